This design comes from an exercise in tuning for small area on the open sky130 flow, not from production work.
Where RTL was checked, it was by simulation tests only, not by an equivalence proof against the original.
Runs are listed by start time; runs that overlapped did not see each other's results, and the first one shown may already differ from the original design.
The series may have gaps, and a smaller design here may also do less where the tests do not look.
No functional check of the RTL was part of runs 1 to 4, 10, 11 and 23 to 26.
The flow treats the clock pin as an ideal source, which a real chip does not have.

$ cat constraint.sdc
create_clock -name core_clock -period 10.0 [get_ports {ACLK}]
set_input_delay 2.0000 -clock core_clock [delete_from_list [all_inputs] [get_ports {ACLK}]]
set_output_delay 2.0000 -clock core_clock [all_outputs]
set_load 0.01 [all_outputs]
$ cat config.mk
export PLATFORM = sky130hd
export DESIGN_NAME = axi_gpio_top
export DESIGN_NICKNAME = axi_gpio_top
export VERILOG_FILES = /design/flow/design.v
export SDC_FILE = /design/flow/constraint.sdc
export NUM_CORES = 4
export LEC_CHECK = 0
export ABC_AREA = 1
export CAP_MARGIN = 20
export CORE_MARGIN = 2
export CORE_UTILIZATION = 40
export SLEW_MARGIN = 20
$ cat design.v
 `timescale 1ns/1ps
module synchro( 
  input clk,
  input resetn,
  input  [width-1 : 0]  data_in,
  output [width-1 : 0]  data_out
);
  parameter width = 1; 
  reg  [width-1 : 0] reg_a_s;
  reg  [width-1 : 0] reg_b_s;
  wire [width-1 : 0] reg_b_c;
  always @(posedge clk or negedge resetn) begin
    if (~resetn) begin
      reg_a_s <= 0;
      reg_b_s <= 0;
    end
    else begin
      reg_a_s <= data_in;
      reg_b_s <= reg_b_c;
    end
  end
  assign reg_b_c = reg_a_s;
  assign data_out = reg_b_s;
  endmodule  
 `timescale 1ns/1ps
module debouncer(  
  input        clk,  
  input        res_n,
  input        ena,       
  input  [4:0] deb_time,  
  input        data_in,  
  output       data_out  
);
  reg unsigned [17:0]  cnt_c, cnt_s;  
  reg fil_val_c, fil_val_s;  
  always @(posedge clk or negedge res_n) begin
    if (~res_n) begin
      cnt_s     <= 18'h00000;
      fil_val_s <= 1'b0;
    end
    else begin
      if (ena == 1'b1) begin
        cnt_s     <= cnt_c;
        fil_val_s <= fil_val_c;
      end
    end
  end 
  always @(*) begin
    fil_val_c = fil_val_s;
    if (data_in != fil_val_s && (deb_time + 1) == cnt_s[17:13]) begin
      fil_val_c = data_in;
    end
  end
  always @(*) begin
    cnt_c = cnt_s;
    if (ena == 1'b1 && data_in != fil_val_s) begin
      cnt_c = cnt_s + 1;
    end else begin
      cnt_c = 18'h00000;
    end
  end
  assign data_out = (ena == 1'b1) ? fil_val_s : data_in;
endmodule  
 `timescale 1ns/1ps
module int_ctrl(
  input        clk,
  input        res_n,
  input  [7:0] switch,          
  input  [4:0] button,          
  output [7:0] int_switch_sts,  
  input  [7:0] int_switch_ena,  
  input  [7:0] int_switch_clr,  
  output [4:0] int_button_sts,  
  input  [4:0] int_button_ena,  
  input  [4:0] int_button_clr,  
  input  [4:0] button_posedge,  
  input  [4:0] button_negedge,  
  input        invoke_int,      
  output       interrupt
);
 reg  [7:0] switch_sts_c, switch_sts_s;
 reg  [4:0] button_sts_c, button_sts_s;
 wire [7:0] switch_val_c;
 reg  [7:0] switch_val_s;  
 wire [4:0] button_val_c;
 reg  [4:0] button_val_s;  
 reg  interrupt_s;
 wire interrupt_c;
 integer i,j;
 always @(posedge clk or negedge res_n) begin
    if (~res_n) begin
      switch_sts_s <= 8'h00;
      button_sts_s <= 5'h00;
      switch_val_s <= 8'h00;
      button_val_s <= 5'h00;
      interrupt_s  <= 1'b0;
    end
    else begin
      switch_sts_s <= switch_sts_c;
      button_sts_s <= button_sts_c;
      switch_val_s <= switch_val_c;
      button_val_s <= button_val_c;
      interrupt_s  <= interrupt_c;
    end
 end
 assign button_val_c = button;  
 assign switch_val_c = switch; 
 always @(*) begin
   button_sts_c = button_sts_s;
   for (i = 0; i < 5 ; i = i + 1) begin
       button_sts_c[i] = button_sts_s[i];
     if (int_button_ena[i] == 0) begin
       button_sts_c[i] = 1'b0;
     end else begin
       if (invoke_int == 1'b1) begin  
         button_sts_c[i] = 1'b1;
       end else if (button[i] != button_val_s[i]) begin
         if (button[i] == 1'b1 && button_posedge[i] == 1'b1 || button[i] == 1'b0 && button_negedge[i] == 1'b1) begin
           button_sts_c[i] = 1'b1;  
         end 
       end else if (int_button_clr[i] == 1'b1) begin
         button_sts_c[i] = 1'b0;
       end
     end
   end
 end
 always @(*) begin
   switch_sts_c = switch_sts_s;
   for (j = 0; j < 8 ; j = j + 1) begin 
     if (int_switch_ena[j] == 0) begin
       switch_sts_c[j] = 1'b0;
     end else begin
       if (switch[j] != switch_val_s[j] || invoke_int == 1'b1) begin
         switch_sts_c[j] = 1'b1;
       end else if (int_switch_clr[j] == 1'b1) begin
         switch_sts_c[j] = 1'b0;
       end
     end
   end
 end 
 assign interrupt_c = switch_sts_s[7] | switch_sts_s[6] | switch_sts_s[5] | switch_sts_s[4] | switch_sts_s[3] | switch_sts_s[2] | switch_sts_s[1] | switch_sts_s[0] | button_sts_s[4] | button_sts_s[3] | button_sts_s[2] | button_sts_s[1] | button_sts_s[0];  
 assign interrupt      = interrupt_s;
 assign int_switch_sts = switch_sts_s;
 assign int_button_sts = button_sts_s;
endmodule  
 `timescale 1ns/1ps
module axi_lite(  
  input ACLK,
  input ARESETn,
  input        AWVALID,
  output       AWREADY,
  input [31:0] AWADDR,
  input [2 :0] AWPROT,
  input        WVALID,
  output       WREADY,
  input [31:0] WDATA,
  input [3 :0] WSTRB,  
  output       BVALID,
  input        BREADY,
  output[1 :0] BRESP,
  input        ARVALID,
  output       ARREADY,
  input [31:0] ARADDR,
  input [2 :0] ARPROT,
  output       RVALID,
  input        RREADY,
  output[31:0] RDATA,
  output[1 :0] RRESP,
  output [7:0] led,             
  input  [7:0] switch,          
  input  [4:0] button,          
  input  [7:0] int_switch_sts,  
  output [7:0] int_switch_ena,  
  output [7:0] int_switch_clr,  
  input  [4:0] int_button_sts,  
  output [4:0] int_button_ena,  
  output [4:0] int_button_clr,  
  output [4:0] button_posedge,  
  output [4:0] button_negedge,  
  output [7:0] deb_switch_ena,  
  output [4:0] deb_button_ena,  
  output [4:0] deb_time,        
  output       invoke_int_test
);
  reg  arready_c, arready_s; 
  reg  rvalid_c, rvalid_s;
  reg  awready_c, awready_s;
  reg  wready_c, wready_s;
  reg  bvalid_c, bvalid_s;
  reg  [1:0]  rresp_c, rresp_s;  
  reg  [1:0]  bresp_c, bresp_s;  
  reg  [31:0]  rdata_c, rdata_s;
  reg  [7:0] led_c, led_s;
  reg  [7:0] switch_ena_c, switch_ena_s;
  reg  [4:0] button_ena_c, button_ena_s;
  reg  [7:0] switch_clr_c, switch_clr_s;
  reg  [4:0] button_clr_c, button_clr_s;  
  reg  [4:0] button_pos_c, button_pos_s;  
  reg  [4:0] button_neg_c, button_neg_s;  
  reg  [7:0] deb_switch_ena_c, deb_switch_ena_s;
  reg  [4:0] deb_button_ena_c, deb_button_ena_s;
  reg  [4:0] deb_time_c, deb_time_s; 
  reg        invoke_int_c, invoke_int_s;
  parameter R_IDLE   = 2'b00;
  parameter R_AREADY = 2'b01;
  parameter R_VDATA  = 2'b10;
  reg [1:0] fsm_read_c, fsm_read_s;
  parameter W_IDLE     = 2'b00;
  parameter W_ADDR_DAT = 2'b01;
  parameter W_RESP     = 2'b10;
  reg [1:0] fsm_write_c, fsm_write_s;
  parameter OKAY   = 2'b00;
  parameter EXOKAY = 2'b01;
  parameter SLVERR = 2'b10;
  parameter DECERR = 2'b11;
  integer i;
  always @(posedge ACLK or negedge ARESETn) begin
    if (~ARESETn) begin
      arready_s    <= 1'b0;
      rvalid_s     <= 1'b0;
      awready_s    <= 1'b0;
      wready_s     <= 1'b0;
      bvalid_s     <= 1'b0;
      rresp_s      <= 2'b0;
      bresp_s      <= 2'b0;
      rdata_s      <= 32'h00000000;
      fsm_read_s   <= R_IDLE;  
      fsm_write_s  <= W_IDLE;
      led_s            <= 8'b0;
      switch_ena_s     <= 8'h00;
      button_ena_s     <= 5'b0;
      switch_clr_s     <= 8'h00;
      button_clr_s     <= 5'h00;
      button_pos_s     <= 5'b0;
      button_neg_s     <= 5'b0;
      deb_switch_ena_s <= 8'hff;
      deb_button_ena_s <= 5'h1f;
      deb_time_s       <= 5'b0;
      invoke_int_s     <= 1'b0;
    end
    else begin
      arready_s   <= arready_c;
      rvalid_s    <= rvalid_c;
      awready_s   <= awready_c;
      wready_s    <= wready_c;
      bvalid_s    <= bvalid_c;
      rresp_s     <= rresp_c;
      bresp_s     <= bresp_c;
      led_s       <= led_c; 
      rdata_s     <= rdata_c;
      fsm_read_s  <= fsm_read_c;  
      fsm_write_s <= fsm_write_c;
      led_s            <= led_c;
      switch_ena_s     <= switch_ena_c;
      button_ena_s     <= button_ena_c;
      switch_clr_s     <= switch_clr_c;
      button_clr_s     <= button_clr_c;      
      button_pos_s     <= button_pos_c;
      button_neg_s     <= button_neg_c;
      deb_switch_ena_s <= deb_switch_ena_c;
      deb_button_ena_s <= deb_button_ena_c;
      deb_time_s       <= deb_time_c;
      invoke_int_s     <= invoke_int_c;
    end
  end
  always @(*) begin  
    fsm_read_c = fsm_read_s;
    case (fsm_read_s)
      R_IDLE: begin
        fsm_read_c = R_AREADY;
      end
      R_AREADY: begin
        if (ARVALID == 1'b1) 
          fsm_read_c = R_VDATA;
        else
          fsm_read_c = R_AREADY;
      end
      R_VDATA: begin
        if (RREADY == 1'b1) begin
          fsm_read_c = R_IDLE;
        end else
          fsm_read_c = R_VDATA;
      end
    endcase
  end
  always @(*) begin  
    rvalid_c  = 1'b0;
    arready_c = 1'b0; 
    case (fsm_read_c)
      R_IDLE: begin
        arready_c = 1'b0;
      end
      R_AREADY: begin
        arready_c = 1'b1;
      end
      R_VDATA: begin
        rvalid_c = 1'b1;
      end
    endcase
  end 
  always @(*) begin
    rdata_c = 32'h00000000;
    rresp_c = OKAY;
    if (ARVALID == 1'b1 && fsm_read_s == R_AREADY) begin
        case (ARADDR[5:2])
        4'b0000: begin  
          rdata_c = {24'h000000, led_s};
        end
        4'b0001: begin  
          rdata_c = {16'h0000, 3'b000, button, switch};
        end
        4'b0010: begin  
          rdata_c = {16'h0000, 3'b000, int_button_sts, int_switch_sts};
        end      
        4'b0011: begin  
          rdata_c = {16'h0000, 3'b000, button_ena_s, switch_ena_s};
        end
        4'b0100: begin  
          rdata_c = {16'h0000, 3'b000, button_ena_s, switch_ena_s};
        end
        4'b0101: begin  
          rdata_c = {16'h0000, 3'b000, button_neg_s, 3'b000, button_pos_s};
        end
        4'b0110: begin  
          rdata_c = 32'h00000000;
        end
        4'b0111: begin  
          rdata_c = 32'h00000000;
        end      
        4'b1000: begin  
          rdata_c = {16'h0000, 3'b000, deb_button_ena_s, deb_switch_ena_s};
        end
        4'b1001: begin  
          rdata_c = {24'h000000, 3'b000, deb_time_s};
        end
        4'b1010: begin  
          rdata_c = 32'h7e8155aa;
        end      
        4'b1011: begin  
          rdata_c = 32'h00000000;
        end           
        default: begin
          rresp_c = DECERR;
        end
      endcase
    end else if (fsm_read_s == R_VDATA) begin
      rdata_c = rdata_s;
      rresp_c = rresp_s;
    end else begin
      rdata_c = 8'h00;
    end
  end  
  always @(*) begin  
    fsm_write_c = fsm_write_s;
    case (fsm_write_s)
      W_IDLE: begin
        if (AWVALID == 1'b1 && WVALID == 1'b1) 
          fsm_write_c = W_ADDR_DAT;
      end
      W_ADDR_DAT: begin
        fsm_write_c = W_RESP;
      end
      W_RESP: begin
        if (BREADY == 1'b1) 
          fsm_write_c = W_IDLE;
      end
    endcase
  end
  always @(*) begin  
    awready_c = 1'b0;
    wready_c  = 1'b0;
    bvalid_c  = 1'b0;
    case (fsm_write_c)
      W_IDLE: begin
        awready_c = 1'b0;
        wready_c  = 1'b0;
        bvalid_c  = 1'b0;
      end
      W_ADDR_DAT: begin  
        awready_c = 1'b1;
        wready_c  = 1'b1;
        bvalid_c  = 1'b0;        
      end
      W_RESP: begin
        awready_c = 1'b0;
        wready_c  = 1'b0;
        bvalid_c  = 1'b1;      
      end
    endcase
  end  
  always @(*) begin
    bresp_c = bresp_s;
    led_c            = led_s;
    switch_ena_c     = switch_ena_s;
    button_ena_c     = button_ena_s;
    button_pos_c     = button_pos_s;
    button_neg_c     = button_neg_s;
    deb_switch_ena_c = deb_switch_ena_s;
    deb_button_ena_c = deb_button_ena_s;
    deb_time_c       = deb_time_s;
    invoke_int_c     = 1'b0;
    if (switch_clr_s != 8'h00) begin
      switch_clr_c = 8'h00;
    end else begin
      switch_clr_c = switch_clr_s;
    end
    if (button_clr_s != 5'h00) begin
      button_clr_c = 5'h00;
    end else begin
      button_clr_c = button_clr_s;
    end
    if (fsm_write_s == W_ADDR_DAT) begin
      bresp_c = OKAY;
      case(AWADDR[5:2])
        4'b0000: begin
          if (WSTRB[0] == 1'b1) begin
            led_c = WDATA[7:0];
          end
        end
        4'b0001: begin  
        end
        4'b0010: begin  
          if (WSTRB[0] == 1'b1) begin
            for (i=0; i < 8; i=i+1) begin
              if (WDATA[i] == 1) begin 
                switch_clr_c[i] = 1'b1;
              end
            end
          end
          if (WSTRB[1] == 1'b1) begin
            for (i=0; i < 5; i=i+1) begin
              if (WDATA[i+8] == 1) begin 
                button_clr_c[i] = 1'b1;
              end
            end
          end
        end
        4'b0011: begin  
          if (WSTRB[0] == 1'b1) begin
            for (i=0; i < 8; i=i+1) begin
              if (WDATA[i] == 1) begin 
                switch_ena_c[i] = 1'b1;
              end
            end
          end
          if (WSTRB[1] == 1'b1) begin
            for (i=0; i < 5; i=i+1) begin
              if (WDATA[i+8] == 1) begin 
                button_ena_c[i] = 1'b1;
              end
            end
          end          
        end        
        4'b0100: begin  
          if (WSTRB[0] == 1'b1) begin
            for (i=0; i < 8; i=i+1) begin
              if (WDATA[i] == 1) begin 
                switch_ena_c[i] = 1'b0;
              end
            end
          end
          if (WSTRB[1] == 1'b1) begin
            for (i=0; i < 5; i=i+1) begin
              if (WDATA[i+8] == 1) begin 
                button_ena_c[i] = 1'b0;
              end
            end
          end         
        end
        4'b0101: begin
          if (WSTRB[0] == 1'b1) begin
            button_pos_c = WDATA[4:0];
          end
          if (WSTRB[1] == 1'b1) begin
            button_neg_c = WDATA[12:8];
          end
        end
        4'b0110: begin  
          if (WSTRB[0] == 1'b1 && WDATA[0] == 1'b1) begin
            switch_ena_c = 8'hff;
            button_ena_c = 5'h1f;
            button_pos_c = 5'h1f;
            button_neg_c = 5'h1f;
          end
        end
        4'b0111: begin  
          if (WSTRB[0] == 1'b1 && WDATA[0] == 1'b1) begin
            switch_ena_c = 8'h00;
            button_ena_c = 5'h00;
          end
        end
        4'b1000: begin
          if (WSTRB[0] == 1'b1) begin
            deb_switch_ena_c = WDATA[7:0];
          end 
          if (WSTRB[1] == 1'b1) begin
            deb_button_ena_c = WDATA[12:8];
          end           
        end
        4'b1001: begin
          if (WSTRB[0] == 1'b1) begin
            deb_time_c = WDATA[4:0];
          end           
        end
        4'b1010: begin
        end        
        4'b1011: begin  
          if (WSTRB[0] == 1'b1 && WDATA[0] == 1'b1) begin
            invoke_int_c = 1'b1;
          end  
        end          
        default: begin
          bresp_c = DECERR;
        end        
      endcase
    end
  end
  assign ARREADY = arready_s;
  assign RVALID  = rvalid_s;
  assign RDATA   = rdata_s;
  assign RRESP   = rresp_s;
  assign AWREADY = awready_s;
  assign WREADY  = wready_s;
  assign BVALID  = bvalid_s;
  assign BRESP   = bresp_s;
  assign led            = led_s;  
  assign int_switch_ena = switch_ena_s;
  assign int_button_ena = button_ena_s; 
  assign int_switch_clr = switch_clr_s;
  assign int_button_clr = button_clr_s;
  assign button_posedge = button_pos_s;
  assign button_negedge = button_neg_s;
  assign deb_switch_ena = deb_switch_ena_s;
  assign deb_button_ena = deb_button_ena_s;
  assign deb_time       = deb_time_s;
  assign invoke_int_test= invoke_int_s;
endmodule  
 `timescale 1ns/1ps
module axi_gpio_top(  
  input ACLK,
  input ARESETn,
  input        AWVALID,
  output       AWREADY,
  input [31:0] AWADDR,
  input [2 :0] AWPROT,
  input        WVALID,
  output       WREADY,
  input [31:0] WDATA,
  input [3 :0] WSTRB,  
  output       BVALID,
  input        BREADY,
  output[1 :0] BRESP,
  input        ARVALID,
  output       ARREADY,
  input [31:0] ARADDR,
  input [2 :0] ARPROT,
  output       RVALID,
  input        RREADY,
  output[31:0] RDATA,
  output[1 :0] RRESP,
  output [7:0] led,      
  input  [7:0] switch,   
  input  [4:0] button,    
  output interrupt
);
  wire [7:0] int_switch_sts;
  wire [7:0] int_switch_ena;
  wire [7:0] int_switch_clr;
  wire [4:0] int_button_sts;
  wire [4:0] int_button_ena;
  wire [4:0] int_button_clr;
  wire [4:0] button_posedge;
  wire [4:0] button_negedge;
  wire [7:0] deb_switch_ena;
  wire [4:0] deb_button_ena;
  wire [7:0] switch_synch;
  wire [4:0] button_synch;
  wire [7:0] switch_deb;
  wire [4:0] button_deb;  
  wire [4:0] deb_time;
  wire       invoke_int;
  synchro#(8) 
  synchro_switch(  
    .clk     (ACLK),
    .resetn  (ARESETn),
    .data_in (switch),
    .data_out(switch_synch)
  );
  synchro#(5) 
  synchro_button(  
    .clk     (ACLK),
    .resetn  (ARESETn),
    .data_in (button),
    .data_out(button_synch)
  ); 
 genvar i;
 generate
    for (i=0; i<=7; i=i+1) begin : switch_debouncers 
    debouncer i_debouncer(  
     .clk(ACLK), 
     .res_n(ARESETn),
     .ena(deb_switch_ena[i]),
     .deb_time(deb_time),
     .data_in(switch_synch[i]), 
     .data_out(switch_deb[i])      
 );
 end 
 endgenerate
 genvar j;
 generate
    for (j=0; j<=4; j=j+1) begin : buttton_debouncers
    debouncer j_debouncer(  
     .clk(ACLK), 
     .res_n(ARESETn),
     .ena(deb_button_ena[j]),
     .deb_time(deb_time),
     .data_in(button_synch[j]), 
     .data_out(button_deb[j])      
 );
 end 
 endgenerate
 int_ctrl i_int_ctrl(  
   .clk(ACLK),
   .res_n(ARESETn),
   .switch(switch_deb),          
   .button(button_deb),          
   .int_switch_sts(int_switch_sts),
   .int_switch_ena(int_switch_ena), 
   .int_switch_clr(int_switch_clr),
   .int_button_sts(int_button_sts),
   .int_button_ena(int_button_ena),
   .int_button_clr(int_button_clr),
   .button_posedge(button_posedge),
   .button_negedge(button_negedge), 
   .invoke_int(invoke_int),
   .interrupt(interrupt)
);
 axi_lite i_axi_lite(  
   .ACLK(ACLK),
   .ARESETn(ARESETn),
   .AWVALID(AWVALID),
   .AWREADY(AWREADY),
   .AWADDR(AWADDR),
   .AWPROT(AWPROT),
   .WVALID(WVALID),
   .WREADY(WREADY),
   .WDATA(WDATA),
   .WSTRB(WSTRB),  
   .BVALID(BVALID),
   .BREADY(BREADY),
   .BRESP(BRESP),
   .ARVALID(ARVALID),
   .ARREADY(ARREADY),
   .ARADDR(ARADDR),
   .ARPROT(ARPROT),
   .RVALID(RVALID),
   .RREADY(RREADY),
   .RDATA(RDATA),
   .RRESP(RRESP),
   .led(led),            
   .switch(switch_deb),         
   .button(button_deb),         
   .int_switch_sts(int_switch_sts), 
   .int_switch_ena(int_switch_ena), 
   .int_switch_clr(int_switch_clr), 
   .int_button_sts(int_button_sts), 
   .int_button_ena(int_button_ena),
   .int_button_clr(int_button_clr),
   .button_posedge(button_posedge),
   .button_negedge(button_negedge), 
   .deb_switch_ena(deb_switch_ena),
   .deb_button_ena(deb_button_ena),
   .deb_time(deb_time),
   .invoke_int_test(invoke_int)
);  
endmodule  
$ cat run.sh
#!/bin/bash
# synth_recipe.tcl (not shown) runs the flow's synth.tcl, then flattens the netlist and writes it again
# the make line also repeats each setting of config.mk as NAME=value (left out here)
make -C /OpenROAD-flow-scripts/flow DESIGN_CONFIG=/design/flow/config.mk WORK_HOME=/design/flow/orfs CLKGATE_MAP_FILE= SYNTH_SCRIPT=/design/flow/synth_recipe.tcl finish
==> results of run 1 <==
layer usage:
| layer | track usage (%) | part of all wire (%) | vias to the layer above |
|---|---|---|---|
| li1 | - | - | 9287 |
| met1 | 30.38 | 47 | 8905 |
| met2 | 33.45 | 44 | 527 |
| met3 | 3.248 | 6.2 | 95 |
| met4 | 7.086 | 2.7 | 2 |
| met5 | 0 | 0.023 | - |
area by class of cell:
type,instances,area (sq um)
inverters,379,1425
well taps,680,850.8
clock inverters,17,269.0
flip-flops and latches,387,9701
fillers,5049,27750
multi-input cells,1980,9395
clock buffers,64,1287
repair buffers,94,935.9
cells in the final DEF (no fill, tap or decap), types with 11 or more instances in the layout:
master           instances
nand2_1                746
xor2_1                  29
dfrtp_1                374
nand4_1                 56
o31ai_1                 11
nor2_2                  20
ha_1                    14
o211ai_1                17
dfstp_2                 13
nor3_1                  57
clkdlybuf4s50_1         81
a31oi_1                 16
a22o_1                  11
xnor2_1                 15
inv_1                  368
a21oi_1                116
nand3_1                179
buf_4                   11
nor2_1                 303
o21ai_0                231
nand2_2                 15
clkbuf_16               45
o22ai_1                 38
a22oi_1                 20
o21ai_1                 12
per-stage QoR:
stage	instance area (sq um)	std cells	util [%]	setup WS [ns]	hold WS, ns
after global placement	22280	3519	43.17	5.828	0.3337
after global routing	23860	3601	46.24	6.149	0.3562
after detailed placement	22280	3519	43.17	5.802	0.3347
after floorplan	21010	2820	-	7.024	0.3312
final	23860	3601	46.24	6.336	0.3427
after CTS	23840	3600	46.18	6.308	0.3472
worst paths after layout:
path | start | to | slack, ns
setup / recovery | i_axi_lite.led_s[2]$_DFFE_PN0P_ | led[2] | 6.34
hold / removal | synchro_button.reg_a_s[4]$_DFF_PN0_ | synchro_button.reg_b_s[4]$_DFF_PN0_ | 0.34
setup reg to reg | i_axi_lite.deb_time_s[0]$_DFFE_PN0P_ | buttton_debouncers[0].j_debouncer.fil_val_s$_DFFE_PN0P_ | 6.80
hold reg to reg | synchro_button.reg_a_s[4]$_DFF_PN0_ | synchro_button.reg_b_s[4]$_DFF_PN0_ | 0.34
max in group asynchronous | ARESETn | synchro_button.reg_a_s[4]$_DFF_PN0_ | 6.58
min in group asynchronous | ARESETn | switch_debouncers[0].i_debouncer.cnt_s[4]$_DFFE_PN0P_ | 1.39
synth_stat cells, drive strengths merged, types with 8 or more instances:
| cell | n |
|---|---|
| nand3 | 183 |
| o21ai | 247 |
| dfrtp | 374 |
| xor2 | 29 |
| a21oi | 117 |
| nand4 | 57 |
| nand2 | 761 |
| a22oi | 20 |
| a22o | 11 |
| clkbuf | 13 |
| nor2 | 328 |
| buf | 61 |
| o22ai | 38 |
| o21bai | 8 |
| inv | 376 |
| a31oi | 16 |
| nor4 | 8 |
| o31ai | 11 |
| dfstp | 13 |
| ha | 14 |
| o211ai | 17 |
| nor3 | 59 |
| xnor2 | 15 |
logic make-up (layout without fill, tap and decap cells):
| logic type | count (synthesis) | count (layout) | share of synthesized area, % |
|---|---|---|---|
| AOI/OAI and AO/OA | 496 | 496 | 13.26 |
| xor gates and xnor gates | 44 | 44 | 1.837 |
| adders and majority gates | 14 | 14 | 0.8351 |
| buffers and inverters | 453 | 554 | 9.126 |
| DFF | 387 | 387 | 46.25 |
| muxes | 1 | 1 | 0.05368 |
| other | 1 | 10 | 0.01788 |
| and+or+nand+nor | 1415 | 1415 | 28.63 |
==> results.yml, run 1 <==
setup_path:
  critical_path.top_delay_family: "buffers and inverters"
  cp_slowest_cell: "clkdlybuf4s50_1"
  setup.worst_path.class: "reg -> out"
  start_kind: "flip-flop"
  reg2reg_depth: 11
  crit_required_ns: 8.00
  timing.critical_path.buf_inv: 1
  cp_max_fo: 3
  cp_data_arrival_time_ns: 1.66
  slowest_delay_ns: 0.60
  cp-end-kind: "primary output"
  path_cells: "clkdlybuf4s50_1"
  worst-path-stages: 1
floorplanning:
  io_pins: 176
  die-height_um: 233
  start_util_pct: 40.64
  core_area_sq_mm: 0.05161
  chipWidth_um: 233
  rows: 83
  die_area_sq_mm: 0.05429
cts:
  holdBufCountCts: 0
  clk_pin_slew_ns: 0.06
  clk_latency_ns: 0.57
  cts_buffers: 45
  cts_root_buffer: "clkbuf_16"
  max-clock-path-buffers: 3
  cts_resized: 0
  postCtsSetupBuffers: 0
  cts_tree: "yes"
  clock-sinks: 387
  cts.htree.levels: 2
cells_and_area:
  top_regs: "switch_debouncers.i_debouncer.cnt_s (144), buttton_debouncers.j_debouncer.cnt_s (90), i_axi_lite.rdata_s (14)"
  final_nets: 3027
  largest_register: "switch_debouncers.i_debouncer.cnt_s"
  drive_gt1_share_pct: 5.512
  antenna_cells: 0
  area_delta_synth_final_pct: 13.77
  largest_reg_flops: 144
global_route:
  grt_overflow_total: 0
  grt_pass1_vias: 17980
  grt_pass1_wl_um: 93340
  grt_max_degree: 78
  antenna_found_initial: 1
  groute.usage.overall_pct: 21.42
timing:
  clock.fmax_mhz: 272.9
  rsz0062_at_grt: "false"
  worst_pin_slew_ns: 0.8919
  finalMaxSlewViolations: 0
  finalSetupTns_ns: 0
  hold_viol_final: 0
  skew_ns: 0.01114
  relSlewSlack_pct: 40.54
  setup-violations-final: 0
  fin_crit_sh_pct: 36.64
  fin_crit_ns: 3.664
synthesis:
  synth_async_sr_flop_share_pct: 100.0
  syn_inst: 2811
  synth_top_area_cell: "dfrtp_1"
  syn_area_sq_mm: 0.02098
  synth-edff-count: 0
  ys_seq_area_share_pct: 46.25
  synth_area_per_cell_sq_um: 7.462
  synth_cell_types: 53
  synth-seq-cells: 387
  yosys_warnings: 5
  synth_area_leaders: "dfrtp_1 45%, nand2_1 13%, inv_1 6.6%"
  synth-main-ff-cell: "dfrtp_1"
  yosys.area.top_type_share_pct: 44.62
drt:
  vias: 18820
  first_iter_violations: 1777
  drtAntennaViolNets: 0
  drtPass1Iterations: 6
  wl_per_cell_um: 15.72
  viasPerCell: 5.225
  drc: 0
  drt-total-wl_um: 56620
placement:
  gp_congestion: 0.8879
  io_buffers: 82
  hpwl_um: 39130
status:
  status: "finished clean"
hold_path:
  hold_class: "reg -> reg"
  worstHoldPathCells: 0
job:
  drv_cap: 0
Power of run 1 is not shown: the default activity estimate is doubtful for this run.
==> run 2: changes to the inputs <==
==> design.v (replaced) <==
`timescale 1ns/1ps
module synchro(
  input                clk,
  input                resetn,
  input  [width-1 : 0] data_in,
  output [width-1 : 0] data_out
);
  parameter width = 1;
  reg [width-1 : 0] reg_a_s;
  reg [width-1 : 0] reg_b_s;
  always @(posedge clk or negedge resetn) begin
    if (~resetn) begin
      reg_a_s <= 0;
      reg_b_s <= 0;
    end else begin
      reg_a_s <= data_in;
      reg_b_s <= reg_a_s;
    end
  end
  assign data_out = reg_b_s;
endmodule  
`timescale 1ns/1ps
module debouncer(
  input        clk,
  input        res_n,
  input        ena,       
  input  [4:0] tgt,       
  input        tgt_ok,    
  input        data_in,   
  output       data_out   
);
  reg [12:0] lo;
  reg [4:0]  hi;
  reg        fil;
  wire d     = data_in ^ fil;
  wire z     = ~|lo[11:0];
  wire wrap  = lo[12] & z;                          
  wire fb    = lo[12] ^ lo[3] ^ lo[2] ^ lo[0] ^ z;
  wire match = tgt_ok & (hi == tgt);
  always @(posedge clk or negedge res_n) begin
    if (~res_n) begin
      lo  <= 13'h0;
      hi  <= 5'h0;
      fil <= 1'b0;
    end else if (ena) begin
      if (d) begin
        lo <= {lo[11:0], fb};
        hi <= hi + {4'h0, wrap};
      end else begin
        lo <= 13'h0;
        hi <= 5'h0;
      end
      fil <= fil ^ (d & match);
    end
  end
  assign data_out = ena ? fil : data_in;
endmodule  
`timescale 1ns/1ps
module int_ctrl(
  input        clk,
  input        res_n,
  input  [7:0] switch,          
  input  [4:0] button,          
  output [7:0] int_switch_sts,  
  input  [7:0] int_switch_ena,  
  input  [7:0] int_switch_clr,  
  output [4:0] int_button_sts,  
  input  [4:0] int_button_ena,  
  input  [4:0] int_button_clr,  
  input  [4:0] button_posedge,  
  input  [4:0] button_negedge,  
  input        invoke_int,      
  output       interrupt
);
  reg [7:0] sw_sts;
  reg [4:0] bt_sts;
  reg       irq;
  reg [7:0] sw_prev;
  reg [4:0] bt_prev;
  wire [7:0] sw_chg = switch ^ sw_prev;
  wire [4:0] bt_chg = button ^ bt_prev;
  wire [4:0] bt_hit = bt_chg & ((button & button_posedge) | (~button & button_negedge));
  wire [7:0] sw_nxt = int_switch_ena & ({8{invoke_int}} | sw_chg | (sw_sts & ~int_switch_clr));
  wire [4:0] bt_nxt = int_button_ena & ({5{invoke_int}} | bt_hit | (bt_sts & (bt_chg | ~int_button_clr)));
  always @(posedge clk or negedge res_n) begin
    if (~res_n) begin
      sw_sts <= 8'h00;
      bt_sts <= 5'h00;
      irq    <= 1'b0;
    end else begin
      sw_sts <= sw_nxt;
      bt_sts <= bt_nxt;
      irq    <= |{sw_sts, bt_sts};
    end
  end
  always @(posedge clk) begin
    sw_prev <= switch;
    bt_prev <= button;
  end
  assign interrupt      = irq;
  assign int_switch_sts = sw_sts;
  assign int_button_sts = bt_sts;
endmodule  
`timescale 1ns/1ps
module axi_lite(
  input         ACLK,
  input         ARESETn,
  input         AWVALID,
  output        AWREADY,
  input  [31:0] AWADDR,
  input  [2 :0] AWPROT,
  input         WVALID,
  output        WREADY,
  input  [31:0] WDATA,
  input  [3 :0] WSTRB,
  output        BVALID,
  input         BREADY,
  output [1 :0] BRESP,
  input         ARVALID,
  output        ARREADY,
  input  [31:0] ARADDR,
  input  [2 :0] ARPROT,
  output        RVALID,
  input         RREADY,
  output [31:0] RDATA,
  output [1 :0] RRESP,
  output [7:0] led,
  input  [7:0] switch,
  input  [4:0] button,
  input  [7:0] int_switch_sts,
  output [7:0] int_switch_ena,
  output [7:0] int_switch_clr,
  input  [4:0] int_button_sts,
  output [4:0] int_button_ena,
  output [4:0] int_button_clr,
  output [4:0] button_posedge,
  output [4:0] button_negedge,
  output [7:0] deb_switch_ena,
  output [4:0] deb_button_ena,
  output [4:0] deb_time,
  output       invoke_int_test
);
  localparam [31:0] ID = 32'h7e8155aa;
  reg ar, rv, aw, bv;
  reg [7:0] led_s;
  reg [7:0] sw_ena;
  reg [4:0] bt_ena;
  reg [4:0] bt_pos;
  reg [4:0] bt_neg;
  reg [7:0] deb_sw_ena;
  reg [4:0] deb_bt_ena;
  reg [4:0] deb_t;
  reg [12:0] rdat;
  reg        rid;    
  reg        rdec;   
  reg        bdec;   
  reg [7:0]  sw_clr;
  reg [4:0]  bt_clr;
  reg        inv;
  wire [3:0] wa = AWADDR[5:2];
  wire [3:0] ra = ARADDR[5:2];
  wire s0 = WSTRB[0];
  wire s1 = WSTRB[1];
  wire w0 = s0 & WDATA[0];
  always @(posedge ACLK or negedge ARESETn) begin
    if (~ARESETn) begin
      ar         <= 1'b0;
      rv         <= 1'b0;
      aw         <= 1'b0;
      bv         <= 1'b0;
      led_s      <= 8'h00;
      sw_ena     <= 8'h00;
      bt_ena     <= 5'h00;
      bt_pos     <= 5'h00;
      bt_neg     <= 5'h00;
      deb_sw_ena <= 8'hff;
      deb_bt_ena <= 5'h1f;
      deb_t      <= 5'h00;
    end else begin
      ar <= (~ar & ~rv) | (ar & ~ARVALID);
      rv <= (ar & ARVALID) | (rv & ~RREADY);
      aw <= ~aw & ~bv & AWVALID & WVALID;
      bv <= aw | (bv & ~BREADY);
      if (aw) begin
        case (wa)
          4'd0: if (s0) led_s <= WDATA[7:0];
          4'd3: begin
            if (s0) sw_ena <= sw_ena | WDATA[7:0];
            if (s1) bt_ena <= bt_ena | WDATA[12:8];
          end
          4'd4: begin
            if (s0) sw_ena <= sw_ena & ~WDATA[7:0];
            if (s1) bt_ena <= bt_ena & ~WDATA[12:8];
          end
          4'd5: begin
            if (s0) bt_pos <= WDATA[4:0];
            if (s1) bt_neg <= WDATA[12:8];
          end
          4'd6: if (w0) begin
            sw_ena <= 8'hff;
            bt_ena <= 5'h1f;
            bt_pos <= 5'h1f;
            bt_neg <= 5'h1f;
          end
          4'd7: if (w0) begin
            sw_ena <= 8'h00;
            bt_ena <= 5'h00;
          end
          4'd8: begin
            if (s0) deb_sw_ena <= WDATA[7:0];
            if (s1) deb_bt_ena <= WDATA[12:8];
          end
          4'd9: if (s0) deb_t <= WDATA[4:0];
          default: ;
        endcase
      end
    end
  end
  always @(posedge ACLK) begin
    sw_clr <= {8{aw & (wa == 4'd2) & s0}} & WDATA[7:0];
    bt_clr <= {5{aw & (wa == 4'd2) & s1}} & WDATA[12:8];
    inv    <= aw & (wa == 4'd11) & w0;
    if (aw)
      bdec <= wa[3] & wa[2];
    if (ar) begin
      rid  <= (ra == 4'd10);
      rdec <= ra[3] & ra[2];
      case (ra)
        4'd0:    rdat <= {5'h00, led_s};
        4'd1:    rdat <= {button, switch};
        4'd2:    rdat <= {int_button_sts, int_switch_sts};
        4'd3:    rdat <= {bt_ena, sw_ena};
        4'd4:    rdat <= {bt_ena, sw_ena};
        4'd5:    rdat <= {bt_neg, 3'b000, bt_pos};
        4'd8:    rdat <= {deb_bt_ena, deb_sw_ena};
        4'd9:    rdat <= {8'h00, deb_t};
        4'd10:   rdat <= ID[12:0];
        default: rdat <= 13'h0000;
      endcase
    end
  end
  assign ARREADY = ar;
  assign RVALID  = rv;
  assign RDATA   = {ID[31:13] & {19{rid}}, rdat};
  assign RRESP   = {rdec, rdec};
  assign AWREADY = aw;
  assign WREADY  = aw;
  assign BVALID  = bv;
  assign BRESP   = {bdec, bdec};
  assign led             = led_s;
  assign int_switch_ena  = sw_ena;
  assign int_button_ena  = bt_ena;
  assign int_switch_clr  = sw_clr;
  assign int_button_clr  = bt_clr;
  assign button_posedge  = bt_pos;
  assign button_negedge  = bt_neg;
  assign deb_switch_ena  = deb_sw_ena;
  assign deb_button_ena  = deb_bt_ena;
  assign deb_time        = deb_t;
  assign invoke_int_test = inv;
endmodule  
 `timescale 1ns/1ps
module axi_gpio_top(  
  input ACLK,
  input ARESETn,
  input        AWVALID,
  output       AWREADY,
  input [31:0] AWADDR,
  input [2 :0] AWPROT,
  input        WVALID,
  output       WREADY,
  input [31:0] WDATA,
  input [3 :0] WSTRB,  
  output       BVALID,
  input        BREADY,
  output[1 :0] BRESP,
  input        ARVALID,
  output       ARREADY,
  input [31:0] ARADDR,
  input [2 :0] ARPROT,
  output       RVALID,
  input        RREADY,
  output[31:0] RDATA,
  output[1 :0] RRESP,
  output [7:0] led,      
  input  [7:0] switch,   
  input  [4:0] button,    
  output interrupt
);
  wire [7:0] int_switch_sts;
  wire [7:0] int_switch_ena;
  wire [7:0] int_switch_clr;
  wire [4:0] int_button_sts;
  wire [4:0] int_button_ena;
  wire [4:0] int_button_clr;
  wire [4:0] button_posedge;
  wire [4:0] button_negedge;
  wire [7:0] deb_switch_ena;
  wire [4:0] deb_button_ena;
  wire [7:0] switch_synch;
  wire [4:0] button_synch;
  wire [7:0] switch_deb;
  wire [4:0] button_deb;  
  wire [4:0] deb_time;
  wire       invoke_int;
  wire [4:0] deb_tgt    = deb_time + 5'd1;
  wire       deb_tgt_ok = ~&deb_time;
  synchro#(8) 
  synchro_switch(  
    .clk     (ACLK),
    .resetn  (ARESETn),
    .data_in (switch),
    .data_out(switch_synch)
  );
  synchro#(5) 
  synchro_button(  
    .clk     (ACLK),
    .resetn  (ARESETn),
    .data_in (button),
    .data_out(button_synch)
  ); 
 genvar i;
 generate
    for (i=0; i<=7; i=i+1) begin : switch_debouncers 
    debouncer i_debouncer(  
     .clk(ACLK), 
     .res_n(ARESETn),
     .ena(deb_switch_ena[i]),
     .tgt(deb_tgt),
     .tgt_ok(deb_tgt_ok),
     .data_in(switch_synch[i]), 
     .data_out(switch_deb[i])      
 );
 end 
 endgenerate
 genvar j;
 generate
    for (j=0; j<=4; j=j+1) begin : buttton_debouncers
    debouncer j_debouncer(  
     .clk(ACLK), 
     .res_n(ARESETn),
     .ena(deb_button_ena[j]),
     .tgt(deb_tgt),
     .tgt_ok(deb_tgt_ok),
     .data_in(button_synch[j]), 
     .data_out(button_deb[j])      
 );
 end 
 endgenerate
 int_ctrl i_int_ctrl(  
   .clk(ACLK),
   .res_n(ARESETn),
   .switch(switch_deb),          
   .button(button_deb),          
   .int_switch_sts(int_switch_sts),
   .int_switch_ena(int_switch_ena), 
   .int_switch_clr(int_switch_clr),
   .int_button_sts(int_button_sts),
   .int_button_ena(int_button_ena),
   .int_button_clr(int_button_clr),
   .button_posedge(button_posedge),
   .button_negedge(button_negedge), 
   .invoke_int(invoke_int),
   .interrupt(interrupt)
);
 axi_lite i_axi_lite(  
   .ACLK(ACLK),
   .ARESETn(ARESETn),
   .AWVALID(AWVALID),
   .AWREADY(AWREADY),
   .AWADDR(AWADDR),
   .AWPROT(AWPROT),
   .WVALID(WVALID),
   .WREADY(WREADY),
   .WDATA(WDATA),
   .WSTRB(WSTRB),  
   .BVALID(BVALID),
   .BREADY(BREADY),
   .BRESP(BRESP),
   .ARVALID(ARVALID),
   .ARREADY(ARREADY),
   .ARADDR(ARADDR),
   .ARPROT(ARPROT),
   .RVALID(RVALID),
   .RREADY(RREADY),
   .RDATA(RDATA),
   .RRESP(RRESP),
   .led(led),            
   .switch(switch_deb),         
   .button(button_deb),         
   .int_switch_sts(int_switch_sts), 
   .int_switch_ena(int_switch_ena), 
   .int_switch_clr(int_switch_clr), 
   .int_button_sts(int_button_sts), 
   .int_button_ena(int_button_ena),
   .int_button_clr(int_button_clr),
   .button_posedge(button_posedge),
   .button_negedge(button_negedge), 
   .deb_switch_ena(deb_switch_ena),
   .deb_button_ena(deb_button_ena),
   .deb_time(deb_time),
   .invoke_int_test(invoke_int)
);  
endmodule  
==> results.yml, run 2 <==
placement:
  io_buffers: 82
  gp_congestion: 0.8282
  hpwl_um: 30670
timing:
  skew_ns: 0.007978
  fin_crit_sh_pct: 36.70
  worst_pin_slew_ns: 1.076
  rsz0062_at_grt: "false"
  finalSetupTns_ns: 0
  fin_crit_ns: 3.670
  clock.fmax_mhz: 272.4
  finalMaxSlewViolations: 0
  hold_viol_final: 0
  setup-violations-final: 0
  relSlewSlack_pct: 28.11
drt:
  drt-total-wl_um: 45990
  first_iter_violations: 1120
  viasPerCell: 5.062
  drtPass1Iterations: 6
  drc: 0
  wl_per_cell_um: 15.33
  vias: 15190
  drtAntennaViolNets: 0
setup_path:
  timing.critical_path.buf_inv: 1
  cp-end-kind: "primary output"
  cp_max_fo: 8
  r2r_start: "i_axi_lite.deb_t[1]$_DFFE_PN0P_"
  setup.worst_path.class: "reg -> out"
  reg2reg_depth: 13
  crit_required_ns: 8.00
  cp_slowest_cell: "clkdlybuf4s50_1"
  slowest_delay_ns: 0.60
  path_cells: "clkdlybuf4s50_1"
  start_kind: "flip-flop"
  cp_data_arrival_time_ns: 1.67
  r2r_slack_ns: 6.72
  critical_path.top_delay_family: "buffers and inverters"
synthesis:
  syn_inst: 2309
  yosys.area.top_type_share_pct: 44.35
  syn_area_sq_mm: 0.01845
  ys_seq_area_share_pct: 51.73
  synth-edff-count: 16
  synth_cell_types: 40
  synthXorXnorAreaFrac_pct: 0.7120
  synth_area_per_cell_sq_um: 7.991
  synth_top_family_by_area: "simple AND/OR/NAND/NOR gates"
  synth_async_sr_flop_share_pct: 88.77
  synth-seq-cells: 383
  synth_area_leaders: "dfrtp_1 44%, nand2_1 11%, inv_1 7.7%"
  synth_most_common_cell: "nand2_1"
  synth-main-ff-cell: "dfrtp_1"
  netlist_top_cells_count: "519 x nand2_1, 379 x inv_1, 327 x dfrtp_1"
  synth_top_area_cell: "dfrtp_1"
  synthMuxAreaShare_pct: 0
  synth_compound_area_share_pct: 11.84
  synth-simple-area-share_pct: 23.44
  synth_fa_ha_area_share_pct: 1.899
  yosys_warnings: 5
cells_and_area:
  layout_common_cells: "519 x nand2_1, 379 x inv_1, 327 x dfrtp_1, 263 x nor2_1, 168 x o22ai_1"
  final_nets: 2522
  largest_reg_flops: 104
  multi_input_area_sq_mm: 0.007028
  drive_gt1_share_pct: 5.167
  top_regs: "switch_debouncers.i_debouncer.lo (104), buttton_debouncers.j_debouncer.lo (65), switch_debouncers.i_debouncer.hi (40)"
  layout_commonest_cell: "nand2_1"
  seqCellArea_sq_mm: 0.009545
  antenna_cells: 0
  fillerInstances: 4441
  largest_register: "switch_debouncers.i_debouncer.lo"
  utilization_pct: 46.27
  area_delta_synth_final_pct: 14.04
floorplanning:
  die_area_sq_mm: 0.04786
  io_pins: 176
  chipWidth_um: 218.8
  rows: 78
  start_util_pct: 40.57
  core_area_sq_mm: 0.04548
  die-height_um: 218.8
global_route:
  grt_max_degree: 87
  grt_overflow_total: 0
  antenna_found_initial: 1
  grt_pass1_vias: 14670
  grt_pass1_wl_um: 74870
  groute.usage.overall_pct: 19.64
status:
  status: "finished clean"
cts:
  cts_root_buffer: "clkbuf_16"
  postCtsSetupBuffers: 0
  clk_latency_ns: 0.56
  clock-sinks: 383
  cts_tree: "yes"
  max-clock-path-buffers: 3
  cts_resized: 0
  clk_pin_slew_ns: 0.06
  cts_buffers: 43
  cts.htree.levels: 2
  holdBufCountCts: 0
hold_path:
  worstHoldPathCells: 0
  hold_start: "synchro_button.reg_a_s[3]$_DFF_PN0_"
  hold_class: "reg -> reg"
  holdPathEnd: "synchro_button.reg_b_s[3]$_DFF_PN0_"
job:
  drv_cap: 0
==> run 2: changes by cell type after synthesis, sizes merged, moves of 12 or more <==
| cell | delta |
|---|---|
| nand4 | -30 |
| ha | +14 |
| o22ai | +130 |
| dfrtp | -47 |
| a21oi | -62 |
| o21ai | -129 |
| xor2 | -24 |
| nor2 | -58 |
| nand3 | -48 |
| edfxtp | +16 |
| o211ai | -12 |
| a31oi | -16 |
| nand2 | -229 |
| dfxtp | +27 |
==> run 2: layer usage <==
metal | vias to the layer above | global-route usage, % | wire (um)
met1 | 7219 | 26.64 | 21050
met5 | - | 0 | 10
met3 | 94 | 3.839 | 2438
met2 | 342 | 31.59 | 21130
li1 | 7530 | - | -
met4 | 2 | 6.509 | 1349
==> run 2: stage by stage <==
step	cell area, sq um	cells	hold WS, ns	worst slack (ns)
2_1_floorplan	18490	2318	0.3312	7.069
6_report	21040	3000	0.3427	6.330
3_3_place_gp	19660	2923	0.3342	5.875
3_5_place_dp	19660	2923	0.3373	5.835
4_1_cts	21040	3000	0.3452	6.307
5_1_grt	21040	3000	0.3552	6.236
==> run 2: worst max path at each step <==
stage	cells after the start	slack (ns)	start	to
after floorplan	7	7.07	ARADDR[5]	i_axi_lite.rdat[2]$_DFFE_PP_
after global placement	8	5.87	ARADDR[5]	i_axi_lite.rdat[7]$_DFFE_PP_
after detailed placement	8	5.83	ARADDR[5]	i_axi_lite.rdat[7]$_DFFE_PP_
after CTS	1	6.31	i_axi_lite.aw$_DFF_PN0_	AWREADY
after global routing	3	6.24	ARESETn	switch_debouncers[4].i_debouncer.lo[4]$_DFFE_PN0P_
final	1	6.33	i_axi_lite.aw$_DFF_PN0_	AWREADY
==> run 2: logic make-up (layout without fill, tap and decap cells) <==
family / after synthesis / count (layout)
flops: 383 / 383
other cells: 1 / 10
simple gates: 1036 / 1036
fa+ha+maj: 28 / 28
compound gates: 374 / 374
xor+xnor: 15 / 15
buf+inv: 472 / 554
==> run 2: final cells by class <==
cell class,count,share of cell area (%)
clock buffer,67,6.077
clock inverter,10,0.4519
inverter,387,6.910
multi-input combinational,1463,33.40
sequential,383,45.36
tap,600,3.568
timing repair buffer,90,4.228
Power of run 2 is not shown: the default activity estimate is doubtful for this run.
==> run 3: changes to the inputs <==
--- a/config.mk
+++ b/config.mk
@@ -9,4 +9,5 @@
 export CAP_MARGIN = 20
 export CORE_MARGIN = 2
 export CORE_UTILIZATION = 40
+export CTS_BUF_LIST = sky130_fd_sc_hd__clkbuf_4
 export SLEW_MARGIN = 20
==> results.yml, run 3 <==
global_route:
  grt_overflow_total: 0
  antenna_found_initial: 2
  grt_pass1_vias: 15200
  grt_pass1_wl_um: 75710
  grt_max_degree: 87
  groute.usage.overall_pct: 19.89
cts:
  cts_root_buffer: "clkbuf_4"
  clk_latency_ns: 0.81
  holdBufCountCts: 0
  cts_resized: 0
  cts_buffers: 104
  cts.htree.levels: 3
  clk_pin_slew_ns: 0.07
  cts_tree: "yes"
  postCtsSetupBuffers: 0
  clock-sinks: 383
  max-clock-path-buffers: 3
hold_path:
  holdPathEnd: "synchro_switch.reg_b_s[5]$_DFF_PN0_"
  hold_class: "reg -> reg"
  hold_start: "synchro_switch.reg_a_s[5]$_DFF_PN0_"
  worstHoldPathCells: 0
setup_path:
  start_kind: "flip-flop"
  path_cells: "clkdlybuf4s50_1"
  timing.critical_path.buf_inv: 1
  slowest_delay_ns: 0.60
  reg2reg_depth: 13
  crit_required_ns: 8.00
  cp_data_arrival_time_ns: 1.91
  setup.worst_path.class: "reg -> out"
  r2r_slack_ns: 6.74
  cp-end-kind: "primary output"
  critical_path.top_delay_family: "buffers and inverters"
  r2r_start: "i_axi_lite.deb_t[1]$_DFFE_PN0P_"
  cp_max_fo: 8
  cp_slowest_cell: "clkdlybuf4s50_1"
timing:
  fin_crit_ns: 3.906
  worst_pin_slew_ns: 1.026
  finalSetupTns_ns: 0
  rsz0062_at_grt: "false"
  relSlewSlack_pct: 31.41
  hold_viol_final: 0
  finalMaxSlewViolations: 0
  setup-violations-final: 0
  clock.fmax_mhz: 256.0
  skew_ns: 0.03945
  fin_crit_sh_pct: 39.06
cells_and_area:
  area_delta_synth_final_pct: 13.96
  drive_gt1_share_pct: 9.590
  top_regs: "switch_debouncers.i_debouncer.lo (104), buttton_debouncers.j_debouncer.lo (65), switch_debouncers.i_debouncer.hi (40)"
  largest_reg_flops: 104
  fillerInstances: 4551
  largest_register: "switch_debouncers.i_debouncer.lo"
  layout_commonest_cell: "nand2_1"
  utilization_pct: 46.23
  final_nets: 2583
  layout_common_cells: "519 x nand2_1, 379 x inv_1, 327 x dfrtp_1, 263 x nor2_1, 171 x clkbuf_4"
synthesis:
  synth-seq-cells: 383
  synth_area_leaders: "dfrtp_1 44%, nand2_1 11%, inv_1 7.7%"
  synth-edff-count: 16
  synth_async_sr_flop_share_pct: 88.77
  synth_most_common_cell: "nand2_1"
  ys_seq_area_share_pct: 51.73
  synth_cell_types: 40
  syn_inst: 2309
  yosys.area.top_type_share_pct: 44.35
  synth_top_area_cell: "dfrtp_1"
  netlist_top_cells_count: "519 x nand2_1, 379 x inv_1, 327 x dfrtp_1"
  syn_area_sq_mm: 0.01845
  yosys_warnings: 5
  synth_area_per_cell_sq_um: 7.991
  synth-main-ff-cell: "dfrtp_1"
floorplanning:
  die-height_um: 218.8
  die_area_sq_mm: 0.04786
  io_pins: 176
  rows: 78
  start_util_pct: 40.57
  core_area_sq_mm: 0.04548
  chipWidth_um: 218.8
status:
  status: "finished clean"
drt:
  viasPerCell: 5.017
  vias: 15620
  drt-total-wl_um: 46140
  wl_per_cell_um: 14.82
  first_iter_violations: 1098
  drc: 0
  drtPass1Iterations: 6
  drtAntennaViolNets: 0
placement:
  hpwl_um: 30670
  io_buffers: 82
  gp_congestion: 0.8282
job:
  drv_cap: 0
run 3: cell count changes in the layout (fill, tap and decap cells not counted), sizes merged:
cell    before  now
clkinv       9   17
bufinv       2    0
clkbuf      67  171
inv        386  389
diode        0    1
run 3: logic make-up after synthesis:
family	synth area share, %
compound gates	11.84
xor+xnor	0.7120
fa+ha+maj	1.899
buf+inv	10.36
flops	51.73
other cells	0.02032
simple gates	23.44
run 3: final cells by class:
class	instances	area (sq um)	area share, %
clock inverters	19	72.57	0.3451
flip-flops and latches	383	9545	45.40
diodes	1	2.502	0.01190
repair buffers	90	889.6	4.231
clock buffers	171	1284	6.105
multi-input cells	1463	7028	33.42
inverters	387	1454	6.915
well taps	600	750.7	3.570
run 3: how the worst max path moves through the flow:
stage,slack (ns),endpoint,cells after the start,startpoint
final,6.09,AWREADY,1,i_axi_lite.aw$_DFF_PN0_
after floorplan,7.07,i_axi_lite.rdat[2]$_DFFE_PP_,7,ARADDR[5]
after global routing,6.00,RDATA[25],1,i_axi_lite.rid$_DFFE_PP_
after global placement,5.87,i_axi_lite.rdat[7]$_DFFE_PP_,8,ARADDR[5]
after detailed placement,5.83,i_axi_lite.rdat[7]$_DFFE_PP_,8,ARADDR[5]
after CTS,6.00,AWREADY,1,i_axi_lite.aw$_DFF_PN0_
run 3: layer usage:
| metal | vias up | track usage, % | part of all wire, % | wire length (um) |
|---|---|---|---|---|
| met5 | - | 0 | 0.022 | 10 |
| li1 | 7726 | - | - | - |
| met2 | 386 | 31.70 | 46 | 21440 |
| met4 | 2 | 7.995 | 2.8 | 1310 |
| met3 | 105 | 4.255 | 5.1 | 2359 |
| met1 | 7404 | 26.42 | 46 | 21010 |
run 3: per-stage QoR:
stage,cells,instance area (sq um),hold WS (ns),setup slack [ns]
2_1_floorplan,2318,18490,0.3312,7.069
3_3_place_gp,2923,19660,0.3342,5.875
3_5_place_dp,2923,19660,0.3373,5.835
4_1_cts,3113,21020,0.3523,6.003
5_1_grt,3114,21030,0.3485,5.996
6_report,3114,21030,0.3403,6.094
Power of run 3 is not shown: the default activity estimate is doubtful for this run.
==> run 4: changes to the inputs <==
--- a/config.mk
+++ b/config.mk
@@ -9,5 +9,5 @@
 export CAP_MARGIN = 20
 export CORE_MARGIN = 2
 export CORE_UTILIZATION = 40
-export CTS_BUF_LIST = sky130_fd_sc_hd__clkbuf_4
+export CTS_BUF_LIST = sky130_fd_sc_hd__clkbuf_8
 export SLEW_MARGIN = 20
==> results.yml, run 4 <==
timing:
  hold_viol_final: 0
  finalSetupTns_ns: 0
  worst_pin_slew_ns: 1.070
  setup-violations-final: 0
  fin_crit_sh_pct: 37.33
  skew_ns: 0.02300
  finalMaxSlewViolations: 0
  rsz0062_at_grt: "false"
  fin_crit_ns: 3.733
  relSlewSlack_pct: 28.51
  clock.fmax_mhz: 267.9
setup_path:
  crit_required_ns: 8.00
  cp-end-kind: "primary output"
  start_kind: "flip-flop"
  timing.critical_path.buf_inv: 1
  setup.worst_path.class: "reg -> out"
  critical_path.top_delay_family: "buffers and inverters"
  path_cells: "clkdlybuf4s50_1"
  cp_data_arrival_time_ns: 1.73
  slowest_delay_ns: 0.60
  cp_max_fo: 8
  cp_slowest_cell: "clkdlybuf4s50_1"
synthesis:
  synth_async_sr_flop_share_pct: 88.77
  yosys_warnings: 5
  synth-seq-cells: 383
  synth_area_per_cell_sq_um: 7.991
  synth-main-ff-cell: "dfrtp_1"
  netlist_top_cells_count: "519 x nand2_1, 379 x inv_1, 327 x dfrtp_1"
  yosys.area.top_type_share_pct: 44.35
  synth_cell_types: 40
  synth_most_common_cell: "nand2_1"
  ys_seq_area_share_pct: 51.73
  syn_inst: 2309
  synth_top_area_cell: "dfrtp_1"
  synth_area_leaders: "dfrtp_1 44%, nand2_1 11%, inv_1 7.7%"
  synth-edff-count: 16
  syn_area_sq_mm: 0.01845
drt:
  viasPerCell: 5.045
  vias: 15370
  drt-total-wl_um: 46330
  drtPass1Iterations: 5
  drc: 0
  drtAntennaViolNets: 0
  first_iter_violations: 1217
  wl_per_cell_um: 15.20
cells_and_area:
  final_nets: 2547
  drive_gt1_share_pct: 6.623
  area_delta_synth_final_pct: 14.24
  layout_common_cells: "519 x nand2_1, 406 x inv_1, 327 x dfrtp_1, 263 x nor2_1, 168 x o22ai_1"
  fillerInstances: 4462
  utilization_pct: 46.35
  layout_commonest_cell: "nand2_1"
  largest_register: "switch_debouncers.i_debouncer.lo"
  top_regs: "switch_debouncers.i_debouncer.lo (104), buttton_debouncers.j_debouncer.lo (65), switch_debouncers.i_debouncer.hi (40)"
  largest_reg_flops: 104
cts:
  max-clock-path-buffers: 3
  clk_pin_slew_ns: 0.06
  holdBufCountCts: 0
  cts_resized: 0
  clk_latency_ns: 0.63
  cts_root_buffer: "clkbuf_8"
  cts_buffers: 68
  postCtsSetupBuffers: 0
  cts.htree.levels: 3
  cts_tree: "yes"
  clock-sinks: 383
hold_path:
  hold_class: "reg -> reg"
floorplanning:
  rows: 78
  die-height_um: 218.8
  io_pins: 176
  chipWidth_um: 218.8
  die_area_sq_mm: 0.04786
  core_area_sq_mm: 0.04548
  start_util_pct: 40.57
job:
  drv_cap: 0
placement:
  gp_congestion: 0.8282
  hpwl_um: 30670
  io_buffers: 82
global_route:
  grt_pass1_vias: 14890
  groute.usage.overall_pct: 19.85
  grt_max_degree: 87
  grt_overflow_total: 0
  antenna_found_initial: 1
  grt_pass1_wl_um: 75430
status:
  status: "finished clean"
[run 4: cell types whose count changed in the layout (fill, tap and decap cells not counted), moves of 3 or more]
cell	previous run	this run
clkinv_1	15	0
clkbuf_4	171	0
clkinvlp_4	0	4
inv_1	379	406
inv_2	10	7
clkbuf_8	0	90
[run 4: worst paths after layout]
check | slack, ns | end | cells after the start | from
setup / recovery | 6.27 | AWREADY | 1 | i_axi_lite.aw$_DFF_PN0_
hold / removal | 0.35 | synchro_button.reg_b_s[3]$_DFF_PN0_ | 0 | synchro_button.reg_a_s[3]$_DFF_PN0_
setup reg to reg | 6.71 | flip-flop | 13 | i_axi_lite.deb_t[1]$_DFFE_PN0P_
hold reg to reg | 0.35 | synchro_button.reg_b_s[3]$_DFF_PN0_ | 0 | synchro_button.reg_a_s[3]$_DFF_PN0_
max in group asynchronous | 6.66 | switch_debouncers[4].i_debouncer.hi[4]$_DFFE_PN0P_ | 3 | ARESETn
min in group asynchronous | 1.39 | buttton_debouncers[0].j_debouncer.lo[7]$_DFFE_PN0P_ | 1 | ARESETn
[run 4: area by class of cell]
type | count | area, sq um | share of cell area, %
Inverter | 387 | 1454 | 6.897
Clock inverter | 33 | 170.2 | 0.8073
Clock buffer | 90 | 1239 | 5.876
Sequential cell | 383 | 9545 | 45.28
Timing Repair Buffer | 90 | 889.6 | 4.220
Antenna cell | 1 | 2.502 | 0.01187
Multi-Input combinational cell | 1463 | 7028 | 33.34
Tap cell | 600 | 750.7 | 3.561
[run 4: through the flow]
step                      hold WS [ns]  cell area, sq um  instances  setup slack (ns)
after floorplan                 0.3312             18490       2318             7.069
after detailed placement        0.3373             19660       2923             5.835
final                           0.3492             21080       3047             6.267
after global placement          0.3342             19660       2923             5.875
after global routing            0.3558             21080       3046             6.191
after CTS                       0.3518             21070       3046             6.231
[run 4: metal layers]
metal	part of all wire, %	track usage, %	routed length [um]
met5	0.022	0	10
met4	3.0	7.590	1404
met3	5.2	4.006	2426
met2	46	31.67	21430
met1	45	26.68	21050
[run 4: cells by family (layout without fill, tap and decap cells)]
logic type / Yosys count / after routing / synth area share, %
and+or+nand+nor: 1036 / 1036 / 23.44
adders and majority gates: 28 / 28 / 1.899
xor gates and xnor gates: 15 / 15 / 0.7120
AOI/OAI and AO/OA: 374 / 374 / 11.84
other: 1 / 11 / 0.02032
DFF: 383 / 383 / 51.73
buffers and inverters: 472 / 600 / 10.36
Power of run 4 is not shown: the default activity estimate is doubtful for this run.
==> run 5: changes to the inputs <==
--- a/design.v
+++ b/design.v
@@ -33,24 +33,27 @@
   reg [4:0]  hi;
   reg        fil;
   wire d     = data_in ^ fil;
-  wire z     = ~|lo[11:0];
-  wire wrap  = lo[12] & z;                          
-  wire fb    = lo[12] ^ lo[3] ^ lo[2] ^ lo[0] ^ z;
+  wire hold  = ~ena;
+  wire adv   = ena & d;                             
+  wire lz    = ~|lo[11:0];
+  wire wrap  = lo[12] & lz;                         
+  wire lfb   = lo[12] ^ lo[3] ^ lo[2] ^ lo[0] ^ lz;
+  wire hz    = ~|hi[3:0];
+  wire hfb   = hi[4] ^ hi[2] ^ hz;
+  wire hadv  = adv & wrap;
+  wire hhold = hold | (adv & ~wrap);
   wire match = tgt_ok & (hi == tgt);
+  wire [12:0] lo_n = ({13{hold}} & lo) | ({13{adv}} & {lo[11:0], lfb});
+  wire [4:0]  hi_n = ({5{hhold}} & hi) | ({5{hadv}} & {hi[3:0], hfb});
   always @(posedge clk or negedge res_n) begin
     if (~res_n) begin
       lo  <= 13'h0;
       hi  <= 5'h0;
       fil <= 1'b0;
-    end else if (ena) begin
-      if (d) begin
-        lo <= {lo[11:0], fb};
-        hi <= hi + {4'h0, wrap};
-      end else begin
-        lo <= 13'h0;
-        hi <= 5'h0;
-      end
-      fil <= fil ^ (d & match);
+    end else begin
+      lo  <= lo_n;
+      hi  <= hi_n;
+      fil <= fil ^ (adv & match);
     end
   end
   assign data_out = ena ? fil : data_in;
@@ -303,7 +306,43 @@
   wire [4:0] button_deb;  
   wire [4:0] deb_time;
   wire       invoke_int;
-  wire [4:0] deb_tgt    = deb_time + 5'd1;
+  reg [4:0] deb_tgt;
+  always @(*) begin
+    case (deb_time)
+      5'd0: deb_tgt = 5'd1;
+      5'd1: deb_tgt = 5'd2;
+      5'd2: deb_tgt = 5'd4;
+      5'd3: deb_tgt = 5'd9;
+      5'd4: deb_tgt = 5'd18;
+      5'd5: deb_tgt = 5'd5;
+      5'd6: deb_tgt = 5'd11;
+      5'd7: deb_tgt = 5'd22;
+      5'd8: deb_tgt = 5'd12;
+      5'd9: deb_tgt = 5'd25;
+      5'd10: deb_tgt = 5'd19;
+      5'd11: deb_tgt = 5'd7;
+      5'd12: deb_tgt = 5'd15;
+      5'd13: deb_tgt = 5'd31;
+      5'd14: deb_tgt = 5'd30;
+      5'd15: deb_tgt = 5'd28;
+      5'd16: deb_tgt = 5'd24;
+      5'd17: deb_tgt = 5'd17;
+      5'd18: deb_tgt = 5'd3;
+      5'd19: deb_tgt = 5'd6;
+      5'd20: deb_tgt = 5'd13;
+      5'd21: deb_tgt = 5'd27;
+      5'd22: deb_tgt = 5'd23;
+      5'd23: deb_tgt = 5'd14;
+      5'd24: deb_tgt = 5'd29;
+      5'd25: deb_tgt = 5'd26;
+      5'd26: deb_tgt = 5'd21;
+      5'd27: deb_tgt = 5'd10;
+      5'd28: deb_tgt = 5'd20;
+      5'd29: deb_tgt = 5'd8;
+      5'd30: deb_tgt = 5'd16;
+      default: deb_tgt = 5'd0;
+    endcase
+  end
   wire       deb_tgt_ok = ~&deb_time;
   synchro#(8) 
   synchro_switch(  
--- a/config.mk
+++ b/config.mk
@@ -9,5 +9,6 @@
 export CAP_MARGIN = 20
 export CORE_MARGIN = 2
 export CORE_UTILIZATION = 40
-export CTS_BUF_LIST = sky130_fd_sc_hd__clkbuf_8
+export CTS_CLUSTER_DIAMETER = 100
+export CTS_CLUSTER_SIZE = 30
 export SLEW_MARGIN = 20
==> results.yml, run 5 <==
placement:
  gp_congestion: 0.8697
  io_buffers: 82
  post-place-ws_ns: 5.715
  dp_cells: 2655
  hpwl_um: 29770
timing:
  clock.fmax_mhz: 260.6
  finalSetupTns_ns: 0
  skew_ns: 0.02124
  relSlewSlack_pct: 27.62
  fin_crit_ns: 3.837
  rsz0062_at_grt: "false"
  setup_slack_ns: 6.163
  setup-violations-final: 0
  worst_pin_slew_ns: 1.084
  fin_crit_sh_pct: 38.37
  finalMaxSlewViolations: 0
  hold_viol_final: 0
  hold_slack_ns: 0.3602
synthesis:
  syn_area_sq_mm: 0.01778
  synth_area_leaders: "dfrtp_1 46%, inv_1 8.0%, o22ai_1 7.6%"
  yosys.area.top_type_share_pct: 46.02
  ys_seq_area_share_pct: 53.68
  synth-seq-cells: 383
  synth_most_common_cell: "inv_1"
  netlist_top_cells_count: "379 x inv_1, 360 x nand2_1, 327 x dfrtp_1"
  synth_area_per_cell_sq_um: 8.636
  yosys_warnings: 6
  synth-main-ff-cell: "dfrtp_1"
  synth_cell_types: 44
  synth-edff-count: 16
  synth_top_area_cell: "dfrtp_1"
  synth_async_sr_flop_share_pct: 88.77
  syn_inst: 2059
job:
  drv_cap: 0
floorplanning:
  die-height_um: 214.8
  die_area_sq_mm: 0.04616
  start_util_pct: 40.39
  io_pins: 176
  chipWidth_um: 214.8
  rows: 77
  core_area_sq_mm: 0.04403
setup_path:
  cp-endpoint: "i_axi_lite.rdat[4]$_DFFE_PP_"
  cp_data_arrival_time_ns: 4.10
  setup.worst_path.class: "in -> reg"
  cp-end-kind: "flip-flop"
  cp-startpoint: "ARADDR[3]"
  cp_max_fo: 10
  start_kind: "primary input"
  r2r_start: "i_axi_lite.deb_t[0]$_DFFE_PN0P_"
  reg2reg_to: "switch_debouncers[3].i_debouncer.fil$_DFF_PN0_"
  r2r_slack_ns: 6.98
  crit_required_ns: 10.26
  reg2reg_depth: 13
cells_and_area:
  finalNonFillerCells: 2683
  seqCellArea_sq_mm: 0.009545
  layout_commonest_cell: "inv_1"
  largest_register: "switch_debouncers.i_debouncer.lo"
  fillerInstances: 4322
  largest_reg_flops: 104
  antenna_cells: 0
  layout_common_cells: "379 x inv_1, 360 x nand2_1, 327 x dfrtp_1, 217 x o22ai_1, 124 x nor2_1"
  multi_input_area_sq_mm: 0.006339
  final_nets: 2215
  area_delta_synth_final_pct: 9.246
  drive_gt1_share_pct: 3.778
  top_regs: "switch_debouncers.i_debouncer.lo (104), buttton_debouncers.j_debouncer.lo (65), switch_debouncers.i_debouncer.hi (40)"
drt:
  drtAntennaViolNets: 0
  drt-total-wl_um: 43250
  drtPass1Iterations: 5
  drc: 0
  first_iter_violations: 1107
  viasPerCell: 5.156
  wl_per_cell_um: 16.12
  vias: 13830
cts:
  clock-sinks: 383
  cts_resized: 0
  cts_tree: "yes"
  clk_pin_slew_ns: 0.11
  cts_root_buffer: "clkbuf_16"
  max-clock-path-buffers: 3
  cts.htree.levels: 1
  cts_buffers: 16
  postCtsSetupBuffers: 0
  clk_latency_ns: 0.55
  holdBufCountCts: 0
global_route:
  groute.usage.overall_pct: 18.75
  grt_max_degree: 166
  antenna_found_initial: 0
  grt_pass1_wl_um: 70480
  grt_overflow_total: 0
  grt_pass1_vias: 13290
hold_path:
  hold_class: "reg -> reg"
status:
  status: "finished clean"
==> run 5: kinds of logic (layout without fill, tap and decap cells) <==
group                    count (synthesis)  after routing  share of synthesized area (%)
XOR/XNOR                                58             58                          2.857
other                                    1             10                        0.02109
flip-flops                             383            383                          53.68
adder cells (fa/ha/maj)                  8              8                         0.5629
AO/OA/AOI/OAI                          430            430                          14.66
AND/OR/NAND/NOR                        706            706                          17.34
buffers and inverters                  473            496                          10.88
==> run 5: layout make-up <==
class	count	share of cell area [%]
Clock inverter	1	0.1546
Multi-Input combinational cell	1212	32.63
Inverter	383	7.401
Timing Repair Buffer	85	4.431
Sequential cell	383	49.14
Tap cell	592	3.813
Clock buffer	27	2.435
==> run 5: layer usage <==
metal	vias up	GRT usage [%]	routed length [um]
met3	59	2.463	1915
met5	-	0	0
met2	304	31.09	20400
met1	6646	26.13	20030
met4	0	4.444	897
li1	6825	-	-
==> run 5: worst min path at each step <==
| stage | start | slack [ns] | end | cells past startpoint |
|---|---|---|---|---|
| floorplan | synchro_button.reg_a_s[0]$_DFF_PN0_ | 0.33 | synchro_button.reg_b_s[0]$_DFF_PN0_ | 0 |
| global placement | synchro_switch.reg_a_s[0]$_DFF_PN0_ | 0.33 | synchro_switch.reg_b_s[0]$_DFF_PN0_ | 0 |
| detailed placement | synchro_switch.reg_a_s[1]$_DFF_PN0_ | 0.34 | synchro_switch.reg_b_s[1]$_DFF_PN0_ | 0 |
| CTS | synchro_switch.reg_a_s[0]$_DFF_PN0_ | 0.36 | synchro_switch.reg_b_s[0]$_DFF_PN0_ | 0 |
| global route | synchro_switch.reg_a_s[1]$_DFF_PN0_ | 0.37 | synchro_switch.reg_b_s[1]$_DFF_PN0_ | 0 |
| finish | synchro_switch.reg_a_s[1]$_DFF_PN0_ | 0.36 | synchro_switch.reg_b_s[1]$_DFF_PN0_ | 0 |
==> run 5: worst max-delay path, stage by stage <==
cell,delay [ns]
clkdlybuf4s50_1,0.56
nor2_1,0.10
nand2_1,0.19
clkinv_1,0.51
a221oi_1,0.51
o211ai_1,0.21
==> run 5: metrics by stage <==
stage	area, sq um	util (%)
final	19430	44.12
after global routing	19430	44.12
after CTS	19430	44.12
after detailed placement	18920	42.98
after global placement	18920	42.98
after floorplan	17820	-
Power of run 5 is not shown: the default activity estimate is doubtful for this run.
==> run 6: changes to the inputs <==
--- a/config.mk
+++ b/config.mk
@@ -9,6 +9,4 @@
 export CAP_MARGIN = 20
 export CORE_MARGIN = 2
 export CORE_UTILIZATION = 40
-export CTS_CLUSTER_DIAMETER = 100
-export CTS_CLUSTER_SIZE = 30
 export SLEW_MARGIN = 20
==> results.yml, run 6 <==
status:
  status: "finished clean"
drt:
  drt-total-wl_um: 43980
  viasPerCell: 5.146
  first_iter_violations: 1107
  drtAntennaViolNets: 0
  wl_per_cell_um: 16.10
  vias: 14060
  drtPass1Iterations: 6
  drc: 0
timing:
  finalSetupTns_ns: 0
  setup-violations-final: 0
  hold_viol_final: 0
  rsz0062_at_grt: "false"
  skew_ns: 0.01457
  clock.fmax_mhz: 262.3
  relSlewSlack_pct: 27.47
  fin_crit_ns: 3.813
  worst_pin_slew_ns: 1.087
  hold_slack_ns: 0.3478
  fin_crit_sh_pct: 38.13
  finalMaxSlewViolations: 0
placement:
  placed_cell_area_sq_mm: 0.01892
  gp_congestion: 0.8697
  hpwl_um: 29770
  io_buffers: 82
synthesis:
  synth_area_per_cell_sq_um: 8.636
  synthMuxAreaShare_pct: 0
  syn_area_sq_mm: 0.01778
  synth_fa_ha_area_share_pct: 0.5629
  synth-main-ff-cell: "dfrtp_1"
  synth_cell_types: 44
  synth_top_area_cell: "dfrtp_1"
  syn_inst: 2059
  ys_seq_area_share_pct: 53.68
  synth-seq-cells: 383
  yosys_warnings: 6
  synth_async_sr_flop_share_pct: 88.77
  synth_area_leaders: "dfrtp_1 46%, inv_1 8.0%, o22ai_1 7.6%"
  synth_top_family_by_area: "simple AND/OR/NAND/NOR gates"
  synthXorXnorAreaFrac_pct: 2.857
  yosys.area.top_type_share_pct: 46.02
  synth_most_common_cell: "inv_1"
  synth-edff-count: 16
  synth_compound_area_share_pct: 14.66
  synth-simple-area-share_pct: 17.34
  netlist_top_cells_count: "379 x inv_1, 360 x nand2_1, 327 x dfrtp_1"
cts:
  postCtsSetupBuffers: 0
  cts_root_buffer: "clkbuf_16"
  holdBufCountCts: 0
  clk_latency_ns: 0.55
  cts.htree.levels: 2
  clock-sinks: 383
  cts_resized: 0
  max-clock-path-buffers: 3
  cts_tree: "yes"
  cts_buffers: 42
  clk_pin_slew_ns: 0.06
cells_and_area:
  layout_common_cells: "379 x inv_1, 360 x nand2_1, 327 x dfrtp_1, 217 x o22ai_1, 124 x nor2_1"
  fillerInstances: 4252
  top_regs: "switch_debouncers.i_debouncer.lo (104), buttton_debouncers.j_debouncer.lo (65), switch_debouncers.i_debouncer.hi (40)"
  final_nets: 2241
  area_delta_synth_final_pct: 13.97
  largest_reg_flops: 104
  antenna_cells: 0
  largest_register: "switch_debouncers.i_debouncer.lo"
  drive_gt1_share_pct: 5.841
  utilization_pct: 46.03
  fin_area_sq_mm: 0.02027
  layout_commonest_cell: "inv_1"
setup_path:
  reg2reg_depth: 13
  r2r_slack_ns: 6.99
  crit_required_ns: 10.26
  r2r_start: "i_axi_lite.deb_t[0]$_DFFE_PN0P_"
  reg2reg_to: "switch_debouncers[3].i_debouncer.fil$_DFF_PN0_"
  cp-end-kind: "flip-flop"
  setup.worst_path.class: "in -> reg"
  cp_data_arrival_time_ns: 4.07
  cp_max_fo: 10
  start_kind: "primary input"
global_route:
  grt_max_degree: 166
  grt_overflow_total: 0
  grt_pass1_wl_um: 71260
  use_met3_pct: 2.788
  busiest_layer: "met2"
  groute.usage.overall_pct: 19.08
  grt_use_met2_pct: 31.56
  grt_pass1_vias: 13590
  antenna_found_initial: 0
  met1_usage_pct: 26.10
floorplanning:
  io_pins: 176
  die_area_sq_mm: 0.04616
  chipWidth_um: 214.8
  die-height_um: 214.8
  rows: 77
  start_util_pct: 40.39
  core_area_sq_mm: 0.04403
hold_path:
  holdPathEnd: "synchro_switch.reg_b_s[1]$_DFF_PN0_"
  hold_start: "synchro_switch.reg_a_s[1]$_DFF_PN0_"
  hold_class: "reg -> reg"
  worstHoldPathCells: 0
job:
  drv_cap: 0
[run 6: cell counts after synthesis]
Identical to the previous run, type by type.
[run 6: logic make-up after synthesis]
logic type / Yosys count
flip-flops: 383
AO/OA/AOI/OAI: 430
other: 1
buffers and inverters: 473
AND/OR/NAND/NOR: 706
adder cells (fa/ha/maj): 8
XOR/XNOR: 58
[run 6: worst max-delay path, stage by stage]
cell and delay (ns):
clkdlybuf4s50_1 0.57, nor2_1 0.11, nand2_1 0.19, clkinv_1 0.48, a221oi_1 0.50, o211ai_1 0.21
[run 6: metal layers]
metal  vias up  wire [um]  part of all wire, %
li1       6908          -                    -
met4         0        991                  2.3
met3        75       2127                  4.8
met1      6743      20130                   46
met5         -          0                    0
met2       333      20730                   47
[run 6: metrics by stage]
| step | instances | worst slack (ns) |
|---|---|---|
| after floorplan | 2068 | 6.797 |
| after global placement | 2655 | 5.716 |
| after detailed placement | 2655 | 5.715 |
| after CTS | 2732 | 6.291 |
| after global routing | 2732 | 6.040 |
| final | 2732 | 6.187 |
[run 6: final cells by class]
cell class                      instances  area, sq um  area share [%]
Sequential cell                       383         9545           47.10
Clock inverter                         13        98.84          0.4877
Multi-Input combinational cell       1212         6339           31.28
Inverter                              383         1438           7.093
Clock buffer                           64         1245           6.143
Timing Repair Buffer                   85        860.8           4.247
Tap cell                              592        740.7           3.655
[run 6: how the worst max path moves through the flow]
stage | from | endpoint | slack, ns | cells after the start
detailed placement | ARADDR[5] | i_axi_lite.rdat[4]$_DFFE_PP_ | 5.72 | 6
global placement | ARADDR[5] | i_axi_lite.rdat[4]$_DFFE_PP_ | 5.72 | 6
finish | ARADDR[3] | i_axi_lite.rdat[4]$_DFFE_PP_ | 6.19 | 6
global route | ARADDR[5] | i_axi_lite.rdat[4]$_DFFE_PP_ | 6.04 | 6
floorplan | AWADDR[2] | i_axi_lite.sw_ena[5]$_DFFE_PN0P_ | 6.80 | 9
CTS | ARADDR[5] | i_axi_lite.rdat[4]$_DFFE_PP_ | 6.29 | 6
Power of run 6 is not shown: the default activity estimate is doubtful for this run.
==> run 7: changes to the inputs <==
==> flow/run.sh (new file) <==
#!/bin/bash
# Own layout flow: the standard flow (standard.sh) with two changes:
#  - synthesis maps the logic with an area-oriented ABC script (abc_area.script
#    here) instead of ORFS's; everything else in the synthesis is unchanged,
#    so the registers are the standard synthesis's;
#  - port buffering uses sky130_fd_sc_hd__buf_1 cells.
# Each tool's full output stays in orfs/logs/; make's output goes to make.log.
set -euo pipefail
W=$(pwd)
cat > "$W/own_synth.tcl" <<EOT
rename abc my_std_abc
proc abc {args} {
  set i [lsearch -exact \$args -script]
  if {\$i >= 0} { lset args [expr {\$i + 1}] {$W/flow/abc_area.script} }
  my_std_abc {*}\$args
}
source {$W/synth_recipe.tcl}
EOT
sed -e "s#SYNTH_SCRIPT=[^ ']*#SYNTH_SCRIPT=$W/own_synth.tcl#" \
    -e "s#CLKGATE_MAP_FILE= #CLKGATE_MAP_FILE= 'BUFFER_PORTS_ARGS=-buffer_cell sky130_fd_sc_hd__buf_1' #" \
    standard.sh > own_standard.sh
grep -q own_synth.tcl own_standard.sh
grep -q BUFFER_PORTS_ARGS own_standard.sh
bash own_standard.sh > make.log 2>&1
==> flow/abc_area.script (new file) <==
strash
dch
amap
topo
==> standard.sh (new file) <==
#!/bin/bash
# synth_recipe.tcl (not shown) runs the flow's synth.tcl, then flattens the netlist and writes it again
# the make line also repeats each setting of config.mk as NAME=value (left out here)
make -C /OpenROAD-flow-scripts/flow DESIGN_CONFIG=/design/flow/config.mk WORK_HOME=/design/flow/orfs CLKGATE_MAP_FILE= SYNTH_SCRIPT=/design/flow/synth_recipe.tcl "${@:-finish}"
--- a/config.mk
+++ b/config.mk
@@ -9,4 +9,6 @@
 export CAP_MARGIN = 20
 export CORE_MARGIN = 2
 export CORE_UTILIZATION = 40
+export CTS_CLUSTER_DIAMETER = 100
+export CTS_CLUSTER_SIZE = 30
 export SLEW_MARGIN = 20
removed: run.sh
==> results.yml, run 7 <==
status:
  status: "stopped before the end"
  error_line: "ERROR: TCL interpreter returned an error: can't rename \"abc\": command doesn't exist"
  lastStage: "synthesis (1_2_yosys)"
synthesis:
  yosys_warnings: 6
==> run 8: changes to the inputs <==
--- a/flow/run.sh
+++ b/flow/run.sh
@@ -8,11 +8,10 @@
 set -euo pipefail
 W=$(pwd)
 cat > "$W/own_synth.tcl" <<EOT
-rename abc my_std_abc
 proc abc {args} {
   set i [lsearch -exact \$args -script]
   if {\$i >= 0} { lset args [expr {\$i + 1}] {$W/flow/abc_area.script} }
-  my_std_abc {*}\$args
+  yosys abc {*}\$args
 }
 source {$W/synth_recipe.tcl}
 EOT
==> results.yml, run 8 <==
timing:
  fin_crit_sh_pct: 48.02
  setup-violations-final: 0
  skew_ns: 0.01779
  fin_crit_ns: 4.802
  finalSetupTns_ns: 0
  rsz0062_at_grt: "false"
  clock.fmax_mhz: 208.3
  finalMaxSlewViolations: 0
  worst_pin_slew_ns: 1.033
  hold_viol_final: 0
  relSlewSlack_pct: 30.89
setup_path:
  r2r_slack_ns: 6.02
  cp-startpoint: "AWADDR[2]"
  start_kind: "primary input"
  r2r_start: "i_axi_lite.deb_t[0]$_DFFE_PN0P_"
  cp-end-kind: "flip-flop"
  path_common_cell: "nor2_1"
  setup.worst_path.class: "in -> reg"
  timing.critical_path.buf_inv: 3
  cp_max_fo: 12
  critical_path.top_delay_family: "simple AND/OR/NAND/NOR gates"
  reg2reg_to: "buttton_debouncers[3].j_debouncer.fil$_DFF_PN0_"
  reg2reg_depth: 12
  cp_data_arrival_time_ns: 5.22
  crit_required_ns: 10.42
  path_cells: "buf_1, or2_0, nor2_1, nor2_1, clkinv_1, o221ai_1, nor2_1, clkinv_1, o21ai_0, o31a_1"
  slowest_delay_ns: 0.65
  cp_slowest_cell: "nor2_1"
synthesis:
  synth_cell_types: 40
  synth_async_sr_flop_share_pct: 88.77
  synth-seq-cells: 383
  synth-edff-count: 16
  syn_area_sq_mm: 0.01643
  yosys.area.top_type_share_pct: 49.80
  synth_top_area_cell: "dfrtp_1"
  ys_seq_area_share_pct: 58.09
  synth_area_per_cell_sq_um: 9.780
  netlist_top_cells_count: "372 x clkinv_1, 352 x o22ai_1, 327 x dfrtp_1"
  syn_inst: 1680
  synth-main-ff-cell: "dfrtp_1"
  yosys_warnings: 6
  synth_area_leaders: "dfrtp_1 50%, o22ai_1 13%, clkinv_1 8.5%"
  synth_most_common_cell: "clkinv_1"
global_route:
  antenna_found_initial: 3
  grt_pass1_wl_um: 65670
  busiest_layer: "met2"
  grt_use_met2_pct: 30.98
  grt_overflow_total: 0
  use_met3_pct: 2.606
  met1_usage_pct: 27.23
  groute.usage.overall_pct: 19.29
  grt_pass1_vias: 12370
  grt_max_degree: 189
cts:
  clk_latency_ns: 0.54
  cts_root_buffer: "clkbuf_16"
  clk_pin_slew_ns: 0.11
  cts_buffers: 16
  clock-sinks: 383
  max-clock-path-buffers: 3
  holdBufCountCts: 0
  cts_tree: "yes"
  postCtsSetupBuffers: 0
  cts.htree.levels: 1
  cts_resized: 0
cells_and_area:
  largest_reg_flops: 104
  drive_gt1_share_pct: 3.621
  fillerInstances: 3944
  top_regs: "switch_debouncers.i_debouncer.lo (104), buttton_debouncers.j_debouncer.lo (65), switch_debouncers.i_debouncer.hi (40)"
  utilization_pct: 44.34
  layout_common_cells: "372 x clkinv_1, 352 x o22ai_1, 327 x dfrtp_1, 134 x nor2_1, 81 x buf_1"
  area_delta_synth_final_pct: 9.678
  final_nets: 1919
  largest_register: "switch_debouncers.i_debouncer.lo"
  layout_commonest_cell: "clkinv_1"
floorplanning:
  io_pins: 176
  rows: 74
  die-height_um: 206.7
  chipWidth_um: 206.7
  start_util_pct: 40.42
  core_area_sq_mm: 0.04065
  die_area_sq_mm: 0.04271
hold_path:
  worstHoldPathCells: 0
  hold_start: "synchro_switch.reg_a_s[5]$_DFF_PN0_"
  holdPathEnd: "synchro_switch.reg_b_s[5]$_DFF_PN0_"
  hold_class: "reg -> reg"
placement:
  hpwl_um: 27780
  io_buffers: 82
  gp_congestion: 0.8714
status:
  status: "finished clean"
drt:
  first_iter_violations: 851
  drtPass1Iterations: 5
  drc: 0
  viasPerCell: 5.624
  drtAntennaViolNets: 0
  wl_per_cell_um: 17.70
  drt-total-wl_um: 41250
  vias: 13110
job:
  drv_cap: 0
-- run 8: final cells by class --
class                   instances  area, sq um  area share (%)
flip-flops and latches        383         9545           52.97
multi-input cells             910         5440           30.19
inverters                     372         1396           7.748
well taps                     532        665.6           3.694
repair buffers                102        494.2           2.742
clock buffers                  27        462.9           2.569
clock inverters                 1        8.758         0.04860
diodes                          3        7.507         0.04166
-- run 8: through the flow --
stage | instances | worst slack, ns | hold slack [ns] | cell area, sq um
global route | 2327 | 4.780 | 0.3725 | 18010
detailed placement | 2298 | 4.683 | 0.3347 | 17470
floorplan | 1689 | 5.963 | 0.3312 | 16460
CTS | 2326 | 5.244 | 0.3620 | 17940
finish | 2330 | 5.198 | 0.3597 | 18020
global placement | 2295 | 4.797 | 0.3375 | 17450
-- run 8: logic make-up after synthesis --
logic type      synth area share [%]
flops                          58.09
compound gates                 22.84
buf+inv                        9.595
other cells                  0.02282
fa+ha+maj                     0.6092
simple gates                   8.841
-- run 8: worst max-delay path by stage --
stage / to / cells past startpoint
after global placement: i_axi_lite.sw_ena[2]$_DFFE_PN0P_ / 10
after CTS: i_axi_lite.sw_ena[3]$_DFFE_PN0P_ / 10
after global routing: i_axi_lite.sw_ena[0]$_DFFE_PN0P_ / 10
final: i_axi_lite.sw_ena[4]$_DFFE_PN0P_ / 10
after floorplan: i_axi_lite.sw_ena[0]$_DFFE_PN0P_ / 9
after detailed placement: i_axi_lite.sw_ena[3]$_DFFE_PN0P_ / 10
-- run 8: routing by layer --
metal | part of all wire, % | up-vias
li1 | - | 6334
met1 | 46 | 6361
met2 | 46 | 331
met3 | 5.1 | 75
met4 | 3.2 | 4
met5 | 0.068 | -
Power of run 8 is not shown: the default activity estimate is doubtful for this run.
==> run 9: changes to the inputs <==
--- a/config.mk
+++ b/config.mk
@@ -8,7 +8,7 @@
 export ABC_AREA = 1
 export CAP_MARGIN = 20
 export CORE_MARGIN = 2
-export CORE_UTILIZATION = 40
+export CORE_UTILIZATION = 65
 export CTS_CLUSTER_DIAMETER = 100
 export CTS_CLUSTER_SIZE = 30
 export SLEW_MARGIN = 20
==> results.yml, run 9 <==
status:
  status: "finished clean"
synthesis:
  synth_top_area_cell: "dfrtp_1"
  syn_inst: 1680
  synth_most_common_cell: "clkinv_1"
  synth-edff-count: 16
  yosys_warnings: 6
  synth-main-ff-cell: "dfrtp_1"
  ys_seq_area_share_pct: 58.09
  netlist_top_cells_count: "372 x clkinv_1, 352 x o22ai_1, 327 x dfrtp_1"
  synth_async_sr_flop_share_pct: 88.77
  synth-seq-cells: 383
  synth_cell_types: 40
  synth_area_per_cell_sq_um: 9.780
  yosys.area.top_type_share_pct: 49.80
  syn_area_sq_mm: 0.01643
  synth_area_leaders: "dfrtp_1 50%, o22ai_1 13%, clkinv_1 8.5%"
cells_and_area:
  layout_commonest_cell: "clkinv_1"
  multi_input_area_sq_mm: 0.005461
  layout_common_cells: "372 x clkinv_1, 352 x o22ai_1, 327 x dfrtp_1, 135 x nor2_1, 81 x buf_1"
  antenna_cells: 0
  area_delta_synth_final_pct: 7.950
  fillerInstances: 1934
  drive_gt1_share_pct: 3.408
  largest_register: "switch_debouncers.i_debouncer.lo"
  fin_area_sq_mm: 0.01774
  largest_reg_flops: 104
  final_nets: 1914
  top_regs: "switch_debouncers.i_debouncer.lo (104), buttton_debouncers.j_debouncer.lo (65), switch_debouncers.i_debouncer.hi (40)"
  seqCellArea_sq_mm: 0.009545
timing:
  finalMaxSlewViolations: 0
  hold_slack_ns: 0.3592
  fin_crit_sh_pct: 47.89
  setup-violations-final: 0
  rsz0062_at_grt: "false"
  worst_pin_slew_ns: 1.033
  relSlewSlack_pct: 30.94
  hold_viol_final: 0
  finalSetupTns_ns: 0
  skew_ns: 0.01599
  fin_crit_ns: 4.789
  clock.fmax_mhz: 208.8
placement:
  gp_congestion: 0.9324
  placed_cell_area_sq_mm: 0.01721
  hpwl_um: 26690
  io_buffers: 82
drt:
  first_iter_violations: 1139
  drc: 0
  drtPass1Iterations: 7
  wl_per_cell_um: 18.40
  drtAntennaViolNets: 0
  viasPerCell: 6.204
  drt-total-wl_um: 39020
  vias: 13150
setup_path:
  slowest_delay_ns: 0.61
  start_kind: "primary input"
  cp-end-kind: "flip-flop"
  cp_slowest_cell: "or2_0"
  crit_required_ns: 10.43
  cp_max_fo: 12
  setup.worst_path.class: "in -> reg"
  path_cells: "buf_1, or2_0, nor2_1, nor2_1, clkinv_1, o221ai_1, nor2_1, clkinv_1, o21ai_0, o31a_1"
  cp_data_arrival_time_ns: 5.22
  path_common_cell: "nor2_1"
cts:
  clk_latency_ns: 0.53
  cts.htree.levels: 1
  cts_resized: 0
  cts_buffers: 16
  max-clock-path-buffers: 3
  clock-sinks: 383
  clk_pin_slew_ns: 0.12
  holdBufCountCts: 0
  cts_tree: "yes"
  cts_root_buffer: "clkbuf_16"
  postCtsSetupBuffers: 0
job:
  drv_cap: 0
global_route:
  antenna_found_initial: 0
  grt_max_degree: 141
  grt_pass1_wl_um: 63400
  grt_overflow_total: 0
  grt_pass1_vias: 12720
  groute.usage.overall_pct: 29.91
floorplanning:
  die-height_um: 163.0
  io_pins: 176
  chipWidth_um: 163.0
  die_area_sq_mm: 0.02657
  core_area_sq_mm: 0.02496
  start_util_pct: 65.82
  rows: 58
hold_path:
  hold_class: "reg -> reg"
==> run 9: cells by family after synthesis <==
| family | Yosys count | share of synthesized area (%) |
|---|---|---|
| adders and majority gates | 8 | 0.6092 |
| AOI/OAI and AO/OA | 574 | 22.84 |
| DFF | 383 | 58.09 |
| and+or+nand+nor | 318 | 8.841 |
| other | 1 | 0.02282 |
| buffers and inverters | 396 | 9.595 |
==> run 9: metal layers <==
layer / global-route usage, % / vias to the layer above / part of all wire [%]
met5: 0 / - / 0
met4: 10.94 / 0 / 3.8
met3: 4.023 / 109 / 5.8
met2: 48.96 / 425 / 48
met1: 41.34 / 6297 / 42
li1: - / 6321 / -
==> run 9: path summary, 6_finish.rpt <==
| path | startpoint | endpoint | slack (ns) | cells past startpoint |
|---|---|---|---|---|
| max in group asynchronous | ARESETn | switch_debouncers[3].i_debouncer.lo[5]$_DFF_PN0_ | 7.19 | 2 |
| min reg2reg | synchro_switch.reg_a_s[5]$_DFF_PN0_ | synchro_switch.reg_b_s[5]$_DFF_PN0_ | 0.36 | 0 |
| max | AWADDR[2] | i_axi_lite.sw_ena[4]$_DFFE_PN0P_ | 5.21 | 10 |
| min | synchro_switch.reg_a_s[5]$_DFF_PN0_ | synchro_switch.reg_b_s[5]$_DFF_PN0_ | 0.36 | 0 |
| max reg2reg | i_axi_lite.deb_t[0]$_DFFE_PN0P_ | switch_debouncers[3].i_debouncer.fil$_DFF_PN0_ | 5.89 | 13 |
| min in group asynchronous | ARESETn | synchro_switch.reg_a_s[4]$_DFF_PN0_ | 1.60 | 1 |
==> run 9: cell type report <==
cell class | count | area share, %
Timing Repair Buffer | 97 | 2.532
Sequential cell | 383 | 53.82
Clock buffer | 27 | 2.610
Tap cell | 330 | 2.328
Multi-Input combinational cell | 910 | 30.79
Inverter | 372 | 7.872
Clock inverter | 1 | 0.04938
==> run 9: worst max-delay path, delay by kind of cell <==
kind                   cells  cell delay (ns)
AO/OA/AOI/OAI              3             0.61
AND/OR/NAND/NOR            4             1.70
buffers and inverters      3             0.90
==> run 9: per-stage QoR <==
step | std cells | util, % | setup WS, ns
after global placement | 2090 | 68.88 | 4.834
final | 2120 | 71.05 | 5.211
after detailed placement | 2092 | 68.94 | 4.835
after global routing | 2120 | 71.05 | 4.915
after floorplan | 1689 | - | 5.963
after CTS | 2120 | 70.83 | 5.375
Power of run 9 is not shown: the default activity estimate is doubtful for this run.
==> run 10: changes to the inputs <==
--- a/design.v
+++ b/design.v
@@ -219,28 +219,29 @@
       end
     end
   end
+  reg [12:0] rmux;
+  always @(*) begin
+    case (ra)
+      4'd0:    rmux = {5'h00, led_s};
+      4'd1:    rmux = {button, switch};
+      4'd2:    rmux = {int_button_sts, int_switch_sts};
+      4'd3:    rmux = {bt_ena, sw_ena};
+      4'd4:    rmux = {bt_ena, sw_ena};
+      4'd5:    rmux = {bt_neg, 3'b000, bt_pos};
+      4'd8:    rmux = {deb_bt_ena, deb_sw_ena};
+      4'd9:    rmux = {8'h00, deb_t};
+      4'd10:   rmux = ID[12:0];
+      default: rmux = 13'h0000;
+    endcase
+  end
   always @(posedge ACLK) begin
     sw_clr <= {8{aw & (wa == 4'd2) & s0}} & WDATA[7:0];
     bt_clr <= {5{aw & (wa == 4'd2) & s1}} & WDATA[12:8];
     inv    <= aw & (wa == 4'd11) & w0;
-    if (aw)
-      bdec <= wa[3] & wa[2];
-    if (ar) begin
-      rid  <= (ra == 4'd10);
-      rdec <= ra[3] & ra[2];
-      case (ra)
-        4'd0:    rdat <= {5'h00, led_s};
-        4'd1:    rdat <= {button, switch};
-        4'd2:    rdat <= {int_button_sts, int_switch_sts};
-        4'd3:    rdat <= {bt_ena, sw_ena};
-        4'd4:    rdat <= {bt_ena, sw_ena};
-        4'd5:    rdat <= {bt_neg, 3'b000, bt_pos};
-        4'd8:    rdat <= {deb_bt_ena, deb_sw_ena};
-        4'd9:    rdat <= {8'h00, deb_t};
-        4'd10:   rdat <= ID[12:0];
-        default: rdat <= 13'h0000;
-      endcase
-    end
+    bdec   <= (aw & wa[3] & wa[2]) | (bv & bdec);
+    rid    <= (ar & (ra == 4'd10)) | (rv & rid);
+    rdec   <= (ar & ra[3] & ra[2]) | (rv & rdec);
+    rdat   <= ({13{ar}} & rmux) | ({13{rv}} & rdat);
   end
   assign ARREADY = ar;
   assign RVALID  = rv;
--- a/config.mk
+++ b/config.mk
@@ -9,6 +9,6 @@
 export CAP_MARGIN = 20
 export CORE_MARGIN = 2
 export CORE_UTILIZATION = 65
-export CTS_CLUSTER_DIAMETER = 100
-export CTS_CLUSTER_SIZE = 30
+export CTS_CLUSTER_DIAMETER = 60
+export CTS_CLUSTER_SIZE = 20
 export SLEW_MARGIN = 20
==> results.yml, run 10 <==
status:
  status: "finished clean"
cells_and_area:
  largest_reg_flops: 104
  area_delta_synth_final_pct: 12.87
  fin_area_sq_mm: 0.01848
  antenna_cells: 0
  utilization_pct: 74.03
  largest_register: "switch_debouncers.i_debouncer.lo"
  layout_common_cells: "363 x o22ai_1, 352 x clkinv_1, 327 x dfrtp_1, 137 x nor2_1, 81 x buf_1"
  drive_gt1_share_pct: 5.914
  layout_commonest_cell: "o22ai_1"
  final_nets: 1969
  top_regs: "switch_debouncers.i_debouncer.lo (104), buttton_debouncers.j_debouncer.lo (65), switch_debouncers.i_debouncer.hi (40)"
global_route:
  grt_max_degree: 80
  grt_use_met2_pct: 51.64
  met1_usage_pct: 41.21
  groute.usage.overall_pct: 30.50
  grt_overflow_total: 0
  grt_pass1_wl_um: 64660
  busiest_layer: "met2"
  use_met3_pct: 4.456
  grt_pass1_vias: 12840
  antenna_found_initial: 0
cts:
  holdBufCountCts: 0
  cts_resized: 0
  clk_pin_slew_ns: 0.08
  postCtsSetupBuffers: 0
  cts_tree: "yes"
  cts_root_buffer: "clkbuf_16"
  cts_buffers: 34
  max-clock-path-buffers: 3
  cts.htree.levels: 2
  clock-sinks: 383
  clk_latency_ns: 0.52
synthesis:
  synth_area_leaders: "dfrtp_1 50%, o22ai_1 14%, clkinv_1 8.1%"
  yosys.area.top_type_share_pct: 49.97
  synth-seq-cells: 383
  yosys_warnings: 6
  synth-edff-count: 0
  synth_top_area_cell: "dfrtp_1"
  synth_async_sr_flop_share_pct: 88.77
  synth_area_per_cell_sq_um: 9.604
  synth-main-ff-cell: "dfrtp_1"
  synth_cell_types: 42
  ys_seq_area_share_pct: 57.32
  netlist_top_cells_count: "363 x o22ai_1, 352 x clkinv_1, 327 x dfrtp_1"
  synth_most_common_cell: "o22ai_1"
  syn_inst: 1705
  syn_area_sq_mm: 0.01637
drt:
  vias: 13470
  first_iter_violations: 1195
  drtAntennaViolNets: 0
  drt-total-wl_um: 39990
  drc: 0
  viasPerCell: 6.150
  drtPass1Iterations: 5
  wl_per_cell_um: 18.26
setup_path:
  cp_slowest_cell: "nor2_1"
  path_common_cell: "nor2_1"
  start_kind: "primary input"
  timing.critical_path.buf_inv: 3
  cp_max_fo: 12
  critical_path.top_delay_family: "simple AND/OR/NAND/NOR gates"
  path_cells: "buf_1, clkinv_1, nand2_1, nor2_1, nor2_1, clkinv_1, nor2_1, nor2_1, o21ai_1, a211oi_1, o22ai_1"
  cp-end-kind: "flip-flop"
  cp_data_arrival_time_ns: 4.98
  slowest_delay_ns: 0.73
  setup.worst_path.class: "in -> reg"
  crit_required_ns: 10.44
  r2r_slack_ns: 6.29
timing:
  setup_slack_ns: 5.466
  fin_crit_ns: 4.534
  hold_viol_final: 0
  worst_pin_slew_ns: 0.9686
  relSlewSlack_pct: 35.19
  finalMaxSlewViolations: 0
  finalSetupTns_ns: 0
  rsz0062_at_grt: "false"
  setup-violations-final: 0
  skew_ns: 0.02112
  fin_crit_sh_pct: 45.34
  clock.fmax_mhz: 220.6
floorplanning:
  chipWidth_um: 162.7
  rows: 58
  die_area_sq_mm: 0.02648
  start_util_pct: 65.59
  core_area_sq_mm: 0.02496
  die-height_um: 162.7
  io_pins: 176
placement:
  hpwl_um: 26720
  io_buffers: 82
  placed_cell_area_sq_mm: 0.01720
  gp_congestion: 0.9183
  post-place-ws_ns: 4.976
job:
  drv_cap: 0
hold_path:
  hold_class: "reg -> reg"
==> run 10: cell count changes after synthesis, moves of 8 or more <==
cell      previous run  this run
clkinv_1           372       352
a221oi_1            10         1
o221ai_1            23        12
nor2b_1              5        13
o21ai_0             61        70
o22ai_1            352       363
edfxtp_1            16         0
dfxtp_1             27        43
nand2_1             63        78
a21oi_1             31        47
==> run 10: path summary, 6_finish.rpt <==
path | end | from | cells past startpoint
setup / recovery | i_axi_lite.bt_ena[1]$_DFFE_PN0P_ | AWADDR[2] | 11
hold / removal | synchro_button.reg_b_s[2]$_DFF_PN0_ | synchro_button.reg_a_s[2]$_DFF_PN0_ | 0
setup reg to reg | switch_debouncers[2].i_debouncer.fil$_DFF_PN0_ | i_axi_lite.deb_t[0]$_DFFE_PN0P_ | 10
hold reg to reg | synchro_button.reg_b_s[2]$_DFF_PN0_ | synchro_button.reg_a_s[2]$_DFF_PN0_ | 0
max in group asynchronous | switch_debouncers[5].i_debouncer.hi[2]$_DFF_PN0_ | ARESETn | 2
min in group asynchronous | switch_debouncers[0].i_debouncer.lo[7]$_DFF_PN0_ | ARESETn | 1
==> run 10: logic make-up after synthesis <==
group	count (synthesis)	synth area share [%]
compound gates	589	23.09
flops	383	57.32
buf+inv	376	9.169
simple gates	347	9.735
fa+ha+maj	8	0.6113
xor+xnor	1	0.05350
other cells	1	0.02290
==> run 10: layout make-up <==
type	instances	area, sq um
Sequential cell	383	9385
Fill cell	1853	6482
Multi-Input combinational cell	955	5588
Inverter	352	1321
Clock buffer	36	879.6
Timing Repair Buffer	109	534.3
Tap cell	330	412.9
Clock inverter	25	360.3
==> run 10: per-stage QoR <==
stage / std cells / hold WS, ns
after floorplan: 1714 / 0.3312
after global placement: 2127 / 0.3338
after detailed placement: 2128 / 0.3363
after CTS: 2189 / 0.3542
after global routing: 2190 / 0.3629
final: 2190 / 0.3526
==> run 10: layer usage <==
metal	wire, um	up-vias
met1	17020	6513
li1	-	6446
met4	974	0
met5	0	-
met3	2406	73
met2	19580	436
==> run 10: worst register-to-register path: cells and delay by family (launching register included) <==
kind	cells	cell delay, ns
compound gates	5	1.30
buf+inv	2	0.68
simple gates	1	0.53
flops	1	0.52
fa+ha+maj	1	0.40
xor+xnor	1	0.13
Power of run 10 is not shown: the default activity estimate is doubtful for this run.
==> run 11: changes to the inputs <==
==> flow/run.sh (replaced) <==
#!/bin/bash
# Own layout flow: the standard flow (standard.sh), with these changes:
#  - synthesis maps the logic with an area-oriented ABC script (abc_area.script
#    here) instead of ORFS's; everything else in the synthesis is unchanged,
#    so the registers are the standard synthesis's;
#  - port buffering uses sky130_fd_sc_hd__buf_1 cells;
#  - CTS without dummy loads;
#  - after CTS, cells off the critical paths are sized down (post_cts.tcl).
# Each tool's full output stays in orfs/logs/; make's output goes to make.log.
set -euo pipefail
W=$(pwd)
cat > "$W/own_synth.tcl" <<EOT
proc abc {args} {
  set i [lsearch -exact \$args -script]
  if {\$i >= 0} { lset args [expr {\$i + 1}] {$W/flow/abc_area.script} }
  yosys abc {*}\$args
}
source {$W/synth_recipe.tcl}
EOT
EXTRA="'BUFFER_PORTS_ARGS=-buffer_cell sky130_fd_sc_hd__buf_1'"
EXTRA+=" 'CTS_ARGS=-sink_clustering_enable -repair_clock_nets -sink_clustering_size 30 -sink_clustering_max_diameter 100 -dont_use_dummy_load'"
EXTRA+=" 'POST_CTS_TCL=$W/flow/post_cts.tcl'"
sed -e "s#SYNTH_SCRIPT=[^ ']*#SYNTH_SCRIPT=$W/own_synth.tcl#" \
    -e "s#CLKGATE_MAP_FILE= #CLKGATE_MAP_FILE= $EXTRA #" \
    standard.sh > own_standard.sh
grep -q own_synth.tcl own_standard.sh
grep -q POST_CTS_TCL own_standard.sh
bash own_standard.sh > make.log 2>&1
==> flow/post_cts.tcl (new file) <==
# size down cells on paths with slack to spare, then re-legalise
log_cmd repair_timing -recover_power 100 -setup_margin 0 -hold_margin 0 -verbose
detailed_placement
check_placement -verbose
--- a/config.mk
+++ b/config.mk
@@ -8,7 +8,7 @@
 export ABC_AREA = 1
 export CAP_MARGIN = 20
 export CORE_MARGIN = 2
-export CORE_UTILIZATION = 65
-export CTS_CLUSTER_DIAMETER = 60
-export CTS_CLUSTER_SIZE = 20
+export CORE_UTILIZATION = 40
+export CTS_CLUSTER_DIAMETER = 100
+export CTS_CLUSTER_SIZE = 30
 export SLEW_MARGIN = 20
==> results.yml, run 11 <==
status:
  status: "finished clean"
setup_path:
  reg2reg_depth: 11
  r2r_slack_ns: 5.32
  cp-end-kind: "flip-flop"
  start_kind: "primary input"
  reg2reg_to: "buttton_debouncers[0].j_debouncer.fil$_DFF_PN0_"
  cp_max_fo: 13
  cp-startpoint: "AWADDR[2]"
  setup.worst_path.class: "in -> reg"
  cp_data_arrival_time_ns: 5.60
  r2r_start: "i_axi_lite.deb_t[0]$_DFFE_PN0P_"
  cp-endpoint: "i_axi_lite.sw_ena[5]$_DFFE_PN0P_"
  crit_required_ns: 10.39
cells_and_area:
  layout_common_cells: "363 x o22ai_1, 352 x clkinv_1, 327 x dfrtp_1, 137 x nor2_1, 79 x buf_1"
  drive_gt1_share_pct: 2.200
  top_regs: "switch_debouncers.i_debouncer.lo (104), buttton_debouncers.j_debouncer.lo (65), switch_debouncers.i_debouncer.hi (40)"
  largest_register: "switch_debouncers.i_debouncer.lo"
  fin_area_sq_mm: 0.01793
  area_delta_synth_final_pct: 9.490
  final_nets: 1954
  layout_commonest_cell: "o22ai_1"
  finalNonFillerCells: 2351
  largest_reg_flops: 104
synthesis:
  synth-main-ff-cell: "dfrtp_1"
  synth_most_common_cell: "o22ai_1"
  synth_top_area_cell: "dfrtp_1"
  yosys.area.top_type_share_pct: 49.97
  yosys_warnings: 6
  syn_inst: 1705
  synth_async_sr_flop_share_pct: 88.77
  synth-seq-cells: 383
  ys_seq_area_share_pct: 57.32
  synth_area_per_cell_sq_um: 9.604
  netlist_top_cells_count: "363 x o22ai_1, 352 x clkinv_1, 327 x dfrtp_1"
  synth-edff-count: 0
  synth_cell_types: 42
  syn_area_sq_mm: 0.01637
  synth_area_leaders: "dfrtp_1 50%, o22ai_1 14%, clkinv_1 8.1%"
timing:
  clock.fmax_mhz: 192.0
  finalSetupTns_ns: 0
  fin_crit_sh_pct: 52.08
  relSlewSlack_pct: 29.50
  finalMaxSlewViolations: 0
  rsz0062_at_grt: "false"
  fin_crit_ns: 5.208
  skew_ns: 0.06730
  hold_viol_final: 0
  worst_pin_slew_ns: 1.058
  setup-violations-final: 0
floorplanning:
  die-height_um: 206.3
  io_pins: 176
  start_util_pct: 40.29
  rows: 74
  core_area_sq_mm: 0.04065
  chipWidth_um: 206.3
  die_area_sq_mm: 0.04257
global_route:
  busiest_layer: "met2"
  antenna_found_initial: 4
  grt_pass1_wl_um: 65750
  met1_usage_pct: 28.39
  grt_max_degree: 177
  groute.usage.overall_pct: 19.45
  grt_overflow_total: 0
  grt_pass1_vias: 12410
  use_met3_pct: 3.264
  grt_use_met2_pct: 29.39
drt:
  drc: 0
  drtAntennaViolNets: 0
  vias: 13160
  viasPerCell: 5.597
  drtPass1Iterations: 7
  drt-total-wl_um: 40870
  wl_per_cell_um: 17.38
  first_iter_violations: 1020
cts:
  clk_pin_slew_ns: 0.11
  cts_tree: "yes"
  clk_latency_ns: 0.55
  clock-sinks: 383
placement:
  gp_congestion: 0.8847
  placed_cell_area_sq_mm: 0.01746
  dp_cells: 2330
  io_buffers: 82
  hpwl_um: 28280
job:
  drv_cap: 0
hold_path:
  hold_class: "reg -> reg"
[run 11: routing by layer]
metal / up-vias / routed length (um)
li1: 6420 / -
met1: 6281 / 19450
met2: 376 / 17870
met3: 76 / 2361
met4: 6 / 1154
met5: - / 30
[run 11: cell families after synthesis]
logic type	after synthesis	share of synthesized area, %
simple gates	347	9.735
flops	383	57.32
other cells	1	0.02290
compound gates	589	23.09
fa+ha+maj	8	0.6113
buf+inv	376	9.169
xor+xnor	1	0.05350
[run 11: cell type report]
cell class / instances / area (sq um)
fillers: 3928 / 22720
flip-flops and latches: 383 / 9385
multi-input cells: 955 / 5585
inverters: 352 / 1321
well taps: 532 / 665.6
repair buffers: 111 / 543.0
clock buffers: 17 / 425.4
diodes: 1 / 2.502
[run 11: worst min-delay path by stage]
stage                                   startpoint  slack, ns  depth (start not counted)                                   to
3_3_place_gp   synchro_button.reg_a_s[1]$_DFF_PN0_       0.34                          0  synchro_button.reg_b_s[1]$_DFF_PN0_
3_5_place_dp   synchro_button.reg_a_s[4]$_DFF_PN0_       0.33                          0  synchro_button.reg_b_s[4]$_DFF_PN0_
5_1_grt        synchro_button.reg_a_s[0]$_DFF_PN0_       0.32                          0  synchro_button.reg_b_s[0]$_DFF_PN0_
6_report       synchro_button.reg_a_s[0]$_DFF_PN0_       0.30                          0  synchro_button.reg_b_s[0]$_DFF_PN0_
2_1_floorplan  synchro_button.reg_a_s[0]$_DFF_PN0_       0.33                          0  synchro_button.reg_b_s[0]$_DFF_PN0_
[run 11: critical path, cell delays in order]
cell and delay [ns]:
buf_1 0.18, clkinv_1 0.19, nand2_1 0.32, nor2_1 0.30
nor2_1 0.66, clkinv_1 0.50, nor2_1 0.19, nor2_1 0.06
o21ai_0 0.17, clkbuf_1 0.49, clkinv_1 0.31, o32a_1 0.22
[run 11: metrics by stage]
stage	setup slack, ns	hold slack [ns]	utilization [%]
global placement	4.808	0.3360	42.93
detailed placement	4.778	0.3347	42.95
global route	4.532	0.3206	44.11
floorplan	5.740	0.3312	-
finish	4.792	0.3046	44.11
Power of run 11 is not shown: the default activity estimate is doubtful for this run.
==> run 12: changes to the inputs <==
--- a/design.v
+++ b/design.v
@@ -23,7 +23,7 @@
 module debouncer(
   input        clk,
   input        res_n,
-  input        ena,       
+  input        dis,       
   input  [4:0] tgt,       
   input        tgt_ok,    
   input        data_in,   
@@ -33,8 +33,8 @@
   reg [4:0]  hi;
   reg        fil;
   wire d     = data_in ^ fil;
-  wire hold  = ~ena;
-  wire adv   = ena & d;                             
+  wire hold  = dis;
+  wire adv   = ~dis & d;                            
   wire lz    = ~|lo[11:0];
   wire wrap  = lo[12] & lz;                         
   wire lfb   = lo[12] ^ lo[3] ^ lo[2] ^ lo[0] ^ lz;
@@ -56,7 +56,7 @@
       fil <= fil ^ (adv & match);
     end
   end
-  assign data_out = ena ? fil : data_in;
+  assign data_out = dis ? data_in : fil;
 endmodule  
 `timescale 1ns/1ps
 module int_ctrl(
@@ -138,8 +138,8 @@
   output [4:0] int_button_clr,
   output [4:0] button_posedge,
   output [4:0] button_negedge,
-  output [7:0] deb_switch_ena,
-  output [4:0] deb_button_ena,
+  output [7:0] deb_switch_dis,  
+  output [4:0] deb_button_dis,
   output [4:0] deb_time,
   output       invoke_int_test
 );
@@ -150,8 +150,8 @@
   reg [4:0] bt_ena;
   reg [4:0] bt_pos;
   reg [4:0] bt_neg;
-  reg [7:0] deb_sw_ena;
-  reg [4:0] deb_bt_ena;
+  reg [7:0] deb_sw_dis;   
+  reg [4:0] deb_bt_dis;
   reg [4:0] deb_t;
   reg [12:0] rdat;
   reg        rid;    
@@ -176,8 +176,8 @@
       bt_ena     <= 5'h00;
       bt_pos     <= 5'h00;
       bt_neg     <= 5'h00;
-      deb_sw_ena <= 8'hff;
-      deb_bt_ena <= 5'h1f;
+      deb_sw_dis <= 8'h00;
+      deb_bt_dis <= 5'h00;
       deb_t      <= 5'h00;
     end else begin
       ar <= (~ar & ~rv) | (ar & ~ARVALID);
@@ -210,8 +210,8 @@
             bt_ena <= 5'h00;
           end
           4'd8: begin
-            if (s0) deb_sw_ena <= WDATA[7:0];
-            if (s1) deb_bt_ena <= WDATA[12:8];
+            if (s0) deb_sw_dis <= ~WDATA[7:0];
+            if (s1) deb_bt_dis <= ~WDATA[12:8];
           end
           4'd9: if (s0) deb_t <= WDATA[4:0];
           default: ;
@@ -228,7 +228,7 @@
       4'd3:    rmux = {bt_ena, sw_ena};
       4'd4:    rmux = {bt_ena, sw_ena};
       4'd5:    rmux = {bt_neg, 3'b000, bt_pos};
-      4'd8:    rmux = {deb_bt_ena, deb_sw_ena};
+      4'd8:    rmux = ~{deb_bt_dis, deb_sw_dis};
       4'd9:    rmux = {8'h00, deb_t};
       4'd10:   rmux = ID[12:0];
       default: rmux = 13'h0000;
@@ -258,8 +258,8 @@
   assign int_button_clr  = bt_clr;
   assign button_posedge  = bt_pos;
   assign button_negedge  = bt_neg;
-  assign deb_switch_ena  = deb_sw_ena;
-  assign deb_button_ena  = deb_bt_ena;
+  assign deb_switch_dis  = deb_sw_dis;
+  assign deb_button_dis  = deb_bt_dis;
   assign deb_time        = deb_t;
   assign invoke_int_test = inv;
 endmodule  
@@ -299,8 +299,8 @@
   wire [4:0] int_button_clr;
   wire [4:0] button_posedge;
   wire [4:0] button_negedge;
-  wire [7:0] deb_switch_ena;
-  wire [4:0] deb_button_ena;
+  wire [7:0] deb_switch_dis;
+  wire [4:0] deb_button_dis;
   wire [7:0] switch_synch;
   wire [4:0] button_synch;
   wire [7:0] switch_deb;
@@ -365,7 +365,7 @@
     debouncer i_debouncer(  
      .clk(ACLK), 
      .res_n(ARESETn),
-     .ena(deb_switch_ena[i]),
+     .dis(deb_switch_dis[i]),
      .tgt(deb_tgt),
      .tgt_ok(deb_tgt_ok),
      .data_in(switch_synch[i]), 
@@ -379,7 +379,7 @@
     debouncer j_debouncer(  
      .clk(ACLK), 
      .res_n(ARESETn),
-     .ena(deb_button_ena[j]),
+     .dis(deb_button_dis[j]),
      .tgt(deb_tgt),
      .tgt_ok(deb_tgt_ok),
      .data_in(button_synch[j]), 
@@ -436,8 +436,8 @@
    .int_button_clr(int_button_clr),
    .button_posedge(button_posedge),
    .button_negedge(button_negedge), 
-   .deb_switch_ena(deb_switch_ena),
-   .deb_button_ena(deb_button_ena),
+   .deb_switch_dis(deb_switch_dis),
+   .deb_button_dis(deb_button_dis),
    .deb_time(deb_time),
    .invoke_int_test(invoke_int)
 );  
==> flow/abc_area.script (replaced) <==
strash
dch
amap
strash
dch
amap
strash
dch
amap
topo
==> results.yml, run 12 <==
global_route:
  antenna_found_initial: 4
  grt_pass1_wl_um: 66540
  grt_pass1_vias: 12310
  groute.usage.overall_pct: 19.75
  grt_overflow_total: 0
  grt_max_degree: 179
floorplanning:
  rows: 73
  core_area_sq_mm: 0.04001
  die_area_sq_mm: 0.04237
  die-height_um: 205.8
  io_pins: 176
  start_util_pct: 40.73
  chipWidth_um: 205.8
timing:
  finalMaxSlewViolations: 0
  fin_crit_sh_pct: 46.39
  setup-violations-final: 0
  finalSetupTns_ns: 0
  clock.fmax_mhz: 215.5
  relSlewSlack_pct: 27.47
  rsz0062_at_grt: "false"
  skew_ns: 0.06218
  hold_viol_final: 0
  worst_pin_slew_ns: 1.077
  fin_crit_ns: 4.639
cells_and_area:
  layout_commonest_cell: "o22ai_1"
  fillerInstances: 3902
  largest_register: "switch_debouncers.i_debouncer.lo"
  area_delta_synth_final_pct: 9.705
  top_regs: "switch_debouncers.i_debouncer.lo (104), buttton_debouncers.j_debouncer.lo (65), switch_debouncers.i_debouncer.hi (40)"
  drive_gt1_share_pct: 2.694
  utilization_pct: 44.69
  layout_common_cells: "354 x o22ai_1, 353 x clkinv_1, 340 x dfrtp_1, 157 x nor2_1, 79 x buf_1"
  final_nets: 1955
  largest_reg_flops: 104
setup_path:
  slowest_delay_ns: 0.80
  start_kind: "flip-flop"
  cp_slowest_cell: "a32oi_1"
  cp-end-kind: "flip-flop"
  path_cells: "clkinv_1, ha_1, a21oi_1, o21ai_0, a32oi_1, buf_4, clkinv_1, o22ai_1, o221ai_1, a221oi_1, o221ai_1, nor4_1, nor2_1, a21oi_1"
  crit_required_ns: 10.49
  setup.worst_path.class: "reg -> reg"
  cp_data_arrival_time_ns: 5.13
  cp_max_fo: 12
synthesis:
  synth-seq-cells: 383
  syn_inst: 1705
  synth_area_per_cell_sq_um: 9.558
  synth_cell_types: 38
  synth-edff-count: 0
  synth_top_area_cell: "dfrtp_1"
  synth-main-ff-cell: "dfrtp_1"
  synth_async_sr_flop_share_pct: 88.77
  synth_top_family_by_area: "compound AO/OA/AOI/OAI gates"
  yosys_warnings: 6
  ys_seq_area_share_pct: 57.49
  yosys.area.top_type_share_pct: 52.21
  synth_area_leaders: "dfrtp_1 52%, o22ai_1 14%, clkinv_1 8.1%"
  synthMuxAreaShare_pct: 0
  synth_most_common_cell: "o22ai_1"
  synth-simple-area-share_pct: 10.04
  synth_compound_area_share_pct: 22.60
  netlist_top_cells_count: "354 x o22ai_1, 353 x clkinv_1, 340 x dfrtp_1"
  synth_fa_ha_area_share_pct: 0.6143
  syn_area_sq_mm: 0.01630
  synthXorXnorAreaFrac_pct: 0
cts:
  clock-sinks: 383
  clk_pin_slew_ns: 0.12
  clk_latency_ns: 0.55
  cts_tree: "yes"
job:
  drv_cap: 0
placement:
  gp_congestion: 0.8884
  io_buffers: 82
  hpwl_um: 28900
drt:
  wl_per_cell_um: 17.81
  drt-total-wl_um: 41750
  viasPerCell: 5.625
  first_iter_violations: 894
  drc: 0
  vias: 13190
  drtAntennaViolNets: 0
  drtPass1Iterations: 5
status:
  status: "finished clean"
hold_path:
  hold_class: "reg -> reg"
[run 12: critical path, delay by kind of cell (launching register included)]
kind / cells / cell delay, ns
DFF: 1 / 0.49
AOI/OAI and AO/OA: 8 / 2.06
buffers and inverters: 3 / 1.27
adders and majority gates: 1 / 0.31
and+or+nand+nor: 2 / 0.42
[run 12: layout make-up]
class | count | area, sq um | area share, %
sequential | 383 | 9369 | 52.41
multi-input combinational | 954 | 5528 | 30.92
inverter | 353 | 1325 | 7.412
tap | 525 | 656.9 | 3.674
timing repair buffer | 112 | 570.5 | 3.191
clock buffer | 17 | 425.4 | 2.380
antenna | 1 | 2.502 | 0.01400
[run 12: worst paths after layout]
check / start / to / slack [ns] / cells after the start
max: i_axi_lite.deb_t[0]$_DFFE_PN0P_ / switch_debouncers[1].i_debouncer.fil$_DFF_PN0_ / 5.36 / 14
min: synchro_switch.reg_a_s[2]$_DFF_PN0_ / synchro_switch.reg_b_s[2]$_DFF_PN0_ / 0.33 / 0
max reg2reg: i_axi_lite.deb_t[0]$_DFFE_PN0P_ / switch_debouncers[1].i_debouncer.fil$_DFF_PN0_ / 5.36 / 14
min reg2reg: synchro_switch.reg_a_s[2]$_DFF_PN0_ / synchro_switch.reg_b_s[2]$_DFF_PN0_ / 0.33 / 0
max in group asynchronous: ARESETn / buttton_debouncers[0].j_debouncer.lo[0]$_DFF_PN0_ / 7.12 / 4
min in group asynchronous: ARESETn / switch_debouncers[1].i_debouncer.lo[10]$_DFF_PN0_ / 1.30 / 1
[run 12: kinds of logic (layout without fill, tap and decap cells)]
group           count (synthesis)  in the layout
compound gates                581            581
buf+inv                       377            482
simple gates                  355            355
fa+ha+maj                       8              8
other cells                     1             11
flops                         383            383
[run 12: per-layer routing]
| layer | GRT usage, % | routed length [um] | vias to the layer above |
|---|---|---|---|
| met2 | 30.77 | 19050 | 367 |
| li1 | - | - | 6399 |
| met3 | 3.342 | 2692 | 88 |
| met1 | 28.00 | 18710 | 6332 |
| met5 | 0 | 24 | - |
| met4 | 6.607 | 1274 | 4 |
[run 12: stage by stage]
stage	hold WS, ns	cell area [sq um]	setup WS [ns]	instances
3_5_place_dp	0.3347	17370	5.464	2324
3_3_place_gp	0.3359	17370	5.525	2324
5_1_grt	0.3439	17880	5.078	2345
2_1_floorplan	0.3312	16330	5.892	1714
6_report	0.3338	17880	5.361	2345
Power of run 12 is not shown: the default activity estimate is doubtful for this run.
==> run 13: changes to the inputs <==
--- a/flow/run.sh
+++ b/flow/run.sh
@@ -18,7 +18,7 @@
 source {$W/synth_recipe.tcl}
 EOT
 EXTRA="'BUFFER_PORTS_ARGS=-buffer_cell sky130_fd_sc_hd__buf_1'"
-EXTRA+=" 'CTS_ARGS=-sink_clustering_enable -repair_clock_nets -sink_clustering_size 30 -sink_clustering_max_diameter 100 -dont_use_dummy_load'"
+EXTRA+=" 'CTS_ARGS=-sink_clustering_enable -repair_clock_nets -sink_clustering_size 30 -sink_clustering_max_diameter 70 -dont_use_dummy_load'"
 EXTRA+=" 'POST_CTS_TCL=$W/flow/post_cts.tcl'"
 sed -e "s#SYNTH_SCRIPT=[^ ']*#SYNTH_SCRIPT=$W/own_synth.tcl#" \
     -e "s#CLKGATE_MAP_FILE= #CLKGATE_MAP_FILE= $EXTRA #" \
==> results.yml, run 13 <==
status:
  status: "finished clean"
floorplanning:
  start_util_pct: 40.73
  core_area_sq_mm: 0.04001
  die-height_um: 205.8
  io_pins: 176
  die_area_sq_mm: 0.04237
  rows: 73
  chipWidth_um: 205.8
drt:
  drt-total-wl_um: 41910
  vias: 13170
  wl_per_cell_um: 17.82
  drtAntennaViolNets: 0
  drc: 0
  drtPass1Iterations: 5
  first_iter_violations: 934
  viasPerCell: 5.601
setup_path:
  cp_max_fo: 16
  crit_required_ns: 10.49
  start_kind: "flip-flop"
  cp_data_arrival_time_ns: 5.05
  cp-end-kind: "flip-flop"
  setup.worst_path.class: "reg -> reg"
synthesis:
  yosys.area.top_type_share_pct: 52.21
  synth_area_leaders: "dfrtp_1 52%, o22ai_1 14%, clkinv_1 8.1%"
  ys_seq_area_share_pct: 57.49
  synth_top_area_cell: "dfrtp_1"
  synth_async_sr_flop_share_pct: 88.77
  syn_area_sq_mm: 0.01630
  synth-main-ff-cell: "dfrtp_1"
  synth-seq-cells: 383
  synth_area_per_cell_sq_um: 9.558
  synth_cell_types: 38
  yosys_warnings: 6
  synth_most_common_cell: "o22ai_1"
  syn_inst: 1705
  netlist_top_cells_count: "354 x o22ai_1, 353 x clkinv_1, 340 x dfrtp_1"
  synth-edff-count: 0
global_route:
  grt_pass1_vias: 12410
  grt_overflow_total: 0
  grt_pass1_wl_um: 67160
  antenna_found_initial: 3
  grt_max_degree: 179
  groute.usage.overall_pct: 19.90
timing:
  clock.fmax_mhz: 219.3
  fin_crit_sh_pct: 45.60
  setup-violations-final: 0
  finalSetupTns_ns: 0
  fin_crit_ns: 4.560
  finalMaxSlewViolations: 0
  hold_viol_final: 0
  worst_pin_slew_ns: 1.051
  hold_slack_ns: 0.3321
  skew_ns: 0.04318
  setup_slack_ns: 5.440
  rsz0062_at_grt: "false"
  relSlewSlack_pct: 29.93
placement:
  hpwl_um: 28900
  post-place-ws_ns: 5.464
  io_buffers: 82
  gp_congestion: 0.8884
cells_and_area:
  utilization_pct: 45.17
  largest_reg_flops: 104
  antenna_cells: 0
  largest_register: "switch_debouncers.i_debouncer.lo"
  drive_gt1_share_pct: 3.120
  area_delta_synth_final_pct: 10.90
  top_regs: "switch_debouncers.i_debouncer.lo (104), buttton_debouncers.j_debouncer.lo (65), switch_debouncers.i_debouncer.hi (40)"
  final_nets: 1963
  layout_common_cells: "354 x o22ai_1, 353 x clkinv_1, 340 x dfrtp_1, 157 x nor2_1, 79 x buf_1"
  layout_commonest_cell: "o22ai_1"
job:
  drv_cap: 0
cts:
  clk_pin_slew_ns: 0.11
  clk_latency_ns: 0.57
  cts_tree: "yes"
  clock-sinks: 383
hold_path:
  hold_class: "reg -> reg"
run 13: final timing paths:
check / from / endpoint / slack (ns) / depth (start not counted)
max: i_axi_lite.deb_t[2]$_DFFE_PN0P_ / switch_debouncers[1].i_debouncer.fil$_DFF_PN0_ / 5.44 / 13
min: synchro_button.reg_a_s[1]$_DFF_PN0_ / synchro_button.reg_b_s[1]$_DFF_PN0_ / 0.33 / 0
max reg2reg: i_axi_lite.deb_t[2]$_DFFE_PN0P_ / switch_debouncers[1].i_debouncer.fil$_DFF_PN0_ / 5.44 / 13
min reg2reg: synchro_button.reg_a_s[1]$_DFF_PN0_ / synchro_button.reg_b_s[1]$_DFF_PN0_ / 0.33 / 0
max in group asynchronous: ARESETn / buttton_debouncers[4].j_debouncer.hi[0]$_DFF_PN0_ / 7.12 / 3
min in group asynchronous: ARESETn / switch_debouncers[1].i_debouncer.lo[3]$_DFF_PN0_ / 1.29 / 1
run 13: layout make-up:
class / count / area [sq um]
Timing Repair Buffer: 111 / 543.0
Clock buffer: 26 / 650.6
Sequential cell: 383 / 9369
Inverter: 353 / 1325
Tap cell: 525 / 656.9
Fill cell: 3884 / 21930
Multi-Input combinational cell: 954 / 5528
run 13: cells by family (layout without fill, tap and decap cells):
| logic type | after synthesis | after routing | share of synthesized area [%] |
|---|---|---|---|
| buffers and inverters | 377 | 490 | 9.237 |
| AOI/OAI and AO/OA | 581 | 581 | 22.60 |
| DFF | 383 | 383 | 57.49 |
| adders and majority gates | 8 | 8 | 0.6143 |
| and+or+nand+nor | 355 | 355 | 10.04 |
| other | 1 | 10 | 0.02301 |
run 13: metrics by stage:
stage	instances	instance area, sq um
3_5_place_dp	2324	17370
5_1_grt	2352	18070
3_3_place_gp	2324	17370
2_1_floorplan	1714	16330
6_report	2352	18070
run 13: critical path: stages, from the launching register on:
cell      delay [ns]
dfrtp_1         0.52
clkinv_1        0.49
a21oi_1         0.25
o21ai_0         0.11
a32oi_1         0.78
buf_4           0.38
clkinv_1        0.53
o22ai_1         0.36
o221ai_1        0.15
a221oi_1        0.22
o221ai_1        0.16
nor4_1          0.36
nor2_1          0.07
a21oi_1         0.13
run 13: routing by layer:
layer / track usage, % / up-vias / wire [um] / part of all wire (%)
li1: - / 6409 / - / -
met1: 28.13 / 6315 / 19020 / 45
met2: 31.27 / 367 / 19160 / 46
met3: 3.168 / 79 / 2371 / 5.7
met4: 6.607 / 4 / 1343 / 3.2
met5: 0 / - / 23 / 0.055
Power of run 13 is not shown: the default activity estimate is doubtful for this run.
==> run 14: changes to the inputs <==
--- a/flow/run.sh
+++ b/flow/run.sh
@@ -18,7 +18,7 @@
 source {$W/synth_recipe.tcl}
 EOT
 EXTRA="'BUFFER_PORTS_ARGS=-buffer_cell sky130_fd_sc_hd__buf_1'"
-EXTRA+=" 'CTS_ARGS=-sink_clustering_enable -repair_clock_nets -sink_clustering_size 30 -sink_clustering_max_diameter 70 -dont_use_dummy_load'"
+EXTRA+=" 'CTS_ARGS=-sink_clustering_enable -repair_clock_nets -sink_clustering_size 30 -sink_clustering_max_diameter 100 -dont_use_dummy_load'"
 EXTRA+=" 'POST_CTS_TCL=$W/flow/post_cts.tcl'"
 sed -e "s#SYNTH_SCRIPT=[^ ']*#SYNTH_SCRIPT=$W/own_synth.tcl#" \
     -e "s#CLKGATE_MAP_FILE= #CLKGATE_MAP_FILE= $EXTRA #" \
==> flow/abc_area.script (replaced) <==
strash
dch
amap
strash
&get -n
&dch
&nf -a -R 1000
&put
==> results.yml, run 14 <==
status:
  status: "finished clean"
synthesis:
  synth_area_per_cell_sq_um: 11.84
  synth_top_area_cell: "dfrtp_1"
  yosys.area.top_type_share_pct: 52.57
  synth_async_sr_flop_share_pct: 88.77
  synth-edff-count: 0
  yosys_warnings: 6
  ys_seq_area_share_pct: 57.89
  syn_area_sq_mm: 0.01618
  synth_area_leaders: "dfrtp_1 53%, a22o_1 13%, dfxtp_1 5.3%"
  synth-seq-cells: 383
  synth-main-ff-cell: "dfrtp_1"
  syn_inst: 1367
  synth_most_common_cell: "dfrtp_1"
  synth_cell_types: 48
  netlist_top_cells_count: "340 x dfrtp_1, 234 x a22o_1, 85 x xnor2_1"
floorplanning:
  core_area_sq_mm: 0.03982
  chipWidth_um: 205.2
  rows: 73
  io_pins: 176
  die-height_um: 205.2
  start_util_pct: 40.64
  die_area_sq_mm: 0.04209
setup_path:
  r2r_slack_ns: 6.17
  cp_slowest_cell: "clkbuf_2"
  slowest_delay_ns: 0.61
  cp_max_fo: 12
  setup.worst_path.class: "reg -> reg"
  cp_data_arrival_time_ns: 4.23
  start_kind: "flip-flop"
  path_common_cell: "a31oi_1"
  crit_required_ns: 10.40
  path_cells: "clkinv_1, ha_1, o21a_1, a31oi_1, nor2_1, a31oi_1, clkbuf_2, xnor2_1, o2111ai_1, a2111oi_0, xor2_1"
  cp-end-kind: "flip-flop"
placement:
  io_buffers: 82
  gp_congestion: 0.8421
  placed_cell_area_sq_mm: 0.01716
  hpwl_um: 25220
timing:
  fin_crit_sh_pct: 38.33
  skew_ns: 0.05594
  setup-violations-final: 0
  finalSetupTns_ns: 0
  fin_crit_ns: 3.833
  worst_pin_slew_ns: 1.050
  rsz0062_at_grt: "false"
  finalMaxSlewViolations: 0
  hold_viol_final: 0
  clock.fmax_mhz: 260.9
  relSlewSlack_pct: 29.41
cells_and_area:
  largest_register: "switch_debouncers.i_debouncer.lo"
  largest_reg_flops: 104
  seqCellArea_sq_mm: 0.009369
  fillerInstances: 3752
  layout_common_cells: "340 x dfrtp_1, 234 x a22o_1, 85 x xnor2_1, 82 x nor2_1, 76 x buf_1"
  multi_input_area_sq_mm: 0.006583
  final_nets: 1600
  drive_gt1_share_pct: 2.732
  utilization_pct: 44.24
  top_regs: "switch_debouncers.i_debouncer.lo (104), buttton_debouncers.j_debouncer.lo (65), switch_debouncers.i_debouncer.hi (40)"
  area_delta_synth_final_pct: 8.859
  fin_area_sq_mm: 0.01762
  layout_commonest_cell: "dfrtp_1"
drt:
  viasPerCell: 5.806
  drtPass1Iterations: 5
  drc: 0
  drtAntennaViolNets: 0
  vias: 11570
  drt-total-wl_um: 38560
  first_iter_violations: 805
  wl_per_cell_um: 19.35
global_route:
  grt_pass1_wl_um: 62310
  use_met3_pct: 3.086
  grt_overflow_total: 0
  grt_pass1_vias: 11230
  antenna_found_initial: 4
  busiest_layer: "met2"
  grt_max_degree: 153
  grt_use_met2_pct: 29.17
  groute.usage.overall_pct: 18.65
  met1_usage_pct: 26.83
cts:
  cts_tree: "yes"
  clk_latency_ns: 0.54
  clock-sinks: 383
  clk_pin_slew_ns: 0.11
hold_path:
  hold_class: "reg -> reg"
job:
  drv_cap: 0
## run 14: stage by stage
stage | hold WS [ns] | instances | setup slack, ns
floorplan | 0.3312 | 1376 | 6.311
global placement | 0.3341 | 1971 | 5.166
detailed placement | 0.3347 | 1971 | 5.476
global route | 0.3658 | 1991 | 5.905
finish | 0.3608 | 1992 | 6.167
## run 14: per-layer routing
layer / wire (um) / part of all wire, %
met3: 1747 / 4.5
met5: 13 / 0.034
met4: 973 / 2.5
met2: 17550 / 46
met1: 18270 / 47
## run 14: logic make-up (layout without fill, tap and decap cells)
| family | count (synthesis) | count (layout) | synth area share (%) |
|---|---|---|---|
| and+or+nand+nor | 318 | 318 | 9.571 |
| buffers and inverters | 58 | 146 | 1.902 |
| xor gates and xnor gates | 117 | 117 | 6.332 |
| adders and majority gates | 8 | 8 | 0.6185 |
| muxes | 24 | 24 | 1.631 |
| other | 1 | 13 | 0.02317 |
| DFF | 383 | 383 | 57.89 |
| AOI/OAI and AO/OA | 458 | 458 | 22.03 |
## run 14: critical path, delay by kind of cell, from the launching register on
family          cells  cell delay (ns)
flops               1             0.59
buf+inv             2             0.89
fa+ha+maj           1             0.36
xor+xnor            2             0.32
simple gates        1             0.05
compound gates      5             1.47
## run 14: final timing paths
check,from,to,cells past startpoint
hold / removal,synchro_switch.reg_a_s[5]$_DFF_PN0_,synchro_switch.reg_b_s[5]$_DFF_PN0_,0
hold reg to reg,synchro_switch.reg_a_s[5]$_DFF_PN0_,synchro_switch.reg_b_s[5]$_DFF_PN0_,0
min in group asynchronous,ARESETn,buttton_debouncers[0].j_debouncer.lo[7]$_DFF_PN0_,1
setup / recovery,i_axi_lite.deb_t[1]$_DFFE_PN0P_,switch_debouncers[2].i_debouncer.fil$_DFF_PN0_,11
max in group asynchronous,ARESETn,buttton_debouncers[3].j_debouncer.hi[1]$_DFF_PN0_,3
setup reg to reg,i_axi_lite.deb_t[1]$_DFFE_PN0P_,switch_debouncers[2].i_debouncer.fil$_DFF_PN0_,11
## run 14: final cells by class
cell class / instances / area share, %
flip-flops and latches: 383 / 53.18
multi-input cells: 935 / 37.36
well taps: 525 / 3.728
repair buffers: 95 / 2.550
clock buffers: 17 / 2.415
inverters: 34 / 0.7244
diodes: 3 / 0.04261
Power of run 14 is not shown: the default activity estimate is doubtful for this run.
==> run 15: changes to the inputs <==
--- a/flow/run.sh
+++ b/flow/run.sh
@@ -3,6 +3,7 @@
 #  - synthesis maps the logic with an area-oriented ABC script (abc_area.script
 #    here) instead of ORFS's; everything else in the synthesis is unchanged,
 #    so the registers are the standard synthesis's;
+#  - no half/full adder extraction before mapping;
 #  - port buffering uses sky130_fd_sc_hd__buf_1 cells;
 #  - CTS without dummy loads;
 #  - after CTS, cells off the critical paths are sized down (post_cts.tcl).
@@ -15,6 +16,8 @@
   if {\$i >= 0} { lset args [expr {\$i + 1}] {$W/flow/abc_area.script} }
   yosys abc {*}\$args
 }
+# ORFS's half/full adder extraction only hurts the area here
+proc extract_fa {args} {}
 source {$W/synth_recipe.tcl}
 EOT
 EXTRA="'BUFFER_PORTS_ARGS=-buffer_cell sky130_fd_sc_hd__buf_1'"
==> results.yml, run 15 <==
hold_path:
  hold_class: "reg -> reg"
  holdPathEnd: "synchro_switch.reg_b_s[3]$_DFF_PN0_"
  worstHoldPathCells: 0
  hold_start: "synchro_switch.reg_a_s[3]$_DFF_PN0_"
synthesis:
  ys_seq_area_share_pct: 58.25
  synth-seq-cells: 383
  yosys_warnings: 6
  synth_area_per_cell_sq_um: 11.91
  synth_cell_types: 46
  synth-edff-count: 0
  syn_inst: 1351
  synth_most_common_cell: "dfrtp_1"
  yosys.area.top_type_share_pct: 52.90
  synth_top_area_cell: "dfrtp_1"
  syn_area_sq_mm: 0.01608
  synth_area_leaders: "dfrtp_1 53%, a22o_1 13%, dfxtp_1 5.4%"
  netlist_top_cells_count: "340 x dfrtp_1, 234 x a22o_1, 93 x nor2_1"
  synth-main-ff-cell: "dfrtp_1"
  synth_async_sr_flop_share_pct: 88.77
timing:
  hold_viol_final: 0
  finalMaxSlewViolations: 0
  worst_pin_slew_ns: 1.095
  clock.fmax_mhz: 247.4
  finalSetupTns_ns: 0
  setup-violations-final: 0
  rsz0062_at_grt: "false"
  fin_crit_sh_pct: 40.41
  skew_ns: 0.05100
  relSlewSlack_pct: 27.03
  fin_crit_ns: 4.041
floorplanning:
  die-height_um: 204.5
  core_area_sq_mm: 0.03973
  start_util_pct: 40.48
  die_area_sq_mm: 0.04183
  chipWidth_um: 204.5
  io_pins: 176
  rows: 73
setup_path:
  cp_data_arrival_time_ns: 4.49
  cp_max_fo: 17
  crit_required_ns: 10.45
  start_kind: "primary input"
  setup.worst_path.class: "in -> reg"
  slowest_delay_ns: 0.87
  r2r_start: "i_axi_lite.deb_t[1]$_DFFE_PN0P_"
  reg2reg_to: "buttton_debouncers[1].j_debouncer.fil$_DFF_PN0_"
  r2r_slack_ns: 6.90
  reg2reg_depth: 9
  cp-end-kind: "flip-flop"
  cp_slowest_cell: "or2_0"
  path_common_cell: "or2_0"
  path_cells: "buf_1, or2_0, nor2_1, a31oi_1, o21ai_0, clkbuf_1, or2_0, o22a_1"
global_route:
  groute.usage.overall_pct: 17.43
  grt_max_degree: 146
  antenna_found_initial: 4
  grt_pass1_wl_um: 58790
  grt_overflow_total: 0
  grt_pass1_vias: 10740
drt:
  wl_met3_um: 1597
  first_iter_violations: 776
  wl_met2_um: 16770
  drt-total-wl_um: 36610
  viasPerCell: 5.645
  met1_length_um: 17250
  drtAntennaViolNets: 0
  drc: 0
  drtPass1Iterations: 5
  vias: 11160
  highest_layer: "met5"
  wl_per_cell_um: 18.52
cts:
  clock-sinks: 383
  clk_latency_ns: 0.55
  cts_tree: "yes"
  clk_pin_slew_ns: 0.12
cells_and_area:
  fillerInstances: 3727
  layout_commonest_cell: "dfrtp_1"
  top_regs: "switch_debouncers.i_debouncer.lo (104), buttton_debouncers.j_debouncer.lo (65), switch_debouncers.i_debouncer.hi (40)"
  layout_common_cells: "340 x dfrtp_1, 234 x a22o_1, 93 x nor2_1, 77 x buf_1, 70 x xnor2_1"
  largest_reg_flops: 104
  largest_register: "switch_debouncers.i_debouncer.lo"
  area_delta_synth_final_pct: 9.024
  drive_gt1_share_pct: 2.481
  final_nets: 1579
job:
  drv_cap: 0
placement:
  gp_congestion: 0.8057
  io_buffers: 82
  hpwl_um: 24500
status:
  status: "finished clean"
run 15: changes by cell type after synthesis, moves of 6 or more:
cell      before  now
nand2_1       71   64
nand3_1       19   12
nor4_1        48   54
o21ai_0       68   49
xnor2_1       85   70
xor2_1        32   67
clkinv_1      34   28
ha_1           8    0
nor2_1        83   93
run 15: how the worst max path moves through the flow:
| stage | from | endpoint | slack [ns] |
|---|---|---|---|
| after floorplan | AWADDR[3] | i_axi_lite.sw_ena[5]$_DFFE_PN0P_ | 6.24 |
| after global placement | AWADDR[3] | i_axi_lite.sw_ena[7]$_DFFE_PN0P_ | 5.57 |
| after detailed placement | AWADDR[3] | i_axi_lite.sw_ena[7]$_DFFE_PN0P_ | 5.53 |
| after global routing | AWADDR[3] | i_axi_lite.sw_ena[0]$_DFFE_PN0P_ | 5.80 |
| final | AWADDR[3] | i_axi_lite.sw_ena[7]$_DFFE_PN0P_ | 5.96 |
run 15: cell families after synthesis:
group | count (synthesis) | synth area share, %
AOI/OAI and AO/OA | 422 | 20.74
DFF | 383 | 58.25
and+or+nand+nor | 332 | 10.17
xor gates and xnor gates | 137 | 7.460
buffers and inverters | 52 | 1.774
muxes | 24 | 1.587
other | 1 | 0.02331
run 15: layout make-up:
type,instances,area [sq um],area share (%)
sequential,383,9369,53.43
tap,525,656.9,3.746
multi-input combinational,925,6516,37.16
antenna,1,2.502,0.01427
timing repair buffer,98,460.4,2.626
clock buffer,17,425.4,2.426
inverter,28,105.1,0.5994
run 15: metrics by stage:
| step | setup slack [ns] | hold slack, ns | util (%) | std cells | cell area (sq um) |
|---|---|---|---|---|---|
| finish | 5.959 | 0.3173 | 44.13 | 1977 | 17540 |
| global placement | 5.565 | 0.3357 | 42.96 | 1956 | 17070 |
| global route | 5.802 | 0.3250 | 44.13 | 1976 | 17530 |
| floorplan | 6.243 | 0.3312 | - | 1360 | 16120 |
| detailed placement | 5.535 | 0.3347 | 42.96 | 1956 | 17070 |
run 15: critical path, delay by kind of cell:
family | cells | cell delay, ns
buffers and inverters | 2 | 0.46
AND/OR/NAND/NOR | 3 | 1.40
AO/OA/AOI/OAI | 3 | 0.63
run 15: layer usage:
| metal | GRT usage [%] | vias to the layer above |
|---|---|---|
| met5 | 0 | - |
| met3 | 2.832 | 52 |
| met1 | 25.00 | 5591 |
| met4 | 4.710 | 6 |
| li1 | - | 5310 |
| met2 | 27.43 | 201 |
Power of run 15 is not shown: the default activity estimate is doubtful for this run.
==> run 16: changes to the inputs <==
--- a/flow/run.sh
+++ b/flow/run.sh
@@ -21,7 +21,7 @@
 source {$W/synth_recipe.tcl}
 EOT
 EXTRA="'BUFFER_PORTS_ARGS=-buffer_cell sky130_fd_sc_hd__buf_1'"
-EXTRA+=" 'CTS_ARGS=-sink_clustering_enable -repair_clock_nets -sink_clustering_size 30 -sink_clustering_max_diameter 100 -dont_use_dummy_load'"
+EXTRA+=" 'CTS_ARGS=-sink_clustering_enable -repair_clock_nets -buf_list sky130_fd_sc_hd__clkbuf_8 -sink_clustering_size 18 -sink_clustering_max_diameter 70 -dont_use_dummy_load'"
 EXTRA+=" 'POST_CTS_TCL=$W/flow/post_cts.tcl'"
 sed -e "s#SYNTH_SCRIPT=[^ ']*#SYNTH_SCRIPT=$W/own_synth.tcl#" \
     -e "s#CLKGATE_MAP_FILE= #CLKGATE_MAP_FILE= $EXTRA #" \
==> results.yml, run 16 <==
placement:
  post-place-ws_ns: 5.535
  placed_cell_area_sq_mm: 0.01707
  hpwl_um: 24500
  gp_congestion: 0.8057
  io_buffers: 82
timing:
  rsz0062_at_grt: "false"
  fin_crit_sh_pct: 39.87
  hold_slack_ns: 0.3149
  hold_viol_final: 0
  fin_crit_ns: 3.987
  skew_ns: 0.03111
  setup_slack_ns: 6.013
  relSlewSlack_pct: 26.75
  finalSetupTns_ns: 0
  clock.fmax_mhz: 250.8
  finalMaxSlewViolations: 0
  worst_pin_slew_ns: 1.099
  setup-violations-final: 0
setup_path:
  crit_required_ns: 10.50
  setup.worst_path.class: "in -> reg"
  r2r_slack_ns: 6.91
  cp-end-kind: "flip-flop"
  cp-startpoint: "AWADDR[3]"
  r2r_start: "i_axi_lite.deb_t[2]$_DFFE_PN0P_"
  slowest_delay_ns: 0.87
  cp_data_arrival_time_ns: 4.49
  start_kind: "primary input"
  path_common_cell: "or2_0"
  cp_max_fo: 17
  cp_slowest_cell: "or2_0"
  path_cells: "buf_1, or2_0, nor2_1, a31oi_1, o21ai_0, clkbuf_1, or2_0, o22a_1"
cts:
  cts_tree: "yes"
  clk_pin_slew_ns: 0.10
  clk_latency_ns: 0.61
  clock-sinks: 383
global_route:
  grt_overflow_total: 0
  groute.usage.overall_pct: 17.67
  grt_pass1_vias: 10820
  antenna_found_initial: 4
  grt_pass1_wl_um: 59310
  grt_max_degree: 146
cells_and_area:
  seqCellArea_sq_mm: 0.009369
  largest_register: "switch_debouncers.i_debouncer.lo"
  multi_input_area_sq_mm: 0.006516
  top_regs: "switch_debouncers.i_debouncer.lo (104), buttton_debouncers.j_debouncer.lo (65), switch_debouncers.i_debouncer.hi (40)"
  largest_reg_flops: 104
  fillerInstances: 3733
  layout_common_cells: "340 x dfrtp_1, 234 x a22o_1, 93 x nor2_1, 77 x buf_1, 70 x xnor2_1"
  drive_gt1_share_pct: 3.151
  fin_area_sq_mm: 0.01748
  area_delta_synth_final_pct: 8.658
  final_nets: 1588
  layout_commonest_cell: "dfrtp_1"
synthesis:
  synth_area_leaders: "dfrtp_1 53%, a22o_1 13%, dfxtp_1 5.4%"
  ys_seq_area_share_pct: 58.25
  synth_most_common_cell: "dfrtp_1"
  netlist_top_cells_count: "340 x dfrtp_1, 234 x a22o_1, 93 x nor2_1"
  synth-edff-count: 0
  syn_area_sq_mm: 0.01608
  yosys.area.top_type_share_pct: 52.90
  synth-seq-cells: 383
  synth_area_per_cell_sq_um: 11.91
  synth_cell_types: 46
  synth-main-ff-cell: "dfrtp_1"
  synth_async_sr_flop_share_pct: 88.77
  yosys_warnings: 6
  syn_inst: 1351
  synth_top_area_cell: "dfrtp_1"
hold_path:
  hold_start: "synchro_button.reg_a_s[1]$_DFF_PN0_"
  hold_class: "reg -> reg"
drt:
  highest_layer: "met5"
  wl_per_cell_um: 18.57
  drtPass1Iterations: 5
  drc: 0
  vias: 11220
  drt-total-wl_um: 36900
  met1_length_um: 17300
  first_iter_violations: 702
  drtAntennaViolNets: 0
  viasPerCell: 5.645
  wl_met3_um: 1825
  wl_met2_um: 16710
floorplanning:
  io_pins: 176
  start_util_pct: 40.48
  die-height_um: 204.5
  chipWidth_um: 204.5
  core_area_sq_mm: 0.03973
  rows: 73
  die_area_sq_mm: 0.04183
job:
  drv_cap: 0
status:
  status: "finished clean"
-- run 16: changes by cell type in the layout (fill, tap and decap cells not counted), sizes merged --
cell / previous run / this run
clkbuf: 26 / 35
diode: 1 / 2
-- run 16: cell type report --
| class | count | share of cell area (%) |
|---|---|---|
| multi-input cells | 925 | 37.29 |
| inverters | 28 | 0.6014 |
| diodes | 2 | 0.02864 |
| repair buffers | 97 | 2.592 |
| flip-flops and latches | 383 | 53.61 |
| well taps | 525 | 3.759 |
| clock buffers | 27 | 2.126 |
-- run 16: worst paths after layout --
kind,depth (start not counted),endpoint
worst max-delay path,8,i_axi_lite.sw_ena[7]$_DFFE_PN0P_
worst min-delay path,0,synchro_button.reg_b_s[1]$_DFF_PN0_
worst max register to register,9,buttton_debouncers[4].j_debouncer.fil$_DFF_PN0_
worst min register to register,0,synchro_button.reg_b_s[1]$_DFF_PN0_
max in group asynchronous,3,buttton_debouncers[3].j_debouncer.hi[2]$_DFF_PN0_
min in group asynchronous,1,switch_debouncers[5].i_debouncer.lo[7]$_DFF_PN0_
-- run 16: cells by family after synthesis --
| logic type | synth area share [%] |
|---|---|
| other cells | 0.02331 |
| mux | 1.587 |
| buf+inv | 1.774 |
| simple gates | 10.17 |
| flops | 58.25 |
| compound gates | 20.74 |
| xor+xnor | 7.460 |
-- run 16: metrics by stage --
stage	instances	utilization, %
2_1_floorplan	1360	-
6_report	1987	43.99
5_1_grt	1985	43.97
3_3_place_gp	1956	42.96
3_5_place_dp	1956	42.96
-- run 16: worst max-delay path, delay by kind of cell --
kind | cells | cell delay, ns
AND/OR/NAND/NOR | 3 | 1.40
AO/OA/AOI/OAI | 3 | 0.62
buffers and inverters | 2 | 0.46
-- run 16: metal layers --
layer  track usage (%)  vias up
li1                  -     5322
met1             25.17     5616
met2             27.32      207
met5                 0        -
met4             5.228        6
met3             3.516       66
Power of run 16 is not shown: the default activity estimate is doubtful for this run.
==> run 17: changes to the inputs <==
--- a/flow/run.sh
+++ b/flow/run.sh
@@ -21,7 +21,7 @@
 source {$W/synth_recipe.tcl}
 EOT
 EXTRA="'BUFFER_PORTS_ARGS=-buffer_cell sky130_fd_sc_hd__buf_1'"
-EXTRA+=" 'CTS_ARGS=-sink_clustering_enable -repair_clock_nets -buf_list sky130_fd_sc_hd__clkbuf_8 -sink_clustering_size 18 -sink_clustering_max_diameter 70 -dont_use_dummy_load'"
+EXTRA+=" 'CTS_ARGS=-sink_clustering_enable -repair_clock_nets -root_buf sky130_fd_sc_hd__clkbuf_16 -tree_buf sky130_fd_sc_hd__clkbuf_16 -buf_list sky130_fd_sc_hd__clkbuf_4 -sink_clustering_size 10 -sink_clustering_max_diameter 50 -dont_use_dummy_load'"
 EXTRA+=" 'POST_CTS_TCL=$W/flow/post_cts.tcl'"
 sed -e "s#SYNTH_SCRIPT=[^ ']*#SYNTH_SCRIPT=$W/own_synth.tcl#" \
     -e "s#CLKGATE_MAP_FILE= #CLKGATE_MAP_FILE= $EXTRA #" \
==> results.yml, run 17 <==
cells_and_area:
  area_delta_synth_final_pct: 9.117
  fillerInstances: 3740
  largest_reg_flops: 104
  final_nets: 1609
  fin_area_sq_mm: 0.01755
  layout_commonest_cell: "dfrtp_1"
  layout_common_cells: "340 x dfrtp_1, 234 x a22o_1, 93 x nor2_1, 77 x buf_1, 70 x xnor2_1"
  top_regs: "switch_debouncers.i_debouncer.lo (104), buttton_debouncers.j_debouncer.lo (65), switch_debouncers.i_debouncer.hi (40)"
  drive_gt1_share_pct: 4.524
  largest_register: "switch_debouncers.i_debouncer.lo"
drt:
  drtAntennaViolNets: 0
  wl_per_cell_um: 18.55
  drt-total-wl_um: 37230
  drtPass1Iterations: 5
  first_iter_violations: 671
  viasPerCell: 5.651
  vias: 11340
  drc: 0
setup_path:
  reg2reg_depth: 9
  start_kind: "primary input"
  cp-end-kind: "flip-flop"
  reg2reg_to: "buttton_debouncers[4].j_debouncer.fil$_DFF_PN0_"
  r2r_start: "i_axi_lite.deb_t[2]$_DFFE_PN0P_"
  r2r_slack_ns: 6.95
  cp_max_fo: 17
  setup.worst_path.class: "in -> reg"
  crit_required_ns: 10.42
  cp_data_arrival_time_ns: 4.48
synthesis:
  yosys_warnings: 6
  synth_top_area_cell: "dfrtp_1"
  synth_area_leaders: "dfrtp_1 53%, a22o_1 13%, dfxtp_1 5.4%"
  synth-edff-count: 0
  synth_async_sr_flop_share_pct: 88.77
  netlist_top_cells_count: "340 x dfrtp_1, 234 x a22o_1, 93 x nor2_1"
  syn_area_sq_mm: 0.01608
  syn_inst: 1351
  synth_cell_types: 46
  synth_area_per_cell_sq_um: 11.91
  synth_most_common_cell: "dfrtp_1"
  synth-main-ff-cell: "dfrtp_1"
  synth-seq-cells: 383
  ys_seq_area_share_pct: 58.25
  yosys.area.top_type_share_pct: 52.90
timing:
  worst_pin_slew_ns: 1.081
  skew_ns: 0.05532
  finalMaxSlewViolations: 0
  clock.fmax_mhz: 246.4
  fin_crit_sh_pct: 40.58
  fin_crit_ns: 4.058
  setup_slack_ns: 5.942
  relSlewSlack_pct: 27.94
  rsz0062_at_grt: "false"
  hold_slack_ns: 0.3426
  hold_viol_final: 0
  finalSetupTns_ns: 0
  setup-violations-final: 0
placement:
  hpwl_um: 24500
  io_buffers: 82
  placed_cell_area_sq_mm: 0.01707
  post-place-ws_ns: 5.535
  gp_congestion: 0.8057
floorplanning:
  rows: 73
  die_area_sq_mm: 0.04183
  start_util_pct: 40.48
  core_area_sq_mm: 0.03973
  chipWidth_um: 204.5
  io_pins: 176
  die-height_um: 204.5
hold_path:
  hold_class: "reg -> reg"
  worstHoldPathCells: 0
  holdPathEnd: "synchro_button.reg_b_s[2]$_DFF_PN0_"
  hold_start: "synchro_button.reg_a_s[2]$_DFF_PN0_"
global_route:
  antenna_found_initial: 4
  grt_max_degree: 146
  groute.usage.overall_pct: 17.97
  grt_overflow_total: 0
  grt_pass1_wl_um: 59750
  grt_pass1_vias: 11060
cts:
  clock-sinks: 383
  clk_latency_ns: 0.54
  cts_tree: "yes"
  clk_pin_slew_ns: 0.12
status:
  status: "finished clean"
job:
  drv_cap: 0
## run 17: cell counts after synthesis
No cell type changed its count.
## run 17: cell type report
class,count,area (sq um),area share (%)
antenna,1,2.502,0.01426
clock buffer,48,447.9,2.552
inverter,28,105.1,0.5988
multi-input combinational,925,6516,37.13
sequential,383,9369,53.38
tap,525,656.9,3.743
timing repair buffer,97,452.9,2.581
## run 17: logic make-up after synthesis
family	Yosys count	synth area share (%)
AOI/OAI and AO/OA	422	20.74
xor gates and xnor gates	137	7.460
buffers and inverters	52	1.774
DFF	383	58.25
muxes	24	1.587
other	1	0.02331
and+or+nand+nor	332	10.17
## run 17: metrics by stage
| stage | utilization, % | instances |
|---|---|---|
| 3_3_place_gp | 42.96 | 1956 |
| 5_1_grt | 44.17 | 2006 |
| 3_5_place_dp | 42.96 | 1956 |
| 2_1_floorplan | - | 1360 |
| 6_report | 44.17 | 2007 |
## run 17: critical path, stage by stage
cell and delay (ns):
buf_1 0.20, or2_0 0.86, nor2_1 0.07, a31oi_1 0.24, o21ai_0 0.11, clkbuf_1 0.26, or2_0 0.46, o22a_1 0.28
## run 17: worst max path at each step
stage	from	end	slack [ns]
after floorplan	AWADDR[3]	i_axi_lite.sw_ena[5]$_DFFE_PN0P_	6.24
after global placement	AWADDR[3]	i_axi_lite.sw_ena[7]$_DFFE_PN0P_	5.57
after detailed placement	AWADDR[3]	i_axi_lite.sw_ena[7]$_DFFE_PN0P_	5.53
after global routing	AWADDR[3]	i_axi_lite.sw_ena[7]$_DFFE_PN0P_	5.79
final	AWADDR[3]	i_axi_lite.sw_ena[7]$_DFFE_PN0P_	5.94
## run 17: layer usage
layer  share of wire, %  GRT usage, %
met5              0.091             0
met4                3.2         7.298
met3                5.7         4.025
met2                 45         27.58
met1                 46         24.69
Power of run 17 is not shown: the default activity estimate is doubtful for this run.
==> run 18: changes to the inputs <==
--- a/flow/run.sh
+++ b/flow/run.sh
@@ -21,7 +21,7 @@
 source {$W/synth_recipe.tcl}
 EOT
 EXTRA="'BUFFER_PORTS_ARGS=-buffer_cell sky130_fd_sc_hd__buf_1'"
-EXTRA+=" 'CTS_ARGS=-sink_clustering_enable -repair_clock_nets -root_buf sky130_fd_sc_hd__clkbuf_16 -tree_buf sky130_fd_sc_hd__clkbuf_16 -buf_list sky130_fd_sc_hd__clkbuf_4 -sink_clustering_size 10 -sink_clustering_max_diameter 50 -dont_use_dummy_load'"
+EXTRA+=" 'CTS_ARGS=-sink_clustering_enable -repair_clock_nets -root_buf sky130_fd_sc_hd__clkbuf_16 -tree_buf sky130_fd_sc_hd__clkbuf_16 -buf_list sky130_fd_sc_hd__clkbuf_8 -sink_clustering_size 20 -sink_clustering_max_diameter 60 -dont_use_dummy_load'"
 EXTRA+=" 'POST_CTS_TCL=$W/flow/post_cts.tcl'"
 sed -e "s#SYNTH_SCRIPT=[^ ']*#SYNTH_SCRIPT=$W/own_synth.tcl#" \
     -e "s#CLKGATE_MAP_FILE= #CLKGATE_MAP_FILE= $EXTRA #" \
==> results.yml, run 18 <==
timing:
  relSlewSlack_pct: 27.33
  skew_ns: 0.04011
  hold_viol_final: 0
  setup-violations-final: 0
  fin_crit_sh_pct: 40.46
  finalMaxSlewViolations: 0
  fin_crit_ns: 4.046
  rsz0062_at_grt: "false"
  finalSetupTns_ns: 0
  clock.fmax_mhz: 247.2
  setup_slack_ns: 5.954
  worst_pin_slew_ns: 1.090
setup_path:
  slowest_delay_ns: 0.87
  worst-path-stages: 8
  crit_required_ns: 10.42
  path_cells: "buf_1, or2_0, nor2_1, a31oi_1, o21ai_0, clkbuf_1, or2_0, o22a_1"
  r2r_slack_ns: 6.96
  setup.worst_path.class: "in -> reg"
  critical_path.top_delay_family: "simple AND/OR/NAND/NOR gates"
  cp_data_arrival_time_ns: 4.47
  reg2reg_depth: 9
  path_common_cell: "or2_0"
  timing.critical_path.buf_inv: 2
  cp-end-kind: "flip-flop"
  cp_slowest_cell: "or2_0"
  cp-startpoint: "AWADDR[3]"
  cp_max_fo: 17
  reg2reg_to: "buttton_debouncers[1].j_debouncer.fil$_DFF_PN0_"
  start_kind: "primary input"
  r2r_start: "i_axi_lite.deb_t[1]$_DFFE_PN0P_"
drt:
  drc: 0
  drtAntennaViolNets: 0
  viasPerCell: 5.656
  vias: 11250
  drtPass1Iterations: 6
  wl_per_cell_um: 18.57
  drt-total-wl_um: 36930
  first_iter_violations: 698
synthesis:
  synth_cell_types: 46
  synth-main-ff-cell: "dfrtp_1"
  synth_top_area_cell: "dfrtp_1"
  synth_area_leaders: "dfrtp_1 53%, a22o_1 13%, dfxtp_1 5.4%"
  synth_area_per_cell_sq_um: 11.91
  netlist_top_cells_count: "340 x dfrtp_1, 234 x a22o_1, 93 x nor2_1"
  synth_most_common_cell: "dfrtp_1"
  synth_async_sr_flop_share_pct: 88.77
  syn_inst: 1351
  synth-edff-count: 0
  synth-seq-cells: 383
  yosys_warnings: 6
  ys_seq_area_share_pct: 58.25
  yosys.area.top_type_share_pct: 52.90
  syn_area_sq_mm: 0.01608
global_route:
  grt_pass1_wl_um: 59340
  grt_pass1_vias: 10870
  grt_max_degree: 146
  groute.usage.overall_pct: 17.69
  antenna_found_initial: 4
  grt_overflow_total: 0
floorplanning:
  start_util_pct: 40.48
  rows: 73
  die_area_sq_mm: 0.04183
  chipWidth_um: 204.5
  io_pins: 176
  die-height_um: 204.5
  core_area_sq_mm: 0.03973
cells_and_area:
  drive_gt1_share_pct: 3.349
  final_nets: 1591
  layout_common_cells: "340 x dfrtp_1, 234 x a22o_1, 93 x nor2_1, 77 x buf_1, 70 x xnor2_1"
  area_delta_synth_final_pct: 9.109
  layout_commonest_cell: "dfrtp_1"
  utilization_pct: 44.17
  top_regs: "switch_debouncers.i_debouncer.lo (104), buttton_debouncers.j_debouncer.lo (65), switch_debouncers.i_debouncer.hi (40)"
  largest_reg_flops: 104
  largest_register: "switch_debouncers.i_debouncer.lo"
  finalNonFillerCells: 1989
hold_path:
  holdPathEnd: "synchro_button.reg_b_s[0]$_DFF_PN0_"
  hold_start: "synchro_button.reg_a_s[0]$_DFF_PN0_"
  hold_class: "reg -> reg"
  worstHoldPathCells: 0
placement:
  post-place-ws_ns: 5.535
  hpwl_um: 24500
  io_buffers: 82
  dp_cells: 1956
  gp_congestion: 0.8057
cts:
  clock-sinks: 383
  clk_pin_slew_ns: 0.10
  clk_latency_ns: 0.55
  cts_tree: "yes"
status:
  status: "finished clean"
job:
  drv_cap: 0
==> run 18: how the worst max path moves through the flow <==
stage | to | slack [ns]
final | i_axi_lite.sw_ena[5]$_DFFE_PN0P_ | 5.95
after global routing | i_axi_lite.sw_ena[5]$_DFFE_PN0P_ | 5.79
after detailed placement | i_axi_lite.sw_ena[7]$_DFFE_PN0P_ | 5.53
after global placement | i_axi_lite.sw_ena[7]$_DFFE_PN0P_ | 5.57
after floorplan | i_axi_lite.sw_ena[5]$_DFFE_PN0P_ | 6.24
==> run 18: final cells by class <==
cell class | instances | area (sq um)
Multi-Input combinational cell | 925 | 6516
Sequential cell | 383 | 9369
Antenna cell | 1 | 2.502
Tap cell | 525 | 656.9
Fill cell | 3726 | 22180
Inverter | 28 | 105.1
Timing Repair Buffer | 97 | 452.9
Clock buffer | 30 | 446.7
==> run 18: routing by layer <==
| layer | vias to the layer above | GRT usage, % | wire [um] |
|---|---|---|---|
| met3 | 63 | 3.595 | 1805 |
| met4 | 6 | 5.409 | 1083 |
| li1 | 5341 | - | - |
| met2 | 225 | 27.55 | 16730 |
| met5 | - | 0 | 34 |
| met1 | 5615 | 24.91 | 17280 |
==> run 18: cell families (layout without fill, tap and decap cells) <==
group                  after synthesis  in the layout  share of synthesized area, %
AO/OA/AOI/OAI                      422            422                         20.74
AND/OR/NAND/NOR                    332            332                         10.17
other                                1             11                       0.02331
multiplexers                        24             24                         1.587
buffers and inverters               52            155                         1.774
flip-flops                         383            383                         58.25
XOR/XNOR                           137            137                         7.460
==> run 18: worst register-to-register path: stages (launching register included) <==
cell	delay, ns
dfrtp_1	0.53
xnor2_1	0.39
xor2_1	0.19
nor2_1	0.09
o31ai_4	0.61
buf_4	0.34
xor2_1	0.10
nor4_1	0.32
nand4_1	0.17
xnor2_1	0.20
==> run 18: metrics by stage <==
step | area, sq um | hold slack [ns]
final | 17550 | 0.3426
after global routing | 17550 | 0.3499
after detailed placement | 17070 | 0.3347
after global placement | 17070 | 0.3357
after floorplan | 16120 | 0.3312
Power of run 18 is not shown: the default activity estimate is doubtful for this run.
==> run 19: changes to the inputs <==
--- a/flow/run.sh
+++ b/flow/run.sh
@@ -21,7 +21,7 @@
 source {$W/synth_recipe.tcl}
 EOT
 EXTRA="'BUFFER_PORTS_ARGS=-buffer_cell sky130_fd_sc_hd__buf_1'"
-EXTRA+=" 'CTS_ARGS=-sink_clustering_enable -repair_clock_nets -root_buf sky130_fd_sc_hd__clkbuf_16 -tree_buf sky130_fd_sc_hd__clkbuf_16 -buf_list sky130_fd_sc_hd__clkbuf_8 -sink_clustering_size 20 -sink_clustering_max_diameter 60 -dont_use_dummy_load'"
+EXTRA+=" 'CTS_ARGS=-sink_clustering_enable -repair_clock_nets -buf_list sky130_fd_sc_hd__clkbuf_8 -sink_clustering_size 18 -sink_clustering_max_diameter 70 -dont_use_dummy_load'"
 EXTRA+=" 'POST_CTS_TCL=$W/flow/post_cts.tcl'"
 sed -e "s#SYNTH_SCRIPT=[^ ']*#SYNTH_SCRIPT=$W/own_synth.tcl#" \
     -e "s#CLKGATE_MAP_FILE= #CLKGATE_MAP_FILE= $EXTRA #" \
--- a/config.mk
+++ b/config.mk
@@ -6,9 +6,7 @@
 export NUM_CORES = 4
 export LEC_CHECK = 0
 export ABC_AREA = 1
-export CAP_MARGIN = 20
+export CAP_MARGIN = 0
 export CORE_MARGIN = 2
 export CORE_UTILIZATION = 40
-export CTS_CLUSTER_DIAMETER = 100
-export CTS_CLUSTER_SIZE = 30
-export SLEW_MARGIN = 20
+export SLEW_MARGIN = 0
==> results.yml, run 19 <==
synthesis:
  syn_inst: 1351
  ys_seq_area_share_pct: 58.25
  yosys_warnings: 6
  synth-seq-cells: 383
  synth-edff-count: 0
  synth_area_per_cell_sq_um: 11.91
  synth_most_common_cell: "dfrtp_1"
  syn_area_sq_mm: 0.01608
  synth_async_sr_flop_share_pct: 88.77
  netlist_top_cells_count: "340 x dfrtp_1, 234 x a22o_1, 93 x nor2_1"
  synth_top_area_cell: "dfrtp_1"
  synth_cell_types: 46
  synth-main-ff-cell: "dfrtp_1"
  yosys.area.top_type_share_pct: 52.90
  synth_area_leaders: "dfrtp_1 53%, a22o_1 13%, dfxtp_1 5.4%"
global_route:
  groute.usage.overall_pct: 17.67
  antenna_found_initial: 4
  grt_overflow_total: 0
  grt_pass1_vias: 10820
  grt_max_degree: 146
  grt_pass1_wl_um: 59310
cells_and_area:
  final_nets: 1587
  largest_register: "switch_debouncers.i_debouncer.lo"
  layout_commonest_cell: "dfrtp_1"
  drive_gt1_share_pct: 3.016
  utilization_pct: 43.87
  layout_common_cells: "340 x dfrtp_1, 234 x a22o_1, 93 x nor2_1, 77 x buf_1, 70 x xnor2_1"
  area_delta_synth_final_pct: 8.370
  top_regs: "switch_debouncers.i_debouncer.lo (104), buttton_debouncers.j_debouncer.lo (65), switch_debouncers.i_debouncer.hi (40)"
  largest_reg_flops: 104
setup_path:
  crit_required_ns: 10.50
  path_cells: "buf_1, or2_0, nor2_1, a31oi_1, o21ai_0, clkbuf_1, or2_0, o22a_1"
  slowest_delay_ns: 0.86
  timing.critical_path.buf_inv: 2
  cp-end-kind: "flip-flop"
  setup.worst_path.class: "in -> reg"
  start_kind: "primary input"
  cp_slowest_cell: "or2_0"
  worst-path-stages: 8
  critical_path.top_delay_family: "simple AND/OR/NAND/NOR gates"
  cp_max_fo: 17
  reg2reg_depth: 9
  cp_data_arrival_time_ns: 4.49
  path_common_cell: "or2_0"
cts:
  clk_pin_slew_ns: 0.10
  clock-sinks: 383
  clk_latency_ns: 0.61
  cts_tree: "yes"
hold_path:
  worstHoldPathCells: 0
  hold_class: "reg -> reg"
drt:
  drtAntennaViolNets: 0
  vias: 11170
  drtPass1Iterations: 5
  wl_per_cell_um: 18.59
  drt-total-wl_um: 36910
  viasPerCell: 5.629
  first_iter_violations: 774
  drc: 0
floorplanning:
  chipWidth_um: 204.5
  rows: 73
  die_area_sq_mm: 0.04183
  die-height_um: 204.5
  start_util_pct: 40.48
  core_area_sq_mm: 0.03973
  io_pins: 176
timing:
  worst_pin_slew_ns: 1.089
  hold_slack_ns: 0.3145
  finalMaxSlewViolations: 0
  skew_ns: 0.03156
  setup-violations-final: 0
  fin_crit_ns: 3.995
  clock.fmax_mhz: 250.3
  relSlewSlack_pct: 27.39
  rsz0062_at_grt: "false"
  fin_crit_sh_pct: 39.95
  hold_viol_final: 0
  finalSetupTns_ns: 0
placement:
  gp_congestion: 0.8057
  io_buffers: 82
  hpwl_um: 24500
status:
  status: "finished clean"
job:
  drv_cap: 0
run 19: cell counts after synthesis:
No cell type changed its count.
run 19: cell type report:
type | count | area [sq um]
tap | 525 | 656.9
timing repair buffer | 96 | 415.4
antenna | 1 | 2.502
fill | 3735 | 22300
inverter | 28 | 105.1
clock buffer | 27 | 371.6
sequential | 383 | 9369
multi-input combinational | 925 | 6510
run 19: final timing paths:
check,from,endpoint,slack (ns)
max reg2reg,i_axi_lite.deb_t[0]$_DFFE_PN0P_,switch_debouncers[7].i_debouncer.fil$_DFF_PN0_,6.85
max,AWADDR[3],i_axi_lite.sw_ena[7]$_DFFE_PN0P_,6.01
min in group asynchronous,ARESETn,switch_debouncers[4].i_debouncer.hi[1]$_DFF_PN0_,1.51
max in group asynchronous,ARESETn,buttton_debouncers[3].j_debouncer.hi[2]$_DFF_PN0_,7.07
min reg2reg,synchro_button.reg_a_s[1]$_DFF_PN0_,synchro_button.reg_b_s[1]$_DFF_PN0_,0.31
min,synchro_button.reg_a_s[1]$_DFF_PN0_,synchro_button.reg_b_s[1]$_DFF_PN0_,0.31
run 19: cells by family after synthesis:
kind of cell,after synthesis,share of synthesized area [%]
AOI/OAI and AO/OA,422,20.74
DFF,383,58.25
and+or+nand+nor,332,10.17
xor gates and xnor gates,137,7.460
buffers and inverters,52,1.774
muxes,24,1.587
other,1,0.02331
run 19: worst reg2reg max path: cells and delay by family, from the launching register on:
kind / cells / cell delay [ns]
AOI/OAI and AO/OA: 2 / 1.04
xor gates and xnor gates: 3 / 0.51
and+or+nand+nor: 3 / 0.63
buffers and inverters: 1 / 0.24
DFF: 1 / 0.60
run 19: per-stage QoR:
stage	std cells	setup WS, ns	cell area, sq um
after global placement	1956	5.565	17070
after global routing	1984	5.879	17430
final	1985	6.005	17430
after detailed placement	1956	5.535	17070
after floorplan	1360	6.243	16120
run 19: metal layers:
layer / GRT usage (%) / vias to the layer above / wire length (um)
met5: 0 / - / 34
met4: 5.228 / 6 / 1030
met3: 3.516 / 66 / 1923
met2: 27.32 / 217 / 16710
met1: 25.17 / 5568 / 17210
li1: - / 5317 / -
Power of run 19 is not shown: the default activity estimate is doubtful for this run.
==> run 20: changes to the inputs <==
--- a/config.mk
+++ b/config.mk
@@ -6,7 +6,7 @@
 export NUM_CORES = 4
 export LEC_CHECK = 0
 export ABC_AREA = 1
-export CAP_MARGIN = 0
+export CAP_MARGIN = 10
 export CORE_MARGIN = 2
 export CORE_UTILIZATION = 40
-export SLEW_MARGIN = 0
+export SLEW_MARGIN = 10
==> results.yml, run 20 <==
setup_path:
  setup.worst_path.class: "in -> reg"
  cp_data_arrival_time_ns: 4.48
  reg2reg_depth: 9
  path_common_cell: "or2_0"
  start_kind: "primary input"
  crit_required_ns: 10.50
  timing.critical_path.buf_inv: 2
  cp_slowest_cell: "or2_0"
  slowest_delay_ns: 0.86
  cp-end-kind: "flip-flop"
  worst-path-stages: 8
  critical_path.top_delay_family: "simple AND/OR/NAND/NOR gates"
  path_cells: "buf_1, or2_0, nor2_1, a31oi_1, o21ai_0, clkbuf_1, or2_0, o22a_1"
  cp_max_fo: 17
hold_path:
  hold_class: "reg -> reg"
  worstHoldPathCells: 0
global_route:
  grt_pass1_vias: 10820
  antenna_found_initial: 4
  grt_pass1_wl_um: 59310
  groute.usage.overall_pct: 17.67
  grt_max_degree: 146
  grt_overflow_total: 0
cells_and_area:
  layout_common_cells: "340 x dfrtp_1, 234 x a22o_1, 93 x nor2_1, 77 x buf_1, 70 x xnor2_1"
  drive_gt1_share_pct: 3.084
  top_regs: "switch_debouncers.i_debouncer.lo (104), buttton_debouncers.j_debouncer.lo (65), switch_debouncers.i_debouncer.hi (40)"
  fillerInstances: 3733
  finalNonFillerCells: 1985
  area_delta_synth_final_pct: 8.549
  layout_commonest_cell: "dfrtp_1"
  largest_register: "switch_debouncers.i_debouncer.lo"
  largest_reg_flops: 104
  final_nets: 1587
timing:
  worst_pin_slew_ns: 1.083
  fin_crit_ns: 3.983
  clock.fmax_mhz: 251.0
  setup-violations-final: 0
  relSlewSlack_pct: 27.77
  hold_viol_final: 0
  skew_ns: 0.03117
  finalSetupTns_ns: 0
  rsz0062_at_grt: "false"
  finalMaxSlewViolations: 0
  fin_crit_sh_pct: 39.83
drt:
  first_iter_violations: 756
  drt-total-wl_um: 36900
  wl_per_cell_um: 18.59
  vias: 11230
  drtPass1Iterations: 5
  drtAntennaViolNets: 0
  drc: 0
  viasPerCell: 5.656
synthesis:
  synth_top_area_cell: "dfrtp_1"
  synth_area_per_cell_sq_um: 11.91
  synth_area_leaders: "dfrtp_1 53%, a22o_1 13%, dfxtp_1 5.4%"
  synth-seq-cells: 383
  synth_async_sr_flop_share_pct: 88.77
  synth-edff-count: 0
  synth_most_common_cell: "dfrtp_1"
  yosys.area.top_type_share_pct: 52.90
  netlist_top_cells_count: "340 x dfrtp_1, 234 x a22o_1, 93 x nor2_1"
  synth_cell_types: 46
  ys_seq_area_share_pct: 58.25
  syn_inst: 1351
  synth-main-ff-cell: "dfrtp_1"
  yosys_warnings: 6
  syn_area_sq_mm: 0.01608
placement:
  hpwl_um: 24500
  dp_cells: 1956
  gp_congestion: 0.8057
  io_buffers: 82
cts:
  clk_latency_ns: 0.61
  clock-sinks: 383
  clk_pin_slew_ns: 0.10
  cts_tree: "yes"
floorplanning:
  chipWidth_um: 204.5
  core_area_sq_mm: 0.03973
  io_pins: 176
  die_area_sq_mm: 0.04183
  die-height_um: 204.5
  start_util_pct: 40.48
  rows: 73
job:
  drv_cap: 0
status:
  status: "finished clean"
## run 20: cell count changes in the layout (fill, tap and decap cells not counted)
cell      delta
buf_16       +1
nor4bb_1     -1
clkbuf_2     -1
nor4bb_2     +1
## run 20: area by class of cell
| type | count | area, sq um | share of cell area, % |
|---|---|---|---|
| Clock buffer | 27 | 371.6 | 2.128 |
| Antenna cell | 1 | 2.502 | 0.01433 |
| Tap cell | 525 | 656.9 | 3.762 |
| Inverter | 28 | 105.1 | 0.6020 |
| Multi-Input combinational cell | 925 | 6516 | 37.32 |
| Timing Repair Buffer | 96 | 437.9 | 2.508 |
| Sequential cell | 383 | 9369 | 53.66 |
## run 20: per-stage QoR
stage               utilization, %  setup WS [ns]  hold WS [ns]  instance area [sq um]
detailed placement           42.96          5.535        0.3347                  17070
floorplan                        -          6.243        0.3312                  16120
global placement             42.96          5.565        0.3357                  17070
finish                       43.94          6.017        0.3148                  17460
global route                 43.94          5.879        0.3104                  17460
## run 20: worst paths after layout
check                                                    start                                           endpoint  slack (ns)
min in group asynchronous                              ARESETn   switch_debouncers[5].i_debouncer.lo[8]$_DFF_PN0_        1.40
hold / removal             synchro_button.reg_a_s[1]$_DFF_PN0_                synchro_button.reg_b_s[1]$_DFF_PN0_        0.31
max in group asynchronous                              ARESETn  buttton_debouncers[3].j_debouncer.hi[2]$_DFF_PN0_        7.38
setup reg to reg               i_axi_lite.deb_t[0]$_DFFE_PN0P_     switch_debouncers[7].i_debouncer.fil$_DFF_PN0_        6.83
hold reg to reg            synchro_button.reg_a_s[1]$_DFF_PN0_                synchro_button.reg_b_s[1]$_DFF_PN0_        0.31
setup / recovery                                     AWADDR[3]                   i_axi_lite.sw_ena[7]$_DFFE_PN0P_        6.02
## run 20: worst reg2reg max path: cells and delay by family, from the launching register on
family	cells	cell delay, ns
AOI/OAI and AO/OA	2	1.05
xor gates and xnor gates	3	0.51
DFF	1	0.61
buffers and inverters	1	0.25
and+or+nand+nor	3	0.63
## run 20: cells by family (layout without fill, tap and decap cells)
family,Yosys count,after routing,synth area share [%]
other,1,11,0.02331
XOR/XNOR,137,137,7.460
buffers and inverters,52,151,1.774
multiplexers,24,24,1.587
AO/OA/AOI/OAI,422,422,20.74
AND/OR/NAND/NOR,332,332,10.17
flip-flops,383,383,58.25
## run 20: per-layer routing
metal | wire [um] | up-vias | global-route usage, %
li1 | - | 5315 | -
met5 | 34 | - | 0
met1 | 17220 | 5638 | 25.17
met2 | 16750 | 202 | 27.32
met3 | 1859 | 67 | 3.516
met4 | 1036 | 6 | 5.228
Power of run 20 is not shown: the default activity estimate is doubtful for this run.
==> run 21: changes to the inputs <==
--- a/design.v
+++ b/design.v
@@ -22,7 +22,7 @@
 `timescale 1ns/1ps
 module debouncer(
   input        clk,
-  input        res_n,
+  input        up,        
   input        dis,       
   input  [4:0] tgt,       
   input        tgt_ok,    
@@ -32,36 +32,34 @@
   reg [12:0] lo;
   reg [4:0]  hi;
   reg        fil;
-  wire d     = data_in ^ fil;
-  wire hold  = dis;
+  wire fil_v = fil & up;                            
+  wire d     = data_in ^ fil_v;
   wire adv   = ~dis & d;                            
+  wire hold  = dis & up;
+  wire step  = adv & up;
   wire lz    = ~|lo[11:0];
   wire wrap  = lo[12] & lz;                         
   wire lfb   = lo[12] ^ lo[3] ^ lo[2] ^ lo[0] ^ lz;
   wire hz    = ~|hi[3:0];
   wire hfb   = hi[4] ^ hi[2] ^ hz;
-  wire hadv  = adv & wrap;
-  wire hhold = hold | (adv & ~wrap);
+  wire hadv  = step & wrap;
+  wire hhold = hold | (step & ~wrap);
   wire match = tgt_ok & (hi == tgt);
-  wire [12:0] lo_n = ({13{hold}} & lo) | ({13{adv}} & {lo[11:0], lfb});
+  wire [12:0] lo_n = ({13{hold}} & lo) | ({12'h000, adv} & {12'h000, lfb | ~up})
+                   | ({13{step}} & {lo[11:0], 1'b0});
   wire [4:0]  hi_n = ({5{hhold}} & hi) | ({5{hadv}} & {hi[3:0], hfb});
-  always @(posedge clk or negedge res_n) begin
-    if (~res_n) begin
-      lo  <= 13'h0;
-      hi  <= 5'h0;
-      fil <= 1'b0;
-    end else begin
-      lo  <= lo_n;
-      hi  <= hi_n;
-      fil <= fil ^ (adv & match);
-    end
+  always @(posedge clk) begin
+    lo  <= lo_n;
+    hi  <= hi_n;
+    fil <= up & (fil ^ (adv & match));
   end
-  assign data_out = dis ? data_in : fil;
+  assign data_out = dis ? data_in : fil_v;
 endmodule  
 `timescale 1ns/1ps
 module int_ctrl(
   input        clk,
   input        res_n,
+  input        up,              
   input  [7:0] switch,          
   input  [4:0] button,          
   output [7:0] int_switch_sts,  
@@ -86,15 +84,14 @@
   wire [7:0] sw_nxt = int_switch_ena & ({8{invoke_int}} | sw_chg | (sw_sts & ~int_switch_clr));
   wire [4:0] bt_nxt = int_button_ena & ({5{invoke_int}} | bt_hit | (bt_sts & (bt_chg | ~int_button_clr)));
   always @(posedge clk or negedge res_n) begin
-    if (~res_n) begin
-      sw_sts <= 8'h00;
-      bt_sts <= 5'h00;
-      irq    <= 1'b0;
-    end else begin
-      sw_sts <= sw_nxt;
-      bt_sts <= bt_nxt;
-      irq    <= |{sw_sts, bt_sts};
-    end
+    if (~res_n)
+      irq <= 1'b0;
+    else
+      irq <= up & |{sw_sts, bt_sts};
+  end
+  always @(posedge clk) begin
+    sw_sts <= sw_nxt;
+    bt_sts <= bt_nxt;
   end
   always @(posedge clk) begin
     sw_prev <= switch;
@@ -345,6 +342,10 @@
     endcase
   end
   wire       deb_tgt_ok = ~&deb_time;
+  reg up_s;
+  always @(posedge ACLK or negedge ARESETn)
+    if (~ARESETn) up_s <= 1'b0;
+    else          up_s <= 1'b1;
   synchro#(8) 
   synchro_switch(  
     .clk     (ACLK),
@@ -364,7 +365,7 @@
     for (i=0; i<=7; i=i+1) begin : switch_debouncers 
     debouncer i_debouncer(  
      .clk(ACLK), 
-     .res_n(ARESETn),
+     .up(up_s),
      .dis(deb_switch_dis[i]),
      .tgt(deb_tgt),
      .tgt_ok(deb_tgt_ok),
@@ -378,7 +379,7 @@
     for (j=0; j<=4; j=j+1) begin : buttton_debouncers
     debouncer j_debouncer(  
      .clk(ACLK), 
-     .res_n(ARESETn),
+     .up(up_s),
      .dis(deb_button_dis[j]),
      .tgt(deb_tgt),
      .tgt_ok(deb_tgt_ok),
@@ -390,6 +391,7 @@
  int_ctrl i_int_ctrl(  
    .clk(ACLK),
    .res_n(ARESETn),
+   .up(up_s),
    .switch(switch_deb),          
    .button(button_deb),          
    .int_switch_sts(int_switch_sts),
==> results.yml, run 21 <==
setup_path:
  r2r_start: "i_axi_lite.deb_t[0]$_DFFE_PN0P_"
  setup.worst_path.class: "in -> reg"
  cp_data_arrival_time_ns: 4.53
  r2r_slack_ns: 6.03
  reg2reg_depth: 11
  crit_required_ns: 10.46
  start_kind: "primary input"
  cp-end-kind: "flip-flop"
  cp_max_fo: 10
  reg2reg_to: "switch_debouncers[7].i_debouncer.fil$_DFF_P_"
global_route:
  grt_pass1_wl_um: 58250
  antenna_found_initial: 2
  grt_pass1_vias: 10660
  grt_max_degree: 69
  groute.usage.overall_pct: 18.35
  grt_overflow_total: 0
cells_and_area:
  layout_commonest_cell: "dfxtp_1"
  top_regs: "switch_debouncers.i_debouncer.lo (104), buttton_debouncers.j_debouncer.lo (65), switch_debouncers.i_debouncer.hi (40)"
  largest_register: "switch_debouncers.i_debouncer.lo"
  fillerInstances: 3673
  layout_common_cells: "303 x dfxtp_1, 247 x a22o_1, 96 x nor2_1, 96 x xnor2_1, 93 x nand2_1"
  final_nets: 1685
  multi_input_area_sq_mm: 0.006958
  largest_reg_flops: 104
  area_delta_synth_final_pct: 8.727
  drive_gt1_share_pct: 2.826
  seqCellArea_sq_mm: 0.008093
synthesis:
  syn_inst: 1448
  netlist_top_cells_count: "303 x dfxtp_1, 247 x a22o_1, 96 x nor2_1, 96 x xnor2_1, 93 x nand2_1"
  synth_area_per_cell_sq_um: 10.54
  synth-seq-cells: 384
  yosys.area.top_type_share_pct: 39.73
  syn_area_sq_mm: 0.01527
  yosys_warnings: 6
  synth_top_area_cell: "dfxtp_1"
  synth-main-ff-cell: "dfxtp_1"
  synth_area_leaders: "dfxtp_1 40%, a22o_1 14%, dfrtp_1 13%"
  synth_most_common_cell: "dfxtp_1"
  synth_cell_types: 44
  ys_seq_area_share_pct: 53.00
  synth_async_sr_flop_share_pct: 21.09
  synth-edff-count: 0
drt:
  wl_per_cell_um: 17.50
  viasPerCell: 5.468
  vias: 11310
  drtAntennaViolNets: 0
  drt-total-wl_um: 36210
  first_iter_violations: 648
  drc: 0
  drtPass1Iterations: 5
placement:
  io_buffers: 82
  hpwl_um: 24230
  gp_congestion: 0.8388
timing:
  relSlewSlack_pct: 19.29
  finalMaxSlewViolations: 0
  setup-violations-final: 0
  fin_crit_ns: 4.071
  rsz0062_at_grt: "false"
  hold_viol_final: 0
  worst_pin_slew_ns: 1.211
  clock.fmax_mhz: 245.6
  skew_ns: 0.04137
  fin_crit_sh_pct: 40.71
  finalSetupTns_ns: 0
floorplanning:
  chipWidth_um: 199.4
  die_area_sq_mm: 0.03975
  die-height_um: 199.4
  rows: 71
  start_util_pct: 40.54
  io_pins: 176
  core_area_sq_mm: 0.03767
hold_path:
  hold_start: "synchro_switch.reg_a_s[7]$_DFF_PN0_"
  worstHoldPathCells: 0
  holdPathEnd: "synchro_switch.reg_b_s[7]$_DFF_PN0_"
  hold_class: "reg -> reg"
cts:
  clk_pin_slew_ns: 0.09
  clock-sinks: 384
  cts_tree: "yes"
  clk_latency_ns: 0.61
status:
  status: "finished clean"
job:
  drv_cap: 0
==> run 21: changes by cell type after synthesis, sizes merged, moves of 13 or more <==
cell   previous run  this run
a22o            234       247
and2             21        54
and3              4        28
dfrtp           340        81
dfxtp            43       303
nand2            64        93
nand3            12        26
nand4            23         8
o21ai            49        64
xnor2            70        96
==> run 21: layer usage <==
metal / GRT usage (%) / share of wire (%)
met5: 0 / 0.028
met4: 5.048 / 2.0
met1: 26.08 / 49
met2: 29.05 / 45
met3: 2.802 / 4.2
==> run 21: final cells by class <==
cell class                      count  area share (%)
Clock buffer                       29           2.404
Antenna cell                        1         0.01507
Sequential cell                   384           48.75
Inverter                           26          0.5879
Timing Repair Buffer               95           2.480
Tap cell                          511           3.851
Multi-Input combinational cell   1023           41.91
==> run 21: stage by stage <==
| step | setup slack (ns) | instance area, sq um | hold WS (ns) | util (%) | instances |
|---|---|---|---|---|---|
| after floorplan | 6.264 | 15300 | 0.3312 | - | 1457 |
| after detailed placement | 5.368 | 16200 | 0.3358 | 43.01 | 2038 |
| after global placement | 5.478 | 16200 | 0.3337 | 43.01 | 2038 |
| final | 5.929 | 16600 | 0.3137 | 44.07 | 2069 |
| after global routing | 5.727 | 16600 | 0.3297 | 44.07 | 2069 |
==> run 21: worst max-delay path: stages <==
cell and delay, ns:
clkbuf_1 0.18, or2_0 0.51, nor2_1 0.47, a31oi_1 0.14, o21ai_0 0.87, nor2_1 0.11, o22a_1 0.23
==> run 21: worst max-delay path by stage <==
stage | startpoint | slack, ns | to
final | AWADDR[3] | 5.93 | i_axi_lite.sw_ena[2]$_DFFE_PN0P_
after global routing | i_axi_lite.deb_t[0]$_DFFE_PN0P_ | 5.73 | switch_debouncers[7].i_debouncer.fil$_DFF_P_
after detailed placement | AWADDR[3] | 5.37 | i_axi_lite.sw_ena[1]$_DFFE_PN0P_
after global placement | AWADDR[3] | 5.48 | i_axi_lite.sw_ena[3]$_DFFE_PN0P_
after floorplan | AWADDR[3] | 6.26 | i_axi_lite.sw_ena[0]$_DFFE_PN0P_
==> run 21: cells by family (layout without fill, tap and decap cells) <==
family	count (synthesis)	in the layout	share of synthesized area (%)
AOI/OAI and AO/OA	444	444	22.41
and+or+nand+nor	400	400	12.90
DFF	384	384	53.00
xor gates and xnor gates	157	157	9.006
buffers and inverters	50	150	1.819
muxes	11	11	0.8113
other	2	12	0.04919
Power of run 21 is not shown: the default activity estimate is doubtful for this run.
==> run 22: changes to the inputs <==
--- a/config.mk
+++ b/config.mk
@@ -8,5 +8,5 @@
 export ABC_AREA = 1
 export CAP_MARGIN = 10
 export CORE_MARGIN = 2
-export CORE_UTILIZATION = 40
+export CORE_UTILIZATION = 60
 export SLEW_MARGIN = 10
==> results.yml, run 22 <==
status:
  status: "finished clean"
synthesis:
  yosys.area.top_type_share_pct: 39.73
  synth_most_common_cell: "dfxtp_1"
  synth_area_leaders: "dfxtp_1 40%, a22o_1 14%, dfrtp_1 13%"
  synth_top_area_cell: "dfxtp_1"
  yosys_warnings: 6
  syn_inst: 1448
  synth-edff-count: 0
  syn_area_sq_mm: 0.01527
  synth-main-ff-cell: "dfxtp_1"
  netlist_top_cells_count: "303 x dfxtp_1, 247 x a22o_1, 96 x nor2_1, 96 x xnor2_1, 93 x nand2_1"
  ys_seq_area_share_pct: 53.00
  synth-seq-cells: 384
  synth_async_sr_flop_share_pct: 21.09
  synth_cell_types: 44
  synth_area_per_cell_sq_um: 10.54
timing:
  worst_pin_slew_ns: 1.147
  relSlewSlack_pct: 23.54
  clock.fmax_mhz: 251.2
  hold_viol_final: 0
  skew_ns: 0.01340
  setup-violations-final: 0
  rsz0062_at_grt: "false"
  setup_slack_ns: 6.020
  fin_crit_sh_pct: 39.80
  finalSetupTns_ns: 0
  finalMaxSlewViolations: 0
  fin_crit_ns: 3.980
setup_path:
  setup.worst_path.class: "in -> reg"
  cp_data_arrival_time_ns: 4.45
  cp_max_fo: 10
  crit_required_ns: 10.47
  cp-end-kind: "flip-flop"
  start_kind: "primary input"
  reg2reg_depth: 10
placement:
  placed_cell_area_sq_mm: 0.01598
  post-place-ws_ns: 5.487
  io_buffers: 82
  hpwl_um: 22310
  gp_congestion: 0.8832
floorplanning:
  rows: 58
  die-height_um: 163.5
  core_area_sq_mm: 0.02511
  start_util_pct: 60.81
  io_pins: 176
  die_area_sq_mm: 0.02674
  chipWidth_um: 163.5
global_route:
  grt_overflow_total: 0
  met1_usage_pct: 37.10
  grt_pass1_vias: 10490
  grt_pass1_wl_um: 54970
  grt_max_degree: 77
  grt_use_met2_pct: 39.68
  antenna_found_initial: 0
  busiest_layer: "met2"
  use_met3_pct: 3.631
  groute.usage.overall_pct: 25.36
drt:
  first_iter_violations: 869
  wl_per_cell_um: 18.05
  vias: 11250
  drt-total-wl_um: 34010
  drtPass1Iterations: 5
  viasPerCell: 5.970
  drtAntennaViolNets: 0
  drc: 0
cells_and_area:
  top_regs: "switch_debouncers.i_debouncer.lo (104), buttton_debouncers.j_debouncer.lo (65), switch_debouncers.i_debouncer.hi (40)"
  drive_gt1_share_pct: 2.831
  final_nets: 1682
  layout_commonest_cell: "dfxtp_1"
  antenna_cells: 0
  largest_reg_flops: 104
  fin_area_sq_mm: 0.01636
  area_delta_synth_final_pct: 7.121
  layout_common_cells: "303 x dfxtp_1, 247 x a22o_1, 96 x nor2_1, 96 x xnor2_1, 93 x nand2_1"
  largest_register: "switch_debouncers.i_debouncer.lo"
hold_path:
  worstHoldPathCells: 0
  hold_class: "reg -> reg"
cts:
  clk_latency_ns: 0.58
  clock-sinks: 384
  cts_tree: "yes"
  clk_pin_slew_ns: 0.11
job:
  drv_cap: 0
-- run 22: cell types whose count changed in the layout (fill, tap and decap cells not counted), sizes merged --
cell,delta
buf,+3
clkbuf,-6
diode,-1
-- run 22: logic make-up after synthesis --
family | Yosys count | share of synthesized area [%]
compound gates | 444 | 22.41
simple gates | 400 | 12.90
flops | 384 | 53.00
xor+xnor | 157 | 9.006
buf+inv | 50 | 1.819
mux | 11 | 0.8113
other cells | 2 | 0.04919
-- run 22: final cells by class --
class / count / area, sq um
Inverter: 26 / 97.59
Timing Repair Buffer: 96 / 435.4
Fill cell: 2085 / 8753
Multi-Input combinational cell: 1023 / 6972
Clock buffer: 25 / 344.1
Tap cell: 330 / 412.9
Sequential cell: 384 / 8094
-- run 22: worst max-delay path, cell delays in order --
cell and delay (ns):
clkbuf_1 0.17, or2_0 0.48, nor2_1 0.43, a31oi_1 0.12
o21ai_0 0.89, nor2_1 0.12, o22a_1 0.24
-- run 22: path summary, 6_finish.rpt --
path / start / to / slack [ns]
hold reg to reg: synchro_button.reg_a_s[2]$_DFF_PN0_ / synchro_button.reg_b_s[2]$_DFF_PN0_ / 0.35
setup reg to reg: i_axi_lite.deb_t[0]$_DFFE_PN0P_ / switch_debouncers[5].i_debouncer.fil$_DFF_P_ / 6.83
setup / recovery: AWADDR[3] / i_axi_lite.sw_ena[3]$_DFFE_PN0P_ / 6.02
hold / removal: synchro_button.reg_a_s[2]$_DFF_PN0_ / synchro_button.reg_b_s[2]$_DFF_PN0_ / 0.35
min in group asynchronous: ARESETn / synchro_switch.reg_a_s[1]$_DFF_PN0_ / 1.26
max in group asynchronous: ARESETn / i_axi_lite.bt_neg[1]$_DFFE_PN0P_ / 7.66
-- run 22: through the flow --
step	util [%]	cells	hold slack, ns
floorplan	-	1457	0.3312
global route	65.14	1884	0.3642
finish	65.14	1884	0.3541
detailed placement	63.63	1857	0.3347
global placement	63.63	1857	0.3325
-- run 22: routing by layer --
layer  share of wire [%]  up-vias
met4                 2.4        0
met1                  48     5373
met3                 5.2       56
met2                  44      267
met5                   0        -
li1                    -     5551
Power of run 22 is not shown: the default activity estimate is doubtful for this run.
==> run 23: changes to the inputs <==
--- a/design.v
+++ b/design.v
@@ -35,7 +35,7 @@
   wire fil_v = fil & up;                            
   wire d     = data_in ^ fil_v;
   wire adv   = ~dis & d;                            
-  wire hold  = dis & up;
+  wire hold  = dis;                                 
   wire step  = adv & up;
   wire lz    = ~|lo[11:0];
   wire wrap  = lo[12] & lz;                         
@@ -162,6 +162,9 @@
   wire s0 = WSTRB[0];
   wire s1 = WSTRB[1];
   wire w0 = s0 & WDATA[0];
+  wire [12:0] wmask = {{5{s1}} & WDATA[12:8], {8{s0}} & WDATA[7:0]};
+  wire [12:0] ena_set = {13{aw & (wa == 4'd3)}} & wmask | {13{aw & (wa == 4'd6) & w0}};
+  wire [12:0] ena_clr = {13{aw & (wa == 4'd4)}} & wmask | {13{aw & (wa == 4'd7) & w0}};
   always @(posedge ACLK or negedge ARESETn) begin
     if (~ARESETn) begin
       ar         <= 1'b0;
@@ -181,31 +184,19 @@
       rv <= (ar & ARVALID) | (rv & ~RREADY);
       aw <= ~aw & ~bv & AWVALID & WVALID;
       bv <= aw | (bv & ~BREADY);
+      sw_ena <= (sw_ena & ~ena_clr[7:0]) | ena_set[7:0];
+      bt_ena <= (bt_ena & ~ena_clr[12:8]) | ena_set[12:8];
       if (aw) begin
         case (wa)
           4'd0: if (s0) led_s <= WDATA[7:0];
-          4'd3: begin
-            if (s0) sw_ena <= sw_ena | WDATA[7:0];
-            if (s1) bt_ena <= bt_ena | WDATA[12:8];
-          end
-          4'd4: begin
-            if (s0) sw_ena <= sw_ena & ~WDATA[7:0];
-            if (s1) bt_ena <= bt_ena & ~WDATA[12:8];
-          end
           4'd5: begin
             if (s0) bt_pos <= WDATA[4:0];
             if (s1) bt_neg <= WDATA[12:8];
           end
           4'd6: if (w0) begin
-            sw_ena <= 8'hff;
-            bt_ena <= 5'h1f;
             bt_pos <= 5'h1f;
             bt_neg <= 5'h1f;
           end
-          4'd7: if (w0) begin
-            sw_ena <= 8'h00;
-            bt_ena <= 5'h00;
-          end
           4'd8: begin
             if (s0) deb_sw_dis <= ~WDATA[7:0];
             if (s1) deb_bt_dis <= ~WDATA[12:8];
@@ -216,21 +207,15 @@
       end
     end
   end
-  reg [12:0] rmux;
-  always @(*) begin
-    case (ra)
-      4'd0:    rmux = {5'h00, led_s};
-      4'd1:    rmux = {button, switch};
-      4'd2:    rmux = {int_button_sts, int_switch_sts};
-      4'd3:    rmux = {bt_ena, sw_ena};
-      4'd4:    rmux = {bt_ena, sw_ena};
-      4'd5:    rmux = {bt_neg, 3'b000, bt_pos};
-      4'd8:    rmux = ~{deb_bt_dis, deb_sw_dis};
-      4'd9:    rmux = {8'h00, deb_t};
-      4'd10:   rmux = ID[12:0];
-      default: rmux = 13'h0000;
-    endcase
-  end
+  wire [12:0] rmux =
+      ({13{ra == 4'd0}}  & {5'h00, led_s})
+    | ({13{ra == 4'd1}}  & {button, switch})
+    | ({13{ra == 4'd2}}  & {int_button_sts, int_switch_sts})
+    | ({13{ra == 4'd3 || ra == 4'd4}} & {bt_ena, sw_ena})
+    | ({13{ra == 4'd5}}  & {bt_neg, 3'b000, bt_pos})
+    | ({13{ra == 4'd8}}  & ~{deb_bt_dis, deb_sw_dis})
+    | ({13{ra == 4'd9}}  & {8'h00, deb_t})
+    | ({13{ra == 4'd10}} & ID[12:0]);
   always @(posedge ACLK) begin
     sw_clr <= {8{aw & (wa == 4'd2) & s0}} & WDATA[7:0];
     bt_clr <= {5{aw & (wa == 4'd2) & s1}} & WDATA[12:8];
==> flow/run.sh (replaced) <==
#!/bin/bash
# Own layout flow: the standard flow (standard.sh), with these changes:
#  - synthesis maps the logic with an area-oriented ABC script (abc_area.script
#    here) instead of ORFS's, and skips ORFS's half/full adder extraction;
#    everything else in the synthesis is unchanged, so the registers are the
#    standard synthesis's;
#  - port buffering uses sky130_fd_sc_hd__buf_1 cells;
#  - CTS clusters at most 18 flip-flops per sky130_fd_sc_hd__clkbuf_8, with no
#    dummy loads;
#  - after CTS, cells off the critical paths are sized down (post_cts.tcl).
# Each tool's full output stays in orfs/logs/; make's output goes to make.log.
set -euo pipefail
W=$(pwd)
cat > "$W/own_synth.tcl" <<EOT
proc abc {args} {
  set i [lsearch -exact \$args -script]
  if {\$i >= 0} { lset args [expr {\$i + 1}] {$W/flow/abc_area.script} }
  yosys abc {*}\$args
}
# ORFS's half/full adder extraction only hurts the area here
proc extract_fa {args} {}
source {$W/synth_recipe.tcl}
EOT
EXTRA="'BUFFER_PORTS_ARGS=-buffer_cell sky130_fd_sc_hd__buf_1'"
EXTRA+=" 'CTS_ARGS=-sink_clustering_enable -repair_clock_nets -buf_list sky130_fd_sc_hd__clkbuf_8 -sink_clustering_size 16 -sink_clustering_max_diameter 50 -dont_use_dummy_load'"
EXTRA+=" 'POST_CTS_TCL=$W/flow/post_cts.tcl'"
sed -e "s#SYNTH_SCRIPT=[^ ']*#SYNTH_SCRIPT=$W/own_synth.tcl#" \
    -e "s#CLKGATE_MAP_FILE= #CLKGATE_MAP_FILE= $EXTRA #" \
    standard.sh > own_standard.sh
grep -q own_synth.tcl own_standard.sh
grep -q POST_CTS_TCL own_standard.sh
bash own_standard.sh > make.log 2>&1
==> flow/abc_area.script (replaced) <==
strash
dch
amap
strash
&get -n
&dch
&nf -a -R 1000
&put
strash
dch
amap
strash
&get -n
&dch
&nf -a -R 1000
&put
--- a/config.mk
+++ b/config.mk
@@ -8,5 +8,5 @@
 export ABC_AREA = 1
 export CAP_MARGIN = 10
 export CORE_MARGIN = 2
-export CORE_UTILIZATION = 60
+export CORE_UTILIZATION = 40
 export SLEW_MARGIN = 10
==> results.yml, run 23 <==
synthesis:
  syn_area_sq_mm: 0.01508
  yosys_warnings: 6
  synth_area_per_cell_sq_um: 10.55
  syn_inst: 1429
  synth-seq-cells: 384
  ys_seq_area_share_pct: 53.66
  synth_top_area_cell: "dfxtp_1"
  synth-main-ff-cell: "dfxtp_1"
  netlist_top_cells_count: "303 x dfxtp_1, 246 x a22o_1, 146 x nand2_1"
  synth_area_leaders: "dfxtp_1 40%, a22o_1 14%, dfrtp_1 13%"
  synth-edff-count: 0
  synth_async_sr_flop_share_pct: 21.09
  synth_most_common_cell: "dfxtp_1"
  synth_cell_types: 43
  yosys.area.top_type_share_pct: 40.22
cells_and_area:
  layout_common_cells: "303 x dfxtp_1, 246 x a22o_1, 146 x nand2_1, 84 x nor2_1, 81 x dfrtp_1"
  top_regs: "switch_debouncers.i_debouncer.lo (104), buttton_debouncers.j_debouncer.lo (65), switch_debouncers.i_debouncer.hi (40)"
  drive_gt1_share_pct: 3.558
  largest_reg_flops: 104
  area_delta_synth_final_pct: 9.607
  final_nets: 1674
  utilization_pct: 44.20
  layout_commonest_cell: "dfxtp_1"
  largest_register: "switch_debouncers.i_debouncer.lo"
hold_path:
  holdPathEnd: "synchro_switch.reg_b_s[2]$_DFF_PN0_"
  hold_start: "synchro_switch.reg_a_s[2]$_DFF_PN0_"
  worstHoldPathCells: 0
  hold_class: "reg -> reg"
timing:
  finalSetupTns_ns: 0
  relSlewSlack_pct: 25.38
  worst_pin_slew_ns: 1.119
  setup_slack_ns: 6.170
  skew_ns: 0.04358
  rsz0062_at_grt: "false"
  fin_crit_sh_pct: 38.30
  clock.fmax_mhz: 261.1
  setup-violations-final: 0
  fin_crit_ns: 3.830
  finalMaxSlewViolations: 0
  hold_viol_final: 0
floorplanning:
  io_pins: 176
  chipWidth_um: 198.2
  rows: 71
  die-height_um: 198.2
  core_area_sq_mm: 0.03740
  start_util_pct: 40.33
  die_area_sq_mm: 0.03927
setup_path:
  reg2reg_to: "switch_debouncers[3].i_debouncer.hi[4]$_DFF_P_"
  start_kind: "primary input"
  r2r_start: "up_s$_DFF_PN0_"
  cp_slowest_cell: "clkbuf_1"
  r2r_slack_ns: 6.61
  cp_data_arrival_time_ns: 4.24
  slowest_delay_ns: 0.83
  cp-end-kind: "flip-flop"
  reg2reg_depth: 7
  crit_required_ns: 10.41
  setup.worst_path.class: "in -> reg"
  path_cells: "buf_1, clkbuf_1, nand3_1, mux2_1"
  cp_max_fo: 23
placement:
  gp_congestion: 0.8184
  post-place-ws_ns: 6.019
  io_buffers: 82
  hpwl_um: 23250
drt:
  drt-total-wl_um: 35590
  wl_per_cell_um: 17.29
  drtAntennaViolNets: 0
  vias: 11320
  first_iter_violations: 788
  drc: 0
  drtPass1Iterations: 5
  viasPerCell: 5.502
global_route:
  antenna_found_initial: 1
  grt_overflow_total: 0
  groute.usage.overall_pct: 18.11
  grt_max_degree: 62
  grt_pass1_wl_um: 56960
  grt_pass1_vias: 10620
job:
  drv_cap: 0
cts:
  clk_latency_ns: 0.56
  cts_tree: "yes"
  clk_pin_slew_ns: 0.09
  clock-sinks: 384
status:
  status: "finished clean"
==> run 23: cell types whose count changed in the layout (fill, tap and decap cells not counted), sizes merged, moves of 10 or more <==
cell | previous run | this run
nand2 | 93 | 146
and2 | 54 | 20
xnor2 | 96 | 71
nand3 | 26 | 50
o21ai | 64 | 49
a21oi | 41 | 27
clkbuf | 32 | 45
nor2 | 96 | 84
clkinv | 26 | 15
xor2 | 61 | 71
==> run 23: through the flow <==
step | instance area [sq um] | hold slack [ns] | cells
6_report | 16530 | 0.3266 | 2058
5_1_grt | 16530 | 0.3320 | 2058
3_5_place_dp | 16010 | 0.3371 | 2019
3_3_place_gp | 16010 | 0.3338 | 2019
2_1_floorplan | 15120 | 0.3312 | 1438
==> run 23: critical path: cells and delay by family <==
kind | cells | cell delay [ns]
simple gates | 1 | 0.79
mux | 1 | 0.53
buf+inv | 2 | 0.91
==> run 23: routing by layer <==
metal	track usage, %	vias up	part of all wire, %
met3	2.879	47	5.5
met5	0	-	0
met2	28.02	257	44
met4	4.985	0	2.0
li1	-	5529	-
met1	26.16	5491	49
==> run 23: kinds of logic (layout without fill, tap and decap cells) <==
| family | Yosys count | count (layout) | share of synthesized area [%] |
|---|---|---|---|
| AO/OA/AOI/OAI | 418 | 418 | 22.00 |
| XOR/XNOR | 142 | 142 | 8.246 |
| buffers and inverters | 39 | 147 | 1.568 |
| flip-flops | 384 | 384 | 53.66 |
| multiplexers | 12 | 12 | 0.8960 |
| other | 2 | 12 | 0.04979 |
| AND/OR/NAND/NOR | 432 | 432 | 13.58 |
==> run 23: final cells by class <==
| cell class | count | area (sq um) |
|---|---|---|
| Fill cell | 3622 | 20870 |
| Tap cell | 511 | 639.4 |
| Sequential cell | 384 | 8093 |
| Multi-Input combinational cell | 1015 | 6822 |
| Inverter | 15 | 56.30 |
| Antenna cell | 1 | 2.502 |
| Clock buffer | 37 | 509.2 |
| Timing Repair Buffer | 95 | 409.1 |
==> run 23: how the worst max path moves through the flow <==
| stage | start | endpoint | slack (ns) | depth (start not counted) |
|---|---|---|---|---|
| 6_report | WSTRB[0] | i_axi_lite.led_s[4]$_DFFE_PN0P_ | 6.17 | 4 |
| 5_1_grt | WSTRB[0] | i_axi_lite.sw_ena[6]$_DFF_PN0_ | 6.06 | 7 |
| 3_5_place_dp | ARADDR[4] | i_axi_lite.rdat[8]$_DFF_P_ | 6.02 | 7 |
| 3_3_place_gp | ARADDR[4] | i_axi_lite.rdat[8]$_DFF_P_ | 6.03 | 7 |
| 2_1_floorplan | ARADDR[5] | i_axi_lite.rdat[2]$_DFF_P_ | 6.39 | 7 |
Power of run 23 is not shown: the default activity estimate is doubtful for this run.
==> run 24: changes to the inputs <==
--- a/flow/run.sh
+++ b/flow/run.sh
@@ -22,7 +22,7 @@
 source {$W/synth_recipe.tcl}
 EOT
 EXTRA="'BUFFER_PORTS_ARGS=-buffer_cell sky130_fd_sc_hd__buf_1'"
-EXTRA+=" 'CTS_ARGS=-sink_clustering_enable -repair_clock_nets -buf_list sky130_fd_sc_hd__clkbuf_8 -sink_clustering_size 16 -sink_clustering_max_diameter 50 -dont_use_dummy_load'"
+EXTRA+=" 'CTS_ARGS=-sink_clustering_enable -repair_clock_nets -buf_list sky130_fd_sc_hd__clkbuf_8 -sink_clustering_size 15 -sink_clustering_max_diameter 60 -dont_use_dummy_load'"
 EXTRA+=" 'POST_CTS_TCL=$W/flow/post_cts.tcl'"
 sed -e "s#SYNTH_SCRIPT=[^ ']*#SYNTH_SCRIPT=$W/own_synth.tcl#" \
     -e "s#CLKGATE_MAP_FILE= #CLKGATE_MAP_FILE= $EXTRA #" \
--- a/config.mk
+++ b/config.mk
@@ -8,5 +8,5 @@
 export ABC_AREA = 1
 export CAP_MARGIN = 10
 export CORE_MARGIN = 2
-export CORE_UTILIZATION = 40
+export CORE_UTILIZATION = 60
 export SLEW_MARGIN = 10
==> results.yml, run 24 <==
drt:
  vias: 11360
  viasPerCell: 6.064
  first_iter_violations: 904
  drtPass1Iterations: 7
  wl_per_cell_um: 18.39
  drt-total-wl_um: 34450
  drtAntennaViolNets: 0
  drc: 0
setup_path:
  timing.critical_path.buf_inv: 2
  crit_required_ns: 10.44
  path_cells: "clkinv_1, nand2_1, nand2b_1, a21oi_1, a311oi_1, a31oi_2, clkbuf_1, xor2_1, o21ai_0, nor4_1, nand2_1, nand2_1, nor2_1"
  cp_slowest_cell: "a31oi_2"
  path_common_cell: "nand2_1"
  setup.worst_path.class: "reg -> reg"
  cp_max_fo: 10
  slowest_delay_ns: 0.73
  critical_path.top_delay_family: "compound AO/OA/AOI/OAI gates"
  cp_data_arrival_time_ns: 4.06
  start_kind: "flip-flop"
  cp-end-kind: "flip-flop"
timing:
  fin_crit_sh_pct: 36.19
  relSlewSlack_pct: 19.60
  setup_slack_ns: 6.381
  rsz0062_at_grt: "false"
  skew_ns: 0.03918
  worst_pin_slew_ns: 1.197
  hold_viol_final: 0
  finalSetupTns_ns: 0
  finalMaxSlewViolations: 0
  setup-violations-final: 0
  fin_crit_ns: 3.619
  clock.fmax_mhz: 276.4
cells_and_area:
  fin_area_sq_mm: 0.01626
  largest_register: "switch_debouncers.i_debouncer.lo"
  antenna_cells: 0
  layout_common_cells: "303 x dfxtp_1, 246 x a22o_1, 146 x nand2_1, 84 x nor2_1, 81 x dfrtp_1"
  area_delta_synth_final_pct: 7.823
  final_nets: 1671
  drive_gt1_share_pct: 3.370
  top_regs: "switch_debouncers.i_debouncer.lo (104), buttton_debouncers.j_debouncer.lo (65), switch_debouncers.i_debouncer.hi (40)"
  layout_commonest_cell: "dfxtp_1"
  fillerInstances: 2084
  largest_reg_flops: 104
synthesis:
  synth_area_leaders: "dfxtp_1 40%, a22o_1 14%, dfrtp_1 13%"
  synth_area_per_cell_sq_um: 10.55
  synth-edff-count: 0
  synth_cell_types: 43
  synth-main-ff-cell: "dfxtp_1"
  yosys_warnings: 6
  synth-seq-cells: 384
  synth_most_common_cell: "dfxtp_1"
  synth_top_area_cell: "dfxtp_1"
  netlist_top_cells_count: "303 x dfxtp_1, 246 x a22o_1, 146 x nand2_1"
  syn_area_sq_mm: 0.01508
  synth_async_sr_flop_share_pct: 21.09
  yosys.area.top_type_share_pct: 40.22
  syn_inst: 1429
  ys_seq_area_share_pct: 53.66
floorplanning:
  die_area_sq_mm: 0.02642
  rows: 58
  die-height_um: 162.5
  io_pins: 176
  start_util_pct: 60.41
  core_area_sq_mm: 0.02496
  chipWidth_um: 162.5
global_route:
  grt_max_degree: 64
  antenna_found_initial: 0
  grt_pass1_wl_um: 54620
  grt_pass1_vias: 10370
  grt_overflow_total: 0
  groute.usage.overall_pct: 25.67
placement:
  placed_cell_area_sq_mm: 0.01578
  hpwl_um: 22190
  gp_congestion: 0.8719
  io_buffers: 82
  post-place-ws_ns: 6.009
hold_path:
  hold_class: "reg -> reg"
status:
  status: "finished clean"
cts:
  cts_tree: "yes"
  clk_latency_ns: 0.55
  clk_pin_slew_ns: 0.09
  clock-sinks: 384
job:
  drv_cap: 0
==> run 24: cell counts after synthesis <==
No cell type changed its count.
==> run 24: final timing paths <==
check	slack, ns	depth (start not counted)	start	end
worst max register to register	6.38	13	i_axi_lite.deb_t[0]$_DFFE_PN0P_	switch_debouncers[1].i_debouncer.fil$_DFF_P_
worst max-delay path	6.38	13	i_axi_lite.deb_t[0]$_DFFE_PN0P_	switch_debouncers[1].i_debouncer.fil$_DFF_P_
worst min register to register	0.34	0	synchro_button.reg_a_s[1]$_DFF_PN0_	synchro_button.reg_b_s[1]$_DFF_PN0_
worst min-delay path	0.34	0	synchro_button.reg_a_s[1]$_DFF_PN0_	synchro_button.reg_b_s[1]$_DFF_PN0_
max in group asynchronous	7.06	3	ARESETn	synchro_switch.reg_a_s[1]$_DFF_PN0_
min in group asynchronous	1.63	1	ARESETn	i_axi_lite.aw$_DFF_PN0_
==> run 24: per-stage QoR <==
step           hold WS, ns  utilization, %  cells
2_1_floorplan       0.3312               -   1438
3_3_place_gp        0.3328           63.20   1838
3_5_place_dp        0.3347           63.20   1838
5_1_grt             0.3423           65.14   1873
6_report            0.3374           65.14   1873
==> run 24: cell families after synthesis <==
logic type	count (synthesis)	synth area share [%]
AND/OR/NAND/NOR	432	13.58
other	2	0.04979
multiplexers	12	0.8960
XOR/XNOR	142	8.246
flip-flops	384	53.66
buffers and inverters	39	1.568
AO/OA/AOI/OAI	418	22.00
==> run 24: cell type report <==
type	instances	area, sq um	area share, %
Inverter	15	56.30	0.3462
Timing Repair Buffer	95	419.2	2.578
Tap cell	330	412.9	2.539
Clock buffer	34	467.9	2.878
Sequential cell	384	8093	49.77
Multi-Input combinational cell	1015	6813	41.89
==> run 24: metal layers <==
layer	track usage [%]	vias to the layer above	routed length [um]
met2	39.85	342	15250
met4	6.557	0	612
met5	0	-	0
met3	4.074	50	2158
met1	37.67	5433	16430
li1	-	5532	-
==> run 24: worst register-to-register path, cell delays in order (launching register included) <==
cell and delay, ns:
dfrtp_1 0.57, clkinv_1 0.23, nand2_1 0.13, nand2b_1 0.11, a21oi_1 0.13, a311oi_1 0.07, a31oi_2 0.73, clkbuf_1 0.67
xor2_1 0.19, o21ai_0 0.10, nor4_1 0.36, nand2_1 0.09, nand2_1 0.07, nor2_1 0.05
Power of run 24 is not shown: the default activity estimate is doubtful for this run.
==> run 25: changes to the inputs <==
--- a/flow/run.sh
+++ b/flow/run.sh
@@ -22,7 +22,7 @@
 source {$W/synth_recipe.tcl}
 EOT
 EXTRA="'BUFFER_PORTS_ARGS=-buffer_cell sky130_fd_sc_hd__buf_1'"
-EXTRA+=" 'CTS_ARGS=-sink_clustering_enable -repair_clock_nets -buf_list sky130_fd_sc_hd__clkbuf_8 -sink_clustering_size 15 -sink_clustering_max_diameter 60 -dont_use_dummy_load'"
+EXTRA+=" 'CTS_ARGS=-sink_clustering_enable -repair_clock_nets -buf_list sky130_fd_sc_hd__clkbuf_8 -sink_clustering_size 17 -sink_clustering_max_diameter 55 -dont_use_dummy_load'"
 EXTRA+=" 'POST_CTS_TCL=$W/flow/post_cts.tcl'"
 sed -e "s#SYNTH_SCRIPT=[^ ']*#SYNTH_SCRIPT=$W/own_synth.tcl#" \
     -e "s#CLKGATE_MAP_FILE= #CLKGATE_MAP_FILE= $EXTRA #" \
==> results.yml, run 25 <==
hold_path:
  holdPathEnd: "synchro_button.reg_b_s[1]$_DFF_PN0_"
  hold_start: "synchro_button.reg_a_s[1]$_DFF_PN0_"
  worstHoldPathCells: 0
  hold_class: "reg -> reg"
timing:
  hold_viol_final: 0
  finalSetupTns_ns: 0
  skew_ns: 0.03764
  clock.fmax_mhz: 278.5
  finalMaxSlewViolations: 0
  rsz0062_at_grt: "false"
  fin_crit_ns: 3.591
  setup-violations-final: 0
  fin_crit_sh_pct: 35.91
  relSlewSlack_pct: 22.21
  worst_pin_slew_ns: 1.158
global_route:
  groute.usage.overall_pct: 25.48
  grt_pass1_vias: 10280
  grt_pass1_wl_um: 54200
  grt_max_degree: 64
  antenna_found_initial: 0
  grt_overflow_total: 0
drt:
  first_iter_violations: 1087
  drc: 0
  drtPass1Iterations: 5
  vias: 11380
  drt-total-wl_um: 34220
  viasPerCell: 6.070
  wl_per_cell_um: 18.26
  drtAntennaViolNets: 0
synthesis:
  synth-main-ff-cell: "dfxtp_1"
  yosys_warnings: 6
  synth_area_per_cell_sq_um: 10.55
  synth-seq-cells: 384
  synth_area_leaders: "dfxtp_1 40%, a22o_1 14%, dfrtp_1 13%"
  netlist_top_cells_count: "303 x dfxtp_1, 246 x a22o_1, 146 x nand2_1"
  synth_top_area_cell: "dfxtp_1"
  yosys.area.top_type_share_pct: 40.22
  syn_area_sq_mm: 0.01508
  ys_seq_area_share_pct: 53.66
  synth_most_common_cell: "dfxtp_1"
  synth_cell_types: 43
  synth_async_sr_flop_share_pct: 21.09
  synth-edff-count: 0
  syn_inst: 1429
setup_path:
  cp_max_fo: 10
  cp-end-kind: "flip-flop"
  r2r_slack_ns: 6.41
  reg2reg_depth: 13
  cp_data_arrival_time_ns: 4.04
  r2r_start: "i_axi_lite.deb_t[0]$_DFFE_PN0P_"
  crit_required_ns: 10.45
  setup.worst_path.class: "reg -> reg"
  cp-startpoint: "i_axi_lite.deb_t[0]$_DFFE_PN0P_"
  start_kind: "flip-flop"
  reg2reg_to: "switch_debouncers[1].i_debouncer.fil$_DFF_P_"
floorplanning:
  io_pins: 176
  core_area_sq_mm: 0.02496
  die_area_sq_mm: 0.02642
  rows: 58
  start_util_pct: 60.41
  die-height_um: 162.5
  chipWidth_um: 162.5
status:
  status: "finished clean"
cts:
  clk_latency_ns: 0.55
  cts_tree: "yes"
  clk_pin_slew_ns: 0.10
  clock-sinks: 384
cells_and_area:
  final_nets: 1672
  antenna_cells: 0
  layout_common_cells: "303 x dfxtp_1, 246 x a22o_1, 146 x nand2_1, 84 x nor2_1, 81 x dfrtp_1"
  largest_register: "switch_debouncers.i_debouncer.lo"
  layout_commonest_cell: "dfxtp_1"
  finalNonFillerCells: 1874
  top_regs: "switch_debouncers.i_debouncer.lo (104), buttton_debouncers.j_debouncer.lo (65), switch_debouncers.i_debouncer.hi (40)"
  area_delta_synth_final_pct: 7.914
  drive_gt1_share_pct: 3.433
  largest_reg_flops: 104
placement:
  gp_congestion: 0.8719
  io_buffers: 82
  hpwl_um: 22190
  dp_cells: 1838
job:
  drv_cap: 0
-- run 25: cell counts after synthesis --
No cell type changed its count.
-- run 25: worst max-delay path by stage --
stage | endpoint | cells after the start
2_1_floorplan | i_axi_lite.rdat[2]$_DFF_P_ | 7
3_5_place_dp | i_axi_lite.rdat[2]$_DFF_P_ | 10
6_report | switch_debouncers[1].i_debouncer.fil$_DFF_P_ | 13
5_1_grt | switch_debouncers[7].i_debouncer.fil$_DFF_P_ | 12
3_3_place_gp | i_axi_lite.rdat[3]$_DFF_P_ | 7
-- run 25: cell type report --
type | instances | area (sq um)
Clock buffer | 35 | 481.7
Fill cell | 2078 | 8688
Inverter | 15 | 56.30
Multi-Input combinational cell | 1015 | 6813
Sequential cell | 384 | 8093
Tap cell | 330 | 412.9
Timing Repair Buffer | 95 | 419.2
-- run 25: kinds of logic (layout without fill, tap and decap cells) --
kind of cell | count (synthesis) | after routing | share of synthesized area, %
multiplexers | 12 | 12 | 0.8960
flip-flops | 384 | 384 | 53.66
other | 2 | 11 | 0.04979
buffers and inverters | 39 | 145 | 1.568
AND/OR/NAND/NOR | 432 | 432 | 13.58
XOR/XNOR | 142 | 142 | 8.246
AO/OA/AOI/OAI | 418 | 418 | 22.00
-- run 25: critical path, cell delays in order, from the launching register on --
cell and delay (ns):
dfrtp_1 0.56, clkinv_1 0.22, nand2_1 0.13, nand2b_1 0.11
a21oi_1 0.13, a311oi_1 0.07, a31oi_2 0.73, clkbuf_1 0.68
xor2_1 0.18, o21ai_0 0.10, nor4_1 0.36, nand2_1 0.09
nand2_1 0.07, nor2_1 0.05
-- run 25: metrics by stage --
| stage | util, % | cell area [sq um] | hold slack, ns | setup slack [ns] |
|---|---|---|---|---|
| after global placement | 63.20 | 15780 | 0.3328 | 6.053 |
| after global routing | 65.20 | 16280 | 0.3362 | 6.129 |
| after detailed placement | 63.20 | 15780 | 0.3347 | 6.009 |
| final | 65.20 | 16280 | 0.3299 | 6.409 |
| after floorplan | - | 15120 | 0.3312 | 6.388 |
-- run 25: metal layers --
metal	up-vias	global-route usage (%)	routed length, um
li1	5532	-	-
met1	5446	37.60	16330
met2	339	39.34	15160
met3	58	3.871	2069
met4	0	6.758	672
met5	-	0	0
Power of run 25 is not shown: the default activity estimate is doubtful for this run.
==> run 26: changes to the inputs <==
--- a/flow/run.sh
+++ b/flow/run.sh
@@ -22,7 +22,7 @@
 source {$W/synth_recipe.tcl}
 EOT
 EXTRA="'BUFFER_PORTS_ARGS=-buffer_cell sky130_fd_sc_hd__buf_1'"
-EXTRA+=" 'CTS_ARGS=-sink_clustering_enable -repair_clock_nets -buf_list sky130_fd_sc_hd__clkbuf_8 -sink_clustering_size 17 -sink_clustering_max_diameter 55 -dont_use_dummy_load'"
+EXTRA+=" 'CTS_ARGS=-sink_clustering_enable -repair_clock_nets -buf_list sky130_fd_sc_hd__clkbuf_16 -sink_clustering_size 28 -sink_clustering_max_diameter 45 -dont_use_dummy_load'"
 EXTRA+=" 'POST_CTS_TCL=$W/flow/post_cts.tcl'"
 sed -e "s#SYNTH_SCRIPT=[^ ']*#SYNTH_SCRIPT=$W/own_synth.tcl#" \
     -e "s#CLKGATE_MAP_FILE= #CLKGATE_MAP_FILE= $EXTRA #" \
==> results.yml, run 26 <==
status:
  status: "finished clean"
cells_and_area:
  drive_gt1_share_pct: 3.806
  fillerInstances: 2002
  layout_common_cells: "303 x dfxtp_1, 246 x a22o_1, 146 x nand2_1, 84 x nor2_1, 81 x dfrtp_1"
  largest_reg_flops: 104
  antenna_cells: 0
  top_regs: "switch_debouncers.i_debouncer.lo (104), buttton_debouncers.j_debouncer.lo (65), switch_debouncers.i_debouncer.hi (40)"
  largest_register: "switch_debouncers.i_debouncer.lo"
  final_nets: 1678
  area_delta_synth_final_pct: 11.52
  finalNonFillerCells: 1880
  layout_commonest_cell: "dfxtp_1"
hold_path:
  hold_class: "reg -> reg"
drt:
  wl_per_cell_um: 18.46
  drc: 0
  drt-total-wl_um: 34700
  viasPerCell: 6.068
  drtPass1Iterations: 6
  drtAntennaViolNets: 0
  first_iter_violations: 1133
  vias: 11410
synthesis:
  synth-seq-cells: 384
  yosys_warnings: 6
  netlist_top_cells_count: "303 x dfxtp_1, 246 x a22o_1, 146 x nand2_1"
  synth_compound_area_share_pct: 22.00
  synth_area_leaders: "dfxtp_1 40%, a22o_1 14%, dfrtp_1 13%"
  synthMuxAreaShare_pct: 0.8960
  synth_most_common_cell: "dfxtp_1"
  yosys.area.top_type_share_pct: 40.22
  synthXorXnorAreaFrac_pct: 8.246
  ys_seq_area_share_pct: 53.66
  synth_area_per_cell_sq_um: 10.55
  synth_top_area_cell: "dfxtp_1"
  synth_cell_types: 43
  synth-edff-count: 0
  synth_async_sr_flop_share_pct: 21.09
  synth_top_family_by_area: "compound AO/OA/AOI/OAI gates"
  synth-simple-area-share_pct: 13.58
  synth-main-ff-cell: "dfxtp_1"
  synth_fa_ha_area_share_pct: 0
  syn_area_sq_mm: 0.01508
  syn_inst: 1429
timing:
  fin_crit_ns: 3.661
  finalSetupTns_ns: 0
  relSlewSlack_pct: 18.04
  worst_pin_slew_ns: 1.220
  clock.fmax_mhz: 273.2
  finalMaxSlewViolations: 0
  skew_ns: 0.05082
  fin_crit_sh_pct: 36.61
  rsz0062_at_grt: "false"
  hold_viol_final: 0
  setup-violations-final: 0
  hold_slack_ns: 0.3297
setup_path:
  cp-startpoint: "i_axi_lite.deb_t[0]$_DFFE_PN0P_"
  cp-endpoint: "switch_debouncers[1].i_debouncer.fil$_DFF_P_"
  reg2reg_depth: 13
  crit_required_ns: 10.39
  start_kind: "flip-flop"
  r2r_slack_ns: 6.34
  cp-end-kind: "flip-flop"
  path_cells: "clkinv_1, nand2_1, nand2b_1, a21oi_1, a311oi_1, a31oi_2, clkbuf_1, xor2_1, o21ai_0, nor4_1, nand2_1, nand2_1, nor2_1"
  cp_data_arrival_time_ns: 4.06
  path_common_cell: "nand2_1"
  cp_max_fo: 10
  r2r_start: "i_axi_lite.deb_t[0]$_DFFE_PN0P_"
  slowest_delay_ns: 0.76
  setup.worst_path.class: "reg -> reg"
  reg2reg_to: "switch_debouncers[1].i_debouncer.fil$_DFF_P_"
  cp_slowest_cell: "a31oi_2"
global_route:
  grt_overflow_total: 0
  grt_max_degree: 64
  groute.usage.overall_pct: 25.92
  grt_pass1_wl_um: 54900
  grt_pass1_vias: 10430
  antenna_found_initial: 0
floorplanning:
  io_pins: 176
  core_area_sq_mm: 0.02496
  die-height_um: 162.5
  start_util_pct: 60.41
  rows: 58
  die_area_sq_mm: 0.02642
  chipWidth_um: 162.5
cts:
  clock-sinks: 384
  cts_tree: "yes"
  clk_pin_slew_ns: 0.06
  clk_latency_ns: 0.54
job:
  drv_cap: 0
placement:
  io_buffers: 82
  hpwl_um: 22190
  gp_congestion: 0.8719
  dp_cells: 1838
[run 26: changes by cell type in the layout (fill, tap and decap cells not counted)]
cell       previous run  this run
clkbuf_16             0        41
clkbuf_8             35         0
[run 26: worst max-delay path, delay by kind of cell (launching register included)]
kind	cells	cell delay (ns)
simple gates	6	0.81
buf+inv	2	0.91
compound gates	4	1.06
xor+xnor	1	0.18
flops	1	0.57
[run 26: logic make-up after synthesis]
group,count (synthesis)
simple gates,432
xor+xnor,142
mux,12
compound gates,418
buf+inv,39
flops,384
other cells,2
[run 26: area by class of cell]
cell class	instances	area (sq um)	share of cell area [%]
clock buffer	41	1026	6.100
inverter	15	56.30	0.3347
multi-input combinational	1015	6813	40.50
sequential	384	8093	48.11
tap	330	412.9	2.455
timing repair buffer	95	419.2	2.492
[run 26: routing by layer]
layer	part of all wire (%)	wire (um)	vias to the layer above	track usage, %
li1	-	-	5557	-
met1	46	16030	5427	37.47
met2	44	15400	359	40.27
met3	7.1	2467	64	4.176
met4	2.3	799	0	7.884
met5	0	0	-	0
[run 26: per-stage QoR]
stage / setup slack [ns] / instance area [sq um] / utilization [%]
2_1_floorplan: 6.388 / 15120 / -
3_3_place_gp: 6.053 / 15780 / 63.20
3_5_place_dp: 6.009 / 15780 / 63.20
5_1_grt: 6.121 / 16820 / 67.38
6_report: 6.339 / 16820 / 67.38
[run 26: how the worst min path moves through the flow]
stage | start | end | cells after the start
finish | synchro_button.reg_a_s[1]$_DFF_PN0_ | synchro_button.reg_b_s[1]$_DFF_PN0_ | 0
global placement | synchro_button.reg_a_s[0]$_DFF_PN0_ | synchro_button.reg_b_s[0]$_DFF_PN0_ | 0
detailed placement | synchro_switch.reg_a_s[3]$_DFF_PN0_ | synchro_switch.reg_b_s[3]$_DFF_PN0_ | 0
global route | synchro_button.reg_a_s[1]$_DFF_PN0_ | synchro_button.reg_b_s[1]$_DFF_PN0_ | 0
floorplan | synchro_button.reg_a_s[0]$_DFF_PN0_ | synchro_button.reg_b_s[0]$_DFF_PN0_ | 0
Power of run 26 is not shown: the default activity estimate is doubtful for this run.
==> run 27: changes to the inputs <==
--- a/design.v
+++ b/design.v
@@ -22,6 +22,7 @@
 `timescale 1ns/1ps
 module debouncer(
   input        clk,
+  input        res_n,
   input        up,        
   input        dis,       
   input  [4:0] tgt,       
@@ -32,8 +33,7 @@
   reg [12:0] lo;
   reg [4:0]  hi;
   reg        fil;
-  wire fil_v = fil & up;                            
-  wire d     = data_in ^ fil_v;
+  wire d     = data_in ^ fil;
   wire adv   = ~dis & d;                            
   wire hold  = dis;                                 
   wire step  = adv & up;
@@ -51,9 +51,14 @@
   always @(posedge clk) begin
     lo  <= lo_n;
     hi  <= hi_n;
-    fil <= up & (fil ^ (adv & match));
   end
-  assign data_out = dis ? data_in : fil_v;
+  always @(posedge clk or negedge res_n) begin
+    if (~res_n)
+      fil <= 1'b0;
+    else
+      fil <= fil ^ (step & match);
+  end
+  assign data_out = dis ? data_in : fil;
 endmodule  
 `timescale 1ns/1ps
 module int_ctrl(
@@ -350,6 +355,7 @@
     for (i=0; i<=7; i=i+1) begin : switch_debouncers 
     debouncer i_debouncer(  
      .clk(ACLK), 
+     .res_n(ARESETn),
      .up(up_s),
      .dis(deb_switch_dis[i]),
      .tgt(deb_tgt),
@@ -364,6 +370,7 @@
     for (j=0; j<=4; j=j+1) begin : buttton_debouncers
     debouncer j_debouncer(  
      .clk(ACLK), 
+     .res_n(ARESETn),
      .up(up_s),
      .dis(deb_button_dis[j]),
      .tgt(deb_tgt),
--- a/flow/run.sh
+++ b/flow/run.sh
@@ -22,7 +22,7 @@
 source {$W/synth_recipe.tcl}
 EOT
 EXTRA="'BUFFER_PORTS_ARGS=-buffer_cell sky130_fd_sc_hd__buf_1'"
-EXTRA+=" 'CTS_ARGS=-sink_clustering_enable -repair_clock_nets -buf_list sky130_fd_sc_hd__clkbuf_16 -sink_clustering_size 28 -sink_clustering_max_diameter 45 -dont_use_dummy_load'"
+EXTRA+=" 'CTS_ARGS=-sink_clustering_enable -repair_clock_nets -buf_list sky130_fd_sc_hd__clkbuf_8 -sink_clustering_size 18 -sink_clustering_max_diameter 70 -dont_use_dummy_load'"
 EXTRA+=" 'POST_CTS_TCL=$W/flow/post_cts.tcl'"
 sed -e "s#SYNTH_SCRIPT=[^ ']*#SYNTH_SCRIPT=$W/own_synth.tcl#" \
     -e "s#CLKGATE_MAP_FILE= #CLKGATE_MAP_FILE= $EXTRA #" \
==> flow/post_cts.tcl (replaced) <==
# size down cells on paths with slack to spare, then re-legalise
log_cmd repair_timing -recover_power 100 -setup_margin 0 -hold_margin 0 -verbose

estimate_parasitics -placement
set slow_drivers {}
foreach pin [get_pins -of_objects [all_registers -edge_triggered] -filter "is_clock==1"] {
  set s 0.0
  foreach prop {slew_max_rise slew_max_fall} {
    set v [get_property $pin $prop]
    if {[string is double -strict $v] && $v > $s} { set s $v }
  }
  if {$s > 0.095} {
    foreach drv [get_pins -of_objects [get_nets -of_objects $pin] -filter "direction==output"] {
      lappend slow_drivers [get_full_name [get_cells -of_objects $drv]]
    }
  }
}
foreach inst [lsort -unique $slow_drivers] {
  set cell [get_property [get_cells $inst] ref_name]
  set bigger [string map {clkbuf_4 clkbuf_8 clkbuf_8 clkbuf_16} $cell]
  if {$bigger ne $cell} {
    puts "upsizing clock buffer $inst: $cell -> $bigger"
    replace_cell [get_cells $inst] [get_lib_cells $bigger]
  }
}
detailed_placement
check_placement -verbose
==> results.yml, run 27 <==
floorplanning:
  core_area_sq_mm: 0.02446
  die_area_sq_mm: 0.02627
  io_pins: 176
  die-height_um: 162.1
  chipWidth_um: 162.1
  rows: 57
  start_util_pct: 61.31
synthesis:
  syn_area_sq_mm: 0.01500
  synth_top_area_cell: "dfxtp_1"
  synth_area_per_cell_sq_um: 10.98
  syn_inst: 1366
  synth_area_leaders: "dfxtp_1 39%, dfrtp_1 16%, a22o_1 14%"
  synth_async_sr_flop_share_pct: 24.48
  ys_seq_area_share_pct: 54.40
  yosys_warnings: 6
  synth-main-ff-cell: "dfxtp_1"
  synth-edff-count: 0
  synth_most_common_cell: "dfxtp_1"
  synth_cell_types: 47
  yosys.area.top_type_share_pct: 38.71
  netlist_top_cells_count: "290 x dfxtp_1, 247 x a22o_1, 113 x nand2_1"
  synth-seq-cells: 384
timing:
  worst_pin_slew_ns: 1.081
  clock.fmax_mhz: 260.1
  relSlewSlack_pct: 27.69
  skew_ns: 0.01570
  finalMaxSlewViolations: 0
  hold_viol_final: 0
  fin_crit_ns: 3.844
  fin_crit_sh_pct: 38.44
  setup-violations-final: 0
  rsz0062_at_grt: "false"
  finalSetupTns_ns: 0
drt:
  met1_length_um: 16560
  drtPass1Iterations: 5
  vias: 11100
  wl_met2_um: 14940
  drc: 0
  highest_layer: "met4"
  drtAntennaViolNets: 0
  drt-total-wl_um: 34270
  wl_met3_um: 1927
  first_iter_violations: 836
  wl_per_cell_um: 19.07
  viasPerCell: 6.175
cells_and_area:
  seqCellArea_sq_mm: 0.008158
  largest_reg_flops: 104
  fillerInstances: 1962
  area_delta_synth_final_pct: 8.752
  final_nets: 1600
  drive_gt1_share_pct: 2.921
  top_regs: "switch_debouncers.i_debouncer.lo (104), buttton_debouncers.j_debouncer.lo (65), switch_debouncers.i_debouncer.hi (40)"
  layout_commonest_cell: "dfxtp_1"
  layout_common_cells: "290 x dfxtp_1, 247 x a22o_1, 113 x nand2_1, 104 x xnor2_1, 94 x dfrtp_1"
  multi_input_area_sq_mm: 0.006606
  largest_register: "switch_debouncers.i_debouncer.lo"
setup_path:
  slowest_delay_ns: 0.48
  crit_required_ns: 10.52
  cp_max_fo: 10
  cp_data_arrival_time_ns: 4.37
  cp-end-kind: "flip-flop"
  setup.worst_path.class: "in -> reg"
  start_kind: "primary input"
  path_cells: "clkbuf_1, nand2b_1, or3_1, clkinv_1, a22oi_1, o211ai_1, a221o_1, a22o_1"
  cp_slowest_cell: "or3_1"
cts:
  clock-sinks: 384
  clk_pin_slew_ns: 0.08
  cts_tree: "yes"
  clk_latency_ns: 0.63
placement:
  gp_congestion: 0.8499
  hpwl_um: 22610
  io_buffers: 82
global_route:
  grt_max_degree: 60
  groute.usage.overall_pct: 25.81
  grt_overflow_total: 0
  antenna_found_initial: 1
  grt_pass1_wl_um: 54810
  grt_pass1_vias: 10390
job:
  drv_cap: 0
status:
  status: "finished clean"
hold_path:
  hold_class: "reg -> reg"
==> run 27: changes by cell type in the layout (fill, tap and decap cells not counted), moves of 13 or more <==
cell,previous run,this run
nor2_1,84,55
nand2_1,146,113
xnor2_1,71,104
xor2_1,71,30
nand3_1,50,17
clkbuf_16,41,21
clkinv_1,15,31
dfrtp_1,81,94
dfxtp_1,303,290
==> run 27: through the flow <==
stage / std cells / worst slack [ns] / utilization, % / hold slack (ns) / cell area (sq um)
3_5_place_dp: 1769 / 5.582 / 64.13 / 0.3347 / 15690
6_report: 1797 / 6.156 / 66.67 / 0.3481 / 16310
3_3_place_gp: 1769 / 5.653 / 64.13 / 0.3340 / 15690
2_1_floorplan: 1375 / 6.464 / - / 0.3312 / 15030
5_1_grt: 1797 / 6.081 / 66.67 / 0.3579 / 16310
==> run 27: path summary, 6_finish.rpt <==
kind,start,to,slack (ns),cells past startpoint
setup / recovery,ARADDR[3],i_axi_lite.rdat[10]$_DFF_P_,6.16,8
hold / removal,synchro_switch.reg_a_s[6]$_DFF_PN0_,synchro_switch.reg_b_s[6]$_DFF_PN0_,0.35,0
setup reg to reg,i_axi_lite.deb_t[1]$_DFFE_PN0P_,buttton_debouncers[4].j_debouncer.fil$_DFF_PN0_,6.62,12
hold reg to reg,synchro_switch.reg_a_s[6]$_DFF_PN0_,synchro_switch.reg_b_s[6]$_DFF_PN0_,0.35,0
max in group asynchronous,ARESETn,i_axi_lite.deb_t[4]$_DFFE_PN0P_,7.91,3
min in group asynchronous,ARESETn,synchro_switch.reg_a_s[1]$_DFF_PN0_,1.23,1
==> run 27: cell type report <==
type / instances / area share (%)
Antenna cell: 1 / 0.01534
Clock buffer: 25 / 3.560
Inverter: 31 / 0.7135
Multi-Input combinational cell: 936 / 40.51
Sequential cell: 384 / 50.02
Tap cell: 324 / 2.486
Timing Repair Buffer: 96 / 2.700
==> run 27: cell families after synthesis <==
kind of cell / share of synthesized area [%]
compound gates: 23.02
flops: 54.40
simple gates: 11.03
xor+xnor: 7.826
buf+inv: 1.977
mux: 1.702
other cells: 0.05008
==> run 27: metal layers <==
metal / global-route usage, % / vias up
met5: 0 / -
met4: 6.718 / 0
met3: 3.830 / 60
met2: 39.94 / 288
met1: 38.13 / 5397
li1: - / 5351
==> run 27: critical path, delay by kind of cell <==
kind | cells | cell delay [ns]
AO/OA/AOI/OAI | 4 | 0.82
buffers and inverters | 2 | 0.84
AND/OR/NAND/NOR | 2 | 0.69
Power of run 27 is not shown: the default activity estimate is doubtful for this run.
==> run 28: changes to the inputs <==
--- a/flow/run.sh
+++ b/flow/run.sh
@@ -5,7 +5,7 @@
 #    everything else in the synthesis is unchanged, so the registers are the
 #    standard synthesis's;
 #  - port buffering uses sky130_fd_sc_hd__buf_1 cells;
-#  - CTS clusters at most 18 flip-flops per sky130_fd_sc_hd__clkbuf_8, with no
+#  - CTS clusters at most 15 flip-flops per sky130_fd_sc_hd__clkbuf_8, with no
 #    dummy loads;
 #  - after CTS, cells off the critical paths are sized down (post_cts.tcl).
 # Each tool's full output stays in orfs/logs/; make's output goes to make.log.
@@ -22,7 +22,7 @@
 source {$W/synth_recipe.tcl}
 EOT
 EXTRA="'BUFFER_PORTS_ARGS=-buffer_cell sky130_fd_sc_hd__buf_1'"
-EXTRA+=" 'CTS_ARGS=-sink_clustering_enable -repair_clock_nets -buf_list sky130_fd_sc_hd__clkbuf_8 -sink_clustering_size 18 -sink_clustering_max_diameter 70 -dont_use_dummy_load'"
+EXTRA+=" 'CTS_ARGS=-sink_clustering_enable -repair_clock_nets -buf_list sky130_fd_sc_hd__clkbuf_8 -sink_clustering_size 15 -sink_clustering_max_diameter 60 -dont_use_dummy_load'"
 EXTRA+=" 'POST_CTS_TCL=$W/flow/post_cts.tcl'"
 sed -e "s#SYNTH_SCRIPT=[^ ']*#SYNTH_SCRIPT=$W/own_synth.tcl#" \
     -e "s#CLKGATE_MAP_FILE= #CLKGATE_MAP_FILE= $EXTRA #" \
==> flow/post_cts.tcl (replaced) <==
# size down cells on paths with slack to spare, then re-legalise
log_cmd repair_timing -recover_power 100 -setup_margin 0 -hold_margin 0 -verbose
detailed_placement
check_placement -verbose
==> results.yml, run 28 <==
setup_path:
  start_kind: "primary input"
  cp_max_fo: 10
  reg2reg_depth: 12
  setup.worst_path.class: "in -> reg"
  cp_slowest_cell: "or3_1"
  path_cells: "clkbuf_1, nand2b_1, or3_1, clkinv_1, a22oi_1, o211ai_1, a221o_1, a22o_1"
  reg2reg_to: "buttton_debouncers[4].j_debouncer.fil$_DFF_PN0_"
  r2r_slack_ns: 6.63
  crit_required_ns: 10.46
  slowest_delay_ns: 0.48
  r2r_start: "i_axi_lite.deb_t[1]$_DFFE_PN0P_"
  cp-startpoint: "ARADDR[3]"
  cp-end-kind: "flip-flop"
  cp-endpoint: "i_axi_lite.rdat[10]$_DFF_P_"
  cp_data_arrival_time_ns: 4.37
drt:
  drtAntennaViolNets: 0
  drtPass1Iterations: 8
  wl_per_cell_um: 18.99
  drc: 0
  drt-total-wl_um: 34290
  vias: 11180
  viasPerCell: 6.190
  first_iter_violations: 797
cts:
  clock-sinks: 384
  clk_latency_ns: 0.54
  clk_pin_slew_ns: 0.10
  cts_tree: "yes"
cells_and_area:
  layout_commonest_cell: "dfxtp_1"
  area_delta_synth_final_pct: 8.001
  largest_register: "switch_debouncers.i_debouncer.lo"
  largest_reg_flops: 104
  multi_input_area_sq_mm: 0.006606
  top_regs: "switch_debouncers.i_debouncer.lo (104), buttton_debouncers.j_debouncer.lo (65), switch_debouncers.i_debouncer.hi (40)"
  layout_common_cells: "290 x dfxtp_1, 247 x a22o_1, 113 x nand2_1, 104 x xnor2_1, 94 x dfrtp_1"
  seqCellArea_sq_mm: 0.008158
  final_nets: 1609
  fillerInstances: 1997
  drive_gt1_share_pct: 3.511
global_route:
  groute.usage.overall_pct: 25.98
  antenna_found_initial: 1
  grt_pass1_vias: 10410
  busiest_layer: "met2"
  use_met3_pct: 3.882
  grt_use_met2_pct: 39.98
  grt_overflow_total: 0
  met1_usage_pct: 38.25
  grt_max_degree: 60
  grt_pass1_wl_um: 54940
placement:
  gp_congestion: 0.8499
  io_buffers: 82
  hpwl_um: 22610
synthesis:
  synth_area_per_cell_sq_um: 10.98
  syn_inst: 1366
  synth_cell_types: 47
  synth-seq-cells: 384
  synth_async_sr_flop_share_pct: 24.48
  ys_seq_area_share_pct: 54.40
  synth-edff-count: 0
  synth_area_leaders: "dfxtp_1 39%, dfrtp_1 16%, a22o_1 14%"
  synth_most_common_cell: "dfxtp_1"
  syn_area_sq_mm: 0.01500
  synth_top_area_cell: "dfxtp_1"
  netlist_top_cells_count: "290 x dfxtp_1, 247 x a22o_1, 113 x nand2_1"
  yosys_warnings: 6
  synth-main-ff-cell: "dfxtp_1"
  yosys.area.top_type_share_pct: 38.71
timing:
  finalMaxSlewViolations: 0
  setup-violations-final: 0
  rsz0062_at_grt: "false"
  finalSetupTns_ns: 0
  fin_crit_sh_pct: 39.07
  skew_ns: 0.04211
  hold_viol_final: 0
  clock.fmax_mhz: 255.9
  worst_pin_slew_ns: 1.100
  relSlewSlack_pct: 26.42
  fin_crit_ns: 3.907
floorplanning:
  io_pins: 176
  die_area_sq_mm: 0.02627
  core_area_sq_mm: 0.02446
  chipWidth_um: 162.1
  rows: 57
  start_util_pct: 61.31
  die-height_um: 162.1
status:
  status: "finished clean"
hold_path:
  hold_class: "reg -> reg"
job:
  drv_cap: 0
run 28: layer usage:
metal / wire length (um) / vias to the layer above
met5: 0 / -
met4: 709 / 0
met3: 1967 / 50
met2: 15110 / 312
met1: 16500 / 5454
li1: - / 5363
run 28: kinds of logic (layout without fill, tap and decap cells):
group | Yosys count | after routing | share of synthesized area, %
simple gates | 338 | 338 | 11.03
buf+inv | 55 | 161 | 1.977
mux | 24 | 24 | 1.702
other cells | 2 | 12 | 0.05008
xor+xnor | 134 | 134 | 7.826
compound gates | 429 | 429 | 23.02
flops | 384 | 384 | 54.40
run 28: cell type report:
type                    count  area share [%]
multi-input cells         936           40.79
inverters                  31          0.7184
clock buffers              34           2.889
flip-flops and latches    384           50.37
repair buffers             96           2.719
diodes                      1         0.01545
well taps                 324           2.503
run 28: critical path, delay by kind of cell:
kind	cells	cell delay [ns]
buffers and inverters	2	0.84
AOI/OAI and AO/OA	4	0.83
and+or+nand+nor	2	0.69
run 28: metrics by stage:
stage                     hold WS [ns]  worst slack, ns  instances  util, %  instance area, sq um
after floorplan                 0.3312            6.464       1375        -                 15030
after global placement          0.3340            5.653       1769    64.13                 15690
after detailed placement        0.3347            5.582       1769    64.13                 15690
after global routing            0.3583            6.013       1806    66.21                 16200
final                           0.3489            6.093       1806    66.21                 16200
run 28: worst min-delay path by stage:
| stage | cells past startpoint | slack, ns | start | end |
|---|---|---|---|---|
| 5_1_grt | 0 | 0.36 | synchro_switch.reg_a_s[4]$_DFF_PN0_ | synchro_switch.reg_b_s[4]$_DFF_PN0_ |
| 3_3_place_gp | 0 | 0.33 | synchro_button.reg_a_s[1]$_DFF_PN0_ | synchro_button.reg_b_s[1]$_DFF_PN0_ |
| 2_1_floorplan | 0 | 0.33 | synchro_button.reg_a_s[0]$_DFF_PN0_ | synchro_button.reg_b_s[0]$_DFF_PN0_ |
| 6_report | 0 | 0.35 | synchro_button.reg_a_s[2]$_DFF_PN0_ | synchro_button.reg_b_s[2]$_DFF_PN0_ |
| 3_5_place_dp | 0 | 0.33 | synchro_button.reg_a_s[1]$_DFF_PN0_ | synchro_button.reg_b_s[1]$_DFF_PN0_ |
Power of run 28 is not shown: the default activity estimate is doubtful for this run.
==> run 29: changes to the inputs <==
--- a/flow/run.sh
+++ b/flow/run.sh
@@ -5,9 +5,10 @@
 #    everything else in the synthesis is unchanged, so the registers are the
 #    standard synthesis's;
 #  - port buffering uses sky130_fd_sc_hd__buf_1 cells;
-#  - CTS clusters at most 15 flip-flops per sky130_fd_sc_hd__clkbuf_8, with no
+#  - CTS clusters at most 18 flip-flops per sky130_fd_sc_hd__clkbuf_8, with no
 #    dummy loads;
-#  - after CTS, cells off the critical paths are sized down (post_cts.tcl).
+#  - after CTS, cells off the critical paths are sized down, and clock
+#    buffers whose flip-flops see a slow clock edge are sized up (post_cts.tcl).
 # Each tool's full output stays in orfs/logs/; make's output goes to make.log.
 set -euo pipefail
 W=$(pwd)
@@ -22,7 +23,7 @@
 source {$W/synth_recipe.tcl}
 EOT
 EXTRA="'BUFFER_PORTS_ARGS=-buffer_cell sky130_fd_sc_hd__buf_1'"
-EXTRA+=" 'CTS_ARGS=-sink_clustering_enable -repair_clock_nets -buf_list sky130_fd_sc_hd__clkbuf_8 -sink_clustering_size 15 -sink_clustering_max_diameter 60 -dont_use_dummy_load'"
+EXTRA+=" 'CTS_ARGS=-sink_clustering_enable -repair_clock_nets -buf_list sky130_fd_sc_hd__clkbuf_8 -sink_clustering_size 18 -sink_clustering_max_diameter 70 -dont_use_dummy_load'"
 EXTRA+=" 'POST_CTS_TCL=$W/flow/post_cts.tcl'"
 sed -e "s#SYNTH_SCRIPT=[^ ']*#SYNTH_SCRIPT=$W/own_synth.tcl#" \
     -e "s#CLKGATE_MAP_FILE= #CLKGATE_MAP_FILE= $EXTRA #" \
==> flow/post_cts.tcl (replaced) <==
# size down cells on paths with slack to spare, then re-legalise
log_cmd repair_timing -recover_power 100 -setup_margin 0 -hold_margin 0 -verbose

estimate_parasitics -placement
set slow_drivers {}
foreach pin [get_pins -of_objects [all_registers -edge_triggered] -filter "is_clock==1"] {
  set s 0.0
  foreach prop {slew_max_rise slew_max_fall} {
    set v [get_property $pin $prop]
    if {[string is double -strict $v] && $v > $s} { set s $v }
  }
  if {$s > 0.110} {
    foreach drv [get_pins -of_objects [get_nets -of_objects $pin] -filter "direction==output"] {
      lappend slow_drivers [get_full_name [get_cells -of_objects $drv]]
    }
  }
}
foreach inst [lsort -unique $slow_drivers] {
  set cell [get_property [get_cells $inst] ref_name]
  set bigger [string map {clkbuf_4 clkbuf_8 clkbuf_8 clkbuf_16} $cell]
  if {$bigger ne $cell} {
    puts "upsizing clock buffer $inst: $cell -> $bigger"
    replace_cell [get_cells $inst] [get_lib_cells $bigger]
  }
}
detailed_placement
check_placement -verbose
==> results.yml, run 29 <==
floorplanning:
  core_area_sq_mm: 0.02446
  rows: 57
  die_area_sq_mm: 0.02627
  start_util_pct: 61.31
  io_pins: 176
  die-height_um: 162.1
  chipWidth_um: 162.1
setup_path:
  timing.critical_path.buf_inv: 2
  cp_max_fo: 10
  slowest_delay_ns: 0.48
  cp-endpoint: "i_axi_lite.rdat[10]$_DFF_P_"
  path_cells: "clkbuf_1, nand2b_1, or3_1, clkinv_1, a22oi_1, o211ai_1, a221o_1, a22o_1"
  critical_path.top_delay_family: "buffers and inverters"
  cp-end-kind: "flip-flop"
  crit_required_ns: 10.50
  setup.worst_path.class: "in -> reg"
  reg2reg_to: "buttton_debouncers[4].j_debouncer.fil$_DFF_PN0_"
  cp-startpoint: "ARADDR[3]"
  cp_data_arrival_time_ns: 4.34
  cp_slowest_cell: "or3_1"
  start_kind: "primary input"
  r2r_start: "i_axi_lite.deb_t[1]$_DFFE_PN0P_"
  worst-path-stages: 8
  r2r_slack_ns: 6.61
  reg2reg_depth: 12
synthesis:
  synth_area_per_cell_sq_um: 10.98
  syn_area_sq_mm: 0.01500
  synth_cell_types: 47
  synth_most_common_cell: "dfxtp_1"
  ys_seq_area_share_pct: 54.40
  syn_inst: 1366
  synth-main-ff-cell: "dfxtp_1"
  synth-seq-cells: 384
  yosys_warnings: 6
  netlist_top_cells_count: "290 x dfxtp_1, 247 x a22o_1, 113 x nand2_1"
  synth-edff-count: 0
  yosys.area.top_type_share_pct: 38.71
  synth_area_leaders: "dfxtp_1 39%, dfrtp_1 16%, a22o_1 14%"
  synth_async_sr_flop_share_pct: 24.48
  synth_top_area_cell: "dfxtp_1"
global_route:
  grt_max_degree: 60
  groute.usage.overall_pct: 25.71
  grt_overflow_total: 0
  grt_pass1_wl_um: 54660
  grt_pass1_vias: 10340
  antenna_found_initial: 1
timing:
  finalSetupTns_ns: 0
  relSlewSlack_pct: 25.89
  hold_viol_final: 0
  clock.fmax_mhz: 259.9
  fin_crit_sh_pct: 38.47
  worst_pin_slew_ns: 1.108
  hold_slack_ns: 0.3472
  finalMaxSlewViolations: 0
  setup-violations-final: 0
  skew_ns: 0.03937
  fin_crit_ns: 3.847
  rsz0062_at_grt: "false"
hold_path:
  worstHoldPathCells: 0
  hold_class: "reg -> reg"
cells_and_area:
  utilization_pct: 65.94
  drive_gt1_share_pct: 2.921
  fillerInstances: 1999
  largest_register: "switch_debouncers.i_debouncer.lo"
  top_regs: "switch_debouncers.i_debouncer.lo (104), buttton_debouncers.j_debouncer.lo (65), switch_debouncers.i_debouncer.hi (40)"
  area_delta_synth_final_pct: 7.550
  layout_commonest_cell: "dfxtp_1"
  final_nets: 1600
  largest_reg_flops: 104
  finalNonFillerCells: 1797
  layout_common_cells: "290 x dfxtp_1, 247 x a22o_1, 113 x nand2_1, 104 x xnor2_1, 94 x dfrtp_1"
placement:
  io_buffers: 82
  hpwl_um: 22610
  gp_congestion: 0.8499
  dp_cells: 1769
cts:
  clk_latency_ns: 0.61
  cts_tree: "yes"
  clock-sinks: 384
  clk_pin_slew_ns: 0.11
drt:
  first_iter_violations: 772
  viasPerCell: 6.191
  wl_per_cell_um: 19.04
  vias: 11130
  drt-total-wl_um: 34210
  drtPass1Iterations: 5
  drtAntennaViolNets: 0
  drc: 0
status:
  status: "finished clean"
job:
  drv_cap: 0
-- run 29: final cells by class --
cell class	count	area (sq um)	area share (%)
sequential	384	8158	50.58
tap	324	405.4	2.513
inverter	31	116.4	0.7214
timing repair buffer	96	440.4	2.731
clock buffer	25	400.4	2.482
multi-input combinational	936	6606	40.96
antenna	1	2.502	0.01551
-- run 29: worst min path at each step --
stage | from | to
2_1_floorplan | synchro_button.reg_a_s[0]$_DFF_PN0_ | synchro_button.reg_b_s[0]$_DFF_PN0_
3_3_place_gp | synchro_button.reg_a_s[1]$_DFF_PN0_ | synchro_button.reg_b_s[1]$_DFF_PN0_
3_5_place_dp | synchro_button.reg_a_s[1]$_DFF_PN0_ | synchro_button.reg_b_s[1]$_DFF_PN0_
5_1_grt | synchro_button.reg_a_s[2]$_DFF_PN0_ | synchro_button.reg_b_s[2]$_DFF_PN0_
6_report | synchro_switch.reg_a_s[5]$_DFF_PN0_ | synchro_switch.reg_b_s[5]$_DFF_PN0_
-- run 29: routing by layer --
metal,GRT usage [%],wire length [um],vias up
li1,-,-,5355
met1,38.09,16660,5419
met2,39.92,14950,294
met3,3.728,1844,57
met4,6.315,763,0
met5,0,0,-
-- run 29: cell families after synthesis --
family,synth area share [%]
flops,54.40
simple gates,11.03
other cells,0.05008
xor+xnor,7.826
compound gates,23.02
mux,1.702
buf+inv,1.977
-- run 29: per-stage QoR --
stage,cell area (sq um),setup slack (ns)
after floorplan,15030,6.464
after global placement,15690,5.653
after detailed placement,15690,5.582
after global routing,16130,6.061
final,16130,6.153
Power of run 29 is not shown: the default activity estimate is doubtful for this run.
==> run 30: changes to the inputs <==
--- a/flow/run.sh
+++ b/flow/run.sh
@@ -5,7 +5,7 @@
 #    everything else in the synthesis is unchanged, so the registers are the
 #    standard synthesis's;
 #  - port buffering uses sky130_fd_sc_hd__buf_1 cells;
-#  - CTS clusters at most 18 flip-flops per sky130_fd_sc_hd__clkbuf_8, with no
+#  - CTS clusters at most 24 flip-flops per sky130_fd_sc_hd__clkbuf_8, with no
 #    dummy loads;
 #  - after CTS, cells off the critical paths are sized down, and clock
 #    buffers whose flip-flops see a slow clock edge are sized up (post_cts.tcl).
@@ -23,7 +23,7 @@
 source {$W/synth_recipe.tcl}
 EOT
 EXTRA="'BUFFER_PORTS_ARGS=-buffer_cell sky130_fd_sc_hd__buf_1'"
-EXTRA+=" 'CTS_ARGS=-sink_clustering_enable -repair_clock_nets -buf_list sky130_fd_sc_hd__clkbuf_8 -sink_clustering_size 18 -sink_clustering_max_diameter 70 -dont_use_dummy_load'"
+EXTRA+=" 'CTS_ARGS=-sink_clustering_enable -repair_clock_nets -buf_list sky130_fd_sc_hd__clkbuf_8 -sink_clustering_size 24 -sink_clustering_max_diameter 70 -dont_use_dummy_load'"
 EXTRA+=" 'POST_CTS_TCL=$W/flow/post_cts.tcl'"
 sed -e "s#SYNTH_SCRIPT=[^ ']*#SYNTH_SCRIPT=$W/own_synth.tcl#" \
     -e "s#CLKGATE_MAP_FILE= #CLKGATE_MAP_FILE= $EXTRA #" \
==> results.yml, run 30 <==
synthesis:
  ys_seq_area_share_pct: 54.40
  netlist_top_cells_count: "290 x dfxtp_1, 247 x a22o_1, 113 x nand2_1"
  synth-simple-area-share_pct: 11.03
  synth_area_per_cell_sq_um: 10.98
  syn_area_sq_mm: 0.01500
  yosys_warnings: 6
  synth-seq-cells: 384
  synth_area_leaders: "dfxtp_1 39%, dfrtp_1 16%, a22o_1 14%"
  synth_top_family_by_area: "compound AO/OA/AOI/OAI gates"
  synth_async_sr_flop_share_pct: 24.48
  synth_most_common_cell: "dfxtp_1"
  syn_inst: 1366
  synth-main-ff-cell: "dfxtp_1"
  synth-edff-count: 0
  synth_top_area_cell: "dfxtp_1"
  synth_compound_area_share_pct: 23.02
  synthXorXnorAreaFrac_pct: 7.826
  yosys.area.top_type_share_pct: 38.71
  synth_fa_ha_area_share_pct: 0
  synth_cell_types: 47
  synthMuxAreaShare_pct: 1.702
cells_and_area:
  largest_reg_flops: 104
  layout_commonest_cell: "dfxtp_1"
  top_regs: "switch_debouncers.i_debouncer.lo (104), buttton_debouncers.j_debouncer.lo (65), switch_debouncers.i_debouncer.hi (40)"
  finalNonFillerCells: 1794
  layout_common_cells: "290 x dfxtp_1, 247 x a22o_1, 113 x nand2_1, 104 x xnor2_1, 94 x dfrtp_1"
  largest_register: "switch_debouncers.i_debouncer.lo"
  drive_gt1_share_pct: 2.723
  area_delta_synth_final_pct: 7.801
  final_nets: 1597
  fillerInstances: 1972
setup_path:
  cp-end-kind: "flip-flop"
  cp_data_arrival_time_ns: 4.37
  cp_max_fo: 10
  path_cells: "clkbuf_1, nand2b_1, or3_1, clkinv_1, a22oi_1, o211ai_1, a221o_1, a22o_1"
  setup.worst_path.class: "in -> reg"
  start_kind: "primary input"
  cp_slowest_cell: "or3_1"
  slowest_delay_ns: 0.48
  crit_required_ns: 10.49
timing:
  relSlewSlack_pct: 28.19
  finalMaxSlewViolations: 0
  clock.fmax_mhz: 258.1
  skew_ns: 0.02960
  hold_slack_ns: 0.3432
  fin_crit_ns: 3.875
  setup_slack_ns: 6.125
  rsz0062_at_grt: "false"
  hold_viol_final: 0
  worst_pin_slew_ns: 1.074
  finalSetupTns_ns: 0
  fin_crit_sh_pct: 38.75
  setup-violations-final: 0
global_route:
  grt_pass1_vias: 10380
  antenna_found_initial: 1
  groute.usage.overall_pct: 25.71
  grt_max_degree: 60
  grt_overflow_total: 0
  grt_pass1_wl_um: 54700
floorplanning:
  die_area_sq_mm: 0.02627
  rows: 57
  start_util_pct: 61.31
  chipWidth_um: 162.1
  io_pins: 176
  core_area_sq_mm: 0.02446
  die-height_um: 162.1
drt:
  first_iter_violations: 762
  vias: 11040
  drtPass1Iterations: 5
  drc: 0
  wl_per_cell_um: 19.02
  viasPerCell: 6.153
  drtAntennaViolNets: 0
  drt-total-wl_um: 34110
hold_path:
  hold_class: "reg -> reg"
placement:
  io_buffers: 82
  gp_congestion: 0.8499
  hpwl_um: 22610
  dp_cells: 1769
  post-place-ws_ns: 5.582
cts:
  clk_latency_ns: 0.60
  clk_pin_slew_ns: 0.09
  cts_tree: "yes"
  clock-sinks: 384
job:
  drv_cap: 0
status:
  status: "finished clean"
run 30: cell counts after synthesis:
Identical to the previous run, type by type.
run 30: layout make-up:
class	instances	area, sq um	share of cell area, %
Timing Repair Buffer	96	440.4	2.724
Multi-Input combinational cell	936	6606	40.86
Clock buffer	22	437.9	2.709
Sequential cell	384	8158	50.46
Antenna cell	1	2.502	0.01548
Tap cell	324	405.4	2.508
Inverter	31	116.4	0.7198
run 30: final timing paths:
kind	from	to	slack [ns]	depth (start not counted)
setup / recovery	ARADDR[3]	i_axi_lite.rdat[10]$_DFF_P_	6.13	8
hold / removal	synchro_switch.reg_a_s[0]$_DFF_PN0_	synchro_switch.reg_b_s[0]$_DFF_PN0_	0.34	0
setup reg to reg	i_axi_lite.deb_t[1]$_DFFE_PN0P_	buttton_debouncers[4].j_debouncer.fil$_DFF_PN0_	6.64	12
hold reg to reg	synchro_switch.reg_a_s[0]$_DFF_PN0_	synchro_switch.reg_b_s[0]$_DFF_PN0_	0.34	0
max in group asynchronous	ARESETn	synchro_switch.reg_a_s[4]$_DFF_PN0_	7.86	3
min in group asynchronous	ARESETn	synchro_switch.reg_a_s[3]$_DFF_PN0_	1.29	1
run 30: cells by family (layout without fill, tap and decap cells):
logic type      count (synthesis)  in the layout
buf+inv                        55            149
simple gates                  338            338
other cells                     2             12
mux                            24             24
flops                         384            384
xor+xnor                      134            134
compound gates                429            429
run 30: per-layer routing:
| metal | vias up | routed length (um) | global-route usage (%) | share of wire, % |
|---|---|---|---|---|
| li1 | 5331 | - | - | - |
| met2 | 280 | 15010 | 40.35 | 44 |
| met3 | 46 | 1975 | 4.086 | 5.8 |
| met4 | 0 | 639 | 5.471 | 1.9 |
| met1 | 5382 | 16490 | 37.82 | 48 |
| met5 | - | 0 | 0 | 0 |
run 30: through the flow:
stage / utilization [%] / instance area, sq um
3_5_place_dp: 64.13 / 15690
2_1_floorplan: - / 15030
5_1_grt: 66.09 / 16170
3_3_place_gp: 64.13 / 15690
6_report: 66.09 / 16170
run 30: worst max-delay path: cells and delay by family:
kind | cells | cell delay (ns)
buf+inv | 2 | 0.84
compound gates | 4 | 0.83
simple gates | 2 | 0.69
Power of run 30 is not shown: the default activity estimate is doubtful for this run.
==> run 31: changes to the inputs <==
--- a/flow/run.sh
+++ b/flow/run.sh
@@ -5,7 +5,7 @@
 #    everything else in the synthesis is unchanged, so the registers are the
 #    standard synthesis's;
 #  - port buffering uses sky130_fd_sc_hd__buf_1 cells;
-#  - CTS clusters at most 24 flip-flops per sky130_fd_sc_hd__clkbuf_8, with no
+#  - CTS clusters at most 18 flip-flops per sky130_fd_sc_hd__clkbuf_8, with no
 #    dummy loads;
 #  - after CTS, cells off the critical paths are sized down, and clock
 #    buffers whose flip-flops see a slow clock edge are sized up (post_cts.tcl).
@@ -23,7 +23,8 @@
 source {$W/synth_recipe.tcl}
 EOT
 EXTRA="'BUFFER_PORTS_ARGS=-buffer_cell sky130_fd_sc_hd__buf_1'"
-EXTRA+=" 'CTS_ARGS=-sink_clustering_enable -repair_clock_nets -buf_list sky130_fd_sc_hd__clkbuf_8 -sink_clustering_size 24 -sink_clustering_max_diameter 70 -dont_use_dummy_load'"
+EXTRA+=" 'CTS_ARGS=-sink_clustering_enable -repair_clock_nets -buf_list sky130_fd_sc_hd__clkbuf_8 -sink_clustering_size 18 -sink_clustering_max_diameter 70 -dont_use_dummy_load'"
+EXTRA+=" 'SKIP_REPAIR_TIE_FANOUT=1'"
 EXTRA+=" 'POST_CTS_TCL=$W/flow/post_cts.tcl'"
 sed -e "s#SYNTH_SCRIPT=[^ ']*#SYNTH_SCRIPT=$W/own_synth.tcl#" \
     -e "s#CLKGATE_MAP_FILE= #CLKGATE_MAP_FILE= $EXTRA #" \
==> results.yml, run 31 <==
synthesis:
  syn_area_sq_mm: 0.01500
  synth_area_per_cell_sq_um: 10.98
  synth_cell_types: 47
  yosys.area.top_type_share_pct: 38.71
  ys_seq_area_share_pct: 54.40
  synth-seq-cells: 384
  synth-main-ff-cell: "dfxtp_1"
  syn_inst: 1366
  synth-simple-area-share_pct: 11.03
  synth_async_sr_flop_share_pct: 24.48
  netlist_top_cells_count: "290 x dfxtp_1, 247 x a22o_1, 113 x nand2_1"
  synth_fa_ha_area_share_pct: 0
  synth_top_area_cell: "dfxtp_1"
  synthMuxAreaShare_pct: 1.702
  synthXorXnorAreaFrac_pct: 7.826
  synth_area_leaders: "dfxtp_1 39%, dfrtp_1 16%, a22o_1 14%"
  yosys_warnings: 6
  synth_most_common_cell: "dfxtp_1"
  synth_top_family_by_area: "compound AO/OA/AOI/OAI gates"
  synth_compound_area_share_pct: 23.02
  synth-edff-count: 0
cells_and_area:
  fillerInstances: 1976
  drive_gt1_share_pct: 2.869
  fin_area_sq_mm: 0.01614
  layout_commonest_cell: "dfxtp_1"
  layout_common_cells: "290 x dfxtp_1, 247 x a22o_1, 113 x nand2_1, 104 x xnor2_1, 94 x dfrtp_1"
  utilization_pct: 65.96
  antenna_cells: 0
  largest_reg_flops: 104
  finalNonFillerCells: 1788
  top_regs: "switch_debouncers.i_debouncer.lo (104), buttton_debouncers.j_debouncer.lo (65), switch_debouncers.i_debouncer.hi (40)"
  area_delta_synth_final_pct: 7.592
  largest_register: "switch_debouncers.i_debouncer.lo"
  final_nets: 1592
drt:
  drc: 0
  drt-total-wl_um: 34530
  first_iter_violations: 973
  viasPerCell: 6.132
  drtAntennaViolNets: 0
  wl_per_cell_um: 19.31
  drtPass1Iterations: 5
  vias: 10960
setup_path:
  cp_data_arrival_time_ns: 4.41
  timing.critical_path.buf_inv: 2
  cp-endpoint: "i_axi_lite.rdat[10]$_DFF_P_"
  setup.worst_path.class: "in -> reg"
  worst-path-stages: 8
  cp-startpoint: "ARADDR[3]"
  cp_max_fo: 10
  r2r_slack_ns: 6.50
  critical_path.top_delay_family: "buffers and inverters"
  slowest_delay_ns: 0.49
  cp_slowest_cell: "or3_1"
  reg2reg_depth: 10
  start_kind: "primary input"
  cp-end-kind: "flip-flop"
  reg2reg_to: "buttton_debouncers[3].j_debouncer.fil$_DFF_PN0_"
  crit_required_ns: 10.51
  r2r_start: "i_axi_lite.deb_t[2]$_DFFE_PN0P_"
  path_cells: "clkbuf_1, nand2b_1, or3_1, clkinv_1, a22oi_1, o211ai_1, a221o_1, a22o_1"
cts:
  clock-sinks: 384
  clk_latency_ns: 0.60
  cts_tree: "yes"
  clk_pin_slew_ns: 0.10
timing:
  skew_ns: 0.05303
  rsz0062_at_grt: "false"
  clock.fmax_mhz: 256.4
  hold_viol_final: 0
  relSlewSlack_pct: 21.93
  finalMaxSlewViolations: 0
  fin_crit_ns: 3.900
  setup-violations-final: 0
  worst_pin_slew_ns: 1.168
  finalSetupTns_ns: 0
  fin_crit_sh_pct: 39.00
floorplanning:
  rows: 57
  chipWidth_um: 162.1
  io_pins: 176
  core_area_sq_mm: 0.02446
  start_util_pct: 61.31
  die-height_um: 162.1
  die_area_sq_mm: 0.02627
placement:
  placed_cell_area_sq_mm: 0.01565
  hpwl_um: 22450
  io_buffers: 82
  gp_congestion: 0.8732
  dp_cells: 1760
global_route:
  grt_max_degree: 63
  grt_pass1_vias: 10550
  grt_overflow_total: 0
  grt_pass1_wl_um: 56150
  groute.usage.overall_pct: 26.35
  antenna_found_initial: 0
hold_path:
  hold_class: "reg -> reg"
status:
  status: "finished clean"
job:
  drv_cap: 0
[run 31: cell count changes in the layout (fill, tap and decap cells not counted), sizes merged]
cell    before  now
diode        1    0
conb        11    2
clkbuf      29   35
buf         89   87
[run 31: how the worst min path moves through the flow]
stage	from	end	cells past startpoint
finish	synchro_button.reg_a_s[0]$_DFF_PN0_	synchro_button.reg_b_s[0]$_DFF_PN0_	0
global route	synchro_button.reg_a_s[2]$_DFF_PN0_	synchro_button.reg_b_s[2]$_DFF_PN0_	0
detailed placement	synchro_switch.reg_a_s[5]$_DFF_PN0_	synchro_switch.reg_b_s[5]$_DFF_PN0_	0
global placement	synchro_switch.reg_a_s[1]$_DFF_PN0_	synchro_switch.reg_b_s[1]$_DFF_PN0_	0
floorplan	synchro_button.reg_a_s[0]$_DFF_PN0_	synchro_button.reg_b_s[0]$_DFF_PN0_	0
[run 31: kinds of logic (layout without fill, tap and decap cells)]
logic type / count (synthesis) / after routing
flops: 384 / 384
buf+inv: 55 / 153
mux: 24 / 24
other cells: 2 / 2
compound gates: 429 / 429
xor+xnor: 134 / 134
simple gates: 338 / 338
[run 31: cell type report]
| cell class | instances | area (sq um) | area share (%) |
|---|---|---|---|
| Clock buffer | 26 | 447.9 | 2.776 |
| Inverter | 31 | 116.4 | 0.7212 |
| Multi-Input combinational cell | 927 | 6573 | 40.73 |
| Sequential cell | 384 | 8158 | 50.56 |
| Tap cell | 324 | 405.4 | 2.512 |
| Timing Repair Buffer | 96 | 435.4 | 2.699 |
[run 31: metrics by stage]
stage | hold slack (ns) | setup slack (ns)
after floorplan | 0.3312 | 6.464
after global placement | 0.3332 | 5.600
after detailed placement | 0.3347 | 5.609
after global routing | 0.3476 | 6.026
final | 0.3372 | 6.100
[run 31: per-layer routing]
layer / track usage (%) / up-vias / share of wire (%)
li1: - / 5332 / -
met1: 38.18 / 5252 / 46
met2: 40.77 / 315 / 44
met3: 4.775 / 65 / 6.6
met4: 7.281 / 0 / 3.1
met5: 0 / - / 0
Power of run 31 is not shown: the default activity estimate is doubtful for this run.
==> run 32: changes to the inputs <==
--- a/flow/run.sh
+++ b/flow/run.sh
@@ -23,8 +23,7 @@
 source {$W/synth_recipe.tcl}
 EOT
 EXTRA="'BUFFER_PORTS_ARGS=-buffer_cell sky130_fd_sc_hd__buf_1'"
-EXTRA+=" 'CTS_ARGS=-sink_clustering_enable -repair_clock_nets -buf_list sky130_fd_sc_hd__clkbuf_8 -sink_clustering_size 18 -sink_clustering_max_diameter 70 -dont_use_dummy_load'"
-EXTRA+=" 'SKIP_REPAIR_TIE_FANOUT=1'"
+EXTRA+=" 'CTS_ARGS=-sink_clustering_enable -repair_clock_nets -buf_list sky130_fd_sc_hd__clkbuf_8 -sink_clustering_size 20 -sink_clustering_max_diameter 80 -dont_use_dummy_load'"
 EXTRA+=" 'POST_CTS_TCL=$W/flow/post_cts.tcl'"
 sed -e "s#SYNTH_SCRIPT=[^ ']*#SYNTH_SCRIPT=$W/own_synth.tcl#" \
     -e "s#CLKGATE_MAP_FILE= #CLKGATE_MAP_FILE= $EXTRA #" \
==> results.yml, run 32 <==
status:
  status: "finished clean"
setup_path:
  reg2reg_to: "switch_debouncers[4].i_debouncer.fil$_DFF_PN0_"
  r2r_start: "i_axi_lite.deb_t[1]$_DFFE_PN0P_"
  cp-end-kind: "flip-flop"
  crit_required_ns: 10.53
  start_kind: "primary input"
  r2r_slack_ns: 6.67
  cp-endpoint: "i_axi_lite.rdat[10]$_DFF_P_"
  reg2reg_depth: 11
  cp-startpoint: "ARADDR[3]"
  cp_data_arrival_time_ns: 4.39
  cp_max_fo: 10
  setup.worst_path.class: "in -> reg"
cells_and_area:
  drive_gt1_share_pct: 2.789
  utilization_pct: 66.47
  final_nets: 1598
  fillerInstances: 1966
  largest_register: "switch_debouncers.i_debouncer.lo"
  largest_reg_flops: 104
  layout_common_cells: "290 x dfxtp_1, 247 x a22o_1, 113 x nand2_1, 104 x xnor2_1, 94 x dfrtp_1"
  layout_commonest_cell: "dfxtp_1"
  top_regs: "switch_debouncers.i_debouncer.lo (104), buttton_debouncers.j_debouncer.lo (65), switch_debouncers.i_debouncer.hi (40)"
  area_delta_synth_final_pct: 8.418
placement:
  gp_congestion: 0.8499
  hpwl_um: 22610
  io_buffers: 82
drt:
  drtPass1Iterations: 7
  drc: 0
  drtAntennaViolNets: 0
  drt-total-wl_um: 34190
  first_iter_violations: 744
  vias: 11110
  wl_per_cell_um: 19.04
  viasPerCell: 6.187
synthesis:
  yosys_warnings: 6
  syn_area_sq_mm: 0.01500
  synth-seq-cells: 384
  synth_area_leaders: "dfxtp_1 39%, dfrtp_1 16%, a22o_1 14%"
  netlist_top_cells_count: "290 x dfxtp_1, 247 x a22o_1, 113 x nand2_1"
  ys_seq_area_share_pct: 54.40
  synth_cell_types: 47
  synth_async_sr_flop_share_pct: 24.48
  synth_area_per_cell_sq_um: 10.98
  synth_most_common_cell: "dfxtp_1"
  syn_inst: 1366
  synth_top_area_cell: "dfxtp_1"
  synth-main-ff-cell: "dfxtp_1"
  yosys.area.top_type_share_pct: 38.71
  synth-edff-count: 0
timing:
  rsz0062_at_grt: "false"
  fin_crit_ns: 3.851
  fin_crit_sh_pct: 38.51
  relSlewSlack_pct: 24.38
  skew_ns: 0.06816
  hold_viol_final: 0
  clock.fmax_mhz: 259.7
  worst_pin_slew_ns: 1.131
  finalSetupTns_ns: 0
  setup-violations-final: 0
  finalMaxSlewViolations: 0
  hold_slack_ns: 0.2963
floorplanning:
  die-height_um: 162.1
  io_pins: 176
  core_area_sq_mm: 0.02446
  rows: 57
  chipWidth_um: 162.1
  die_area_sq_mm: 0.02627
  start_util_pct: 61.31
global_route:
  grt_pass1_vias: 10360
  antenna_found_initial: 1
  grt_pass1_wl_um: 54650
  grt_max_degree: 60
  grt_overflow_total: 0
  groute.usage.overall_pct: 25.69
cts:
  clock-sinks: 384
  clk_pin_slew_ns: 0.09
  cts_tree: "yes"
  clk_latency_ns: 0.64
job:
  drv_cap: 0
hold_path:
  worstHoldPathCells: 0
  hold_class: "reg -> reg"
==> run 32: logic make-up after synthesis <==
| group | synth area share [%] |
|---|---|
| other | 0.05008 |
| multiplexers | 1.702 |
| XOR/XNOR | 7.826 |
| flip-flops | 54.40 |
| AND/OR/NAND/NOR | 11.03 |
| AO/OA/AOI/OAI | 23.02 |
| buffers and inverters | 1.977 |
==> run 32: worst min path at each step <==
stage / start / to
5_1_grt: synchro_button.reg_a_s[0]$_DFF_PN0_ / synchro_button.reg_b_s[0]$_DFF_PN0_
3_5_place_dp: synchro_button.reg_a_s[1]$_DFF_PN0_ / synchro_button.reg_b_s[1]$_DFF_PN0_
3_3_place_gp: synchro_button.reg_a_s[1]$_DFF_PN0_ / synchro_button.reg_b_s[1]$_DFF_PN0_
6_report: synchro_button.reg_a_s[0]$_DFF_PN0_ / synchro_button.reg_b_s[0]$_DFF_PN0_
2_1_floorplan: synchro_button.reg_a_s[0]$_DFF_PN0_ / synchro_button.reg_b_s[0]$_DFF_PN0_
==> run 32: area by class of cell <==
cell class / instances / area [sq um] / share of cell area [%]
Antenna cell: 1 / 2.502 / 0.01539
Clock buffer: 23 / 530.5 / 3.263
Inverter: 31 / 116.4 / 0.7157
Multi-Input combinational cell: 936 / 6606 / 40.63
Sequential cell: 384 / 8158 / 50.17
Tap cell: 324 / 405.4 / 2.493
Timing Repair Buffer: 96 / 440.4 / 2.709
==> run 32: stage by stage <==
stage | cell area (sq um) | worst slack, ns | instances
2_1_floorplan | 15030 | 6.464 | 1375
3_3_place_gp | 15690 | 5.653 | 1769
3_5_place_dp | 15690 | 5.582 | 1769
5_1_grt | 16260 | 6.086 | 1795
6_report | 16260 | 6.149 | 1795
==> run 32: worst max-delay path, cell delays in order <==
cell	delay, ns
clkbuf_1	0.40
nand2b_1	0.21
or3_1	0.49
clkinv_1	0.45
a22oi_1	0.25
o211ai_1	0.11
a221o_1	0.29
a22o_1	0.18
==> run 32: layer usage <==
| layer | GRT usage (%) | wire (um) |
|---|---|---|
| met5 | 0 | 0 |
| met4 | 6.718 | 818 |
| met3 | 3.779 | 1979 |
| met2 | 39.88 | 14920 |
| met1 | 37.86 | 16470 |
Power of run 32 is not shown: the default activity estimate is doubtful for this run.
==> run 33: changes to the inputs <==
--- a/flow/run.sh
+++ b/flow/run.sh
@@ -23,7 +23,7 @@
 source {$W/synth_recipe.tcl}
 EOT
 EXTRA="'BUFFER_PORTS_ARGS=-buffer_cell sky130_fd_sc_hd__buf_1'"
-EXTRA+=" 'CTS_ARGS=-sink_clustering_enable -repair_clock_nets -buf_list sky130_fd_sc_hd__clkbuf_8 -sink_clustering_size 20 -sink_clustering_max_diameter 80 -dont_use_dummy_load'"
+EXTRA+=" 'CTS_ARGS=-sink_clustering_enable -repair_clock_nets -buf_list sky130_fd_sc_hd__clkbuf_8 -sink_clustering_size 18 -sink_clustering_max_diameter 70 -dont_use_dummy_load'"
 EXTRA+=" 'POST_CTS_TCL=$W/flow/post_cts.tcl'"
 sed -e "s#SYNTH_SCRIPT=[^ ']*#SYNTH_SCRIPT=$W/own_synth.tcl#" \
     -e "s#CLKGATE_MAP_FILE= #CLKGATE_MAP_FILE= $EXTRA #" \
--- a/config.mk
+++ b/config.mk
@@ -8,5 +8,5 @@
 export ABC_AREA = 1
 export CAP_MARGIN = 10
 export CORE_MARGIN = 2
-export CORE_UTILIZATION = 60
+export CORE_UTILIZATION = 70
 export SLEW_MARGIN = 10
==> results.yml, run 33 <==
global_route:
  grt_pass1_vias: 10470
  grt_pass1_wl_um: 53820
  grt_max_degree: 74
  groute.usage.overall_pct: 29.63
  antenna_found_initial: 1
  grt_overflow_total: 0
timing:
  clock.fmax_mhz: 252.5
  setup-violations-final: 0
  finalSetupTns_ns: 0
  finalMaxSlewViolations: 0
  rsz0062_at_grt: "false"
  relSlewSlack_pct: 12.75
  hold_viol_final: 0
  skew_ns: 0.04979
  fin_crit_sh_pct: 39.61
  setup_slack_ns: 6.039
  worst_pin_slew_ns: 1.304
  fin_crit_ns: 3.961
setup_path:
  cp-end-kind: "flip-flop"
  cp-startpoint: "ARADDR[3]"
  start_kind: "primary input"
  cp_data_arrival_time_ns: 4.45
  crit_required_ns: 10.48
  cp_max_fo: 10
  r2r_start: "i_axi_lite.deb_t[2]$_DFFE_PN0P_"
  setup.worst_path.class: "in -> reg"
cts:
  cts_tree: "yes"
  clock-sinks: 384
  clk_pin_slew_ns: 0.11
  clk_latency_ns: 0.60
placement:
  gp_congestion: 0.8675
  hpwl_um: 22480
  post-place-ws_ns: 5.524
  dp_cells: 1719
  io_buffers: 82
drt:
  wl_per_cell_um: 19.31
  vias: 11270
  drtPass1Iterations: 9
  drt-total-wl_um: 33710
  drc: 0
  first_iter_violations: 833
  viasPerCell: 6.452
  drtAntennaViolNets: 0
status:
  status: "finished clean"
cells_and_area:
  largest_reg_flops: 104
  fillerInstances: 1447
  drive_gt1_share_pct: 2.653
  layout_commonest_cell: "dfxtp_1"
  finalNonFillerCells: 1746
  area_delta_synth_final_pct: 6.792
  utilization_pct: 76.19
  layout_common_cells: "290 x dfxtp_1, 247 x a22o_1, 113 x nand2_1, 104 x xnor2_1, 94 x dfrtp_1"
  top_regs: "switch_debouncers.i_debouncer.lo (104), buttton_debouncers.j_debouncer.lo (65), switch_debouncers.i_debouncer.hi (40)"
  largest_register: "switch_debouncers.i_debouncer.lo"
  final_nets: 1598
floorplanning:
  chipWidth_um: 150.4
  die-height_um: 150.4
  start_util_pct: 71.34
  core_area_sq_mm: 0.02102
  die_area_sq_mm: 0.02261
  io_pins: 176
  rows: 53
synthesis:
  syn_inst: 1366
  yosys.area.top_type_share_pct: 38.71
  ys_seq_area_share_pct: 54.40
  synth_area_leaders: "dfxtp_1 39%, dfrtp_1 16%, a22o_1 14%"
  synth-edff-count: 0
  synth_async_sr_flop_share_pct: 24.48
  synth-main-ff-cell: "dfxtp_1"
  netlist_top_cells_count: "290 x dfxtp_1, 247 x a22o_1, 113 x nand2_1"
  synth_top_area_cell: "dfxtp_1"
  yosys_warnings: 6
  synth_most_common_cell: "dfxtp_1"
  synth_area_per_cell_sq_um: 10.98
  synth_cell_types: 47
  syn_area_sq_mm: 0.01500
  synth-seq-cells: 384
hold_path:
  hold_start: "synchro_switch.reg_a_s[2]$_DFF_PN0_"
  hold_class: "reg -> reg"
job:
  drv_cap: 0
[run 33: worst max-delay path, cell delays in order]
cell,delay (ns)
clkbuf_1,0.43
nand2b_1,0.23
or3_1,0.46
clkinv_1,0.44
a22oi_1,0.30
o211ai_1,0.13
a221o_1,0.28
a22o_1,0.17
[run 33: metrics by stage]
| step | area [sq um] | hold slack (ns) |
|---|---|---|
| final | 16020 | 0.3497 |
| after global routing | 16020 | 0.3685 |
| after detailed placement | 15620 | 0.3347 |
| after global placement | 15620 | 0.3320 |
| after floorplan | 15030 | 0.3312 |
[run 33: cell type report]
class                      count  area, sq um  area share (%)
timing repair buffer          94        397.9           2.484
antenna                        1        2.502         0.01562
clock buffer                  25        389.1           2.430
sequential                   384         8158           50.94
tap                          275        344.1           2.148
multi-input combinational    936         6608           41.26
inverter                      31        116.4          0.7266
[run 33: worst paths after layout]
path / endpoint / slack (ns) / cells after the start
max in group asynchronous: up_s$_DFF_PN0_ / 7.32 / 3
worst min-delay path: synchro_switch.reg_b_s[2]$_DFF_PN0_ / 0.35 / 0
worst max register to register: buttton_debouncers[4].j_debouncer.fil$_DFF_PN0_ / 6.22 / 11
min in group asynchronous: synchro_switch.reg_a_s[1]$_DFF_PN0_ / 1.39 / 1
worst min register to register: synchro_switch.reg_b_s[2]$_DFF_PN0_ / 0.35 / 0
worst max-delay path: i_axi_lite.rdat[10]$_DFF_P_ / 6.04 / 8
[run 33: per-layer routing]
metal	vias to the layer above	track usage, %	routed length [um]
met5	-	0	0
met4	0	9.009	1170
met3	83	4.455	2097
met2	369	46.95	15220
met1	5469	42.26	15220
li1	5344	-	-
[run 33: cell families after synthesis]
group                     count (synthesis)  share of synthesized area [%]
buffers and inverters                    55                          1.977
muxes                                    24                          1.702
other                                     2                        0.05008
AOI/OAI and AO/OA                       429                          23.02
xor gates and xnor gates                134                          7.826
DFF                                     384                          54.40
and+or+nand+nor                         338                          11.03
Power of run 33 is not shown: the default activity estimate is doubtful for this run.
==> run 34: changes to the inputs <==
--- a/flow/post_cts.tcl
+++ b/flow/post_cts.tcl
@@ -9,7 +9,7 @@
     set v [get_property $pin $prop]
     if {[string is double -strict $v] && $v > $s} { set s $v }
   }
-  if {$s > 0.110} {
+  if {$s > 0.100} {
     foreach drv [get_pins -of_objects [get_nets -of_objects $pin] -filter "direction==output"] {
       lappend slow_drivers [get_full_name [get_cells -of_objects $drv]]
     }
--- a/config.mk
+++ b/config.mk
@@ -8,5 +8,5 @@
 export ABC_AREA = 1
 export CAP_MARGIN = 10
 export CORE_MARGIN = 2
-export CORE_UTILIZATION = 70
+export CORE_UTILIZATION = 85
 export SLEW_MARGIN = 10
==> results.yml, run 34 <==
status:
  status: "finished clean"
setup_path:
  cp_data_arrival_time_ns: 4.53
  crit_required_ns: 10.53
  cp_max_fo: 10
  start_kind: "primary input"
  setup.worst_path.class: "in -> reg"
  cp-end-kind: "flip-flop"
  r2r_slack_ns: 6.49
job:
  drv_cap: 0
synthesis:
  synth_top_family_by_area: "compound AO/OA/AOI/OAI gates"
  yosys.area.top_type_share_pct: 38.71
  synth_top_area_cell: "dfxtp_1"
  synth_most_common_cell: "dfxtp_1"
  synthMuxAreaShare_pct: 1.702
  synth_area_per_cell_sq_um: 10.98
  netlist_top_cells_count: "290 x dfxtp_1, 247 x a22o_1, 113 x nand2_1"
  synth_compound_area_share_pct: 23.02
  yosys_warnings: 6
  synth_cell_types: 47
  syn_area_sq_mm: 0.01500
  synth-main-ff-cell: "dfxtp_1"
  synth_area_leaders: "dfxtp_1 39%, dfrtp_1 16%, a22o_1 14%"
  synthXorXnorAreaFrac_pct: 7.826
  synth-simple-area-share_pct: 11.03
  ys_seq_area_share_pct: 54.40
  synth_fa_ha_area_share_pct: 0
  synth-seq-cells: 384
  synth_async_sr_flop_share_pct: 24.48
  synth-edff-count: 0
  syn_inst: 1366
cells_and_area:
  fillerInstances: 589
  final_nets: 1595
  largest_register: "switch_debouncers.i_debouncer.lo"
  area_delta_synth_final_pct: 7.367
  layout_commonest_cell: "dfxtp_1"
  drive_gt1_share_pct: 2.727
  antenna_cells: 0
  top_regs: "switch_debouncers.i_debouncer.lo (104), buttton_debouncers.j_debouncer.lo (65), switch_debouncers.i_debouncer.hi (40)"
  largest_reg_flops: 104
  layout_common_cells: "290 x dfxtp_1, 247 x a22o_1, 113 x nand2_1, 104 x xnor2_1, 94 x dfrtp_1"
timing:
  hold_slack_ns: 0.3344
  fin_crit_ns: 3.994
  hold_viol_final: 0
  clock.fmax_mhz: 250.4
  finalSetupTns_ns: 0
  skew_ns: 0.05536
  rsz0062_at_grt: "false"
  finalMaxSlewViolations: 0
  relSlewSlack_pct: 12.59
  fin_crit_sh_pct: 39.94
  setup-violations-final: 0
  setup_slack_ns: 6.006
  worst_pin_slew_ns: 1.306
global_route:
  grt_max_degree: 54
  grt_overflow_total: 0
  grt_pass1_wl_um: 62900
  groute.usage.overall_pct: 42.86
  grt_pass1_vias: 12170
  antenna_found_initial: 0
cts:
  clock-sinks: 384
  clk_pin_slew_ns: 0.10
  clk_latency_ns: 0.65
  cts_tree: "yes"
floorplanning:
  die_area_sq_mm: 0.01872
  core_area_sq_mm: 0.01730
  start_util_pct: 86.70
  rows: 48
  chipWidth_um: 136.8
  die-height_um: 136.8
  io_pins: 176
placement:
  io_buffers: 82
  gp_congestion: 0.8998
  post-place-ws_ns: 5.610
  hpwl_um: 23990
drt:
  drc: 0
  vias: 12590
  drtAntennaViolNets: 0
  wl_per_cell_um: 24.03
  first_iter_violations: 1790
  drt-total-wl_um: 40660
  drtPass1Iterations: 9
  viasPerCell: 7.443
hold_path:
  hold_class: "reg -> reg"
==> run 34: area by class of cell <==
class,instances,area (sq um),share of cell area [%]
Inverter,31,116.4,0.7227
Timing Repair Buffer,91,382.9,2.378
Tap cell,225,281.5,1.748
Clock buffer,25,546.8,3.396
Sequential cell,384,8158,50.66
Multi-Input combinational cell,936,6616,41.09
==> run 34: logic make-up after synthesis <==
group / Yosys count
muxes: 24
and+or+nand+nor: 338
DFF: 384
AOI/OAI and AO/OA: 429
buffers and inverters: 55
xor gates and xnor gates: 134
other: 2
==> run 34: path summary, 6_finish.rpt <==
path,from,to,cells past startpoint
max in group asynchronous,ARESETn,switch_debouncers[3].i_debouncer.fil$_DFF_PN0_,3
min in group asynchronous,ARESETn,synchro_switch.reg_b_s[6]$_DFF_PN0_,1
min,synchro_switch.reg_a_s[6]$_DFF_PN0_,synchro_switch.reg_b_s[6]$_DFF_PN0_,0
min reg2reg,synchro_switch.reg_a_s[6]$_DFF_PN0_,synchro_switch.reg_b_s[6]$_DFF_PN0_,0
max,ARADDR[3],i_axi_lite.rdat[10]$_DFF_P_,8
max reg2reg,up_s$_DFF_PN0_,buttton_debouncers[1].j_debouncer.fil$_DFF_PN0_,6
==> run 34: critical path: stages <==
cell and delay (ns):
clkbuf_1 0.45, nand2b_1 0.23, or3_1 0.49, clkinv_1 0.43, a22oi_1 0.26, o211ai_1 0.16, a221o_1 0.32, a22o_1 0.19
==> run 34: per-layer routing <==
layer / vias up / part of all wire (%) / GRT usage (%) / wire (um)
li1: 5347 / - / - / -
met1: 5923 / 36 / 52.86 / 14550
met2: 1010 / 47 / 69.97 / 18910
met3: 312 / 11 / 9.593 / 4472
met4: 2 / 6.6 / 24.23 / 2680
met5: - / 0.11 / 0 / 46
==> run 34: stage by stage <==
step | util [%] | cell area, sq um | std cells
floorplan | - | 15030 | 1375
global placement | 89.87 | 15540 | 1666
detailed placement | 89.87 | 15540 | 1666
global route | 93.09 | 16100 | 1692
finish | 93.09 | 16100 | 1692
Power of run 34 is not shown: the default activity estimate is doubtful for this run.
==> run 35: changes to the inputs <==
--- a/config.mk
+++ b/config.mk
@@ -8,5 +8,5 @@
 export ABC_AREA = 1
 export CAP_MARGIN = 10
 export CORE_MARGIN = 2
-export CORE_UTILIZATION = 85
+export CORE_UTILIZATION = 80
 export SLEW_MARGIN = 10
==> results.yml, run 35 <==
status:
  status: "finished clean"
setup_path:
  cp_data_arrival_time_ns: 4.70
  r2r_slack_ns: 5.85
  reg2reg_depth: 11
  start_kind: "flip-flop"
  crit_required_ns: 10.55
  cp-startpoint: "i_axi_lite.deb_t[2]$_DFFE_PN0P_"
  setup.worst_path.class: "reg -> reg"
  cp_max_fo: 16
  reg2reg_to: "buttton_debouncers[4].j_debouncer.fil$_DFF_PN0_"
  r2r_start: "i_axi_lite.deb_t[2]$_DFFE_PN0P_"
  cp-end-kind: "flip-flop"
synthesis:
  netlist_top_cells_count: "290 x dfxtp_1, 247 x a22o_1, 113 x nand2_1"
  yosys_warnings: 6
  synth_area_leaders: "dfxtp_1 39%, dfrtp_1 16%, a22o_1 14%"
  synth_cell_types: 47
  synthXorXnorAreaFrac_pct: 7.826
  synth-simple-area-share_pct: 11.03
  synth-main-ff-cell: "dfxtp_1"
  ys_seq_area_share_pct: 54.40
  synth_async_sr_flop_share_pct: 24.48
  synth-edff-count: 0
  synth_fa_ha_area_share_pct: 0
  synth_area_per_cell_sq_um: 10.98
  syn_area_sq_mm: 0.01500
  synth_most_common_cell: "dfxtp_1"
  synthMuxAreaShare_pct: 1.702
  synth_top_family_by_area: "compound AO/OA/AOI/OAI gates"
  yosys.area.top_type_share_pct: 38.71
  synth_compound_area_share_pct: 23.02
  synth_top_area_cell: "dfxtp_1"
  synth-seq-cells: 384
  syn_inst: 1366
cts:
  cts_tree: "yes"
  clk_pin_slew_ns: 0.10
  clk_latency_ns: 0.63
  clock-sinks: 384
placement:
  hpwl_um: 23350
  placed_cell_area_sq_mm: 0.01555
  gp_congestion: 0.9036
  io_buffers: 82
drt:
  first_iter_violations: 1164
  wl_met3_um: 3086
  met1_length_um: 14690
  drt-total-wl_um: 36450
  viasPerCell: 6.805
  wl_per_cell_um: 21.41
  highest_layer: "met4"
  drtAntennaViolNets: 0
  drc: 0
  vias: 11580
  wl_met2_um: 17310
  drtPass1Iterations: 7
cells_and_area:
  largest_reg_flops: 104
  antenna_cells: 0
  top_regs: "switch_debouncers.i_debouncer.lo (104), buttton_debouncers.j_debouncer.lo (65), switch_debouncers.i_debouncer.hi (40)"
  area_delta_synth_final_pct: 7.559
  largest_register: "switch_debouncers.i_debouncer.lo"
  layout_commonest_cell: "dfxtp_1"
  layout_common_cells: "290 x dfxtp_1, 247 x a22o_1, 113 x nand2_1, 104 x xnor2_1, 94 x dfrtp_1"
  drive_gt1_share_pct: 2.725
  fin_area_sq_mm: 0.01613
  final_nets: 1596
timing:
  hold_viol_final: 0
  hold_slack_ns: 0.3369
  worst_pin_slew_ns: 1.332
  setup-violations-final: 0
  relSlewSlack_pct: 11.21
  finalMaxSlewViolations: 0
  finalSetupTns_ns: 0
  rsz0062_at_grt: "false"
  fin_crit_ns: 4.146
  skew_ns: 0.02730
  clock.fmax_mhz: 241.2
  fin_crit_sh_pct: 41.46
global_route:
  grt_overflow_total: 0
  groute.usage.overall_pct: 36.28
  grt_pass1_wl_um: 58060
  grt_pass1_vias: 11300
  grt_max_degree: 49
  antenna_found_initial: 0
floorplanning:
  rows: 50
  die_area_sq_mm: 0.01986
  start_util_pct: 80.99
  die-height_um: 140.9
  core_area_sq_mm: 0.01852
  io_pins: 176
  chipWidth_um: 140.9
hold_path:
  hold_class: "reg -> reg"
  worstHoldPathCells: 0
  holdPathEnd: "synchro_button.reg_b_s[2]$_DFF_PN0_"
  hold_start: "synchro_button.reg_a_s[2]$_DFF_PN0_"
job:
  drv_cap: 0
[run 35: cell counts after synthesis]
No cell type changed its count.
[run 35: worst max path at each step]
stage / endpoint / slack (ns) / cells past startpoint
global route: buttton_debouncers[4].j_debouncer.fil$_DFF_PN0_ / 5.64 / 11
finish: buttton_debouncers[4].j_debouncer.fil$_DFF_PN0_ / 5.85 / 11
global placement: i_axi_lite.rdat[10]$_DFF_P_ / 5.67 / 8
detailed placement: i_axi_lite.rdat[10]$_DFF_P_ / 5.58 / 8
floorplan: buttton_debouncers[4].j_debouncer.fil$_DFF_PN0_ / 6.46 / 10
[run 35: cell families (layout without fill, tap and decap cells)]
logic type      Yosys count  in the layout
compound gates          429            429
flops                   384            384
simple gates            338            338
xor+xnor                134            134
buf+inv                  55            148
mux                      24             24
other cells               2             11
[run 35: cell type report]
class | instances | area, sq um
timing repair buffer | 92 | 392.9
sequential | 384 | 8158
clock buffer | 25 | 558.0
multi-input combinational | 936 | 6613
fill | 956 | 2387
inverter | 31 | 116.4
tap | 234 | 292.8
[run 35: worst max-delay path, cell delays in order, from the launching register on]
cell and delay (ns):
dfrtp_1 0.66, and2_0 0.25, o21ai_0 0.13, nor2_1 0.15, a211oi_1 0.07, a21oi_1 1.04
clkbuf_1 0.61, o21ai_0 0.18, a2111oi_0 0.40, o21ai_0 0.19, a21oi_1 0.20, xor2_1 0.17
[run 35: metal layers]
metal / vias up / track usage, %
li1: 5366 / -
met1: 5558 / 48.40
met2: 547 / 60.18
met3: 111 / 6.318
met4: 0 / 13.53
met5: - / 0
[run 35: through the flow]
stage | utilization (%) | cells | setup WS, ns
floorplan | - | 1375 | 6.464
global placement | 84.00 | 1675 | 5.667
detailed placement | 84.00 | 1675 | 5.580
global route | 87.11 | 1702 | 5.641
finish | 87.11 | 1702 | 5.854
Power of run 35 is not shown: the default activity estimate is doubtful for this run.
==> run 36: changes to the inputs <==
--- a/flow/post_cts.tcl
+++ b/flow/post_cts.tcl
@@ -9,7 +9,7 @@
     set v [get_property $pin $prop]
     if {[string is double -strict $v] && $v > $s} { set s $v }
   }
-  if {$s > 0.100} {
+  if {$s > 0.105} {
     foreach drv [get_pins -of_objects [get_nets -of_objects $pin] -filter "direction==output"] {
       lappend slow_drivers [get_full_name [get_cells -of_objects $drv]]
     }
==> results.yml, run 36 <==
drt:
  drt-total-wl_um: 35660
  first_iter_violations: 1032
  drtPass1Iterations: 5
  vias: 11550
  drtAntennaViolNets: 0
  drc: 0
  wl_per_cell_um: 20.95
  viasPerCell: 6.788
cells_and_area:
  final_nets: 1596
  antenna_cells: 0
  largest_register: "switch_debouncers.i_debouncer.lo"
  area_delta_synth_final_pct: 6.808
  drive_gt1_share_pct: 2.725
  largest_reg_flops: 104
  fin_area_sq_mm: 0.01602
  top_regs: "switch_debouncers.i_debouncer.lo (104), buttton_debouncers.j_debouncer.lo (65), switch_debouncers.i_debouncer.hi (40)"
  layout_common_cells: "290 x dfxtp_1, 247 x a22o_1, 113 x nand2_1, 104 x xnor2_1, 94 x dfrtp_1"
  finalNonFillerCells: 1702
  layout_commonest_cell: "dfxtp_1"
  utilization_pct: 86.50
setup_path:
  cp_data_arrival_time_ns: 4.71
  cp_max_fo: 16
  slowest_delay_ns: 1.03
  cp-end-kind: "flip-flop"
  r2r_start: "i_axi_lite.deb_t[2]$_DFFE_PN0P_"
  setup.worst_path.class: "reg -> reg"
  reg2reg_depth: 11
  start_kind: "flip-flop"
  path_cells: "and2_0, o21ai_0, nor2_1, a211oi_1, a21oi_1, clkbuf_1, o21ai_0, a2111oi_0, o21ai_0, a21oi_1, xor2_1"
  cp_slowest_cell: "a21oi_1"
  reg2reg_to: "buttton_debouncers[4].j_debouncer.fil$_DFF_PN0_"
  r2r_slack_ns: 5.82
  crit_required_ns: 10.53
  path_common_cell: "o21ai_0"
placement:
  gp_congestion: 0.9036
  dp_cells: 1675
  io_buffers: 82
  hpwl_um: 23350
  placed_cell_area_sq_mm: 0.01555
synthesis:
  netlist_top_cells_count: "290 x dfxtp_1, 247 x a22o_1, 113 x nand2_1"
  syn_inst: 1366
  synth_async_sr_flop_share_pct: 24.48
  synth_cell_types: 47
  ys_seq_area_share_pct: 54.40
  synth_most_common_cell: "dfxtp_1"
  syn_area_sq_mm: 0.01500
  synth_top_area_cell: "dfxtp_1"
  synth_area_leaders: "dfxtp_1 39%, dfrtp_1 16%, a22o_1 14%"
  yosys.area.top_type_share_pct: 38.71
  synth_area_per_cell_sq_um: 10.98
  synth-seq-cells: 384
  synth-edff-count: 0
  yosys_warnings: 6
  synth-main-ff-cell: "dfxtp_1"
floorplanning:
  core_area_sq_mm: 0.01852
  die_area_sq_mm: 0.01986
  rows: 50
  die-height_um: 140.9
  io_pins: 176
  chipWidth_um: 140.9
  start_util_pct: 80.99
timing:
  relSlewSlack_pct: 11.51
  finalMaxSlewViolations: 0
  rsz0062_at_grt: "false"
  fin_crit_sh_pct: 41.79
  fin_crit_ns: 4.179
  hold_viol_final: 0
  finalSetupTns_ns: 0
  setup-violations-final: 0
  worst_pin_slew_ns: 1.327
  skew_ns: 0.04873
  clock.fmax_mhz: 239.3
global_route:
  grt_pass1_vias: 11250
  grt_overflow_total: 0
  grt_pass1_wl_um: 57350
  grt_max_degree: 49
  groute.usage.overall_pct: 35.86
  antenna_found_initial: 0
cts:
  cts_tree: "yes"
  clk_pin_slew_ns: 0.10
  clock-sinks: 384
  clk_latency_ns: 0.63
hold_path:
  hold_start: "synchro_switch.reg_a_s[4]$_DFF_PN0_"
  worstHoldPathCells: 0
  hold_class: "reg -> reg"
  holdPathEnd: "synchro_switch.reg_b_s[4]$_DFF_PN0_"
job:
  drv_cap: 0
status:
  status: "finished clean"
-- run 36: changes by cell type in the layout (fill, tap and decap cells not counted) --
cell / previous run / this run
clkbuf_16: 19 / 9
clkbuf_8: 6 / 16
-- run 36: layer usage --
metal	vias up	GRT usage, %	routed length (um)
li1	5349	-	-
met1	5566	47.87	14350
met2	509	58.38	16720
met3	128	6.250	2926
met4	2	14.95	1638
met5	-	2.757	26
-- run 36: logic make-up after synthesis --
kind of cell,share of synthesized area [%]
compound gates,23.02
flops,54.40
simple gates,11.03
xor+xnor,7.826
buf+inv,1.977
mux,1.702
other cells,0.05008
-- run 36: worst max-delay path, delay by kind of cell (launching register included) --
family,cells,cell delay (ns)
AO/OA/AOI/OAI,7,2.24
XOR/XNOR,1,0.17
buffers and inverters,1,0.61
flip-flops,1,0.66
AND/OR/NAND/NOR,2,0.39
-- run 36: area by class of cell --
| type | instances | area [sq um] |
|---|---|---|
| sequential | 384 | 8158 |
| multi-input combinational | 936 | 6613 |
| fill | 991 | 2500 |
| clock buffer | 25 | 445.4 |
| timing repair buffer | 92 | 392.9 |
| tap | 234 | 292.8 |
| inverter | 31 | 116.4 |
-- run 36: how the worst max path moves through the flow --
stage | from | to | cells past startpoint
after floorplan | i_axi_lite.deb_t[0]$_DFFE_PN0P_ | buttton_debouncers[4].j_debouncer.fil$_DFF_PN0_ | 10
final | i_axi_lite.deb_t[2]$_DFFE_PN0P_ | buttton_debouncers[4].j_debouncer.fil$_DFF_PN0_ | 11
after global routing | i_axi_lite.deb_t[2]$_DFFE_PN0P_ | buttton_debouncers[4].j_debouncer.fil$_DFF_PN0_ | 11
after global placement | ARADDR[3] | i_axi_lite.rdat[10]$_DFF_P_ | 8
after detailed placement | ARADDR[3] | i_axi_lite.rdat[10]$_DFF_P_ | 8
-- run 36: metrics by stage --
step	hold WS, ns	setup slack, ns
after floorplan	0.3312	6.464
after global placement	0.3321	5.667
after detailed placement	0.3363	5.580
after global routing	0.3582	5.649
final	0.3550	5.821
Power of run 36 is not shown: the default activity estimate is doubtful for this run.
==> run 37: changes to the inputs <==
--- a/flow/post_cts.tcl
+++ b/flow/post_cts.tcl
@@ -9,7 +9,7 @@
     set v [get_property $pin $prop]
     if {[string is double -strict $v] && $v > $s} { set s $v }
   }
-  if {$s > 0.105} {
+  if {$s > 0.110} {
     foreach drv [get_pins -of_objects [get_nets -of_objects $pin] -filter "direction==output"] {
       lappend slow_drivers [get_full_name [get_cells -of_objects $drv]]
     }
==> results.yml, run 37 <==
cells_and_area:
  layout_commonest_cell: "dfxtp_1"
  area_delta_synth_final_pct: 6.132
  utilization_pct: 85.95
  largest_reg_flops: 104
  antenna_cells: 0
  final_nets: 1596
  largest_register: "switch_debouncers.i_debouncer.lo"
  layout_common_cells: "290 x dfxtp_1, 247 x a22o_1, 113 x nand2_1, 104 x xnor2_1, 94 x dfrtp_1"
  top_regs: "switch_debouncers.i_debouncer.lo (104), buttton_debouncers.j_debouncer.lo (65), switch_debouncers.i_debouncer.hi (40)"
  drive_gt1_share_pct: 2.725
global_route:
  grt_pass1_vias: 11140
  grt_max_degree: 49
  grt_pass1_wl_um: 56810
  antenna_found_initial: 0
  groute.usage.overall_pct: 35.44
  grt_overflow_total: 0
drt:
  drt-total-wl_um: 35430
  drtAntennaViolNets: 0
  wl_per_cell_um: 20.82
  viasPerCell: 6.786
  vias: 11550
  first_iter_violations: 1008
  drtPass1Iterations: 6
  drc: 0
timing:
  fin_crit_ns: 4.083
  clock.fmax_mhz: 244.9
  finalSetupTns_ns: 0
  worst_pin_slew_ns: 1.284
  rsz0062_at_grt: "false"
  skew_ns: 0.05158
  finalMaxSlewViolations: 0
  fin_crit_sh_pct: 40.83
  hold_viol_final: 0
  relSlewSlack_pct: 14.11
  setup-violations-final: 0
synthesis:
  synth_async_sr_flop_share_pct: 24.48
  yosys.area.top_type_share_pct: 38.71
  synth-edff-count: 0
  synth-seq-cells: 384
  synth_cell_types: 47
  syn_inst: 1366
  netlist_top_cells_count: "290 x dfxtp_1, 247 x a22o_1, 113 x nand2_1"
  synth_most_common_cell: "dfxtp_1"
  synth-main-ff-cell: "dfxtp_1"
  synth_area_leaders: "dfxtp_1 39%, dfrtp_1 16%, a22o_1 14%"
  syn_area_sq_mm: 0.01500
  ys_seq_area_share_pct: 54.40
  yosys_warnings: 6
  synth_area_per_cell_sq_um: 10.98
  synth_top_area_cell: "dfxtp_1"
cts:
  clock-sinks: 384
  cts_tree: "yes"
  clk_pin_slew_ns: 0.11
  clk_latency_ns: 0.59
setup_path:
  cp-end-kind: "flip-flop"
  critical_path.top_delay_family: "compound AO/OA/AOI/OAI gates"
  reg2reg_depth: 11
  crit_required_ns: 10.51
  reg2reg_to: "buttton_debouncers[4].j_debouncer.fil$_DFF_PN0_"
  cp_data_arrival_time_ns: 4.60
  cp_slowest_cell: "a21oi_1"
  path_cells: "and2_0, o21ai_0, nor2_1, a211oi_1, a21oi_1, clkbuf_1, o21ai_0, a2111oi_0, o21ai_0, a21oi_1, xor2_1"
  setup.worst_path.class: "reg -> reg"
  r2r_slack_ns: 5.92
  slowest_delay_ns: 0.98
  cp_max_fo: 16
  start_kind: "flip-flop"
  timing.critical_path.buf_inv: 1
  path_common_cell: "o21ai_0"
  r2r_start: "i_axi_lite.deb_t[2]$_DFFE_PN0P_"
hold_path:
  holdPathEnd: "synchro_button.reg_b_s[0]$_DFF_PN0_"
  worstHoldPathCells: 0
  hold_class: "reg -> reg"
  hold_start: "synchro_button.reg_a_s[0]$_DFF_PN0_"
floorplanning:
  chipWidth_um: 140.9
  io_pins: 176
  die_area_sq_mm: 0.01986
  start_util_pct: 80.99
  rows: 50
  die-height_um: 140.9
  core_area_sq_mm: 0.01852
job:
  drv_cap: 0
placement:
  hpwl_um: 23350
  io_buffers: 82
  gp_congestion: 0.9036
status:
  status: "finished clean"
[run 37: cell type report]
class	instances	area, sq um
Inverter	31	116.4
Multi-Input combinational cell	936	6613
Fill cell	1009	2601
Sequential cell	384	8158
Clock buffer	25	344.1
Tap cell	234	292.8
Timing Repair Buffer	92	392.9
[run 37: how the worst max path moves through the flow]
stage	start	to	slack [ns]	depth (start not counted)
detailed placement	ARADDR[3]	i_axi_lite.rdat[10]$_DFF_P_	5.58	8
global route	i_axi_lite.deb_t[2]$_DFFE_PN0P_	buttton_debouncers[4].j_debouncer.fil$_DFF_PN0_	5.63	11
global placement	ARADDR[3]	i_axi_lite.rdat[10]$_DFF_P_	5.67	8
finish	i_axi_lite.deb_t[2]$_DFFE_PN0P_	buttton_debouncers[4].j_debouncer.fil$_DFF_PN0_	5.92	11
floorplan	i_axi_lite.deb_t[0]$_DFFE_PN0P_	buttton_debouncers[4].j_debouncer.fil$_DFF_PN0_	6.46	10
[run 37: through the flow]
| step | worst slack, ns | std cells | area [sq um] | hold slack (ns) |
|---|---|---|---|---|
| 2_1_floorplan | 6.464 | 1375 | 15030 | 0.3312 |
| 3_3_place_gp | 5.667 | 1675 | 15550 | 0.3321 |
| 3_5_place_dp | 5.580 | 1675 | 15550 | 0.3363 |
| 5_1_grt | 5.628 | 1702 | 15920 | 0.3702 |
| 6_report | 5.917 | 1702 | 15920 | 0.3587 |
[run 37: logic make-up (layout without fill, tap and decap cells)]
logic type,after synthesis,in the layout,synth area share [%]
buffers and inverters,55,148,1.977
xor gates and xnor gates,134,134,7.826
other,2,11,0.05008
and+or+nand+nor,338,338,11.03
DFF,384,384,54.40
muxes,24,24,1.702
AOI/OAI and AO/OA,429,429,23.02
[run 37: worst register-to-register path, delay by kind of cell, from the launching register on]
kind | cells | cell delay [ns]
DFF | 1 | 0.66
AOI/OAI and AO/OA | 7 | 2.15
buffers and inverters | 1 | 0.61
xor gates and xnor gates | 1 | 0.17
and+or+nand+nor | 2 | 0.42
[run 37: routing by layer]
metal	wire length [um]	global-route usage (%)	up-vias
li1	-	-	5352
met3	2997	6.080	109
met2	16470	56.64	530
met4	1433	14.63	0
met5	0	0	-
met1	14530	48.65	5558
Power of run 37 is not shown: the default activity estimate is doubtful for this run.

[static timing again, ports no longer ideal]
No port has a modelled driver above. Below, the same layouts with a new extraction and two added sets of constraints. Step 1, drivers: a clkbuf_16 drives ACLK and a buf_2 each remaining input, both assumed. Step 2 times the ports against the registers' clock, not the clock port: input delays grow and output delays shrink by t, the midpoint of the rising clock arrivals with the driver on. a / b / c = ideal / step 1 / step 2; a / b = the first two.
run | shift t [ns] | setup WS [ns] | worst slew at a driven data input, ns
run 1 | 0.623 | 6.336 / 6.281 / 5.754 | 0.07
run 2 | 0.615 | 6.330 / 6.273 / 5.784 | 0.11
run 3 | 0.844 | 6.094 / 6.046 / 5.851 | 0.11
run 4 | 0.671 | 6.267 / 6.216 / 5.782 | 0.11
run 5 | 0.590 | 6.163 / 6.189 / 5.599 | 0.05
run 6 | 0.601 | 6.187 / 6.216 / 5.615 | 0.05
run 8 | 0.581 | 5.198 / 5.157 / 4.576 | 0.11
run 9 | 0.571 | 5.211 / 5.223 / 4.652 | 0.04
run 10 | 0.562 | 5.466 / 5.481 / 4.918 | 0.04
run 11 | 0.573 | 4.792 / 4.821 / 4.248 | 0.08
run 12 | 0.573 | 5.361 / 5.361 / 5.224 | 0.09
run 13 | 0.599 | 5.440 / 5.440 / 5.226 | 0.08
run 14 | 0.567 | 6.167 / 6.167 / 5.657 | 0.08
run 15 | 0.572 | 5.959 / 5.948 / 5.376 | 0.09
run 16 | 0.647 | 6.013 / 5.993 / 5.346 | 0.09
run 17 | 0.570 | 5.942 / 5.920 / 5.350 | 0.09
run 18 | 0.585 | 5.954 / 5.940 / 5.355 | 0.09
run 19 | 0.649 | 6.005 / 5.985 / 5.337 | 0.09
run 20 | 0.649 | 6.017 / 5.997 / 5.348 | 0.09
run 21 | 0.647 | 5.929 / 5.935 / 5.288 | 0.08
run 22 | 0.619 | 6.020 / 5.979 / 5.403 | 0.07
run 23 | 0.585 | 6.170 / 6.189 / 5.604 | 0.09
run 24 | 0.575 | 6.381 / 6.338 / 5.922 | 0.07
run 25 | 0.573 | 6.409 / 6.372 / 5.906 | 0.07
run 26 | 0.559 | 6.339 / 6.339 / 5.915 | 0.07
run 27 | 0.671 | 6.156 / 6.177 / 5.506 | 0.07
run 28 | 0.576 | 6.093 / 6.114 / 5.538 | 0.07
run 29 | 0.633 | 6.153 / 6.172 / 5.539 | 0.07
run 30 | 0.628 | 6.125 / 6.147 / 5.519 | 0.07
run 31 | 0.624 | 6.100 / 6.112 / 5.488 | 0.06
run 32 | 0.634 | 6.149 / 6.171 / 5.537 | 0.07
run 33 | 0.617 | 6.039 / 6.059 / 5.442 | 0.07
run 34 | 0.662 | 6.006 / 6.018 / 5.356 | 0.06
run 35 | 0.667 | 5.854 / 5.854 / 5.429 | 0.06
run 36 | 0.645 | 5.821 / 5.821 / 5.404 | 0.07
run 37 | 0.612 | 5.917 / 5.917 / 5.510 | 0.07
After both steps setup and hold are still met in every run listed. For run 20, which loses most, drivers alone change the setup slack by -0.020 ns; drivers and shift together by -0.669 ns.
